This design comes from an exercise in tuning for small area, a short achievable clock period and few clock cycles on the open sky130 flow, not from production work. Where RTL was checked, it was by simulation tests only, not by an equivalence proof against the original. The runs stand in the order in which they began. Some may have run side by side, so a run need not build on the results above it, and the first need not be the original design. Some runs may be left out. An edit can pass the tests and still lose a function that they never use. For runs 2 to 6, 10, 13 to 15, 23 and 24, only the layout was checked, not whether the RTL still works.

`design/flow/design.v`:
```
module Conv(
  clk,
  rst_n,
  image_valid,
  filter_valid,
  in_data,
  out_valid,
  out_data
);
input clk,rst_n,image_valid,filter_valid;
input [2:0] in_data;
output logic [8:0]out_data;
output logic out_valid;
logic [2:0] A,B,C,D,E,F,G,H,I;
logic [2:0] A1,A2,A3,A4,A5,A6,A7,A8,B1,B2,B3,B4,B5,B6,B7,B8,C1,C2,C3,C4,C5,C6,C7,C8,D1,D2,D3,D4,D5,D6,D7,D8,E1,E2,E3,E4,E5,E6,E7,E8,F1,F2,F3,F4,F5,F6,F7,F8,G1,G2,G3,G4,G5,G6,G7,G8,H1,H2,H3,H4,H5,H6,H7,H8;
logic [5:0] cntin;
logic [5:0] cnt_mul;
logic [3:0] cnt_out;
logic [8:0] CO1,CO2,CO3,CO4;
logic [8:0] CON1,CON2,CON3,CON4,CON5,CON6,CON7,CON8,CON9,CON10,CON11,CON12,CON13,CON14,CON15,CON16,CON17,CON18,CON19,CON20,CON21,CON22,CON23,CON24,CON25,CON26,CON27,CON28,CON29,CON30,CON31,CON32,CON33,CON34,CON35,CON36;
logic [2:0] i1,i2,i3,i4,i5,i6,i7,i8,i9;
logic [1:0] c_state, n_state;
logic [8:0] comp1,comp2,sol,temp_con;
parameter GET_dATA= 2'b00,MUL= 2'b01,OUT = 2'b10;
	assign comp1 = (CO1>CO2)? CO1 : CO2;
	assign comp2 = (CO3>CO4)? CO3 : CO4;
	assign sol = (comp1 >comp2)? comp1 : comp2;
always_ff @(posedge clk or negedge rst_n)
begin
	if (!rst_n) 
	begin
		out_data <= 0;
		out_valid <= 0 ;
		c_state <= 2'b00;
		cntin <=0;
		cnt_out<=0;
		cnt_mul<=0;
	end
    else        
	begin
	c_state <= n_state;
		case (c_state)
		  GET_dATA: 
			begin
				out_valid <= 0 ;
				out_data <=0;
				cnt_out<=0;
				if (filter_valid)
				begin
					A<=B;B<=C;C<=D;
					D<=E;E<=F;F<=G;
					G<=H;H<=I;I<=in_data;
				end
				else if (image_valid)
				begin
					cntin<=cntin+1;
					A1<=A2;A2<=A3;A3<=A4;A4<=A5;A5<=A6;A6<=A7;A7<=A8;A8<=B1;
					B1<=B2;B2<=B3;B3<=B4;B4<=B5;B5<=B6;B6<=B7;B7<=B8;B8<=C1;
					C1<=C2;C2<=C3;C3<=C4;C4<=C5;C5<=C6;C6<=C7;C7<=C8;C8<=D1;
					D1<=D2;D2<=D3;D3<=D4;D4<=D5;D5<=D6;D6<=D7;D7<=D8;D8<=E1;
					E1<=E2;E2<=E3;E3<=E4;E4<=E5;E5<=E6;E6<=E7;E7<=E8;E8<=F1;
					F1<=F2;F2<=F3;F3<=F4;F4<=F5;F5<=F6;F6<=F7;F7<=F8;F8<=G1;
					G1<=G2;G2<=G3;G3<=G4;G4<=G5;G5<=G6;G6<=G7;G7<=G8;G8<=H1;
					H1<=H2;H2<=H3;H3<=H4;H4<=H5;H5<=H6;H6<=H7;H7<=H8;H8<=in_data;
				end
			end
		  MUL: 
			begin
				cntin<=0;
				cnt_mul<=cnt_mul+1;
				CON1<=CON2;CON2<=CON3;CON3<=CON4;CON4<=CON5;CON5<=CON6;CON6<=CON7;CON7<=CON8;CON8<=CON9;CON9<=CON10;
				CON10<=CON11;CON11<=CON12;CON12<=CON13;CON13<=CON14;CON14<=CON15;CON15<=CON16;CON16<=CON17;CON17<=CON18;CON18<=CON19;CON19<=CON20;
				CON20<=CON21;CON21<=CON22;CON22<=CON23;CON23<=CON24;CON24<=CON25;CON25<=CON26;CON26<=CON27;CON27<=CON28;CON28<=CON29;CON29<=CON30;
				CON30<=CON31;CON31<=CON32;CON32<=CON33;CON33<=CON34;CON34<=CON35;CON35<=CON36;CON36<=temp_con;
				if (cnt_mul==0)begin
					i1<=A1;
					i2<=A2;i3<=A3;i4<=B1;i5<=B2;i6<=B3;i7<=C1;i8<=C2;i9<=C3;
				end
				else if(cnt_mul==1)begin
					i1<=A2;
					i2<=A3;i3<=A4;i4<=B2;i5<=B3;i6<=B4;i7<=C2;i8<=C3;i9<=C4;			
				end
				else if(cnt_mul==2)begin
					i1<=A3;
					i2<=A4;i3<=A5;i4<=B3;i5<=B4;i6<=B5;i7<=C3;i8<=C4;i9<=C5;				
				end
				else if(cnt_mul==3)begin
					i1<=A4;
					i2<=A5;i3<=A6;i4<=B4;i5<=B5;i6<=B6;i7<=C4;i8<=C5;i9<=C6;		
				end
				else if(cnt_mul==4)begin
					i1<=A5
					;i2<=A6;i3<=A7;i4<=B5;i5<=B6;i6<=B7;i7<=C5;i8<=C6;i9<=C7;					
				end
				else if(cnt_mul==5)begin
					i1<=A6;
					i2<=A7;i3<=A8;i4<=B6;i5<=B7;i6<=B8;i7<=C6;i8<=C7;i9<=C8;				
				end
				else if(cnt_mul==6)begin
					i1<=B1;
					i2<=B2;i3<=B3;i4<=C1;i5<=C2;i6<=C3;i7<=D1;i8<=D2;i9<=D3;
				end
				else if(cnt_mul==7)begin
					i1<=B2;
					i2<=B3;i3<=B4;i4<=C2;i5<=C3;i6<=C4;i7<=D2;i8<=D3;i9<=D4;			
				end
				else if(cnt_mul==8)begin
					i1<=B3;
					i2<=B4;i3<=B5;i4<=C3;i5<=C4;i6<=C5;i7<=D3;i8<=D4;i9<=D5;				
				end
				else if(cnt_mul==9)begin
					i1<=B4;
					i2<=B5;i3<=B6;i4<=C4;i5<=C5;i6<=C6;i7<=D4;i8<=D5;i9<=D6;		
				end
				else if(cnt_mul==10)begin
					i1<=B5;
					i2<=B6;i3<=B7;i4<=C5;i5<=C6;i6<=C7;i7<=D5;i8<=D6;i9<=D7;					
				end
				else if(cnt_mul==11)begin
					i1<=B6;
					i2<=B7;i3<=B8;i4<=C6;i5<=C7;i6<=C8;i7<=D6;i8<=D7;i9<=D8;						
				end
				else if(cnt_mul==12)begin
					i1<=C1;
					i2<=C2;i3<=C3;i4<=D1;i5<=D2;i6<=D3;i7<=E1;i8<=E2;i9<=E3;
				end
				else if(cnt_mul==13)begin
					i1<=C2;
					i2<=C3;i3<=C4;i4<=D2;i5<=D3;i6<=D4;i7<=E2;i8<=E3;i9<=E4;			
				end
				else if(cnt_mul==14)begin
					i1<=C3;
					i2<=C4;i3<=C5;i4<=D3;i5<=D4;i6<=D5;i7<=E3;i8<=E4;i9<=E5;				
				end
				else if(cnt_mul==15)begin
					i1<=C4;
					i2<=C5;i3<=C6;i4<=D4;i5<=D5;i6<=D6;i7<=E4;i8<=E5;i9<=E6;		
				end
				else if(cnt_mul==16)begin
					i1<=C5;
					i2<=C6;i3<=C7;i4<=D5;i5<=D6;i6<=D7;i7<=E5;i8<=E6;i9<=E7;					
				end
				else if(cnt_mul==17)begin
					i1<=C6;
					i2<=C7;i3<=C8;i4<=D6;i5<=D7;i6<=D8;i7<=E6;i8<=E7;i9<=E8;	
				end	
				else if (cnt_mul==18)begin
					i1<=D1;
					i2<=D2;i3<=D3;i4<=E1;i5<=E2;i6<=E3;i7<=F1;i8<=F2;i9<=F3;
				end
				else if(cnt_mul==19)begin
					i1<=D2;
					i2<=D3;i3<=D4;i4<=E2;i5<=E3;i6<=E4;i7<=F2;i8<=F3;i9<=F4;			
				end
				else if(cnt_mul==20)begin
					i1<=D3;
					i2<=D4;i3<=D5;i4<=E3;i5<=E4;i6<=E5;i7<=F3;i8<=F4;i9<=F5;				
				end
				else if(cnt_mul==21)begin
					i1<=D4;
					i2<=D5;i3<=D6;i4<=E4;i5<=E5;i6<=E6;i7<=F4;i8<=F5;i9<=F6;		
				end
				else if(cnt_mul==22)begin
					i1<=D5;
					i2<=D6;i3<=D7;i4<=E5;i5<=E6;i6<=E7;i7<=F5;i8<=F6;i9<=F7;					
				end
				else if(cnt_mul==23)begin
					i1<=D6;
					i2<=D7;i3<=D8;i4<=E6;i5<=E7;i6<=E8;i7<=F6;i8<=F7;i9<=F8;	
				end
				else if(cnt_mul==24)begin
					i1<=E1;
					i2<=E2;i3<=E3;i4<=F1;i5<=F2;i6<=F3;i7<=G1;i8<=G2;i9<=G3;
				end
				else if(cnt_mul==25)begin
					i1<=E2;
					i2<=E3;i3<=E4;i4<=F2;i5<=F3;i6<=F4;i7<=G2;i8<=G3;i9<=G4;			
				end
				else if(cnt_mul==26)begin
					i1<=E3;
					i2<=E4;i3<=E5;i4<=F3;i5<=F4;i6<=F5;i7<=G3;i8<=G4;i9<=G5;				
				end
				else if(cnt_mul==27)begin
					i1<=E4;
					i2<=E5;i3<=E6;i4<=F4;i5<=F5;i6<=F6;i7<=G4;i8<=G5;i9<=G6;		
				end
				else if(cnt_mul==28)begin
					i1<=E5;
					i2<=E6;i3<=E7;i4<=F5;i5<=F6;i6<=F7;i7<=G5;i8<=G6;i9<=G7;					
				end
				else if(cnt_mul==29)begin
					i1<=E6;
					i2<=E7;i3<=E8;i4<=F6;i5<=F7;i6<=F8;i7<=G6;i8<=G7;i9<=G8;	
				end	
				else if(cnt_mul==30)begin
					i1<=F1;
					i2<=F2;i3<=F3;i4<=G1;i5<=G2;i6<=G3;i7<=H1;i8<=H2;i9<=H3;
				end
				else if(cnt_mul==31)begin
					i1<=F2;
					i2<=F3;i3<=F4;i4<=G2;i5<=G3;i6<=G4;i7<=H2;i8<=H3;i9<=H4;			
				end
				else if(cnt_mul==32)begin
					i1<=F3;
					i2<=F4;i3<=F5;i4<=G3;i5<=G4;i6<=G5;i7<=H3;i8<=H4;i9<=H5;				
				end
				else if(cnt_mul==33)begin
					i1<=F4;
					i2<=F5;i3<=F6;i4<=G4;i5<=G5;i6<=G6;i7<=H4;i8<=H5;i9<=H6;		
				end
				else if(cnt_mul==34)begin
					i1<=F5;
					i2<=F6;i3<=F7;i4<=G5;i5<=G6;i6<=G7;i7<=H5;i8<=H6;i9<=H7;					
				end
				else if(cnt_mul==35)begin
					i1<=F6;
					i2<=F7;i3<=F8;i4<=G6;i5<=G7;i6<=G8;i7<=H6;i8<=H7;i9<=H8;	
				end
			end
		  OUT:
			begin
				cnt_mul<=0;
				cnt_out<=cnt_out+1;
				cntin <=0;
				CO1 <= CON1;CON1<=CON3;CON3<=CON5;CON5<=CON13;CON13<=CON15;CON15<=CON17;CON17<=CON25;CON25<=CON27;CON27<=CON29;
				CO2 <= CON2;CON2<=CON4;CON4<=CON6;CON6<=CON14;CON14<=CON16;CON16<=CON18;CON18<=CON26;CON26<=CON28;CON28<=CON30;
				CO3 <= CON7;CON7<=CON9;CON9<=CON11;CON11<=CON19;CON19<=CON21;CON21<=CON23;CON23<=CON31;CON31<=CON33;CON33<=CON35;
				CO4 <= CON8;CON8<=CON10;CON10<=CON12;CON12<=CON20;CON20<=CON22;CON22<=CON24;CON24<=CON32;CON32<=CON34;CON34<=CON36;
				if (cnt_out > 0 && cnt_out < 10)
				begin
					out_data<=sol;
					out_valid <= 1;
				end
			end
		endcase
    end
end	
always_comb      
begin
	n_state ='bx;
	case (c_state)
		GET_dATA: 
		    begin
			if (image_valid||filter_valid) 
				begin
				if(cntin==63) n_state = MUL;
				else n_state = GET_dATA;
				end 
			else 
				begin
				n_state = GET_dATA;
				end
			end
		MUL:
			begin
				if(cnt_mul==36)
				n_state = OUT;	
				else 
				n_state = MUL;
			end
		OUT:
			begin
			if (cnt_out == 9) n_state = GET_dATA;
			else n_state = OUT;
			end
	endcase
	temp_con = A*i1+B*i2+C*i3+D*i4+E*i5+F*i6+G*i7+H*i8+I*i9;
end
endmodule
```
`design/flow/run.sh`:
```
#!/bin/bash
# synth_recipe.tcl (not shown) runs the flow's synth.tcl, then flattens the netlist and writes it again
# the make line also repeats each setting of config.mk as NAME=value (left out here)
make -C /OpenROAD-flow-scripts/flow DESIGN_CONFIG=/design/flow/config.mk WORK_HOME=/design/flow/orfs CLKGATE_MAP_FILE= SYNTH_SCRIPT=/design/flow/synth_recipe.tcl finish
```
`design/flow/config.mk`:
```
export PLATFORM = sky130hd
export DESIGN_NAME = Conv
export DESIGN_NICKNAME = Conv
export VERILOG_FILES = /design/flow/design.v
export SDC_FILE = /design/flow/constraint.sdc
export NUM_CORES = 4
export LEC_CHECK = 0
export CAP_MARGIN = 20
export CORE_MARGIN = 2
export CORE_UTILIZATION = 40
export SLEW_MARGIN = 20
```
`design/flow/constraint.sdc`:
```
create_clock -name core_clock -period 6.0 [get_ports {clk}]
set_input_delay 1.2000 -clock core_clock [delete_from_list [all_inputs] [get_ports {clk}]]
set_output_delay 1.2000 -clock core_clock [all_outputs]
set_load 0.01 [all_outputs]
```
==> run_results.csv, run 1 <==
group,metric,value,unit
clock_tree,cts_buffer_depth,3,
clock_tree,holdBufCountCts,0,
critical_path,cp_cell_sequence,"nand2_1, fa_1, fa_1, inv_1, fa_1, inv_1, fa_1, fa_1, fa_1, inv_1, ha_1, ha_1, fa_1, a21o_1, a21oi_1, o21bai_1, a21oi_1, xor2_1",
die,die_width,305,um
synth,synth_area,36300,um^2
die,die_y,305,um
critical_path,critPathMaxFanout,4,
hold_path,min_from,"CON1[7]$_DFFE_PP_",
layout,antenna_cells,0,
timing,finalCritPeriodShare,93.1,%
place,gp_congestion,0.998,
global_routing,grt_remaining_overflow,0,
critical_path,timing.rr.end,"CON36[8]$_DFFE_PP_",
critical_path,critPathLaunchType,"flop",
critical_path,slowest_stage,"fa_1",
global_routing,antenna_found_initial,0,
synth,synth_cell_types,94,
critical_path,ff2ff_setup_slack,420,ps
critical_path,critPathKind,"reg -> reg",
synth,syn_inst,3112,
layout,fin_util,44.8,%
timing,period_minus_slack,5580,ps
global_routing,grt_pass1_wl,173000,um
critical_path,crit_top_cell,"fa_1",
detailed_routing,avgRoutedWirePerCell,26.8,um
clock_tree,clk_pin_slew_worst_paths,60,ps
synth,syn_nets,3273,
clock_tree,clk_latency,630,ps
job,maxCapViolCount,0,
synth,avgSynthCellArea,11.7,um^2
timing,max_slew.worst_pin.slew,1190,ps
detailed_routing,drtIter0Drc,3833,
synth,yosys.area.top_type,"edfxtp_1",
clock_tree,cts_setup_buffers,0,
hold_path,hp-class,"reg -> reg",
timing,worst_hold_slack,418,ps
detailed_routing,ant_nets,0,
critical_path,cpPeakStageDelay,530,ps
clock_tree,cts-buffers-inserted,72,
timing,setup_viol,0,
timing,totalNegativeSetupSlack,0,ps
global_routing,first_global_vias,26524,
synth,synth_area_leaders,"edfxtp_1 50%, mux2_2 9.0%, fa_1 3.7%",
synth,synthArstFlopShare,4.42,%
synth,synth-seq-area-share,52.1,%
global_routing,grt_max_degree,196,
timing,final_max_slew_viol_count,0,
synth,ys.warnings.count,1,
timing,hold_viol_final,0,
clock_tree,cts_resized,0,
die,dieArea,93200,um^2
synth,synth.top_cell.area_share,50.1,%
place,place_hpwl,78800,um
synth,synth-edff-count,606,
hold_path,hold_end,"CO1[7]$_DFFE_PP_",
synth,synth_commonest_cells,"606 x edfxtp_1, 290 x mux2_2, 211 x nand2_1",
synth,synth-seq-cells,634,
layout,final_layout_size_suffix_gt1_share,18.2,%
detailed_routing,first_pass_iters,6,
detailed_routing,drc,0,
clock_tree,cts-root-buf,"clkbuf_16",
global_routing,grt.total_usage,24.3,%
timing,rsz0062_at_grt,"no",
layout,area_growth,11.1,%
critical_path,worstPathRequired,6370,ps
detailed_routing,viasPerCell,6.41,
layout,nFillCells,8304,
hold_path,whs_path_depth,0,
die,core.rowCount,110,
detailed_routing,wirelength,116000,um
critical_path,critPathArrivalTime,5950,ps
die,core_area,90000,um^2
clock_tree,cts_sinks,634,
outcome,status,"no timing/DRC/antenna violations",
layout,final_nets,3248,
timing,relSlewSlack,20.4,%
timing,finClkSkew,25.2,ps
critical_path,r2r_cells,18,
die,io_pins,17,
timing,fmax,179,MHz
critical_path,timing.rr.start,"D[2]$_DFFE_PP_",
detailed_routing,vias,27689,
synth,yosysMostFrequentCell,"edfxtp_1",
die,start_util,40.3,%
clock_tree,htree_levels,3,
clock_tree,cts_tree,"yes",
synth,synthFlopType,"edfxtp_1",
critical_path,endpoint_kind,"flop",
place,portBuffers,16,
==> logic make-up (layout without fill, tap and decap cells) <==
group	count (synthesis)	count (layout)	share of synthesized area, %
mux	330	330	10.1
fa+ha+maj	154	154	6.69
flops	634	634	52.1
buf+inv	357	391	4.10
compound gates	852	852	16.3
simple gates	778	778	10.6
xor+xnor	7	7	0.169
==> critical path, delay by kind of cell, from the launching register on <==
kind | cells | cell delay (ps)
xor gates and xnor gates | 1 | 80
DFF | 1 | 390
and+or+nand+nor | 1 | 100
adders and majority gates | 9 | 3940
AOI/OAI and AO/OA | 4 | 690
buffers and inverters | 3 | 140
==> through the flow <==
| stage | cell area (um^2) | setup WS (ps) | instances |
|---|---|---|---|
| 2_1_floorplan | 36300 | 675 | 3112 |
| 5_1_grt | 40300 | 140 | 4322 |
| 3_5_place_dp | 37900 | 404 | 4189 |
| 3_3_place_gp | 37900 | 483 | 4189 |
| 4_1_cts | 40300 | 407 | 4322 |
| 6_report | 40300 | 416 | 4322 |
==> worst max-delay path by stage <==
stage,slack [ps],cells past startpoint,from,to
3_5_place_dp,400,18,D[2]$_DFFE_PP_,CON36[8]$_DFFE_PP_
4_1_cts,410,18,D[2]$_DFFE_PP_,CON36[8]$_DFFE_PP_
3_3_place_gp,480,18,D[2]$_DFFE_PP_,CON36[8]$_DFFE_PP_
6_report,420,18,D[2]$_DFFE_PP_,CON36[8]$_DFFE_PP_
2_1_floorplan,680,18,D[2]$_DFFE_PP_,CON36[8]$_DFFE_PP_
5_1_grt,140,18,D[2]$_DFFE_PP_,CON36[8]$_DFFE_PP_
==> placed cells by master (no fill, tap or decap), drive strengths merged, types with 40 or more instances in the layout <==
cell    netlist  layout
a221oi      105     105
clkbuf      141      91
mux2        290     290
o221ai       46      46
o21ai       183     183
nand3        64      64
a211oi       42      42
mux2i        40      40
o22ai       102     102
nor2        229     229
edfxtp      606     606
a22oi        48      48
inv         128     132
a21oi       121     121
fa           67      67
ha           87      87
nand2       215     215
and2         58      58
nor3         73      73
buf          87     114
==> area by class of cell <==
class	count	area [um^2]	share of cell area [%]
clock buffers	91	1920	4.77
clock inverters	42	508	1.26
inverters	129	484	1.20
multi-input cells	2121	15900	39.6
flip-flops and latches	634	18900	46.9
well taps	1176	1470	3.65
repair buffers	129	1080	2.68
==> metal layers <==
| layer | track usage (%) | part of all wire [%] | vias to the layer above |
|---|---|---|---|
| met4 | 15.0 | 7.1 | 0 |
| met3 | 6.69 | 11 | 479 |
| met5 | 0 | 0 | - |
| met2 | 35.2 | 42 | 1795 |
| met1 | 32.3 | 40 | 13368 |
| li1 | - | - | 12047 |
Testbench counts, summed over its fixed seeds: cycles 15,360.
Power of run 1 is not shown: the default activity estimate is doubtful for this run.
==> run 2, diff against run 1 <==
==> design/flow/design.v (replaced) <==
module Conv(
  clk,
  rst_n,
  image_valid,
  filter_valid,
  in_data,
  out_valid,
  out_data
);
input clk,rst_n,image_valid,filter_valid;
input [2:0] in_data;
output logic [8:0] out_data;
output logic out_valid;
logic [2:0] f [0:8];     
logic [2:0] q [0:16];    
logic [5:0] cnt;         
logic [8:0] U;           
logic [8:0] S;           
logic [8:0] C;           
logic [8:0] M [0:2];     
logic v0, v1;
logic first0, last0, first1, last1;
logic [2:0] sel0, sel1;
wire [2:0] row = cnt[5:3];
wire [2:0] col = cnt[2:0];
always_ff @(posedge clk) begin
  if (filter_valid) begin
    for (int k = 0; k < 8; k++) f[k] <= f[k+1];
    f[8] <= in_data;
  end
  if (image_valid) begin
    q[0] <= in_data;
    for (int k = 1; k < 17; k++) q[k] <= q[k-1];
    U <= f[0]*q[16] + f[1]*q[15] + f[2]*q[14] + f[3]*q[8] + f[4]*q[7] + f[5]*q[6];
    S <= U + f[6]*q[1] + f[7]*q[0];
    first0 <= ~row[0] & ~col[0];
    last0  <= row[0] & col[0];
    sel0   <= {col[2] & col[1], col[2] & ~col[1], ~col[2]};
  end
  C <= S + f[8]*q[0];
  first1 <= first0;
  last1  <= last0;
  sel1   <= sel0;
end
logic [8:0] mb, mx;
always_comb begin
  mb = sel1[0] ? M[0] : (sel1[1] ? M[1] : M[2]);
  mx = (C > mb) ? C : mb;
end
always_ff @(posedge clk) begin
  if (v1) begin
    if (sel1[0]) M[0] <= first1 ? C : mx;
    if (sel1[1]) M[1] <= first1 ? C : mx;
    if (sel1[2]) M[2] <= first1 ? C : mx;
  end
  out_data <= mx;
end
always_ff @(posedge clk or negedge rst_n) begin
  if (!rst_n) begin
    cnt <= 0;
    v0 <= 0;
    v1 <= 0;
    out_valid <= 0;
  end else begin
    if (image_valid) cnt <= cnt + 1;
    v0 <= image_valid & (row[2] | row[1]) & (col[2] | col[1]);
    v1 <= v0;
    out_valid <= v1 & last1;
  end
end
endmodule
==> run_results.csv, run 2 <==
group,metric,value,unit
critical_path,critPathMaxFanout,4,
clock_tree,cts_setup_buffers,0,
critical_path,cpLargestDelayFamily,"adder cells",
critical_path,timing.critical_path.buf_inv,4,
detailed_routing,drc,0,
detailed_routing,avgRoutedWirePerCell,15.0,um
clock_tree,cts_resized,0,
global_routing,antenna_found_initial,0,
synth,synthXorXnorAreaFrac,1.96,%
synth,synth_top_family_by_area,"adder cells",
place,portBuffers,16,
critical_path,critPathKind,"reg -> reg",
synth,yosys.area_share.adder,23.8,%
timing,rsz0062_at_grt,"no",
layout,area_growth,12.4,%
die,io_pins,17,
critical_path,slowest_stage,"fa_1",
timing,max_slew.worst_pin.slew,1010,ps
die,die_width,150,um
critical_path,worstPathRequired,6190,ps
global_routing,grt_pass1_wl,23800,um
synth,synth-seq-cells,160,
layout,layout_commonest_cell,"edfxtp_1",
die,start_util,40.6,%
layout,largest_register,"q",
global_routing,first_global_vias,4799,
detailed_routing,ant_nets,0,
synth,ys.warnings.count,4,
timing,finalWorstSetupSlack,680,ps
clock_tree,clk_pin_slew_worst_paths,70,ps
global_routing,grt_remaining_overflow,0,
critical_path,cpPeakStageDelay,550,ps
synth,syn_nets,755,
global_routing,grt_max_degree,81,
clock_tree,htree_levels,4,
synth,yosysMostFrequentCell,"edfxtp_1",
critical_path,cp_cell_sequence,"and2_1, fa_1, inv_1, fa_1, inv_1, fa_1, fa_1, inv_1, fa_1, inv_1, ha_1, ha_1, fa_1, a21o_1, a21oi_1, nor2b_1, o21ai_0, nand2b_1",
clock_tree,cts_buffer_depth,2,
clock_tree,cts_tree,"yes",
synth,synth_simple_gate_area_share,8.18,%
synth,synth-seq-area-share,53.5,%
synth,synth_cell_types,38,
synth,synth_commonest_cells,"128 x edfxtp_1, 114 x inv_1, 67 x ha_1",
critical_path,critPathLaunchType,"flop",
synth,yosys.area.top_type,"edfxtp_1",
layout,largest_register_ffs,51,
synth,synthFlopType,"edfxtp_1",
synth,avgSynthCellArea,13.6,um^2
job,maxCapViolCount,0,
detailed_routing,wirelength,14100,um
timing,finalCritPeriodShare,88.7,%
critical_path,ff2ff_setup_slack,680,ps
critical_path,endpoint_kind,"flop",
synth,synth_area,8470,um^2
place,place_hpwl,10200,um
layout,antenna_cells,0,
timing,relSlewSlack,32.9,%
timing,fmax,188,MHz
detailed_routing,vias,4370,
hold_path,hp-class,"reg -> reg",
die,core_area,20900,um^2
clock_tree,cts-buffers-inserted,17,
detailed_routing,first_pass_iters,4,
place,dp_worst_setup_slack,702,ps
detailed_routing,viasPerCell,4.64,
timing,final_max_slew_viol_count,0,
place,gp_congestion,0.834,
synth,synth.top_cell.area_share,45.4,%
synth,synth_area_leaders,"edfxtp_1 45%, fa_1 14%, ha_1 9.9%",
layout,mostFrequentLayoutCells,"128 x edfxtp_1, 114 x inv_1, 67 x ha_1, 66 x and2_1, 59 x fa_1",
clock_tree,clk_latency,430,ps
die,dieArea,22400,um^2
critical_path,crit_top_cell,"fa_1",
synth,synth-edff-count,128,
timing,period_minus_slack,5320,ps
global_routing,grt.total_usage,14.0,%
clock_tree,holdBufCountCts,0,
timing,hold_viol_final,0,
synth,synthMuxAreaShare,3.99,%
layout,nFillCells,1878,
detailed_routing,drtIter0Drc,158,
die,die_y,150,um
layout,largest_registers,"q x51, M x27, f x27",
layout,final_nets,786,
timing,setup_viol,0,
outcome,status,"no timing/DRC/antenna violations",
clock_tree,cts_sinks,160,
timing,totalNegativeSetupSlack,0,ps
critical_path,critPathArrivalTime,5510,ps
die,core.rowCount,53,
clock_tree,cts-root-buf,"clkbuf_16",
synth,syn_inst,622,
synth,synth_compound_area_share,3.18,%
layout,final_layout_size_suffix_gt1_share,8.56,%
timing,finClkSkew,9.09,ps
synth,synthArstFlopShare,5.63,%
run 2: changes by cell type after synthesis, sizes merged, moves of 110 or more:
| cell | previous run | this run |
|---|---|---|
| edfxtp | 606 | 128 |
| mux2 | 290 | 19 |
| nor2 | 229 | 7 |
| nand2 | 215 | 40 |
| o21ai | 183 | 15 |
| clkbuf | 141 | 2 |
| a21oi | 121 | 11 |
run 2: final timing paths:
| check | from | endpoint | cells past startpoint |
|---|---|---|---|
| worst max-delay path | f[2][0]$_DFFE_PP_ | U[8]$_DFFE_PP_ | 18 |
| worst min-delay path | sel0[1]$_DFFE_PP_ | sel1[1]$_DFF_P_ | 0 |
| worst max register to register | f[2][0]$_DFFE_PP_ | U[8]$_DFFE_PP_ | 18 |
| worst min register to register | sel0[1]$_DFFE_PP_ | sel1[1]$_DFF_P_ | 0 |
| max in group asynchronous | rst_n | cnt[3]$_DFFE_PN0P_ | 1 |
| min in group asynchronous | rst_n | v0$_DFF_PN0_ | 1 |
run 2: per-layer routing:
| metal | track usage [%] | part of all wire [%] | vias up |
|---|---|---|---|
| met5 | 0 | 0 | - |
| met1 | 17.8 | 47 | 2191 |
| met3 | 3.66 | 2.2 | 19 |
| li1 | - | - | 2127 |
| met2 | 23.6 | 49 | 33 |
| met4 | 3.71 | 1.2 | 0 |
run 2: layout make-up:
cell class | instances | area (um^2) | share of cell area, %
Multi-Input combinational cell | 343 | 3490 | 36.6
Sequential cell | 160 | 4530 | 47.6
Clock inverter | 15 | 141 | 1.49
Clock buffer | 17 | 425 | 4.47
Timing Repair Buffer | 17 | 165 | 1.74
Tap cell | 275 | 344 | 3.61
Inverter | 114 | 428 | 4.50
run 2: worst reg2reg max path, delay by kind of cell, from the launching register on:
family                   cells  cell delay, ps
AND/OR/NAND/NOR              3             330
buffers and inverters        4             220
adder cells (fa/ha/maj)      8            3550
flip-flops                   1             420
AO/OA/AOI/OAI                3             550
run 2: kinds of logic (layout without fill, tap and decap cells):
| kind of cell | after synthesis | in the layout |
|---|---|---|
| adders and majority gates | 126 | 126 |
| buffers and inverters | 119 | 163 |
| AOI/OAI and AO/OA | 42 | 42 |
| and+or+nand+nor | 128 | 128 |
| muxes | 28 | 28 |
| DFF | 160 | 160 |
| xor gates and xnor gates | 19 | 19 |
run 2: per-stage QoR:
step | cell area [um^2] | cells | hold WS, ps | util [%]
floorplan | 8470 | 622 | 323 | -
global placement | 8950 | 909 | 327 | 42.9
detailed placement | 8950 | 909 | 330 | 42.9
CTS | 9520 | 941 | 341 | 45.6
global route | 9520 | 941 | 344 | 45.6
finish | 9520 | 941 | 341 | 45.6
Power of run 2 is not shown: the default activity estimate is doubtful for this run.
==> run 3, diff against run 2 <==
--- a/design/flow/config.mk
+++ b/design/flow/config.mk
@@ -10,2 +10,3 @@
 export CORE_UTILIZATION = 40
+export SETUP_SLACK_MARGIN = 3.0
 export SLEW_MARGIN = 20
==> run_results.csv, run 3 <==
group,metric,value,unit
die,core.rowCount,53,
detailed_routing,ant_nets,0,
critical_path,endpoint_kind,"flop",
global_routing,grt_pass1_wl,24500,um
clock_tree,clk_latency,430,ps
critical_path,cpPeakStageDelay,540,ps
layout,largest_register,"q",
clock_tree,cts-buffers-inserted,17,
global_routing,grt.total_usage,14.3,%
hold_path,hp-class,"reg -> reg",
clock_tree,clk_pin_slew_worst_paths,70,ps
die,die_y,150,um
hold_path,whs_path_depth,0,
synth,synth-edff-count,128,
critical_path,cpLargestDelayFamily,"adder cells",
synth,synth_simple_gate_area_share,8.18,%
synth,synth_commonest_cells,"128 x edfxtp_1, 114 x inv_1, 67 x ha_1",
layout,area_growth,16.9,%
synth,synthArstFlopShare,5.63,%
die,start_util,40.6,%
detailed_routing,first_pass_iters,4,
detailed_routing,viasPerCell,4.69,
timing,rsz0062_at_grt,"yes",
job,maxCapViolCount,0,
clock_tree,cts_tree,"yes",
synth,synth_compound_area_share,3.18,%
synth,ys.warnings.count,4,
critical_path,worstPathRequired,6180,ps
place,gp_congestion,0.765,
synth,avgSynthCellArea,13.6,um^2
synth,synth-seq-cells,160,
place,dpl-instance-area,9030,um^2
synth,syn_nets,755,
synth,synthMuxAreaShare,3.99,%
layout,final_layout_size_suffix_gt1_share,17.7,%
critical_path,cp_cell_sequence,"and2_4, fa_1, inv_2, fa_2, inv_2, fa_2, fa_2, inv_2, fa_2, inv_2, ha_4, ha_4, fa_2, a21o_1, a21oi_2, nor2b_1, o21ai_1, nand2b_1",
die,io_pins,17,
layout,final_area,9900,um^2
outcome,status,"no timing/DRC/antenna violations",
critical_path,r2r_cells,18,
detailed_routing,vias,4539,
timing,final_max_slew_viol_count,0,
critical_path,critPathArrivalTime,5010,ps
die,die_width,150,um
timing,setup_viol,0,
detailed_routing,drtIter0Drc,176,
clock_tree,cts-root-buf,"clkbuf_16",
detailed_routing,avgRoutedWirePerCell,15.1,um
die,dieArea,22400,um^2
layout,largest_registers,"q x51, M x27, f x27",
layout,final_nets,813,
die,core_area,20900,um^2
timing,period_minus_slack,4830,ps
synth,syn_inst,622,
place,place_hpwl,10100,um
timing,totalNegativeSetupSlack,0,ps
timing,hold_viol_final,0,
global_routing,grt_max_degree,81,
critical_path,critPathKind,"reg -> reg",
layout,largest_register_ffs,51,
synth,synth.top_cell.area_share,45.4,%
critical_path,critPathLaunchType,"flop",
synth,yosys.area_share.adder,23.8,%
synth,synth-seq-area-share,53.5,%
clock_tree,htree_levels,4,
layout,layout_commonest_cell,"edfxtp_1",
global_routing,grt_remaining_overflow,0,
synth,synth_area,8470,um^2
global_routing,first_global_vias,4932,
synth,yosysMostFrequentCell,"edfxtp_1",
synth,synth_area_leaders,"edfxtp_1 45%, fa_1 14%, ha_1 9.9%",
timing,worst_hold_slack,342,ps
detailed_routing,drc,0,
place,portBuffers,16,
timing,finClkSkew,13.4,ps
timing,max_slew.worst_pin.slew,1000,ps
clock_tree,holdBufCountCts,0,
timing,fmax,207,MHz
critical_path,critPathMaxFanout,2,
synth,synth_top_family_by_area,"adder cells",
synth,synth_cell_types,38,
critical_path,crit_top_cell,"fa_2",
critical_path,slowest_stage,"fa_1",
layout,nFillCells,1828,
layout,antenna_cells,0,
clock_tree,cts_buffer_depth,2,
clock_tree,cts_sinks,160,
timing,finalCritPeriodShare,80.5,%
critical_path,cp.depth,18,
synth,synthFlopType,"edfxtp_1",
timing,relSlewSlack,33.2,%
synth,yosys.area.top_type,"edfxtp_1",
detailed_routing,wirelength,14600,um
synth,synthXorXnorAreaFrac,1.96,%
critical_path,timing.critical_path.buf_inv,4,
global_routing,antenna_found_initial,0,
layout,mostFrequentLayoutCells,"128 x edfxtp_1, 105 x inv_1, 61 x and2_1, 61 x ha_1, 52 x fa_1",
[run 3: worst paths after layout]
kind	from	to	slack, ps
min in group asynchronous	rst_n	out_valid$_DFF_PN0_	1060
hold reg to reg	first0$_DFFE_PP_	first1$_DFF_P_	340
setup reg to reg	q[14][0]$_DFFE_PP_	U[8]$_DFFE_PP_	1170
max in group asynchronous	rst_n	cnt[2]$_DFFE_PN0P_	4660
hold / removal	first0$_DFFE_PP_	first1$_DFF_P_	340
setup / recovery	q[14][0]$_DFFE_PP_	U[8]$_DFFE_PP_	1170
[run 3: worst reg2reg max path: cells and delay by family, from the launching register on]
kind / cells / cell delay [ps]
adder cells (fa/ha/maj): 8 / 3280
buffers and inverters: 4 / 160
AO/OA/AOI/OAI: 3 / 430
AND/OR/NAND/NOR: 3 / 320
flip-flops: 1 / 410
[run 3: cells by family after synthesis]
logic type,Yosys count
AO/OA/AOI/OAI,42
flip-flops,160
XOR/XNOR,19
AND/OR/NAND/NOR,128
buffers and inverters,119
multiplexers,28
adder cells (fa/ha/maj),126
[run 3: layout make-up]
cell class	count	area [um^2]	share of cell area [%]
Multi-Input combinational cell	343	3630	36.6
Tap cell	275	344	3.47
Clock inverter	15	169	1.71
Sequential cell	160	4530	45.8
Clock buffer	17	425	4.30
Timing Repair Buffer	44	375	3.79
Inverter	114	428	4.32
[run 3: metal layers]
layer,track usage (%),up-vias,wire length (um)
li1,-,2183,-
met3,3.08,13,362
met5,0,-,0
met2,24.4,48,7440
met4,4.33,0,175
met1,18.2,2295,6620
[run 3: stage by stage]
stage | std cells | setup slack [ps] | util [%]
floorplan | 622 | 1250 | -
global placement | 909 | 1130 | 43.2
finish | 968 | 1170 | 47.4
global route | 968 | 955 | 47.4
CTS | 965 | 1180 | 47.1
detailed placement | 909 | 1070 | 43.2
[run 3: repair_timing]
action,CTS,global route
setup endpoints to repair,52,45
buffers inserted,24,3
resized for setup,8,20
pin swaps,6,11
Power of run 3 is not shown: the default activity estimate is doubtful for this run.
==> run 4, diff against run 3 <==
==> design/flow/design.v (replaced) <==
module Conv(
  clk,
  rst_n,
  image_valid,
  filter_valid,
  in_data,
  out_valid,
  out_data
);
input clk,rst_n,image_valid,filter_valid;
input [2:0] in_data;
output logic [8:0] out_data;
output logic out_valid;
function automatic [5:0] m3(input [2:0] a, input [2:0] b);
  case ({a, b})
    6'd0: m3 = 6'd0;
    6'd1: m3 = 6'd0;
    6'd2: m3 = 6'd0;
    6'd3: m3 = 6'd0;
    6'd4: m3 = 6'd0;
    6'd5: m3 = 6'd0;
    6'd6: m3 = 6'd0;
    6'd7: m3 = 6'd0;
    6'd8: m3 = 6'd0;
    6'd9: m3 = 6'd1;
    6'd10: m3 = 6'd2;
    6'd11: m3 = 6'd3;
    6'd12: m3 = 6'd4;
    6'd13: m3 = 6'd5;
    6'd14: m3 = 6'd6;
    6'd15: m3 = 6'd7;
    6'd16: m3 = 6'd0;
    6'd17: m3 = 6'd2;
    6'd18: m3 = 6'd4;
    6'd19: m3 = 6'd6;
    6'd20: m3 = 6'd8;
    6'd21: m3 = 6'd10;
    6'd22: m3 = 6'd12;
    6'd23: m3 = 6'd14;
    6'd24: m3 = 6'd0;
    6'd25: m3 = 6'd3;
    6'd26: m3 = 6'd6;
    6'd27: m3 = 6'd9;
    6'd28: m3 = 6'd12;
    6'd29: m3 = 6'd15;
    6'd30: m3 = 6'd18;
    6'd31: m3 = 6'd21;
    6'd32: m3 = 6'd0;
    6'd33: m3 = 6'd4;
    6'd34: m3 = 6'd8;
    6'd35: m3 = 6'd12;
    6'd36: m3 = 6'd16;
    6'd37: m3 = 6'd20;
    6'd38: m3 = 6'd24;
    6'd39: m3 = 6'd28;
    6'd40: m3 = 6'd0;
    6'd41: m3 = 6'd5;
    6'd42: m3 = 6'd10;
    6'd43: m3 = 6'd15;
    6'd44: m3 = 6'd20;
    6'd45: m3 = 6'd25;
    6'd46: m3 = 6'd30;
    6'd47: m3 = 6'd35;
    6'd48: m3 = 6'd0;
    6'd49: m3 = 6'd6;
    6'd50: m3 = 6'd12;
    6'd51: m3 = 6'd18;
    6'd52: m3 = 6'd24;
    6'd53: m3 = 6'd30;
    6'd54: m3 = 6'd36;
    6'd55: m3 = 6'd42;
    6'd56: m3 = 6'd0;
    6'd57: m3 = 6'd7;
    6'd58: m3 = 6'd14;
    6'd59: m3 = 6'd21;
    6'd60: m3 = 6'd28;
    6'd61: m3 = 6'd35;
    6'd62: m3 = 6'd42;
    6'd63: m3 = 6'd49;
  endcase
endfunction
logic [2:0] f [0:8];     
logic [2:0] q [0:15];    
logic [5:0] cnt;         
logic [7:0] A;           
logic [8:0] B, S;
logic [5:0] Z;           
logic [8:0] M [0:2];     
logic v0;                
always_ff @(posedge clk) begin
  if (filter_valid) begin
    for (int k = 0; k < 8; k++) f[k] <= f[k+1];
    f[8] <= in_data;
  end
  if (image_valid) begin
    q[0] <= in_data;
    for (int k = 1; k < 16; k++) q[k] <= q[k-1];
    A <= m3(f[0], q[15]) + m3(f[1], q[14]) + m3(f[2], q[13]) + m3(f[3], q[7]);
    B <= A + m3(f[4], q[7]) + m3(f[5], q[6]);
    S <= B + m3(f[6], q[1]) + m3(f[7], q[0]);
  end
  Z <= m3(f[8], in_data);
end
wire [2:0] cc = cnt[2:0];
wire xeven = cc[0];
wire yeven = ~(cnt[3] ^ (cc == 3'd0));
wire first = yeven & xeven;
wire last  = ~yeven & ~xeven;
wire [2:0] sel = {cc == 3'd7 || cc == 3'd0, cc == 3'd5 || cc == 3'd6, cc == 3'd3 || cc == 3'd4};
logic [8:0] C, mb, mx;
always_comb begin
  C  = S + Z;
  mb = sel[0] ? M[0] : (sel[1] ? M[1] : M[2]);
  mx = (C > mb) ? C : mb;
end
always_ff @(posedge clk) begin
  if (v0) begin
    if (sel[0]) M[0] <= first ? C : mx;
    if (sel[1]) M[1] <= first ? C : mx;
    if (sel[2]) M[2] <= first ? C : mx;
  end
  out_data <= mx;
end
wire [2:0] row = cnt[5:3];
wire [2:0] col = cnt[2:0];
always_ff @(posedge clk or negedge rst_n) begin
  if (!rst_n) begin
    cnt <= 0;
    v0 <= 0;
    out_valid <= 0;
  end else begin
    if (image_valid) cnt <= cnt + 1;
    v0 <= image_valid & (row[2] | row[1]) & (col[2] | col[1]);
    out_valid <= v0 & last;
  end
end
endmodule
--- a/design/flow/config.mk
+++ b/design/flow/config.mk
@@ -10,3 +10,2 @@
 export CORE_UTILIZATION = 40
-export SETUP_SLACK_MARGIN = 3.0
 export SLEW_MARGIN = 20
==> run_results.csv, run 4 <==
group,metric,value,unit
outcome,status,"no timing/DRC/antenna violations",
layout,final_layout_size_suffix_gt1_share,5.49,%
global_routing,grt.total_usage,15.3,%
layout,multi_input_area,4550,um^2
synth,synthArstFlopShare,5.30,%
critical_path,critPathLaunchType,"flop",
synth,yosysMostFrequentCell,"edfxtp_1",
clock_tree,clk_pin_slew_worst_paths,70,ps
layout,mostFrequentLayoutCells,"128 x edfxtp_1, 108 x nand2_1, 73 x ha_1, 72 x inv_1, 71 x o21ai_0",
global_routing,first_global_vias,5703,
timing,fmax,243,MHz
hold_path,min_from,"q[10][0]$_DFFE_PP_",
timing,max_slew.worst_pin.slew,890,ps
layout,antenna_cells,0,
hold_path,hold_end,"q[11][0]$_DFFE_PP_",
critical_path,endpoint_kind,"flop",
layout,layout_commonest_cell,"edfxtp_1",
critical_path,timing.rr.end,"A[7]$_DFFE_PP_",
die,io_pins,17,
critical_path,cpPeakStageDelay,610,ps
synth,avgSynthCellArea,10.6,um^2
critical_path,slowest_stage,"edfxtp_1",
layout,nFillCells,2088,
global_routing,grt_pass1_wl,29300,um
layout,largest_register_ffs,48,
clock_tree,cts_buffer_depth,2,
critical_path,critPathMaxFanout,12,
layout,final_area,10300,um^2
layout,largest_registers,"q x48, M x27, f x27",
timing,worst_hold_slack,417,ps
timing,finalCritPeriodShare,68.6,%
place,gp_congestion,0.843,
clock_tree,clk_latency,440,ps
timing,period_minus_slack,4120,ps
layout,final_nets,987,
synth,yosys.area.top_type,"edfxtp_1",
clock_tree,htree_levels,4,
timing,finClkSkew,17.7,ps
synth,syn_inst,879,
clock_tree,holdBufCountCts,0,
place,place_hpwl,12000,um
detailed_routing,avgRoutedWirePerCell,14.4,um
global_routing,grt_remaining_overflow,0,
clock_tree,cts-buffers-inserted,17,
place,portBuffers,16,
global_routing,antenna_found_initial,0,
hold_path,whs_path_depth,0,
synth,synth_commonest_cells,"128 x edfxtp_1, 108 x nand2_1, 73 x ha_1",
layout,seq_area,4340,um^2
synth,syn_nets,986,
die,core.rowCount,55,
job,maxCapViolCount,0,
synth,synth-edff-count,128,
timing,final_max_slew_viol_count,0,
detailed_routing,ant_nets,0,
critical_path,worstPathRequired,6190,ps
clock_tree,cts_setup_buffers,0,
layout,fin_cells,1206,
synth,synth_cell_types,48,
synth,synthFlopType,"edfxtp_1",
die,core_area,22800,um^2
critical_path,critPathKind,"reg -> reg",
synth,ys.warnings.count,4,
critical_path,timing.rr.start,"q[14][1]$_DFFE_PP_",
detailed_routing,first_pass_iters,6,
timing,hold_viol_final,0,
synth,synth.top_cell.area_share,41.2,%
clock_tree,cts-root-buf,"clkbuf_16",
timing,rsz0062_at_grt,"no",
detailed_routing,drtIter0Drc,399,
place,dpl.cell_count,1174,
clock_tree,cts_tree,"yes",
layout,largest_register,"q",
die,die_y,157,um
die,dieArea,24600,um^2
place,dpl-instance-area,9740,um^2
critical_path,ff2ff_setup_slack,1880,ps
synth,synth_area,9330,um^2
detailed_routing,viasPerCell,5.06,
timing,relSlewSlack,40.5,%
detailed_routing,wirelength,17400,um
timing,setup_viol,0,
detailed_routing,drc,0,
global_routing,grt_max_degree,47,
clock_tree,cts_resized,0,
synth,synth_area_leaders,"edfxtp_1 41%, ha_1 9.8%, fa_1 5.8%",
timing,totalNegativeSetupSlack,0,ps
die,die_width,157,um
critical_path,cp_cell_sequence,"inv_1, ha_1, nand2_1, o21ai_0, nand2_1, o21ai_0, fa_1, inv_1, fa_1, inv_1, ha_1, fa_1, a21oi_1, nor2_1, nor2_1, nor2b_1, o21ai_0, nand2b_1",
layout,area_growth,10.9,%
detailed_routing,vias,6098,
synth,synth-seq-area-share,46.6,%
die,start_util,40.9,%
clock_tree,cts_sinks,151,
critical_path,critPathArrivalTime,4300,ps
hold_path,hp-class,"reg -> reg",
synth,synth-seq-cells,151,
critical_path,r2r_cells,18,
run 4: cell count changes in the layout (fill, tap and decap cells not counted), moves of 12 or more:
cell and delta:
o21ai_0 +63, nand2_1 +68, mux2i_1 +30, nor2_1 +30, nor2b_1 +25, a21oi_1 +66
xnor2_1 +13, and2_1 -57, fa_1 -25, buf_4 -22, ha_1 +12, inv_1 -33
run 4: worst max path at each step:
stage | endpoint | slack [ps] | cells past startpoint | from
2_1_floorplan | A[7]$_DFFE_PP_ | 2300 | 18 | q[13][0]$_DFFE_PP_
3_3_place_gp | A[7]$_DFFE_PP_ | 2010 | 16 | q[14][1]$_DFFE_PP_
3_5_place_dp | A[7]$_DFFE_PP_ | 1930 | 18 | q[14][1]$_DFFE_PP_
4_1_cts | A[7]$_DFFE_PP_ | 1900 | 18 | q[14][1]$_DFFE_PP_
5_1_grt | A[7]$_DFFE_PP_ | 1600 | 18 | q[14][1]$_DFFE_PP_
6_report | A[7]$_DFFE_PP_ | 1880 | 18 | q[14][1]$_DFFE_PP_
run 4: metal layers:
metal	wire length (um)	vias up	global-route usage [%]	part of all wire [%]
li1	-	3112	-	-
met3	747	13	3.85	4.3
met2	7650	110	22.7	44
met5	0	-	0	0
met1	8840	2863	22.3	51
met4	140	0	3.67	0.81
run 4: per-stage QoR:
stage | setup slack, ps | util [%]
4_1_cts | 1900 | 45.4
3_3_place_gp | 2010 | 42.8
5_1_grt | 1600 | 45.4
2_1_floorplan | 2300 | -
6_report | 1880 | 45.4
3_5_place_dp | 1930 | 42.8
run 4: kinds of logic after synthesis:
family | count (synthesis) | share of synthesized area, %
AND/OR/NAND/NOR | 223 | 10.9
AO/OA/AOI/OAI | 206 | 12.9
buffers and inverters | 110 | 4.62
adder cells (fa/ha/maj) | 100 | 15.6
XOR/XNOR | 40 | 3.76
multiplexers | 49 | 5.68
flip-flops | 151 | 46.6
run 4: area by class of cell:
| cell class | instances | share of cell area [%] |
|---|---|---|
| inverter | 72 | 2.61 |
| clock inverter | 15 | 1.68 |
| timing repair buffer | 20 | 1.81 |
| multi-input combinational | 618 | 44.0 |
| sequential | 151 | 42.0 |
| clock buffer | 17 | 4.11 |
| tap | 313 | 3.79 |
run 4: critical path: cells and delay by family, from the launching register on:
kind | cells | cell delay [ps]
AO/OA/AOI/OAI | 4 | 530
AND/OR/NAND/NOR | 6 | 530
buffers and inverters | 3 | 210
adder cells (fa/ha/maj) | 5 | 2000
flip-flops | 1 | 610
Power of run 4 is not shown: the default activity estimate is doubtful for this run.
==> run 5, diff against run 4 <==
--- a/design/flow/config.mk
+++ b/design/flow/config.mk
@@ -10,2 +10,3 @@
 export CORE_UTILIZATION = 40
+export SETUP_SLACK_MARGIN = 3.5
 export SLEW_MARGIN = 20
==> run_results.csv, run 5 <==
group,metric,value,unit
die,io_pins,17,
hold_path,hold_end,"q[9][0]$_DFFE_PP_",
synth,synth_cell_types,48,
timing,final_max_slew_viol_count,0,
place,dp_worst_setup_slack,2150,ps
layout,area_growth,26.5,%
synth,yosys.area.top_type,"edfxtp_1",
critical_path,endpoint_kind,"flop",
layout,layout_commonest_cell,"edfxtp_1",
timing,totalNegativeSetupSlack,0,ps
layout,final_area,11800,um^2
layout,largest_register_ffs,48,
critical_path,timing.rr.start,"q[14][1]$_DFFE_PP_",
layout,largest_registers,"q x48, M x27, f x27",
global_routing,grt_pass1_wl,31200,um
critical_path,critPathLaunchType,"flop",
die,dieArea,24600,um^2
hold_path,hp-class,"reg -> reg",
synth,synth-edff-count,128,
synth,avgSynthCellArea,10.6,um^2
timing,rsz0062_at_grt,"yes",
synth,synthArstFlopShare,5.30,%
layout,final_layout_size_suffix_gt1_share,27.1,%
detailed_routing,ant_nets,0,
clock_tree,cts_tree,"yes",
critical_path,ff2ff_setup_slack,2330,ps
critical_path,cpLargestDelayFamily,"adder cells",
critical_path,cpPeakStageDelay,530,ps
layout,final_nets,1069,
timing,finalCritPeriodShare,61.2,%
global_routing,grt.total_usage,16.3,%
global_routing,first_global_vias,6159,
synth,synth.top_cell.area_share,41.2,%
clock_tree,clk_pin_slew_worst_paths,70,ps
die,start_util,40.9,%
synth,synthFlopType,"edfxtp_1",
clock_tree,htree_levels,4,
layout,antenna_cells,0,
timing,setup_viol,0,
die,die_y,157,um
clock_tree,cts_sinks,151,
place,dpl.cell_count,1174,
synth,yosysMostFrequentCell,"edfxtp_1",
global_routing,antenna_found_initial,0,
synth,synth-seq-area-share,46.6,%
critical_path,worstPathRequired,6190,ps
layout,fin_cells,1288,
critical_path,timing.rr.end,"A[6]$_DFFE_PP_",
layout,largest_register,"q",
timing,finClkSkew,14.0,ps
critical_path,critPathArrivalTime,3860,ps
global_routing,grt_max_degree,43,
timing,finalWorstSetupSlack,2330,ps
synth,synth_commonest_cells,"128 x edfxtp_1, 108 x nand2_1, 73 x ha_1",
detailed_routing,drtIter0Drc,301,
outcome,status,"no timing/DRC/antenna violations",
place,portBuffers,16,
place,dpl-instance-area,9910,um^2
place,gp_congestion,0.836,
critical_path,slowest_stage,"fa_1",
detailed_routing,vias,6527,
die,core_area,22800,um^2
critical_path,critPathKind,"reg -> reg",
critical_path,cp_cell_sequence,"ha_2, nand2_2, o21ai_1, mux4_2, nand2_2, o21ai_2, fa_1, fa_1, ha_1, a21o_1, a21oi_2, o21bai_1, a21oi_2, xnor2_1",
detailed_routing,first_pass_iters,5,
clock_tree,cts-root-buf,"clkbuf_16",
global_routing,grt_remaining_overflow,0,
detailed_routing,wirelength,19200,um
timing,fmax,272,MHz
layout,mostFrequentLayoutCells,"128 x edfxtp_1, 103 x nand2_1, 71 x buf_4, 51 x inv_1, 50 x ha_1",
timing,max_slew.worst_pin.slew,945,ps
job,maxCapViolCount,0,
timing,relSlewSlack,36.8,%
detailed_routing,drc,0,
synth,synth_area_leaders,"edfxtp_1 41%, ha_1 9.8%, fa_1 5.8%",
critical_path,critPathMaxFanout,5,
synth,ys.warnings.count,4,
clock_tree,cts_buffer_depth,2,
critical_path,r2r_cells,14,
synth,syn_nets,986,
die,core.rowCount,55,
layout,nFillCells,2000,
hold_path,whs_path_depth,0,
synth,synth-seq-cells,151,
detailed_routing,avgRoutedWirePerCell,14.9,um
timing,hold_viol_final,0,
synth,syn_inst,879,
timing,period_minus_slack,3670,ps
critical_path,timing.critical_path.buf_inv,0,
synth,synth_area,9330,um^2
place,place_hpwl,12200,um
hold_path,min_from,"q[8][0]$_DFFE_PP_",
die,die_width,157,um
detailed_routing,viasPerCell,5.07,
clock_tree,clk_latency,430,ps
clock_tree,cts-buffers-inserted,17,
-- run 5: cell counts after synthesis --
No cell type changed its count.
-- run 5: layout make-up --
class                      count  area, um^2  area share [%]
inverter                      72         278            2.36
timing repair buffer         102         891            7.55
clock inverter                15         176            1.50
tap                          313         392            3.32
sequential                   151        4350            36.9
clock buffer                  17         425            3.61
multi-input combinational    618        5290            44.8
-- run 5: worst reg2reg max path: stages, from the launching register on --
cell      delay [ps]
edfxtp_1         500
ha_2             230
nand2_2           60
o21ai_1           60
mux4_2           470
nand2_2           90
o21ai_2           60
fa_1             530
fa_1             470
ha_1             320
a21o_1           170
a21oi_2          140
o21bai_1         100
a21oi_2          150
xnor2_1           80
-- run 5: metrics by stage --
| step | hold WS (ps) | util (%) |
|---|---|---|
| after global routing | 418 | 51.8 |
| after global placement | 400 | 43.5 |
| after CTS | 419 | 49.5 |
| final | 416 | 51.8 |
| after detailed placement | 406 | 43.5 |
| after floorplan | 400 | - |
-- run 5: kinds of logic (layout without fill, tap and decap cells) --
logic type      after synthesis  in the layout  synth area share [%]
compound gates              206            206                  12.9
xor+xnor                     40             40                  3.76
fa+ha+maj                   100            100                  15.6
buf+inv                     110            206                  4.62
flops                       151            151                  46.6
mux                          49             49                  5.68
simple gates                223            223                  10.9
-- run 5: metal layers --
layer / track usage (%) / routed length, um / vias up
met5: 0 / 0 / -
met1: 22.9 / 9410 / 3149
met2: 25.5 / 9120 / 73
met3: 2.99 / 424 / 24
li1: - / - / 3281
met4: 5.29 / 271 / 0
-- run 5: timing repair --
action	CTS	global route
buffers inserted	60	22
gates resized for setup	64	81
endpoints found under the setup margin	61	59
cloned	0	0
pin swaps	47	43
hold buffers	0	0
-- run 5: how the worst max path moves through the flow --
| stage | startpoint | end | slack (ps) | cells after the start |
|---|---|---|---|---|
| after CTS | q[14][1]$_DFFE_PP_ | A[6]$_DFFE_PP_ | 2340 | 14 |
| after global routing | q[14][1]$_DFFE_PP_ | A[7]$_DFFE_PP_ | 2170 | 16 |
| final | q[14][1]$_DFFE_PP_ | A[6]$_DFFE_PP_ | 2330 | 14 |
| after global placement | q[14][1]$_DFFE_PP_ | A[7]$_DFFE_PP_ | 2190 | 16 |
| after detailed placement | q[14][1]$_DFFE_PP_ | A[7]$_DFFE_PP_ | 2150 | 16 |
| after floorplan | q[14][1]$_DFFE_PP_ | A[7]$_DFFE_PP_ | 2430 | 15 |
Power of run 5 is not shown: the default activity estimate is doubtful for this run.
==> run 6, diff against run 5 <==
==> design/flow/design.v (replaced) <==
module Conv(
  clk,
  rst_n,
  image_valid,
  filter_valid,
  in_data,
  out_valid,
  out_data
);
input clk,rst_n,image_valid,filter_valid;
input [2:0] in_data;
output [8:0] out_data;
output logic out_valid;
logic [2:0] f [0:8];     
logic [2:0] q [0:16];    
logic [5:0] cnt;         
logic [8:0] U1_s, U1_c;
logic [8:0] S_s, S_c;
logic [8:0] C;          
logic [8:0] M0, M1, M2;  
logic v0, v1;            
logic [5:0] pos1;        
wire u1_1 = (f[0][0] & q[16][0]) ^ (f[1][0] & q[15][0]) ^ (f[2][0] & q[14][0]);
wire u1_2 = ((f[0][0] & q[16][0]) & (f[1][0] & q[15][0])) | ((f[2][0] & q[14][0]) & ((f[0][0] & q[16][0]) ^ (f[1][0] & q[15][0])));
wire u1_3 = (f[3][0] & q[8][0]) ^ (f[4][0] & q[7][0]) ^ (f[5][0] & q[6][0]);
wire u1_4 = ((f[3][0] & q[8][0]) & (f[4][0] & q[7][0])) | ((f[5][0] & q[6][0]) & ((f[3][0] & q[8][0]) ^ (f[4][0] & q[7][0])));
wire u1_5 = (f[0][0] & q[16][1]) ^ (f[0][1] & q[16][0]) ^ (f[1][0] & q[15][1]);
wire u1_6 = ((f[0][0] & q[16][1]) & (f[0][1] & q[16][0])) | ((f[1][0] & q[15][1]) & ((f[0][0] & q[16][1]) ^ (f[0][1] & q[16][0])));
wire u1_7 = (f[1][1] & q[15][0]) ^ (f[2][0] & q[14][1]) ^ (f[2][1] & q[14][0]);
wire u1_8 = ((f[1][1] & q[15][0]) & (f[2][0] & q[14][1])) | ((f[2][1] & q[14][0]) & ((f[1][1] & q[15][0]) ^ (f[2][0] & q[14][1])));
wire u1_9 = (f[3][0] & q[8][1]) ^ (f[3][1] & q[8][0]) ^ (f[4][0] & q[7][1]);
wire u1_10 = ((f[3][0] & q[8][1]) & (f[3][1] & q[8][0])) | ((f[4][0] & q[7][1]) & ((f[3][0] & q[8][1]) ^ (f[3][1] & q[8][0])));
wire u1_11 = (f[4][1] & q[7][0]) ^ (f[5][0] & q[6][1]) ^ (f[5][1] & q[6][0]);
wire u1_12 = ((f[4][1] & q[7][0]) & (f[5][0] & q[6][1])) | ((f[5][1] & q[6][0]) & ((f[4][1] & q[7][0]) ^ (f[5][0] & q[6][1])));
wire u1_13 = u1_2 ^ u1_4 ^ u1_11;
wire u1_14 = (u1_2 & u1_4) | (u1_11 & (u1_2 ^ u1_4));
wire u1_15 = u1_5 ^ u1_7 ^ u1_9;
wire u1_16 = (u1_5 & u1_7) | (u1_9 & (u1_5 ^ u1_7));
wire u1_17 = (f[0][0] & q[16][2]) ^ (f[0][1] & q[16][1]) ^ (f[0][2] & q[16][0]);
wire u1_18 = ((f[0][0] & q[16][2]) & (f[0][1] & q[16][1])) | ((f[0][2] & q[16][0]) & ((f[0][0] & q[16][2]) ^ (f[0][1] & q[16][1])));
wire u1_19 = (f[1][0] & q[15][2]) ^ (f[1][1] & q[15][1]) ^ (f[1][2] & q[15][0]);
wire u1_20 = ((f[1][0] & q[15][2]) & (f[1][1] & q[15][1])) | ((f[1][2] & q[15][0]) & ((f[1][0] & q[15][2]) ^ (f[1][1] & q[15][1])));
wire u1_21 = (f[2][0] & q[14][2]) ^ (f[2][1] & q[14][1]) ^ (f[2][2] & q[14][0]);
wire u1_22 = ((f[2][0] & q[14][2]) & (f[2][1] & q[14][1])) | ((f[2][2] & q[14][0]) & ((f[2][0] & q[14][2]) ^ (f[2][1] & q[14][1])));
wire u1_23 = (f[3][0] & q[8][2]) ^ (f[3][1] & q[8][1]) ^ (f[3][2] & q[8][0]);
wire u1_24 = ((f[3][0] & q[8][2]) & (f[3][1] & q[8][1])) | ((f[3][2] & q[8][0]) & ((f[3][0] & q[8][2]) ^ (f[3][1] & q[8][1])));
wire u1_25 = (f[4][0] & q[7][2]) ^ (f[4][1] & q[7][1]) ^ (f[4][2] & q[7][0]);
wire u1_26 = ((f[4][0] & q[7][2]) & (f[4][1] & q[7][1])) | ((f[4][2] & q[7][0]) & ((f[4][0] & q[7][2]) ^ (f[4][1] & q[7][1])));
wire u1_27 = (f[5][0] & q[6][2]) ^ (f[5][1] & q[6][1]) ^ (f[5][2] & q[6][0]);
wire u1_28 = ((f[5][0] & q[6][2]) & (f[5][1] & q[6][1])) | ((f[5][2] & q[6][0]) & ((f[5][0] & q[6][2]) ^ (f[5][1] & q[6][1])));
wire u1_29 = u1_10 ^ u1_12 ^ u1_6;
wire u1_30 = (u1_10 & u1_12) | (u1_6 & (u1_10 ^ u1_12));
wire u1_31 = u1_8 ^ u1_17 ^ u1_19;
wire u1_32 = (u1_8 & u1_17) | (u1_19 & (u1_8 ^ u1_17));
wire u1_33 = u1_21 ^ u1_23 ^ u1_25;
wire u1_34 = (u1_21 & u1_23) | (u1_25 & (u1_21 ^ u1_23));
wire u1_35 = u1_27 ^ u1_14 ^ u1_16;
wire u1_36 = (u1_27 & u1_14) | (u1_16 & (u1_27 ^ u1_14));
wire u1_37 = u1_29 ^ u1_31 ^ u1_33;
wire u1_38 = (u1_29 & u1_31) | (u1_33 & (u1_29 ^ u1_31));
wire u1_39 = (f[0][1] & q[16][2]) ^ (f[0][2] & q[16][1]) ^ (f[1][1] & q[15][2]);
wire u1_40 = ((f[0][1] & q[16][2]) & (f[0][2] & q[16][1])) | ((f[1][1] & q[15][2]) & ((f[0][1] & q[16][2]) ^ (f[0][2] & q[16][1])));
wire u1_41 = (f[1][2] & q[15][1]) ^ (f[2][1] & q[14][2]) ^ (f[2][2] & q[14][1]);
wire u1_42 = ((f[1][2] & q[15][1]) & (f[2][1] & q[14][2])) | ((f[2][2] & q[14][1]) & ((f[1][2] & q[15][1]) ^ (f[2][1] & q[14][2])));
wire u1_43 = (f[3][1] & q[8][2]) ^ (f[3][2] & q[8][1]) ^ (f[4][1] & q[7][2]);
wire u1_44 = ((f[3][1] & q[8][2]) & (f[3][2] & q[8][1])) | ((f[4][1] & q[7][2]) & ((f[3][1] & q[8][2]) ^ (f[3][2] & q[8][1])));
wire u1_45 = (f[4][2] & q[7][1]) ^ (f[5][1] & q[6][2]) ^ (f[5][2] & q[6][1]);
wire u1_46 = ((f[4][2] & q[7][1]) & (f[5][1] & q[6][2])) | ((f[5][2] & q[6][1]) & ((f[4][2] & q[7][1]) ^ (f[5][1] & q[6][2])));
wire u1_47 = u1_18 ^ u1_20 ^ u1_22;
wire u1_48 = (u1_18 & u1_20) | (u1_22 & (u1_18 ^ u1_20));
wire u1_49 = u1_24 ^ u1_26 ^ u1_28;
wire u1_50 = (u1_24 & u1_26) | (u1_28 & (u1_24 ^ u1_26));
wire u1_51 = u1_39 ^ u1_41 ^ u1_43;
wire u1_52 = (u1_39 & u1_41) | (u1_43 & (u1_39 ^ u1_41));
wire u1_53 = u1_45 ^ u1_30 ^ u1_32;
wire u1_54 = (u1_45 & u1_30) | (u1_32 & (u1_45 ^ u1_30));
wire u1_55 = u1_34 ^ u1_47 ^ u1_49;
wire u1_56 = (u1_34 & u1_47) | (u1_49 & (u1_34 ^ u1_47));
wire u1_57 = u1_51 ^ u1_36 ^ u1_38;
wire u1_58 = (u1_51 & u1_36) | (u1_38 & (u1_51 ^ u1_36));
wire u1_59 = u1_53 ^ u1_55 ^ u1_57;
wire u1_60 = (u1_53 & u1_55) | (u1_57 & (u1_53 ^ u1_55));
wire u1_61 = (f[0][2] & q[16][2]) ^ (f[1][2] & q[15][2]) ^ (f[2][2] & q[14][2]);
wire u1_62 = ((f[0][2] & q[16][2]) & (f[1][2] & q[15][2])) | ((f[2][2] & q[14][2]) & ((f[0][2] & q[16][2]) ^ (f[1][2] & q[15][2])));
wire u1_63 = (f[3][2] & q[8][2]) ^ (f[4][2] & q[7][2]) ^ (f[5][2] & q[6][2]);
wire u1_64 = ((f[3][2] & q[8][2]) & (f[4][2] & q[7][2])) | ((f[5][2] & q[6][2]) & ((f[3][2] & q[8][2]) ^ (f[4][2] & q[7][2])));
wire u1_65 = u1_40 ^ u1_42 ^ u1_44;
wire u1_66 = (u1_40 & u1_42) | (u1_44 & (u1_40 ^ u1_42));
wire u1_67 = u1_46 ^ u1_61 ^ u1_63;
wire u1_68 = (u1_46 & u1_61) | (u1_63 & (u1_46 ^ u1_61));
wire u1_69 = u1_48 ^ u1_50 ^ u1_52;
wire u1_70 = (u1_48 & u1_50) | (u1_52 & (u1_48 ^ u1_50));
wire u1_71 = u1_65 ^ u1_67 ^ u1_54;
wire u1_72 = (u1_65 & u1_67) | (u1_54 & (u1_65 ^ u1_67));
wire u1_73 = u1_56 ^ u1_69 ^ u1_71;
wire u1_74 = (u1_56 & u1_69) | (u1_71 & (u1_56 ^ u1_69));
wire u1_75 = u1_58 ^ u1_73 ^ u1_60;
wire u1_76 = (u1_58 & u1_73) | (u1_60 & (u1_58 ^ u1_73));
wire u1_77 = u1_62 ^ u1_64 ^ u1_66;
wire u1_78 = (u1_62 & u1_64) | (u1_66 & (u1_62 ^ u1_64));
wire u1_79 = u1_68 ^ u1_70 ^ u1_77;
wire u1_80 = (u1_68 & u1_70) | (u1_77 & (u1_68 ^ u1_70));
wire u1_81 = u1_72 ^ u1_79 ^ u1_74;
wire u1_82 = (u1_72 & u1_79) | (u1_74 & (u1_72 ^ u1_79));
wire u1_83 = u1_78 ^ u1_80 ^ u1_82;
wire u1_84 = (u1_78 & u1_80) | (u1_82 & (u1_78 ^ u1_80));
wire [8:0] u1_a = {1'b0, u1_84, u1_83, u1_81, u1_75, u1_59, u1_35, u1_13, u1_1};
wire [8:0] u1_b = {1'b0, 1'b0, 1'b0, u1_76, 1'b0, 1'b0, u1_37, u1_15, u1_3};
wire s_1 = U1_c[0] ^ U1_s[0] ^ (f[6][0] & q[1][0]);
wire s_2 = (U1_c[0] & U1_s[0]) | ((f[6][0] & q[1][0]) & (U1_c[0] ^ U1_s[0]));
wire s_3 = U1_c[1] ^ U1_s[1] ^ (f[6][0] & q[1][1]);
wire s_4 = (U1_c[1] & U1_s[1]) | ((f[6][0] & q[1][1]) & (U1_c[1] ^ U1_s[1]));
wire s_5 = (f[6][1] & q[1][0]) ^ (f[7][0] & q[0][1]) ^ (f[7][1] & q[0][0]);
wire s_6 = ((f[6][1] & q[1][0]) & (f[7][0] & q[0][1])) | ((f[7][1] & q[0][0]) & ((f[6][1] & q[1][0]) ^ (f[7][0] & q[0][1])));
wire s_7 = s_2 ^ s_3 ^ s_5;
wire s_8 = (s_2 & s_3) | (s_5 & (s_2 ^ s_3));
wire s_9 = U1_c[2] ^ U1_s[2] ^ (f[6][0] & q[1][2]);
wire s_10 = (U1_c[2] & U1_s[2]) | ((f[6][0] & q[1][2]) & (U1_c[2] ^ U1_s[2]));
wire s_11 = (f[6][1] & q[1][1]) ^ (f[6][2] & q[1][0]) ^ (f[7][0] & q[0][2]);
wire s_12 = ((f[6][1] & q[1][1]) & (f[6][2] & q[1][0])) | ((f[7][0] & q[0][2]) & ((f[6][1] & q[1][1]) ^ (f[6][2] & q[1][0])));
wire s_13 = (f[7][1] & q[0][1]) ^ (f[7][2] & q[0][0]) ^ s_4;
wire s_14 = ((f[7][1] & q[0][1]) & (f[7][2] & q[0][0])) | (s_4 & ((f[7][1] & q[0][1]) ^ (f[7][2] & q[0][0])));
wire s_15 = s_6 ^ s_11 ^ s_9;
wire s_16 = (s_6 & s_11) | (s_9 & (s_6 ^ s_11));
wire s_17 = s_13 ^ s_8 ^ s_15;
wire s_18 = (s_13 & s_8) | (s_15 & (s_13 ^ s_8));
wire s_19 = U1_c[3] ^ U1_s[3] ^ (f[6][1] & q[1][2]);
wire s_20 = (U1_c[3] & U1_s[3]) | ((f[6][1] & q[1][2]) & (U1_c[3] ^ U1_s[3]));
wire s_21 = (f[6][2] & q[1][1]) ^ (f[7][1] & q[0][2]) ^ (f[7][2] & q[0][1]);
wire s_22 = ((f[6][2] & q[1][1]) & (f[7][1] & q[0][2])) | ((f[7][2] & q[0][1]) & ((f[6][2] & q[1][1]) ^ (f[7][1] & q[0][2])));
wire s_23 = s_10 ^ s_12 ^ s_19;
wire s_24 = (s_10 & s_12) | (s_19 & (s_10 ^ s_12));
wire s_25 = s_21 ^ s_14 ^ s_16;
wire s_26 = (s_21 & s_14) | (s_16 & (s_21 ^ s_14));
wire s_27 = s_23 ^ s_18 ^ s_25;
wire s_28 = (s_23 & s_18) | (s_25 & (s_23 ^ s_18));
wire s_29 = U1_c[4] ^ U1_s[4] ^ (f[6][2] & q[1][2]);
wire s_30 = (U1_c[4] & U1_s[4]) | ((f[6][2] & q[1][2]) & (U1_c[4] ^ U1_s[4]));
wire s_31 = (f[7][2] & q[0][2]) ^ s_20 ^ s_22;
wire s_32 = ((f[7][2] & q[0][2]) & s_20) | (s_22 & ((f[7][2] & q[0][2]) ^ s_20));
wire s_33 = s_29 ^ s_24 ^ s_31;
wire s_34 = (s_29 & s_24) | (s_31 & (s_29 ^ s_24));
wire s_35 = s_26 ^ s_33 ^ s_28;
wire s_36 = (s_26 & s_33) | (s_28 & (s_26 ^ s_33));
wire s_37 = U1_c[5] ^ U1_s[5] ^ s_30;
wire s_38 = (U1_c[5] & U1_s[5]) | (s_30 & (U1_c[5] ^ U1_s[5]));
wire s_39 = s_32 ^ s_37 ^ s_34;
wire s_40 = (s_32 & s_37) | (s_34 & (s_32 ^ s_37));
wire s_41 = U1_c[6] ^ U1_s[6] ^ s_38;
wire s_42 = (U1_c[6] & U1_s[6]) | (s_38 & (U1_c[6] ^ U1_s[6]));
wire s_43 = U1_c[7] ^ U1_s[7] ^ s_42;
wire s_44 = (U1_c[7] & U1_s[7]) | (s_42 & (U1_c[7] ^ U1_s[7]));
wire s_45 = U1_c[8] ^ U1_s[8] ^ s_44;
wire s_46 = (U1_c[8] & U1_s[8]) | (s_44 & (U1_c[8] ^ U1_s[8]));
wire [8:0] s_a = {s_45, s_43, s_41, s_39, s_35, s_27, s_17, s_7, (f[7][0] & q[0][0])};
wire [8:0] s_b = {1'b0, 1'b0, s_40, s_36, 1'b0, 1'b0, 1'b0, 1'b0, s_1};
wire c_1 = S_c[0] ^ S_s[0] ^ (f[8][0] & q[0][0]);
wire c_2 = (S_c[0] & S_s[0]) | ((f[8][0] & q[0][0]) & (S_c[0] ^ S_s[0]));
wire c_3 = S_c[1] ^ S_s[1] ^ (f[8][0] & q[0][1]);
wire c_4 = (S_c[1] & S_s[1]) | ((f[8][0] & q[0][1]) & (S_c[1] ^ S_s[1]));
wire c_5 = (f[8][1] & q[0][0]) ^ c_2 ^ c_3;
wire c_6 = ((f[8][1] & q[0][0]) & c_2) | (c_3 & ((f[8][1] & q[0][0]) ^ c_2));
wire c_7 = S_c[2] ^ S_s[2] ^ (f[8][0] & q[0][2]);
wire c_8 = (S_c[2] & S_s[2]) | ((f[8][0] & q[0][2]) & (S_c[2] ^ S_s[2]));
wire c_9 = (f[8][1] & q[0][1]) ^ (f[8][2] & q[0][0]) ^ c_4;
wire c_10 = ((f[8][1] & q[0][1]) & (f[8][2] & q[0][0])) | (c_4 & ((f[8][1] & q[0][1]) ^ (f[8][2] & q[0][0])));
wire c_11 = c_7 ^ c_6 ^ c_9;
wire c_12 = (c_7 & c_6) | (c_9 & (c_7 ^ c_6));
wire c_13 = S_c[3] ^ S_s[3] ^ (f[8][1] & q[0][2]);
wire c_14 = (S_c[3] & S_s[3]) | ((f[8][1] & q[0][2]) & (S_c[3] ^ S_s[3]));
wire c_15 = (f[8][2] & q[0][1]) ^ c_8 ^ c_13;
wire c_16 = ((f[8][2] & q[0][1]) & c_8) | (c_13 & ((f[8][2] & q[0][1]) ^ c_8));
wire c_17 = c_10 ^ c_15 ^ c_12;
wire c_18 = (c_10 & c_15) | (c_12 & (c_10 ^ c_15));
wire c_19 = S_c[4] ^ S_s[4] ^ (f[8][2] & q[0][2]);
wire c_20 = (S_c[4] & S_s[4]) | ((f[8][2] & q[0][2]) & (S_c[4] ^ S_s[4]));
wire c_21 = c_14 ^ c_19 ^ c_16;
wire c_22 = (c_14 & c_19) | (c_16 & (c_14 ^ c_19));
wire c_23 = S_c[5] ^ S_s[5] ^ c_20;
wire c_24 = (S_c[5] & S_s[5]) | (c_20 & (S_c[5] ^ S_s[5]));
wire c_25 = S_c[6] ^ S_s[6] ^ c_24;
wire c_26 = (S_c[6] & S_s[6]) | (c_24 & (S_c[6] ^ S_s[6]));
wire c_27 = S_c[7] ^ S_s[7] ^ c_26;
wire c_28 = (S_c[7] & S_s[7]) | (c_26 & (S_c[7] ^ S_s[7]));
wire c_29 = S_c[8] ^ S_s[8] ^ c_28;
wire c_30 = (S_c[8] & S_s[8]) | (c_28 & (S_c[8] ^ S_s[8]));
wire [8:0] c_a = {c_29, c_27, c_25, c_23, c_21, c_17, c_11, c_5, c_1};
wire [8:0] c_b = {1'b0, 1'b0, 1'b0, c_22, c_18, 1'b0, 1'b0, 1'b0, 1'b0};
always_ff @(posedge clk) begin
  if (filter_valid) begin
    for (int k = 0; k < 8; k++) f[k] <= f[k+1];
    f[8] <= in_data;
  end
  if (image_valid) begin
    q[0] <= in_data;
    for (int k = 1; k < 17; k++) q[k] <= q[k-1];
    U1_s <= u1_a;
    U1_c <= u1_b;
    S_s <= s_a;
    S_c <= s_b;
  end
  C <= c_a + c_b;
  pos1 <= cnt;
end
wire [2:0] cc = pos1[2:0];
wire codd  = ~cc[0];                            
wire rodd  = pos1[3] ^ (cc == 3'd0);            
wire first = ~rodd & ~codd;
wire last  = rodd & codd;
logic [8:0] mx;
always_comb mx = (C > M0) ? C : M0;
always_ff @(posedge clk) begin
  if (v1) begin
    if (codd) begin
      M0 <= M1;
      M1 <= M2;
      M2 <= mx;
    end else begin
      M0 <= first ? C : mx;
    end
  end
end
assign out_data = M2;
wire [2:0] row = cnt[5:3];
wire [2:0] col = cnt[2:0];
always_ff @(posedge clk or negedge rst_n) begin
  if (!rst_n) begin
    cnt <= 0;
    v0 <= 0;
    v1 <= 0;
    out_valid <= 0;
  end else begin
    if (image_valid) cnt <= cnt + 1;
    v0 <= image_valid & (row[2] | row[1]) & (col[2] | col[1]);
    v1 <= v0;
    out_valid <= v1 & last;
  end
end
endmodule
--- a/design/flow/config.mk
+++ b/design/flow/config.mk
@@ -10,3 +10,2 @@
 export CORE_UTILIZATION = 40
-export SETUP_SLACK_MARGIN = 3.5
 export SLEW_MARGIN = 20
==> run_results.csv, run 6 <==
group,metric,value,unit
clock_tree,cts_setup_buffers,0,
critical_path,ff2ff_setup_slack,1950,ps
global_routing,grt_remaining_overflow,0,
critical_path,r2r_cells,10,
clock_tree,cts_tree,"yes",
timing,final_max_slew_viol_count,0,
synth,avgSynthCellArea,15.0,um^2
synth,synth_cell_types,28,
critical_path,critPathArrivalTime,4200,ps
critical_path,cp_cell_sequence,"and2_1, fa_1, fa_1, fa_1, fa_1, inv_1, fa_1, fa_1, inv_1, fa_1",
synth,synth_area_leaders,"edfxtp_1 52%, fa_1 19%, inv_1 4.2%",
layout,largest_registers,"q x51, f x27",
die,die_y,140,um
global_routing,antenna_found_initial,0,
layout,largest_register_ffs,51,
critical_path,slowest_stage,"fa_1",
clock_tree,cts_sinks,151,
critical_path,endpoint_kind,"flop",
detailed_routing,wirelength,11600,um
place,portBuffers,16,
synth,synth.top_cell.area_share,52.4,%
synth,yosysMostFrequentCell,"edfxtp_1",
critical_path,cp.depth,10,
detailed_routing,vias,3529,
die,io_pins,17,
critical_path,critPathMaxFanout,3,
hold_path,hp-class,"reg -> reg",
layout,largest_register,"q",
timing,relSlewSlack,55.8,%
layout,layout_commonest_cell,"edfxtp_1",
detailed_routing,avgRoutedWirePerCell,15.1,um
die,core_area,18000,um^2
job,maxCapViolCount,0,
timing,max_slew.worst_pin.slew,663,ps
synth,synth_commonest_cells,"129 x edfxtp_1, 82 x inv_1, 70 x fa_1",
global_routing,grt.total_usage,13.2,%
clock_tree,cts_buffer_depth,2,
critical_path,critPathLaunchType,"flop",
critical_path,cpPeakStageDelay,520,ps
timing,setup_viol,0,
layout,area_growth,14.0,%
synth,yosys.area.top_type,"edfxtp_1",
layout,nFillCells,1610,
die,start_util,41.0,%
die,dieArea,19600,um^2
detailed_routing,drtIter0Drc,205,
critical_path,cpLargestDelayFamily,"adder cells",
detailed_routing,first_pass_iters,4,
clock_tree,cts-root-buf,"clkbuf_16",
synth,synth_area,7390,um^2
timing,period_minus_slack,4050,ps
place,place_hpwl,8340,um
synth,synth-seq-area-share,59.0,%
synth,synthArstFlopShare,5.96,%
synth,syn_inst,492,
die,core.rowCount,49,
layout,multi_input_area,2700,um^2
clock_tree,cts-buffers-inserted,17,
critical_path,timing.rr.end,"U1_s[6]$_DFFE_PP_",
timing,fmax,247,MHz
detailed_routing,viasPerCell,4.60,
clock_tree,holdBufCountCts,0,
clock_tree,clk_latency,420,ps
die,die_width,140,um
timing,hold_viol_final,0,
clock_tree,htree_levels,4,
synth,synth-edff-count,129,
place,gp_congestion,0.837,
layout,final_layout_size_suffix_gt1_share,9.46,%
detailed_routing,drc,0,
synth,synth-seq-cells,151,
synth,ys.warnings.count,3,
critical_path,critPathKind,"reg -> reg",
critical_path,worstSetupStartpoint,"f[0][0]$_DFFE_PP_",
clock_tree,clk_pin_slew_worst_paths,60,ps
critical_path,worstPathRequired,6150,ps
global_routing,first_global_vias,3879,
timing,rsz0062_at_grt,"no",
timing,finClkSkew,8.89,ps
layout,final_nets,624,
critical_path,crit_top_cell,"fa_1",
layout,seq_area,4360,um^2
layout,mostFrequentLayoutCells,"129 x edfxtp_1, 82 x inv_1, 70 x fa_1, 47 x and2_1, 40 x nand2_1",
timing,finalCritPeriodShare,67.4,%
layout,antenna_cells,0,
critical_path,timing.rr.start,"f[0][0]$_DFFE_PP_",
synth,syn_nets,590,
clock_tree,cts_resized,0,
timing,totalNegativeSetupSlack,0,ps
critical_path,endpoint,"U1_s[6]$_DFFE_PP_",
synth,synthFlopType,"edfxtp_1",
global_routing,grt_pass1_wl,19800,um
global_routing,grt_max_degree,54,
outcome,status,"no timing/DRC/antenna violations",
detailed_routing,ant_nets,0,
critical_path,timing.critical_path.buf_inv,2,
==> run 6: cell types whose count changed after synthesis, moves of 21 or more <==
cell	delta
xnor2_1	-22
ha_1	-52
clkbuf_1	-30
mux2i_1	-35
nor2_1	-28
fa_1	+43
nor2b_1	-21
a21oi_1	-53
nand2_1	-68
and2_1	+43
o21ai_0	-70
==> run 6: layout make-up <==
class	count	area share (%)
Clock buffer	17	5.05
Clock inverter	15	1.97
Inverter	82	3.65
Multi-Input combinational cell	255	32.1
Sequential cell	151	51.7
Tap cell	229	3.40
Timing Repair Buffer	19	2.14
==> run 6: per-stage QoR <==
stage	hold WS, ps	setup slack (ps)	utilization (%)	cells	cell area [um^2]
detailed placement	338	1970	43.5	736	7840
global route	357	1830	46.8	768	8430
CTS	350	1960	46.8	768	8430
floorplan	331	2200	-	492	7390
finish	348	1950	46.8	768	8430
global placement	336	2070	43.5	736	7840
==> run 6: kinds of logic after synthesis <==
family	after synthesis	share of synthesized area [%]
mux	23	3.44
buf+inv	86	4.47
flops	151	59.0
simple gates	107	7.45
compound gates	25	2.10
xor+xnor	9	1.07
fa+ha+maj	91	22.5
==> run 6: worst min path at each step <==
stage	from	end	slack, ps	cells past startpoint
2_1_floorplan	v0$_DFF_PN0_	v1$_DFF_PN0_	330	0
3_3_place_gp	v0$_DFF_PN0_	v1$_DFF_PN0_	340	0
3_5_place_dp	v0$_DFF_PN0_	v1$_DFF_PN0_	340	0
4_1_cts	v0$_DFF_PN0_	v1$_DFF_PN0_	350	0
5_1_grt	v0$_DFF_PN0_	v1$_DFF_PN0_	360	0
6_report	v0$_DFF_PN0_	v1$_DFF_PN0_	350	0
==> run 6: layer usage <==
| metal | track usage, % | share of wire, % | vias up |
|---|---|---|---|
| met5 | 0 | 0 | - |
| met4 | 3.11 | 0.77 | 0 |
| met3 | 4.24 | 3.2 | 9 |
| met2 | 21.3 | 50 | 42 |
| met1 | 17.6 | 46 | 1785 |
| li1 | - | - | 1693 |
Power of run 6 is not shown: the default activity estimate is doubtful for this run.
==> run 7, diff against run 6 <==
==> design/flow/design.v (replaced) <==
module Conv(
  clk,
  rst_n,
  image_valid,
  filter_valid,
  in_data,
  out_valid,
  out_data
);
input clk,rst_n,image_valid,filter_valid;
input [2:0] in_data;
output [8:0] out_data;
output logic out_valid;
logic [2:0] f [0:8];     
logic [2:0] q [0:14];    
logic [5:0] cnt;         
logic [6:0] U1_s, U1_c;
logic [7:0] U2_s, U2_c;
logic [8:0] U3_s, U3_c;
logic [8:0] S_s, S_c;
logic [8:0] C;          
logic [8:0] M0, M1, M2;  
logic v0, v1;            
logic [5:0] pos1;        
wire u1_1 = (f[0][0] & q[14][1]) ^ (f[0][1] & q[14][0]) ^ (f[1][0] & q[13][1]);
wire u1_2 = ((f[0][0] & q[14][1]) & (f[0][1] & q[14][0])) | ((f[1][0] & q[13][1]) & ((f[0][0] & q[14][1]) ^ (f[0][1] & q[14][0])));
wire u1_3 = (f[0][0] & q[14][2]) ^ (f[0][1] & q[14][1]) ^ (f[0][2] & q[14][0]);
wire u1_4 = ((f[0][0] & q[14][2]) & (f[0][1] & q[14][1])) | ((f[0][2] & q[14][0]) & ((f[0][0] & q[14][2]) ^ (f[0][1] & q[14][1])));
wire u1_5 = (f[1][0] & q[13][2]) ^ (f[1][1] & q[13][1]) ^ (f[1][2] & q[13][0]);
wire u1_6 = ((f[1][0] & q[13][2]) & (f[1][1] & q[13][1])) | ((f[1][2] & q[13][0]) & ((f[1][0] & q[13][2]) ^ (f[1][1] & q[13][1])));
wire u1_7 = u1_2 ^ u1_3 ^ u1_5;
wire u1_8 = (u1_2 & u1_3) | (u1_5 & (u1_2 ^ u1_3));
wire u1_9 = (f[0][1] & q[14][2]) ^ (f[0][2] & q[14][1]) ^ (f[1][1] & q[13][2]);
wire u1_10 = ((f[0][1] & q[14][2]) & (f[0][2] & q[14][1])) | ((f[1][1] & q[13][2]) & ((f[0][1] & q[14][2]) ^ (f[0][2] & q[14][1])));
wire u1_11 = (f[1][2] & q[13][1]) ^ u1_4 ^ u1_6;
wire u1_12 = ((f[1][2] & q[13][1]) & u1_4) | (u1_6 & ((f[1][2] & q[13][1]) ^ u1_4));
wire u1_13 = u1_9 ^ u1_11 ^ u1_8;
wire u1_14 = (u1_9 & u1_11) | (u1_8 & (u1_9 ^ u1_11));
wire u1_15 = (f[0][2] & q[14][2]) ^ (f[1][2] & q[13][2]) ^ u1_10;
wire u1_16 = ((f[0][2] & q[14][2]) & (f[1][2] & q[13][2])) | (u1_10 & ((f[0][2] & q[14][2]) ^ (f[1][2] & q[13][2])));
wire u1_17 = u1_12 ^ u1_15 ^ u1_14;
wire u1_18 = (u1_12 & u1_15) | (u1_14 & (u1_12 ^ u1_15));
wire [6:0] u1_a = {1'b0, u1_16, u1_17, u1_13, u1_7, (f[1][1] & q[13][0]), (f[0][0] & q[14][0])};
wire [6:0] u1_b = {1'b0, u1_18, 1'b0, 1'b0, 1'b0, u1_1, (f[1][0] & q[13][0])};
wire u2_1 = U1_c[0] ^ U1_s[0] ^ (f[2][0] & q[13][0]);
wire u2_2 = (U1_c[0] & U1_s[0]) | ((f[2][0] & q[13][0]) & (U1_c[0] ^ U1_s[0]));
wire u2_3 = U1_c[1] ^ U1_s[1] ^ (f[2][0] & q[13][1]);
wire u2_4 = (U1_c[1] & U1_s[1]) | ((f[2][0] & q[13][1]) & (U1_c[1] ^ U1_s[1]));
wire u2_5 = (f[2][1] & q[13][0]) ^ (f[3][0] & q[7][1]) ^ (f[3][1] & q[7][0]);
wire u2_6 = ((f[2][1] & q[13][0]) & (f[3][0] & q[7][1])) | ((f[3][1] & q[7][0]) & ((f[2][1] & q[13][0]) ^ (f[3][0] & q[7][1])));
wire u2_7 = u2_2 ^ u2_3 ^ u2_5;
wire u2_8 = (u2_2 & u2_3) | (u2_5 & (u2_2 ^ u2_3));
wire u2_9 = U1_c[2] ^ U1_s[2] ^ (f[2][0] & q[13][2]);
wire u2_10 = (U1_c[2] & U1_s[2]) | ((f[2][0] & q[13][2]) & (U1_c[2] ^ U1_s[2]));
wire u2_11 = (f[2][1] & q[13][1]) ^ (f[2][2] & q[13][0]) ^ (f[3][0] & q[7][2]);
wire u2_12 = ((f[2][1] & q[13][1]) & (f[2][2] & q[13][0])) | ((f[3][0] & q[7][2]) & ((f[2][1] & q[13][1]) ^ (f[2][2] & q[13][0])));
wire u2_13 = (f[3][1] & q[7][1]) ^ (f[3][2] & q[7][0]) ^ u2_4;
wire u2_14 = ((f[3][1] & q[7][1]) & (f[3][2] & q[7][0])) | (u2_4 & ((f[3][1] & q[7][1]) ^ (f[3][2] & q[7][0])));
wire u2_15 = u2_6 ^ u2_11 ^ u2_9;
wire u2_16 = (u2_6 & u2_11) | (u2_9 & (u2_6 ^ u2_11));
wire u2_17 = u2_13 ^ u2_8 ^ u2_15;
wire u2_18 = (u2_13 & u2_8) | (u2_15 & (u2_13 ^ u2_8));
wire u2_19 = U1_c[3] ^ U1_s[3] ^ (f[2][1] & q[13][2]);
wire u2_20 = (U1_c[3] & U1_s[3]) | ((f[2][1] & q[13][2]) & (U1_c[3] ^ U1_s[3]));
wire u2_21 = (f[2][2] & q[13][1]) ^ (f[3][1] & q[7][2]) ^ (f[3][2] & q[7][1]);
wire u2_22 = ((f[2][2] & q[13][1]) & (f[3][1] & q[7][2])) | ((f[3][2] & q[7][1]) & ((f[2][2] & q[13][1]) ^ (f[3][1] & q[7][2])));
wire u2_23 = u2_10 ^ u2_12 ^ u2_19;
wire u2_24 = (u2_10 & u2_12) | (u2_19 & (u2_10 ^ u2_12));
wire u2_25 = u2_21 ^ u2_14 ^ u2_16;
wire u2_26 = (u2_21 & u2_14) | (u2_16 & (u2_21 ^ u2_14));
wire u2_27 = u2_23 ^ u2_18 ^ u2_25;
wire u2_28 = (u2_23 & u2_18) | (u2_25 & (u2_23 ^ u2_18));
wire u2_29 = U1_c[4] ^ U1_s[4] ^ (f[2][2] & q[13][2]);
wire u2_30 = (U1_c[4] & U1_s[4]) | ((f[2][2] & q[13][2]) & (U1_c[4] ^ U1_s[4]));
wire u2_31 = (f[3][2] & q[7][2]) ^ u2_20 ^ u2_22;
wire u2_32 = ((f[3][2] & q[7][2]) & u2_20) | (u2_22 & ((f[3][2] & q[7][2]) ^ u2_20));
wire u2_33 = u2_29 ^ u2_24 ^ u2_31;
wire u2_34 = (u2_29 & u2_24) | (u2_31 & (u2_29 ^ u2_24));
wire u2_35 = u2_26 ^ u2_33 ^ u2_28;
wire u2_36 = (u2_26 & u2_33) | (u2_28 & (u2_26 ^ u2_33));
wire u2_37 = U1_c[5] ^ U1_s[5] ^ u2_30;
wire u2_38 = (U1_c[5] & U1_s[5]) | (u2_30 & (U1_c[5] ^ U1_s[5]));
wire u2_39 = u2_32 ^ u2_37 ^ u2_34;
wire u2_40 = (u2_32 & u2_37) | (u2_34 & (u2_32 ^ u2_37));
wire u2_41 = U1_c[6] ^ U1_s[6] ^ u2_38;
wire u2_42 = (U1_c[6] & U1_s[6]) | (u2_38 & (U1_c[6] ^ U1_s[6]));
wire [7:0] u2_a = {u2_42, u2_41, u2_39, u2_35, u2_27, u2_17, u2_7, (f[3][0] & q[7][0])};
wire [7:0] u2_b = {1'b0, u2_40, u2_36, 1'b0, 1'b0, 1'b0, 1'b0, u2_1};
wire u3_1 = U2_c[0] ^ U2_s[0] ^ (f[4][0] & q[7][0]);
wire u3_2 = (U2_c[0] & U2_s[0]) | ((f[4][0] & q[7][0]) & (U2_c[0] ^ U2_s[0]));
wire u3_3 = U2_c[1] ^ U2_s[1] ^ (f[4][0] & q[7][1]);
wire u3_4 = (U2_c[1] & U2_s[1]) | ((f[4][0] & q[7][1]) & (U2_c[1] ^ U2_s[1]));
wire u3_5 = (f[4][1] & q[7][0]) ^ (f[5][0] & q[6][1]) ^ (f[5][1] & q[6][0]);
wire u3_6 = ((f[4][1] & q[7][0]) & (f[5][0] & q[6][1])) | ((f[5][1] & q[6][0]) & ((f[4][1] & q[7][0]) ^ (f[5][0] & q[6][1])));
wire u3_7 = u3_2 ^ u3_3 ^ u3_5;
wire u3_8 = (u3_2 & u3_3) | (u3_5 & (u3_2 ^ u3_3));
wire u3_9 = U2_c[2] ^ U2_s[2] ^ (f[4][0] & q[7][2]);
wire u3_10 = (U2_c[2] & U2_s[2]) | ((f[4][0] & q[7][2]) & (U2_c[2] ^ U2_s[2]));
wire u3_11 = (f[4][1] & q[7][1]) ^ (f[4][2] & q[7][0]) ^ (f[5][0] & q[6][2]);
wire u3_12 = ((f[4][1] & q[7][1]) & (f[4][2] & q[7][0])) | ((f[5][0] & q[6][2]) & ((f[4][1] & q[7][1]) ^ (f[4][2] & q[7][0])));
wire u3_13 = (f[5][1] & q[6][1]) ^ (f[5][2] & q[6][0]) ^ u3_4;
wire u3_14 = ((f[5][1] & q[6][1]) & (f[5][2] & q[6][0])) | (u3_4 & ((f[5][1] & q[6][1]) ^ (f[5][2] & q[6][0])));
wire u3_15 = u3_6 ^ u3_11 ^ u3_9;
wire u3_16 = (u3_6 & u3_11) | (u3_9 & (u3_6 ^ u3_11));
wire u3_17 = u3_13 ^ u3_8 ^ u3_15;
wire u3_18 = (u3_13 & u3_8) | (u3_15 & (u3_13 ^ u3_8));
wire u3_19 = U2_c[3] ^ U2_s[3] ^ (f[4][1] & q[7][2]);
wire u3_20 = (U2_c[3] & U2_s[3]) | ((f[4][1] & q[7][2]) & (U2_c[3] ^ U2_s[3]));
wire u3_21 = (f[4][2] & q[7][1]) ^ (f[5][1] & q[6][2]) ^ (f[5][2] & q[6][1]);
wire u3_22 = ((f[4][2] & q[7][1]) & (f[5][1] & q[6][2])) | ((f[5][2] & q[6][1]) & ((f[4][2] & q[7][1]) ^ (f[5][1] & q[6][2])));
wire u3_23 = u3_10 ^ u3_12 ^ u3_19;
wire u3_24 = (u3_10 & u3_12) | (u3_19 & (u3_10 ^ u3_12));
wire u3_25 = u3_21 ^ u3_14 ^ u3_16;
wire u3_26 = (u3_21 & u3_14) | (u3_16 & (u3_21 ^ u3_14));
wire u3_27 = u3_23 ^ u3_18 ^ u3_25;
wire u3_28 = (u3_23 & u3_18) | (u3_25 & (u3_23 ^ u3_18));
wire u3_29 = U2_c[4] ^ U2_s[4] ^ (f[4][2] & q[7][2]);
wire u3_30 = (U2_c[4] & U2_s[4]) | ((f[4][2] & q[7][2]) & (U2_c[4] ^ U2_s[4]));
wire u3_31 = (f[5][2] & q[6][2]) ^ u3_20 ^ u3_22;
wire u3_32 = ((f[5][2] & q[6][2]) & u3_20) | (u3_22 & ((f[5][2] & q[6][2]) ^ u3_20));
wire u3_33 = u3_29 ^ u3_24 ^ u3_31;
wire u3_34 = (u3_29 & u3_24) | (u3_31 & (u3_29 ^ u3_24));
wire u3_35 = u3_26 ^ u3_33 ^ u3_28;
wire u3_36 = (u3_26 & u3_33) | (u3_28 & (u3_26 ^ u3_33));
wire u3_37 = U2_c[5] ^ U2_s[5] ^ u3_30;
wire u3_38 = (U2_c[5] & U2_s[5]) | (u3_30 & (U2_c[5] ^ U2_s[5]));
wire u3_39 = u3_32 ^ u3_37 ^ u3_34;
wire u3_40 = (u3_32 & u3_37) | (u3_34 & (u3_32 ^ u3_37));
wire u3_41 = U2_c[6] ^ U2_s[6] ^ u3_38;
wire u3_42 = (U2_c[6] & U2_s[6]) | (u3_38 & (U2_c[6] ^ U2_s[6]));
wire u3_43 = U2_c[7] ^ U2_s[7] ^ u3_42;
wire u3_44 = (U2_c[7] & U2_s[7]) | (u3_42 & (U2_c[7] ^ U2_s[7]));
wire [8:0] u3_a = {u3_44, u3_43, u3_41, u3_39, u3_35, u3_27, u3_17, u3_7, (f[5][0] & q[6][0])};
wire [8:0] u3_b = {1'b0, 1'b0, u3_40, u3_36, 1'b0, 1'b0, 1'b0, 1'b0, u3_1};
wire s_1 = U3_c[0] ^ U3_s[0] ^ (f[6][0] & q[1][0]);
wire s_2 = (U3_c[0] & U3_s[0]) | ((f[6][0] & q[1][0]) & (U3_c[0] ^ U3_s[0]));
wire s_3 = U3_c[1] ^ U3_s[1] ^ (f[6][0] & q[1][1]);
wire s_4 = (U3_c[1] & U3_s[1]) | ((f[6][0] & q[1][1]) & (U3_c[1] ^ U3_s[1]));
wire s_5 = (f[6][1] & q[1][0]) ^ (f[7][0] & q[0][1]) ^ (f[7][1] & q[0][0]);
wire s_6 = ((f[6][1] & q[1][0]) & (f[7][0] & q[0][1])) | ((f[7][1] & q[0][0]) & ((f[6][1] & q[1][0]) ^ (f[7][0] & q[0][1])));
wire s_7 = s_2 ^ s_3 ^ s_5;
wire s_8 = (s_2 & s_3) | (s_5 & (s_2 ^ s_3));
wire s_9 = U3_c[2] ^ U3_s[2] ^ (f[6][0] & q[1][2]);
wire s_10 = (U3_c[2] & U3_s[2]) | ((f[6][0] & q[1][2]) & (U3_c[2] ^ U3_s[2]));
wire s_11 = (f[6][1] & q[1][1]) ^ (f[6][2] & q[1][0]) ^ (f[7][0] & q[0][2]);
wire s_12 = ((f[6][1] & q[1][1]) & (f[6][2] & q[1][0])) | ((f[7][0] & q[0][2]) & ((f[6][1] & q[1][1]) ^ (f[6][2] & q[1][0])));
wire s_13 = (f[7][1] & q[0][1]) ^ (f[7][2] & q[0][0]) ^ s_4;
wire s_14 = ((f[7][1] & q[0][1]) & (f[7][2] & q[0][0])) | (s_4 & ((f[7][1] & q[0][1]) ^ (f[7][2] & q[0][0])));
wire s_15 = s_6 ^ s_11 ^ s_9;
wire s_16 = (s_6 & s_11) | (s_9 & (s_6 ^ s_11));
wire s_17 = s_13 ^ s_8 ^ s_15;
wire s_18 = (s_13 & s_8) | (s_15 & (s_13 ^ s_8));
wire s_19 = U3_c[3] ^ U3_s[3] ^ (f[6][1] & q[1][2]);
wire s_20 = (U3_c[3] & U3_s[3]) | ((f[6][1] & q[1][2]) & (U3_c[3] ^ U3_s[3]));
wire s_21 = (f[6][2] & q[1][1]) ^ (f[7][1] & q[0][2]) ^ (f[7][2] & q[0][1]);
wire s_22 = ((f[6][2] & q[1][1]) & (f[7][1] & q[0][2])) | ((f[7][2] & q[0][1]) & ((f[6][2] & q[1][1]) ^ (f[7][1] & q[0][2])));
wire s_23 = s_10 ^ s_12 ^ s_19;
wire s_24 = (s_10 & s_12) | (s_19 & (s_10 ^ s_12));
wire s_25 = s_21 ^ s_14 ^ s_16;
wire s_26 = (s_21 & s_14) | (s_16 & (s_21 ^ s_14));
wire s_27 = s_23 ^ s_18 ^ s_25;
wire s_28 = (s_23 & s_18) | (s_25 & (s_23 ^ s_18));
wire s_29 = U3_c[4] ^ U3_s[4] ^ (f[6][2] & q[1][2]);
wire s_30 = (U3_c[4] & U3_s[4]) | ((f[6][2] & q[1][2]) & (U3_c[4] ^ U3_s[4]));
wire s_31 = (f[7][2] & q[0][2]) ^ s_20 ^ s_22;
wire s_32 = ((f[7][2] & q[0][2]) & s_20) | (s_22 & ((f[7][2] & q[0][2]) ^ s_20));
wire s_33 = s_29 ^ s_24 ^ s_31;
wire s_34 = (s_29 & s_24) | (s_31 & (s_29 ^ s_24));
wire s_35 = s_26 ^ s_33 ^ s_28;
wire s_36 = (s_26 & s_33) | (s_28 & (s_26 ^ s_33));
wire s_37 = U3_c[5] ^ U3_s[5] ^ s_30;
wire s_38 = (U3_c[5] & U3_s[5]) | (s_30 & (U3_c[5] ^ U3_s[5]));
wire s_39 = s_32 ^ s_37 ^ s_34;
wire s_40 = (s_32 & s_37) | (s_34 & (s_32 ^ s_37));
wire s_41 = U3_c[6] ^ U3_s[6] ^ s_38;
wire s_42 = (U3_c[6] & U3_s[6]) | (s_38 & (U3_c[6] ^ U3_s[6]));
wire s_43 = U3_c[7] ^ U3_s[7] ^ s_42;
wire s_44 = (U3_c[7] & U3_s[7]) | (s_42 & (U3_c[7] ^ U3_s[7]));
wire s_45 = U3_c[8] ^ U3_s[8] ^ s_44;
wire s_46 = (U3_c[8] & U3_s[8]) | (s_44 & (U3_c[8] ^ U3_s[8]));
wire [8:0] s_a = {s_45, s_43, s_41, s_39, s_35, s_27, s_17, s_7, (f[7][0] & q[0][0])};
wire [8:0] s_b = {1'b0, 1'b0, s_40, s_36, 1'b0, 1'b0, 1'b0, 1'b0, s_1};
wire c_1 = S_c[0] ^ S_s[0] ^ (f[8][0] & q[0][0]);
wire c_2 = (S_c[0] & S_s[0]) | ((f[8][0] & q[0][0]) & (S_c[0] ^ S_s[0]));
wire c_3 = S_c[1] ^ S_s[1] ^ (f[8][0] & q[0][1]);
wire c_4 = (S_c[1] & S_s[1]) | ((f[8][0] & q[0][1]) & (S_c[1] ^ S_s[1]));
wire c_5 = (f[8][1] & q[0][0]) ^ c_2 ^ c_3;
wire c_6 = ((f[8][1] & q[0][0]) & c_2) | (c_3 & ((f[8][1] & q[0][0]) ^ c_2));
wire c_7 = S_c[2] ^ S_s[2] ^ (f[8][0] & q[0][2]);
wire c_8 = (S_c[2] & S_s[2]) | ((f[8][0] & q[0][2]) & (S_c[2] ^ S_s[2]));
wire c_9 = (f[8][1] & q[0][1]) ^ (f[8][2] & q[0][0]) ^ c_4;
wire c_10 = ((f[8][1] & q[0][1]) & (f[8][2] & q[0][0])) | (c_4 & ((f[8][1] & q[0][1]) ^ (f[8][2] & q[0][0])));
wire c_11 = c_7 ^ c_6 ^ c_9;
wire c_12 = (c_7 & c_6) | (c_9 & (c_7 ^ c_6));
wire c_13 = S_c[3] ^ S_s[3] ^ (f[8][1] & q[0][2]);
wire c_14 = (S_c[3] & S_s[3]) | ((f[8][1] & q[0][2]) & (S_c[3] ^ S_s[3]));
wire c_15 = (f[8][2] & q[0][1]) ^ c_8 ^ c_13;
wire c_16 = ((f[8][2] & q[0][1]) & c_8) | (c_13 & ((f[8][2] & q[0][1]) ^ c_8));
wire c_17 = c_10 ^ c_15 ^ c_12;
wire c_18 = (c_10 & c_15) | (c_12 & (c_10 ^ c_15));
wire c_19 = S_c[4] ^ S_s[4] ^ (f[8][2] & q[0][2]);
wire c_20 = (S_c[4] & S_s[4]) | ((f[8][2] & q[0][2]) & (S_c[4] ^ S_s[4]));
wire c_21 = c_14 ^ c_19 ^ c_16;
wire c_22 = (c_14 & c_19) | (c_16 & (c_14 ^ c_19));
wire c_23 = S_c[5] ^ S_s[5] ^ c_20;
wire c_24 = (S_c[5] & S_s[5]) | (c_20 & (S_c[5] ^ S_s[5]));
wire c_25 = S_c[6] ^ S_s[6] ^ c_24;
wire c_26 = (S_c[6] & S_s[6]) | (c_24 & (S_c[6] ^ S_s[6]));
wire c_27 = S_c[7] ^ S_s[7] ^ c_26;
wire c_28 = (S_c[7] & S_s[7]) | (c_26 & (S_c[7] ^ S_s[7]));
wire c_29 = S_c[8] ^ S_s[8] ^ c_28;
wire c_30 = (S_c[8] & S_s[8]) | (c_28 & (S_c[8] ^ S_s[8]));
wire [8:0] c_a = {c_29, c_27, c_25, c_23, c_21, c_17, c_11, c_5, c_1};
wire [8:0] c_b = {1'b0, 1'b0, 1'b0, c_22, c_18, 1'b0, 1'b0, 1'b0, 1'b0};
always_ff @(posedge clk) begin
  if (filter_valid) begin
    for (int k = 0; k < 8; k++) f[k] <= f[k+1];
    f[8] <= in_data;
  end
  if (image_valid) begin
    q[0] <= in_data;
    for (int k = 1; k < 15; k++) q[k] <= q[k-1];
    U1_s <= u1_a;
    U1_c <= u1_b;
    U2_s <= u2_a;
    U2_c <= u2_b;
    U3_s <= u3_a;
    U3_c <= u3_b;
    S_s <= s_a;
    S_c <= s_b;
  end
  C <= c_a + c_b;
  pos1 <= cnt;
end
wire [2:0] cc = pos1[2:0];
wire codd  = ~cc[0];                            
wire rodd  = pos1[3] ^ (cc == 3'd0);            
wire first = ~rodd & ~codd;
wire last  = rodd & codd;
logic [8:0] mx;
always_comb mx = (C > M0) ? C : M0;
always_ff @(posedge clk) begin
  if (v1) begin
    if (codd) begin
      M0 <= M1;
      M1 <= M2;
      M2 <= mx;
    end else begin
      M0 <= first ? C : mx;
    end
  end
end
assign out_data = M2;
wire [2:0] row = cnt[5:3];
wire [2:0] col = cnt[2:0];
always_ff @(posedge clk or negedge rst_n) begin
  if (!rst_n) begin
    cnt <= 0;
    v0 <= 0;
    v1 <= 0;
    out_valid <= 0;
  end else begin
    if (image_valid) cnt <= cnt + 1;
    v0 <= image_valid & (row[2] | row[1]) & (col[2] | col[1]);
    v1 <= v0;
    out_valid <= v1 & last;
  end
end
endmodule
==> run_results.csv, run 7 <==
group,metric,value,unit
outcome,status,"no timing/DRC/antenna violations",
critical_path,worstSetupStartpoint,"q[7][1]$_DFFE_PP_",
timing,fmax,309,MHz
layout,largest_register,"q",
detailed_routing,drc,0,
synth,avgSynthCellArea,14.6,um^2
synth,yosysMostFrequentCell,"edfxtp_1",
detailed_routing,viasPerCell,4.61,
clock_tree,cts_resized,0,
critical_path,worstPathRequired,6170,ps
clock_tree,clk_latency,430,ps
hold_path,hp-class,"reg -> reg",
critical_path,critPathLaunchType,"flop",
timing,setup_viol,0,
synth,synth_commonest_cells,"141 x edfxtp_1, 111 x inv_1, 70 x fa_1",
critical_path,critPathArrivalTime,3400,ps
layout,final_layout_size_suffix_gt1_share,8.66,%
clock_tree,cts_tree,"yes",
clock_tree,cts-buffers-inserted,17,
layout,nFillCells,1713,
timing,final_max_slew_viol_count,0,
layout,area_growth,13.2,%
die,die_y,145,um
critical_path,endpoint_kind,"flop",
layout,final_nets,682,
die,core.rowCount,51,
global_routing,gr-usage-met3,3.55,%
detailed_routing,ant_nets,0,
synth,syn_inst,542,
place,place_hpwl,8420,um
detailed_routing,drtIter0Drc,279,
place,gp_congestion,0.789,
clock_tree,cts_buffer_depth,2,
die,core_area,19500,um^2
layout,seq_area,4720,um^2
global_routing,grt.met1_usage,16.9,%
die,start_util,40.8,%
critical_path,endpoint,"U3_s[4]$_DFFE_PP_",
critical_path,critPathMaxFanout,7,
layout,largest_register_ffs,45,
global_routing,antenna_found_initial,0,
synth,synth-seq-cells,163,
global_routing,first_global_vias,4154,
clock_tree,clk_pin_slew_worst_paths,70,ps
detailed_routing,wirelength,12100,um
detailed_routing,vias,3936,
layout,multi_input_area,2770,um^2
critical_path,timing.rr.start,"q[7][1]$_DFFE_PP_",
layout,mostFrequentLayoutCells,"141 x edfxtp_1, 111 x inv_1, 70 x fa_1, 55 x nand2_1, 34 x and2_1",
critical_path,timing.rr.end,"U3_s[4]$_DFFE_PP_",
job,maxCapViolCount,0,
clock_tree,holdBufCountCts,0,
place,portBuffers,16,
global_routing,use_met2,20.6,%
detailed_routing,first_pass_iters,4,
clock_tree,cts_sinks,163,
clock_tree,cts_setup_buffers,0,
synth,ys.warnings.count,3,
timing,max_slew.worst_pin.slew,765,ps
synth,yosys.area.top_type,"edfxtp_1",
die,dieArea,21000,um^2
synth,synth_area,7930,um^2
layout,largest_registers,"q x45, f x27",
synth,synthArstFlopShare,5.52,%
critical_path,ff2ff_setup_slack,2760,ps
layout,layout_commonest_cell,"edfxtp_1",
clock_tree,cts-root-buf,"clkbuf_16",
global_routing,grt_pass1_wl,20400,um
synth,synth.top_cell.area_share,53.4,%
clock_tree,htree_levels,4,
synth,synth_area_leaders,"edfxtp_1 53%, fa_1 18%, inv_1 5.3%",
global_routing,busiest_layer,"met2",
synth,synth-edff-count,141,
synth,synth-seq-area-share,59.5,%
timing,finalCritPeriodShare,54.0,%
critical_path,critPathKind,"reg -> reg",
timing,relSlewSlack,48.9,%
synth,syn_nets,648,
die,io_pins,17,
global_routing,grt.total_usage,12.9,%
timing,rsz0062_at_grt,"no",
layout,antenna_cells,0,
global_routing,grt_remaining_overflow,0,
global_routing,grt_max_degree,57,
timing,finClkSkew,11.2,ps
critical_path,r2r_cells,9,
synth,synthFlopType,"edfxtp_1",
detailed_routing,avgRoutedWirePerCell,14.2,um
timing,hold_viol_final,0,
die,die_width,145,um
timing,period_minus_slack,3240,ps
timing,totalNegativeSetupSlack,0,ps
synth,synth_cell_types,28,
-- run 7: changes by cell type after synthesis, moves of 8 or more --
cell / previous run / this run
inv_1: 82 / 111
edfxtp_1: 129 / 141
and2_1: 47 / 34
ha_1: 21 / 29
nand2_1: 40 / 55
-- run 7: area by class of cell --
type / instances / area share (%)
Clock buffer: 18 / 4.78
Clock inverter: 14 / 1.44
Inverter: 111 / 4.64
Multi-Input combinational cell: 264 / 30.9
Sequential cell: 163 / 52.6
Tap cell: 265 / 3.69
Timing Repair Buffer: 19 / 2.01
-- run 7: worst min-delay path by stage --
stage,start,endpoint,slack [ps],depth (start not counted)
2_1_floorplan,v0$_DFF_PN0_,v1$_DFF_PN0_,330,0
4_1_cts,v0$_DFF_PN0_,v1$_DFF_PN0_,360,0
5_1_grt,v0$_DFF_PN0_,v1$_DFF_PN0_,360,0
6_report,v0$_DFF_PN0_,v1$_DFF_PN0_,350,0
3_3_place_gp,v0$_DFF_PN0_,v1$_DFF_PN0_,330,0
3_5_place_dp,v0$_DFF_PN0_,v1$_DFF_PN0_,350,0
-- run 7: routing by layer --
metal / part of all wire [%] / wire, um
met1: 47 / 5650
met2: 49 / 5930
met3: 3.2 / 390
met4: 1.4 / 176
met5: 0 / 0
-- run 7: worst max-delay path, stage by stage, from the launching register on --
cell and delay (ps):
edfxtp_1 470, nand2_1 110, fa_1 550, inv_1 50, fa_1 490, inv_1 50, fa_1 380, fa_1 400
inv_1 80, fa_1 400
-- run 7: kinds of logic after synthesis --
| group | synth area share [%] |
|---|---|
| AO/OA/AOI/OAI | 1.99 |
| XOR/XNOR | 0.994 |
| adder cells (fa/ha/maj) | 22.2 |
| buffers and inverters | 5.54 |
| flip-flops | 59.5 |
| multiplexers | 3.20 |
| AND/OR/NAND/NOR | 6.53 |
-- run 7: through the flow --
step                      hold WS [ps]  worst slack, ps  cells  utilization, %  instance area (um^2)
after global placement             333             2830    822            43.3                  8420
after floorplan                    331             2930    542               -                  7930
after global routing               365             2630    854            46.1                  8980
after detailed placement           346             2750    822            43.3                  8420
after CTS                          357             2740    854            46.1                  8980
final                              348             2760    854            46.1                  8980
Testbench counts for the RTL of run 7, summed over its fixed seeds: cycles 9,600.
Power of run 7 is not shown: the default activity estimate is doubtful for this run.
==> run 8, diff against run 7 <==
--- a/design/flow/config.mk
+++ b/design/flow/config.mk
@@ -10,2 +10,3 @@
 export CORE_UTILIZATION = 40
+export SETUP_SLACK_MARGIN = 3.4
 export SLEW_MARGIN = 20
==> run_results.csv, run 8 <==
group,metric,value,unit
outcome,status,"no timing/DRC/antenna violations",
die,core.rowCount,51,
timing,max_slew.worst_pin.slew,695,ps
critical_path,worstPathRequired,6170,ps
critical_path,r2r_cells,9,
die,dieArea,21000,um^2
synth,synth_commonest_cells,"141 x edfxtp_1, 111 x inv_1, 70 x fa_1",
layout,final_layout_size_suffix_gt1_share,28.0,%
critical_path,timing.rr.start,"q[7][1]$_DFFE_PP_",
die,start_util,40.8,%
hold_path,whs_path_depth,0,
detailed_routing,wirelength,12900,um
timing,finalWorstSetupSlack,2980,ps
critical_path,timing.rr.end,"U3_s[4]$_DFFE_PP_",
global_routing,grt_max_degree,49,
global_routing,grt.total_usage,13.7,%
layout,antenna_cells,0,
place,place_hpwl,8650,um
synth,yosysMostFrequentCell,"edfxtp_1",
timing,relSlewSlack,53.6,%
clock_tree,clk_latency,430,ps
synth,synthFlopType,"edfxtp_1",
synth,synth-edff-count,141,
clock_tree,htree_levels,4,
hold_path,hold_end,"v1$_DFF_PN0_",
synth,synth-seq-area-share,59.5,%
timing,period_minus_slack,3020,ps
clock_tree,clk_pin_slew_worst_paths,70,ps
die,io_pins,17,
synth,yosys.area.top_type,"edfxtp_1",
global_routing,grt_pass1_wl,21400,um
place,dp_worst_setup_slack,2900,ps
place,portBuffers,16,
clock_tree,cts_buffer_depth,2,
die,die_width,145,um
critical_path,critPathLaunchType,"flop",
layout,largest_register_ffs,45,
clock_tree,cts_tree,"yes",
global_routing,use_met2,21.8,%
timing,fmax,331,MHz
clock_tree,cts-root-buf,"clkbuf_16",
synth,synth_cell_types,28,
global_routing,grt.met1_usage,18.3,%
timing,setup_viol,0,
synth,synth.top_cell.area_share,53.4,%
timing,totalNegativeSetupSlack,0,ps
timing,final_max_slew_viol_count,0,
job,maxCapViolCount,0,
critical_path,ff2ff_setup_slack,2980,ps
detailed_routing,first_pass_iters,4,
detailed_routing,ant_nets,0,
global_routing,gr-usage-met3,3.09,%
clock_tree,cts_sinks,163,
synth,syn_nets,648,
layout,final_nets,718,
critical_path,critPathKind,"reg -> reg",
die,die_y,145,um
detailed_routing,vias,4066,
detailed_routing,avgRoutedWirePerCell,14.5,um
synth,syn_inst,542,
hold_path,hp-class,"reg -> reg",
timing,finalCritPeriodShare,50.4,%
hold_path,min_from,"v0$_DFF_PN0_",
critical_path,critPathMaxFanout,2,
synth,synth_area_leaders,"edfxtp_1 53%, fa_1 18%, inv_1 5.3%",
detailed_routing,drc,0,
synth,avgSynthCellArea,14.6,um^2
global_routing,grt_remaining_overflow,0,
synth,ys.warnings.count,3,
die,core_area,19500,um^2
clock_tree,cts-buffers-inserted,17,
synth,synthArstFlopShare,5.52,%
critical_path,endpoint_kind,"flop",
timing,hold_viol_final,0,
layout,largest_registers,"q x45, f x27",
layout,mostFrequentLayoutCells,"141 x edfxtp_1, 80 x inv_1, 46 x nand2_1, 35 x fa_2, 35 x fa_1",
detailed_routing,drtIter0Drc,342,
detailed_routing,viasPerCell,4.57,
layout,area_growth,20.1,%
timing,rsz0062_at_grt,"yes",
global_routing,first_global_vias,4338,
global_routing,busiest_layer,"met2",
synth,synth_area,7930,um^2
synth,synth-seq-cells,163,
timing,worst_hold_slack,368,ps
global_routing,antenna_found_initial,0,
layout,layout_commonest_cell,"edfxtp_1",
layout,largest_register,"q",
timing,finClkSkew,10.0,ps
place,gp_congestion,0.804,
critical_path,critPathArrivalTime,3190,ps
## run 8: cell counts after synthesis
Identical to the previous run, type by type.
## run 8: metrics by stage
| stage | std cells | cell area, um^2 | util [%] |
|---|---|---|---|
| after floorplan | 542 | 7970 | - |
| after global placement | 822 | 8460 | 43.5 |
| after detailed placement | 822 | 8460 | 43.5 |
| after CTS | 873 | 9240 | 47.5 |
| after global routing | 890 | 9520 | 48.9 |
| final | 890 | 9520 | 48.9 |
## run 8: kinds of logic (layout without fill, tap and decap cells)
| family | after synthesis | count (layout) | synth area share, % |
|---|---|---|---|
| AOI/OAI and AO/OA | 25 | 25 | 1.99 |
| muxes | 23 | 23 | 3.20 |
| DFF | 163 | 163 | 59.5 |
| adders and majority gates | 99 | 99 | 22.2 |
| xor gates and xnor gates | 9 | 9 | 0.994 |
| buffers and inverters | 115 | 198 | 5.54 |
| and+or+nand+nor | 108 | 108 | 6.53 |
## run 8: critical path, stage by stage, from the launching register on
cell      delay, ps
edfxtp_1        390
nand2_2          70
fa_1            550
inv_2            40
fa_2            560
inv_2            40
fa_2            340
fa_2            340
inv_2            60
fa_1            370
## run 8: timing repair
action / 4_1_cts / 5_1_grt
pin swaps: 18 / 23
gates cloned: 0 / 0
setup endpoints to repair: 15 / 22
setup buffers: 19 / 17
resized for setup: 14 / 61
hold buffers: 0 / 0
hold endpoints to repair: 0 / 0
## run 8: per-layer routing
metal / share of wire, % / wire, um
met5: 0 / 0
met2: 48 / 6200
met4: 1.9 / 248
met3: 2.8 / 361
met1: 47 / 6060
## run 8: final cells by class
| class | instances | area [um^2] |
|---|---|---|
| Inverter | 111 | 417 |
| Multi-Input combinational cell | 264 | 2960 |
| Fill cell | 1687 | 9940 |
| Clock inverter | 15 | 169 |
| Clock buffer | 17 | 425 |
| Tap cell | 265 | 332 |
| Sequential cell | 163 | 4720 |
| Timing Repair Buffer | 55 | 500 |
## run 8: worst max path at each step
stage                      start           endpoint  slack (ps)  cells past startpoint
6_report       q[7][1]$_DFFE_PP_  U3_s[4]$_DFFE_PP_        2980                      9
5_1_grt        f[6][1]$_DFFE_PP_   S_s[4]$_DFFE_PP_        2900                      9
4_1_cts        q[7][1]$_DFFE_PP_  U3_s[4]$_DFFE_PP_        2960                      9
3_5_place_dp   q[7][0]$_DFFE_PP_  U3_s[4]$_DFFE_PP_        2900                      9
3_3_place_gp   q[7][0]$_DFFE_PP_  U3_s[4]$_DFFE_PP_        2950                      9
2_1_floorplan  q[7][0]$_DFFE_PP_  U3_s[4]$_DFFE_PP_        3050                      9
Power of run 8 is not shown: the default activity estimate is doubtful for this run.
==> run 9, diff against run 8 <==
--- a/design/flow/config.mk
+++ b/design/flow/config.mk
@@ -10,3 +10,3 @@
 export CORE_UTILIZATION = 40
-export SETUP_SLACK_MARGIN = 3.4
+export SETUP_SLACK_MARGIN = 3.0
 export SLEW_MARGIN = 20
==> run_results.csv, run 9 <==
group,metric,value,unit
outcome,status,"no timing/DRC/antenna violations",
synth,synth_area_leaders,"edfxtp_1 53%, fa_1 18%, inv_1 5.3%",
synth,synth-seq-cells,163,
timing,finalCritPeriodShare,50.6,%
global_routing,first_global_vias,4181,
timing,fmax,329,MHz
critical_path,cp_cell_sequence,"buf_4, and2_1, ha_1, fa_2, inv_2, fa_2, fa_2, inv_2, fa_1",
detailed_routing,ant_nets,0,
synth,synth.top_cell.area_share,53.4,%
clock_tree,cts_sinks,163,
synth,ys.warnings.count,3,
global_routing,grt_pass1_wl,21300,um
detailed_routing,vias,4030,
critical_path,critPathKind,"reg -> reg",
die,dieArea,21000,um^2
clock_tree,clk_pin_slew_worst_paths,60,ps
detailed_routing,wirelength,13000,um
hold_path,hp-class,"reg -> reg",
layout,area_growth,15.9,%
critical_path,critPathArrivalTime,3190,ps
die,io_pins,17,
timing,setup_viol,0,
layout,seq_area,4720,um^2
critical_path,cpLargestDelayFamily,"adder cells",
critical_path,crit_top_cell,"fa_2",
die,core_area,19500,um^2
critical_path,critPathMaxFanout,3,
layout,layout_commonest_cell,"edfxtp_1",
clock_tree,cts_buffer_depth,2,
synth,synth_commonest_cells,"141 x edfxtp_1, 111 x inv_1, 70 x fa_1",
layout,final_layout_size_suffix_gt1_share,16.7,%
place,gp_congestion,0.807,
synth,synth-seq-area-share,59.5,%
layout,largest_registers,"q x45, f x27",
critical_path,timing.critical_path.buf_inv,3,
critical_path,endpoint_kind,"flop",
layout,multi_input_area,2810,um^2
timing,max_slew.worst_pin.slew,906,ps
critical_path,cpPeakStageDelay,540,ps
place,portBuffers,16,
timing,finClkSkew,10.5,ps
timing,final_max_slew_viol_count,0,
layout,largest_register_ffs,45,
synth,syn_nets,648,
timing,totalNegativeSetupSlack,0,ps
job,maxCapViolCount,0,
die,start_util,40.8,%
synth,synth_area,7930,um^2
critical_path,critPathLaunchType,"flop",
layout,mostFrequentLayoutCells,"141 x edfxtp_1, 101 x inv_1, 58 x fa_1, 52 x nand2_1, 34 x and2_1",
clock_tree,htree_levels,4,
synth,synthArstFlopShare,5.52,%
detailed_routing,drtIter0Drc,227,
global_routing,antenna_found_initial,0,
timing,relSlewSlack,39.5,%
critical_path,worstPathRequired,6150,ps
die,die_width,145,um
timing,rsz0062_at_grt,"yes",
synth,yosys.area.top_type,"edfxtp_1",
synth,syn_inst,542,
timing,period_minus_slack,3040,ps
layout,largest_register,"q",
critical_path,slowest_stage,"fa_2",
synth,avgSynthCellArea,14.6,um^2
place,place_hpwl,8380,um
detailed_routing,avgRoutedWirePerCell,14.8,um
die,die_y,145,um
clock_tree,clk_latency,420,ps
synth,synth-edff-count,141,
clock_tree,cts-buffers-inserted,17,
timing,hold_viol_final,0,
timing,worst_hold_slack,348,ps
global_routing,grt_remaining_overflow,0,
detailed_routing,drc,0,
die,core.rowCount,51,
detailed_routing,viasPerCell,4.60,
clock_tree,cts-root-buf,"clkbuf_16",
detailed_routing,first_pass_iters,4,
layout,nFillCells,1699,
layout,final_nets,705,
synth,synth_cell_types,28,
layout,antenna_cells,0,
global_routing,grt.total_usage,13.6,%
global_routing,grt_max_degree,62,
clock_tree,cts_tree,"yes",
synth,yosysMostFrequentCell,"edfxtp_1",
synth,synthFlopType,"edfxtp_1",
==> run 9: cell counts after synthesis <==
No cell type changed its count.
==> run 9: what timing repair did <==
action / in CTS / in global routing
endpoints found under the setup margin: 4 / 6
resized for setup: 9 / 14
gates cloned: 0 / 0
hold buffers: 0 / 0
buffers inserted: 19 / 4
pin swaps: 8 / 9
==> run 9: final cells by class <==
| class | count | area share [%] |
|---|---|---|
| inverters | 111 | 4.53 |
| flip-flops and latches | 163 | 51.3 |
| clock buffers | 21 | 5.23 |
| well taps | 265 | 3.61 |
| clock inverters | 11 | 0.844 |
| multi-input cells | 264 | 30.6 |
| repair buffers | 42 | 3.84 |
==> run 9: final timing paths <==
check	startpoint	endpoint	slack, ps	depth (start not counted)
worst max-delay path	q[7][2]$_DFFE_PP_	U3_s[4]$_DFFE_PP_	2960	9
worst min-delay path	v0$_DFF_PN0_	v1$_DFF_PN0_	350	0
worst max register to register	q[7][2]$_DFFE_PP_	U3_s[4]$_DFFE_PP_	2960	9
worst min register to register	v0$_DFF_PN0_	v1$_DFF_PN0_	350	0
max in group asynchronous	rst_n	cnt[4]$_DFFE_PN0P_	4610	1
min in group asynchronous	rst_n	cnt[2]$_DFFE_PN0P_	1090	1
==> run 9: metal layers <==
layer  GRT usage, %  vias to the layer above  part of all wire, %
li1               -                     1881                    -
met1           18.0                     2085                   46
met2           22.2                       55                   50
met3           3.69                        9                  3.1
met4           4.24                        0                 0.97
met5              0                        -                    0
==> run 9: cells by family after synthesis <==
kind of cell	synth area share (%)
flops	59.5
fa+ha+maj	22.2
simple gates	6.53
compound gates	1.99
xor+xnor	0.994
buf+inv	5.54
mux	3.20
==> run 9: metrics by stage <==
| step | utilization, % | worst slack [ps] | std cells | area (um^2) |
|---|---|---|---|---|
| after floorplan | - | 2990 | 542 | 7940 |
| after global placement | 43.3 | 2880 | 822 | 8430 |
| after detailed placement | 43.3 | 2830 | 822 | 8430 |
| after CTS | 47.0 | 2960 | 873 | 9140 |
| after global routing | 47.2 | 2900 | 877 | 9190 |
| final | 47.2 | 2960 | 877 | 9190 |
==> run 9: worst reg2reg max path, cell delays in order, from the launching register on <==
cell      delay (ps)
edfxtp_1         450
buf_4            180
and2_1           150
ha_1             300
fa_2             540
inv_2             40
fa_2             330
fa_2             340
inv_2             60
fa_1             390
Power of run 9 is not shown: the default activity estimate is doubtful for this run.
==> run 10, diff against run 9 <==
==> design/flow/design.v (replaced) <==
module Conv(
  clk,
  rst_n,
  image_valid,
  filter_valid,
  in_data,
  out_valid,
  out_data
);
input clk,rst_n,image_valid,filter_valid;
input [2:0] in_data;
output [8:0] out_data;
output logic out_valid;
logic [2:0] f [0:8];     
logic [2:0] q [0:14];    
logic [5:0] cnt;         
logic [6:0] U1_s, U1_c;
logic [7:0] U2_s, U2_c;
logic [8:0] U3_s, U3_c;
logic [8:0] S_s, S_c;
logic [8:0] C;          
logic [8:0] M0, M1, M2;  
logic v0, v1;            
logic [5:0] pos1;        
wire u1_1, u1_2;
assign {u1_2, u1_1} = (f[0][0] & q[14][1]) + (f[0][1] & q[14][0]) + (f[1][0] & q[13][1]);
wire u1_3, u1_4;
assign {u1_4, u1_3} = (f[0][0] & q[14][2]) + (f[0][1] & q[14][1]) + (f[0][2] & q[14][0]);
wire u1_5, u1_6;
assign {u1_6, u1_5} = (f[1][0] & q[13][2]) + (f[1][1] & q[13][1]) + (f[1][2] & q[13][0]);
wire u1_7, u1_8;
assign {u1_8, u1_7} = u1_2 + u1_3 + u1_5;
wire u1_9, u1_10;
assign {u1_10, u1_9} = (f[0][1] & q[14][2]) + (f[0][2] & q[14][1]) + (f[1][1] & q[13][2]);
wire u1_11, u1_12;
assign {u1_12, u1_11} = (f[1][2] & q[13][1]) + u1_4 + u1_6;
wire u1_13, u1_14;
assign {u1_14, u1_13} = u1_9 + u1_11 + u1_8;
wire u1_15, u1_16;
assign {u1_16, u1_15} = (f[0][2] & q[14][2]) + (f[1][2] & q[13][2]) + u1_10;
wire u1_17, u1_18;
assign {u1_18, u1_17} = u1_12 + u1_15 + u1_14;
wire [6:0] u1_a = {1'b0, u1_16, u1_17, u1_13, u1_7, (f[1][1] & q[13][0]), (f[0][0] & q[14][0])};
wire [6:0] u1_b = {1'b0, u1_18, 1'b0, 1'b0, 1'b0, u1_1, (f[1][0] & q[13][0])};
wire u2_1, u2_2;
assign {u2_2, u2_1} = U1_c[0] + U1_s[0] + (f[2][0] & q[13][0]);
wire u2_3, u2_4;
assign {u2_4, u2_3} = U1_c[1] + U1_s[1] + (f[2][0] & q[13][1]);
wire u2_5, u2_6;
assign {u2_6, u2_5} = (f[2][1] & q[13][0]) + (f[3][0] & q[7][1]) + (f[3][1] & q[7][0]);
wire u2_7, u2_8;
assign {u2_8, u2_7} = u2_2 + u2_3 + u2_5;
wire u2_9, u2_10;
assign {u2_10, u2_9} = U1_c[2] + U1_s[2] + (f[2][0] & q[13][2]);
wire u2_11, u2_12;
assign {u2_12, u2_11} = (f[2][1] & q[13][1]) + (f[2][2] & q[13][0]) + (f[3][0] & q[7][2]);
wire u2_13, u2_14;
assign {u2_14, u2_13} = (f[3][1] & q[7][1]) + (f[3][2] & q[7][0]) + u2_4;
wire u2_15, u2_16;
assign {u2_16, u2_15} = u2_6 + u2_11 + u2_9;
wire u2_17, u2_18;
assign {u2_18, u2_17} = u2_13 + u2_8 + u2_15;
wire u2_19, u2_20;
assign {u2_20, u2_19} = U1_c[3] + U1_s[3] + (f[2][1] & q[13][2]);
wire u2_21, u2_22;
assign {u2_22, u2_21} = (f[2][2] & q[13][1]) + (f[3][1] & q[7][2]) + (f[3][2] & q[7][1]);
wire u2_23, u2_24;
assign {u2_24, u2_23} = u2_10 + u2_12 + u2_19;
wire u2_25, u2_26;
assign {u2_26, u2_25} = u2_21 + u2_14 + u2_16;
wire u2_27, u2_28;
assign {u2_28, u2_27} = u2_23 + u2_18 + u2_25;
wire u2_29, u2_30;
assign {u2_30, u2_29} = U1_c[4] + U1_s[4] + (f[2][2] & q[13][2]);
wire u2_31, u2_32;
assign {u2_32, u2_31} = (f[3][2] & q[7][2]) + u2_20 + u2_22;
wire u2_33, u2_34;
assign {u2_34, u2_33} = u2_29 + u2_24 + u2_31;
wire u2_35, u2_36;
assign {u2_36, u2_35} = u2_26 + u2_33 + u2_28;
wire u2_37, u2_38;
assign {u2_38, u2_37} = U1_c[5] + U1_s[5] + u2_30;
wire u2_39, u2_40;
assign {u2_40, u2_39} = u2_32 + u2_37 + u2_34;
wire u2_41, u2_42;
assign {u2_42, u2_41} = U1_c[6] + U1_s[6] + u2_38;
wire [7:0] u2_a = {u2_42, u2_41, u2_39, u2_35, u2_27, u2_17, u2_7, (f[3][0] & q[7][0])};
wire [7:0] u2_b = {1'b0, u2_40, u2_36, 1'b0, 1'b0, 1'b0, 1'b0, u2_1};
wire u3_1, u3_2;
assign {u3_2, u3_1} = U2_c[0] + U2_s[0] + (f[4][0] & q[7][0]);
wire u3_3, u3_4;
assign {u3_4, u3_3} = U2_c[1] + U2_s[1] + (f[4][0] & q[7][1]);
wire u3_5, u3_6;
assign {u3_6, u3_5} = (f[4][1] & q[7][0]) + (f[5][0] & q[6][1]) + (f[5][1] & q[6][0]);
wire u3_7, u3_8;
assign {u3_8, u3_7} = u3_2 + u3_3 + u3_5;
wire u3_9, u3_10;
assign {u3_10, u3_9} = U2_c[2] + U2_s[2] + (f[4][0] & q[7][2]);
wire u3_11, u3_12;
assign {u3_12, u3_11} = (f[4][1] & q[7][1]) + (f[4][2] & q[7][0]) + (f[5][0] & q[6][2]);
wire u3_13, u3_14;
assign {u3_14, u3_13} = (f[5][1] & q[6][1]) + (f[5][2] & q[6][0]) + u3_4;
wire u3_15, u3_16;
assign {u3_16, u3_15} = u3_6 + u3_11 + u3_9;
wire u3_17, u3_18;
assign {u3_18, u3_17} = u3_13 + u3_8 + u3_15;
wire u3_19, u3_20;
assign {u3_20, u3_19} = U2_c[3] + U2_s[3] + (f[4][1] & q[7][2]);
wire u3_21, u3_22;
assign {u3_22, u3_21} = (f[4][2] & q[7][1]) + (f[5][1] & q[6][2]) + (f[5][2] & q[6][1]);
wire u3_23, u3_24;
assign {u3_24, u3_23} = u3_10 + u3_12 + u3_19;
wire u3_25, u3_26;
assign {u3_26, u3_25} = u3_21 + u3_14 + u3_16;
wire u3_27, u3_28;
assign {u3_28, u3_27} = u3_23 + u3_18 + u3_25;
wire u3_29, u3_30;
assign {u3_30, u3_29} = U2_c[4] + U2_s[4] + (f[4][2] & q[7][2]);
wire u3_31, u3_32;
assign {u3_32, u3_31} = (f[5][2] & q[6][2]) + u3_20 + u3_22;
wire u3_33, u3_34;
assign {u3_34, u3_33} = u3_29 + u3_24 + u3_31;
wire u3_35, u3_36;
assign {u3_36, u3_35} = u3_26 + u3_33 + u3_28;
wire u3_37, u3_38;
assign {u3_38, u3_37} = U2_c[5] + U2_s[5] + u3_30;
wire u3_39, u3_40;
assign {u3_40, u3_39} = u3_32 + u3_37 + u3_34;
wire u3_41, u3_42;
assign {u3_42, u3_41} = U2_c[6] + U2_s[6] + u3_38;
wire u3_43, u3_44;
assign {u3_44, u3_43} = U2_c[7] + U2_s[7] + u3_42;
wire [8:0] u3_a = {u3_44, u3_43, u3_41, u3_39, u3_35, u3_27, u3_17, u3_7, (f[5][0] & q[6][0])};
wire [8:0] u3_b = {1'b0, 1'b0, u3_40, u3_36, 1'b0, 1'b0, 1'b0, 1'b0, u3_1};
wire s_1, s_2;
assign {s_2, s_1} = U3_c[0] + U3_s[0] + (f[6][0] & q[1][0]);
wire s_3, s_4;
assign {s_4, s_3} = U3_c[1] + U3_s[1] + (f[6][0] & q[1][1]);
wire s_5, s_6;
assign {s_6, s_5} = (f[6][1] & q[1][0]) + (f[7][0] & q[0][1]) + (f[7][1] & q[0][0]);
wire s_7, s_8;
assign {s_8, s_7} = s_2 + s_3 + s_5;
wire s_9, s_10;
assign {s_10, s_9} = U3_c[2] + U3_s[2] + (f[6][0] & q[1][2]);
wire s_11, s_12;
assign {s_12, s_11} = (f[6][1] & q[1][1]) + (f[6][2] & q[1][0]) + (f[7][0] & q[0][2]);
wire s_13, s_14;
assign {s_14, s_13} = (f[7][1] & q[0][1]) + (f[7][2] & q[0][0]) + s_4;
wire s_15, s_16;
assign {s_16, s_15} = s_6 + s_11 + s_9;
wire s_17, s_18;
assign {s_18, s_17} = s_13 + s_8 + s_15;
wire s_19, s_20;
assign {s_20, s_19} = U3_c[3] + U3_s[3] + (f[6][1] & q[1][2]);
wire s_21, s_22;
assign {s_22, s_21} = (f[6][2] & q[1][1]) + (f[7][1] & q[0][2]) + (f[7][2] & q[0][1]);
wire s_23, s_24;
assign {s_24, s_23} = s_10 + s_12 + s_19;
wire s_25, s_26;
assign {s_26, s_25} = s_21 + s_14 + s_16;
wire s_27, s_28;
assign {s_28, s_27} = s_23 + s_18 + s_25;
wire s_29, s_30;
assign {s_30, s_29} = U3_c[4] + U3_s[4] + (f[6][2] & q[1][2]);
wire s_31, s_32;
assign {s_32, s_31} = (f[7][2] & q[0][2]) + s_20 + s_22;
wire s_33, s_34;
assign {s_34, s_33} = s_29 + s_24 + s_31;
wire s_35, s_36;
assign {s_36, s_35} = s_26 + s_33 + s_28;
wire s_37, s_38;
assign {s_38, s_37} = U3_c[5] + U3_s[5] + s_30;
wire s_39, s_40;
assign {s_40, s_39} = s_32 + s_37 + s_34;
wire s_41, s_42;
assign {s_42, s_41} = U3_c[6] + U3_s[6] + s_38;
wire s_43, s_44;
assign {s_44, s_43} = U3_c[7] + U3_s[7] + s_42;
wire s_45, s_46;
assign {s_46, s_45} = U3_c[8] + U3_s[8] + s_44;
wire [8:0] s_a = {s_45, s_43, s_41, s_39, s_35, s_27, s_17, s_7, (f[7][0] & q[0][0])};
wire [8:0] s_b = {1'b0, 1'b0, s_40, s_36, 1'b0, 1'b0, 1'b0, 1'b0, s_1};
wire c_1, c_2;
assign {c_2, c_1} = S_c[0] + S_s[0] + (f[8][0] & q[0][0]);
wire c_3, c_4;
assign {c_4, c_3} = S_c[1] + S_s[1] + (f[8][0] & q[0][1]);
wire c_5, c_6;
assign {c_6, c_5} = (f[8][1] & q[0][0]) + c_2 + c_3;
wire c_7, c_8;
assign {c_8, c_7} = S_c[2] + S_s[2] + (f[8][0] & q[0][2]);
wire c_9, c_10;
assign {c_10, c_9} = (f[8][1] & q[0][1]) + (f[8][2] & q[0][0]) + c_4;
wire c_11, c_12;
assign {c_12, c_11} = c_7 + c_6 + c_9;
wire c_13, c_14;
assign {c_14, c_13} = S_c[3] + S_s[3] + (f[8][1] & q[0][2]);
wire c_15, c_16;
assign {c_16, c_15} = (f[8][2] & q[0][1]) + c_8 + c_13;
wire c_17, c_18;
assign {c_18, c_17} = c_10 + c_15 + c_12;
wire c_19, c_20;
assign {c_20, c_19} = S_c[4] + S_s[4] + (f[8][2] & q[0][2]);
wire c_21, c_22;
assign {c_22, c_21} = c_14 + c_19 + c_16;
wire c_23, c_24;
assign {c_24, c_23} = S_c[5] + S_s[5] + c_20;
wire c_25, c_26;
assign {c_26, c_25} = S_c[6] + S_s[6] + c_24;
wire c_27, c_28;
assign {c_28, c_27} = S_c[7] + S_s[7] + c_26;
wire c_29, c_30;
assign {c_30, c_29} = S_c[8] + S_s[8] + c_28;
wire [8:0] c_a = {c_29, c_27, c_25, c_23, c_21, c_17, c_11, c_5, c_1};
wire [8:0] c_b = {1'b0, 1'b0, 1'b0, c_22, c_18, 1'b0, 1'b0, 1'b0, 1'b0};
always_ff @(posedge clk) begin
  if (filter_valid) begin
    for (int k = 0; k < 8; k++) f[k] <= f[k+1];
    f[8] <= in_data;
  end
  if (image_valid) begin
    q[0] <= in_data;
    for (int k = 1; k < 15; k++) q[k] <= q[k-1];
    U1_s <= u1_a;
    U1_c <= u1_b;
    U2_s <= u2_a;
    U2_c <= u2_b;
    U3_s <= u3_a;
    U3_c <= u3_b;
    S_s <= s_a;
    S_c <= s_b;
  end
  C <= c_a + c_b;
  pos1 <= cnt;
end
wire [2:0] cc = pos1[2:0];
wire codd  = ~cc[0];                            
wire rodd  = pos1[3] ^ (cc == 3'd0);            
wire first = ~rodd & ~codd;
wire last  = rodd & codd;
logic [8:0] mx;
always_comb mx = (C > M0) ? C : M0;
always_ff @(posedge clk) begin
  if (v1) begin
    if (codd) begin
      M0 <= M1;
      M1 <= M2;
      M2 <= mx;
    end else begin
      M0 <= first ? C : mx;
    end
  end
end
assign out_data = M2;
wire [2:0] row = cnt[5:3];
wire [2:0] col = cnt[2:0];
always_ff @(posedge clk or negedge rst_n) begin
  if (!rst_n) begin
    cnt <= 0;
    v0 <= 0;
    v1 <= 0;
    out_valid <= 0;
  end else begin
    if (image_valid) cnt <= cnt + 1;
    v0 <= image_valid & (row[2] | row[1]) & (col[2] | col[1]);
    v1 <= v0;
    out_valid <= v1 & last;
  end
end
endmodule
--- a/design/flow/config.mk
+++ b/design/flow/config.mk
@@ -9,3 +9,6 @@
 export CORE_MARGIN = 2
-export CORE_UTILIZATION = 40
+export CORE_UTILIZATION = 70
+export CTS_BUF_LIST = sky130_fd_sc_hd__clkbuf_8
+export CTS_CLUSTER_DIAMETER = 100
+export CTS_CLUSTER_SIZE = 40
 export SETUP_SLACK_MARGIN = 3.0
==> run_results.csv, run 10 <==
group,metric,value,unit
place,dpl.cell_count,658,
critical_path,critPathMaxFanout,4,
detailed_routing,viasPerCell,5.63,
synth,synthFlopType,"edfxtp_1",
synth,synthArstFlopShare,5.52,%
die,dieArea,12000,um^2
clock_tree,holdBufCountCts,0,
clock_tree,htree_levels,4,
synth,synth-seq-area-share,60.3,%
layout,mostFrequentLayoutCells,"141 x edfxtp_1, 78 x inv_1, 61 x and2_1, 50 x fa_1, 29 x ha_1",
synth,synth_commonest_cells,"141 x edfxtp_1, 77 x inv_1, 70 x fa_1",
critical_path,ff2ff_setup_slack,2980,ps
timing,period_minus_slack,3020,ps
layout,antenna_cells,0,
place,dpl-instance-area,8150,um^2
global_routing,antenna_found_initial,1,
detailed_routing,ant_nets,0,
layout,largest_register_ffs,45,
timing,setup_viol,0,
detailed_routing,first_pass_iters,4,
global_routing,first_global_vias,4067,
clock_tree,cts_buffer_depth,2,
timing,finClkSkew,11.1,ps
die,start_util,71.9,%
timing,fmax,331,MHz
layout,fin_cells,706,
layout,seq_area,4720,um^2
global_routing,grt_pass1_wl,21100,um
critical_path,critPathKind,"reg -> reg",
job,maxCapViolCount,0,
critical_path,endpoint_kind,"flop",
clock_tree,cts-root-buf,"clkbuf_8",
synth,syn_nets,609,
detailed_routing,drc,0,
die,core_area,10900,um^2
layout,largest_register,"q",
place,place_hpwl,8820,um
synth,avgSynthCellArea,15.6,um^2
layout,multi_input_area,2860,um^2
clock_tree,clk_latency,450,ps
clock_tree,clk_pin_slew_worst_paths,80,ps
synth,synth-edff-count,141,
global_routing,grt.total_usage,24.5,%
detailed_routing,drtIter0Drc,252,
layout,largest_registers,"q x45, f x27",
layout,area_growth,11.3,%
synth,syn_inst,503,
critical_path,critPathLaunchType,"flop",
timing,hold_viol_final,0,
clock_tree,cts_sinks,163,
clock_tree,cts-buffers-inserted,17,
synth,ys.warnings.count,3,
detailed_routing,vias,3978,
hold_path,hp-class,"reg -> reg",
layout,layout_commonest_cell,"edfxtp_1",
timing,finalCritPeriodShare,50.3,%
synth,synth_area,7830,um^2
synth,yosysMostFrequentCell,"edfxtp_1",
die,core.rowCount,38,
layout,final_nets,659,
clock_tree,cts_tree,"yes",
outcome,status,"no timing/DRC/antenna violations",
timing,final_max_slew_viol_count,0,
synth,synth.top_cell.area_share,54.1,%
layout,final_area,8720,um^2
detailed_routing,avgRoutedWirePerCell,18.7,um
place,gp_congestion,0.829,
critical_path,worstPathRequired,6190,ps
timing,totalNegativeSetupSlack,0,ps
synth,synth_cell_types,28,
die,die_y,110,um
critical_path,r2r_cells,7,
critical_path,critPathArrivalTime,3210,ps
timing,rsz0062_at_grt,"yes",
die,die_width,110,um
layout,final_layout_size_suffix_gt1_share,17.0,%
die,io_pins,17,
layout,nFillCells,601,
hold_path,whs_path_depth,0,
timing,max_slew.worst_pin.slew,764,ps
place,portBuffers,16,
synth,synth-seq-cells,163,
detailed_routing,wirelength,13200,um
global_routing,grt_max_degree,54,
global_routing,grt_remaining_overflow,0,
timing,relSlewSlack,48.7,%
synth,yosys.area.top_type,"edfxtp_1",
synth,synth_area_leaders,"edfxtp_1 54%, fa_1 18%, and2_1 5.2%",
[run 10: logic make-up after synthesis]
logic type / Yosys count / synth area share [%]
mux: 7 / 1.01
fa+ha+maj: 99 / 22.5
compound gates: 29 / 2.86
flops: 163 / 60.3
simple gates: 114 / 8.09
xor+xnor: 10 / 1.12
buf+inv: 81 / 4.12
[run 10: per-stage QoR]
step | utilization, % | hold slack [ps] | setup slack [ps]
5_1_grt | 80.1 | 382 | 2900
3_5_place_dp | 74.9 | 336 | 2810
4_1_cts | 79.5 | 367 | 2970
6_report | 80.1 | 363 | 2980
3_3_place_gp | 74.9 | 340 | 2910
2_1_floorplan | - | 331 | 3010
[run 10: path summary, 6_finish.rpt]
check                             startpoint             endpoint
hold reg to reg                 v0$_DFF_PN0_         v1$_DFF_PN0_
min in group asynchronous              rst_n   cnt[0]$_DFFE_PN0P_
max in group asynchronous              rst_n  out_valid$_DFF_PN0_
setup / recovery           f[7][0]$_DFFE_PP_     S_s[4]$_DFFE_PP_
setup reg to reg           f[7][0]$_DFFE_PP_     S_s[4]$_DFFE_PP_
hold / removal                  v0$_DFF_PN0_         v1$_DFF_PN0_
[run 10: final cells by class]
cell class                 count  share of cell area [%]
clock inverter                10                   0.775
clock buffer                  22                    3.47
multi-input combinational    259                    32.8
inverter                      77                    3.32
timing repair buffer          35                    3.49
tap                          140                    2.01
sequential                   163                    54.1
[run 10: timing repair]
item                       4_1_cts  5_1_grt
cloned                           0        0
setup endpoints to repair       10       12
pin swaps                        7       23
buffers inserted                13        3
gates resized for setup         15       19
[run 10: layer usage]
layer,part of all wire (%),global-route usage (%)
met5,0.098,0
met4,2.9,10.7
met3,4.0,5.51
met2,50,38.7
met1,43,33.4
[run 10: critical path, cell delays in order, from the launching register on]
cell and delay, ps:
edfxtp_1 470, nand2_2 100, fa_1 510, fa_2 560, inv_2 40, fa_2 330, fa_2 340, fa_2 410
Power of run 10 is not shown: the default activity estimate is doubtful for this run.
==> run 11, diff against run 10 <==
==> design/flow/design.v (replaced) <==
module Conv(
  clk,
  rst_n,
  image_valid,
  filter_valid,
  in_data,
  out_valid,
  out_data
);
input clk,rst_n,image_valid,filter_valid;
input [2:0] in_data;
output [8:0] out_data;
output logic out_valid;
function automatic [5:0] m3(input [2:0] a, input [2:0] b);
  case ({a, b})
    6'd0: m3 = 6'd0;
    6'd1: m3 = 6'd0;
    6'd2: m3 = 6'd0;
    6'd3: m3 = 6'd0;
    6'd4: m3 = 6'd0;
    6'd5: m3 = 6'd0;
    6'd6: m3 = 6'd0;
    6'd7: m3 = 6'd0;
    6'd8: m3 = 6'd0;
    6'd9: m3 = 6'd1;
    6'd10: m3 = 6'd2;
    6'd11: m3 = 6'd3;
    6'd12: m3 = 6'd4;
    6'd13: m3 = 6'd5;
    6'd14: m3 = 6'd6;
    6'd15: m3 = 6'd7;
    6'd16: m3 = 6'd0;
    6'd17: m3 = 6'd2;
    6'd18: m3 = 6'd4;
    6'd19: m3 = 6'd6;
    6'd20: m3 = 6'd8;
    6'd21: m3 = 6'd10;
    6'd22: m3 = 6'd12;
    6'd23: m3 = 6'd14;
    6'd24: m3 = 6'd0;
    6'd25: m3 = 6'd3;
    6'd26: m3 = 6'd6;
    6'd27: m3 = 6'd9;
    6'd28: m3 = 6'd12;
    6'd29: m3 = 6'd15;
    6'd30: m3 = 6'd18;
    6'd31: m3 = 6'd21;
    6'd32: m3 = 6'd0;
    6'd33: m3 = 6'd4;
    6'd34: m3 = 6'd8;
    6'd35: m3 = 6'd12;
    6'd36: m3 = 6'd16;
    6'd37: m3 = 6'd20;
    6'd38: m3 = 6'd24;
    6'd39: m3 = 6'd28;
    6'd40: m3 = 6'd0;
    6'd41: m3 = 6'd5;
    6'd42: m3 = 6'd10;
    6'd43: m3 = 6'd15;
    6'd44: m3 = 6'd20;
    6'd45: m3 = 6'd25;
    6'd46: m3 = 6'd30;
    6'd47: m3 = 6'd35;
    6'd48: m3 = 6'd0;
    6'd49: m3 = 6'd6;
    6'd50: m3 = 6'd12;
    6'd51: m3 = 6'd18;
    6'd52: m3 = 6'd24;
    6'd53: m3 = 6'd30;
    6'd54: m3 = 6'd36;
    6'd55: m3 = 6'd42;
    6'd56: m3 = 6'd0;
    6'd57: m3 = 6'd7;
    6'd58: m3 = 6'd14;
    6'd59: m3 = 6'd21;
    6'd60: m3 = 6'd28;
    6'd61: m3 = 6'd35;
    6'd62: m3 = 6'd42;
    6'd63: m3 = 6'd49;
  endcase
endfunction
logic [2:0] f [0:8];     
logic [2:0] q [0:14];    
logic [5:0] cnt;         
logic [6:0] U1_s, U1_c;
logic [7:0] U2_s, U2_c;
logic [8:0] U3_s, U3_c;
logic [8:0] S_s, S_c;
logic [5:0] Z;           
logic [8:0] C;           
logic [8:0] M0, M1, M2;  
logic v0, v1;            
logic [5:0] pos1;        
wire u1_1, u1_2;
assign {u1_2, u1_1} = (f[0][0] & q[14][2]) + (f[0][1] & q[14][1]) + (f[0][2] & q[14][0]);
wire u1_3 = (f[0][1] & q[14][2]) ^ (f[0][2] & q[14][1]);
wire u1_4 = (f[0][1] & q[14][2]) & (f[0][2] & q[14][1]);
wire u1_5 = (f[0][0] & q[14][1]) ^ (f[0][1] & q[14][0]);
wire u1_6 = (f[0][0] & q[14][1]) & (f[0][1] & q[14][0]);
wire u1_7, u1_8;
assign {u1_8, u1_7} = (f[1][0] & q[13][2]) + (f[1][1] & q[13][1]) + (f[1][2] & q[13][0]);
wire u1_9, u1_10;
assign {u1_10, u1_9} = (f[1][1] & q[13][2]) + (f[1][2] & q[13][1]) + u1_3;
wire u1_11 = (f[0][2] & q[14][2]) ^ (f[1][2] & q[13][2]);
wire u1_12 = (f[0][2] & q[14][2]) & (f[1][2] & q[13][2]);
wire u1_13 = (f[1][0] & q[13][1]) ^ (f[1][1] & q[13][0]);
wire u1_14 = (f[1][0] & q[13][1]) & (f[1][1] & q[13][0]);
wire u1_15, u1_16;
assign {u1_16, u1_15} = u1_6 + u1_1 + u1_7;
wire u1_17, u1_18;
assign {u1_18, u1_17} = u1_2 + u1_8 + u1_9;
wire u1_19, u1_20;
assign {u1_20, u1_19} = u1_4 + u1_11 + u1_10;
wire [6:0] u1_a = {1'b0, u1_12, u1_18, u1_16, u1_14, u1_13, (f[0][0] & q[14][0])};
wire [6:0] u1_b = {1'b0, u1_20, u1_19, u1_17, u1_15, u1_5, (f[1][0] & q[13][0])};
wire u2_1, u2_2;
assign {u2_2, u2_1} = U1_c[2] + U1_s[2] + (f[2][0] & q[13][2]);
wire u2_3 = U1_c[3] ^ U1_s[3];
wire u2_4 = U1_c[3] & U1_s[3];
wire u2_5, u2_6;
assign {u2_6, u2_5} = U1_c[1] + U1_s[1] + (f[2][0] & q[13][1]);
wire u2_7, u2_8;
assign {u2_8, u2_7} = (f[2][1] & q[13][1]) + (f[2][2] & q[13][0]) + (f[3][0] & q[7][2]);
wire u2_9 = (f[3][1] & q[7][1]) ^ (f[3][2] & q[7][0]);
wire u2_10 = (f[3][1] & q[7][1]) & (f[3][2] & q[7][0]);
wire u2_11, u2_12;
assign {u2_12, u2_11} = (f[2][1] & q[13][2]) + (f[2][2] & q[13][1]) + (f[3][1] & q[7][2]);
wire u2_13, u2_14;
assign {u2_14, u2_13} = (f[3][2] & q[7][1]) + u2_3 + u2_2;
wire u2_15, u2_16;
assign {u2_16, u2_15} = U1_c[4] + U1_s[4] + (f[2][2] & q[13][2]);
wire u2_17 = (f[3][2] & q[7][2]) ^ u2_4;
wire u2_18 = (f[3][2] & q[7][2]) & u2_4;
wire u2_19 = U1_c[0] ^ U1_s[0];
wire u2_20 = U1_c[0] & U1_s[0];
wire u2_21, u2_22;
assign {u2_22, u2_21} = (f[2][1] & q[13][0]) + (f[3][0] & q[7][1]) + (f[3][1] & q[7][0]);
wire u2_23, u2_24;
assign {u2_24, u2_23} = u2_9 + u2_6 + u2_1;
wire u2_25, u2_26;
assign {u2_26, u2_25} = u2_10 + u2_8 + u2_11;
wire u2_27, u2_28;
assign {u2_28, u2_27} = u2_17 + u2_12 + u2_15;
wire u2_29, u2_30;
assign {u2_30, u2_29} = U1_c[5] + U1_s[5] + u2_18;
wire u2_31 = (f[2][0] & q[13][0]) ^ (f[3][0] & q[7][0]);
wire u2_32 = (f[2][0] & q[13][0]) & (f[3][0] & q[7][0]);
wire u2_33, u2_34;
assign {u2_34, u2_33} = u2_20 + u2_21 + u2_5;
wire u2_35, u2_36;
assign {u2_36, u2_35} = u2_22 + u2_7 + u2_23;
wire u2_37, u2_38;
assign {u2_38, u2_37} = u2_13 + u2_24 + u2_25;
wire u2_39, u2_40;
assign {u2_40, u2_39} = u2_14 + u2_26 + u2_27;
wire u2_41, u2_42;
assign {u2_42, u2_41} = u2_16 + u2_29 + u2_28;
wire u2_43, u2_44;
assign {u2_44, u2_43} = U1_c[6] + U1_s[6] + u2_30;
wire [7:0] u2_a = {u2_44, u2_43, u2_40, u2_38, u2_36, u2_34, u2_32, u2_19};
wire [7:0] u2_b = {1'b0, u2_42, u2_41, u2_39, u2_37, u2_35, u2_33, u2_31};
wire u3_1, u3_2;
assign {u3_2, u3_1} = U2_c[2] + U2_s[2] + (f[4][0] & q[7][2]);
wire u3_3 = U2_c[3] ^ U2_s[3];
wire u3_4 = U2_c[3] & U2_s[3];
wire u3_5, u3_6;
assign {u3_6, u3_5} = U2_c[1] + U2_s[1] + (f[4][0] & q[7][1]);
wire u3_7, u3_8;
assign {u3_8, u3_7} = (f[4][1] & q[7][1]) + (f[4][2] & q[7][0]) + (f[5][0] & q[6][2]);
wire u3_9 = (f[5][1] & q[6][1]) ^ (f[5][2] & q[6][0]);
wire u3_10 = (f[5][1] & q[6][1]) & (f[5][2] & q[6][0]);
wire u3_11, u3_12;
assign {u3_12, u3_11} = (f[4][1] & q[7][2]) + (f[4][2] & q[7][1]) + (f[5][1] & q[6][2]);
wire u3_13, u3_14;
assign {u3_14, u3_13} = (f[5][2] & q[6][1]) + u3_3 + u3_2;
wire u3_15, u3_16;
assign {u3_16, u3_15} = U2_c[4] + U2_s[4] + (f[4][2] & q[7][2]);
wire u3_17 = (f[5][2] & q[6][2]) ^ u3_4;
wire u3_18 = (f[5][2] & q[6][2]) & u3_4;
wire u3_19 = U2_c[0] ^ U2_s[0];
wire u3_20 = U2_c[0] & U2_s[0];
wire u3_21, u3_22;
assign {u3_22, u3_21} = (f[4][1] & q[7][0]) + (f[5][0] & q[6][1]) + (f[5][1] & q[6][0]);
wire u3_23, u3_24;
assign {u3_24, u3_23} = u3_9 + u3_6 + u3_1;
wire u3_25, u3_26;
assign {u3_26, u3_25} = u3_10 + u3_8 + u3_11;
wire u3_27, u3_28;
assign {u3_28, u3_27} = u3_17 + u3_12 + u3_15;
wire u3_29, u3_30;
assign {u3_30, u3_29} = U2_c[5] + U2_s[5] + u3_18;
wire u3_31 = (f[4][0] & q[7][0]) ^ (f[5][0] & q[6][0]);
wire u3_32 = (f[4][0] & q[7][0]) & (f[5][0] & q[6][0]);
wire u3_33, u3_34;
assign {u3_34, u3_33} = u3_20 + u3_21 + u3_5;
wire u3_35, u3_36;
assign {u3_36, u3_35} = u3_22 + u3_7 + u3_23;
wire u3_37, u3_38;
assign {u3_38, u3_37} = u3_13 + u3_24 + u3_25;
wire u3_39, u3_40;
assign {u3_40, u3_39} = u3_14 + u3_26 + u3_27;
wire u3_41, u3_42;
assign {u3_42, u3_41} = u3_16 + u3_29 + u3_28;
wire u3_43, u3_44;
assign {u3_44, u3_43} = U2_c[6] + U2_s[6] + u3_30;
wire u3_45 = U2_c[7] ^ U2_s[7];
wire u3_46 = U2_c[7] & U2_s[7];
wire [8:0] u3_a = {u3_46, u3_45, u3_43, u3_40, u3_38, u3_36, u3_34, u3_32, u3_19};
wire [8:0] u3_b = {1'b0, u3_44, u3_42, u3_41, u3_39, u3_37, u3_35, u3_33, u3_31};
wire s_1, s_2;
assign {s_2, s_1} = U3_c[2] + U3_s[2] + (f[6][0] & q[1][2]);
wire s_3 = U3_c[3] ^ U3_s[3];
wire s_4 = U3_c[3] & U3_s[3];
wire s_5, s_6;
assign {s_6, s_5} = U3_c[1] + U3_s[1] + (f[6][0] & q[1][1]);
wire s_7, s_8;
assign {s_8, s_7} = (f[6][1] & q[1][1]) + (f[6][2] & q[1][0]) + (f[7][0] & q[0][2]);
wire s_9 = (f[7][1] & q[0][1]) ^ (f[7][2] & q[0][0]);
wire s_10 = (f[7][1] & q[0][1]) & (f[7][2] & q[0][0]);
wire s_11, s_12;
assign {s_12, s_11} = (f[6][1] & q[1][2]) + (f[6][2] & q[1][1]) + (f[7][1] & q[0][2]);
wire s_13, s_14;
assign {s_14, s_13} = (f[7][2] & q[0][1]) + s_3 + s_2;
wire s_15, s_16;
assign {s_16, s_15} = U3_c[4] + U3_s[4] + (f[6][2] & q[1][2]);
wire s_17 = (f[7][2] & q[0][2]) ^ s_4;
wire s_18 = (f[7][2] & q[0][2]) & s_4;
wire s_19 = U3_c[0] ^ U3_s[0];
wire s_20 = U3_c[0] & U3_s[0];
wire s_21, s_22;
assign {s_22, s_21} = (f[6][1] & q[1][0]) + (f[7][0] & q[0][1]) + (f[7][1] & q[0][0]);
wire s_23, s_24;
assign {s_24, s_23} = s_9 + s_6 + s_1;
wire s_25, s_26;
assign {s_26, s_25} = s_10 + s_8 + s_11;
wire s_27, s_28;
assign {s_28, s_27} = s_17 + s_12 + s_15;
wire s_29, s_30;
assign {s_30, s_29} = U3_c[5] + U3_s[5] + s_18;
wire s_31 = (f[6][0] & q[1][0]) ^ (f[7][0] & q[0][0]);
wire s_32 = (f[6][0] & q[1][0]) & (f[7][0] & q[0][0]);
wire s_33, s_34;
assign {s_34, s_33} = s_20 + s_21 + s_5;
wire s_35, s_36;
assign {s_36, s_35} = s_22 + s_7 + s_23;
wire s_37, s_38;
assign {s_38, s_37} = s_13 + s_24 + s_25;
wire s_39, s_40;
assign {s_40, s_39} = s_14 + s_26 + s_27;
wire s_41, s_42;
assign {s_42, s_41} = s_16 + s_29 + s_28;
wire s_43, s_44;
assign {s_44, s_43} = U3_c[6] + U3_s[6] + s_30;
wire s_45 = U3_c[7] ^ U3_s[7];
wire s_46 = U3_c[7] & U3_s[7];
wire s_47 = U3_c[8] ^ U3_s[8];
wire s_48 = U3_c[8] & U3_s[8];
wire [8:0] s_a = {s_46, s_45, s_43, s_40, s_38, s_36, s_34, s_32, s_19};
wire [8:0] s_b = {s_47, s_44, s_42, s_41, s_39, s_37, s_35, s_33, s_31};
wire c_1 = S_c[0] ^ S_s[0];
wire c_2 = S_c[0] & S_s[0];
wire c_3, c_4;
assign {c_4, c_3} = S_c[1] + S_s[1] + Z[1];
wire c_5, c_6;
assign {c_6, c_5} = S_c[2] + S_s[2] + Z[2];
wire c_7, c_8;
assign {c_8, c_7} = S_c[3] + S_s[3] + Z[3];
wire c_9, c_10;
assign {c_10, c_9} = S_c[4] + S_s[4] + Z[4];
wire c_11, c_12;
assign {c_12, c_11} = S_c[5] + S_s[5] + Z[5];
wire c_13 = S_c[6] ^ S_s[6];
wire c_14 = S_c[6] & S_s[6];
wire c_15 = S_c[7] ^ S_s[7];
wire c_16 = S_c[7] & S_s[7];
wire c_17 = S_c[8] ^ S_s[8];
wire c_18 = S_c[8] & S_s[8];
wire [8:0] c_a = {c_16, c_14, c_13, c_10, c_8, c_6, c_4, c_2, Z[0]};
wire [8:0] c_b = {c_17, c_15, c_12, c_11, c_9, c_7, c_5, c_3, c_1};
wire csum_g0_0 = c_a[0] & c_b[0];
wire csum_p0_0 = c_a[0] ^ c_b[0];
wire csum_g0_1 = c_a[1] & c_b[1];
wire csum_p0_1 = c_a[1] ^ c_b[1];
wire csum_g0_2 = c_a[2] & c_b[2];
wire csum_p0_2 = c_a[2] ^ c_b[2];
wire csum_g0_3 = c_a[3] & c_b[3];
wire csum_p0_3 = c_a[3] ^ c_b[3];
wire csum_g0_4 = c_a[4] & c_b[4];
wire csum_p0_4 = c_a[4] ^ c_b[4];
wire csum_g0_5 = c_a[5] & c_b[5];
wire csum_p0_5 = c_a[5] ^ c_b[5];
wire csum_g0_6 = c_a[6] & c_b[6];
wire csum_p0_6 = c_a[6] ^ c_b[6];
wire csum_g0_7 = c_a[7] & c_b[7];
wire csum_p0_7 = c_a[7] ^ c_b[7];
wire csum_g0_8 = c_a[8] & c_b[8];
wire csum_p0_8 = c_a[8] ^ c_b[8];
wire csum_g1_1 = csum_g0_1 | (csum_p0_1 & csum_g0_0);
wire csum_g1_2 = csum_g0_2 | (csum_p0_2 & csum_g0_1);
wire csum_p1_2 = csum_p0_2 & csum_p0_1;
wire csum_g1_3 = csum_g0_3 | (csum_p0_3 & csum_g0_2);
wire csum_p1_3 = csum_p0_3 & csum_p0_2;
wire csum_g1_4 = csum_g0_4 | (csum_p0_4 & csum_g0_3);
wire csum_p1_4 = csum_p0_4 & csum_p0_3;
wire csum_g1_5 = csum_g0_5 | (csum_p0_5 & csum_g0_4);
wire csum_p1_5 = csum_p0_5 & csum_p0_4;
wire csum_g1_6 = csum_g0_6 | (csum_p0_6 & csum_g0_5);
wire csum_p1_6 = csum_p0_6 & csum_p0_5;
wire csum_g1_7 = csum_g0_7 | (csum_p0_7 & csum_g0_6);
wire csum_p1_7 = csum_p0_7 & csum_p0_6;
wire csum_g1_8 = csum_g0_8 | (csum_p0_8 & csum_g0_7);
wire csum_p1_8 = csum_p0_8 & csum_p0_7;
wire csum_g2_2 = csum_g1_2 | (csum_p1_2 & csum_g0_0);
wire csum_g2_3 = csum_g1_3 | (csum_p1_3 & csum_g1_1);
wire csum_g2_4 = csum_g1_4 | (csum_p1_4 & csum_g1_2);
wire csum_p2_4 = csum_p1_4 & csum_p1_2;
wire csum_g2_5 = csum_g1_5 | (csum_p1_5 & csum_g1_3);
wire csum_p2_5 = csum_p1_5 & csum_p1_3;
wire csum_g2_6 = csum_g1_6 | (csum_p1_6 & csum_g1_4);
wire csum_p2_6 = csum_p1_6 & csum_p1_4;
wire csum_g2_7 = csum_g1_7 | (csum_p1_7 & csum_g1_5);
wire csum_p2_7 = csum_p1_7 & csum_p1_5;
wire csum_g2_8 = csum_g1_8 | (csum_p1_8 & csum_g1_6);
wire csum_p2_8 = csum_p1_8 & csum_p1_6;
wire csum_g3_4 = csum_g2_4 | (csum_p2_4 & csum_g0_0);
wire csum_g3_5 = csum_g2_5 | (csum_p2_5 & csum_g1_1);
wire csum_g3_6 = csum_g2_6 | (csum_p2_6 & csum_g2_2);
wire csum_g3_7 = csum_g2_7 | (csum_p2_7 & csum_g2_3);
wire csum_g3_8 = csum_g2_8 | (csum_p2_8 & csum_g2_4);
wire csum_p3_8 = csum_p2_8 & csum_p2_4;
wire csum_g4_8 = csum_g3_8 | (csum_p3_8 & csum_g0_0);
wire [8:0] csum = {(csum_p0_8 ^ csum_g3_7), (csum_p0_7 ^ csum_g3_6), (csum_p0_6 ^ csum_g3_5), (csum_p0_5 ^ csum_g3_4), (csum_p0_4 ^ csum_g2_3), (csum_p0_3 ^ csum_g2_2), (csum_p0_2 ^ csum_g1_1), (csum_p0_1 ^ csum_g0_0), csum_p0_0};
always_ff @(posedge clk) begin
  if (filter_valid) begin
    for (int k = 0; k < 8; k++) f[k] <= f[k+1];
    f[8] <= in_data;
  end
  if (image_valid) begin
    q[0] <= in_data;
    for (int k = 1; k < 15; k++) q[k] <= q[k-1];
    U1_s <= u1_a;
    U1_c <= u1_b;
    U2_s <= u2_a;
    U2_c <= u2_b;
    U3_s <= u3_a;
    U3_c <= u3_b;
    S_s <= s_a;
    S_c <= s_b;
  end
  Z <= m3(f[8], in_data);
  C <= csum;
  pos1 <= cnt;
end
wire [2:0] cc = pos1[2:0];
wire codd  = ~cc[0];                            
wire rodd  = pos1[3] ^ (cc == 3'd0);            
wire first = ~rodd & ~codd;
wire last  = rodd & codd;
logic [8:0] mx;
always_comb mx = (C > M0) ? C : M0;
always_ff @(posedge clk) begin
  if (v1) begin
    if (codd) begin
      M0 <= M1;
      M1 <= M2;
      M2 <= mx;
    end else begin
      M0 <= first ? C : mx;
    end
  end
end
assign out_data = M2;
wire [2:0] row = cnt[5:3];
wire [2:0] col = cnt[2:0];
always_ff @(posedge clk or negedge rst_n) begin
  if (!rst_n) begin
    cnt <= 0;
    v0 <= 0;
    v1 <= 0;
    out_valid <= 0;
  end else begin
    if (image_valid) cnt <= cnt + 1;
    v0 <= image_valid & (row[2] | row[1]) & (col[2] | col[1]);
    v1 <= v0;
    out_valid <= v1 & last;
  end
end
endmodule
--- a/design/flow/config.mk
+++ b/design/flow/config.mk
@@ -13,3 +13,3 @@
 export CTS_CLUSTER_SIZE = 40
-export SETUP_SLACK_MARGIN = 3.0
+export SETUP_SLACK_MARGIN = 3.5
 export SLEW_MARGIN = 20
==> run_results.csv, run 11 <==
group,metric,value,unit
outcome,status,"no timing/DRC/antenna violations",
synth,synth_cell_types,41,
clock_tree,holdBufCountCts,0,
synth,synth_commonest_cells,"156 x edfxtp_1, 98 x inv_1, 62 x fa_1",
die,dieArea,13500,um^2
layout,layout_commonest_cell,"edfxtp_1",
layout,seq_area,5290,um^2
critical_path,critPathLaunchType,"input port",
synth,ys.warnings.count,3,
synth,syn_inst,609,
layout,largest_register_ffs,45,
clock_tree,htree_levels,4,
detailed_routing,vias,4629,
synth,synth_simple_gate_area_share,7.70,%
clock_tree,cts_tree,"yes",
synth,synth_area_leaders,"edfxtp_1 53%, fa_1 14%, ha_1 6.2%",
detailed_routing,drtIter0Drc,335,
timing,fmax,389,MHz
die,core_area,12200,um^2
synth,synth_compound_area_share,4.94,%
timing,setup_viol,0,
critical_path,ff2ff_setup_slack,3500,ps
synth,synthXorXnorAreaFrac,1.39,%
timing,finClkSkew,18.1,ps
detailed_routing,first_pass_iters,5,
clock_tree,cts_sinks,184,
critical_path,cp_cell_sequence,"clkdlybuf4s50_1, nand2_1, a211oi_1, a21oi_1, nand2_1, o31ai_1",
layout,final_layout_size_suffix_gt1_share,9.79,%
synth,synth.top_cell.area_share,53.2,%
critical_path,endpoint,"Z[3]$_DFF_P_",
synth,synthFlopType,"edfxtp_1",
synth,syn_nets,722,
global_routing,antenna_found_initial,0,
detailed_routing,viasPerCell,5.56,
clock_tree,clk_latency,460,ps
timing,rsz0062_at_grt,"yes",
layout,final_nets,764,
global_routing,grt_pass1_wl,23200,um
place,portBuffers,16,
layout,largest_registers,"q x45, f x27",
place,place_hpwl,9880,um
clock_tree,cts_buffer_depth,2,
synth,synth-edff-count,156,
clock_tree,cts-root-buf,"clkbuf_8",
die,core.rowCount,40,
timing,totalNegativeSetupSlack,0,ps
global_routing,grt.total_usage,23.3,%
timing,relSlewSlack,56.4,%
detailed_routing,ant_nets,0,
layout,area_growth,9.20,%
global_routing,first_global_vias,4873,
timing,hold_viol_final,0,
timing,max_slew.worst_pin.slew,649,ps
critical_path,critPathMaxFanout,14,
die,io_pins,17,
critical_path,worstPathRequired,6330,ps
layout,largest_register,"q",
synth,synth_top_family_by_area,"adder cells",
clock_tree,clk_pin_slew_worst_paths,90,ps
critical_path,timing.rr.start,"q[13][2]$_DFFE_PP_",
critical_path,cpPeakStageDelay,820,ps
job,maxCapViolCount,0,
timing,finalCritPeriodShare,42.8,%
critical_path,critPathKind,"in -> reg",
global_routing,grt_remaining_overflow,0,
synth,synth-seq-cells,184,
synth,yosys.area.top_type,"edfxtp_1",
critical_path,worstSetupStartpoint,"in_data[2]",
detailed_routing,wirelength,14400,um
synth,synth_area,8810,um^2
synth,yosys.area_share.adder,20.3,%
synth,avgSynthCellArea,14.5,um^2
critical_path,critPathArrivalTime,2900,ps
timing,period_minus_slack,2570,ps
critical_path,r2r_cells,6,
synth,synthMuxAreaShare,1.09,%
die,die_y,116,um
die,start_util,72.4,%
timing,final_max_slew_viol_count,0,
critical_path,timing.rr.end,"U2_c[4]$_DFFE_PP_",
place,gp_congestion,0.832,
die,die_width,116,um
synth,yosysMostFrequentCell,"edfxtp_1",
detailed_routing,avgRoutedWirePerCell,17.3,um
global_routing,grt_max_degree,70,
hold_path,hp-class,"reg -> reg",
layout,antenna_cells,0,
detailed_routing,drc,0,
critical_path,crit_top_cell,"nand2_1",
layout,multi_input_area,3150,um^2
synth,synth-seq-area-share,60.0,%
layout,mostFrequentLayoutCells,"156 x edfxtp_1, 97 x inv_1, 61 x fa_1, 47 x nand2_1, 45 x and2_1",
synth,synthArstFlopShare,4.89,%
layout,nFillCells,729,
critical_path,endpoint_kind,"flop",
clock_tree,cts-buffers-inserted,17,
critical_path,slowest_stage,"clkdlybuf4s50_1",
==> run 11: cell count changes after synthesis, moves of 6 or more <==
cell      delta
dfxtp_1      +6
inv_1       +21
ha_1        +15
edfxtp_1    +15
o21ai_0      +8
o221a_2      -6
mux2_2       -6
nand2_1     +24
fa_1         -8
and2_1      -16
or3_1        -6
a21oi_1      +9
==> run 11: logic make-up (layout without fill, tap and decap cells) <==
family / count (synthesis) / count (layout)
AOI/OAI and AO/OA: 63 / 63
and+or+nand+nor: 130 / 131
adders and majority gates: 106 / 106
muxes: 7 / 7
DFF: 184 / 184
buffers and inverters: 105 / 159
xor gates and xnor gates: 14 / 14
==> run 11: worst min path at each step <==
| stage | end | from | depth (start not counted) | slack (ps) |
|---|---|---|---|---|
| 2_1_floorplan | v1$_DFF_PN0_ | v0$_DFF_PN0_ | 0 | 330 |
| 3_3_place_gp | v1$_DFF_PN0_ | v0$_DFF_PN0_ | 0 | 330 |
| 3_5_place_dp | v1$_DFF_PN0_ | v0$_DFF_PN0_ | 0 | 350 |
| 4_1_cts | v1$_DFF_PN0_ | v0$_DFF_PN0_ | 0 | 370 |
| 5_1_grt | v1$_DFF_PN0_ | v0$_DFF_PN0_ | 0 | 380 |
| 6_report | v1$_DFF_PN0_ | v0$_DFF_PN0_ | 0 | 370 |
==> run 11: cell type report <==
class                           instances  area share (%)
Inverter                               98            3.82
Timing Repair Buffer                   29            2.59
Clock inverter                         12           0.806
Tap cell                              168            2.18
Multi-Input combinational cell        321            32.7
Sequential cell                       184            55.0
Clock buffer                           20            2.86
==> run 11: layer usage <==
| layer | vias to the layer above | share of wire, % | routed length (um) | global-route usage, % |
|---|---|---|---|---|
| li1 | 2147 | - | - | - |
| met1 | 2349 | 43 | 6230 | 30.0 |
| met3 | 26 | 3.7 | 530 | 5.81 |
| met2 | 107 | 51 | 7400 | 39.0 |
| met4 | 0 | 1.5 | 222 | 8.97 |
| met5 | - | 0 | 0 | 0 |
==> run 11: critical path, delay by kind of cell <==
family | cells | cell delay, ps
AND/OR/NAND/NOR | 2 | 370
buffers and inverters | 1 | 820
AO/OA/AOI/OAI | 3 | 500
==> run 11: through the flow <==
stage          hold WS [ps]  area [um^2]  utilization [%]  worst slack (ps)  cells
2_1_floorplan           331         8810                -              3620    609
3_3_place_gp            333         9170             75.4              2970    789
3_5_place_dp            351         9170             75.4              2820    789
4_1_cts                 372         9540             78.5              3390    824
5_1_grt                 377         9620             79.1              3450    832
6_report                368         9620             79.1              3430    832
==> run 11: what timing repair did <==
| item | CTS | global route |
|---|---|---|
| buffers inserted | 3 | 7 |
| resized for setup | 15 | 8 |
| pin swaps | 4 | 9 |
| endpoints found under the setup margin | 23 | 16 |
| cloned | 0 | 1 |
Testbench counts for the RTL of run 11, summed over its fixed seeds: cycles 9,600.
Power of run 11 is not shown: the default activity estimate is doubtful for this run.
==> run 12, diff against run 11 <==
--- a/design/flow/config.mk
+++ b/design/flow/config.mk
@@ -13,3 +13,4 @@
 export CTS_CLUSTER_SIZE = 40
-export SETUP_SLACK_MARGIN = 3.5
+export SETUP_SLACK_MARGIN = 3.9
 export SLEW_MARGIN = 20
+export TNS_END_PERCENT = 100
==> run_results.csv, run 12 <==
group,metric,value,unit
detailed_routing,routed.top_layer,"met4",
critical_path,worstPathRequired,6230,ps
timing,totalNegativeSetupSlack,0,ps
timing,max_slew.worst_pin.slew,751,ps
global_routing,grt.total_usage,24.9,%
timing,final_max_slew_viol_count,0,
critical_path,worstSetupStartpoint,"q[13][2]$_DFFE_PP_",
layout,largest_registers,"q x45, f x27",
critical_path,critPathMaxFanout,5,
layout,area_growth,16.0,%
synth,synthFlopType,"edfxtp_1",
global_routing,first_global_vias,5089,
die,core.rowCount,40,
timing,hold_viol_final,0,
detailed_routing,first_pass_iters,5,
critical_path,critPathLaunchType,"flop",
synth,synth-seq-area-share,60.0,%
layout,layout_commonest_cell,"edfxtp_1",
synth,synth-edff-count,156,
critical_path,critPathArrivalTime,2680,ps
detailed_routing,vias,4858,
synth,synth.top_cell.area_share,53.2,%
timing,period_minus_slack,2450,ps
detailed_routing,drtIter0Drc,434,
detailed_routing,ant_nets,0,
timing,fmax,408,MHz
detailed_routing,routed-wl-met2,8330,um
layout,nFillCells,617,
place,gp_congestion,0.803,
outcome,status,"no timing/DRC/antenna violations",
layout,antenna_cells,0,
detailed_routing,wirelength,16100,um
layout,largest_register_ffs,45,
clock_tree,cts_tree,"yes",
place,dpl.cell_count,789,
timing,relSlewSlack,49.9,%
die,start_util,72.4,%
synth,synth-seq-cells,184,
clock_tree,cts_buffer_depth,2,
global_routing,grt_remaining_overflow,0,
synth,synth_simple_gate_area_share,7.70,%
die,die_y,116,um
synth,synth_area,8810,um^2
place,place_hpwl,9910,um
layout,final_layout_size_suffix_gt1_share,27.0,%
layout,fin_cells,865,
die,io_pins,17,
timing,setup_viol,0,
detailed_routing,wl_met1,6400,um
detailed_routing,wl_met3,851,um
place,portBuffers,16,
synth,yosys.area_share.adder,20.3,%
critical_path,endpoint_kind,"flop",
critical_path,timing.rr.start,"q[13][2]$_DFFE_PP_",
synth,synthXorXnorAreaFrac,1.39,%
synth,synth_cell_types,41,
detailed_routing,viasPerCell,5.62,
synth,syn_nets,722,
clock_tree,cts_sinks,184,
synth,yosys.area.top_type,"edfxtp_1",
synth,ys.warnings.count,3,
clock_tree,htree_levels,4,
layout,largest_register,"q",
timing,rsz0062_at_grt,"yes",
synth,syn_inst,609,
synth,synthArstFlopShare,4.89,%
clock_tree,clk_latency,470,ps
layout,final_nets,797,
synth,avgSynthCellArea,14.5,um^2
detailed_routing,drc,0,
clock_tree,cts-root-buf,"clkbuf_8",
synth,synth_area_leaders,"edfxtp_1 53%, fa_1 14%, ha_1 6.2%",
job,maxCapViolCount,0,
synth,yosysMostFrequentCell,"edfxtp_1",
layout,mostFrequentLayoutCells,"156 x edfxtp_1, 80 x inv_1, 44 x fa_1, 40 x and2_1",
detailed_routing,avgRoutedWirePerCell,18.6,um
global_routing,grt_pass1_wl,24600,um
hold_path,hp-class,"reg -> reg",
timing,finalCritPeriodShare,40.8,%
synth,synth_compound_area_share,4.94,%
clock_tree,clk_pin_slew_worst_paths,100,ps
die,core_area,12200,um^2
synth,synth_commonest_cells,"156 x edfxtp_1, 98 x inv_1, 62 x fa_1",
global_routing,antenna_found_initial,0,
die,dieArea,13500,um^2
hold_path,min_from,"v0$_DFF_PN0_",
critical_path,ff2ff_setup_slack,3550,ps
synth,synthMuxAreaShare,1.09,%
clock_tree,cts-buffers-inserted,17,
timing,finClkSkew,11.3,ps
global_routing,grt_max_degree,61,
die,die_width,116,um
synth,synth_top_family_by_area,"adder cells",
critical_path,critPathKind,"reg -> reg",
## run 12: final timing paths
path / end / depth (start not counted)
worst max-delay path: U2_c[4]$_DFFE_PP_ / 6
worst min-delay path: v1$_DFF_PN0_ / 0
worst max register to register: U2_c[4]$_DFFE_PP_ / 6
worst min register to register: v1$_DFF_PN0_ / 0
max in group asynchronous: out_valid$_DFF_PN0_ / 1
min in group asynchronous: cnt[4]$_DFFE_PN0P_ / 1
## run 12: per-stage QoR
step | utilization [%] | setup slack (ps) | instance area [um^2] | hold slack, ps
after CTS | 81.9 | 3550 | 9960 | 363
after floorplan | - | 3670 | 8910 | 331
after detailed placement | 76.3 | 2910 | 9270 | 341
final | 84.0 | 3550 | 10200 | 359
after global placement | 76.3 | 3090 | 9270 | 333
after global routing | 84.0 | 3490 | 10200 | 364
## run 12: routing by layer
| layer | GRT usage [%] | vias up |
|---|---|---|
| met5 | 0 | - |
| met4 | 9.52 | 0 |
| met3 | 5.19 | 39 |
| met2 | 42.8 | 140 |
| met1 | 31.8 | 2455 |
| li1 | - | 2224 |
## run 12: cell type report
cell class                      count  area, um^2  area share (%)
Multi-Input combinational cell    321        3450            33.8
Tap cell                          168         210            2.06
Timing Repair Buffer               62         497            4.86
Inverter                           98         372            3.64
Clock buffer                       17         234            2.29
Sequential cell                   184        5290            51.8
Clock inverter                     15         161            1.58
## run 12: timing repair
action                                  CTS  global route
endpoints found under the setup margin  119           122
setup buffers                            29            14
hold buffers                              0             0
gates resized for setup                  83            56
pin swaps                                37            23
cloned                                    1             0
## run 12: logic make-up after synthesis
logic type,after synthesis
flops,184
simple gates,130
mux,7
xor+xnor,14
buf+inv,105
compound gates,63
fa+ha+maj,106
## run 12: worst max-delay path, stage by stage (launching register included)
cell and delay [ps]:
edfxtp_1 520, and2_4 200, fa_1 510, inv_2 40, fa_1 440, inv_1 80, fa_2 420
Power of run 12 is not shown: the default activity estimate is doubtful for this run.
==> run 13, diff against run 12 <==
--- a/design/flow/design.v
+++ b/design/flow/design.v
@@ -92,3 +92,3 @@
 logic v0, v1;            
-logic [5:0] pos1;        
+logic codd, first, last;  
 wire u1_1, u1_2;
@@ -332,2 +332,4 @@
 wire [8:0] csum = {(csum_p0_8 ^ csum_g3_7), (csum_p0_7 ^ csum_g3_6), (csum_p0_6 ^ csum_g3_5), (csum_p0_5 ^ csum_g3_4), (csum_p0_4 ^ csum_g2_3), (csum_p0_3 ^ csum_g2_2), (csum_p0_2 ^ csum_g1_1), (csum_p0_1 ^ csum_g0_0), csum_p0_0};
+wire [2:0] cc = cnt[2:0];
+wire rodd = cnt[3] ^ (cc == 3'd0);
 always_ff @(posedge clk) begin
@@ -351,11 +353,9 @@
   C <= csum;
-  pos1 <= cnt;
+  codd  <= ~cc[0];
+  first <= ~rodd & cc[0];
+  last  <= rodd & ~cc[0];
 end
-wire [2:0] cc = pos1[2:0];
-wire codd  = ~cc[0];                            
-wire rodd  = pos1[3] ^ (cc == 3'd0);            
-wire first = ~rodd & ~codd;
-wire last  = rodd & codd;
 logic [8:0] mx;
-always_comb mx = (C > M0) ? C : M0;
+wire gt = C > M0;
+always_comb mx = gt ? C : M0;
 always_ff @(posedge clk) begin
@@ -366,4 +366,4 @@
       M2 <= mx;
-    end else begin
-      M0 <= first ? C : mx;
+    end else if (first || gt) begin
+      M0 <= C;
     end
--- a/design/flow/config.mk
+++ b/design/flow/config.mk
@@ -13,4 +13,3 @@
 export CTS_CLUSTER_SIZE = 40
-export SETUP_SLACK_MARGIN = 3.9
+export SETUP_SLACK_MARGIN = 3.5
 export SLEW_MARGIN = 20
-export TNS_END_PERCENT = 100
==> run_results.csv, run 13 <==
group,metric,value,unit
die,die_width,116,um
synth,yosysMostFrequentCell,"edfxtp_1",
die,io_pins,17,
detailed_routing,first_pass_iters,6,
layout,final_layout_size_suffix_gt1_share,12.2,%
detailed_routing,wirelength,13600,um
critical_path,worstPathRequired,6210,ps
layout,largest_register_ffs,45,
timing,period_minus_slack,2480,ps
layout,layout_commonest_cell,"edfxtp_1",
detailed_routing,drtIter0Drc,249,
job,maxCapViolCount,0,
global_routing,first_global_vias,4641,
place,portBuffers,16,
die,core.rowCount,40,
hold_path,min_from,"v0$_DFF_PN0_",
clock_tree,cts_tree,"yes",
timing,hold_viol_final,0,
synth,synth_area,8730,um^2
critical_path,timing.rr.end,"U2_c[4]$_DFFE_PP_",
layout,fin_cells,814,
critical_path,critPathMaxFanout,4,
synth,synth-seq-cells,183,
clock_tree,cts_sinks,183,
critical_path,critPathArrivalTime,2690,ps
detailed_routing,viasPerCell,5.39,
clock_tree,cts_buffer_depth,2,
critical_path,endpoint_kind,"flop",
place,gp_congestion,0.807,
critical_path,crit_top_cell,"fa_1",
timing,final_max_slew_viol_count,0,
layout,final_nets,747,
detailed_routing,vias,4388,
global_routing,antenna_found_initial,0,
timing,relSlewSlack,45.6,%
hold_path,whs_path_depth,0,
clock_tree,htree_levels,4,
place,place_hpwl,9630,um
global_routing,grt_remaining_overflow,0,
synth,synthFlopType,"edfxtp_1",
detailed_routing,drc,0,
critical_path,r2r_cells,6,
synth,synth_compound_area_share,2.78,%
die,core_area,12100,um^2
timing,fmax,403,MHz
synth,synth.top_cell.area_share,53.7,%
timing,rsz0062_at_grt,"yes",
layout,largest_register,"q",
critical_path,timing.rr.start,"q[13][2]$_DFFE_PP_",
timing,finClkSkew,14.0,ps
timing,max_slew.worst_pin.slew,816,ps
clock_tree,clk_latency,460,ps
layout,antenna_cells,0,
synth,syn_nets,701,
critical_path,cp_cell_sequence,"and2_4, fa_1, inv_1, fa_1, inv_1, fa_1",
die,dieArea,13400,um^2
synth,yosys.area_share.adder,20.7,%
layout,largest_registers,"q x45, f x27",
synth,synth_simple_gate_area_share,7.50,%
place,dpl.cell_count,770,
critical_path,critPathKind,"reg -> reg",
global_routing,grt_pass1_wl,22800,um
outcome,status,"no timing/DRC/antenna violations",
clock_tree,clk_pin_slew_worst_paths,90,ps
global_routing,grt.total_usage,23.3,%
synth,ys.warnings.count,3,
synth,synth-seq-area-share,60.4,%
critical_path,cpPeakStageDelay,520,ps
timing,totalNegativeSetupSlack,0,ps
critical_path,slowest_stage,"fa_1",
clock_tree,cts-buffers-inserted,17,
synth,avgSynthCellArea,14.9,um^2
layout,area_growth,9.71,%
synth,yosys.area.top_type,"edfxtp_1",
layout,mostFrequentLayoutCells,"156 x edfxtp_1, 95 x inv_1, 61 x fa_1, 46 x and2_1, 45 x ha_1",
critical_path,critPathLaunchType,"flop",
die,die_y,116,um
synth,synth_commonest_cells,"156 x edfxtp_1, 97 x inv_1, 62 x fa_1",
synth,syn_inst,587,
synth,synth_area_leaders,"edfxtp_1 54%, fa_1 14%, ha_1 6.5%",
detailed_routing,avgRoutedWirePerCell,16.7,um
synth,synth_cell_types,40,
global_routing,grt_max_degree,64,
detailed_routing,ant_nets,0,
synth,synth-edff-count,156,
hold_path,hold_end,"v1$_DFF_PN0_",
timing,setup_viol,0,
critical_path,worstSetupStartpoint,"q[13][2]$_DFFE_PP_",
critical_path,ff2ff_setup_slack,3520,ps
layout,fin_util,79.0,%
die,start_util,72.1,%
synth,synthXorXnorAreaFrac,1.41,%
synth,synthArstFlopShare,4.92,%
layout,nFillCells,728,
synth,synth_top_family_by_area,"adder cells",
synth,synthMuxAreaShare,2.88,%
timing,finalCritPeriodShare,41.4,%
hold_path,hp-class,"reg -> reg",
clock_tree,cts-root-buf,"clkbuf_8",
run 13: kinds of logic (layout without fill, tap and decap cells):
| group | after synthesis | in the layout |
|---|---|---|
| xor gates and xnor gates | 14 | 14 |
| adders and majority gates | 107 | 107 |
| AOI/OAI and AO/OA | 35 | 35 |
| DFF | 183 | 183 |
| and+or+nand+nor | 124 | 124 |
| muxes | 23 | 23 |
| buffers and inverters | 101 | 160 |
run 13: layout make-up:
type,instances,area [um^2],area share (%)
well taps,168,210,2.20
flip-flops and latches,183,5270,55.0
clock buffers,17,234,2.44
multi-input cells,303,3100,32.3
clock inverters,15,144,1.50
inverters,97,364,3.80
repair buffers,31,255,2.67
run 13: per-layer routing:
layer | up-vias | track usage [%] | routed length, um | share of wire (%)
met2 | 100 | 38.3 | 6890 | 51
li1 | 2063 | - | - | -
met5 | - | 0 | 0 | 0
met4 | 0 | 8.73 | 276 | 2.0
met3 | 27 | 6.07 | 651 | 4.8
met1 | 2198 | 30.4 | 5780 | 42
run 13: worst max path at each step:
stage / end / slack (ps)
after floorplan: U3_c[4]$_DFFE_PP_ / 3610
after global placement: Z[3]$_DFF_P_ / 3020
after detailed placement: Z[3]$_DFF_P_ / 2900
after CTS: U2_c[4]$_DFFE_PP_ / 3500
after global routing: U2_c[4]$_DFFE_PP_ / 3420
final: U2_c[4]$_DFFE_PP_ / 3520
run 13: through the flow:
stage	cell area (um^2)	worst slack, ps	hold WS (ps)
floorplan	8730	3610	331
global placement	9100	3020	332
detailed placement	9100	2900	347
CTS	9530	3500	367
global route	9570	3420	369
finish	9570	3520	363
run 13: worst max-delay path: cells and delay by family (launching register included):
family | cells | cell delay (ps)
AND/OR/NAND/NOR | 1 | 190
adder cells (fa/ha/maj) | 3 | 1430
flip-flops | 1 | 490
buffers and inverters | 2 | 110
run 13: repair_timing:
| item | 4_1_cts | 5_1_grt |
|---|---|---|
| setup buffers | 8 | 4 |
| resized for setup | 14 | 8 |
| hold buffers | 0 | 0 |
| pin swaps | 2 | 7 |
| endpoints found under the setup margin | 19 | 14 |
Power of run 13 is not shown: the default activity estimate is doubtful for this run.
==> run 14, diff against run 13 <==
--- a/design/flow/config.mk
+++ b/design/flow/config.mk
@@ -9,6 +9,6 @@
 export CORE_MARGIN = 2
-export CORE_UTILIZATION = 70
-export CTS_BUF_LIST = sky130_fd_sc_hd__clkbuf_8
-export CTS_CLUSTER_DIAMETER = 100
-export CTS_CLUSTER_SIZE = 40
+export CORE_UTILIZATION = 75
+export CTS_BUF_LIST = sky130_fd_sc_hd__clkbuf_4 sky130_fd_sc_hd__clkbuf_8
+export CTS_CLUSTER_DIAMETER = 50
+export CTS_CLUSTER_SIZE = 20
 export SETUP_SLACK_MARGIN = 3.5
==> run_results.csv, run 14 <==
group,metric,value,unit
clock_tree,htree_levels,4,
global_routing,grt_max_degree,64,
die,die_y,112,um
timing,worst_hold_slack,359,ps
synth,synth_cell_types,40,
detailed_routing,drtIter0Drc,269,
detailed_routing,routed-wl-met2,7850,um
detailed_routing,routed.top_layer,"met4",
clock_tree,cts-root-buf,"clkbuf_8",
timing,totalNegativeSetupSlack,0,ps
synth,synth-seq-cells,183,
detailed_routing,drc,0,
timing,rsz0062_at_grt,"yes",
timing,finalCritPeriodShare,41.5,%
detailed_routing,wl_met3,706,um
hold_path,min_from,"v0$_DFF_PN0_",
synth,avgSynthCellArea,14.9,um^2
layout,seq_area,5270,um^2
detailed_routing,viasPerCell,5.72,
layout,largest_register,"q",
critical_path,slowest_stage,"fa_2",
critical_path,timing.critical_path.buf_inv,2,
detailed_routing,wl_met1,5980,um
timing,max_slew.worst_pin.slew,865,ps
synth,synth-seq-area-share,60.4,%
clock_tree,cts_tree,"yes",
die,io_pins,17,
timing,relSlewSlack,42.3,%
global_routing,grt_pass1_wl,24700,um
critical_path,worstPathRequired,6200,ps
job,maxCapViolCount,0,
die,start_util,76.8,%
layout,mostFrequentLayoutCells,"156 x edfxtp_1, 93 x inv_1, 61 x fa_1, 46 x and2_1, 45 x ha_1",
detailed_routing,wirelength,14800,um
detailed_routing,vias,4492,
critical_path,critPathLaunchType,"flop",
place,portBuffers,16,
detailed_routing,avgRoutedWirePerCell,18.9,um
timing,period_minus_slack,2490,ps
critical_path,cpPeakStageDelay,540,ps
hold_path,hp-class,"reg -> reg",
critical_path,critPathMaxFanout,4,
timing,finClkSkew,8.99,ps
critical_path,timing.rr.start,"f[4][2]$_DFFE_PP_",
timing,setup_viol,0,
detailed_routing,ant_nets,0,
critical_path,cp_cell_sequence,"and2_4, fa_1, inv_2, fa_2, inv_2, fa_1",
synth,synth_commonest_cells,"156 x edfxtp_1, 97 x inv_1, 62 x fa_1",
synth,synthArstFlopShare,4.92,%
synth,synth-edff-count,156,
die,core.rowCount,39,
layout,final_layout_size_suffix_gt1_share,11.4,%
place,place_hpwl,10300,um
clock_tree,cts_sinks,183,
layout,largest_register_ffs,45,
outcome,status,"no timing/DRC/antenna violations",
layout,area_growth,8.90,%
synth,syn_inst,587,
critical_path,worstSetupStartpoint,"f[4][2]$_DFFE_PP_",
timing,fmax,402,MHz
synth,yosys.area.top_type,"edfxtp_1",
synth,synth_area_leaders,"edfxtp_1 54%, fa_1 14%, ha_1 6.5%",
die,dieArea,12500,um^2
critical_path,critPathArrivalTime,2690,ps
global_routing,antenna_found_initial,0,
clock_tree,clk_latency,450,ps
global_routing,grt_remaining_overflow,0,
layout,multi_input_area,3090,um^2
timing,final_max_slew_viol_count,0,
layout,layout_commonest_cell,"edfxtp_1",
synth,ys.warnings.count,3,
clock_tree,cts-buffers-inserted,17,
place,gp_congestion,0.840,
critical_path,cpLargestDelayFamily,"adder cells",
critical_path,critPathKind,"reg -> reg",
synth,yosysMostFrequentCell,"edfxtp_1",
timing,hold_viol_final,0,
critical_path,endpoint_kind,"flop",
die,die_width,112,um
synth,synthFlopType,"edfxtp_1",
layout,antenna_cells,0,
detailed_routing,first_pass_iters,5,
synth,syn_nets,701,
layout,nFillCells,556,
clock_tree,clk_pin_slew_worst_paths,90,ps
synth,synth.top_cell.area_share,53.7,%
global_routing,grt.total_usage,26.3,%
layout,largest_registers,"q x45, f x27",
die,core_area,11400,um^2
clock_tree,cts_buffer_depth,2,
global_routing,first_global_vias,4899,
layout,final_nets,744,
synth,synth_area,8730,um^2
## run 14: cell counts after synthesis
Identical to the previous run, type by type.
## run 14: timing repair
item / in CTS / in global routing
hold buffers: 0 / 0
setup buffers: 3 / 6
endpoints found under the setup margin: 18 / 19
pin swaps: 6 / 11
resized for setup: 15 / 9
## run 14: area by class of cell
type / count / area share, %
repair buffers: 28 / 2.49
flip-flops and latches: 183 / 55.5
multi-input cells: 303 / 32.5
inverters: 97 / 3.83
clock buffers: 20 / 2.70
clock inverters: 11 / 1.13
well taps: 143 / 1.88
## run 14: cells by family after synthesis
logic type | Yosys count | synth area share, %
compound gates | 35 | 2.78
xor+xnor | 14 | 1.41
fa+ha+maj | 107 | 20.7
buf+inv | 101 | 4.37
flops | 183 | 60.4
mux | 23 | 2.88
simple gates | 124 | 7.50
## run 14: path summary, 6_finish.rpt
path | endpoint | slack, ps | cells after the start
min in group asynchronous | cnt[0]$_DFFE_PN0P_ | 1030 | 1
hold / removal | v1$_DFF_PN0_ | 360 | 0
setup / recovery | U3_c[4]$_DFFE_PP_ | 3510 | 6
setup reg to reg | U3_c[4]$_DFFE_PP_ | 3510 | 6
max in group asynchronous | cnt[4]$_DFFE_PN0P_ | 4690 | 1
hold reg to reg | v1$_DFF_PN0_ | 360 | 0
## run 14: through the flow
step / cells / setup slack [ps] / area (um^2) / util, %
2_1_floorplan: 587 / 3610 / 8730 / -
3_5_place_dp: 745 / 2920 / 9070 / 79.8
5_1_grt: 785 / 3440 / 9500 / 83.6
6_report: 785 / 3510 / 9500 / 83.6
3_3_place_gp: 745 / 3000 / 9070 / 79.8
4_1_cts: 779 / 3490 / 9450 / 83.1
## run 14: layer usage
metal  up-vias  GRT usage (%)
li1       2055              -
met1      2282           34.4
met2       133           44.0
met3        22           6.04
met4         0           9.63
met5         -              0
Power of run 14 is not shown: the default activity estimate is doubtful for this run.
==> run 15, diff against run 14 <==
==> design/flow/design.v (replaced) <==
module Conv(
  clk,
  rst_n,
  image_valid,
  filter_valid,
  in_data,
  out_valid,
  out_data
);
input clk,rst_n,image_valid,filter_valid;
input [2:0] in_data;
output [8:0] out_data;
output logic out_valid;
function automatic [5:0] m3(input [2:0] a, input [2:0] b);
  case ({a, b})
    6'd0: m3 = 6'd0;
    6'd1: m3 = 6'd0;
    6'd2: m3 = 6'd0;
    6'd3: m3 = 6'd0;
    6'd4: m3 = 6'd0;
    6'd5: m3 = 6'd0;
    6'd6: m3 = 6'd0;
    6'd7: m3 = 6'd0;
    6'd8: m3 = 6'd0;
    6'd9: m3 = 6'd1;
    6'd10: m3 = 6'd2;
    6'd11: m3 = 6'd3;
    6'd12: m3 = 6'd4;
    6'd13: m3 = 6'd5;
    6'd14: m3 = 6'd6;
    6'd15: m3 = 6'd7;
    6'd16: m3 = 6'd0;
    6'd17: m3 = 6'd2;
    6'd18: m3 = 6'd4;
    6'd19: m3 = 6'd6;
    6'd20: m3 = 6'd8;
    6'd21: m3 = 6'd10;
    6'd22: m3 = 6'd12;
    6'd23: m3 = 6'd14;
    6'd24: m3 = 6'd0;
    6'd25: m3 = 6'd3;
    6'd26: m3 = 6'd6;
    6'd27: m3 = 6'd9;
    6'd28: m3 = 6'd12;
    6'd29: m3 = 6'd15;
    6'd30: m3 = 6'd18;
    6'd31: m3 = 6'd21;
    6'd32: m3 = 6'd0;
    6'd33: m3 = 6'd4;
    6'd34: m3 = 6'd8;
    6'd35: m3 = 6'd12;
    6'd36: m3 = 6'd16;
    6'd37: m3 = 6'd20;
    6'd38: m3 = 6'd24;
    6'd39: m3 = 6'd28;
    6'd40: m3 = 6'd0;
    6'd41: m3 = 6'd5;
    6'd42: m3 = 6'd10;
    6'd43: m3 = 6'd15;
    6'd44: m3 = 6'd20;
    6'd45: m3 = 6'd25;
    6'd46: m3 = 6'd30;
    6'd47: m3 = 6'd35;
    6'd48: m3 = 6'd0;
    6'd49: m3 = 6'd6;
    6'd50: m3 = 6'd12;
    6'd51: m3 = 6'd18;
    6'd52: m3 = 6'd24;
    6'd53: m3 = 6'd30;
    6'd54: m3 = 6'd36;
    6'd55: m3 = 6'd42;
    6'd56: m3 = 6'd0;
    6'd57: m3 = 6'd7;
    6'd58: m3 = 6'd14;
    6'd59: m3 = 6'd21;
    6'd60: m3 = 6'd28;
    6'd61: m3 = 6'd35;
    6'd62: m3 = 6'd42;
    6'd63: m3 = 6'd49;
  endcase
endfunction
logic [2:0] f [0:8];     
logic [2:0] q [0:16];    
logic [5:0] cnt;         
logic [7:0] U1_s, U1_c;
logic [8:0] S_s, S_c;
logic [5:0] Z;           
logic [8:0] C;           
logic [8:0] M0, M1, M2;  
logic v0, v1;            
logic codd, first, last;  
wire u1_1 = (f[0][0] & q[16][2]) ^ (f[0][1] & q[16][1]) ^ (f[0][2] & q[16][0]);
wire u1_2 = ((f[0][0] & q[16][2]) ^ (f[0][1] & q[16][1])) ? (f[0][2] & q[16][0]) : (f[0][0] & q[16][2]);
wire u1_3 = (f[1][0] & q[15][2]) ^ (f[1][1] & q[15][1]);
wire u1_4 = (f[1][0] & q[15][2]) & (f[1][1] & q[15][1]);
wire u1_5 = (f[0][1] & q[16][2]) ^ (f[0][2] & q[16][1]);
wire u1_6 = (f[0][1] & q[16][2]) & (f[0][2] & q[16][1]);
wire u1_7 = (f[0][0] & q[16][1]) ^ (f[0][1] & q[16][0]) ^ (f[1][0] & q[15][1]);
wire u1_8 = ((f[0][0] & q[16][1]) ^ (f[0][1] & q[16][0])) ? (f[1][0] & q[15][1]) : (f[0][0] & q[16][1]);
wire u1_9 = (f[1][2] & q[15][0]) ^ (f[2][0] & q[14][2]) ^ (f[2][1] & q[14][1]);
wire u1_10 = ((f[1][2] & q[15][0]) ^ (f[2][0] & q[14][2])) ? (f[2][1] & q[14][1]) : (f[1][2] & q[15][0]);
wire u1_11 = (f[2][2] & q[14][0]) ^ (f[3][0] & q[8][2]) ^ (f[3][1] & q[8][1]);
wire u1_12 = ((f[2][2] & q[14][0]) ^ (f[3][0] & q[8][2])) ? (f[3][1] & q[8][1]) : (f[2][2] & q[14][0]);
wire u1_13 = (f[1][1] & q[15][2]) ^ (f[1][2] & q[15][1]) ^ (f[2][1] & q[14][2]);
wire u1_14 = ((f[1][1] & q[15][2]) ^ (f[1][2] & q[15][1])) ? (f[2][1] & q[14][2]) : (f[1][1] & q[15][2]);
wire u1_15 = (f[2][2] & q[14][1]) ^ (f[3][1] & q[8][2]) ^ (f[3][2] & q[8][1]);
wire u1_16 = ((f[2][2] & q[14][1]) ^ (f[3][1] & q[8][2])) ? (f[3][2] & q[8][1]) : (f[2][2] & q[14][1]);
wire u1_17 = u1_4 ^ u1_5;
wire u1_18 = u1_4 & u1_5;
wire u1_19 = (f[0][2] & q[16][2]) ^ (f[1][2] & q[15][2]) ^ (f[2][2] & q[14][2]);
wire u1_20 = ((f[0][2] & q[16][2]) ^ (f[1][2] & q[15][2])) ? (f[2][2] & q[14][2]) : (f[0][2] & q[16][2]);
wire u1_21 = (f[1][1] & q[15][0]) ^ (f[2][0] & q[14][1]) ^ (f[2][1] & q[14][0]);
wire u1_22 = ((f[1][1] & q[15][0]) ^ (f[2][0] & q[14][1])) ? (f[2][1] & q[14][0]) : (f[1][1] & q[15][0]);
wire u1_23 = (f[3][2] & q[8][0]) ^ u1_3 ^ u1_8;
wire u1_24 = ((f[3][2] & q[8][0]) ^ u1_3) ? u1_8 : (f[3][2] & q[8][0]);
wire u1_25 = u1_1 ^ u1_11;
wire u1_26 = u1_1 & u1_11;
wire u1_27 = u1_10 ^ u1_12 ^ u1_2;
wire u1_28 = (u1_10 ^ u1_12) ? u1_2 : u1_10;
wire u1_29 = u1_13 ^ u1_15 ^ u1_17;
wire u1_30 = (u1_13 ^ u1_15) ? u1_17 : u1_13;
wire u1_31 = (f[3][2] & q[8][2]) ^ u1_6 ^ u1_14;
wire u1_32 = ((f[3][2] & q[8][2]) ^ u1_6) ? u1_14 : (f[3][2] & q[8][2]);
wire u1_33 = u1_16 ^ u1_18 ^ u1_19;
wire u1_34 = (u1_16 ^ u1_18) ? u1_19 : u1_16;
wire u1_35 = (f[0][0] & q[16][0]) ^ (f[1][0] & q[15][0]);
wire u1_36 = (f[0][0] & q[16][0]) & (f[1][0] & q[15][0]);
wire u1_37 = (f[3][0] & q[8][1]) ^ (f[3][1] & q[8][0]) ^ u1_21;
wire u1_38 = ((f[3][0] & q[8][1]) ^ (f[3][1] & q[8][0])) ? u1_21 : (f[3][0] & q[8][1]);
wire u1_39 = u1_22 ^ u1_9 ^ u1_25;
wire u1_40 = (u1_22 ^ u1_9) ? u1_25 : u1_22;
wire u1_41 = u1_26 ^ u1_24 ^ u1_27;
wire u1_42 = (u1_26 ^ u1_24) ? u1_27 : u1_26;
wire u1_43 = u1_28 ^ u1_31 ^ u1_33;
wire u1_44 = (u1_28 ^ u1_31) ? u1_33 : u1_28;
wire u1_45 = u1_20 ^ u1_32;
wire u1_46 = u1_20 & u1_32;
wire u1_47 = (f[2][0] & q[14][0]) ^ (f[3][0] & q[8][0]);
wire u1_48 = (f[2][0] & q[14][0]) & (f[3][0] & q[8][0]);
wire u1_49 = u1_36 ^ u1_7 ^ u1_37;
wire u1_50 = (u1_36 ^ u1_7) ? u1_37 : u1_36;
wire u1_51 = u1_23 ^ u1_38 ^ u1_39;
wire u1_52 = (u1_23 ^ u1_38) ? u1_39 : u1_23;
wire u1_53 = u1_29 ^ u1_40 ^ u1_41;
wire u1_54 = (u1_29 ^ u1_40) ? u1_41 : u1_29;
wire u1_55 = u1_30 ^ u1_42 ^ u1_43;
wire u1_56 = (u1_30 ^ u1_42) ? u1_43 : u1_30;
wire u1_57 = u1_34 ^ u1_45 ^ u1_44;
wire u1_58 = (u1_34 ^ u1_45) ? u1_44 : u1_34;
wire [7:0] u1_a = {1'b0, u1_46, u1_56, u1_54, u1_52, u1_50, u1_48, u1_35};
wire [7:0] u1_b = {1'b0, u1_58, u1_57, u1_55, u1_53, u1_51, u1_49, u1_47};
wire s_1 = U1_c[2] ^ U1_s[2];
wire s_2 = U1_c[2] & U1_s[2];
wire s_3 = U1_c[1] ^ U1_s[1];
wire s_4 = U1_c[1] & U1_s[1];
wire s_5 = (f[4][0] & q[8][2]) ^ (f[4][1] & q[8][1]) ^ (f[4][2] & q[8][0]);
wire s_6 = ((f[4][0] & q[8][2]) ^ (f[4][1] & q[8][1])) ? (f[4][2] & q[8][0]) : (f[4][0] & q[8][2]);
wire s_7 = (f[5][0] & q[7][2]) ^ (f[5][1] & q[7][1]) ^ (f[5][2] & q[7][0]);
wire s_8 = ((f[5][0] & q[7][2]) ^ (f[5][1] & q[7][1])) ? (f[5][2] & q[7][0]) : (f[5][0] & q[7][2]);
wire s_9 = (f[6][0] & q[1][2]) ^ (f[6][1] & q[1][1]);
wire s_10 = (f[6][0] & q[1][2]) & (f[6][1] & q[1][1]);
wire s_11 = U1_c[3] ^ U1_s[3] ^ (f[4][1] & q[8][2]);
wire s_12 = (U1_c[3] ^ U1_s[3]) ? (f[4][1] & q[8][2]) : U1_c[3];
wire s_13 = (f[4][2] & q[8][1]) ^ (f[5][1] & q[7][2]) ^ (f[5][2] & q[7][1]);
wire s_14 = ((f[4][2] & q[8][1]) ^ (f[5][1] & q[7][2])) ? (f[5][2] & q[7][1]) : (f[4][2] & q[8][1]);
wire s_15 = (f[6][1] & q[1][2]) ^ (f[6][2] & q[1][1]);
wire s_16 = (f[6][1] & q[1][2]) & (f[6][2] & q[1][1]);
wire s_17 = (f[4][0] & q[8][1]) ^ (f[4][1] & q[8][0]) ^ (f[5][0] & q[7][1]);
wire s_18 = ((f[4][0] & q[8][1]) ^ (f[4][1] & q[8][0])) ? (f[5][0] & q[7][1]) : (f[4][0] & q[8][1]);
wire s_19 = (f[5][1] & q[7][0]) ^ (f[6][0] & q[1][1]);
wire s_20 = (f[5][1] & q[7][0]) & (f[6][0] & q[1][1]);
wire s_21 = (f[6][2] & q[1][0]) ^ (f[7][0] & q[0][2]) ^ (f[7][1] & q[0][1]);
wire s_22 = ((f[6][2] & q[1][0]) ^ (f[7][0] & q[0][2])) ? (f[7][1] & q[0][1]) : (f[6][2] & q[1][0]);
wire s_23 = (f[7][2] & q[0][0]) ^ s_4 ^ s_1;
wire s_24 = ((f[7][2] & q[0][0]) ^ s_4) ? s_1 : (f[7][2] & q[0][0]);
wire s_25 = s_9 ^ s_5;
wire s_26 = s_9 & s_5;
wire s_27 = (f[7][1] & q[0][2]) ^ (f[7][2] & q[0][1]) ^ s_2;
wire s_28 = ((f[7][1] & q[0][2]) ^ (f[7][2] & q[0][1])) ? s_2 : (f[7][1] & q[0][2]);
wire s_29 = s_10 ^ s_15 ^ s_6;
wire s_30 = (s_10 ^ s_15) ? s_6 : s_10;
wire s_31 = s_8 ^ s_11 ^ s_13;
wire s_32 = (s_8 ^ s_11) ? s_13 : s_8;
wire s_33 = U1_c[4] ^ U1_s[4] ^ (f[4][2] & q[8][2]);
wire s_34 = (U1_c[4] ^ U1_s[4]) ? (f[4][2] & q[8][2]) : U1_c[4];
wire s_35 = (f[5][2] & q[7][2]) ^ (f[6][2] & q[1][2]) ^ (f[7][2] & q[0][2]);
wire s_36 = ((f[5][2] & q[7][2]) ^ (f[6][2] & q[1][2])) ? (f[7][2] & q[0][2]) : (f[5][2] & q[7][2]);
wire s_37 = s_16 ^ s_12 ^ s_14;
wire s_38 = (s_16 ^ s_12) ? s_14 : s_16;
wire s_39 = U1_c[0] ^ U1_s[0] ^ (f[4][0] & q[8][0]);
wire s_40 = (U1_c[0] ^ U1_s[0]) ? (f[4][0] & q[8][0]) : U1_c[0];
wire s_41 = (f[6][1] & q[1][0]) ^ (f[7][0] & q[0][1]) ^ (f[7][1] & q[0][0]);
wire s_42 = ((f[6][1] & q[1][0]) ^ (f[7][0] & q[0][1])) ? (f[7][1] & q[0][0]) : (f[6][1] & q[1][0]);
wire s_43 = s_3 ^ s_19;
wire s_44 = s_3 & s_19;
wire s_45 = s_20 ^ s_18 ^ s_21;
wire s_46 = (s_20 ^ s_18) ? s_21 : s_20;
wire s_47 = s_7 ^ s_23 ^ s_25;
wire s_48 = (s_7 ^ s_23) ? s_25 : s_7;
wire s_49 = s_22 ^ s_27 ^ s_24;
wire s_50 = (s_22 ^ s_27) ? s_24 : s_22;
wire s_51 = s_26 ^ s_29 ^ s_31;
wire s_52 = (s_26 ^ s_29) ? s_31 : s_26;
wire s_53 = s_28 ^ s_33 ^ s_35;
wire s_54 = (s_28 ^ s_33) ? s_35 : s_28;
wire s_55 = s_30 ^ s_32 ^ s_37;
wire s_56 = (s_30 ^ s_32) ? s_37 : s_30;
wire s_57 = U1_c[5] ^ U1_s[5] ^ s_34;
wire s_58 = (U1_c[5] ^ U1_s[5]) ? s_34 : U1_c[5];
wire s_59 = s_36 ^ s_38;
wire s_60 = s_36 & s_38;
wire s_61 = (f[5][0] & q[7][0]) ^ (f[6][0] & q[1][0]);
wire s_62 = (f[5][0] & q[7][0]) & (f[6][0] & q[1][0]);
wire s_63 = s_40 ^ s_17 ^ s_41;
wire s_64 = (s_40 ^ s_17) ? s_41 : s_40;
wire s_65 = s_42 ^ s_44 ^ s_45;
wire s_66 = (s_42 ^ s_44) ? s_45 : s_42;
wire s_67 = s_46 ^ s_49 ^ s_48;
wire s_68 = (s_46 ^ s_49) ? s_48 : s_46;
wire s_69 = s_50 ^ s_53 ^ s_52;
wire s_70 = (s_50 ^ s_53) ? s_52 : s_50;
wire s_71 = s_54 ^ s_57 ^ s_59;
wire s_72 = (s_54 ^ s_57) ? s_59 : s_54;
wire s_73 = U1_c[6] ^ U1_s[6] ^ s_58;
wire s_74 = (U1_c[6] ^ U1_s[6]) ? s_58 : U1_c[6];
wire s_75 = (f[7][0] & q[0][0]) ^ s_61;
wire s_76 = (f[7][0] & q[0][0]) & s_61;
wire s_77 = s_62 ^ s_43 ^ s_63;
wire s_78 = (s_62 ^ s_43) ? s_63 : s_62;
wire s_79 = s_64 ^ s_47 ^ s_65;
wire s_80 = (s_64 ^ s_47) ? s_65 : s_64;
wire s_81 = s_66 ^ s_51 ^ s_67;
wire s_82 = (s_66 ^ s_51) ? s_67 : s_66;
wire s_83 = s_55 ^ s_68 ^ s_69;
wire s_84 = (s_55 ^ s_68) ? s_69 : s_55;
wire s_85 = s_56 ^ s_71 ^ s_70;
wire s_86 = (s_56 ^ s_71) ? s_70 : s_56;
wire s_87 = s_60 ^ s_73 ^ s_72;
wire s_88 = (s_60 ^ s_73) ? s_72 : s_60;
wire s_89 = U1_c[7] ^ U1_s[7] ^ s_74;
wire s_90 = (U1_c[7] ^ U1_s[7]) ? s_74 : U1_c[7];
wire [8:0] s_a = {s_90, s_89, s_87, s_84, s_82, s_80, s_78, s_76, s_39};
wire [8:0] s_b = {1'b0, s_88, s_86, s_85, s_83, s_81, s_79, s_77, s_75};
wire c_1 = S_c[0] ^ S_s[0];
wire c_2 = S_c[0] & S_s[0];
wire c_3 = S_c[1] ^ S_s[1] ^ Z[1];
wire c_4 = (S_c[1] ^ S_s[1]) ? Z[1] : S_c[1];
wire c_5 = S_c[2] ^ S_s[2] ^ Z[2];
wire c_6 = (S_c[2] ^ S_s[2]) ? Z[2] : S_c[2];
wire c_7 = S_c[3] ^ S_s[3] ^ Z[3];
wire c_8 = (S_c[3] ^ S_s[3]) ? Z[3] : S_c[3];
wire c_9 = S_c[4] ^ S_s[4] ^ Z[4];
wire c_10 = (S_c[4] ^ S_s[4]) ? Z[4] : S_c[4];
wire c_11 = S_c[5] ^ S_s[5] ^ Z[5];
wire c_12 = (S_c[5] ^ S_s[5]) ? Z[5] : S_c[5];
wire c_13 = S_c[6] ^ S_s[6];
wire c_14 = S_c[6] & S_s[6];
wire c_15 = S_c[7] ^ S_s[7];
wire c_16 = S_c[7] & S_s[7];
wire c_17 = S_c[8] ^ S_s[8];
wire c_18 = S_c[8] & S_s[8];
wire [8:0] c_a = {c_16, c_14, c_13, c_10, c_8, c_6, c_4, c_2, Z[0]};
wire [8:0] c_b = {c_17, c_15, c_12, c_11, c_9, c_7, c_5, c_3, c_1};
wire csum_g0_0 = c_a[0] & c_b[0];
wire csum_p0_0 = c_a[0] ^ c_b[0];
wire csum_g0_1 = c_a[1] & c_b[1];
wire csum_p0_1 = c_a[1] ^ c_b[1];
wire csum_g0_2 = c_a[2] & c_b[2];
wire csum_p0_2 = c_a[2] ^ c_b[2];
wire csum_g0_3 = c_a[3] & c_b[3];
wire csum_p0_3 = c_a[3] ^ c_b[3];
wire csum_g0_4 = c_a[4] & c_b[4];
wire csum_p0_4 = c_a[4] ^ c_b[4];
wire csum_g0_5 = c_a[5] & c_b[5];
wire csum_p0_5 = c_a[5] ^ c_b[5];
wire csum_g0_6 = c_a[6] & c_b[6];
wire csum_p0_6 = c_a[6] ^ c_b[6];
wire csum_g0_7 = c_a[7] & c_b[7];
wire csum_p0_7 = c_a[7] ^ c_b[7];
wire csum_g0_8 = c_a[8] & c_b[8];
wire csum_p0_8 = c_a[8] ^ c_b[8];
wire csum_g1_1 = csum_g0_1 | (csum_p0_1 & csum_g0_0);
wire csum_g1_2 = csum_g0_2 | (csum_p0_2 & csum_g0_1);
wire csum_p1_2 = csum_p0_2 & csum_p0_1;
wire csum_g1_3 = csum_g0_3 | (csum_p0_3 & csum_g0_2);
wire csum_p1_3 = csum_p0_3 & csum_p0_2;
wire csum_g1_4 = csum_g0_4 | (csum_p0_4 & csum_g0_3);
wire csum_p1_4 = csum_p0_4 & csum_p0_3;
wire csum_g1_5 = csum_g0_5 | (csum_p0_5 & csum_g0_4);
wire csum_p1_5 = csum_p0_5 & csum_p0_4;
wire csum_g1_6 = csum_g0_6 | (csum_p0_6 & csum_g0_5);
wire csum_p1_6 = csum_p0_6 & csum_p0_5;
wire csum_g1_7 = csum_g0_7 | (csum_p0_7 & csum_g0_6);
wire csum_p1_7 = csum_p0_7 & csum_p0_6;
wire csum_g1_8 = csum_g0_8 | (csum_p0_8 & csum_g0_7);
wire csum_p1_8 = csum_p0_8 & csum_p0_7;
wire csum_g2_2 = csum_g1_2 | (csum_p1_2 & csum_g0_0);
wire csum_g2_3 = csum_g1_3 | (csum_p1_3 & csum_g1_1);
wire csum_g2_4 = csum_g1_4 | (csum_p1_4 & csum_g1_2);
wire csum_p2_4 = csum_p1_4 & csum_p1_2;
wire csum_g2_5 = csum_g1_5 | (csum_p1_5 & csum_g1_3);
wire csum_p2_5 = csum_p1_5 & csum_p1_3;
wire csum_g2_6 = csum_g1_6 | (csum_p1_6 & csum_g1_4);
wire csum_p2_6 = csum_p1_6 & csum_p1_4;
wire csum_g2_7 = csum_g1_7 | (csum_p1_7 & csum_g1_5);
wire csum_p2_7 = csum_p1_7 & csum_p1_5;
wire csum_g2_8 = csum_g1_8 | (csum_p1_8 & csum_g1_6);
wire csum_p2_8 = csum_p1_8 & csum_p1_6;
wire csum_g3_4 = csum_g2_4 | (csum_p2_4 & csum_g0_0);
wire csum_g3_5 = csum_g2_5 | (csum_p2_5 & csum_g1_1);
wire csum_g3_6 = csum_g2_6 | (csum_p2_6 & csum_g2_2);
wire csum_g3_7 = csum_g2_7 | (csum_p2_7 & csum_g2_3);
wire csum_g3_8 = csum_g2_8 | (csum_p2_8 & csum_g2_4);
wire csum_p3_8 = csum_p2_8 & csum_p2_4;
wire csum_g4_8 = csum_g3_8 | (csum_p3_8 & csum_g0_0);
wire [8:0] csum = {(csum_p0_8 ^ csum_g3_7), (csum_p0_7 ^ csum_g3_6), (csum_p0_6 ^ csum_g3_5), (csum_p0_5 ^ csum_g3_4), (csum_p0_4 ^ csum_g2_3), (csum_p0_3 ^ csum_g2_2), (csum_p0_2 ^ csum_g1_1), (csum_p0_1 ^ csum_g0_0), csum_p0_0};
wire [2:0] cc = cnt[2:0];
wire rodd = cnt[3] ^ (cc == 3'd0);
always_ff @(posedge clk) begin
  if (filter_valid) begin
    for (int k = 0; k < 8; k++) f[k] <= f[k+1];
    f[8] <= in_data;
  end
  if (image_valid) begin
    q[0] <= in_data;
    for (int k = 1; k < 17; k++) q[k] <= q[k-1];
    U1_s <= u1_a;
    U1_c <= u1_b;
    S_s <= s_a;
    S_c <= s_b;
  end
  Z <= m3(f[8], in_data);
  C <= csum;
  codd  <= ~cc[0];
  first <= ~rodd & cc[0];
  last  <= rodd & ~cc[0];
end
logic [8:0] mx;
wire gt = C > M0;
always_comb mx = gt ? C : M0;
always_ff @(posedge clk) begin
  if (v1) begin
    if (codd) begin
      M0 <= M1;
      M1 <= M2;
      M2 <= mx;
    end else if (first || gt) begin
      M0 <= C;
    end
  end
end
assign out_data = M2;
wire [2:0] row = cnt[5:3];
wire [2:0] col = cnt[2:0];
always_ff @(posedge clk or negedge rst_n) begin
  if (!rst_n) begin
    cnt <= 0;
    v0 <= 0;
    v1 <= 0;
    out_valid <= 0;
  end else begin
    if (image_valid) cnt <= cnt + 1;
    v0 <= image_valid & (row[2] | row[1]) & (col[2] | col[1]);
    v1 <= v0;
    out_valid <= v1 & last;
  end
end
endmodule
==> run_results.csv, run 15 <==
group,metric,value,unit
outcome,status,"no timing/DRC/antenna violations",
layout,final_layout_size_suffix_gt1_share,17.2,%
synth,yosysMostFrequentCell,"edfxtp_1",
detailed_routing,vias,5064,
layout,largest_registers,"q x51, f x27",
layout,antenna_cells,0,
synth,synthFlopType,"edfxtp_1",
timing,relSlewSlack,44.1,%
clock_tree,clk_pin_slew_worst_paths,80,ps
critical_path,critPathArrivalTime,2790,ps
synth,syn_inst,632,
synth,synth_cell_types,40,
critical_path,slowest_stage,"edfxtp_1",
clock_tree,cts_tree,"yes",
timing,period_minus_slack,2570,ps
synth,synth-edff-count,135,
synth,synth.top_cell.area_share,49.5,%
synth,synthArstFlopShare,5.56,%
timing,finClkSkew,14.8,ps
global_routing,first_global_vias,4916,
clock_tree,cts_buffer_depth,2,
hold_path,hp-class,"reg -> reg",
layout,area_growth,12.1,%
synth,synth_area_leaders,"edfxtp_1 50%, xnor2_1 11%, ha_1 6.6%",
layout,mostFrequentLayoutCells,"135 x edfxtp_1, 95 x xnor2_1, 67 x nand2_1, 40 x ha_1, 34 x maj3_1",
global_routing,grt_max_degree,68,
place,portBuffers,16,
timing,hold_viol_final,0,
layout,layout_commonest_cell,"edfxtp_1",
timing,final_max_slew_viol_count,0,
detailed_routing,first_pass_iters,6,
synth,synth-seq-cells,162,
die,core_area,10700,um^2
critical_path,cp_cell_sequence,"and2_4, ha_4, nor2_4, and2b_2, xnor2_2, maj3_2, maj3_2, maj3_2",
timing,setup_viol,0,
critical_path,crit_top_cell,"maj3_2",
die,io_pins,17,
layout,seq_area,4640,um^2
die,start_util,76.2,%
layout,largest_register,"q",
die,core.rowCount,38,
place,place_hpwl,10600,um
timing,max_slew.worst_pin.slew,838,ps
clock_tree,cts-root-buf,"clkbuf_8",
critical_path,cpPeakStageDelay,450,ps
global_routing,grt_pass1_wl,24100,um
global_routing,antenna_found_initial,0,
synth,ys.warnings.count,3,
detailed_routing,drc,0,
global_routing,grt.total_usage,27.9,%
detailed_routing,ant_nets,0,
synth,syn_nets,683,
layout,final_nets,737,
synth,synth_area,8190,um^2
timing,finalCritPeriodShare,42.8,%
critical_path,endpoint_kind,"flop",
global_routing,grt_remaining_overflow,0,
clock_tree,cts-buffers-inserted,17,
detailed_routing,drtIter0Drc,330,
synth,yosys.area.top_type,"edfxtp_1",
timing,rsz0062_at_grt,"yes",
critical_path,critPathLaunchType,"flop",
die,die_width,108,um
timing,fmax,389,MHz
synth,synth-seq-area-share,56.7,%
clock_tree,htree_levels,4,
critical_path,critPathKind,"reg -> reg",
layout,multi_input_area,3550,um^2
layout,largest_register_ffs,51,
timing,totalNegativeSetupSlack,0,ps
detailed_routing,wirelength,16200,um
clock_tree,cts_sinks,162,
synth,avgSynthCellArea,13.0,um^2
critical_path,critPathMaxFanout,3,
layout,nFillCells,547,
place,gp_congestion,0.824,
detailed_routing,viasPerCell,6.04,
die,dieArea,11800,um^2
synth,synth_commonest_cells,"135 x edfxtp_1, 100 x xnor2_1, 74 x nand2_1",
detailed_routing,avgRoutedWirePerCell,19.3,um
clock_tree,clk_latency,480,ps
job,maxCapViolCount,0,
critical_path,worstPathRequired,6220,ps
die,die_y,108,um
## run 15: final timing paths
kind                       depth (start not counted)                 end  slack [ps]               from
setup / recovery                                   8    S_c[6]$_DFFE_PP_        3430  q[1][1]$_DFFE_PP_
hold / removal                                     0        v1$_DFF_PN0_         360       v0$_DFF_PN0_
setup reg to reg                                   8    S_c[6]$_DFFE_PP_        3430  q[1][1]$_DFFE_PP_
hold reg to reg                                    0        v1$_DFF_PN0_         360       v0$_DFF_PN0_
max in group asynchronous                          1  cnt[1]$_DFFE_PN0P_        4700              rst_n
min in group asynchronous                          1  cnt[4]$_DFFE_PN0P_        1020              rst_n
## run 15: layout make-up
class	count	area share [%]
Sequential cell	162	50.5
Multi-Input combinational cell	434	38.7
Timing Repair Buffer	40	3.54
Clock buffer	21	2.88
Tap cell	140	1.91
Inverter	31	1.27
Clock inverter	11	1.16
## run 15: layer usage
metal	routed length (um)	vias to the layer above	share of wire [%]	GRT usage [%]
li1	-	2324	-	-
met1	6370	2478	39	33.6
met2	8450	220	52	48.9
met3	917	42	5.7	6.15
met4	414	0	2.6	10.8
met5	0	-	0	0
## run 15: worst max-delay path: cells and delay by family, from the launching register on
family | cells | cell delay [ps]
adder cells (fa/ha/maj) | 4 | 1190
AND/OR/NAND/NOR | 3 | 530
flip-flops | 1 | 450
XOR/XNOR | 1 | 150
## run 15: repair_timing
action | CTS | global route
hold buffers | 0 | 0
pin swaps | 7 | 17
endpoints found under the hold margin | 0 | 0
gates cloned | 0 | 1
setup buffers | 18 | 4
gates resized for setup | 23 | 31
endpoints found under the setup margin | 37 | 29
## run 15: through the flow
step | utilization, % | cells | worst slack (ps) | hold WS, ps | instance area, um^2
finish | 85.4 | 839 | 3430 | 358 | 9180
global placement | 79.2 | 784 | 2950 | 342 | 8510
floorplan | - | 632 | 3490 | 331 | 8190
global route | 85.4 | 839 | 3410 | 374 | 9180
CTS | 84.1 | 834 | 3480 | 357 | 9030
detailed placement | 79.2 | 784 | 2760 | 348 | 8510
## run 15: cell families (layout without fill, tap and decap cells)
| family | count (synthesis) | after routing | synth area share, % |
|---|---|---|---|
| flip-flops | 162 | 162 | 56.7 |
| XOR/XNOR | 133 | 133 | 14.9 |
| AND/OR/NAND/NOR | 126 | 126 | 6.94 |
| adder cells (fa/ha/maj) | 91 | 91 | 12.7 |
| AO/OA/AOI/OAI | 65 | 66 | 4.69 |
| buffers and inverters | 37 | 103 | 1.70 |
| multiplexers | 18 | 18 | 2.46 |
Power of run 15 is not shown: the default activity estimate is doubtful for this run.
==> run 16, diff against run 15 <==
==> design/flow/design.v (replaced) <==
module Conv(
  clk,
  rst_n,
  image_valid,
  filter_valid,
  in_data,
  out_valid,
  out_data
);
input clk,rst_n,image_valid,filter_valid;
input [2:0] in_data;
output [8:0] out_data;
output logic out_valid;
function automatic [5:0] m3(input [2:0] a, input [2:0] b);
  case ({a, b})
    6'd0: m3 = 6'd0;
    6'd1: m3 = 6'd0;
    6'd2: m3 = 6'd0;
    6'd3: m3 = 6'd0;
    6'd4: m3 = 6'd0;
    6'd5: m3 = 6'd0;
    6'd6: m3 = 6'd0;
    6'd7: m3 = 6'd0;
    6'd8: m3 = 6'd0;
    6'd9: m3 = 6'd1;
    6'd10: m3 = 6'd2;
    6'd11: m3 = 6'd3;
    6'd12: m3 = 6'd4;
    6'd13: m3 = 6'd5;
    6'd14: m3 = 6'd6;
    6'd15: m3 = 6'd7;
    6'd16: m3 = 6'd0;
    6'd17: m3 = 6'd2;
    6'd18: m3 = 6'd4;
    6'd19: m3 = 6'd6;
    6'd20: m3 = 6'd8;
    6'd21: m3 = 6'd10;
    6'd22: m3 = 6'd12;
    6'd23: m3 = 6'd14;
    6'd24: m3 = 6'd0;
    6'd25: m3 = 6'd3;
    6'd26: m3 = 6'd6;
    6'd27: m3 = 6'd9;
    6'd28: m3 = 6'd12;
    6'd29: m3 = 6'd15;
    6'd30: m3 = 6'd18;
    6'd31: m3 = 6'd21;
    6'd32: m3 = 6'd0;
    6'd33: m3 = 6'd4;
    6'd34: m3 = 6'd8;
    6'd35: m3 = 6'd12;
    6'd36: m3 = 6'd16;
    6'd37: m3 = 6'd20;
    6'd38: m3 = 6'd24;
    6'd39: m3 = 6'd28;
    6'd40: m3 = 6'd0;
    6'd41: m3 = 6'd5;
    6'd42: m3 = 6'd10;
    6'd43: m3 = 6'd15;
    6'd44: m3 = 6'd20;
    6'd45: m3 = 6'd25;
    6'd46: m3 = 6'd30;
    6'd47: m3 = 6'd35;
    6'd48: m3 = 6'd0;
    6'd49: m3 = 6'd6;
    6'd50: m3 = 6'd12;
    6'd51: m3 = 6'd18;
    6'd52: m3 = 6'd24;
    6'd53: m3 = 6'd30;
    6'd54: m3 = 6'd36;
    6'd55: m3 = 6'd42;
    6'd56: m3 = 6'd0;
    6'd57: m3 = 6'd7;
    6'd58: m3 = 6'd14;
    6'd59: m3 = 6'd21;
    6'd60: m3 = 6'd28;
    6'd61: m3 = 6'd35;
    6'd62: m3 = 6'd42;
    6'd63: m3 = 6'd49;
  endcase
endfunction
logic [2:0] f [0:8];     
logic [2:0] q [0:15];    
logic [5:0] cnt;         
logic [7:0] U1_s, U1_c;
logic [8:0] U2_s, U2_c;
logic [8:0] S_s, S_c;
logic [5:0] Z;           
logic [8:0] C;           
logic [8:0] M0, M1, M2;  
logic v0, v1;            
logic codd, first, last;  
wire u1_1 = (f[0][0] & q[15][0]) ^ (f[1][0] & q[14][0]);
wire u1_2 = (f[0][0] & q[15][0]) & (f[1][0] & q[14][0]);
wire u1_3 = (f[0][0] & q[15][1]) ^ (f[0][1] & q[15][0]) ^ (f[1][0] & q[14][1]);
wire u1_4 = ((f[0][0] & q[15][1]) ^ (f[0][1] & q[15][0])) ? (f[1][0] & q[14][1]) : (f[0][0] & q[15][1]);
wire u1_5 = (f[1][1] & q[14][0]) ^ (f[2][0] & q[13][1]) ^ (f[2][1] & q[13][0]);
wire u1_6 = ((f[1][1] & q[14][0]) ^ (f[2][0] & q[13][1])) ? (f[2][1] & q[13][0]) : (f[1][1] & q[14][0]);
wire u1_7 = u1_2 ^ u1_3;
wire u1_8 = u1_2 & u1_3;
wire u1_9 = (f[0][0] & q[15][2]) ^ (f[0][1] & q[15][1]) ^ (f[0][2] & q[15][0]);
wire u1_10 = ((f[0][0] & q[15][2]) ^ (f[0][1] & q[15][1])) ? (f[0][2] & q[15][0]) : (f[0][0] & q[15][2]);
wire u1_11 = (f[1][0] & q[14][2]) ^ (f[1][1] & q[14][1]) ^ (f[1][2] & q[14][0]);
wire u1_12 = ((f[1][0] & q[14][2]) ^ (f[1][1] & q[14][1])) ? (f[1][2] & q[14][0]) : (f[1][0] & q[14][2]);
wire u1_13 = (f[2][0] & q[13][2]) ^ (f[2][1] & q[13][1]) ^ (f[2][2] & q[13][0]);
wire u1_14 = ((f[2][0] & q[13][2]) ^ (f[2][1] & q[13][1])) ? (f[2][2] & q[13][0]) : (f[2][0] & q[13][2]);
wire u1_15 = u1_4 ^ u1_6 ^ u1_11;
wire u1_16 = (u1_4 ^ u1_6) ? u1_11 : u1_4;
wire u1_17 = u1_13 ^ u1_9 ^ u1_8;
wire u1_18 = (u1_13 ^ u1_9) ? u1_8 : u1_13;
wire u1_19 = (f[0][1] & q[15][2]) ^ (f[0][2] & q[15][1]) ^ (f[1][1] & q[14][2]);
wire u1_20 = ((f[0][1] & q[15][2]) ^ (f[0][2] & q[15][1])) ? (f[1][1] & q[14][2]) : (f[0][1] & q[15][2]);
wire u1_21 = (f[1][2] & q[14][1]) ^ (f[2][1] & q[13][2]) ^ (f[2][2] & q[13][1]);
wire u1_22 = ((f[1][2] & q[14][1]) ^ (f[2][1] & q[13][2])) ? (f[2][2] & q[13][1]) : (f[1][2] & q[14][1]);
wire u1_23 = u1_10 ^ u1_12 ^ u1_14;
wire u1_24 = (u1_10 ^ u1_12) ? u1_14 : u1_10;
wire u1_25 = u1_19 ^ u1_21 ^ u1_16;
wire u1_26 = (u1_19 ^ u1_21) ? u1_16 : u1_19;
wire u1_27 = u1_23 ^ u1_18;
wire u1_28 = u1_23 & u1_18;
wire u1_29 = (f[0][2] & q[15][2]) ^ (f[1][2] & q[14][2]) ^ (f[2][2] & q[13][2]);
wire u1_30 = ((f[0][2] & q[15][2]) ^ (f[1][2] & q[14][2])) ? (f[2][2] & q[13][2]) : (f[0][2] & q[15][2]);
wire u1_31 = u1_20 ^ u1_22 ^ u1_29;
wire u1_32 = (u1_20 ^ u1_22) ? u1_29 : u1_20;
wire u1_33 = u1_24 ^ u1_31 ^ u1_28;
wire u1_34 = (u1_24 ^ u1_31) ? u1_28 : u1_24;
wire u1_35 = u1_30 ^ u1_32;
wire u1_36 = u1_30 & u1_32;
wire [7:0] u1_a = {1'b0, u1_36, u1_35, u1_26, u1_25, u1_15, u1_5, (f[2][0] & q[13][0])};
wire [7:0] u1_b = {1'b0, 1'b0, u1_34, u1_33, u1_27, u1_17, u1_7, u1_1};
wire u2_1 = U1_c[0] ^ U1_s[0] ^ (f[3][0] & q[8][0]);
wire u2_2 = (U1_c[0] ^ U1_s[0]) ? (f[3][0] & q[8][0]) : U1_c[0];
wire u2_3 = (f[4][0] & q[7][0]) ^ (f[5][0] & q[6][0]);
wire u2_4 = (f[4][0] & q[7][0]) & (f[5][0] & q[6][0]);
wire u2_5 = U1_c[1] ^ U1_s[1] ^ (f[3][0] & q[8][1]);
wire u2_6 = (U1_c[1] ^ U1_s[1]) ? (f[3][0] & q[8][1]) : U1_c[1];
wire u2_7 = (f[3][1] & q[8][0]) ^ (f[4][0] & q[7][1]) ^ (f[4][1] & q[7][0]);
wire u2_8 = ((f[3][1] & q[8][0]) ^ (f[4][0] & q[7][1])) ? (f[4][1] & q[7][0]) : (f[3][1] & q[8][0]);
wire u2_9 = (f[5][0] & q[6][1]) ^ (f[5][1] & q[6][0]) ^ u2_4;
wire u2_10 = ((f[5][0] & q[6][1]) ^ (f[5][1] & q[6][0])) ? u2_4 : (f[5][0] & q[6][1]);
wire u2_11 = u2_2 ^ u2_5 ^ u2_7;
wire u2_12 = (u2_2 ^ u2_5) ? u2_7 : u2_2;
wire u2_13 = U1_c[2] ^ U1_s[2] ^ (f[3][0] & q[8][2]);
wire u2_14 = (U1_c[2] ^ U1_s[2]) ? (f[3][0] & q[8][2]) : U1_c[2];
wire u2_15 = (f[3][1] & q[8][1]) ^ (f[3][2] & q[8][0]) ^ (f[4][0] & q[7][2]);
wire u2_16 = ((f[3][1] & q[8][1]) ^ (f[3][2] & q[8][0])) ? (f[4][0] & q[7][2]) : (f[3][1] & q[8][1]);
wire u2_17 = (f[4][1] & q[7][1]) ^ (f[4][2] & q[7][0]) ^ (f[5][0] & q[6][2]);
wire u2_18 = ((f[4][1] & q[7][1]) ^ (f[4][2] & q[7][0])) ? (f[5][0] & q[6][2]) : (f[4][1] & q[7][1]);
wire u2_19 = (f[5][1] & q[6][1]) ^ (f[5][2] & q[6][0]) ^ u2_6;
wire u2_20 = ((f[5][1] & q[6][1]) ^ (f[5][2] & q[6][0])) ? u2_6 : (f[5][1] & q[6][1]);
wire u2_21 = u2_8 ^ u2_13 ^ u2_15;
wire u2_22 = (u2_8 ^ u2_13) ? u2_15 : u2_8;
wire u2_23 = u2_17 ^ u2_10 ^ u2_12;
wire u2_24 = (u2_17 ^ u2_10) ? u2_12 : u2_17;
wire u2_25 = u2_19 ^ u2_21;
wire u2_26 = u2_19 & u2_21;
wire u2_27 = U1_c[3] ^ U1_s[3] ^ (f[3][1] & q[8][2]);
wire u2_28 = (U1_c[3] ^ U1_s[3]) ? (f[3][1] & q[8][2]) : U1_c[3];
wire u2_29 = (f[3][2] & q[8][1]) ^ (f[4][1] & q[7][2]) ^ (f[4][2] & q[7][1]);
wire u2_30 = ((f[3][2] & q[8][1]) ^ (f[4][1] & q[7][2])) ? (f[4][2] & q[7][1]) : (f[3][2] & q[8][1]);
wire u2_31 = (f[5][1] & q[6][2]) ^ (f[5][2] & q[6][1]) ^ u2_14;
wire u2_32 = ((f[5][1] & q[6][2]) ^ (f[5][2] & q[6][1])) ? u2_14 : (f[5][1] & q[6][2]);
wire u2_33 = u2_16 ^ u2_18 ^ u2_27;
wire u2_34 = (u2_16 ^ u2_18) ? u2_27 : u2_16;
wire u2_35 = u2_29 ^ u2_20 ^ u2_22;
wire u2_36 = (u2_29 ^ u2_20) ? u2_22 : u2_29;
wire u2_37 = u2_31 ^ u2_33 ^ u2_26;
wire u2_38 = (u2_31 ^ u2_33) ? u2_26 : u2_31;
wire u2_39 = u2_24 ^ u2_35;
wire u2_40 = u2_24 & u2_35;
wire u2_41 = U1_c[4] ^ U1_s[4] ^ (f[3][2] & q[8][2]);
wire u2_42 = (U1_c[4] ^ U1_s[4]) ? (f[3][2] & q[8][2]) : U1_c[4];
wire u2_43 = (f[4][2] & q[7][2]) ^ (f[5][2] & q[6][2]) ^ u2_28;
wire u2_44 = ((f[4][2] & q[7][2]) ^ (f[5][2] & q[6][2])) ? u2_28 : (f[4][2] & q[7][2]);
wire u2_45 = u2_30 ^ u2_41 ^ u2_32;
wire u2_46 = (u2_30 ^ u2_41) ? u2_32 : u2_30;
wire u2_47 = u2_34 ^ u2_43 ^ u2_36;
wire u2_48 = (u2_34 ^ u2_43) ? u2_36 : u2_34;
wire u2_49 = u2_45 ^ u2_38 ^ u2_40;
wire u2_50 = (u2_45 ^ u2_38) ? u2_40 : u2_45;
wire u2_51 = U1_c[5] ^ U1_s[5] ^ u2_42;
wire u2_52 = (U1_c[5] ^ U1_s[5]) ? u2_42 : U1_c[5];
wire u2_53 = u2_44 ^ u2_51 ^ u2_46;
wire u2_54 = (u2_44 ^ u2_51) ? u2_46 : u2_44;
wire u2_55 = u2_48 ^ u2_53;
wire u2_56 = u2_48 & u2_53;
wire u2_57 = U1_c[6] ^ U1_s[6] ^ u2_52;
wire u2_58 = (U1_c[6] ^ U1_s[6]) ? u2_52 : U1_c[6];
wire u2_59 = u2_57 ^ u2_54;
wire u2_60 = u2_57 & u2_54;
wire u2_61 = U1_c[7] ^ U1_s[7] ^ u2_58;
wire u2_62 = (U1_c[7] ^ U1_s[7]) ? u2_58 : U1_c[7];
wire [8:0] u2_a = {u2_62, u2_61, u2_56, u2_50, u2_47, u2_37, u2_25, u2_9, u2_3};
wire [8:0] u2_b = {1'b0, u2_60, u2_59, u2_55, u2_49, u2_39, u2_23, u2_11, u2_1};
wire s_1 = U2_c[0] ^ U2_s[0] ^ (f[6][0] & q[1][0]);
wire s_2 = (U2_c[0] ^ U2_s[0]) ? (f[6][0] & q[1][0]) : U2_c[0];
wire s_3 = U2_c[1] ^ U2_s[1] ^ (f[6][0] & q[1][1]);
wire s_4 = (U2_c[1] ^ U2_s[1]) ? (f[6][0] & q[1][1]) : U2_c[1];
wire s_5 = (f[6][1] & q[1][0]) ^ (f[7][0] & q[0][1]) ^ (f[7][1] & q[0][0]);
wire s_6 = ((f[6][1] & q[1][0]) ^ (f[7][0] & q[0][1])) ? (f[7][1] & q[0][0]) : (f[6][1] & q[1][0]);
wire s_7 = s_2 ^ s_3;
wire s_8 = s_2 & s_3;
wire s_9 = U2_c[2] ^ U2_s[2] ^ (f[6][0] & q[1][2]);
wire s_10 = (U2_c[2] ^ U2_s[2]) ? (f[6][0] & q[1][2]) : U2_c[2];
wire s_11 = (f[6][1] & q[1][1]) ^ (f[6][2] & q[1][0]) ^ (f[7][0] & q[0][2]);
wire s_12 = ((f[6][1] & q[1][1]) ^ (f[6][2] & q[1][0])) ? (f[7][0] & q[0][2]) : (f[6][1] & q[1][1]);
wire s_13 = (f[7][1] & q[0][1]) ^ (f[7][2] & q[0][0]) ^ s_4;
wire s_14 = ((f[7][1] & q[0][1]) ^ (f[7][2] & q[0][0])) ? s_4 : (f[7][1] & q[0][1]);
wire s_15 = s_6 ^ s_11 ^ s_9;
wire s_16 = (s_6 ^ s_11) ? s_9 : s_6;
wire s_17 = s_8 ^ s_13;
wire s_18 = s_8 & s_13;
wire s_19 = U2_c[3] ^ U2_s[3] ^ (f[6][1] & q[1][2]);
wire s_20 = (U2_c[3] ^ U2_s[3]) ? (f[6][1] & q[1][2]) : U2_c[3];
wire s_21 = (f[6][2] & q[1][1]) ^ (f[7][1] & q[0][2]) ^ (f[7][2] & q[0][1]);
wire s_22 = ((f[6][2] & q[1][1]) ^ (f[7][1] & q[0][2])) ? (f[7][2] & q[0][1]) : (f[6][2] & q[1][1]);
wire s_23 = s_10 ^ s_12 ^ s_19;
wire s_24 = (s_10 ^ s_12) ? s_19 : s_10;
wire s_25 = s_21 ^ s_14 ^ s_16;
wire s_26 = (s_21 ^ s_14) ? s_16 : s_21;
wire s_27 = s_23 ^ s_18;
wire s_28 = s_23 & s_18;
wire s_29 = U2_c[4] ^ U2_s[4] ^ (f[6][2] & q[1][2]);
wire s_30 = (U2_c[4] ^ U2_s[4]) ? (f[6][2] & q[1][2]) : U2_c[4];
wire s_31 = (f[7][2] & q[0][2]) ^ s_20 ^ s_22;
wire s_32 = ((f[7][2] & q[0][2]) ^ s_20) ? s_22 : (f[7][2] & q[0][2]);
wire s_33 = s_29 ^ s_24 ^ s_31;
wire s_34 = (s_29 ^ s_24) ? s_31 : s_29;
wire s_35 = s_28 ^ s_26;
wire s_36 = s_28 & s_26;
wire s_37 = U2_c[5] ^ U2_s[5] ^ s_30;
wire s_38 = (U2_c[5] ^ U2_s[5]) ? s_30 : U2_c[5];
wire s_39 = s_32 ^ s_37 ^ s_34;
wire s_40 = (s_32 ^ s_37) ? s_34 : s_32;
wire s_41 = U2_c[6] ^ U2_s[6] ^ s_38;
wire s_42 = (U2_c[6] ^ U2_s[6]) ? s_38 : U2_c[6];
wire s_43 = U2_c[7] ^ U2_s[7];
wire s_44 = U2_c[7] & U2_s[7];
wire s_45 = U2_c[8] ^ U2_s[8];
wire s_46 = U2_c[8] & U2_s[8];
wire [8:0] s_a = {s_44, s_43, s_41, s_36, s_33, s_25, s_15, s_5, (f[7][0] & q[0][0])};
wire [8:0] s_b = {s_45, s_42, s_40, s_39, s_35, s_27, s_17, s_7, s_1};
wire c_1 = S_c[0] ^ S_s[0];
wire c_2 = S_c[0] & S_s[0];
wire c_3 = S_c[1] ^ S_s[1] ^ Z[1];
wire c_4 = (S_c[1] ^ S_s[1]) ? Z[1] : S_c[1];
wire c_5 = S_c[2] ^ S_s[2] ^ Z[2];
wire c_6 = (S_c[2] ^ S_s[2]) ? Z[2] : S_c[2];
wire c_7 = S_c[3] ^ S_s[3] ^ Z[3];
wire c_8 = (S_c[3] ^ S_s[3]) ? Z[3] : S_c[3];
wire c_9 = S_c[4] ^ S_s[4] ^ Z[4];
wire c_10 = (S_c[4] ^ S_s[4]) ? Z[4] : S_c[4];
wire c_11 = S_c[5] ^ S_s[5] ^ Z[5];
wire c_12 = (S_c[5] ^ S_s[5]) ? Z[5] : S_c[5];
wire c_13 = S_c[6] ^ S_s[6];
wire c_14 = S_c[6] & S_s[6];
wire c_15 = S_c[7] ^ S_s[7];
wire c_16 = S_c[7] & S_s[7];
wire c_17 = S_c[8] ^ S_s[8];
wire c_18 = S_c[8] & S_s[8];
wire [8:0] c_a = {c_16, c_14, c_13, c_10, c_8, c_6, c_4, c_2, Z[0]};
wire [8:0] c_b = {c_17, c_15, c_12, c_11, c_9, c_7, c_5, c_3, c_1};
wire csum_g0_0 = c_a[0] & c_b[0];
wire csum_p0_0 = c_a[0] ^ c_b[0];
wire csum_g0_1 = c_a[1] & c_b[1];
wire csum_p0_1 = c_a[1] ^ c_b[1];
wire csum_g0_2 = c_a[2] & c_b[2];
wire csum_p0_2 = c_a[2] ^ c_b[2];
wire csum_g0_3 = c_a[3] & c_b[3];
wire csum_p0_3 = c_a[3] ^ c_b[3];
wire csum_g0_4 = c_a[4] & c_b[4];
wire csum_p0_4 = c_a[4] ^ c_b[4];
wire csum_g0_5 = c_a[5] & c_b[5];
wire csum_p0_5 = c_a[5] ^ c_b[5];
wire csum_g0_6 = c_a[6] & c_b[6];
wire csum_p0_6 = c_a[6] ^ c_b[6];
wire csum_g0_7 = c_a[7] & c_b[7];
wire csum_p0_7 = c_a[7] ^ c_b[7];
wire csum_g0_8 = c_a[8] & c_b[8];
wire csum_p0_8 = c_a[8] ^ c_b[8];
wire csum_g1_1 = csum_g0_1 | (csum_p0_1 & csum_g0_0);
wire csum_g1_2 = csum_g0_2 | (csum_p0_2 & csum_g0_1);
wire csum_p1_2 = csum_p0_2 & csum_p0_1;
wire csum_g1_3 = csum_g0_3 | (csum_p0_3 & csum_g0_2);
wire csum_p1_3 = csum_p0_3 & csum_p0_2;
wire csum_g1_4 = csum_g0_4 | (csum_p0_4 & csum_g0_3);
wire csum_p1_4 = csum_p0_4 & csum_p0_3;
wire csum_g1_5 = csum_g0_5 | (csum_p0_5 & csum_g0_4);
wire csum_p1_5 = csum_p0_5 & csum_p0_4;
wire csum_g1_6 = csum_g0_6 | (csum_p0_6 & csum_g0_5);
wire csum_p1_6 = csum_p0_6 & csum_p0_5;
wire csum_g1_7 = csum_g0_7 | (csum_p0_7 & csum_g0_6);
wire csum_p1_7 = csum_p0_7 & csum_p0_6;
wire csum_g1_8 = csum_g0_8 | (csum_p0_8 & csum_g0_7);
wire csum_p1_8 = csum_p0_8 & csum_p0_7;
wire csum_g2_2 = csum_g1_2 | (csum_p1_2 & csum_g0_0);
wire csum_g2_3 = csum_g1_3 | (csum_p1_3 & csum_g1_1);
wire csum_g2_4 = csum_g1_4 | (csum_p1_4 & csum_g1_2);
wire csum_p2_4 = csum_p1_4 & csum_p1_2;
wire csum_g2_5 = csum_g1_5 | (csum_p1_5 & csum_g1_3);
wire csum_p2_5 = csum_p1_5 & csum_p1_3;
wire csum_g2_6 = csum_g1_6 | (csum_p1_6 & csum_g1_4);
wire csum_p2_6 = csum_p1_6 & csum_p1_4;
wire csum_g2_7 = csum_g1_7 | (csum_p1_7 & csum_g1_5);
wire csum_p2_7 = csum_p1_7 & csum_p1_5;
wire csum_g2_8 = csum_g1_8 | (csum_p1_8 & csum_g1_6);
wire csum_p2_8 = csum_p1_8 & csum_p1_6;
wire csum_g3_4 = csum_g2_4 | (csum_p2_4 & csum_g0_0);
wire csum_g3_5 = csum_g2_5 | (csum_p2_5 & csum_g1_1);
wire csum_g3_6 = csum_g2_6 | (csum_p2_6 & csum_g2_2);
wire csum_g3_7 = csum_g2_7 | (csum_p2_7 & csum_g2_3);
wire csum_g3_8 = csum_g2_8 | (csum_p2_8 & csum_g2_4);
wire csum_p3_8 = csum_p2_8 & csum_p2_4;
wire csum_g4_8 = csum_g3_8 | (csum_p3_8 & csum_g0_0);
wire [8:0] csum = {(csum_p0_8 ^ csum_g3_7), (csum_p0_7 ^ csum_g3_6), (csum_p0_6 ^ csum_g3_5), (csum_p0_5 ^ csum_g3_4), (csum_p0_4 ^ csum_g2_3), (csum_p0_3 ^ csum_g2_2), (csum_p0_2 ^ csum_g1_1), (csum_p0_1 ^ csum_g0_0), csum_p0_0};
wire [2:0] cc = cnt[2:0];
wire rodd = cnt[3] ^ (cc == 3'd0);
always_ff @(posedge clk) begin
  if (filter_valid) begin
    for (int k = 0; k < 8; k++) f[k] <= f[k+1];
    f[8] <= in_data;
  end
  if (image_valid) begin
    q[0] <= in_data;
    for (int k = 1; k < 16; k++) q[k] <= q[k-1];
    U1_s <= u1_a;
    U1_c <= u1_b;
    U2_s <= u2_a;
    U2_c <= u2_b;
    S_s <= s_a;
    S_c <= s_b;
  end
  Z <= m3(f[8], in_data);
  C <= csum;
  codd  <= ~cc[0];
  first <= ~rodd & cc[0];
  last  <= rodd & ~cc[0];
end
logic [8:0] mx;
wire gt = C > M0;
always_comb mx = gt ? C : M0;
always_ff @(posedge clk) begin
  if (v1) begin
    if (codd) begin
      M0 <= M1;
      M1 <= M2;
      M2 <= mx;
    end else if (first || gt) begin
      M0 <= C;
    end
  end
end
assign out_data = M2;
wire [2:0] row = cnt[5:3];
wire [2:0] col = cnt[2:0];
always_ff @(posedge clk or negedge rst_n) begin
  if (!rst_n) begin
    cnt <= 0;
    v0 <= 0;
    v1 <= 0;
    out_valid <= 0;
  end else begin
    if (image_valid) cnt <= cnt + 1;
    v0 <= image_valid & (row[2] | row[1]) & (col[2] | col[1]);
    v1 <= v0;
    out_valid <= v1 & last;
  end
end
endmodule
==> run_results.csv, run 16 <==
group,metric,value,unit
synth,syn_inst,669,
synth,synth-seq-cells,175,
timing,rsz0062_at_grt,"yes",
detailed_routing,vias,5035,
synth,avgSynthCellArea,12.8,um^2
synth,ys.warnings.count,3,
timing,max_slew.worst_pin.slew,906,ps
synth,yosys.area.top_type,"edfxtp_1",
synth,synthFlopType,"edfxtp_1",
clock_tree,clk_pin_slew_worst_paths,90,ps
hold_path,whs_path_depth,0,
place,dp_worst_setup_slack,2970,ps
timing,hold_viol_final,0,
place,gp_congestion,0.908,
die,die_y,111,um
layout,final_layout_size_suffix_gt1_share,11.2,%
job,maxCapViolCount,0,
layout,mostFrequentLayoutCells,"148 x edfxtp_1, 100 x xnor2_1, 89 x nand2_1, 40 x ha_1, 32 x xor2_1",
global_routing,first_global_vias,5173,
synth,yosys.area_share.adder,10.1,%
place,dpl-instance-area,8910,um^2
timing,final_max_slew_viol_count,0,
critical_path,critPathLaunchType,"flop",
clock_tree,cts_sinks,175,
die,core.rowCount,39,
critical_path,ff2ff_setup_slack,3560,ps
layout,area_growth,9.23,%
critical_path,endpoint_kind,"flop",
detailed_routing,drc,0,
detailed_routing,wirelength,14800,um
hold_path,hold_end,"v1$_DFF_PN0_",
timing,finClkSkew,11.8,ps
critical_path,worstPathRequired,6210,ps
synth,synth_area,8580,um^2
hold_path,min_from,"v0$_DFF_PN0_",
critical_path,timing.rr.start,"q[7][1]$_DFFE_PP_",
die,die_width,111,um
clock_tree,cts-root-buf,"clkbuf_8",
global_routing,grt_remaining_overflow,0,
global_routing,grt.total_usage,25.3,%
synth,synthArstFlopShare,5.14,%
place,dpl.cell_count,825,
layout,final_area,9370,um^2
timing,fmax,410,MHz
synth,synthXorXnorAreaFrac,14.0,%
layout,layout_commonest_cell,"edfxtp_1",
synth,yosysMostFrequentCell,"edfxtp_1",
clock_tree,htree_levels,4,
layout,largest_register_ffs,48,
timing,setup_viol,0,
layout,antenna_cells,0,
synth,synthMuxAreaShare,2.58,%
synth,synth_commonest_cells,"148 x edfxtp_1, 101 x xnor2_1, 90 x nand2_1",
critical_path,timing.rr.end,"U2_s[5]$_DFFE_PP_",
place,place_hpwl,10600,um
place,portBuffers,16,
timing,finalWorstSetupSlack,3560,ps
detailed_routing,drtIter0Drc,285,
timing,totalNegativeSetupSlack,0,ps
synth,synth-edff-count,148,
timing,period_minus_slack,2440,ps
die,io_pins,17,
clock_tree,holdBufCountCts,0,
global_routing,grt_max_degree,61,
die,start_util,76.1,%
layout,final_nets,756,
critical_path,r2r_cells,8,
detailed_routing,viasPerCell,5.83,
clock_tree,cts_tree,"yes",
detailed_routing,avgRoutedWirePerCell,17.1,um
synth,synth_cell_types,44,
layout,largest_register,"q",
synth,synth-seq-area-share,58.6,%
synth,syn_nets,717,
timing,relSlewSlack,39.6,%
critical_path,critPathKind,"reg -> reg",
layout,largest_registers,"q x48, f x27",
synth,synth_top_family_by_area,"XOR/XNOR gates",
detailed_routing,ant_nets,0,
global_routing,antenna_found_initial,0,
hold_path,hp-class,"reg -> reg",
clock_tree,cts-buffers-inserted,17,
critical_path,critPathMaxFanout,5,
synth,synth.top_cell.area_share,51.8,%
timing,finalCritPeriodShare,40.6,%
synth,synth_simple_gate_area_share,7.58,%
clock_tree,cts_buffer_depth,2,
detailed_routing,first_pass_iters,7,
die,core_area,11300,um^2
critical_path,critPathArrivalTime,2640,ps
die,dieArea,12300,um^2
synth,synth_area_leaders,"edfxtp_1 52%, xnor2_1 10%, ha_1 5.8%",
synth,synth_compound_area_share,5.83,%
outcome,status,"no timing/DRC/antenna violations",
global_routing,grt_pass1_wl,24500,um
clock_tree,clk_latency,450,ps
layout,fin_cells,864,
-- run 16: cell types whose count changed after synthesis, sizes merged, moves of 6 or more --
cell / before / now
and2: 21 / 11
edfxtp: 135 / 148
inv: 31 / 25
maj3: 47 / 34
nand2: 77 / 95
nor2: 14 / 24
o21ai: 19 / 30
-- run 16: area by class of cell --
type                    instances  area (um^2)
clock buffers                  20          256
clock inverters                12          120
multi-input cells             464         3470
fillers                       617         1900
repair buffers                 25          223
flip-flops and latches        175         5030
inverters                      25         93.8
well taps                     143          179
-- run 16: layer usage --
| metal | global-route usage [%] | part of all wire (%) |
|---|---|---|
| met1 | 32.2 | 42 |
| met2 | 42.7 | 51 |
| met3 | 4.70 | 4.7 |
| met4 | 11.7 | 1.8 |
| met5 | 0 | 0 |
-- run 16: worst max-delay path by stage --
stage	from	end	slack [ps]
2_1_floorplan	M0[1]$_DFFE_PP_	M0[0]$_DFFE_PP_	3600
5_1_grt	S_c[1]$_DFFE_PP_	C[8]$_DFF_P_	3470
4_1_cts	S_s[0]$_DFFE_PP_	C[8]$_DFF_P_	3510
6_report	q[7][1]$_DFFE_PP_	U2_s[5]$_DFFE_PP_	3560
3_5_place_dp	in_data[1]	Z[3]$_DFF_P_	2970
3_3_place_gp	in_data[1]	Z[3]$_DFF_P_	3010
-- run 16: kinds of logic after synthesis --
logic type | count (synthesis)
DFF | 175
and+or+nand+nor | 151
adders and majority gates | 75
xor gates and xnor gates | 135
buffers and inverters | 30
muxes | 20
AOI/OAI and AO/OA | 83
-- run 16: metrics by stage --
stage,hold slack [ps],utilization [%]
floorplan,331,-
global placement,342,79.1
detailed placement,339,79.1
CTS,368,82.6
global route,392,83.2
finish,368,83.2
-- run 16: worst max-delay path, stage by stage (launching register included) --
cell	delay, ps
edfxtp_1	500
nand2_1	160
xor2_1	190
xnor2_1	140
nor2_1	120
o21ai_1	110
maj3_1	390
ha_1	270
maj3_2	310
-- run 16: what timing repair did --
item / in CTS / in global routing
setup buffers: 1 / 6
endpoints found under the hold margin: 0 / 0
setup endpoints to repair: 29 / 24
pin swaps: 1 / 1
resized for setup: 15 / 6
Testbench counts for the RTL of run 16, summed over its fixed seeds: cycles 9,600.
Power of run 16 is not shown: the default activity estimate is doubtful for this run.
==> run 17, diff against run 16 <==
--- a/design/flow/config.mk
+++ b/design/flow/config.mk
@@ -9,3 +9,3 @@
 export CORE_MARGIN = 2
-export CORE_UTILIZATION = 75
+export CORE_UTILIZATION = 80
 export CTS_BUF_LIST = sky130_fd_sc_hd__clkbuf_4 sky130_fd_sc_hd__clkbuf_8
@@ -13,3 +13,3 @@
 export CTS_CLUSTER_SIZE = 20
-export SETUP_SLACK_MARGIN = 3.5
+export SETUP_SLACK_MARGIN = 3.7
 export SLEW_MARGIN = 20
==> run_results.csv, run 17 <==
group,metric,value,unit
global_routing,grt_pass1_wl,34900,um
global_routing,antenna_found_initial,2,
hold_path,hp-class,"reg -> reg",
clock_tree,cts-root-buf,"clkbuf_8",
critical_path,slowest_stage,"maj3_1",
layout,final_nets,791,
detailed_routing,wirelength,30900,um
layout,largest_register_ffs,48,
die,start_util,82.7,%
layout,final_layout_size_suffix_gt1_share,24.3,%
global_routing,grt.total_usage,41.6,%
global_routing,grt_max_degree,57,
critical_path,worstPathRequired,6280,ps
timing,finalCritPeriodShare,45.2,%
layout,nFillCells,152,
critical_path,critPathKind,"reg -> reg",
layout,mostFrequentLayoutCells,"148 x edfxtp_1, 89 x xnor2_1, 82 x nand2_1, 41 x buf_4, 34 x ha_1",
synth,synthFlopType,"edfxtp_1",
die,die_y,108,um
critical_path,critPathMaxFanout,4,
synth,synth_top_family_by_area,"XOR/XNOR gates",
synth,synth_cell_types,44,
clock_tree,clk_pin_slew_worst_paths,120,ps
clock_tree,clk_latency,520,ps
detailed_routing,viasPerCell,7.72,
layout,largest_register,"q",
synth,synth_compound_area_share,5.83,%
synth,syn_nets,717,
critical_path,cpPeakStageDelay,590,ps
die,io_pins,17,
global_routing,first_global_vias,6232,
critical_path,critPathLaunchType,"flop",
timing,hold_viol_final,0,
clock_tree,cts_buffer_depth,2,
timing,finClkSkew,24.3,ps
place,place_hpwl,10900,um
clock_tree,cts_tree,"yes",
timing,fmax,368,MHz
layout,layout_commonest_cell,"edfxtp_1",
clock_tree,htree_levels,4,
place,portBuffers,16,
die,core_area,10400,um^2
timing,setup_viol,0,
clock_tree,holdBufCountCts,0,
synth,synthXorXnorAreaFrac,14.0,%
die,die_width,108,um
detailed_routing,vias,6900,
timing,max_slew.worst_pin.slew,854,ps
synth,yosys.area_share.adder,10.1,%
synth,synth-seq-cells,175,
critical_path,endpoint_kind,"flop",
synth,synthMuxAreaShare,2.58,%
synth,synthArstFlopShare,5.14,%
synth,synth_commonest_cells,"148 x edfxtp_1, 101 x xnor2_1, 90 x nand2_1",
detailed_routing,avgRoutedWirePerCell,34.6,um
clock_tree,cts-buffers-inserted,17,
synth,synth_simple_gate_area_share,7.58,%
global_routing,grt_remaining_overflow,0,
synth,ys.warnings.count,3,
synth,synth_area_leaders,"edfxtp_1 52%, xnor2_1 10%, ha_1 5.8%",
detailed_routing,drc,0,
synth,synth-seq-area-share,58.6,%
timing,totalNegativeSetupSlack,0,ps
synth,synth-edff-count,148,
timing,rsz0062_at_grt,"yes",
critical_path,cp_cell_sequence,"nand2_1, maj3_1, o21ai_0, maj3_2, xnor2_1",
layout,largest_registers,"q x48, f x27",
place,gp_congestion,0.859,
detailed_routing,drtIter0Drc,1451,
job,maxCapViolCount,0,
timing,relSlewSlack,43.1,%
critical_path,cpLargestDelayFamily,"adder cells",
synth,synth.top_cell.area_share,51.8,%
outcome,status,"no timing/DRC/antenna violations",
die,dieArea,11600,um^2
synth,synth_area,8580,um^2
detailed_routing,ant_nets,0,
synth,yosysMostFrequentCell,"edfxtp_1",
timing,period_minus_slack,2710,ps
synth,syn_inst,669,
timing,worst_hold_slack,376,ps
layout,area_growth,17.3,%
critical_path,critPathArrivalTime,3000,ps
detailed_routing,first_pass_iters,7,
critical_path,timing.critical_path.buf_inv,0,
timing,final_max_slew_viol_count,0,
synth,yosys.area.top_type,"edfxtp_1",
die,core.rowCount,37,
synth,avgSynthCellArea,12.8,um^2
clock_tree,cts_sinks,175,
run 17: final timing paths:
check	cells after the start	end	slack, ps	from
setup reg to reg	5	S_c[5]$_DFFE_PP_	3290	q[1][0]$_DFFE_PP_
min in group asynchronous	1	cnt[1]$_DFFE_PN0P_	1010	rst_n
hold reg to reg	0	v1$_DFF_PN0_	380	v0$_DFF_PN0_
setup / recovery	5	S_c[5]$_DFFE_PP_	3290	q[1][0]$_DFFE_PP_
hold / removal	0	v1$_DFF_PN0_	380	v0$_DFF_PN0_
max in group asynchronous	1	cnt[3]$_DFFE_PN0P_	4650	rst_n
run 17: layout make-up:
type	instances	area [um^2]	area share [%]
clock inverters	15	264	2.62
flip-flops and latches	175	5030	50.0
inverters	25	93.8	0.932
well taps	136	170	1.69
clock buffers	17	234	2.32
multi-input cells	465	3820	38.0
diodes	2	5.00	0.0497
repair buffers	59	447	4.44
run 17: metrics by stage:
step	cell area [um^2]	setup WS [ps]	instances	utilization, %
floorplan	8580	3760	669	-
global placement	8910	3030	818	85.9
detailed placement	8910	2850	818	85.9
CTS	9660	3640	868	93.1
global route	10100	3370	892	97.0
finish	10100	3290	894	97.1
run 17: what timing repair did:
action | 4_1_cts | 5_1_grt
setup buffers | 17 | 24
cloned | 1 | 0
pin swaps | 12 | 35
resized for setup | 82 | 58
setup endpoints to repair | 40 | 79
run 17: kinds of logic (layout without fill, tap and decap cells):
family | count (synthesis) | in the layout
XOR/XNOR | 135 | 135
other | 0 | 2
flip-flops | 175 | 175
AO/OA/AOI/OAI | 83 | 84
AND/OR/NAND/NOR | 151 | 151
buffers and inverters | 30 | 116
multiplexers | 20 | 20
adder cells (fa/ha/maj) | 75 | 75
run 17: routing by layer:
layer  part of all wire [%]  up-vias  track usage, %
met1                     29     3118            48.8
met3                     16      341            10.7
met5                      0        -               0
li1                       -     2511               -
met4                     12        0            21.9
met2                     44      930            70.5
run 17: worst reg2reg max path: cells and delay by family, from the launching register on:
family          cells  cell delay [ps]
simple gates        1              380
compound gates      1              500
xor+xnor            1              100
flops               1              540
fa+ha+maj           2              980
Power of run 17 is not shown: the default activity estimate is doubtful for this run.
==> run 18, diff against run 17 <==
--- a/design/flow/config.mk
+++ b/design/flow/config.mk
@@ -7,5 +7,6 @@
 export LEC_CHECK = 0
+export ABC_AREA = 1
 export CAP_MARGIN = 20
 export CORE_MARGIN = 2
-export CORE_UTILIZATION = 80
+export CORE_UTILIZATION = 75
 export CTS_BUF_LIST = sky130_fd_sc_hd__clkbuf_4 sky130_fd_sc_hd__clkbuf_8
@@ -13,3 +14,3 @@
 export CTS_CLUSTER_SIZE = 20
-export SETUP_SLACK_MARGIN = 3.7
+export SETUP_SLACK_MARGIN = 3.5
 export SLEW_MARGIN = 20
==> run_results.csv, run 18 <==
group,metric,value,unit
clock_tree,cts_buffer_depth,2,
critical_path,worstSetupStartpoint,"M2[6]$_DFFE_PP_",
critical_path,cpLargestDelayFamily,"flip-flops",
timing,setup_viol,0,
synth,synth-seq-cells,175,
synth,synth_commonest_cells,"218 x nand2_1, 148 x edfxtp_1, 95 x inv_1",
synth,synth-seq-area-share,57.3,%
synth,synth_cell_types,50,
timing,totalNegativeSetupSlack,0,ps
timing,hold_viol_final,0,
critical_path,critPathLaunchType,"flop",
global_routing,grt_remaining_overflow,0,
layout,antenna_cells,0,
global_routing,first_global_vias,5706,
timing,finClkSkew,16.6,ps
critical_path,timing.rr.start,"S_s[2]$_DFFE_PP_",
global_routing,grt.total_usage,27.8,%
place,portBuffers,16,
die,die_width,112,um
critical_path,cpPeakStageDelay,430,ps
clock_tree,cts-root-buf,"clkbuf_8",
place,gp_congestion,0.901,
detailed_routing,wirelength,16600,um
layout,mostFrequentLayoutCells,"218 x nand2_1, 148 x edfxtp_1, 95 x inv_1, 50 x xor2_1, 40 x ha_1",
synth,avgSynthCellArea,10.7,um^2
clock_tree,cts_tree,"yes",
layout,fin_util,83.4,%
layout,area_growth,8.51,%
layout,layout_commonest_cell,"nand2_1",
job,maxCapViolCount,0,
die,start_util,76.9,%
synth,ys.warnings.count,3,
timing,finalCritPeriodShare,39.8,%
synth,synth_area_leaders,"edfxtp_1 51%, nand2_1 9.3%, ha_1 5.7%",
synth,synth.top_cell.area_share,50.6,%
synth,synth_area,8780,um^2
layout,nFillCells,611,
timing,fmax,418,MHz
detailed_routing,viasPerCell,5.78,
timing,rsz0062_at_grt,"yes",
hold_path,hp-class,"reg -> reg",
outcome,status,"no timing/DRC/antenna violations",
layout,largest_register,"q",
critical_path,slowest_stage,"edfxtp_1",
die,core.rowCount,39,
clock_tree,holdBufCountCts,0,
layout,largest_registers,"q x48, f x27",
detailed_routing,first_pass_iters,6,
global_routing,grt_max_degree,52,
detailed_routing,avgRoutedWirePerCell,16.4,um
die,dieArea,12600,um^2
hold_path,min_from,"v0$_DFF_PN0_",
detailed_routing,vias,5853,
timing,worst_hold_slack,367,ps
critical_path,critPathKind,"reg -> out",
synth,syn_nets,872,
synth,syn_inst,824,
place,place_hpwl,11700,um
synth,synthArstFlopShare,5.14,%
detailed_routing,drc,0,
global_routing,grt_pass1_wl,27100,um
critical_path,cp_cell_sequence,"dlygate4sd2_1",
critical_path,timing.critical_path.buf_inv,1,
detailed_routing,drtIter0Drc,486,
clock_tree,cts_sinks,175,
clock_tree,htree_levels,4,
critical_path,worstPathRequired,4800,ps
detailed_routing,ant_nets,0,
layout,largest_register_ffs,48,
synth,synthFlopType,"edfxtp_1",
synth,synth-edff-count,148,
clock_tree,cts-buffers-inserted,17,
die,io_pins,17,
clock_tree,clk_pin_slew_worst_paths,90,ps
timing,period_minus_slack,2390,ps
die,core_area,11400,um^2
synth,yosysMostFrequentCell,"nand2_1",
place,dpl-instance-area,9100,um^2
critical_path,critPathMaxFanout,2,
layout,final_nets,905,
die,die_y,112,um
timing,max_slew.worst_pin.slew,678,ps
critical_path,critPathArrivalTime,1190,ps
timing,relSlewSlack,54.8,%
layout,final_area,9530,um^2
critical_path,endpoint_kind,"output pin",
synth,yosys.area.top_type,"edfxtp_1",
global_routing,antenna_found_initial,0,
timing,final_max_slew_viol_count,0,
layout,final_layout_size_suffix_gt1_share,8.28,%
clock_tree,clk_latency,470,ps
run 18: changes by cell type after synthesis, moves of 17 or more:
cell and change:
nand2_1 +128, mux2_2 -17, xnor2_1 -67, maj3_1 -21, inv_1 +70, xor2_1 +18
run 18: area by class of cell:
type / count / area [um^2] / area share, %
repair buffers: 18 / 160 / 1.68
multi-input cells: 547 / 3380 / 35.5
well taps: 143 / 179 / 1.88
flip-flops and latches: 175 / 5030 / 52.8
clock inverters: 11 / 140 / 1.47
inverters: 98 / 368 / 3.86
clock buffers: 21 / 264 / 2.77
run 18: path summary, 6_finish.rpt:
check	to	slack, ps	cells after the start
hold reg to reg	v1$_DFF_PN0_	370	0
min in group asynchronous	cnt[0]$_DFFE_PN0P_	1030	1
setup reg to reg	C[8]$_DFF_P_	3640	11
hold / removal	v1$_DFF_PN0_	370	0
max in group asynchronous	cnt[4]$_DFFE_PN0P_	4690	1
setup / recovery	out_data[6]	3610	1
run 18: through the flow:
| stage | std cells | setup WS (ps) |
|---|---|---|
| 2_1_floorplan | 824 | 3570 |
| 4_1_cts | 1012 | 3560 |
| 3_5_place_dp | 980 | 3110 |
| 3_3_place_gp | 980 | 3110 |
| 5_1_grt | 1013 | 3480 |
| 6_report | 1013 | 3610 |
run 18: worst reg2reg max path: stages (launching register included):
cell	delay (ps)
edfxtp_1	430
maj3_1	390
ha_1	360
a21oi_1	160
o21ai_1	110
nand2_1	70
nand2_1	60
a21oi_1	280
nor2_1	80
nor2_1	100
o21bai_1	80
xor2_1	140
run 18: logic make-up (layout without fill, tap and decap cells):
kind of cell / count (synthesis) / in the layout / synth area share (%)
AOI/OAI and AO/OA: 99 / 99 / 6.87
xor gates and xnor gates: 88 / 88 / 9.25
adders and majority gates: 50 / 50 / 6.97
buffers and inverters: 102 / 148 / 4.40
DFF: 175 / 175 / 57.3
and+or+nand+nor: 310 / 310 / 15.2
run 18: what timing repair did:
action	in CTS	in global routing
gates resized for setup	11	6
setup buffers	0	1
setup endpoints to repair	19	13
pin swaps	0	1
run 18: metal layers:
metal  track usage [%]  up-vias  share of wire, %
met4              8.37        0               1.8
li1                  -     2827                 -
met5                 0        -                 0
met1              37.1     2770                43
met2              45.5      226                48
met3              7.61       30               7.0
Power of run 18 is not shown: the default activity estimate is doubtful for this run.
==> run 19, diff against run 18 <==
--- a/design/flow/config.mk
+++ b/design/flow/config.mk
@@ -10,3 +10,3 @@
 export CORE_MARGIN = 2
-export CORE_UTILIZATION = 75
+export CORE_UTILIZATION = 70
 export CTS_BUF_LIST = sky130_fd_sc_hd__clkbuf_4 sky130_fd_sc_hd__clkbuf_8
@@ -14,3 +14,3 @@
 export CTS_CLUSTER_SIZE = 20
-export SETUP_SLACK_MARGIN = 3.5
+export SETUP_SLACK_MARGIN = 3.6
 export SLEW_MARGIN = 20
==> run_results.csv, run 19 <==
group,metric,value,unit
timing,finalWorstSetupSlack,3600,ps
synth,synth_commonest_cells,"218 x nand2_1, 148 x edfxtp_1, 95 x inv_1",
global_routing,busiest_layer,"met2",
die,core_area,12100,um^2
critical_path,endpoint_kind,"output pin",
synth,avgSynthCellArea,10.7,um^2
timing,period_minus_slack,2400,ps
synth,synthFlopType,"edfxtp_1",
detailed_routing,first_pass_iters,4,
detailed_routing,drc,0,
global_routing,grt.met1_usage,32.5,%
global_routing,grt_max_degree,63,
critical_path,cp.depth,1,
synth,yosys.area.top_type,"edfxtp_1",
timing,rsz0062_at_grt,"no",
timing,fmax,417,MHz
timing,setup_viol,0,
timing,final_max_slew_viol_count,0,
timing,totalNegativeSetupSlack,0,ps
layout,layout_commonest_cell,"nand2_1",
layout,largest_registers,"q x48, f x27",
detailed_routing,avgRoutedWirePerCell,15.3,um
timing,finClkSkew,9.52,ps
critical_path,endpoint,"out_data[0]",
detailed_routing,viasPerCell,5.43,
place,gp_congestion,0.829,
place,dp_worst_setup_slack,3160,ps
clock_tree,clk_pin_slew_worst_paths,80,ps
synth,synthArstFlopShare,5.14,%
synth,synth-seq-area-share,57.3,%
layout,largest_register_ffs,48,
synth,yosysMostFrequentCell,"nand2_1",
critical_path,cpPeakStageDelay,420,ps
global_routing,use_met2,40.9,%
synth,syn_nets,872,
layout,largest_register,"q",
clock_tree,cts-buffers-inserted,17,
detailed_routing,drtIter0Drc,459,
die,io_pins,17,
critical_path,critPathKind,"reg -> out",
synth,synth.top_cell.area_share,50.6,%
die,die_y,116,um
layout,final_nets,913,
clock_tree,htree_levels,4,
critical_path,worstPathRequired,4800,ps
synth,synth_area_leaders,"edfxtp_1 51%, nand2_1 9.3%, ha_1 5.7%",
place,place_hpwl,11100,um
global_routing,gr-usage-met3,7.22,%
critical_path,timing.rr.end,"C[8]$_DFF_P_",
global_routing,grt.total_usage,25.0,%
die,die_width,116,um
layout,area_growth,10.9,%
critical_path,timing.critical_path.buf_inv,1,
synth,synth-edff-count,148,
place,portBuffers,16,
global_routing,grt_pass1_wl,25500,um
layout,mostFrequentLayoutCells,"218 x nand2_1, 148 x edfxtp_1, 95 x inv_1, 50 x xor2_1, 38 x ha_1",
critical_path,cpLargestDelayFamily,"flip-flops",
critical_path,slowest_stage,"edfxtp_1",
critical_path,cp_cell_sequence,"dlygate4sd2_1",
timing,max_slew.worst_pin.slew,770,ps
detailed_routing,wirelength,16100,um
outcome,status,"no timing/DRC/antenna violations",
die,start_util,72.5,%
detailed_routing,vias,5682,
clock_tree,cts-root-buf,"clkbuf_8",
timing,hold_viol_final,0,
clock_tree,cts_sinks,175,
global_routing,grt_remaining_overflow,0,
critical_path,critPathLaunchType,"flop",
critical_path,ff2ff_setup_slack,3700,ps
layout,antenna_cells,0,
synth,synth_area,8780,um^2
timing,relSlewSlack,48.7,%
synth,syn_inst,824,
clock_tree,cts_tree,"yes",
clock_tree,holdBufCountCts,0,
hold_path,whs_path_depth,0,
layout,final_layout_size_suffix_gt1_share,9.68,%
die,dieArea,13500,um^2
detailed_routing,ant_nets,0,
timing,finalCritPeriodShare,40.0,%
synth,ys.warnings.count,3,
synth,synth_cell_types,50,
clock_tree,clk_latency,450,ps
critical_path,critPathArrivalTime,1200,ps
synth,synth-seq-cells,175,
die,core.rowCount,40,
clock_tree,cts_buffer_depth,2,
job,maxCapViolCount,0,
critical_path,worstSetupStartpoint,"M2[0]$_DFFE_PP_",
global_routing,antenna_found_initial,0,
global_routing,first_global_vias,5573,
critical_path,r2r_cells,13,
critical_path,critPathMaxFanout,2,
hold_path,hp-class,"reg -> reg",
critical_path,timing.rr.start,"S_s[3]$_DFFE_PP_",
## run 19: cell counts after synthesis
Identical to the previous run, type by type.
## run 19: cell type report
cell class                      instances  area, um^2
Sequential cell                       175        5030
Multi-Input combinational cell        547        3410
Fill cell                             751        2380
Inverter                               98         368
Clock inverter                         15         243
Clock buffer                           17         234
Timing Repair Buffer                   26         234
Tap cell                              168         210
## run 19: worst min-delay path by stage
stage | to | startpoint
floorplan | v1$_DFF_PN0_ | v0$_DFF_PN0_
global placement | v1$_DFF_PN0_ | v0$_DFF_PN0_
detailed placement | v1$_DFF_PN0_ | v0$_DFF_PN0_
CTS | v1$_DFF_PN0_ | v0$_DFF_PN0_
global route | v1$_DFF_PN0_ | v0$_DFF_PN0_
finish | v1$_DFF_PN0_ | v0$_DFF_PN0_
## run 19: metrics by stage
stage	util [%]	instance area [um^2]	instances	hold WS (ps)
floorplan	-	8780	824	331
finish	80.4	9730	1046	367
global route	80.4	9730	1046	385
global placement	75.4	9140	1005	347
detailed placement	75.4	9130	1005	340
CTS	79.3	9610	1037	363
## run 19: worst register-to-register path, stage by stage, from the launching register on
cell,delay (ps)
edfxtp_1,420
xnor2_1,220
xor2_1,180
inv_1,70
ha_1,340
a21oi_2,170
o21ai_2,90
nand2_1,80
nand2_1,70
a21oi_2,160
nor2_1,60
nor2_1,100
o21bai_1,90
xor2_1,150
## run 19: timing repair
item,CTS,global route
setup endpoints to repair,20,17
setup buffers,0,9
resized for setup,14,11
pin swaps,0,5
## run 19: cell families (layout without fill, tap and decap cells)
| logic type | count (synthesis) | in the layout | synth area share [%] |
|---|---|---|---|
| compound gates | 99 | 99 | 6.87 |
| xor+xnor | 88 | 88 | 9.25 |
| fa+ha+maj | 50 | 50 | 6.97 |
| buf+inv | 102 | 156 | 4.40 |
| flops | 175 | 175 | 57.3 |
| simple gates | 310 | 310 | 15.2 |
## run 19: routing by layer
metal	wire (um)	up-vias
met5	0	-
met4	399	0
met3	699	35
met2	7680	130
met1	7270	2675
li1	-	2842
Power of run 19 is not shown: the default activity estimate is doubtful for this run.
==> run 20, diff against run 19 <==
==> design/flow/config.mk (replaced) <==
export PLATFORM = sky130hd
export DESIGN_NAME = Conv
export DESIGN_NICKNAME = Conv
export VERILOG_FILES = /design/flow/design.v
export SDC_FILE = /design/flow/constraint.sdc
export NUM_CORES = 4
export LEC_CHECK = 0
export CAP_MARGIN = 20
export CORE_MARGIN = 2
export CORE_UTILIZATION = 70
export CTS_BUF_LIST = sky130_fd_sc_hd__clkbuf_8
export CTS_CLUSTER_DIAMETER = 100
export CTS_CLUSTER_SIZE = 40
export SETUP_SLACK_MARGIN = 3.5
export SLEW_MARGIN = 20
==> run_results.csv, run 20 <==
group,metric,value,unit
outcome,status,"no timing/DRC/antenna violations",
clock_tree,clk_pin_slew_worst_paths,90,ps
critical_path,critPathLaunchType,"flop",
synth,synth_simple_gate_area_share,7.58,%
synth,synth_area_leaders,"edfxtp_1 52%, xnor2_1 10%, ha_1 5.8%",
timing,rsz0062_at_grt,"no",
global_routing,grt.met1_usage,31.5,%
synth,synthXorXnorAreaFrac,14.0,%
synth,syn_inst,669,
global_routing,antenna_found_initial,0,
clock_tree,cts-buffers-inserted,17,
detailed_routing,avgRoutedWirePerCell,17.2,um
die,io_pins,17,
critical_path,critPathMaxFanout,4,
layout,layout_commonest_cell,"edfxtp_1",
synth,synth_cell_types,44,
clock_tree,clk_latency,480,ps
synth,synth_compound_area_share,5.83,%
synth,synth.top_cell.area_share,51.8,%
layout,final_area,9430,um^2
clock_tree,cts_sinks,175,
synth,yosys.area_share.adder,10.1,%
die,dieArea,13200,um^2
layout,area_growth,9.86,%
timing,totalNegativeSetupSlack,0,ps
synth,synthArstFlopShare,5.14,%
clock_tree,cts_tree,"yes",
timing,final_max_slew_viol_count,0,
critical_path,ff2ff_setup_slack,3590,ps
detailed_routing,drtIter0Drc,312,
timing,finClkSkew,10.5,ps
detailed_routing,ant_nets,0,
die,die_width,115,um
place,gp_congestion,0.837,
layout,final_nets,756,
detailed_routing,wirelength,14900,um
timing,relSlewSlack,46.1,%
global_routing,use_met2,39.8,%
layout,nFillCells,724,
synth,ys.warnings.count,3,
detailed_routing,first_pass_iters,5,
critical_path,critPathArrivalTime,2650,ps
detailed_routing,drc,0,
synth,avgSynthCellArea,12.8,um^2
place,portBuffers,16,
layout,final_layout_size_suffix_gt1_share,11.8,%
global_routing,gr-usage-met3,5.45,%
synth,synth_area,8580,um^2
global_routing,grt_pass1_wl,24000,um
synth,synthMuxAreaShare,2.58,%
synth,synth-seq-area-share,58.6,%
synth,syn_nets,717,
die,core_area,12000,um^2
layout,largest_registers,"q x48, f x27",
die,die_y,115,um
layout,antenna_cells,0,
clock_tree,cts_buffer_depth,2,
timing,max_slew.worst_pin.slew,809,ps
place,place_hpwl,10200,um
die,start_util,71.4,%
critical_path,endpoint_kind,"flop",
synth,yosys.area.top_type,"edfxtp_1",
clock_tree,holdBufCountCts,0,
global_routing,grt_remaining_overflow,0,
timing,period_minus_slack,2410,ps
synth,synth-seq-cells,175,
synth,synth-edff-count,148,
critical_path,worstPathRequired,6230,ps
synth,synth_commonest_cells,"148 x edfxtp_1, 101 x xnor2_1, 90 x nand2_1",
hold_path,hp-class,"reg -> reg",
global_routing,grt_max_degree,56,
die,core.rowCount,40,
timing,setup_viol,0,
layout,largest_register,"q",
clock_tree,htree_levels,4,
detailed_routing,viasPerCell,5.79,
synth,yosysMostFrequentCell,"edfxtp_1",
clock_tree,cts-root-buf,"clkbuf_8",
global_routing,grt.total_usage,24.2,%
timing,fmax,414,MHz
synth,synthFlopType,"edfxtp_1",
layout,largest_register_ffs,48,
detailed_routing,vias,5024,
place,dpl-instance-area,8920,um^2
timing,finalCritPeriodShare,40.2,%
timing,hold_viol_final,0,
global_routing,busiest_layer,"met2",
synth,synth_top_family_by_area,"XOR/XNOR gates",
job,maxCapViolCount,0,
global_routing,first_global_vias,4996,
layout,mostFrequentLayoutCells,"148 x edfxtp_1, 100 x xnor2_1, 89 x nand2_1, 40 x ha_1, 31 x xor2_1",
critical_path,critPathKind,"reg -> reg",
## run 20: layout make-up
| class | instances | area [um^2] | area share (%) |
|---|---|---|---|
| clock buffer | 17 | 234 | 2.48 |
| clock inverter | 15 | 173 | 1.83 |
| inverter | 25 | 93.8 | 0.995 |
| multi-input combinational | 464 | 3490 | 37.0 |
| sequential | 175 | 5030 | 53.4 |
| tap | 147 | 184 | 1.95 |
| timing repair buffer | 25 | 226 | 2.40 |
## run 20: worst max-delay path: stages (launching register included)
cell      delay (ps)
edfxtp_1         470
nand2_1          150
maj3_2           360
xor2_1           180
xnor2_1          150
ha_1             220
maj3_2           330
maj3_2           300
## run 20: stage by stage
step | setup slack [ps] | util [%] | std cells | hold slack (ps)
finish | 3590 | 78.5 | 868 | 368
global route | 3480 | 78.5 | 868 | 375
CTS | 3460 | 77.6 | 861 | 372
detailed placement | 2930 | 74.2 | 829 | 343
global placement | 3030 | 74.2 | 829 | 350
floorplan | 3600 | - | 669 | 331
## run 20: cells by family after synthesis
family	count (synthesis)
XOR/XNOR	135
adder cells (fa/ha/maj)	75
AO/OA/AOI/OAI	83
buffers and inverters	30
multiplexers	20
AND/OR/NAND/NOR	151
flip-flops	175
## run 20: what timing repair did
action                                  CTS  global route
pin swaps                                 0             2
setup buffers                             0             7
endpoints found under the setup margin   20            25
resized for setup                        13            11
## run 20: routing by layer
metal | wire length [um] | share of wire [%]
met1 | 6670 | 45
met4 | 293 | 2.0
met5 | 0 | 0
met3 | 541 | 3.6
met2 | 7440 | 50
## run 20: path summary, 6_finish.rpt
path,from,end,cells past startpoint
max,q[8][0]$_DFFE_PP_,U2_s[5]$_DFFE_PP_,7
min,v0$_DFF_PN0_,v1$_DFF_PN0_,0
max reg2reg,q[8][0]$_DFFE_PP_,U2_s[5]$_DFFE_PP_,7
min reg2reg,v0$_DFF_PN0_,v1$_DFF_PN0_,0
max in group asynchronous,rst_n,cnt[0]$_DFFE_PN0P_,1
min in group asynchronous,rst_n,cnt[2]$_DFFE_PN0P_,1
Power of run 20 is not shown: the default activity estimate is doubtful for this run.
==> run 21, diff against run 20 <==
--- a/design/flow/design.v
+++ b/design/flow/design.v
@@ -329,5 +329,5 @@
     U2_c <= u2_b;
-    S_s <= s_a;
-    S_c <= s_b;
   end
+  S_s <= s_a;
+  S_c <= s_b;
   Z <= m3(f[8], in_data);
--- a/design/flow/config.mk
+++ b/design/flow/config.mk
@@ -9,6 +9,6 @@
 export CORE_MARGIN = 2
-export CORE_UTILIZATION = 70
-export CTS_BUF_LIST = sky130_fd_sc_hd__clkbuf_8
-export CTS_CLUSTER_DIAMETER = 100
-export CTS_CLUSTER_SIZE = 40
+export CORE_UTILIZATION = 75
+export CTS_BUF_LIST = sky130_fd_sc_hd__clkbuf_4 sky130_fd_sc_hd__clkbuf_8
+export CTS_CLUSTER_DIAMETER = 50
+export CTS_CLUSTER_SIZE = 20
 export SETUP_SLACK_MARGIN = 3.5
==> run_results.csv, run 21 <==
group,metric,value,unit
layout,largest_register_ffs,48,
synth,synth-edff-count,131,
critical_path,worstPathRequired,6360,ps
global_routing,first_global_vias,5068,
synth,synth_commonest_cells,"131 x edfxtp_1, 101 x xnor2_1, 95 x nand2_1",
clock_tree,cts-root-buf,"clkbuf_8",
synth,synth-seq-area-share,58.0,%
place,dp_worst_setup_slack,2790,ps
synth,synth-seq-cells,175,
detailed_routing,wirelength,15300,um
global_routing,grt_pass1_wl,23800,um
critical_path,critPathMaxFanout,10,
clock_tree,clk_latency,470,ps
detailed_routing,viasPerCell,5.84,
critical_path,critPathLaunchType,"input port",
synth,synthFlopType,"edfxtp_1",
detailed_routing,first_pass_iters,5,
clock_tree,cts_tree,"yes",
place,place_hpwl,10200,um
critical_path,cp_cell_sequence,"dlygate4sd2_1, inv_1, ha_1, and3_1, a211oi_1, a21oi_1, a22o_1",
critical_path,slowest_stage,"dlygate4sd2_1",
die,core.rowCount,38,
synth,synth_cell_types,42,
timing,final_max_slew_viol_count,0,
clock_tree,clk_pin_slew_worst_paths,90,ps
place,dpl-instance-area,8700,um^2
layout,mostFrequentLayoutCells,"131 x edfxtp_1, 97 x xnor2_1, 95 x nand2_1, 40 x ha_1, 35 x dfxtp_1",
synth,synthArstFlopShare,5.14,%
synth,yosysMostFrequentCell,"edfxtp_1",
critical_path,critPathKind,"in -> reg",
timing,finClkSkew,10.4,ps
outcome,status,"no timing/DRC/antenna violations",
layout,largest_registers,"q x48, f x27",
clock_tree,cts_buffer_depth,2,
timing,hold_viol_final,0,
synth,synth.top_cell.area_share,47.0,%
global_routing,grt_remaining_overflow,0,
synth,ys.warnings.count,3,
timing,period_minus_slack,2480,ps
critical_path,cpLargestDelayFamily,"buffers and inverters",
global_routing,grt_max_degree,56,
global_routing,antenna_found_initial,0,
synth,syn_nets,715,
timing,max_slew.worst_pin.slew,818,ps
hold_path,hp-class,"reg -> reg",
global_routing,grt.total_usage,26.9,%
clock_tree,cts_sinks,175,
layout,final_nets,757,
layout,largest_register,"q",
layout,final_layout_size_suffix_gt1_share,11.4,%
job,maxCapViolCount,0,
layout,final_area,9220,um^2
clock_tree,cts-buffers-inserted,17,
die,start_util,76.9,%
synth,yosys.area.top_type,"edfxtp_1",
die,dieArea,12000,um^2
detailed_routing,vias,5034,
place,gp_congestion,0.872,
place,portBuffers,16,
die,die_width,110,um
layout,antenna_cells,0,
timing,finalWorstSetupSlack,3520,ps
detailed_routing,drc,0,
timing,relSlewSlack,45.5,%
timing,rsz0062_at_grt,"yes",
die,die_y,110,um
synth,synth_area_leaders,"edfxtp_1 47%, xnor2_1 11%, dfxtp_1 8.4%",
timing,fmax,403,MHz
synth,synth_area,8370,um^2
detailed_routing,ant_nets,0,
die,io_pins,17,
synth,avgSynthCellArea,12.6,um^2
critical_path,endpoint_kind,"flop",
detailed_routing,avgRoutedWirePerCell,17.7,um
timing,setup_viol,0,
layout,layout_commonest_cell,"edfxtp_1",
clock_tree,htree_levels,4,
synth,syn_inst,667,
layout,area_growth,10.1,%
detailed_routing,drtIter0Drc,367,
critical_path,critPathArrivalTime,2840,ps
critical_path,timing.critical_path.buf_inv,2,
timing,totalNegativeSetupSlack,0,ps
critical_path,cpPeakStageDelay,420,ps
timing,finalCritPeriodShare,41.4,%
die,core_area,10900,um^2
-- run 21: cell families (layout without fill, tap and decap cells) --
family | after synthesis | after routing | share of synthesized area [%]
compound gates | 82 | 82 | 5.89
xor+xnor | 135 | 135 | 14.2
fa+ha+maj | 76 | 76 | 10.5
buf+inv | 32 | 87 | 1.43
flops | 175 | 175 | 58.0
mux | 19 | 19 | 2.52
simple gates | 148 | 148 | 7.44
-- run 21: final cells by class --
| type | count | area (um^2) |
|---|---|---|
| Multi-Input combinational cell | 460 | 3450 |
| Inverter | 27 | 101 |
| Fill cell | 541 | 1670 |
| Tap cell | 140 | 175 |
| Clock inverter | 7 | 87.6 |
| Timing Repair Buffer | 28 | 236 |
| Sequential cell | 175 | 4860 |
| Clock buffer | 25 | 307 |
-- run 21: routing by layer --
layer / routed length, um / global-route usage, % / vias up
met5: 0 / 0 / -
met4: 363 / 11.8 / 0
met3: 881 / 5.99 / 35
met2: 7630 / 45.3 / 176
met1: 6380 / 33.4 / 2406
li1: - / - / 2417
-- run 21: path summary, 6_finish.rpt --
kind                              startpoint                 to  slack, ps  cells past startpoint
min reg2reg                     v0$_DFF_PN0_       v1$_DFF_PN0_        390                      0
max in group asynchronous              rst_n       v1$_DFF_PN0_       4690                      1
min in group asynchronous              rst_n       v0$_DFF_PN0_       1020                      1
min                             v0$_DFF_PN0_       v1$_DFF_PN0_        390                      0
max reg2reg                f[4][0]$_DFFE_PP_  U2_s[5]$_DFFE_PP_       3560                      8
max                               in_data[1]       Z[3]$_DFF_P_       3520                      7
-- run 21: what timing repair did --
action,4_1_cts,5_1_grt
gates resized for setup,15,10
hold buffers,0,0
pin swaps,0,1
endpoints found under the setup margin,24,14
setup buffers,2,8
-- run 21: through the flow --
| step | util, % | hold slack [ps] | cells |
|---|---|---|---|
| after CTS | 83.7 | 395 | 854 |
| after floorplan | - | 331 | 667 |
| after detailed placement | 79.9 | 350 | 820 |
| after global placement | 79.9 | 345 | 820 |
| after global routing | 84.6 | 402 | 862 |
| final | 84.6 | 388 | 862 |
-- run 21: worst reg2reg max path, cell delays in order, from the launching register on --
cell and delay [ps]:
edfxtp_1 420, nand2_1 190, xor2_1 250, xnor2_1 150, nor2_1 140, o21ai_1 110, maj3_1 390, ha_1 250
maj3_2 310
Testbench counts for the RTL of run 21, summed over its fixed seeds: cycles 9,600.
Power of run 21 is not shown: the default activity estimate is doubtful for this run.
==> run 22, diff against run 21 <==
--- a/design/flow/config.mk
+++ b/design/flow/config.mk
@@ -9,6 +9,6 @@
 export CORE_MARGIN = 2
-export CORE_UTILIZATION = 75
-export CTS_BUF_LIST = sky130_fd_sc_hd__clkbuf_4 sky130_fd_sc_hd__clkbuf_8
-export CTS_CLUSTER_DIAMETER = 50
-export CTS_CLUSTER_SIZE = 20
+export CORE_UTILIZATION = 70
+export CTS_BUF_LIST = sky130_fd_sc_hd__clkbuf_8
+export CTS_CLUSTER_DIAMETER = 100
+export CTS_CLUSTER_SIZE = 40
 export SETUP_SLACK_MARGIN = 3.5
==> run_results.csv, run 22 <==
group,metric,value,unit
detailed_routing,drc,0,
critical_path,critPathLaunchType,"flop",
synth,synthFlopType,"edfxtp_1",
critical_path,critPathArrivalTime,2610,ps
timing,max_slew.worst_pin.slew,811,ps
detailed_routing,first_pass_iters,5,
global_routing,grt_pass1_wl,23000,um
clock_tree,cts_sinks,175,
detailed_routing,drtIter0Drc,389,
hold_path,hp-class,"reg -> reg",
job,maxCapViolCount,0,
synth,synth-seq-area-share,58.0,%
layout,area_growth,10.1,%
layout,largest_register_ffs,48,
clock_tree,clk_pin_slew_worst_paths,90,ps
die,core_area,11600,um^2
timing,totalNegativeSetupSlack,0,ps
synth,yosys.area.top_type,"edfxtp_1",
detailed_routing,wirelength,14200,um
die,start_util,72.4,%
synth,synth_commonest_cells,"131 x edfxtp_1, 101 x xnor2_1, 95 x nand2_1",
critical_path,critPathKind,"reg -> reg",
die,die_width,113,um
layout,fin_util,79.7,%
global_routing,antenna_found_initial,0,
synth,synth_area_leaders,"edfxtp_1 47%, xnor2_1 11%, dfxtp_1 8.4%",
timing,relSlewSlack,45.9,%
global_routing,grt_remaining_overflow,0,
synth,synth-edff-count,131,
synth,syn_nets,715,
timing,setup_viol,0,
synth,yosysMostFrequentCell,"edfxtp_1",
global_routing,grt_max_degree,58,
clock_tree,cts-buffers-inserted,17,
die,dieArea,12900,um^2
layout,layout_commonest_cell,"edfxtp_1",
timing,finClkSkew,11.6,ps
synth,synth-seq-cells,175,
synth,synthArstFlopShare,5.14,%
place,gp_congestion,0.840,
synth,synth.top_cell.area_share,47.0,%
critical_path,worstPathRequired,6200,ps
layout,largest_registers,"q x48, f x27",
die,core.rowCount,39,
clock_tree,cts_tree,"yes",
clock_tree,cts_buffer_depth,2,
die,io_pins,17,
timing,period_minus_slack,2410,ps
global_routing,first_global_vias,4749,
synth,ys.warnings.count,3,
place,portBuffers,16,
clock_tree,clk_latency,450,ps
layout,multi_input_area,3430,um^2
detailed_routing,vias,4922,
global_routing,grt.total_usage,23.5,%
place,place_hpwl,9590,um
layout,antenna_cells,0,
detailed_routing,avgRoutedWirePerCell,16.5,um
clock_tree,htree_levels,4,
critical_path,critPathMaxFanout,4,
outcome,status,"no timing/DRC/antenna violations",
timing,hold_viol_final,0,
layout,final_layout_size_suffix_gt1_share,9.78,%
timing,fmax,415,MHz
layout,mostFrequentLayoutCells,"131 x edfxtp_1, 100 x xnor2_1, 94 x nand2_1, 40 x ha_1, 35 x dfxtp_1",
clock_tree,holdBufCountCts,0,
critical_path,endpoint_kind,"flop",
layout,seq_area,4860,um^2
synth,syn_inst,667,
layout,final_nets,751,
synth,synth_cell_types,42,
layout,nFillCells,691,
timing,worst_hold_slack,355,ps
layout,largest_register,"q",
synth,avgSynthCellArea,12.6,um^2
die,die_y,113,um
detailed_routing,viasPerCell,5.73,
timing,finalCritPeriodShare,40.2,%
clock_tree,cts-root-buf,"clkbuf_8",
timing,final_max_slew_viol_count,0,
synth,synth_area,8370,um^2
timing,rsz0062_at_grt,"yes",
detailed_routing,ant_nets,0,
run 22: cell families (layout without fill, tap and decap cells):
family,Yosys count,in the layout,synth area share (%)
simple gates,148,148,7.44
xor+xnor,135,135,14.2
flops,175,175,58.0
fa+ha+maj,76,76,10.5
mux,19,19,2.52
compound gates,82,82,5.89
buf+inv,32,81,1.43
run 22: final cells by class:
cell class	count	share of cell area, %
Clock inverter	15	2.47
Timing Repair Buffer	22	2.05
Tap cell	143	1.94
Sequential cell	175	52.7
Inverter	27	1.10
Clock buffer	17	2.54
Multi-Input combinational cell	460	37.2
run 22: critical path, cell delays in order (launching register included):
cell	delay [ps]
edfxtp_1	490
and2_1	210
ha_1	230
a21oi_1	110
o21ai_0	140
maj3_1	400
ha_1	270
maj3_2	320
run 22: path summary, 6_finish.rpt:
| kind | start | to | slack [ps] | cells past startpoint |
|---|---|---|---|---|
| max in group asynchronous | rst_n | cnt[0]$_DFFE_PN0P_ | 4670 | 1 |
| min in group asynchronous | rst_n | cnt[3]$_DFFE_PN0P_ | 1040 | 1 |
| min reg2reg | v0$_DFF_PN0_ | v1$_DFF_PN0_ | 350 | 0 |
| max reg2reg | q[7][0]$_DFFE_PP_ | U2_s[5]$_DFFE_PP_ | 3590 | 7 |
| max | q[7][0]$_DFFE_PP_ | U2_s[5]$_DFFE_PP_ | 3590 | 7 |
| min | v0$_DFF_PN0_ | v1$_DFF_PN0_ | 350 | 0 |
run 22: what timing repair did:
| item | 4_1_cts | 5_1_grt |
|---|---|---|
| endpoints found under the setup margin | 20 | 14 |
| setup buffers | 0 | 4 |
| cloned | 0 | 0 |
| resized for setup | 13 | 9 |
run 22: metrics by stage:
stage	area, um^2	std cells	worst slack [ps]
floorplan	8370	667	3720
global placement	8710	823	2940
detailed placement	8710	823	2860
CTS	9160	855	3510
global route	9220	859	3470
finish	9220	859	3590
run 22: per-layer routing:
layer | share of wire, % | up-vias | track usage [%]
li1 | - | 2407 | -
met1 | 43 | 2360 | 30.1
met2 | 50 | 122 | 39.4
met3 | 4.1 | 33 | 5.69
met4 | 2.4 | 0 | 8.94
met5 | 0 | - | 0
Power of run 22 is not shown: the default activity estimate is doubtful for this run.
==> run 23, diff against run 22 <==
==> design/flow/design.v (replaced) <==
module Conv(
  clk,
  rst_n,
  image_valid,
  filter_valid,
  in_data,
  out_valid,
  out_data
);
input clk,rst_n,image_valid,filter_valid;
input [2:0] in_data;
output [8:0] out_data;
output logic out_valid;
function automatic [5:0] m3(input [2:0] a, input [2:0] b);
  case ({a, b})
    6'd0: m3 = 6'd0;
    6'd1: m3 = 6'd0;
    6'd2: m3 = 6'd0;
    6'd3: m3 = 6'd0;
    6'd4: m3 = 6'd0;
    6'd5: m3 = 6'd0;
    6'd6: m3 = 6'd0;
    6'd7: m3 = 6'd0;
    6'd8: m3 = 6'd0;
    6'd9: m3 = 6'd1;
    6'd10: m3 = 6'd2;
    6'd11: m3 = 6'd3;
    6'd12: m3 = 6'd4;
    6'd13: m3 = 6'd5;
    6'd14: m3 = 6'd6;
    6'd15: m3 = 6'd7;
    6'd16: m3 = 6'd0;
    6'd17: m3 = 6'd2;
    6'd18: m3 = 6'd4;
    6'd19: m3 = 6'd6;
    6'd20: m3 = 6'd8;
    6'd21: m3 = 6'd10;
    6'd22: m3 = 6'd12;
    6'd23: m3 = 6'd14;
    6'd24: m3 = 6'd0;
    6'd25: m3 = 6'd3;
    6'd26: m3 = 6'd6;
    6'd27: m3 = 6'd9;
    6'd28: m3 = 6'd12;
    6'd29: m3 = 6'd15;
    6'd30: m3 = 6'd18;
    6'd31: m3 = 6'd21;
    6'd32: m3 = 6'd0;
    6'd33: m3 = 6'd4;
    6'd34: m3 = 6'd8;
    6'd35: m3 = 6'd12;
    6'd36: m3 = 6'd16;
    6'd37: m3 = 6'd20;
    6'd38: m3 = 6'd24;
    6'd39: m3 = 6'd28;
    6'd40: m3 = 6'd0;
    6'd41: m3 = 6'd5;
    6'd42: m3 = 6'd10;
    6'd43: m3 = 6'd15;
    6'd44: m3 = 6'd20;
    6'd45: m3 = 6'd25;
    6'd46: m3 = 6'd30;
    6'd47: m3 = 6'd35;
    6'd48: m3 = 6'd0;
    6'd49: m3 = 6'd6;
    6'd50: m3 = 6'd12;
    6'd51: m3 = 6'd18;
    6'd52: m3 = 6'd24;
    6'd53: m3 = 6'd30;
    6'd54: m3 = 6'd36;
    6'd55: m3 = 6'd42;
    6'd56: m3 = 6'd0;
    6'd57: m3 = 6'd7;
    6'd58: m3 = 6'd14;
    6'd59: m3 = 6'd21;
    6'd60: m3 = 6'd28;
    6'd61: m3 = 6'd35;
    6'd62: m3 = 6'd42;
    6'd63: m3 = 6'd49;
  endcase
endfunction
logic [2:0] f [0:8];     
logic [2:0] q [0:16];    
logic [5:0] cnt;         
logic [7:0] U1_s, U1_c;
logic [8:0] S_s, S_c;
logic [5:0] Z;           
logic [8:0] C;           
logic [8:0] M0, M1, M2;  
logic v0, v1;            
logic codd, first, last;  
wire u1_1 = (f[0][0] & q[16][0]) ^ (f[1][0] & q[15][0]) ^ (f[2][0] & q[14][0]);
wire u1_2 = ((f[0][0] & q[16][0]) ^ (f[1][0] & q[15][0])) ? (f[2][0] & q[14][0]) : (f[0][0] & q[16][0]);
wire u1_3 = (f[0][0] & q[16][1]) ^ (f[0][1] & q[16][0]) ^ (f[1][0] & q[15][1]);
wire u1_4 = ((f[0][0] & q[16][1]) ^ (f[0][1] & q[16][0])) ? (f[1][0] & q[15][1]) : (f[0][0] & q[16][1]);
wire u1_5 = (f[1][1] & q[15][0]) ^ (f[2][0] & q[14][1]) ^ (f[2][1] & q[14][0]);
wire u1_6 = ((f[1][1] & q[15][0]) ^ (f[2][0] & q[14][1])) ? (f[2][1] & q[14][0]) : (f[1][1] & q[15][0]);
wire u1_7 = (f[3][0] & q[8][1]) ^ (f[3][1] & q[8][0]) ^ u1_2;
wire u1_8 = ((f[3][0] & q[8][1]) ^ (f[3][1] & q[8][0])) ? u1_2 : (f[3][0] & q[8][1]);
wire u1_9 = u1_3 ^ u1_5;
wire u1_10 = u1_3 & u1_5;
wire u1_11 = (f[0][0] & q[16][2]) ^ (f[0][1] & q[16][1]) ^ (f[0][2] & q[16][0]);
wire u1_12 = ((f[0][0] & q[16][2]) ^ (f[0][1] & q[16][1])) ? (f[0][2] & q[16][0]) : (f[0][0] & q[16][2]);
wire u1_13 = (f[1][0] & q[15][2]) ^ (f[1][1] & q[15][1]) ^ (f[1][2] & q[15][0]);
wire u1_14 = ((f[1][0] & q[15][2]) ^ (f[1][1] & q[15][1])) ? (f[1][2] & q[15][0]) : (f[1][0] & q[15][2]);
wire u1_15 = (f[2][0] & q[14][2]) ^ (f[2][1] & q[14][1]) ^ (f[2][2] & q[14][0]);
wire u1_16 = ((f[2][0] & q[14][2]) ^ (f[2][1] & q[14][1])) ? (f[2][2] & q[14][0]) : (f[2][0] & q[14][2]);
wire u1_17 = (f[3][0] & q[8][2]) ^ (f[3][1] & q[8][1]) ^ (f[3][2] & q[8][0]);
wire u1_18 = ((f[3][0] & q[8][2]) ^ (f[3][1] & q[8][1])) ? (f[3][2] & q[8][0]) : (f[3][0] & q[8][2]);
wire u1_19 = u1_4 ^ u1_6 ^ u1_11;
wire u1_20 = (u1_4 ^ u1_6) ? u1_11 : u1_4;
wire u1_21 = u1_13 ^ u1_15 ^ u1_17;
wire u1_22 = (u1_13 ^ u1_15) ? u1_17 : u1_13;
wire u1_23 = u1_10 ^ u1_8 ^ u1_19;
wire u1_24 = (u1_10 ^ u1_8) ? u1_19 : u1_10;
wire u1_25 = (f[0][1] & q[16][2]) ^ (f[0][2] & q[16][1]) ^ (f[1][1] & q[15][2]);
wire u1_26 = ((f[0][1] & q[16][2]) ^ (f[0][2] & q[16][1])) ? (f[1][1] & q[15][2]) : (f[0][1] & q[16][2]);
wire u1_27 = (f[1][2] & q[15][1]) ^ (f[2][1] & q[14][2]) ^ (f[2][2] & q[14][1]);
wire u1_28 = ((f[1][2] & q[15][1]) ^ (f[2][1] & q[14][2])) ? (f[2][2] & q[14][1]) : (f[1][2] & q[15][1]);
wire u1_29 = (f[3][1] & q[8][2]) ^ (f[3][2] & q[8][1]) ^ u1_12;
wire u1_30 = ((f[3][1] & q[8][2]) ^ (f[3][2] & q[8][1])) ? u1_12 : (f[3][1] & q[8][2]);
wire u1_31 = u1_14 ^ u1_16 ^ u1_18;
wire u1_32 = (u1_14 ^ u1_16) ? u1_18 : u1_14;
wire u1_33 = u1_25 ^ u1_27 ^ u1_20;
wire u1_34 = (u1_25 ^ u1_27) ? u1_20 : u1_25;
wire u1_35 = u1_22 ^ u1_29 ^ u1_31;
wire u1_36 = (u1_22 ^ u1_29) ? u1_31 : u1_22;
wire u1_37 = u1_24 ^ u1_33;
wire u1_38 = u1_24 & u1_33;
wire u1_39 = (f[0][2] & q[16][2]) ^ (f[1][2] & q[15][2]) ^ (f[2][2] & q[14][2]);
wire u1_40 = ((f[0][2] & q[16][2]) ^ (f[1][2] & q[15][2])) ? (f[2][2] & q[14][2]) : (f[0][2] & q[16][2]);
wire u1_41 = (f[3][2] & q[8][2]) ^ u1_26 ^ u1_28;
wire u1_42 = ((f[3][2] & q[8][2]) ^ u1_26) ? u1_28 : (f[3][2] & q[8][2]);
wire u1_43 = u1_39 ^ u1_30 ^ u1_32;
wire u1_44 = (u1_39 ^ u1_30) ? u1_32 : u1_39;
wire u1_45 = u1_41 ^ u1_34 ^ u1_36;
wire u1_46 = (u1_41 ^ u1_34) ? u1_36 : u1_41;
wire u1_47 = u1_43 ^ u1_38;
wire u1_48 = u1_43 & u1_38;
wire u1_49 = u1_40 ^ u1_42 ^ u1_44;
wire u1_50 = (u1_40 ^ u1_42) ? u1_44 : u1_40;
wire u1_51 = u1_46 ^ u1_48;
wire u1_52 = u1_46 & u1_48;
wire [7:0] u1_a = {1'b0, u1_50, u1_49, u1_45, u1_35, u1_21, u1_9, (f[3][0] & q[8][0])};
wire [7:0] u1_b = {1'b0, u1_52, u1_51, u1_47, u1_37, u1_23, u1_7, u1_1};
wire s_1 = U1_c[0] ^ U1_s[0] ^ (f[4][0] & q[8][0]);
wire s_2 = (U1_c[0] ^ U1_s[0]) ? (f[4][0] & q[8][0]) : U1_c[0];
wire s_3 = (f[5][0] & q[7][0]) ^ (f[6][0] & q[1][0]) ^ (f[7][0] & q[0][0]);
wire s_4 = ((f[5][0] & q[7][0]) ^ (f[6][0] & q[1][0])) ? (f[7][0] & q[0][0]) : (f[5][0] & q[7][0]);
wire s_5 = U1_c[1] ^ U1_s[1] ^ (f[4][0] & q[8][1]);
wire s_6 = (U1_c[1] ^ U1_s[1]) ? (f[4][0] & q[8][1]) : U1_c[1];
wire s_7 = (f[4][1] & q[8][0]) ^ (f[5][0] & q[7][1]) ^ (f[5][1] & q[7][0]);
wire s_8 = ((f[4][1] & q[8][0]) ^ (f[5][0] & q[7][1])) ? (f[5][1] & q[7][0]) : (f[4][1] & q[8][0]);
wire s_9 = (f[6][0] & q[1][1]) ^ (f[6][1] & q[1][0]) ^ (f[7][0] & q[0][1]);
wire s_10 = ((f[6][0] & q[1][1]) ^ (f[6][1] & q[1][0])) ? (f[7][0] & q[0][1]) : (f[6][0] & q[1][1]);
wire s_11 = (f[7][1] & q[0][0]) ^ s_2 ^ s_4;
wire s_12 = ((f[7][1] & q[0][0]) ^ s_2) ? s_4 : (f[7][1] & q[0][0]);
wire s_13 = s_5 ^ s_7 ^ s_9;
wire s_14 = (s_5 ^ s_7) ? s_9 : s_5;
wire s_15 = U1_c[2] ^ U1_s[2] ^ (f[4][0] & q[8][2]);
wire s_16 = (U1_c[2] ^ U1_s[2]) ? (f[4][0] & q[8][2]) : U1_c[2];
wire s_17 = (f[4][1] & q[8][1]) ^ (f[4][2] & q[8][0]) ^ (f[5][0] & q[7][2]);
wire s_18 = ((f[4][1] & q[8][1]) ^ (f[4][2] & q[8][0])) ? (f[5][0] & q[7][2]) : (f[4][1] & q[8][1]);
wire s_19 = (f[5][1] & q[7][1]) ^ (f[5][2] & q[7][0]) ^ (f[6][0] & q[1][2]);
wire s_20 = ((f[5][1] & q[7][1]) ^ (f[5][2] & q[7][0])) ? (f[6][0] & q[1][2]) : (f[5][1] & q[7][1]);
wire s_21 = (f[6][1] & q[1][1]) ^ (f[6][2] & q[1][0]) ^ (f[7][0] & q[0][2]);
wire s_22 = ((f[6][1] & q[1][1]) ^ (f[6][2] & q[1][0])) ? (f[7][0] & q[0][2]) : (f[6][1] & q[1][1]);
wire s_23 = (f[7][1] & q[0][1]) ^ (f[7][2] & q[0][0]) ^ s_10;
wire s_24 = ((f[7][1] & q[0][1]) ^ (f[7][2] & q[0][0])) ? s_10 : (f[7][1] & q[0][1]);
wire s_25 = s_6 ^ s_8 ^ s_15;
wire s_26 = (s_6 ^ s_8) ? s_15 : s_6;
wire s_27 = s_17 ^ s_19 ^ s_21;
wire s_28 = (s_17 ^ s_19) ? s_21 : s_17;
wire s_29 = s_12 ^ s_14 ^ s_23;
wire s_30 = (s_12 ^ s_14) ? s_23 : s_12;
wire s_31 = s_25 ^ s_27;
wire s_32 = s_25 & s_27;
wire s_33 = U1_c[3] ^ U1_s[3] ^ (f[4][1] & q[8][2]);
wire s_34 = (U1_c[3] ^ U1_s[3]) ? (f[4][1] & q[8][2]) : U1_c[3];
wire s_35 = (f[4][2] & q[8][1]) ^ (f[5][1] & q[7][2]) ^ (f[5][2] & q[7][1]);
wire s_36 = ((f[4][2] & q[8][1]) ^ (f[5][1] & q[7][2])) ? (f[5][2] & q[7][1]) : (f[4][2] & q[8][1]);
wire s_37 = (f[6][1] & q[1][2]) ^ (f[6][2] & q[1][1]) ^ (f[7][1] & q[0][2]);
wire s_38 = ((f[6][1] & q[1][2]) ^ (f[6][2] & q[1][1])) ? (f[7][1] & q[0][2]) : (f[6][1] & q[1][2]);
wire s_39 = (f[7][2] & q[0][1]) ^ s_16 ^ s_18;
wire s_40 = ((f[7][2] & q[0][1]) ^ s_16) ? s_18 : (f[7][2] & q[0][1]);
wire s_41 = s_20 ^ s_22 ^ s_33;
wire s_42 = (s_20 ^ s_22) ? s_33 : s_20;
wire s_43 = s_35 ^ s_37 ^ s_24;
wire s_44 = (s_35 ^ s_37) ? s_24 : s_35;
wire s_45 = s_26 ^ s_28 ^ s_39;
wire s_46 = (s_26 ^ s_28) ? s_39 : s_26;
wire s_47 = s_41 ^ s_32 ^ s_30;
wire s_48 = (s_41 ^ s_32) ? s_30 : s_41;
wire s_49 = s_43 ^ s_45;
wire s_50 = s_43 & s_45;
wire s_51 = U1_c[4] ^ U1_s[4] ^ (f[4][2] & q[8][2]);
wire s_52 = (U1_c[4] ^ U1_s[4]) ? (f[4][2] & q[8][2]) : U1_c[4];
wire s_53 = (f[5][2] & q[7][2]) ^ (f[6][2] & q[1][2]) ^ (f[7][2] & q[0][2]);
wire s_54 = ((f[5][2] & q[7][2]) ^ (f[6][2] & q[1][2])) ? (f[7][2] & q[0][2]) : (f[5][2] & q[7][2]);
wire s_55 = s_34 ^ s_36 ^ s_38;
wire s_56 = (s_34 ^ s_36) ? s_38 : s_34;
wire s_57 = s_51 ^ s_53 ^ s_40;
wire s_58 = (s_51 ^ s_53) ? s_40 : s_51;
wire s_59 = s_42 ^ s_55 ^ s_44;
wire s_60 = (s_42 ^ s_55) ? s_44 : s_42;
wire s_61 = s_46 ^ s_57 ^ s_50;
wire s_62 = (s_46 ^ s_57) ? s_50 : s_46;
wire s_63 = s_48 ^ s_59;
wire s_64 = s_48 & s_59;
wire s_65 = U1_c[5] ^ U1_s[5] ^ s_52;
wire s_66 = (U1_c[5] ^ U1_s[5]) ? s_52 : U1_c[5];
wire s_67 = s_54 ^ s_56 ^ s_65;
wire s_68 = (s_54 ^ s_56) ? s_65 : s_54;
wire s_69 = s_58 ^ s_67 ^ s_60;
wire s_70 = (s_58 ^ s_67) ? s_60 : s_58;
wire s_71 = s_64 ^ s_62;
wire s_72 = s_64 & s_62;
wire s_73 = U1_c[6] ^ U1_s[6] ^ s_66;
wire s_74 = (U1_c[6] ^ U1_s[6]) ? s_66 : U1_c[6];
wire s_75 = s_68 ^ s_73 ^ s_70;
wire s_76 = (s_68 ^ s_73) ? s_70 : s_68;
wire s_77 = U1_c[7] ^ U1_s[7] ^ s_74;
wire s_78 = (U1_c[7] ^ U1_s[7]) ? s_74 : U1_c[7];
wire [8:0] s_a = {s_78, s_77, s_72, s_69, s_61, s_49, s_31, s_11, s_1};
wire [8:0] s_b = {1'b0, s_76, s_75, s_71, s_63, s_47, s_29, s_13, s_3};
wire c_1 = S_c[0] ^ S_s[0];
wire c_2 = S_c[0] & S_s[0];
wire c_3 = S_c[1] ^ S_s[1] ^ Z[1];
wire c_4 = (S_c[1] ^ S_s[1]) ? Z[1] : S_c[1];
wire c_5 = S_c[2] ^ S_s[2] ^ Z[2];
wire c_6 = (S_c[2] ^ S_s[2]) ? Z[2] : S_c[2];
wire c_7 = S_c[3] ^ S_s[3] ^ Z[3];
wire c_8 = (S_c[3] ^ S_s[3]) ? Z[3] : S_c[3];
wire c_9 = S_c[4] ^ S_s[4] ^ Z[4];
wire c_10 = (S_c[4] ^ S_s[4]) ? Z[4] : S_c[4];
wire c_11 = S_c[5] ^ S_s[5] ^ Z[5];
wire c_12 = (S_c[5] ^ S_s[5]) ? Z[5] : S_c[5];
wire c_13 = S_c[6] ^ S_s[6];
wire c_14 = S_c[6] & S_s[6];
wire c_15 = S_c[7] ^ S_s[7];
wire c_16 = S_c[7] & S_s[7];
wire c_17 = S_c[8] ^ S_s[8];
wire c_18 = S_c[8] & S_s[8];
wire [8:0] c_a = {c_16, c_14, c_13, c_10, c_8, c_6, c_4, c_2, Z[0]};
wire [8:0] c_b = {c_17, c_15, c_12, c_11, c_9, c_7, c_5, c_3, c_1};
wire csum_g0_0 = c_a[0] & c_b[0];
wire csum_p0_0 = c_a[0] ^ c_b[0];
wire csum_g0_1 = c_a[1] & c_b[1];
wire csum_p0_1 = c_a[1] ^ c_b[1];
wire csum_g0_2 = c_a[2] & c_b[2];
wire csum_p0_2 = c_a[2] ^ c_b[2];
wire csum_g0_3 = c_a[3] & c_b[3];
wire csum_p0_3 = c_a[3] ^ c_b[3];
wire csum_g0_4 = c_a[4] & c_b[4];
wire csum_p0_4 = c_a[4] ^ c_b[4];
wire csum_g0_5 = c_a[5] & c_b[5];
wire csum_p0_5 = c_a[5] ^ c_b[5];
wire csum_g0_6 = c_a[6] & c_b[6];
wire csum_p0_6 = c_a[6] ^ c_b[6];
wire csum_g0_7 = c_a[7] & c_b[7];
wire csum_p0_7 = c_a[7] ^ c_b[7];
wire csum_g0_8 = c_a[8] & c_b[8];
wire csum_p0_8 = c_a[8] ^ c_b[8];
wire csum_g1_1 = csum_g0_1 | (csum_p0_1 & csum_g0_0);
wire csum_g1_2 = csum_g0_2 | (csum_p0_2 & csum_g0_1);
wire csum_p1_2 = csum_p0_2 & csum_p0_1;
wire csum_g1_3 = csum_g0_3 | (csum_p0_3 & csum_g0_2);
wire csum_p1_3 = csum_p0_3 & csum_p0_2;
wire csum_g1_4 = csum_g0_4 | (csum_p0_4 & csum_g0_3);
wire csum_p1_4 = csum_p0_4 & csum_p0_3;
wire csum_g1_5 = csum_g0_5 | (csum_p0_5 & csum_g0_4);
wire csum_p1_5 = csum_p0_5 & csum_p0_4;
wire csum_g1_6 = csum_g0_6 | (csum_p0_6 & csum_g0_5);
wire csum_p1_6 = csum_p0_6 & csum_p0_5;
wire csum_g1_7 = csum_g0_7 | (csum_p0_7 & csum_g0_6);
wire csum_p1_7 = csum_p0_7 & csum_p0_6;
wire csum_g1_8 = csum_g0_8 | (csum_p0_8 & csum_g0_7);
wire csum_p1_8 = csum_p0_8 & csum_p0_7;
wire csum_g2_2 = csum_g1_2 | (csum_p1_2 & csum_g0_0);
wire csum_g2_3 = csum_g1_3 | (csum_p1_3 & csum_g1_1);
wire csum_g2_4 = csum_g1_4 | (csum_p1_4 & csum_g1_2);
wire csum_p2_4 = csum_p1_4 & csum_p1_2;
wire csum_g2_5 = csum_g1_5 | (csum_p1_5 & csum_g1_3);
wire csum_p2_5 = csum_p1_5 & csum_p1_3;
wire csum_g2_6 = csum_g1_6 | (csum_p1_6 & csum_g1_4);
wire csum_p2_6 = csum_p1_6 & csum_p1_4;
wire csum_g2_7 = csum_g1_7 | (csum_p1_7 & csum_g1_5);
wire csum_p2_7 = csum_p1_7 & csum_p1_5;
wire csum_g2_8 = csum_g1_8 | (csum_p1_8 & csum_g1_6);
wire csum_p2_8 = csum_p1_8 & csum_p1_6;
wire csum_g3_4 = csum_g2_4 | (csum_p2_4 & csum_g0_0);
wire csum_g3_5 = csum_g2_5 | (csum_p2_5 & csum_g1_1);
wire csum_g3_6 = csum_g2_6 | (csum_p2_6 & csum_g2_2);
wire csum_g3_7 = csum_g2_7 | (csum_p2_7 & csum_g2_3);
wire csum_g3_8 = csum_g2_8 | (csum_p2_8 & csum_g2_4);
wire csum_p3_8 = csum_p2_8 & csum_p2_4;
wire csum_g4_8 = csum_g3_8 | (csum_p3_8 & csum_g0_0);
wire [8:0] csum = {(csum_p0_8 ^ csum_g3_7), (csum_p0_7 ^ csum_g3_6), (csum_p0_6 ^ csum_g3_5), (csum_p0_5 ^ csum_g3_4), (csum_p0_4 ^ csum_g2_3), (csum_p0_3 ^ csum_g2_2), (csum_p0_2 ^ csum_g1_1), (csum_p0_1 ^ csum_g0_0), csum_p0_0};
wire [2:0] cc = cnt[2:0];
wire rodd = cnt[3] ^ (cc == 3'd0);
always_ff @(posedge clk) begin
  if (filter_valid) begin
    for (int k = 0; k < 8; k++) f[k] <= f[k+1];
    f[8] <= in_data;
  end
  if (image_valid) begin
    q[0] <= in_data;
    for (int k = 1; k < 17; k++) q[k] <= q[k-1];
    U1_s <= u1_a;
    U1_c <= u1_b;
  end
  S_s <= s_a;
  S_c <= s_b;
  Z <= m3(f[8], in_data);
  C <= csum;
  codd  <= ~cc[0];
  first <= ~rodd & cc[0];
  last  <= rodd & ~cc[0];
end
logic [8:0] mx;
wire gt = C > M0;
always_comb mx = gt ? C : M0;
always_ff @(posedge clk) begin
  if (v1) begin
    if (codd) begin
      M0 <= M1;
      M1 <= M2;
      M2 <= mx;
    end else if (first || gt) begin
      M0 <= C;
    end
  end
end
assign out_data = M2;
wire [2:0] row = cnt[5:3];
wire [2:0] col = cnt[2:0];
always_ff @(posedge clk or negedge rst_n) begin
  if (!rst_n) begin
    cnt <= 0;
    v0 <= 0;
    v1 <= 0;
    out_valid <= 0;
  end else begin
    if (image_valid) cnt <= cnt + 1;
    v0 <= image_valid & (row[2] | row[1]) & (col[2] | col[1]);
    v1 <= v0;
    out_valid <= v1 & last;
  end
end
endmodule
==> run_results.csv, run 23 <==
group,metric,value,unit
critical_path,critPathKind,"reg -> reg",
critical_path,worstPathRequired,6240,ps
global_routing,antenna_found_initial,0,
layout,seq_area,4480,um^2
layout,layout_commonest_cell,"edfxtp_1",
layout,antenna_cells,0,
layout,mostFrequentLayoutCells,"119 x edfxtp_1, 88 x xnor2_1, 87 x nand2_1, 43 x buf_4, 34 x dfxtp_1",
place,gp_congestion,0.899,
die,start_util,72.0,%
clock_tree,clk_latency,480,ps
timing,finalCritPeriodShare,42.9,%
synth,synth-seq-cells,162,
clock_tree,htree_levels,4,
timing,totalNegativeSetupSlack,0,ps
critical_path,critPathArrivalTime,2810,ps
place,place_hpwl,9470,um
synth,synth_commonest_cells,"119 x edfxtp_1, 95 x nand2_1, 95 x xnor2_1",
timing,finalWorstSetupSlack,3430,ps
die,io_pins,17,
detailed_routing,viasPerCell,5.69,
detailed_routing,vias,4857,
timing,rsz0062_at_grt,"yes",
layout,final_layout_size_suffix_gt1_share,21.3,%
synth,yosysMostFrequentCell,"edfxtp_1",
timing,final_max_slew_viol_count,0,
detailed_routing,avgRoutedWirePerCell,17.6,um
synth,synthArstFlopShare,5.56,%
global_routing,first_global_vias,4895,
detailed_routing,ant_nets,0,
timing,setup_viol,0,
hold_path,min_from,"v0$_DFF_PN0_",
timing,fmax,389,MHz
timing,finClkSkew,10.7,ps
detailed_routing,drc,0,
synth,ys.warnings.count,3,
global_routing,grt_pass1_wl,22800,um
die,die_y,110,um
synth,synth-seq-area-share,57.1,%
timing,relSlewSlack,42.1,%
synth,synth_cell_types,39,
detailed_routing,wirelength,15000,um
job,maxCapViolCount,0,
layout,area_growth,15.4,%
synth,synth-edff-count,119,
critical_path,endpoint_kind,"flop",
critical_path,critPathLaunchType,"flop",
critical_path,critPathMaxFanout,4,
clock_tree,holdBufCountCts,0,
critical_path,timing.rr.start,"q[8][1]$_DFFE_PP_",
die,die_width,110,um
synth,synth_area,7840,um^2
synth,synth_area_leaders,"edfxtp_1 46%, xnor2_1 11%, dfxtp_1 8.7%",
layout,nFillCells,585,
synth,syn_inst,627,
die,core.rowCount,38,
layout,largest_registers,"q x51, f x27",
hold_path,hp-class,"reg -> reg",
layout,final_nets,743,
clock_tree,cts_tree,"yes",
synth,synth.top_cell.area_share,45.6,%
layout,multi_input_area,3400,um^2
synth,synthFlopType,"edfxtp_1",
timing,max_slew.worst_pin.slew,868,ps
global_routing,grt_max_degree,41,
detailed_routing,drtIter0Drc,291,
global_routing,grt.total_usage,25.7,%
global_routing,grt_remaining_overflow,0,
die,dieArea,12100,um^2
clock_tree,cts_buffer_depth,2,
clock_tree,cts-buffers-inserted,17,
timing,hold_viol_final,0,
hold_path,whs_path_depth,0,
place,dp_worst_setup_slack,2970,ps
synth,syn_nets,670,
clock_tree,clk_pin_slew_worst_paths,90,ps
clock_tree,cts_sinks,162,
critical_path,worstSetupStartpoint,"q[8][1]$_DFFE_PP_",
synth,yosys.area.top_type,"edfxtp_1",
critical_path,r2r_cells,8,
clock_tree,cts-root-buf,"clkbuf_8",
place,portBuffers,16,
layout,largest_register_ffs,51,
synth,avgSynthCellArea,12.5,um^2
outcome,status,"no timing/DRC/antenna violations",
detailed_routing,first_pass_iters,5,
layout,largest_register,"q",
timing,period_minus_slack,2570,ps
die,core_area,10900,um^2
## run 23: changes by cell type after synthesis, moves of 3 or more
| cell | delta |
|---|---|
| nand3_1 | -3 |
| a21oi_1 | -7 |
| xnor2_1 | -6 |
| maj3_1 | +10 |
| inv_1 | +3 |
| ha_1 | -6 |
| edfxtp_1 | -12 |
| o21ai_0 | -8 |
| and2_1 | -7 |
## run 23: what timing repair did
action / CTS / global route
buffers inserted: 22 / 21
gates resized for setup: 24 / 43
pin swaps: 6 / 22
endpoints found under the hold margin: 0 / 0
endpoints found under the setup margin: 25 / 28
## run 23: worst max-delay path: stages, from the launching register on
cell	delay (ps)
edfxtp_1	480
buf_4	180
nand2_2	90
xor2_2	190
xnor2_1	150
maj3_2	330
maj3_2	310
maj3_1	380
ha_4	230
## run 23: layer usage
layer  routed length (um)  vias to the layer above  part of all wire (%)  GRT usage (%)
met4                  394                        0                   2.6           10.8
met1                 6370                     2380                    42           31.2
met2                 7640                      135                    51           42.2
met3                  597                       31                   4.0           8.30
met5                    0                        -                     0              0
li1                     -                     2311                     -              -
## run 23: cell families (layout without fill, tap and decap cells)
group	count (synthesis)	in the layout	share of synthesized area, %
AO/OA/AOI/OAI	59	59	4.48
XOR/XNOR	132	132	15.0
adder cells (fa/ha/maj)	80	80	11.6
AND/OR/NAND/NOR	138	138	7.23
buffers and inverters	36	122	1.72
multiplexers	20	20	2.82
flip-flops	162	162	57.1
## run 23: final cells by class
class,instances,share of cell area (%)
clock buffer,17,2.59
clock inverter,15,1.92
inverter,30,1.24
multi-input combinational,429,37.6
sequential,162,49.5
tap,140,1.94
timing repair buffer,60,5.23
## run 23: stage by stage
| step | instance area [um^2] | instances | utilization (%) | hold slack (ps) |
|---|---|---|---|---|
| CTS | 8750 | 832 | 80.4 | 369 |
| global placement | 8160 | 778 | 74.9 | 347 |
| detailed placement | 8150 | 778 | 74.9 | 341 |
| floorplan | 7840 | 627 | - | 331 |
| finish | 9050 | 853 | 83.1 | 365 |
| global route | 9050 | 853 | 83.1 | 371 |
## run 23: path summary, 6_finish.rpt
kind / slack [ps] / end
hold / removal: 360 / v1$_DFF_PN0_
min in group asynchronous: 1010 / cnt[1]$_DFFE_PN0P_
setup / recovery: 3430 / U1_c[5]$_DFFE_PP_
hold reg to reg: 360 / v1$_DFF_PN0_
setup reg to reg: 3430 / U1_c[5]$_DFFE_PP_
max in group asynchronous: 4710 / cnt[4]$_DFFE_PN0P_
Power of run 23 is not shown: the default activity estimate is doubtful for this run.
==> run 24, diff against run 23 <==
==> design/flow/design.v (replaced) <==
module Conv(
  clk,
  rst_n,
  image_valid,
  filter_valid,
  in_data,
  out_valid,
  out_data
);
input clk,rst_n,image_valid,filter_valid;
input [2:0] in_data;
output [8:0] out_data;
output logic out_valid;
function automatic [5:0] m3(input [2:0] a, input [2:0] b);
  case ({a, b})
    6'd0: m3 = 6'd0;
    6'd1: m3 = 6'd0;
    6'd2: m3 = 6'd0;
    6'd3: m3 = 6'd0;
    6'd4: m3 = 6'd0;
    6'd5: m3 = 6'd0;
    6'd6: m3 = 6'd0;
    6'd7: m3 = 6'd0;
    6'd8: m3 = 6'd0;
    6'd9: m3 = 6'd1;
    6'd10: m3 = 6'd2;
    6'd11: m3 = 6'd3;
    6'd12: m3 = 6'd4;
    6'd13: m3 = 6'd5;
    6'd14: m3 = 6'd6;
    6'd15: m3 = 6'd7;
    6'd16: m3 = 6'd0;
    6'd17: m3 = 6'd2;
    6'd18: m3 = 6'd4;
    6'd19: m3 = 6'd6;
    6'd20: m3 = 6'd8;
    6'd21: m3 = 6'd10;
    6'd22: m3 = 6'd12;
    6'd23: m3 = 6'd14;
    6'd24: m3 = 6'd0;
    6'd25: m3 = 6'd3;
    6'd26: m3 = 6'd6;
    6'd27: m3 = 6'd9;
    6'd28: m3 = 6'd12;
    6'd29: m3 = 6'd15;
    6'd30: m3 = 6'd18;
    6'd31: m3 = 6'd21;
    6'd32: m3 = 6'd0;
    6'd33: m3 = 6'd4;
    6'd34: m3 = 6'd8;
    6'd35: m3 = 6'd12;
    6'd36: m3 = 6'd16;
    6'd37: m3 = 6'd20;
    6'd38: m3 = 6'd24;
    6'd39: m3 = 6'd28;
    6'd40: m3 = 6'd0;
    6'd41: m3 = 6'd5;
    6'd42: m3 = 6'd10;
    6'd43: m3 = 6'd15;
    6'd44: m3 = 6'd20;
    6'd45: m3 = 6'd25;
    6'd46: m3 = 6'd30;
    6'd47: m3 = 6'd35;
    6'd48: m3 = 6'd0;
    6'd49: m3 = 6'd6;
    6'd50: m3 = 6'd12;
    6'd51: m3 = 6'd18;
    6'd52: m3 = 6'd24;
    6'd53: m3 = 6'd30;
    6'd54: m3 = 6'd36;
    6'd55: m3 = 6'd42;
    6'd56: m3 = 6'd0;
    6'd57: m3 = 6'd7;
    6'd58: m3 = 6'd14;
    6'd59: m3 = 6'd21;
    6'd60: m3 = 6'd28;
    6'd61: m3 = 6'd35;
    6'd62: m3 = 6'd42;
    6'd63: m3 = 6'd49;
  endcase
endfunction
logic [2:0] f [0:8];     
logic [2:0] q [0:15];    
logic [5:0] cnt;         
logic [7:0] U1_s, U1_c;
logic [7:0] U2_s, U2_c;
logic [8:0] S_s, S_c;
logic [5:0] Z;           
logic [8:0] C;           
logic [8:0] M0, M1, M2;  
logic v0, v1;            
logic codd, first, last;  
wire u1_1 = (f[0][0] & q[15][0]) ^ (f[1][0] & q[14][0]);
wire u1_2 = (f[0][0] & q[15][0]) & (f[1][0] & q[14][0]);
wire u1_3 = (f[0][0] & q[15][1]) ^ (f[0][1] & q[15][0]) ^ (f[1][0] & q[14][1]);
wire u1_4 = ((f[0][0] & q[15][1]) ^ (f[0][1] & q[15][0])) ? (f[1][0] & q[14][1]) : (f[0][0] & q[15][1]);
wire u1_5 = (f[1][1] & q[14][0]) ^ (f[2][0] & q[13][1]) ^ (f[2][1] & q[13][0]);
wire u1_6 = ((f[1][1] & q[14][0]) ^ (f[2][0] & q[13][1])) ? (f[2][1] & q[13][0]) : (f[1][1] & q[14][0]);
wire u1_7 = u1_2 ^ u1_3;
wire u1_8 = u1_2 & u1_3;
wire u1_9 = (f[0][0] & q[15][2]) ^ (f[0][1] & q[15][1]) ^ (f[0][2] & q[15][0]);
wire u1_10 = ((f[0][0] & q[15][2]) ^ (f[0][1] & q[15][1])) ? (f[0][2] & q[15][0]) : (f[0][0] & q[15][2]);
wire u1_11 = (f[1][0] & q[14][2]) ^ (f[1][1] & q[14][1]) ^ (f[1][2] & q[14][0]);
wire u1_12 = ((f[1][0] & q[14][2]) ^ (f[1][1] & q[14][1])) ? (f[1][2] & q[14][0]) : (f[1][0] & q[14][2]);
wire u1_13 = (f[2][0] & q[13][2]) ^ (f[2][1] & q[13][1]) ^ (f[2][2] & q[13][0]);
wire u1_14 = ((f[2][0] & q[13][2]) ^ (f[2][1] & q[13][1])) ? (f[2][2] & q[13][0]) : (f[2][0] & q[13][2]);
wire u1_15 = u1_4 ^ u1_6 ^ u1_11;
wire u1_16 = (u1_4 ^ u1_6) ? u1_11 : u1_4;
wire u1_17 = u1_13 ^ u1_9 ^ u1_8;
wire u1_18 = (u1_13 ^ u1_9) ? u1_8 : u1_13;
wire u1_19 = (f[0][1] & q[15][2]) ^ (f[0][2] & q[15][1]) ^ (f[1][1] & q[14][2]);
wire u1_20 = ((f[0][1] & q[15][2]) ^ (f[0][2] & q[15][1])) ? (f[1][1] & q[14][2]) : (f[0][1] & q[15][2]);
wire u1_21 = (f[1][2] & q[14][1]) ^ (f[2][1] & q[13][2]) ^ (f[2][2] & q[13][1]);
wire u1_22 = ((f[1][2] & q[14][1]) ^ (f[2][1] & q[13][2])) ? (f[2][2] & q[13][1]) : (f[1][2] & q[14][1]);
wire u1_23 = u1_10 ^ u1_12 ^ u1_14;
wire u1_24 = (u1_10 ^ u1_12) ? u1_14 : u1_10;
wire u1_25 = u1_19 ^ u1_21 ^ u1_16;
wire u1_26 = (u1_19 ^ u1_21) ? u1_16 : u1_19;
wire u1_27 = u1_23 ^ u1_18;
wire u1_28 = u1_23 & u1_18;
wire u1_29 = (f[0][2] & q[15][2]) ^ (f[1][2] & q[14][2]) ^ (f[2][2] & q[13][2]);
wire u1_30 = ((f[0][2] & q[15][2]) ^ (f[1][2] & q[14][2])) ? (f[2][2] & q[13][2]) : (f[0][2] & q[15][2]);
wire u1_31 = u1_20 ^ u1_22 ^ u1_29;
wire u1_32 = (u1_20 ^ u1_22) ? u1_29 : u1_20;
wire u1_33 = u1_24 ^ u1_31 ^ u1_28;
wire u1_34 = (u1_24 ^ u1_31) ? u1_28 : u1_24;
wire u1_35 = u1_30 ^ u1_32;
wire u1_36 = u1_30 & u1_32;
wire [7:0] u1_a = {1'b0, u1_36, u1_35, u1_26, u1_25, u1_15, u1_5, (f[2][0] & q[13][0])};
wire [7:0] u1_b = {1'b0, 1'b0, u1_34, u1_33, u1_27, u1_17, u1_7, u1_1};
wire u2_1 = U1_c[0] ^ U1_s[0] ^ (f[3][0] & q[8][0]);
wire u2_2 = (U1_c[0] ^ U1_s[0]) ? (f[3][0] & q[8][0]) : U1_c[0];
wire u2_3 = U1_c[1] ^ U1_s[1] ^ (f[3][0] & q[8][1]);
wire u2_4 = (U1_c[1] ^ U1_s[1]) ? (f[3][0] & q[8][1]) : U1_c[1];
wire u2_5 = (f[3][1] & q[8][0]) ^ (f[4][0] & q[7][1]) ^ (f[4][1] & q[7][0]);
wire u2_6 = ((f[3][1] & q[8][0]) ^ (f[4][0] & q[7][1])) ? (f[4][1] & q[7][0]) : (f[3][1] & q[8][0]);
wire u2_7 = u2_2 ^ u2_3;
wire u2_8 = u2_2 & u2_3;
wire u2_9 = U1_c[2] ^ U1_s[2] ^ (f[3][0] & q[8][2]);
wire u2_10 = (U1_c[2] ^ U1_s[2]) ? (f[3][0] & q[8][2]) : U1_c[2];
wire u2_11 = (f[3][1] & q[8][1]) ^ (f[3][2] & q[8][0]) ^ (f[4][0] & q[7][2]);
wire u2_12 = ((f[3][1] & q[8][1]) ^ (f[3][2] & q[8][0])) ? (f[4][0] & q[7][2]) : (f[3][1] & q[8][1]);
wire u2_13 = (f[4][1] & q[7][1]) ^ (f[4][2] & q[7][0]) ^ u2_4;
wire u2_14 = ((f[4][1] & q[7][1]) ^ (f[4][2] & q[7][0])) ? u2_4 : (f[4][1] & q[7][1]);
wire u2_15 = u2_6 ^ u2_11 ^ u2_9;
wire u2_16 = (u2_6 ^ u2_11) ? u2_9 : u2_6;
wire u2_17 = u2_8 ^ u2_13;
wire u2_18 = u2_8 & u2_13;
wire u2_19 = U1_c[3] ^ U1_s[3] ^ (f[3][1] & q[8][2]);
wire u2_20 = (U1_c[3] ^ U1_s[3]) ? (f[3][1] & q[8][2]) : U1_c[3];
wire u2_21 = (f[3][2] & q[8][1]) ^ (f[4][1] & q[7][2]) ^ (f[4][2] & q[7][1]);
wire u2_22 = ((f[3][2] & q[8][1]) ^ (f[4][1] & q[7][2])) ? (f[4][2] & q[7][1]) : (f[3][2] & q[8][1]);
wire u2_23 = u2_10 ^ u2_12 ^ u2_19;
wire u2_24 = (u2_10 ^ u2_12) ? u2_19 : u2_10;
wire u2_25 = u2_21 ^ u2_14 ^ u2_16;
wire u2_26 = (u2_21 ^ u2_14) ? u2_16 : u2_21;
wire u2_27 = u2_23 ^ u2_18;
wire u2_28 = u2_23 & u2_18;
wire u2_29 = U1_c[4] ^ U1_s[4] ^ (f[3][2] & q[8][2]);
wire u2_30 = (U1_c[4] ^ U1_s[4]) ? (f[3][2] & q[8][2]) : U1_c[4];
wire u2_31 = (f[4][2] & q[7][2]) ^ u2_20 ^ u2_22;
wire u2_32 = ((f[4][2] & q[7][2]) ^ u2_20) ? u2_22 : (f[4][2] & q[7][2]);
wire u2_33 = u2_29 ^ u2_24 ^ u2_31;
wire u2_34 = (u2_29 ^ u2_24) ? u2_31 : u2_29;
wire u2_35 = u2_28 ^ u2_26;
wire u2_36 = u2_28 & u2_26;
wire u2_37 = U1_c[5] ^ U1_s[5] ^ u2_30;
wire u2_38 = (U1_c[5] ^ U1_s[5]) ? u2_30 : U1_c[5];
wire u2_39 = u2_32 ^ u2_37 ^ u2_34;
wire u2_40 = (u2_32 ^ u2_37) ? u2_34 : u2_32;
wire u2_41 = U1_c[6] ^ U1_s[6] ^ u2_38;
wire u2_42 = (U1_c[6] ^ U1_s[6]) ? u2_38 : U1_c[6];
wire u2_43 = U1_c[7] ^ U1_s[7];
wire u2_44 = U1_c[7] & U1_s[7];
wire [7:0] u2_a = {u2_43, u2_41, u2_36, u2_33, u2_25, u2_15, u2_5, (f[4][0] & q[7][0])};
wire [7:0] u2_b = {u2_42, u2_40, u2_39, u2_35, u2_27, u2_17, u2_7, u2_1};
wire s_1 = U2_c[0] ^ U2_s[0] ^ (f[5][0] & q[7][0]);
wire s_2 = (U2_c[0] ^ U2_s[0]) ? (f[5][0] & q[7][0]) : U2_c[0];
wire s_3 = (f[6][0] & q[1][0]) ^ (f[7][0] & q[0][0]);
wire s_4 = (f[6][0] & q[1][0]) & (f[7][0] & q[0][0]);
wire s_5 = U2_c[1] ^ U2_s[1] ^ (f[5][0] & q[7][1]);
wire s_6 = (U2_c[1] ^ U2_s[1]) ? (f[5][0] & q[7][1]) : U2_c[1];
wire s_7 = (f[5][1] & q[7][0]) ^ (f[6][0] & q[1][1]) ^ (f[6][1] & q[1][0]);
wire s_8 = ((f[5][1] & q[7][0]) ^ (f[6][0] & q[1][1])) ? (f[6][1] & q[1][0]) : (f[5][1] & q[7][0]);
wire s_9 = (f[7][0] & q[0][1]) ^ (f[7][1] & q[0][0]) ^ s_4;
wire s_10 = ((f[7][0] & q[0][1]) ^ (f[7][1] & q[0][0])) ? s_4 : (f[7][0] & q[0][1]);
wire s_11 = s_2 ^ s_5 ^ s_7;
wire s_12 = (s_2 ^ s_5) ? s_7 : s_2;
wire s_13 = U2_c[2] ^ U2_s[2] ^ (f[5][0] & q[7][2]);
wire s_14 = (U2_c[2] ^ U2_s[2]) ? (f[5][0] & q[7][2]) : U2_c[2];
wire s_15 = (f[5][1] & q[7][1]) ^ (f[5][2] & q[7][0]) ^ (f[6][0] & q[1][2]);
wire s_16 = ((f[5][1] & q[7][1]) ^ (f[5][2] & q[7][0])) ? (f[6][0] & q[1][2]) : (f[5][1] & q[7][1]);
wire s_17 = (f[6][1] & q[1][1]) ^ (f[6][2] & q[1][0]) ^ (f[7][0] & q[0][2]);
wire s_18 = ((f[6][1] & q[1][1]) ^ (f[6][2] & q[1][0])) ? (f[7][0] & q[0][2]) : (f[6][1] & q[1][1]);
wire s_19 = (f[7][1] & q[0][1]) ^ (f[7][2] & q[0][0]) ^ s_6;
wire s_20 = ((f[7][1] & q[0][1]) ^ (f[7][2] & q[0][0])) ? s_6 : (f[7][1] & q[0][1]);
wire s_21 = s_8 ^ s_13 ^ s_15;
wire s_22 = (s_8 ^ s_13) ? s_15 : s_8;
wire s_23 = s_17 ^ s_10 ^ s_12;
wire s_24 = (s_17 ^ s_10) ? s_12 : s_17;
wire s_25 = s_19 ^ s_21;
wire s_26 = s_19 & s_21;
wire s_27 = U2_c[3] ^ U2_s[3] ^ (f[5][1] & q[7][2]);
wire s_28 = (U2_c[3] ^ U2_s[3]) ? (f[5][1] & q[7][2]) : U2_c[3];
wire s_29 = (f[5][2] & q[7][1]) ^ (f[6][1] & q[1][2]) ^ (f[6][2] & q[1][1]);
wire s_30 = ((f[5][2] & q[7][1]) ^ (f[6][1] & q[1][2])) ? (f[6][2] & q[1][1]) : (f[5][2] & q[7][1]);
wire s_31 = (f[7][1] & q[0][2]) ^ (f[7][2] & q[0][1]) ^ s_14;
wire s_32 = ((f[7][1] & q[0][2]) ^ (f[7][2] & q[0][1])) ? s_14 : (f[7][1] & q[0][2]);
wire s_33 = s_16 ^ s_18 ^ s_27;
wire s_34 = (s_16 ^ s_18) ? s_27 : s_16;
wire s_35 = s_29 ^ s_20 ^ s_22;
wire s_36 = (s_29 ^ s_20) ? s_22 : s_29;
wire s_37 = s_31 ^ s_33 ^ s_26;
wire s_38 = (s_31 ^ s_33) ? s_26 : s_31;
wire s_39 = s_24 ^ s_35;
wire s_40 = s_24 & s_35;
wire s_41 = U2_c[4] ^ U2_s[4] ^ (f[5][2] & q[7][2]);
wire s_42 = (U2_c[4] ^ U2_s[4]) ? (f[5][2] & q[7][2]) : U2_c[4];
wire s_43 = (f[6][2] & q[1][2]) ^ (f[7][2] & q[0][2]) ^ s_28;
wire s_44 = ((f[6][2] & q[1][2]) ^ (f[7][2] & q[0][2])) ? s_28 : (f[6][2] & q[1][2]);
wire s_45 = s_30 ^ s_41 ^ s_32;
wire s_46 = (s_30 ^ s_41) ? s_32 : s_30;
wire s_47 = s_34 ^ s_43 ^ s_36;
wire s_48 = (s_34 ^ s_43) ? s_36 : s_34;
wire s_49 = s_45 ^ s_38 ^ s_40;
wire s_50 = (s_45 ^ s_38) ? s_40 : s_45;
wire s_51 = U2_c[5] ^ U2_s[5] ^ s_42;
wire s_52 = (U2_c[5] ^ U2_s[5]) ? s_42 : U2_c[5];
wire s_53 = s_44 ^ s_51 ^ s_46;
wire s_54 = (s_44 ^ s_51) ? s_46 : s_44;
wire s_55 = s_48 ^ s_53;
wire s_56 = s_48 & s_53;
wire s_57 = U2_c[6] ^ U2_s[6] ^ s_52;
wire s_58 = (U2_c[6] ^ U2_s[6]) ? s_52 : U2_c[6];
wire s_59 = s_57 ^ s_54;
wire s_60 = s_57 & s_54;
wire s_61 = U2_c[7] ^ U2_s[7] ^ s_58;
wire s_62 = (U2_c[7] ^ U2_s[7]) ? s_58 : U2_c[7];
wire [8:0] s_a = {s_62, s_61, s_56, s_50, s_47, s_37, s_25, s_9, s_3};
wire [8:0] s_b = {1'b0, s_60, s_59, s_55, s_49, s_39, s_23, s_11, s_1};
wire c_1 = S_c[0] ^ S_s[0];
wire c_2 = S_c[0] & S_s[0];
wire c_3 = S_c[1] ^ S_s[1] ^ Z[1];
wire c_4 = (S_c[1] ^ S_s[1]) ? Z[1] : S_c[1];
wire c_5 = S_c[2] ^ S_s[2] ^ Z[2];
wire c_6 = (S_c[2] ^ S_s[2]) ? Z[2] : S_c[2];
wire c_7 = S_c[3] ^ S_s[3] ^ Z[3];
wire c_8 = (S_c[3] ^ S_s[3]) ? Z[3] : S_c[3];
wire c_9 = S_c[4] ^ S_s[4] ^ Z[4];
wire c_10 = (S_c[4] ^ S_s[4]) ? Z[4] : S_c[4];
wire c_11 = S_c[5] ^ S_s[5] ^ Z[5];
wire c_12 = (S_c[5] ^ S_s[5]) ? Z[5] : S_c[5];
wire c_13 = S_c[6] ^ S_s[6];
wire c_14 = S_c[6] & S_s[6];
wire c_15 = S_c[7] ^ S_s[7];
wire c_16 = S_c[7] & S_s[7];
wire c_17 = S_c[8] ^ S_s[8];
wire c_18 = S_c[8] & S_s[8];
wire [8:0] c_a = {c_16, c_14, c_13, c_10, c_8, c_6, c_4, c_2, Z[0]};
wire [8:0] c_b = {c_17, c_15, c_12, c_11, c_9, c_7, c_5, c_3, c_1};
wire csum_g0_0 = c_a[0] & c_b[0];
wire csum_p0_0 = c_a[0] ^ c_b[0];
wire csum_g0_1 = c_a[1] & c_b[1];
wire csum_p0_1 = c_a[1] ^ c_b[1];
wire csum_g0_2 = c_a[2] & c_b[2];
wire csum_p0_2 = c_a[2] ^ c_b[2];
wire csum_g0_3 = c_a[3] & c_b[3];
wire csum_p0_3 = c_a[3] ^ c_b[3];
wire csum_g0_4 = c_a[4] & c_b[4];
wire csum_p0_4 = c_a[4] ^ c_b[4];
wire csum_g0_5 = c_a[5] & c_b[5];
wire csum_p0_5 = c_a[5] ^ c_b[5];
wire csum_g0_6 = c_a[6] & c_b[6];
wire csum_p0_6 = c_a[6] ^ c_b[6];
wire csum_g0_7 = c_a[7] & c_b[7];
wire csum_p0_7 = c_a[7] ^ c_b[7];
wire csum_g0_8 = c_a[8] & c_b[8];
wire csum_p0_8 = c_a[8] ^ c_b[8];
wire csum_g1_1 = csum_g0_1 | (csum_p0_1 & csum_g0_0);
wire csum_g1_2 = csum_g0_2 | (csum_p0_2 & csum_g0_1);
wire csum_p1_2 = csum_p0_2 & csum_p0_1;
wire csum_g1_3 = csum_g0_3 | (csum_p0_3 & csum_g0_2);
wire csum_p1_3 = csum_p0_3 & csum_p0_2;
wire csum_g1_4 = csum_g0_4 | (csum_p0_4 & csum_g0_3);
wire csum_p1_4 = csum_p0_4 & csum_p0_3;
wire csum_g1_5 = csum_g0_5 | (csum_p0_5 & csum_g0_4);
wire csum_p1_5 = csum_p0_5 & csum_p0_4;
wire csum_g1_6 = csum_g0_6 | (csum_p0_6 & csum_g0_5);
wire csum_p1_6 = csum_p0_6 & csum_p0_5;
wire csum_g1_7 = csum_g0_7 | (csum_p0_7 & csum_g0_6);
wire csum_p1_7 = csum_p0_7 & csum_p0_6;
wire csum_g1_8 = csum_g0_8 | (csum_p0_8 & csum_g0_7);
wire csum_p1_8 = csum_p0_8 & csum_p0_7;
wire csum_g2_2 = csum_g1_2 | (csum_p1_2 & csum_g0_0);
wire csum_g2_3 = csum_g1_3 | (csum_p1_3 & csum_g1_1);
wire csum_g2_4 = csum_g1_4 | (csum_p1_4 & csum_g1_2);
wire csum_p2_4 = csum_p1_4 & csum_p1_2;
wire csum_g2_5 = csum_g1_5 | (csum_p1_5 & csum_g1_3);
wire csum_p2_5 = csum_p1_5 & csum_p1_3;
wire csum_g2_6 = csum_g1_6 | (csum_p1_6 & csum_g1_4);
wire csum_p2_6 = csum_p1_6 & csum_p1_4;
wire csum_g2_7 = csum_g1_7 | (csum_p1_7 & csum_g1_5);
wire csum_p2_7 = csum_p1_7 & csum_p1_5;
wire csum_g2_8 = csum_g1_8 | (csum_p1_8 & csum_g1_6);
wire csum_p2_8 = csum_p1_8 & csum_p1_6;
wire csum_g3_4 = csum_g2_4 | (csum_p2_4 & csum_g0_0);
wire csum_g3_5 = csum_g2_5 | (csum_p2_5 & csum_g1_1);
wire csum_g3_6 = csum_g2_6 | (csum_p2_6 & csum_g2_2);
wire csum_g3_7 = csum_g2_7 | (csum_p2_7 & csum_g2_3);
wire csum_g3_8 = csum_g2_8 | (csum_p2_8 & csum_g2_4);
wire csum_p3_8 = csum_p2_8 & csum_p2_4;
wire csum_g4_8 = csum_g3_8 | (csum_p3_8 & csum_g0_0);
wire [8:0] csum = {(csum_p0_8 ^ csum_g3_7), (csum_p0_7 ^ csum_g3_6), (csum_p0_6 ^ csum_g3_5), (csum_p0_5 ^ csum_g3_4), (csum_p0_4 ^ csum_g2_3), (csum_p0_3 ^ csum_g2_2), (csum_p0_2 ^ csum_g1_1), (csum_p0_1 ^ csum_g0_0), csum_p0_0};
wire [2:0] cc = cnt[2:0];
wire rodd = cnt[3] ^ (cc == 3'd0);
always_ff @(posedge clk) begin
  if (filter_valid) begin
    for (int k = 0; k < 8; k++) f[k] <= f[k+1];
    f[8] <= in_data;
  end
  if (image_valid) begin
    q[0] <= in_data;
    for (int k = 1; k < 16; k++) q[k] <= q[k-1];
    U1_s <= u1_a;
    U1_c <= u1_b;
    U2_s <= u2_a;
    U2_c <= u2_b;
  end
  S_s <= s_a;
  S_c <= s_b;
  Z <= m3(f[8], in_data);
  C <= csum;
  codd  <= ~cc[0];
  first <= ~rodd & cc[0];
  last  <= rodd & ~cc[0];
end
logic [8:0] mx;
wire gt = C > M0;
always_comb mx = gt ? C : M0;
always_ff @(posedge clk) begin
  if (v1) begin
    if (codd) begin
      M0 <= M1;
      M1 <= M2;
      M2 <= mx;
    end else if (first || gt) begin
      M0 <= C;
    end
  end
end
assign out_data = M2;
wire [2:0] row = cnt[5:3];
wire [2:0] col = cnt[2:0];
always_ff @(posedge clk or negedge rst_n) begin
  if (!rst_n) begin
    cnt <= 0;
    v0 <= 0;
    v1 <= 0;
    out_valid <= 0;
  end else begin
    if (image_valid) cnt <= cnt + 1;
    v0 <= image_valid & (row[2] | row[1]) & (col[2] | col[1]);
    v1 <= v0;
    out_valid <= v1 & last;
  end
end
endmodule
==> run_results.csv, run 24 <==
group,metric,value,unit
critical_path,slowest_stage,"clkdlybuf4s50_1",
timing,rsz0062_at_grt,"no",
die,io_pins,17,
detailed_routing,drtIter0Drc,320,
timing,period_minus_slack,2440,ps
critical_path,critPathMaxFanout,6,
detailed_routing,avgRoutedWirePerCell,16.1,um
critical_path,timing.critical_path.buf_inv,2,
clock_tree,htree_levels,4,
clock_tree,cts-root-buf,"clkbuf_8",
hold_path,hp-class,"reg -> reg",
place,gp_congestion,0.826,
clock_tree,clk_pin_slew_worst_paths,80,ps
synth,syn_inst,661,
global_routing,antenna_found_initial,0,
detailed_routing,ant_nets,0,
synth,yosysMostFrequentCell,"edfxtp_1",
synth,synth-seq-cells,174,
synth,synth-seq-area-share,58.0,%
timing,relSlewSlack,33.7,%
critical_path,cpLargestDelayFamily,"buffers and inverters",
timing,finalWorstSetupSlack,3560,ps
global_routing,first_global_vias,4687,
die,die_width,113,um
die,dieArea,12800,um^2
clock_tree,cts-buffers-inserted,17,
layout,layout_commonest_cell,"edfxtp_1",
layout,largest_registers,"q x48, f x27",
layout,mostFrequentLayoutCells,"130 x edfxtp_1, 107 x xnor2_1, 92 x nand2_1, 39 x ha_1, 35 x dfxtp_1",
critical_path,cpPeakStageDelay,590,ps
synth,synthFlopType,"edfxtp_1",
die,start_util,72.3,%
synth,ys.warnings.count,3,
synth,synth_area,8330,um^2
synth,syn_nets,708,
timing,hold_viol_final,0,
die,die_y,113,um
timing,totalNegativeSetupSlack,0,ps
global_routing,grt.total_usage,22.7,%
detailed_routing,first_pass_iters,15,
critical_path,endpoint_kind,"flop",
synth,avgSynthCellArea,12.6,um^2
synth,synthArstFlopShare,5.17,%
detailed_routing,drc,0,
timing,fmax,410,MHz
synth,yosys.area.top_type,"edfxtp_1",
place,portBuffers,16,
place,place_hpwl,9760,um
critical_path,critPathLaunchType,"input port",
synth,synth.top_cell.area_share,46.9,%
detailed_routing,wirelength,13700,um
synth,synth_area_leaders,"edfxtp_1 47%, xnor2_1 11%, dfxtp_1 8.4%",
critical_path,critPathArrivalTime,2740,ps
critical_path,worstPathRequired,6300,ps
layout,largest_register_ffs,48,
layout,area_growth,9.17,%
layout,final_layout_size_suffix_gt1_share,8.77,%
detailed_routing,vias,4759,
die,core_area,11500,um^2
clock_tree,holdBufCountCts,0,
timing,final_max_slew_viol_count,0,
timing,max_slew.worst_pin.slew,994,ps
clock_tree,clk_latency,440,ps
layout,antenna_cells,0,
critical_path,cp_cell_sequence,"clkdlybuf4s50_1, inv_1, ha_1, mux2_2, nand2_1, o21ai_0",
layout,final_nets,741,
clock_tree,cts_tree,"yes",
clock_tree,cts_sinks,174,
synth,synth_commonest_cells,"130 x edfxtp_1, 107 x xnor2_1, 92 x nand2_1",
place,dp_worst_setup_slack,3110,ps
clock_tree,cts_buffer_depth,2,
global_routing,grt_pass1_wl,22300,um
detailed_routing,viasPerCell,5.60,
timing,setup_viol,0,
synth,synth-edff-count,130,
die,core.rowCount,39,
global_routing,grt_max_degree,84,
global_routing,grt_remaining_overflow,0,
layout,largest_register,"q",
timing,finalCritPeriodShare,40.6,%
synth,synth_cell_types,41,
job,maxCapViolCount,0,
timing,finClkSkew,8.48,ps
critical_path,critPathKind,"in -> reg",
outcome,status,"no timing/DRC/antenna violations",
run 24: cell families (layout without fill, tap and decap cells):
| family | Yosys count | count (layout) | synth area share (%) |
|---|---|---|---|
| and+or+nand+nor | 147 | 147 | 7.53 |
| buffers and inverters | 34 | 80 | 1.62 |
| AOI/OAI and AO/OA | 73 | 73 | 5.23 |
| DFF | 174 | 174 | 58.0 |
| xor gates and xnor gates | 136 | 136 | 14.3 |
| muxes | 20 | 20 | 2.68 |
| adders and majority gates | 77 | 77 | 10.6 |
run 24: layout make-up:
| class | instances | area (um^2) |
|---|---|---|
| inverter | 28 | 105 |
| fill | 657 | 2430 |
| sequential | 174 | 4830 |
| timing repair buffer | 20 | 173 |
| multi-input combinational | 453 | 3370 |
| tap | 143 | 179 |
| clock inverter | 15 | 200 |
| clock buffer | 17 | 234 |
run 24: stage by stage:
stage               instance area (um^2)  hold slack (ps)  utilization [%]  instances
finish                              9090              359             78.9        850
global route                        9090              376             78.9        850
CTS                                 9060              364             78.6        847
detailed placement                  8630              336             75.0        815
global placement                    8640              348             75.0        815
floorplan                           8330              331                -        661
run 24: final timing paths:
check / start / to / slack [ps] / depth (start not counted)
setup / recovery: in_data[0] / Z[3]$_DFF_P_ / 3560 / 6
hold / removal: v0$_DFF_PN0_ / v1$_DFF_PN0_ / 360 / 0
setup reg to reg: q[7][1]$_DFFE_PP_ / S_c[5]$_DFF_P_ / 3640 / 6
hold reg to reg: v0$_DFF_PN0_ / v1$_DFF_PN0_ / 360 / 0
max in group asynchronous: rst_n / cnt[3]$_DFFE_PN0P_ / 4700 / 1
min in group asynchronous: rst_n / v1$_DFF_PN0_ / 1030 / 1
run 24: repair_timing:
item	CTS	global route
resized for setup	10	3
setup buffers	0	3
endpoints found under the setup margin	10	22
pin swaps	0	0
run 24: metal layers:
metal | up-vias | track usage [%] | wire length (um) | part of all wire (%)
met4 | 0 | 6.91 | 151 | 1.1
met1 | 2277 | 32.0 | 6640 | 48
met2 | 104 | 34.9 | 6250 | 46
met5 | - | 0 | 0 | 0
li1 | 2361 | - | - | -
met3 | 17 | 6.27 | 659 | 4.8
Power of run 24 is not shown: the default activity estimate is doubtful for this run.

[static timing again, ports no longer ideal]
The flow's constraints put no driver on any port. The routed layouts listed below were extracted and timed again, unchanged, in two steps. Step 1 (the two cells are an assumption about what drives the block):
set clk [get_ports {clk}]
set_driving_cell -lib_cell sky130_fd_sc_hd__clkbuf_16 $clk
set_driving_cell -lib_cell sky130_fd_sc_hd__buf_2 [delete_from_list [all_inputs] $clk]
Step 2 adds t to the input delays and takes it off the output delays; t is the mean of the earliest and latest rising clock arrival at the registers after step 1. Input paths then give back, and output paths get back, about the clock's delay inside the block. Slacks: ideal ports / drivers / drivers and shift; pairs: ideal ports / drivers.
| run | t, ns | slack for setup (ns) | latest minus earliest clock arrival (ns) |
|---|---|---|---|
| run 1 | 0.682 | 0.416 / 0.416 / 0.416 | 0.030 / 0.030 |
| run 2 | 0.469 | 0.680 / 0.680 / 0.680 | 0.010 / 0.011 |
| run 3 | 0.470 | 1.169 / 1.169 / 1.169 | 0.014 / 0.013 |
| run 4 | 0.469 | 1.884 / 1.884 / 1.884 | 0.018 / 0.018 |
| run 5 | 0.475 | 2.326 / 2.326 / 2.326 | 0.014 / 0.014 |
| run 6 | 0.452 | 1.954 / 1.954 / 1.954 | 0.008 / 0.009 |
| run 7 | 0.468 | 2.763 / 2.763 / 2.763 | 0.013 / 0.012 |
| run 8 | 0.469 | 2.978 / 2.978 / 2.978 | 0.012 / 0.011 |
| run 9 | 0.456 | 2.964 / 2.964 / 2.964 | 0.012 / 0.012 |
| run 10 | 0.480 | 2.982 / 2.982 / 2.982 | 0.012 / 0.011 |
| run 11 | 0.486 | 3.432 / 3.440 / 2.954 | 0.018 / 0.018 |
| run 12 | 0.503 | 3.551 / 3.551 / 3.481 | 0.012 / 0.012 |
| run 13 | 0.492 | 3.519 / 3.519 / 3.128 | 0.015 / 0.015 |
| run 14 | 0.481 | 3.511 / 3.511 / 3.150 | 0.010 / 0.010 |
| run 15 | 0.505 | 3.430 / 3.430 / 3.200 | 0.017 / 0.018 |
| run 16 | 0.484 | 3.563 / 3.563 / 3.238 | 0.013 / 0.013 |
| run 17 | 0.548 | 3.286 / 3.286 / 2.784 | 0.024 / 0.024 |
| run 18 | 0.493 | 3.609 / 3.576 / 3.134 | 0.018 / 0.019 |
| run 19 | 0.485 | 3.599 / 3.563 / 3.245 | 0.010 / 0.010 |
| run 20 | 0.512 | 3.586 / 3.558 / 3.183 | 0.011 / 0.011 |
| run 21 | 0.499 | 3.517 / 3.533 / 3.034 | 0.012 / 0.012 |
| run 22 | 0.486 | 3.588 / 3.567 / 3.137 | 0.013 / 0.013 |
| run 23 | 0.506 | 3.427 / 3.427 / 3.152 | 0.011 / 0.011 |
| run 24 | 0.473 | 3.564 / 3.576 / 3.102 | 0.009 / 0.009 |
After both steps setup and hold are still met in every run listed. The setup slack of run 17, which loses most, moves by 0.000 ns with the drivers and by -0.502 ns with both steps.
